From an optimization exercise on the open Yosys and OpenROAD flow, aimed at small area; shortcuts taken in it are not production practice.
The RTL was checked by simulation tests, not by an equivalence proof against the original design.
The runs stand in the order in which they began. Some may have run side by side, so a run need not build on the results above it, and the first need not be the original design.
Some runs may be left out. An edit can pass the tests and still lose a function that they never use.

--- flow/design.v ---
module gaussian_blur #(
   parameter PIXEL_DEPTH = 8,
   parameter KERNEL_SIZE = 7,
   parameter PPC = 1
) (
   input bit clk,
   input bit rst_n,
   input logic [KERNEL_SIZE*(KERNEL_SIZE+PPC-1)*PIXEL_DEPTH-1:0] in_data,
   output logic [PIXEL_DEPTH-1:0] out_pixel
);
logic [KERNEL_SIZE-1:0][KERNEL_SIZE-1 + (PPC-1): 0][PIXEL_DEPTH-1:0] in_win;
assign in_win = in_data;
localparam [KERNEL_SIZE*KERNEL_SIZE*10-1:0] KERNEL = {
   10'd1, 10'd6, 10'd15, 10'd20, 10'd15, 10'd6, 10'd1,
   10'd6, 10'd36, 10'd90, 10'd120, 10'd90, 10'd36, 10'd6,
   10'd15, 10'd90, 10'd225, 10'd300, 10'd225, 10'd90, 10'd15,
   10'd20, 10'd120, 10'd300, 10'd400, 10'd300, 10'd120, 10'd20,
   10'd15, 10'd90, 10'd225, 10'd300, 10'd225, 10'd90, 10'd15,
   10'd6, 10'd36, 10'd90, 10'd120, 10'd90, 10'd36, 10'd6,
   10'd1, 10'd6, 10'd15, 10'd20, 10'd15, 10'd6, 10'd1
};
logic [PIXEL_DEPTH + 11: 0] temp_data;
always_comb begin
   temp_data = 0;
   for(int i = 0; i < KERNEL_SIZE; i++)
      for(int j = 0; j < KERNEL_SIZE; j++)
         temp_data += in_win[i][j] * KERNEL[(KERNEL_SIZE*KERNEL_SIZE-1 - (i*KERNEL_SIZE+j))*10 +: 10];
end
always_ff @(posedge clk) begin
   if(~rst_n) begin
      out_pixel <= '0;
   end else begin
      out_pixel <= temp_data >> 12;
   end
end
endmodule
--- flow/run.sh ---
#!/bin/bash
# synth_recipe.tcl (not shown) runs the flow's synth.tcl, then flattens the netlist and writes it again
# the make line also repeats each setting of config.mk as NAME=value (left out here)
make -C /OpenROAD-flow-scripts/flow DESIGN_CONFIG=/design/flow/config.mk WORK_HOME=/design/flow/orfs CLKGATE_MAP_FILE= SYNTH_SCRIPT=/design/flow/synth_recipe.tcl finish
--- flow/config.mk ---
export PLATFORM = sky130hd
export DESIGN_NAME = gaussian_blur
export DESIGN_NICKNAME = gaussian_blur
export VERILOG_FILES = /design/flow/design.v
export SDC_FILE = /design/flow/constraint.sdc
export NUM_CORES = 4
export LEC_CHECK = 0
export CAP_MARGIN = 20
export CORE_MARGIN = 2
export CORE_UTILIZATION = 40
export SLEW_MARGIN = 20
--- flow/constraint.sdc ---
create_clock -name core_clock -period 16.0 [get_ports {clk}]
set_input_delay 3.2000 -clock core_clock [delete_from_list [all_inputs] [get_ports {clk}]]
set_output_delay 3.2000 -clock core_clock [all_outputs]
set_load 0.01 [all_outputs]
==> run_results.csv, run 1 <==
group,metric,value,unit
run_status,status,"finished clean",
cts,post_cts.repair.setup_buffers,0,
hold_path,hp-start,"rst_n",
floorplan,io_pins,402,
detailed_routing,vias_per_cell,4.659,
setup_path,cp_max_fo,4,
cts,clock-sinks,8,
synthesis,synth.most_common_cell,"inv_1",
setup_path,worst_setup_path_start_kind,"primary input",
cts,clkSlewWorstSetupHoldPaths,0.04,ns
sta,tns,0,ns
synthesis,synth_area_leaders,"fa_1 (46%), ha_1 (26%), inv_1 (13%)",
sta,slew_violations,0,
synthesis,ys_ff_latch,8,
cells_and_area,instances_no_fill,6066,
job,maxCapViolCount,0,
setup_path,slowest_stage,"fa_1",
cells_and_area,largest_reg_flops,8,
detailed_routing,first_pass_iters,5,
setup_path,arrival,14.28,ns
cells_and_area,drive_gt1_share,0.6217,%
global_routing,gr-total-overflow,0,
cells_and_area,layout-area-overhead-vs-synth,13.90,%
cells_and_area,fin_nets,6892,
synthesis,synth_top_flop_cell,"dfxtp_1",
hold_path,holdPathEnd,"out_pixel[6]",
synthesis,synthTopCellsByCount,"inv_1 (1430), fa_1 (958), ha_1 (873)",
detailed_routing,drc,0,
floorplan,die_area,107900,sq um
synthesis,yosys_warnings,1,
placed_design,routabilityCongestion,0.8984,
synthesis,synth_cell_types,58,
setup_path,critical_path_required,16.12,ns
global_routing,antenna_found_initial,20,
sta,whs,3.634,ns
sta,finalHoldViolCount,0,
cells_and_area,fillers,10155,
synthesis,syn_area,42120,sq um
cells_and_area,top_regs,"out_pixel: 8 flops",
cts,cts.hold.buffers_added,0,
floorplan,num_rows,119,
synthesis,syn_area_per_cell,9.884,sq um
cts,cts_tree,"yes",
global_routing,grt_usage,21.80,%
cts,cts_repair_resize_count,0,
sta,final-setup-viol-count,0,
synthesis,synth_top_area_share,45.54,%
placed_design,io_buffers,401,
floorplan,initial_core_util,40.18,%
sta,min_period,14.16,ns
placed_design,dp.cells,6053,
synthesis,synth_edf_count,0,
synthesis,synth_top_area_cell,"fa_1",
setup_path,cp_slowest_stage_delay,0.56,ns
sta,finalCritPeriodShare,88.50,%
detailed_routing,drt-initial-drc-count,926,
floorplan,die_w,328.5,um
detailed_routing,vias,28259,
global_routing,first_global_vias,31484,
cts,cts_buffers,3,
hold_path,hold_depth,3,
global_routing,grt_max_degree,8,
placed_design,dp_hpwl,111200,um
synthesis,synthArstFlopShare,0,%
sta,final.setup.worst_slack,1.840,ns
cells_and_area,top_register,"out_pixel",
cts,htree_levels,1,
floorplan,core_area,104800,sq um
synthesis,synth_seq_area_share,0.3803,%
global_routing,grt_pass1_wl,177500,um
setup_path,cp_common_cell,"fa_1",
sta,max_freq,70.62,MHz
cells_and_area,seqCellArea,160.2,sq um
synthesis,syn-num-nets,6486,
sta,worst_slew_pin_slew,0.6588,ns
cts,cts-root-buf,"clkbuf_16",
detailed_routing,wl_per_cell,18.79,um
placed_design,dp_slack,1.537,ns
floorplan,die_h,328.5,um
synthesis,syn_inst,4261,
hold_path,hold_path_class,"primary input to flop",
detailed_routing,ant_nets,0,
sta,rsz0062_at_grt,"false",
cells_and_area,multi_input_area,36590,sq um
setup_path,path_class,"primary input to flop",
cts,cts_buffer_depth,2,
detailed_routing,drt_wl_total,114000,um
sta,max_slew_margin,55.52,%
setup_path,endpoint_kind,"flop",
==> worst max-delay path by stage <==
stage                       startpoint      endpoint  slack [ns]
after floorplan           in_data[204]  out_pixel[7]        2.78
final                     in_data[204]  out_pixel[7]        1.84
after detailed placement  in_data[204]  out_pixel[7]        1.54
after CTS                 in_data[204]  out_pixel[7]        1.76
after global routing      in_data[121]  out_pixel[7]        1.30
after global placement    in_data[204]  out_pixel[7]        1.66
==> metal layers <==
| metal | GRT usage [%] | wire, um | vias to the layer above |
|---|---|---|---|
| li1 | - | - | 13705 |
| met1 | 28.40 | 49440 | 14055 |
| met2 | 39.46 | 58120 | 398 |
| met3 | 2.394 | 4130 | 81 |
| met4 | 3.534 | 2146 | 20 |
| met5 | 0 | 126 | - |
==> cells by family (layout without fill, tap and decap cells) <==
| kind of cell | after synthesis | after routing | synth area share (%) |
|---|---|---|---|
| other | 0 | 10 | 0 |
| xor gates and xnor gates | 227 | 227 | 4.721 |
| and+or+nand+nor | 373 | 373 | 4.397 |
| AOI/OAI and AO/OA | 388 | 388 | 6.185 |
| adders and majority gates | 1831 | 1831 | 71.47 |
| buffers and inverters | 1430 | 1834 | 12.74 |
| muxes | 4 | 4 | 0.1010 |
| DFF | 8 | 8 | 0.3803 |
==> worst max-delay path, delay by kind of cell <==
kind	cells	cell delay [ns]
mux	1	0.36
compound gates	7	1.45
xor+xnor	1	0.19
fa+ha+maj	17	7.84
simple gates	1	0.21
buf+inv	11	0.99
==> cell usage in the layout (no fill, tap or decap), types with 4 or more instances in the layout <==
cell | synthesis | routed
inv_1 | 1430 | 1430
fa_1 | 958 | 958
ha_1 | 873 | 873
clkdlybuf4s50_1 | 0 | 401
xnor2_1 | 150 | 150
nor2_1 | 115 | 115
a21oi_1 | 112 | 112
xor2_1 | 77 | 77
a21o_1 | 72 | 72
nand2_1 | 64 | 64
o21ai_0 | 62 | 62
nor3_1 | 50 | 50
nor2b_1 | 47 | 47
o21a_1 | 39 | 39
nand2b_1 | 22 | 22
o21bai_1 | 17 | 17
and3_1 | 14 | 14
o41ai_1 | 14 | 14
and2_1 | 11 | 11
a211oi_1 | 11 | 11
diode_2 | 0 | 10
or3_1 | 10 | 10
a21boi_0 | 8 | 8
dfxtp_1 | 8 | 8
or4_1 | 7 | 7
nand3_1 | 7 | 7
o211ai_1 | 7 | 7
or2_2 | 6 | 6
nor4_1 | 6 | 6
a31o_2 | 5 | 5
nand4_1 | 4 | 4
a31oi_1 | 4 | 4
==> layout make-up <==
type,count,area share (%)
timing repair buffer,401,8.367
sequential,8,0.3339
antenna,10,0.05216
multi-input combinational,2823,76.27
tap,1391,3.628
inverter,1430,11.19
clock buffer,3,0.1565
==> stage by stage <==
stage | util (%) | cell area (sq um)
floorplan | - | 42120
global placement | 45.67 | 47870
detailed placement | 45.67 | 47870
CTS | 45.74 | 47950
global route | 45.76 | 47960
finish | 45.76 | 47970
Power of run 1 is not shown: default switching activity piles up to over one toggle a cycle in this logic, so the estimate is an artifact.
==> inputs of run 2 (changes only) <==
==> flow/design.v (replaced) <==
module gb_fa (input a, input b, input c, output s, output co);
assign s = a ^ b ^ c;
assign co = (a & b) | (a & c) | (b & c);
endmodule
module gb_ha (input a, input b, output s, output co);
assign s = a ^ b;
assign co = a & b;
endmodule
module gaussian_blur #(
   parameter PIXEL_DEPTH = 8,
   parameter KERNEL_SIZE = 7,
   parameter PPC = 1
) (
   input bit clk,
   input bit rst_n,
   input logic [KERNEL_SIZE*(KERNEL_SIZE+PPC-1)*PIXEL_DEPTH-1:0] in_data,
   output logic [PIXEL_DEPTH-1:0] out_pixel
);
wire s1;
wire c2;
wire s3;
wire c4;
wire s5;
wire c6;
wire s7;
wire c8;
wire s9;
wire c10;
wire s11;
wire c12;
wire s13;
wire c14;
wire s15;
wire c16;
wire s17;
wire c18;
wire s19;
wire c20;
wire s21;
wire c22;
wire s23;
wire c24;
wire s25;
wire c26;
wire s27;
wire c28;
wire s29;
wire c30;
wire s31;
wire c32;
wire s33;
wire c34;
wire s35;
wire c36;
wire s37;
wire c38;
wire s39;
wire c40;
wire s41;
wire c42;
wire s43;
wire c44;
wire s45;
wire c46;
wire s47;
wire c48;
wire s49;
wire c50;
wire s51;
wire c52;
wire s53;
wire c54;
wire s55;
wire c56;
wire s57;
wire c58;
wire s59;
wire c60;
wire s61;
wire c62;
wire s63;
wire c64;
wire s65;
wire c66;
wire s67;
wire c68;
wire s69;
wire c70;
wire s71;
wire c72;
wire s73;
wire c74;
wire s75;
wire c76;
wire s77;
wire c78;
wire s79;
wire c80;
wire s81;
wire c82;
wire s83;
wire c84;
wire s85;
wire c86;
wire s87;
wire c88;
wire s89;
wire c90;
wire s91;
wire c92;
wire s93;
wire c94;
wire s95;
wire c96;
wire s97;
wire c98;
wire s99;
wire c100;
wire s101;
wire c102;
wire s103;
wire c104;
wire s105;
wire c106;
wire s107;
wire c108;
wire s109;
wire c110;
wire s111;
wire c112;
wire s113;
wire c114;
wire s115;
wire c116;
wire s117;
wire c118;
wire s119;
wire c120;
wire s121;
wire c122;
wire s123;
wire c124;
wire s125;
wire c126;
wire s127;
wire c128;
wire s129;
wire c130;
wire s131;
wire c132;
wire s133;
wire c134;
wire s135;
wire c136;
wire s137;
wire c138;
wire s139;
wire c140;
wire s141;
wire c142;
wire s143;
wire c144;
wire s145;
wire c146;
wire s147;
wire c148;
wire s149;
wire c150;
wire s151;
wire c152;
wire s153;
wire c154;
wire s155;
wire c156;
wire s157;
wire c158;
wire s159;
wire c160;
wire s161;
wire c162;
wire s163;
wire c164;
wire s165;
wire c166;
wire s167;
wire c168;
wire s169;
wire c170;
wire s171;
wire c172;
wire s173;
wire c174;
wire s175;
wire c176;
wire s177;
wire c178;
wire s179;
wire c180;
wire s181;
wire c182;
wire s183;
wire c184;
wire s185;
wire c186;
wire s187;
wire c188;
wire s189;
wire c190;
wire s191;
wire c192;
wire s193;
wire c194;
wire s195;
wire c196;
wire s197;
wire c198;
wire s199;
wire c200;
wire s201;
wire c202;
wire s203;
wire c204;
wire s205;
wire c206;
wire s207;
wire c208;
wire s209;
wire c210;
wire s211;
wire c212;
wire s213;
wire c214;
wire s215;
wire c216;
wire s217;
wire c218;
wire s219;
wire c220;
wire s221;
wire c222;
wire s223;
wire c224;
wire s225;
wire c226;
wire s227;
wire c228;
wire s229;
wire c230;
wire s231;
wire c232;
wire s233;
wire c234;
wire s235;
wire c236;
wire s237;
wire c238;
wire s239;
wire c240;
wire s241;
wire c242;
wire s243;
wire c244;
wire s245;
wire c246;
wire s247;
wire c248;
wire s249;
wire c250;
wire s251;
wire c252;
wire s253;
wire c254;
wire s255;
wire c256;
wire s257;
wire c258;
wire s259;
wire c260;
wire s261;
wire c262;
wire s263;
wire c264;
wire s265;
wire c266;
wire s267;
wire c268;
wire s269;
wire c270;
wire s271;
wire c272;
wire s273;
wire c274;
wire s275;
wire c276;
wire s277;
wire c278;
wire s279;
wire c280;
wire s281;
wire c282;
wire s283;
wire c284;
wire s285;
wire c286;
wire s287;
wire c288;
wire s289;
wire c290;
wire s291;
wire c292;
wire s293;
wire c294;
wire s295;
wire c296;
wire s297;
wire c298;
wire s299;
wire c300;
wire s301;
wire c302;
wire s303;
wire c304;
wire s305;
wire c306;
wire s307;
wire c308;
wire s309;
wire c310;
wire s311;
wire c312;
wire s313;
wire c314;
wire s315;
wire c316;
wire s317;
wire c318;
wire s319;
wire c320;
wire s321;
wire c322;
wire s323;
wire c324;
wire s325;
wire c326;
wire s327;
wire c328;
wire s329;
wire c330;
wire s331;
wire c332;
wire s333;
wire c334;
wire s335;
wire c336;
wire s337;
wire c338;
wire s339;
wire c340;
wire s341;
wire c342;
wire s343;
wire c344;
wire s345;
wire c346;
wire s347;
wire c348;
wire s349;
wire c350;
wire s351;
wire c352;
wire s353;
wire c354;
wire s355;
wire c356;
wire s357;
wire c358;
wire s359;
wire c360;
wire s361;
wire c362;
wire s363;
wire c364;
wire s365;
wire c366;
wire s367;
wire c368;
wire s369;
wire c370;
wire s371;
wire c372;
wire s373;
wire c374;
wire s375;
wire c376;
wire s377;
wire c378;
wire s379;
wire c380;
wire s381;
wire c382;
wire s383;
wire c384;
wire s385;
wire c386;
wire s387;
wire c388;
wire s389;
wire c390;
wire s391;
wire c392;
wire s393;
wire c394;
wire s395;
wire c396;
wire s397;
wire c398;
wire s399;
wire c400;
wire s401;
wire c402;
wire s403;
wire c404;
wire s405;
wire c406;
wire s407;
wire c408;
wire s409;
wire c410;
wire s411;
wire c412;
wire s413;
wire c414;
wire s415;
wire c416;
wire s417;
wire c418;
wire s419;
wire c420;
wire s421;
wire c422;
wire s423;
wire c424;
wire s425;
wire c426;
wire s427;
wire c428;
wire s429;
wire c430;
wire s431;
wire c432;
wire s433;
wire c434;
wire s435;
wire c436;
wire s437;
wire c438;
wire s439;
wire c440;
wire s441;
wire c442;
wire s443;
wire c444;
wire s445;
wire c446;
wire s447;
wire c448;
wire s449;
wire c450;
wire s451;
wire c452;
wire n453;
wire n454;
wire n455;
wire n456;
wire n457;
wire n458;
wire n459;
wire n460;
wire n461;
wire n462;
wire s463;
wire c464;
wire s465;
wire c466;
wire s467;
wire c468;
wire s469;
wire c470;
wire n471;
wire s472;
wire c473;
wire s474;
wire c475;
wire s476;
wire c477;
wire s478;
wire c479;
wire s480;
wire c481;
wire s482;
wire c483;
wire s484;
wire c485;
wire s486;
wire c487;
wire s488;
wire c489;
wire s490;
wire c491;
wire s492;
wire c493;
wire s494;
wire c495;
wire s496;
wire c497;
wire s498;
wire c499;
wire s500;
wire c501;
wire s502;
wire c503;
wire s504;
wire c505;
wire s506;
wire c507;
wire s508;
wire c509;
wire s510;
wire c511;
wire s512;
wire c513;
wire s514;
wire c515;
wire s516;
wire c517;
wire s518;
wire c519;
wire s520;
wire c521;
wire s522;
wire c523;
wire s524;
wire c525;
wire s526;
wire c527;
wire s528;
wire c529;
wire s530;
wire c531;
wire s532;
wire c533;
wire s534;
wire c535;
wire s536;
wire c537;
wire s538;
wire c539;
wire s540;
wire c541;
wire s542;
wire c543;
wire s544;
wire c545;
wire s546;
wire c547;
wire s548;
wire c549;
wire s550;
wire c551;
wire s552;
wire c553;
wire s554;
wire c555;
wire s556;
wire c557;
wire s558;
wire c559;
wire s560;
wire c561;
wire s562;
wire c563;
wire s564;
wire c565;
wire s566;
wire c567;
wire s568;
wire c569;
wire s570;
wire c571;
wire s572;
wire c573;
wire s574;
wire c575;
wire s576;
wire c577;
wire s578;
wire c579;
wire s580;
wire c581;
wire s582;
wire c583;
wire s584;
wire c585;
wire s586;
wire c587;
wire s588;
wire c589;
wire s590;
wire c591;
wire s592;
wire c593;
wire s594;
wire c595;
wire s596;
wire c597;
wire s598;
wire c599;
wire s600;
wire c601;
wire s602;
wire c603;
wire s604;
wire c605;
wire s606;
wire c607;
wire s608;
wire c609;
wire s610;
wire c611;
wire s612;
wire c613;
wire s614;
wire c615;
wire s616;
wire c617;
wire s618;
wire c619;
wire s620;
wire c621;
wire s622;
wire c623;
wire s624;
wire c625;
wire s626;
wire c627;
wire s628;
wire c629;
wire s630;
wire c631;
wire s632;
wire c633;
wire s634;
wire c635;
wire s636;
wire c637;
wire s638;
wire c639;
wire s640;
wire c641;
wire s642;
wire c643;
wire s644;
wire c645;
wire s646;
wire c647;
wire s648;
wire c649;
wire n650;
wire s651;
wire c652;
wire s653;
wire c654;
wire s655;
wire c656;
wire s657;
wire c658;
wire s659;
wire c660;
wire s661;
wire n663;
wire n664;
wire n665;
wire n666;
wire n667;
wire n668;
wire n669;
wire n670;
wire n671;
wire n672;
wire s673;
wire c674;
wire s675;
wire c676;
wire n677;
wire s678;
wire c679;
wire s680;
wire c681;
wire s682;
wire c683;
wire s684;
wire c685;
wire s686;
wire c687;
wire s688;
wire c689;
wire s690;
wire c691;
wire s692;
wire c693;
wire s694;
wire c695;
wire s696;
wire c697;
wire s698;
wire c699;
wire s700;
wire c701;
wire s702;
wire c703;
wire s704;
wire c705;
wire s706;
wire c707;
wire s708;
wire c709;
wire s710;
wire c711;
wire s712;
wire c713;
wire s714;
wire c715;
wire s716;
wire c717;
wire s718;
wire c719;
wire s720;
wire c721;
wire s722;
wire c723;
wire s724;
wire c725;
wire s726;
wire c727;
wire s728;
wire c729;
wire s730;
wire c731;
wire s732;
wire c733;
wire s734;
wire c735;
wire s736;
wire c737;
wire s738;
wire c739;
wire s740;
wire c741;
wire s742;
wire c743;
wire s744;
wire c745;
wire s746;
wire c747;
wire s748;
wire c749;
wire s750;
wire c751;
wire s752;
wire c753;
wire s754;
wire c755;
wire s756;
wire c757;
wire s758;
wire c759;
wire s760;
wire c761;
wire s762;
wire c763;
wire s764;
wire c765;
wire s766;
wire c767;
wire s768;
wire c769;
wire s770;
wire c771;
wire s772;
wire c773;
wire s774;
wire c775;
wire s776;
wire c777;
wire s778;
wire c779;
wire s780;
wire c781;
wire s782;
wire c783;
wire s784;
wire c785;
wire s786;
wire c787;
wire s788;
wire c789;
wire s790;
wire c791;
wire s792;
wire c793;
wire s794;
wire c795;
wire s796;
wire c797;
wire s798;
wire c799;
wire s800;
wire c801;
wire s802;
wire c803;
wire s804;
wire c805;
wire s806;
wire c807;
wire s808;
wire c809;
wire s810;
wire c811;
wire s812;
wire c813;
wire s814;
wire c815;
wire s816;
wire c817;
wire s818;
wire c819;
wire s820;
wire c821;
wire s822;
wire c823;
wire s824;
wire c825;
wire s826;
wire c827;
wire s828;
wire c829;
wire n830;
wire s831;
wire c832;
wire s833;
wire c834;
wire s835;
wire n837;
wire n838;
wire n839;
wire n840;
wire n841;
wire n842;
wire n843;
wire n844;
wire n845;
wire n846;
wire n847;
wire n848;
wire n849;
wire n850;
wire n851;
wire s852;
wire c853;
wire s854;
wire c855;
wire s856;
wire c857;
wire s858;
wire c859;
wire s860;
wire c861;
wire c863;
wire s864;
wire c865;
wire s866;
wire c867;
wire s868;
wire c869;
wire s870;
wire c871;
wire s872;
wire c873;
wire c874;
wire s875;
wire c876;
wire s877;
wire c878;
wire s879;
wire c880;
wire s881;
wire c882;
wire s883;
wire c884;
wire s885;
wire c886;
wire c887;
wire s888;
wire c889;
wire s890;
wire c891;
wire s892;
wire c893;
wire s894;
wire c895;
wire s896;
wire c897;
wire s898;
wire c899;
wire s900;
wire c901;
wire c903;
wire s904;
wire c905;
wire s906;
wire c907;
wire s908;
wire c909;
wire s910;
wire c911;
wire s912;
wire c913;
wire s914;
wire c915;
wire s916;
wire c917;
wire s918;
wire c919;
wire c920;
wire s921;
wire c922;
wire s923;
wire c924;
wire s925;
wire c926;
wire s927;
wire c928;
wire s929;
wire c930;
wire s931;
wire c932;
wire s933;
wire c934;
wire s935;
wire c936;
wire c938;
wire s939;
wire c940;
wire s941;
wire c942;
wire s943;
wire c944;
wire s945;
wire c946;
wire s947;
wire c948;
wire s949;
wire c950;
wire s951;
wire c952;
wire s953;
wire c954;
wire c956;
wire s957;
wire c958;
wire s959;
wire c960;
wire s961;
wire c962;
wire s963;
wire c964;
wire s965;
wire c966;
wire s967;
wire c968;
wire c970;
wire s971;
wire c972;
wire s973;
wire c974;
wire s975;
wire c976;
wire s977;
wire c978;
wire s979;
wire c980;
wire c982;
wire s983;
wire c984;
wire s985;
wire c986;
wire s987;
wire c988;
wire s989;
wire c990;
wire s991;
wire c992;
wire c993;
wire s994;
wire c995;
wire s996;
wire c997;
wire s998;
wire c999;
wire s1000;
wire c1001;
wire s1002;
wire c1003;
wire c1004;
wire s1005;
wire c1006;
wire s1007;
wire c1008;
wire s1009;
wire c1010;
wire s1011;
wire c1012;
wire s1013;
wire c1014;
wire s1015;
wire c1016;
wire s1017;
wire c1018;
wire s1019;
wire c1020;
wire s1021;
wire c1022;
wire s1023;
wire c1024;
wire s1025;
wire c1026;
wire s1027;
wire c1028;
wire s1029;
wire c1030;
wire s1031;
wire c1032;
wire s1033;
wire c1034;
wire s1035;
wire c1036;
wire s1037;
wire c1038;
wire s1039;
wire c1040;
wire s1041;
wire c1042;
wire s1043;
wire c1044;
wire s1045;
wire c1046;
wire s1047;
wire c1048;
wire s1049;
wire c1050;
wire s1051;
wire c1052;
wire n1053;
wire s1054;
wire c1055;
wire s1056;
wire c1057;
wire s1058;
wire c1059;
wire s1060;
wire c1061;
wire s1062;
wire c1063;
wire n1064;
wire s1065;
wire n1067;
wire [7:0] res;
gb_fa us1 (.a(in_data[64]), .b(in_data[96]), .c(in_data[288]), .s(s1), .co(c2));
gb_ha us3 (.a(in_data[320]), .b(s1), .s(s3), .co(c4));
gb_fa us5 (.a(in_data[65]), .b(in_data[97]), .c(in_data[289]), .s(s5), .co(c6));
gb_fa us7 (.a(in_data[321]), .b(c2), .c(s5), .s(s7), .co(c8));
gb_ha us9 (.a(c4), .b(s7), .s(s9), .co(c10));
gb_fa us11 (.a(in_data[66]), .b(in_data[98]), .c(in_data[290]), .s(s11), .co(c12));
gb_fa us13 (.a(in_data[322]), .b(c6), .c(s11), .s(s13), .co(c14));
gb_fa us15 (.a(c8), .b(s13), .c(c10), .s(s15), .co(c16));
gb_fa us17 (.a(in_data[67]), .b(in_data[99]), .c(in_data[291]), .s(s17), .co(c18));
gb_fa us19 (.a(in_data[323]), .b(c12), .c(s17), .s(s19), .co(c20));
gb_fa us21 (.a(c14), .b(s19), .c(c16), .s(s21), .co(c22));
gb_fa us23 (.a(in_data[68]), .b(in_data[100]), .c(in_data[292]), .s(s23), .co(c24));
gb_fa us25 (.a(in_data[324]), .b(c18), .c(s23), .s(s25), .co(c26));
gb_fa us27 (.a(c20), .b(s25), .c(c22), .s(s27), .co(c28));
gb_fa us29 (.a(in_data[69]), .b(in_data[101]), .c(in_data[293]), .s(s29), .co(c30));
gb_fa us31 (.a(in_data[325]), .b(c24), .c(s29), .s(s31), .co(c32));
gb_fa us33 (.a(c26), .b(s31), .c(c28), .s(s33), .co(c34));
gb_fa us35 (.a(in_data[70]), .b(in_data[102]), .c(in_data[294]), .s(s35), .co(c36));
gb_fa us37 (.a(in_data[326]), .b(c30), .c(s35), .s(s37), .co(c38));
gb_fa us39 (.a(c32), .b(s37), .c(c34), .s(s39), .co(c40));
gb_fa us41 (.a(in_data[71]), .b(in_data[103]), .c(in_data[295]), .s(s41), .co(c42));
gb_fa us43 (.a(in_data[327]), .b(c36), .c(s41), .s(s43), .co(c44));
gb_fa us45 (.a(c38), .b(s43), .c(c40), .s(s45), .co(c46));
gb_fa us47 (.a(c42), .b(c44), .c(c46), .s(s47), .co(c48));
gb_fa us49 (.a(in_data[72]), .b(in_data[88]), .c(in_data[120]), .s(s49), .co(c50));
gb_fa us51 (.a(in_data[152]), .b(in_data[232]), .c(in_data[264]), .s(s51), .co(c52));
gb_fa us53 (.a(in_data[296]), .b(in_data[312]), .c(s49), .s(s53), .co(c54));
gb_ha us55 (.a(s51), .b(s53), .s(s55), .co(c56));
gb_fa us57 (.a(in_data[73]), .b(in_data[89]), .c(in_data[121]), .s(s57), .co(c58));
gb_fa us59 (.a(in_data[153]), .b(in_data[233]), .c(in_data[265]), .s(s59), .co(c60));
gb_fa us61 (.a(in_data[297]), .b(in_data[313]), .c(c50), .s(s61), .co(c62));
gb_fa us63 (.a(c52), .b(s57), .c(s59), .s(s63), .co(c64));
gb_fa us65 (.a(c54), .b(s61), .c(s63), .s(s65), .co(c66));
gb_ha us67 (.a(c56), .b(s65), .s(s67), .co(c68));
gb_fa us69 (.a(in_data[74]), .b(in_data[90]), .c(in_data[122]), .s(s69), .co(c70));
gb_fa us71 (.a(in_data[154]), .b(in_data[234]), .c(in_data[266]), .s(s71), .co(c72));
gb_fa us73 (.a(in_data[298]), .b(in_data[314]), .c(c58), .s(s73), .co(c74));
gb_fa us75 (.a(c60), .b(s69), .c(s71), .s(s75), .co(c76));
gb_fa us77 (.a(c62), .b(c64), .c(s73), .s(s77), .co(c78));
gb_fa us79 (.a(s75), .b(c66), .c(s77), .s(s79), .co(c80));
gb_ha us81 (.a(c68), .b(s79), .s(s81), .co(c82));
gb_fa us83 (.a(in_data[75]), .b(in_data[91]), .c(in_data[123]), .s(s83), .co(c84));
gb_fa us85 (.a(in_data[155]), .b(in_data[235]), .c(in_data[267]), .s(s85), .co(c86));
gb_fa us87 (.a(in_data[299]), .b(in_data[315]), .c(c70), .s(s87), .co(c88));
gb_fa us89 (.a(c72), .b(s83), .c(s85), .s(s89), .co(c90));
gb_fa us91 (.a(c74), .b(c76), .c(s87), .s(s91), .co(c92));
gb_fa us93 (.a(s89), .b(c78), .c(s91), .s(s93), .co(c94));
gb_fa us95 (.a(c80), .b(s93), .c(c82), .s(s95), .co(c96));
gb_fa us97 (.a(in_data[76]), .b(in_data[92]), .c(in_data[124]), .s(s97), .co(c98));
gb_fa us99 (.a(in_data[156]), .b(in_data[236]), .c(in_data[268]), .s(s99), .co(c100));
gb_fa us101 (.a(in_data[300]), .b(in_data[316]), .c(c84), .s(s101), .co(c102));
gb_fa us103 (.a(c86), .b(s97), .c(s99), .s(s103), .co(c104));
gb_fa us105 (.a(c88), .b(c90), .c(s101), .s(s105), .co(c106));
gb_fa us107 (.a(s103), .b(c92), .c(s105), .s(s107), .co(c108));
gb_fa us109 (.a(c94), .b(s107), .c(c96), .s(s109), .co(c110));
gb_fa us111 (.a(in_data[77]), .b(in_data[93]), .c(in_data[125]), .s(s111), .co(c112));
gb_fa us113 (.a(in_data[157]), .b(in_data[237]), .c(in_data[269]), .s(s113), .co(c114));
gb_fa us115 (.a(in_data[301]), .b(in_data[317]), .c(c98), .s(s115), .co(c116));
gb_fa us117 (.a(c100), .b(s111), .c(s113), .s(s117), .co(c118));
gb_fa us119 (.a(c102), .b(c104), .c(s115), .s(s119), .co(c120));
gb_fa us121 (.a(s117), .b(c106), .c(s119), .s(s121), .co(c122));
gb_fa us123 (.a(c108), .b(s121), .c(c110), .s(s123), .co(c124));
gb_fa us125 (.a(in_data[78]), .b(in_data[94]), .c(in_data[126]), .s(s125), .co(c126));
gb_fa us127 (.a(in_data[158]), .b(in_data[238]), .c(in_data[270]), .s(s127), .co(c128));
gb_fa us129 (.a(in_data[302]), .b(in_data[318]), .c(c112), .s(s129), .co(c130));
gb_fa us131 (.a(c114), .b(s125), .c(s127), .s(s131), .co(c132));
gb_fa us133 (.a(c116), .b(c118), .c(s129), .s(s133), .co(c134));
gb_fa us135 (.a(s131), .b(c120), .c(s133), .s(s135), .co(c136));
gb_fa us137 (.a(c122), .b(s135), .c(c124), .s(s137), .co(c138));
gb_fa us139 (.a(in_data[79]), .b(in_data[95]), .c(in_data[127]), .s(s139), .co(c140));
gb_fa us141 (.a(in_data[159]), .b(in_data[239]), .c(in_data[271]), .s(s141), .co(c142));
gb_fa us143 (.a(in_data[303]), .b(in_data[319]), .c(c126), .s(s143), .co(c144));
gb_fa us145 (.a(c128), .b(s139), .c(s141), .s(s145), .co(c146));
gb_fa us147 (.a(c130), .b(c132), .c(s143), .s(s147), .co(c148));
gb_fa us149 (.a(s145), .b(c134), .c(s147), .s(s149), .co(c150));
gb_fa us151 (.a(c136), .b(s149), .c(c138), .s(s151), .co(c152));
gb_fa us153 (.a(c140), .b(c142), .c(c144), .s(s153), .co(c154));
gb_fa us155 (.a(c146), .b(c148), .c(s153), .s(s155), .co(c156));
gb_fa us157 (.a(s155), .b(c150), .c(c152), .s(s157), .co(c158));
gb_fa us159 (.a(c154), .b(c156), .c(c158), .s(s159), .co(c160));
gb_fa us161 (.a(in_data[128]), .b(in_data[144]), .c(in_data[240]), .s(s161), .co(c162));
gb_ha us163 (.a(in_data[256]), .b(s161), .s(s163), .co(c164));
gb_fa us165 (.a(in_data[129]), .b(in_data[145]), .c(in_data[241]), .s(s165), .co(c166));
gb_fa us167 (.a(in_data[257]), .b(c162), .c(s165), .s(s167), .co(c168));
gb_ha us169 (.a(c164), .b(s167), .s(s169), .co(c170));
gb_fa us171 (.a(in_data[130]), .b(in_data[146]), .c(in_data[242]), .s(s171), .co(c172));
gb_fa us173 (.a(in_data[258]), .b(c166), .c(s171), .s(s173), .co(c174));
gb_fa us175 (.a(c168), .b(s173), .c(c170), .s(s175), .co(c176));
gb_fa us177 (.a(in_data[131]), .b(in_data[147]), .c(in_data[243]), .s(s177), .co(c178));
gb_fa us179 (.a(in_data[259]), .b(c172), .c(s177), .s(s179), .co(c180));
gb_fa us181 (.a(c174), .b(s179), .c(c176), .s(s181), .co(c182));
gb_fa us183 (.a(in_data[132]), .b(in_data[148]), .c(in_data[244]), .s(s183), .co(c184));
gb_fa us185 (.a(in_data[260]), .b(c178), .c(s183), .s(s185), .co(c186));
gb_fa us187 (.a(c180), .b(s185), .c(c182), .s(s187), .co(c188));
gb_fa us189 (.a(in_data[133]), .b(in_data[149]), .c(in_data[245]), .s(s189), .co(c190));
gb_fa us191 (.a(in_data[261]), .b(c184), .c(s189), .s(s191), .co(c192));
gb_fa us193 (.a(c186), .b(s191), .c(c188), .s(s193), .co(c194));
gb_fa us195 (.a(in_data[134]), .b(in_data[150]), .c(in_data[246]), .s(s195), .co(c196));
gb_fa us197 (.a(in_data[262]), .b(c190), .c(s195), .s(s197), .co(c198));
gb_fa us199 (.a(c192), .b(s197), .c(c194), .s(s199), .co(c200));
gb_fa us201 (.a(in_data[135]), .b(in_data[151]), .c(in_data[247]), .s(s201), .co(c202));
gb_fa us203 (.a(in_data[263]), .b(c196), .c(s201), .s(s203), .co(c204));
gb_fa us205 (.a(c198), .b(s203), .c(c200), .s(s205), .co(c206));
gb_fa us207 (.a(c202), .b(c204), .c(c206), .s(s207), .co(c208));
gb_fa us209 (.a(in_data[80]), .b(in_data[176]), .c(in_data[208]), .s(s209), .co(c210));
gb_ha us211 (.a(in_data[304]), .b(s209), .s(s211), .co(c212));
gb_fa us213 (.a(in_data[81]), .b(in_data[177]), .c(in_data[209]), .s(s213), .co(c214));
gb_fa us215 (.a(in_data[305]), .b(c210), .c(s213), .s(s215), .co(c216));
gb_ha us217 (.a(c212), .b(s215), .s(s217), .co(c218));
gb_fa us219 (.a(in_data[82]), .b(in_data[178]), .c(in_data[210]), .s(s219), .co(c220));
gb_fa us221 (.a(in_data[306]), .b(c214), .c(s219), .s(s221), .co(c222));
gb_fa us223 (.a(c216), .b(s221), .c(c218), .s(s223), .co(c224));
gb_fa us225 (.a(in_data[83]), .b(in_data[179]), .c(in_data[211]), .s(s225), .co(c226));
gb_fa us227 (.a(in_data[307]), .b(c220), .c(s225), .s(s227), .co(c228));
gb_fa us229 (.a(c222), .b(s227), .c(c224), .s(s229), .co(c230));
gb_fa us231 (.a(in_data[84]), .b(in_data[180]), .c(in_data[212]), .s(s231), .co(c232));
gb_fa us233 (.a(in_data[308]), .b(c226), .c(s231), .s(s233), .co(c234));
gb_fa us235 (.a(c228), .b(s233), .c(c230), .s(s235), .co(c236));
gb_fa us237 (.a(in_data[85]), .b(in_data[181]), .c(in_data[213]), .s(s237), .co(c238));
gb_fa us239 (.a(in_data[309]), .b(c232), .c(s237), .s(s239), .co(c240));
gb_fa us241 (.a(c234), .b(s239), .c(c236), .s(s241), .co(c242));
gb_fa us243 (.a(in_data[86]), .b(in_data[182]), .c(in_data[214]), .s(s243), .co(c244));
gb_fa us245 (.a(in_data[310]), .b(c238), .c(s243), .s(s245), .co(c246));
gb_fa us247 (.a(c240), .b(s245), .c(c242), .s(s247), .co(c248));
gb_fa us249 (.a(in_data[87]), .b(in_data[183]), .c(in_data[215]), .s(s249), .co(c250));
gb_fa us251 (.a(in_data[311]), .b(c244), .c(s249), .s(s251), .co(c252));
gb_fa us253 (.a(c246), .b(s251), .c(c248), .s(s253), .co(c254));
gb_fa us255 (.a(c250), .b(c252), .c(c254), .s(s255), .co(c256));
gb_fa us257 (.a(in_data[136]), .b(in_data[184]), .c(in_data[200]), .s(s257), .co(c258));
gb_ha us259 (.a(in_data[248]), .b(s257), .s(s259), .co(c260));
gb_fa us261 (.a(in_data[137]), .b(in_data[185]), .c(in_data[201]), .s(s261), .co(c262));
gb_fa us263 (.a(in_data[249]), .b(c258), .c(s261), .s(s263), .co(c264));
gb_ha us265 (.a(c260), .b(s263), .s(s265), .co(c266));
gb_fa us267 (.a(in_data[138]), .b(in_data[186]), .c(in_data[202]), .s(s267), .co(c268));
gb_fa us269 (.a(in_data[250]), .b(c262), .c(s267), .s(s269), .co(c270));
gb_fa us271 (.a(c264), .b(s269), .c(c266), .s(s271), .co(c272));
gb_fa us273 (.a(in_data[139]), .b(in_data[187]), .c(in_data[203]), .s(s273), .co(c274));
gb_fa us275 (.a(in_data[251]), .b(c268), .c(s273), .s(s275), .co(c276));
gb_fa us277 (.a(c270), .b(s275), .c(c272), .s(s277), .co(c278));
gb_fa us279 (.a(in_data[140]), .b(in_data[188]), .c(in_data[204]), .s(s279), .co(c280));
gb_fa us281 (.a(in_data[252]), .b(c274), .c(s279), .s(s281), .co(c282));
gb_fa us283 (.a(c276), .b(s281), .c(c278), .s(s283), .co(c284));
gb_fa us285 (.a(in_data[141]), .b(in_data[189]), .c(in_data[205]), .s(s285), .co(c286));
gb_fa us287 (.a(in_data[253]), .b(c280), .c(s285), .s(s287), .co(c288));
gb_fa us289 (.a(c282), .b(s287), .c(c284), .s(s289), .co(c290));
gb_fa us291 (.a(in_data[142]), .b(in_data[190]), .c(in_data[206]), .s(s291), .co(c292));
gb_fa us293 (.a(in_data[254]), .b(c286), .c(s291), .s(s293), .co(c294));
gb_fa us295 (.a(c288), .b(s293), .c(c290), .s(s295), .co(c296));
gb_fa us297 (.a(in_data[143]), .b(in_data[191]), .c(in_data[207]), .s(s297), .co(c298));
gb_fa us299 (.a(in_data[255]), .b(c292), .c(s297), .s(s299), .co(c300));
gb_fa us301 (.a(c294), .b(s299), .c(c296), .s(s301), .co(c302));
gb_fa us303 (.a(c298), .b(c300), .c(c302), .s(s303), .co(c304));
gb_fa us305 (.a(in_data[8]), .b(in_data[40]), .c(in_data[56]), .s(s305), .co(c306));
gb_fa us307 (.a(in_data[104]), .b(in_data[280]), .c(in_data[328]), .s(s307), .co(c308));
gb_fa us309 (.a(in_data[344]), .b(in_data[376]), .c(s305), .s(s309), .co(c310));
gb_ha us311 (.a(s307), .b(s309), .s(s311), .co(c312));
gb_fa us313 (.a(in_data[9]), .b(in_data[41]), .c(in_data[57]), .s(s313), .co(c314));
gb_fa us315 (.a(in_data[105]), .b(in_data[281]), .c(in_data[329]), .s(s315), .co(c316));
gb_fa us317 (.a(in_data[345]), .b(in_data[377]), .c(c306), .s(s317), .co(c318));
gb_fa us319 (.a(c308), .b(s313), .c(s315), .s(s319), .co(c320));
gb_fa us321 (.a(s3), .b(c310), .c(s317), .s(s321), .co(c322));
gb_fa us323 (.a(s319), .b(c312), .c(s321), .s(s323), .co(c324));
gb_fa us325 (.a(in_data[10]), .b(in_data[42]), .c(in_data[58]), .s(s325), .co(c326));
gb_fa us327 (.a(in_data[106]), .b(in_data[282]), .c(in_data[330]), .s(s327), .co(c328));
gb_fa us329 (.a(in_data[346]), .b(in_data[378]), .c(c314), .s(s329), .co(c330));
gb_fa us331 (.a(c316), .b(s325), .c(s327), .s(s331), .co(c332));
gb_fa us333 (.a(s3), .b(c318), .c(c320), .s(s333), .co(c334));
gb_fa us335 (.a(s329), .b(s331), .c(s9), .s(s335), .co(c336));
gb_fa us337 (.a(c322), .b(s333), .c(s335), .s(s337), .co(c338));
gb_ha us339 (.a(c324), .b(s337), .s(s339), .co(c340));
gb_fa us341 (.a(in_data[11]), .b(in_data[43]), .c(in_data[59]), .s(s341), .co(c342));
gb_fa us343 (.a(in_data[107]), .b(in_data[283]), .c(in_data[331]), .s(s343), .co(c344));
gb_fa us345 (.a(in_data[347]), .b(in_data[379]), .c(c326), .s(s345), .co(c346));
gb_fa us347 (.a(c328), .b(s341), .c(s343), .s(s347), .co(c348));
gb_fa us349 (.a(c330), .b(c332), .c(s345), .s(s349), .co(c350));
gb_fa us351 (.a(s347), .b(s9), .c(c334), .s(s351), .co(c352));
gb_fa us353 (.a(s349), .b(c336), .c(s15), .s(s353), .co(c354));
gb_fa us355 (.a(s351), .b(c338), .c(s353), .s(s355), .co(c356));
gb_ha us357 (.a(c340), .b(s355), .s(s357), .co(c358));
gb_fa us359 (.a(in_data[12]), .b(in_data[44]), .c(in_data[60]), .s(s359), .co(c360));
gb_fa us361 (.a(in_data[108]), .b(in_data[284]), .c(in_data[332]), .s(s361), .co(c362));
gb_fa us363 (.a(in_data[348]), .b(in_data[380]), .c(c342), .s(s363), .co(c364));
gb_fa us365 (.a(c344), .b(s359), .c(s361), .s(s365), .co(c366));
gb_fa us367 (.a(c346), .b(c348), .c(s363), .s(s367), .co(c368));
gb_fa us369 (.a(s365), .b(c350), .c(s367), .s(s369), .co(c370));
gb_fa us371 (.a(s15), .b(c352), .c(s369), .s(s371), .co(c372));
gb_fa us373 (.a(s21), .b(c354), .c(s371), .s(s373), .co(c374));
gb_fa us375 (.a(c356), .b(c358), .c(s373), .s(s375), .co(c376));
gb_fa us377 (.a(in_data[13]), .b(in_data[45]), .c(in_data[61]), .s(s377), .co(c378));
gb_fa us379 (.a(in_data[109]), .b(in_data[285]), .c(in_data[333]), .s(s379), .co(c380));
gb_fa us381 (.a(in_data[349]), .b(in_data[381]), .c(c360), .s(s381), .co(c382));
gb_fa us383 (.a(c362), .b(s377), .c(s379), .s(s383), .co(c384));
gb_fa us385 (.a(c364), .b(c366), .c(s381), .s(s385), .co(c386));
gb_fa us387 (.a(s383), .b(c368), .c(s385), .s(s387), .co(c388));
gb_fa us389 (.a(c370), .b(s387), .c(s21), .s(s389), .co(c390));
gb_fa us391 (.a(c372), .b(s27), .c(s389), .s(s391), .co(c392));
gb_fa us393 (.a(c374), .b(s391), .c(c376), .s(s393), .co(c394));
gb_fa us395 (.a(in_data[14]), .b(in_data[46]), .c(in_data[62]), .s(s395), .co(c396));
gb_fa us397 (.a(in_data[110]), .b(in_data[286]), .c(in_data[334]), .s(s397), .co(c398));
gb_fa us399 (.a(in_data[350]), .b(in_data[382]), .c(c378), .s(s399), .co(c400));
gb_fa us401 (.a(c380), .b(s395), .c(s397), .s(s401), .co(c402));
gb_fa us403 (.a(c382), .b(c384), .c(s399), .s(s403), .co(c404));
gb_fa us405 (.a(s401), .b(c386), .c(s403), .s(s405), .co(c406));
gb_fa us407 (.a(c388), .b(s405), .c(s27), .s(s407), .co(c408));
gb_fa us409 (.a(c390), .b(s33), .c(c392), .s(s409), .co(c410));
gb_fa us411 (.a(s407), .b(s409), .c(c394), .s(s411), .co(c412));
gb_fa us413 (.a(in_data[15]), .b(in_data[47]), .c(in_data[63]), .s(s413), .co(c414));
gb_fa us415 (.a(in_data[111]), .b(in_data[287]), .c(in_data[335]), .s(s415), .co(c416));
gb_fa us417 (.a(in_data[351]), .b(in_data[383]), .c(c396), .s(s417), .co(c418));
gb_fa us419 (.a(c398), .b(s413), .c(s415), .s(s419), .co(c420));
gb_fa us421 (.a(c400), .b(c402), .c(s417), .s(s421), .co(c422));
gb_fa us423 (.a(s419), .b(c404), .c(s421), .s(s423), .co(c424));
gb_fa us425 (.a(c406), .b(s423), .c(s33), .s(s425), .co(c426));
gb_fa us427 (.a(c408), .b(s39), .c(c410), .s(s427), .co(c428));
gb_fa us429 (.a(s425), .b(s427), .c(c412), .s(s429), .co(c430));
gb_fa us431 (.a(c414), .b(c416), .c(c418), .s(s431), .co(c432));
gb_fa us433 (.a(c420), .b(c422), .c(s431), .s(s433), .co(c434));
gb_fa us435 (.a(s433), .b(c424), .c(s39), .s(s435), .co(c436));
gb_fa us437 (.a(c426), .b(s45), .c(c428), .s(s437), .co(c438));
gb_fa us439 (.a(s435), .b(s437), .c(c430), .s(s439), .co(c440));
gb_fa us441 (.a(c432), .b(c434), .c(s45), .s(s441), .co(c442));
gb_fa us443 (.a(c436), .b(s47), .c(c438), .s(s443), .co(c444));
gb_fa us445 (.a(s441), .b(s443), .c(c440), .s(s445), .co(c446));
gb_fa us447 (.a(c48), .b(s47), .c(c442), .s(s447), .co(c448));
gb_fa us449 (.a(c444), .b(s447), .c(c446), .s(s449), .co(c450));
gb_fa us451 (.a(c48), .b(c448), .c(c450), .s(s451), .co(c452));
assign n453 = ~s163;
assign n454 = ~s169;
assign n455 = ~s175;
assign n456 = ~s181;
assign n457 = ~s187;
assign n458 = ~s193;
assign n459 = ~s199;
assign n460 = ~s205;
assign n461 = ~s207;
assign n462 = ~c208;
gb_fa us463 (.a(in_data[16]), .b(in_data[32]), .c(in_data[112]), .s(s463), .co(c464));
gb_fa us465 (.a(in_data[160]), .b(in_data[224]), .c(in_data[272]), .s(s465), .co(c466));
gb_fa us467 (.a(in_data[352]), .b(in_data[368]), .c(s463), .s(s467), .co(c468));
gb_fa us469 (.a(s465), .b(n453), .c(s467), .s(s469), .co(c470));
assign n471 = ~s469;
gb_fa us472 (.a(in_data[17]), .b(in_data[33]), .c(in_data[113]), .s(s472), .co(c473));
gb_fa us474 (.a(in_data[161]), .b(in_data[225]), .c(in_data[273]), .s(s474), .co(c475));
gb_fa us476 (.a(in_data[353]), .b(in_data[369]), .c(c464), .s(s476), .co(c477));
gb_fa us478 (.a(c466), .b(s472), .c(s474), .s(s478), .co(c479));
gb_fa us480 (.a(c468), .b(s476), .c(s478), .s(s480), .co(c481));
gb_fa us482 (.a(s55), .b(n454), .c(c470), .s(s482), .co(c483));
gb_fa us484 (.a(s469), .b(s480), .c(s482), .s(s484), .co(c485));
gb_fa us486 (.a(in_data[18]), .b(in_data[34]), .c(in_data[114]), .s(s486), .co(c487));
gb_fa us488 (.a(in_data[162]), .b(in_data[226]), .c(in_data[274]), .s(s488), .co(c489));
gb_fa us490 (.a(in_data[354]), .b(in_data[370]), .c(c473), .s(s490), .co(c491));
gb_fa us492 (.a(c475), .b(s486), .c(s488), .s(s492), .co(c493));
gb_fa us494 (.a(c477), .b(c479), .c(s490), .s(s494), .co(c495));
gb_fa us496 (.a(s492), .b(s55), .c(c481), .s(s496), .co(c497));
gb_fa us498 (.a(s494), .b(s67), .c(n455), .s(s498), .co(c499));
gb_fa us500 (.a(c483), .b(s496), .c(s498), .s(s500), .co(c501));
gb_ha us502 (.a(c485), .b(s500), .s(s502), .co(c503));
gb_fa us504 (.a(in_data[19]), .b(in_data[35]), .c(in_data[115]), .s(s504), .co(c505));
gb_fa us506 (.a(in_data[163]), .b(in_data[227]), .c(in_data[275]), .s(s506), .co(c507));
gb_fa us508 (.a(in_data[355]), .b(in_data[371]), .c(c487), .s(s508), .co(c509));
gb_fa us510 (.a(c489), .b(s504), .c(s506), .s(s510), .co(c511));
gb_fa us512 (.a(c491), .b(c493), .c(s508), .s(s512), .co(c513));
gb_fa us514 (.a(s510), .b(c495), .c(s512), .s(s514), .co(c515));
gb_fa us516 (.a(s67), .b(c497), .c(s514), .s(s516), .co(c517));
gb_fa us518 (.a(s81), .b(n456), .c(c499), .s(s518), .co(c519));
gb_fa us520 (.a(s516), .b(c501), .c(s518), .s(s520), .co(c521));
gb_ha us522 (.a(c503), .b(s520), .s(s522), .co(c523));
gb_fa us524 (.a(in_data[20]), .b(in_data[36]), .c(in_data[116]), .s(s524), .co(c525));
gb_fa us526 (.a(in_data[164]), .b(in_data[228]), .c(in_data[276]), .s(s526), .co(c527));
gb_fa us528 (.a(in_data[356]), .b(in_data[372]), .c(c505), .s(s528), .co(c529));
gb_fa us530 (.a(c507), .b(s524), .c(s526), .s(s530), .co(c531));
gb_fa us532 (.a(s163), .b(c509), .c(c511), .s(s532), .co(c533));
gb_fa us534 (.a(s528), .b(s530), .c(c513), .s(s534), .co(c535));
gb_fa us536 (.a(s532), .b(s534), .c(c515), .s(s536), .co(c537));
gb_fa us538 (.a(s81), .b(c517), .c(s536), .s(s538), .co(c539));
gb_fa us540 (.a(s95), .b(n457), .c(c519), .s(s540), .co(c541));
gb_fa us542 (.a(s538), .b(c521), .c(s540), .s(s542), .co(c543));
gb_ha us544 (.a(c523), .b(s542), .s(s544), .co(c545));
gb_fa us546 (.a(in_data[21]), .b(in_data[37]), .c(in_data[117]), .s(s546), .co(c547));
gb_fa us548 (.a(in_data[165]), .b(in_data[229]), .c(in_data[277]), .s(s548), .co(c549));
gb_fa us550 (.a(in_data[357]), .b(in_data[373]), .c(c525), .s(s550), .co(c551));
gb_fa us552 (.a(c527), .b(s546), .c(s548), .s(s552), .co(c553));
gb_fa us554 (.a(c529), .b(c531), .c(s550), .s(s554), .co(c555));
gb_fa us556 (.a(s552), .b(s169), .c(c533), .s(s556), .co(c557));
gb_fa us558 (.a(s554), .b(c535), .c(s556), .s(s558), .co(c559));
gb_fa us560 (.a(c537), .b(s558), .c(s95), .s(s560), .co(c561));
gb_fa us562 (.a(c539), .b(s109), .c(n458), .s(s562), .co(c563));
gb_fa us564 (.a(c541), .b(s560), .c(c543), .s(s564), .co(c565));
gb_fa us566 (.a(s562), .b(c545), .c(s564), .s(s566), .co(c567));
gb_fa us568 (.a(in_data[22]), .b(in_data[38]), .c(in_data[118]), .s(s568), .co(c569));
gb_fa us570 (.a(in_data[166]), .b(in_data[230]), .c(in_data[278]), .s(s570), .co(c571));
gb_fa us572 (.a(in_data[358]), .b(in_data[374]), .c(c547), .s(s572), .co(c573));
gb_fa us574 (.a(c549), .b(s568), .c(s570), .s(s574), .co(c575));
gb_fa us576 (.a(c551), .b(c553), .c(s572), .s(s576), .co(c577));
gb_fa us578 (.a(s574), .b(c555), .c(s576), .s(s578), .co(c579));
gb_fa us580 (.a(s175), .b(c557), .c(s578), .s(s580), .co(c581));
gb_fa us582 (.a(c559), .b(s580), .c(c561), .s(s582), .co(c583));
gb_fa us584 (.a(s109), .b(s123), .c(n459), .s(s584), .co(c585));
gb_fa us586 (.a(c563), .b(s582), .c(c565), .s(s586), .co(c587));
gb_fa us588 (.a(s584), .b(s586), .c(c567), .s(s588), .co(c589));
gb_fa us590 (.a(in_data[23]), .b(in_data[39]), .c(in_data[119]), .s(s590), .co(c591));
gb_fa us592 (.a(in_data[167]), .b(in_data[231]), .c(in_data[279]), .s(s592), .co(c593));
gb_fa us594 (.a(in_data[359]), .b(in_data[375]), .c(c569), .s(s594), .co(c595));
gb_fa us596 (.a(c571), .b(s590), .c(s592), .s(s596), .co(c597));
gb_fa us598 (.a(c573), .b(c575), .c(s594), .s(s598), .co(c599));
gb_fa us600 (.a(s596), .b(c577), .c(s598), .s(s600), .co(c601));
gb_fa us602 (.a(c579), .b(s600), .c(s181), .s(s602), .co(c603));
gb_fa us604 (.a(c581), .b(s602), .c(c583), .s(s604), .co(c605));
gb_fa us606 (.a(s123), .b(s137), .c(n460), .s(s606), .co(c607));
gb_fa us608 (.a(c585), .b(s604), .c(c587), .s(s608), .co(c609));
gb_fa us610 (.a(s606), .b(s608), .c(c589), .s(s610), .co(c611));
gb_fa us612 (.a(c591), .b(c593), .c(c595), .s(s612), .co(c613));
gb_fa us614 (.a(c597), .b(c599), .c(s612), .s(s614), .co(c615));
gb_fa us616 (.a(s614), .b(c601), .c(s187), .s(s616), .co(c617));
gb_fa us618 (.a(c603), .b(s616), .c(c605), .s(s618), .co(c619));
gb_fa us620 (.a(s137), .b(s151), .c(n461), .s(s620), .co(c621));
gb_fa us622 (.a(c607), .b(s618), .c(s620), .s(s622), .co(c623));
gb_fa us624 (.a(c609), .b(s622), .c(c611), .s(s624), .co(c625));
gb_fa us626 (.a(c613), .b(c615), .c(s193), .s(s626), .co(c627));
gb_fa us628 (.a(c617), .b(s626), .c(n462), .s(s628), .co(c629));
gb_fa us630 (.a(c619), .b(s151), .c(s157), .s(s630), .co(c631));
gb_fa us632 (.a(c621), .b(s628), .c(s630), .s(s632), .co(c633));
gb_fa us634 (.a(c623), .b(s632), .c(c625), .s(s634), .co(c635));
assign s636 = ~(s199 ^ c627);
assign c637 = s199 | c627;
gb_fa us638 (.a(s636), .b(c629), .c(s157), .s(s638), .co(c639));
gb_fa us640 (.a(s159), .b(c631), .c(s638), .s(s640), .co(c641));
gb_fa us642 (.a(c633), .b(s640), .c(c635), .s(s642), .co(c643));
gb_fa us644 (.a(s205), .b(c637), .c(c160), .s(s644), .co(c645));
gb_fa us646 (.a(s159), .b(c639), .c(s644), .s(s646), .co(c647));
gb_fa us648 (.a(c641), .b(s646), .c(c643), .s(s648), .co(c649));
assign n650 = ~s648;
assign s651 = ~(s207 ^ c160);
assign c652 = s207 | c160;
gb_fa us653 (.a(c645), .b(s651), .c(c647), .s(s653), .co(c654));
gb_fa us655 (.a(s653), .b(c649), .c(s648), .s(s655), .co(c656));
assign s657 = ~(c208 ^ c652);
assign c658 = c208 | c652;
gb_fa us659 (.a(s657), .b(c654), .c(c656), .s(s659), .co(c660));
assign s661 = ~(c658 ^ c660);
assign n663 = ~s259;
assign n664 = ~s265;
assign n665 = ~s271;
assign n666 = ~s277;
assign n667 = ~s283;
assign n668 = ~s289;
assign n669 = ~s295;
assign n670 = ~s301;
assign n671 = ~s303;
assign n672 = ~c304;
gb_fa us673 (.a(in_data[24]), .b(in_data[168]), .c(in_data[216]), .s(s673), .co(c674));
gb_fa us675 (.a(in_data[360]), .b(s673), .c(n663), .s(s675), .co(c676));
assign n677 = ~s675;
gb_fa us678 (.a(in_data[25]), .b(in_data[169]), .c(in_data[217]), .s(s678), .co(c679));
gb_fa us680 (.a(in_data[361]), .b(c674), .c(s678), .s(s680), .co(c681));
gb_fa us682 (.a(s211), .b(s680), .c(c676), .s(s682), .co(c683));
gb_fa us684 (.a(n664), .b(s675), .c(s682), .s(s684), .co(c685));
gb_fa us686 (.a(in_data[26]), .b(in_data[170]), .c(in_data[218]), .s(s686), .co(c687));
gb_fa us688 (.a(in_data[362]), .b(in_data[192]), .c(c679), .s(s688), .co(c689));
gb_fa us690 (.a(s686), .b(s211), .c(c681), .s(s690), .co(c691));
gb_fa us692 (.a(s688), .b(s217), .c(s690), .s(s692), .co(c693));
gb_fa us694 (.a(c683), .b(n665), .c(s692), .s(s694), .co(c695));
gb_ha us696 (.a(c685), .b(s694), .s(s696), .co(c697));
gb_fa us698 (.a(in_data[27]), .b(in_data[171]), .c(in_data[219]), .s(s698), .co(c699));
gb_fa us700 (.a(in_data[363]), .b(in_data[193]), .c(c687), .s(s700), .co(c701));
gb_fa us702 (.a(s698), .b(c689), .c(s700), .s(s702), .co(c703));
gb_fa us704 (.a(s217), .b(c691), .c(s702), .s(s704), .co(c705));
gb_fa us706 (.a(s223), .b(c693), .c(s704), .s(s706), .co(c707));
gb_fa us708 (.a(n666), .b(c695), .c(s706), .s(s708), .co(c709));
gb_ha us710 (.a(c697), .b(s708), .s(s710), .co(c711));
gb_fa us712 (.a(in_data[28]), .b(in_data[172]), .c(in_data[220]), .s(s712), .co(c713));
gb_fa us714 (.a(in_data[364]), .b(in_data[194]), .c(in_data[192]), .s(s714), .co(c715));
gb_fa us716 (.a(c699), .b(s712), .c(s714), .s(s716), .co(c717));
gb_fa us718 (.a(s259), .b(c701), .c(s716), .s(s718), .co(c719));
gb_fa us720 (.a(c703), .b(s718), .c(s223), .s(s720), .co(c721));
gb_fa us722 (.a(c705), .b(s229), .c(s720), .s(s722), .co(c723));
gb_fa us724 (.a(c707), .b(n667), .c(s722), .s(s724), .co(c725));
gb_fa us726 (.a(c709), .b(c711), .c(s724), .s(s726), .co(c727));
gb_fa us728 (.a(in_data[29]), .b(in_data[173]), .c(in_data[221]), .s(s728), .co(c729));
gb_fa us730 (.a(in_data[365]), .b(in_data[195]), .c(in_data[193]), .s(s730), .co(c731));
gb_fa us732 (.a(c713), .b(c715), .c(s728), .s(s732), .co(c733));
gb_fa us734 (.a(s730), .b(c717), .c(s732), .s(s734), .co(c735));
gb_fa us736 (.a(s265), .b(c719), .c(s734), .s(s736), .co(c737));
gb_fa us738 (.a(s736), .b(s229), .c(c721), .s(s738), .co(c739));
gb_fa us740 (.a(s235), .b(c723), .c(s738), .s(s740), .co(c741));
gb_fa us742 (.a(n668), .b(c725), .c(s740), .s(s742), .co(c743));
gb_ha us744 (.a(c727), .b(s742), .s(s744), .co(c745));
gb_fa us746 (.a(in_data[30]), .b(in_data[174]), .c(in_data[222]), .s(s746), .co(c747));
gb_fa us748 (.a(in_data[366]), .b(in_data[196]), .c(in_data[194]), .s(s748), .co(c749));
gb_fa us750 (.a(c729), .b(c731), .c(s746), .s(s750), .co(c751));
gb_fa us752 (.a(s748), .b(c733), .c(s750), .s(s752), .co(c753));
gb_fa us754 (.a(c735), .b(s752), .c(s271), .s(s754), .co(c755));
gb_fa us756 (.a(c737), .b(s754), .c(s235), .s(s756), .co(c757));
gb_fa us758 (.a(c739), .b(s241), .c(c741), .s(s758), .co(c759));
gb_fa us760 (.a(s756), .b(n669), .c(c743), .s(s760), .co(c761));
gb_fa us762 (.a(s758), .b(c745), .c(s760), .s(s762), .co(c763));
gb_fa us764 (.a(in_data[31]), .b(in_data[175]), .c(in_data[223]), .s(s764), .co(c765));
gb_fa us766 (.a(in_data[367]), .b(in_data[197]), .c(in_data[195]), .s(s766), .co(c767));
gb_fa us768 (.a(c747), .b(c749), .c(s764), .s(s768), .co(c769));
gb_fa us770 (.a(s766), .b(c751), .c(s768), .s(s770), .co(c771));
gb_fa us772 (.a(c753), .b(s770), .c(s277), .s(s772), .co(c773));
gb_fa us774 (.a(c755), .b(s772), .c(s241), .s(s774), .co(c775));
gb_fa us776 (.a(c757), .b(s247), .c(c759), .s(s776), .co(c777));
gb_fa us778 (.a(s774), .b(n670), .c(c761), .s(s778), .co(c779));
gb_fa us780 (.a(s776), .b(c763), .c(s778), .s(s780), .co(c781));
gb_fa us782 (.a(in_data[198]), .b(in_data[196]), .c(c765), .s(s782), .co(c783));
gb_fa us784 (.a(c767), .b(c769), .c(s782), .s(s784), .co(c785));
gb_fa us786 (.a(c771), .b(s784), .c(s283), .s(s786), .co(c787));
gb_fa us788 (.a(c773), .b(s786), .c(s247), .s(s788), .co(c789));
gb_fa us790 (.a(c775), .b(s253), .c(c777), .s(s790), .co(c791));
gb_fa us792 (.a(s788), .b(n671), .c(s790), .s(s792), .co(c793));
gb_fa us794 (.a(c779), .b(s792), .c(c781), .s(s794), .co(c795));
gb_fa us796 (.a(in_data[199]), .b(in_data[197]), .c(c783), .s(s796), .co(c797));
gb_fa us798 (.a(c785), .b(s796), .c(s289), .s(s798), .co(c799));
gb_fa us800 (.a(c787), .b(s798), .c(s253), .s(s800), .co(c801));
gb_fa us802 (.a(c789), .b(s255), .c(n672), .s(s802), .co(c803));
gb_fa us804 (.a(c791), .b(s800), .c(s802), .s(s804), .co(c805));
gb_fa us806 (.a(c793), .b(s804), .c(c795), .s(s806), .co(c807));
assign s808 = ~(in_data[198] ^ c797);
assign c809 = in_data[198] | c797;
gb_fa us810 (.a(s808), .b(s295), .c(c799), .s(s810), .co(c811));
gb_fa us812 (.a(s810), .b(c256), .c(s255), .s(s812), .co(c813));
gb_fa us814 (.a(c801), .b(c803), .c(s812), .s(s814), .co(c815));
gb_fa us816 (.a(c805), .b(s814), .c(c807), .s(s816), .co(c817));
assign s818 = ~(in_data[199] ^ c809);
assign c819 = in_data[199] | c809;
gb_fa us820 (.a(s818), .b(s301), .c(c811), .s(s820), .co(c821));
gb_fa us822 (.a(c256), .b(s820), .c(c813), .s(s822), .co(c823));
gb_fa us824 (.a(c815), .b(s822), .c(c817), .s(s824), .co(c825));
gb_fa us826 (.a(c819), .b(s303), .c(c821), .s(s826), .co(c827));
gb_fa us828 (.a(s826), .b(c823), .c(c825), .s(s828), .co(c829));
assign n830 = ~s828;
assign s831 = ~(c304 ^ c827);
assign c832 = c304 | c827;
gb_fa us833 (.a(s831), .b(c829), .c(s828), .s(s833), .co(c834));
assign s835 = ~(c832 ^ c834);
assign n837 = ~n471;
assign n838 = ~s484;
assign n839 = ~s502;
assign n840 = ~s522;
assign n841 = ~s544;
assign n842 = ~s566;
assign n843 = ~s588;
assign n844 = ~s610;
assign n845 = ~s624;
assign n846 = ~s634;
assign n847 = ~s642;
assign n848 = ~n650;
assign n849 = ~s655;
assign n850 = ~s659;
assign n851 = ~s661;
gb_fa us852 (.a(in_data[0]), .b(in_data[48]), .c(in_data[336]), .s(s852), .co(c853));
gb_fa us854 (.a(in_data[384]), .b(s852), .c(n837), .s(s854), .co(c855));
gb_fa us856 (.a(in_data[1]), .b(in_data[49]), .c(in_data[337]), .s(s856), .co(c857));
gb_fa us858 (.a(in_data[385]), .b(c853), .c(s856), .s(s858), .co(c859));
gb_fa us860 (.a(s858), .b(s311), .c(c855), .s(s860), .co(c861));
assign c863 = (s854 & n838) | (s854 & s860) | (n838 & s860);
gb_fa us864 (.a(in_data[2]), .b(in_data[50]), .c(in_data[338]), .s(s864), .co(c865));
gb_fa us866 (.a(in_data[386]), .b(c857), .c(s864), .s(s866), .co(c867));
gb_fa us868 (.a(c859), .b(s866), .c(s311), .s(s868), .co(c869));
gb_fa us870 (.a(n677), .b(s868), .c(s323), .s(s870), .co(c871));
gb_fa us872 (.a(s870), .b(c861), .c(c863), .s(s872), .co(c873));
assign c874 = n839 & s872;
gb_fa us875 (.a(in_data[3]), .b(in_data[51]), .c(in_data[339]), .s(s875), .co(c876));
gb_fa us877 (.a(in_data[387]), .b(c865), .c(s875), .s(s877), .co(c878));
gb_fa us879 (.a(c867), .b(s877), .c(c869), .s(s879), .co(c880));
gb_fa us881 (.a(s323), .b(s879), .c(s684), .s(s881), .co(c882));
gb_fa us883 (.a(c871), .b(s339), .c(s881), .s(s883), .co(c884));
gb_fa us885 (.a(s883), .b(c873), .c(n840), .s(s885), .co(c886));
assign c887 = c874 & s885;
gb_fa us888 (.a(in_data[4]), .b(in_data[52]), .c(in_data[340]), .s(s888), .co(c889));
gb_fa us890 (.a(in_data[388]), .b(c876), .c(s888), .s(s890), .co(c891));
gb_fa us892 (.a(c878), .b(s890), .c(n677), .s(s892), .co(c893));
gb_fa us894 (.a(n471), .b(s892), .c(c880), .s(s894), .co(c895));
gb_fa us896 (.a(s339), .b(s894), .c(s696), .s(s896), .co(c897));
gb_fa us898 (.a(c882), .b(s357), .c(s896), .s(s898), .co(c899));
gb_fa us900 (.a(c884), .b(s898), .c(n841), .s(s900), .co(c901));
assign c903 = (c886 & c887) | (c886 & s900) | (c887 & s900);
gb_fa us904 (.a(in_data[5]), .b(in_data[53]), .c(in_data[341]), .s(s904), .co(c905));
gb_fa us906 (.a(in_data[389]), .b(c889), .c(s904), .s(s906), .co(c907));
gb_fa us908 (.a(c891), .b(s906), .c(c893), .s(s908), .co(c909));
gb_fa us910 (.a(s684), .b(s908), .c(s484), .s(s910), .co(c911));
gb_fa us912 (.a(c895), .b(s910), .c(s357), .s(s912), .co(c913));
gb_fa us914 (.a(c897), .b(s710), .c(s375), .s(s914), .co(c915));
gb_fa us916 (.a(s912), .b(c899), .c(s914), .s(s916), .co(c917));
gb_fa us918 (.a(s916), .b(c901), .c(n842), .s(s918), .co(c919));
assign c920 = c903 & s918;
gb_fa us921 (.a(in_data[6]), .b(in_data[54]), .c(in_data[342]), .s(s921), .co(c922));
gb_fa us923 (.a(in_data[390]), .b(c905), .c(s921), .s(s923), .co(c924));
gb_fa us925 (.a(c907), .b(s923), .c(c909), .s(s925), .co(c926));
gb_fa us927 (.a(s696), .b(s925), .c(c911), .s(s927), .co(c928));
gb_fa us929 (.a(s502), .b(s927), .c(c913), .s(s929), .co(c930));
gb_fa us931 (.a(s375), .b(s726), .c(s393), .s(s931), .co(c932));
gb_fa us933 (.a(c915), .b(s929), .c(c917), .s(s933), .co(c934));
gb_fa us935 (.a(s931), .b(s933), .c(n843), .s(s935), .co(c936));
assign c938 = (c919 & c920) | (c919 & s935) | (c920 & s935);
gb_fa us939 (.a(in_data[7]), .b(in_data[55]), .c(in_data[343]), .s(s939), .co(c940));
gb_fa us941 (.a(in_data[391]), .b(c922), .c(s939), .s(s941), .co(c942));
gb_fa us943 (.a(c924), .b(s941), .c(c926), .s(s943), .co(c944));
gb_fa us945 (.a(s710), .b(s943), .c(c928), .s(s945), .co(c946));
gb_fa us947 (.a(s522), .b(s945), .c(c930), .s(s947), .co(c948));
gb_fa us949 (.a(s393), .b(s744), .c(s411), .s(s949), .co(c950));
gb_fa us951 (.a(c932), .b(s947), .c(c934), .s(s951), .co(c952));
gb_fa us953 (.a(s949), .b(s951), .c(n844), .s(s953), .co(c954));
assign c956 = (c936 & c938) | (c936 & s953) | (c938 & s953);
gb_fa us957 (.a(c940), .b(c942), .c(c944), .s(s957), .co(c958));
gb_fa us959 (.a(s726), .b(s957), .c(c946), .s(s959), .co(c960));
gb_fa us961 (.a(s544), .b(s959), .c(c948), .s(s961), .co(c962));
gb_fa us963 (.a(s411), .b(s762), .c(s429), .s(s963), .co(c964));
gb_fa us965 (.a(c950), .b(s961), .c(s963), .s(s965), .co(c966));
gb_fa us967 (.a(c952), .b(s965), .c(n845), .s(s967), .co(c968));
assign c970 = (c954 & c956) | (c954 & s967) | (c956 & s967);
gb_fa us971 (.a(c958), .b(s744), .c(c960), .s(s971), .co(c972));
gb_fa us973 (.a(s566), .b(s971), .c(s429), .s(s973), .co(c974));
gb_fa us975 (.a(c962), .b(s780), .c(s439), .s(s975), .co(c976));
gb_fa us977 (.a(c964), .b(s973), .c(c966), .s(s977), .co(c978));
gb_fa us979 (.a(s975), .b(s977), .c(n846), .s(s979), .co(c980));
assign c982 = (c968 & c970) | (c968 & s979) | (c970 & s979);
gb_fa us983 (.a(s762), .b(c972), .c(s588), .s(s983), .co(c984));
gb_fa us985 (.a(s439), .b(c974), .c(s794), .s(s985), .co(c986));
gb_fa us987 (.a(s983), .b(s445), .c(c976), .s(s987), .co(c988));
gb_fa us989 (.a(s985), .b(c978), .c(s987), .s(s989), .co(c990));
gb_fa us991 (.a(s989), .b(n847), .c(c980), .s(s991), .co(c992));
assign c993 = c982 & s991;
gb_fa us994 (.a(s780), .b(s610), .c(c984), .s(s994), .co(c995));
gb_fa us996 (.a(s445), .b(s806), .c(c986), .s(s996), .co(c997));
gb_fa us998 (.a(s994), .b(s449), .c(c988), .s(s998), .co(c999));
gb_fa us1000 (.a(s996), .b(c990), .c(s998), .s(s1000), .co(c1001));
gb_fa us1002 (.a(s1000), .b(c992), .c(n848), .s(s1002), .co(c1003));
assign c1004 = c993 & s1002;
gb_fa us1005 (.a(s794), .b(s624), .c(c995), .s(s1005), .co(c1006));
gb_fa us1007 (.a(s449), .b(s816), .c(c997), .s(s1007), .co(c1008));
gb_fa us1009 (.a(s1005), .b(s451), .c(c999), .s(s1009), .co(c1010));
gb_fa us1011 (.a(s1007), .b(c1001), .c(s1009), .s(s1011), .co(c1012));
gb_fa us1013 (.a(s1011), .b(n849), .c(c1003), .s(s1013), .co(c1014));
gb_ha us1015 (.a(c1004), .b(s1013), .s(s1015), .co(c1016));
gb_fa us1017 (.a(s806), .b(s634), .c(c1006), .s(s1017), .co(c1018));
gb_fa us1019 (.a(c452), .b(s451), .c(s824), .s(s1019), .co(c1020));
gb_fa us1021 (.a(c1008), .b(s1017), .c(c1010), .s(s1021), .co(c1022));
gb_fa us1023 (.a(s1019), .b(c1012), .c(s1021), .s(s1023), .co(c1024));
gb_fa us1025 (.a(s1023), .b(n850), .c(c1014), .s(s1025), .co(c1026));
gb_ha us1027 (.a(c1016), .b(s1025), .s(s1027), .co(c1028));
gb_fa us1029 (.a(s816), .b(c452), .c(s642), .s(s1029), .co(c1030));
gb_fa us1031 (.a(c1018), .b(c1020), .c(n830), .s(s1031), .co(c1032));
gb_fa us1033 (.a(s1029), .b(c1022), .c(s1031), .s(s1033), .co(c1034));
gb_fa us1035 (.a(c1024), .b(s1033), .c(n851), .s(s1035), .co(c1036));
gb_fa us1037 (.a(c1026), .b(c1028), .c(s1035), .s(s1037), .co(c1038));
assign s1039 = ~(s824 ^ c1030);
assign c1040 = s824 | c1030;
gb_fa us1041 (.a(n650), .b(s833), .c(c1032), .s(s1041), .co(c1042));
gb_fa us1043 (.a(s1039), .b(c1034), .c(s1041), .s(s1043), .co(c1044));
gb_fa us1045 (.a(s1043), .b(c1036), .c(c1038), .s(s1045), .co(c1046));
gb_fa us1047 (.a(n830), .b(c1040), .c(s655), .s(s1047), .co(c1048));
gb_fa us1049 (.a(s835), .b(c1042), .c(s1047), .s(s1049), .co(c1050));
gb_fa us1051 (.a(c1044), .b(s1049), .c(c1046), .s(s1051), .co(c1052));
assign n1053 = ~s1051;
assign s1054 = ~(s833 ^ s659);
assign c1055 = s833 | s659;
gb_fa us1056 (.a(c1048), .b(c1050), .c(s1054), .s(s1056), .co(c1057));
gb_fa us1058 (.a(s1056), .b(c1052), .c(s1051), .s(s1058), .co(c1059));
gb_fa us1060 (.a(s835), .b(s661), .c(c1055), .s(s1060), .co(c1061));
gb_fa us1062 (.a(c1057), .b(s1060), .c(c1059), .s(s1062), .co(c1063));
assign n1064 = ~s1062;
assign s1065 = c1061 ^ c1063 ^ s1062;
assign n1067 = ~s1065;
assign res[0] = s1015;
assign res[1] = s1027;
assign res[2] = s1037;
assign res[3] = s1045;
assign res[4] = n1053;
assign res[5] = s1058;
assign res[6] = n1064;
assign res[7] = n1067;
always_ff @(posedge clk) begin
   if (~rst_n) out_pixel <= 8'd0;
   else out_pixel <= res;
end
endmodule
--- a/flow/config.mk
+++ b/flow/config.mk
@@ -8,4 +8,7 @@
 export CAP_MARGIN = 20
 export CORE_MARGIN = 2
 export CORE_UTILIZATION = 40
+export CTS_BUF_LIST = sky130_fd_sc_hd__clkbuf_2
 export SLEW_MARGIN = 20
+export SYNTH_HIERARCHICAL = 1
+export SYNTH_MINIMUM_KEEP_SIZE = 0
==> run_results.csv, run 2 <==
group,metric,value,unit
hold_path,hold_path_class,"primary input to flop",
synthesis,synth_top_flop_cell,"dfxtp_1",
global_routing,grt_max_degree,9,
setup_path,cp_slowest_stage_delay,0.58,ns
setup_path,slowest_stage,"fa_1",
cells_and_area,top_regs,"out_pixel: 8 flops",
setup_path,cp_common_cell,"fa_1",
cts,cts_tree,"yes",
sta,slew_violations,0,
cts,cts-root-buf,"clkbuf_2",
cts,cts_repair_resize_count,0,
sta,worst_slew_pin_slew,0.3628,ns
synthesis,synthMuxAreaShare,0,%
global_routing,grt_pass1_wl,44900,um
synthesis,synth_seq_area_share,1.548,%
cts,cts_buffers,3,
global_routing,antenna_found_initial,0,
synthesis,synth_simple_gate_area_share,0.6290,%
cts,cts_buffer_depth,2,
floorplan,die_w,164.8,um
sta,finalCritPeriodShare,92.29,%
synthesis,ys_ff_latch,8,
synthesis,synth-compound-area-share,0.5322,%
sta,finalHoldViolCount,0,
cells_and_area,top_register,"out_pixel",
placed_design,io_buffers,401,
cells_and_area,antenna-diode-count,0,
synthesis,synthTopCellsByCount,"fa_1 (471), inv_1 (57), ha_1 (30)",
job,maxCapViolCount,0,
cts,htree_levels,1,
setup_path,worst_setup_path_start_kind,"primary input",
synthesis,synthArstFlopShare,0,%
global_routing,first_global_vias,8399,
setup_path,worstPathBufferInverterCount,2,
cells_and_area,layout_common_cells,"fa_1 (471), clkdlybuf4s50_1 (401), inv_1 (57)",
synthesis,yosys_warnings,7,
cells_and_area,fin_nets,1891,
setup_path,path_class,"primary input to flop",
detailed_routing,drc,0,
global_routing,gr-total-overflow,0,
synthesis,syn_inst,590,
cts,clock-sinks,8,
sta,rsz0062_at_grt,"false",
synthesis,syn_area_per_cell,17.53,sq um
sta,min_period,14.77,ns
detailed_routing,vias,6160,
detailed_routing,drt-initial-drc-count,107,
cells_and_area,largest_reg_flops,8,
setup_path,cp_max_fo,3,
sta,max_slew_margin,75.73,%
detailed_routing,first_pass_iters,4,
placed_design,routabilityCongestion,0.9109,
cells_and_area,layout-area-overhead-vs-synth,42.94,%
synthesis,syn_area,10340,sq um
synthesis,synth_xor_xnor_area_share,0.3387,%
synthesis,synth_edf_count,0,
floorplan,num_rows,58,
synthesis,synth_cell_types,17,
cts,cts.hold.buffers_added,0,
synthesis,synth_area_leaders,"fa_1 (91%), ha_1 (3.6%), inv_1 (2.1%)",
cts,clkSlewWorstSetupHoldPaths,0.08,ns
cells_and_area,utilization,58.55,%
global_routing,grt_usage,21.90,%
cells_and_area,fillers,1992,
synthesis,synth.most_common_cell,"fa_1",
floorplan,io_pins,402,
cells_and_area,final_common_cell,"fa_1",
detailed_routing,wl_per_cell,20.62,um
floorplan,die_h,164.8,um
cells_and_area,multi_input_area,9970,sq um
setup_path,arrival,14.90,ns
sta,max_freq,67.72,MHz
cells_and_area,seqCellArea,160.2,sq um
setup_path,crit_family,"adder cells",
sta,final-setup-viol-count,0,
cells_and_area,drive_gt1_share,0.3018,%
floorplan,initial_core_util,40.96,%
detailed_routing,ant_nets,0,
setup_path,critical_path_required,16.13,ns
detailed_routing,vias_per_cell,4.653,
placed_design,dp_hpwl,27850,um
synthesis,synthAdderAreaFrac,94.88,%
synthesis,synth_top_area_cell,"fa_1",
detailed_routing,drt_wl_total,27300,um
synthesis,syn-num-nets,1485,
floorplan,die_area,27160,sq um
cts,post_cts.repair.setup_buffers,0,
synthesis,synth_top_area_share,91.16,%
run_status,status,"finished clean",
setup_path,endpoint_kind,"flop",
floorplan,core_area,25250,sq um
synthesis,synth_top_family_by_area,"adder cells",
sta,tns,0,ns
## run 2: worst paths after layout
kind	endpoint	slack [ns]	from	depth (start not counted)
setup / recovery	out_pixel[7]	1.23	in_data[73]	30
hold / removal	out_pixel[6]	3.67	rst_n	2
## run 2: logic make-up (layout without fill, tap and decap cells)
group,count (synthesis),after routing
flip-flops,8,8
AND/OR/NAND/NOR,11,11
buffers and inverters,57,461
adder cells (fa/ha/maj),502,502
XOR/XNOR,4,4
AO/OA/AOI/OAI,8,8
## run 2: area by class of cell
| class | instances | area share [%] |
|---|---|---|
| multi-input combinational | 525 | 67.43 |
| inverter | 57 | 1.447 |
| tap | 330 | 2.793 |
| sequential | 8 | 1.083 |
| clock buffer | 3 | 0.1015 |
| timing repair buffer | 401 | 27.15 |
## run 2: modules after synthesis, one instance, submodules excluded
module / flops+latches / cells
gaussian_blur: 8 / 97
gb_fa: 0 / 1
gb_ha: 0 / 1
## run 2: per-stage QoR
stage	instances	hold WS, ns	worst slack [ns]	area [sq um]
after global placement	1321	3.912	1.124	14770
after global routing	1324	3.681	0.8893	14790
after floorplan	590	3.322	1.897	10340
final	1324	3.665	1.233	14790
after CTS	1324	3.651	1.161	14790
after detailed placement	1321	3.927	0.8779	14770
## run 2: layer usage
metal | track usage (%) | vias up | wire [um]
met5 | 0 | - | 0
met4 | 2.530 | 0 | 332
met3 | 1.205 | 24 | 1052
met2 | 39.08 | 161 | 15130
met1 | 31.00 | 3405 | 10780
li1 | - | 2570 | -
Power of run 2 is left out for the same reason.
==> inputs of run 3 (changes only) <==
==> flow/flow/run.sh (new file) <==
#!/bin/bash
set -euo pipefail
export BUFFER_PORTS_ARGS="-buffer_cell sky130_fd_sc_hd__buf_1"
bash standard.sh > standard_flow.log 2>&1
==> flow/standard.sh (new file) <==
#!/bin/bash
# synth_recipe.tcl (not shown) runs the flow's synth.tcl, then flattens the netlist and writes it again
# the make line also repeats each setting of config.mk as NAME=value (left out here)
make -C /OpenROAD-flow-scripts/flow DESIGN_CONFIG=/design/flow/config.mk WORK_HOME=/design/flow/orfs CLKGATE_MAP_FILE= SYNTH_SCRIPT=/design/flow/synth_recipe.tcl "${@:-finish}"
removed: flow/run.sh
==> run_results.csv, run 3 <==
group,metric,value,unit
cells_and_area,layout-area-overhead-vs-synth,18.71,%
sta,finalHoldViolCount,0,
global_routing,grt_max_degree,9,
cts,post_cts.repair.setup_buffers,0,
synthesis,synth_seq_area_share,1.548,%
synthesis,syn_area_per_cell,17.53,sq um
floorplan,num_rows,58,
global_routing,antenna_found_initial,0,
cells_and_area,layout_common_cells,"fa_1 (471), buf_1 (401), inv_1 (57)",
cts,cts_tree,"yes",
floorplan,io_pins,402,
setup_path,critical_path_required,16.13,ns
setup_path,endpoint_kind,"flop",
floorplan,die_w,164.8,um
cells_and_area,largest_reg_flops,8,
cts,cts_buffer_depth,2,
global_routing,first_global_vias,7755,
sta,min_period,14.28,ns
global_routing,gr-total-overflow,0,
cells_and_area,seqCellArea,160.2,sq um
cts,cts_repair_resize_count,0,
detailed_routing,drt-initial-drc-count,99,
detailed_routing,wl_per_cell,17.79,um
detailed_routing,ant_nets,0,
sta,worst_slew_pin_slew,0.3858,ns
placed_design,routabilityCongestion,0.8872,
synthesis,synth_top_area_cell,"fa_1",
cells_and_area,drive_gt1_share,0.3018,%
synthesis,synth_area_leaders,"fa_1 (91%), ha_1 (3.6%), inv_1 (2.1%)",
cells_and_area,final_common_cell,"fa_1",
synthesis,yosys_warnings,7,
setup_path,cp_common_cell,"fa_1",
synthesis,syn_inst,590,
cts,cts_buffers,3,
floorplan,die_area,27160,sq um
setup_path,slowest_stage,"fa_1",
synthesis,synth.most_common_cell,"fa_1",
setup_path,path_class,"primary input to flop",
detailed_routing,drc,0,
hold_path,hold_depth,2,
cts,clock-sinks,8,
cts,clkSlewWorstSetupHoldPaths,0.08,ns
synthesis,synth_top_flop_cell,"dfxtp_1",
detailed_routing,vias,5986,
synthesis,syn-num-nets,1485,
global_routing,grt_usage,18.85,%
cts,cts.hold.buffers_added,0,
sta,max_freq,70.01,MHz
detailed_routing,drt_wl_total,23580,um
cells_and_area,top_regs,"out_pixel: 8 flops",
cts,cts-root-buf,"clkbuf_2",
setup_path,cp_max_fo,3,
synthesis,synthTopCellsByCount,"fa_1 (471), inv_1 (57), ha_1 (30)",
cells_and_area,fillers,2268,
synthesis,synth_cell_types,17,
synthesis,synth_top_area_share,91.16,%
cells_and_area,multi_input_area,9970,sq um
hold_path,hold_path_class,"primary input to flop",
detailed_routing,vias_per_cell,4.518,
detailed_routing,first_pass_iters,6,
cells_and_area,top_register,"out_pixel",
sta,finalCritPeriodShare,89.27,%
job,maxCapViolCount,0,
synthesis,ys_ff_latch,8,
placed_design,io_buffers,401,
setup_path,worst_setup_path_start_kind,"primary input",
sta,final-setup-viol-count,0,
global_routing,grt_pass1_wl,38840,um
floorplan,initial_core_util,40.96,%
placed_design,dp_hpwl,24690,um
synthesis,syn_area,10340,sq um
floorplan,core_area,25250,sq um
cts,htree_levels,1,
setup_path,arrival,14.42,ns
setup_path,cp_slowest_stage_delay,0.58,ns
run_status,status,"finished clean",
sta,rsz0062_at_grt,"false",
floorplan,die_h,164.8,um
synthesis,synthArstFlopShare,0,%
sta,max_slew_margin,74.19,%
synthesis,synth_edf_count,0,
cells_and_area,fin_nets,1891,
sta,slew_violations,0,
sta,whs,3.318,ns
sta,tns,0,ns
==> run 3: cell counts after synthesis <==
Identical to the previous run, type by type.
==> run 3: layer usage <==
layer / up-vias / global-route usage, % / share of wire, %
met2: 161 / 33.97 / 56
met5: - / 0 / 0
met3: 22 / 1.557 / 4.3
met1: 3230 / 25.99 / 39
met4: 0 / 2.174 / 1.3
li1: 2573 / - / -
==> run 3: layout make-up <==
class	instances	area share (%)
sequential	8	1.304
inverter	57	1.742
multi-input combinational	525	81.19
antenna	1	0.02038
clock buffer	3	0.1223
tap	330	3.363
timing repair buffer	401	12.26
==> run 3: stage by stage <==
step                area [sq um]  setup slack (ns)  cells  utilization [%]
floorplan                  10340             1.897    590                -
global placement           12260             1.535   1321            48.55
detailed placement         12260             1.380   1321            48.55
CTS                        12280             1.640   1324            48.61
global route               12280             1.335   1324            48.61
finish                     12280             1.717   1325            48.62
==> run 3: cells by family after synthesis <==
kind of cell | Yosys count | synth area share [%]
adders and majority gates | 502 | 94.88
xor gates and xnor gates | 4 | 0.3388
DFF | 8 | 1.548
AOI/OAI and AO/OA | 8 | 0.5323
and+or+nand+nor | 11 | 0.6291
buffers and inverters | 57 | 2.069
==> run 3: worst max-delay path, delay by kind of cell <==
| family | cells | cell delay (ns) |
|---|---|---|
| and+or+nand+nor | 1 | 0.15 |
| buffers and inverters | 2 | 0.16 |
| xor gates and xnor gates | 2 | 0.30 |
| adders and majority gates | 25 | 10.59 |
==> run 3: Yosys stat by module (local to each module, per instance) <==
module	cell area, sq um	cells inside	flip-flops and latches	times used
gb_ha	12.51	1	0	22
gaussian_blur	639.4	97	8	1
gb_fa	20.02	1	0	471
==> run 3: final timing paths <==
path                startpoint      endpoint  slack [ns]
hold / removal           rst_n  out_pixel[7]        3.32
setup / recovery  in_data[153]  out_pixel[7]        1.72
Power of run 3 is left out for the same reason.
==> run 4: too many edits to list; what changed since run 3 <==
flow/design.v: 1655 -> 1675 lines; modules unchanged: 2
  gb_maj: new, 3 lines
  gb_xor: new, 3 lines
  gb_nor: new, 3 lines
  gb_and: new, 3 lines
  gb_inv: new, 3 lines
  gaussian_blur: edited, 1647 -> 1652 lines, shown in part
==> module gb_maj as of run 4 <==
module gb_maj (input a, input b, input c, output y);
assign y = (a & b) | (a & c) | (b & c);
endmodule
==> module gb_xor as of run 4 <==
module gb_xor (input a, input b, output y);
assign y = a ^ b;
endmodule
==> module gb_nor as of run 4 <==
module gb_nor (input a, input b, output y);
assign y = ~(a | b);
endmodule
==> module gb_and as of run 4 <==
module gb_and (input a, input b, output y);
assign y = a & b;
endmodule
==> module gb_inv as of run 4 <==
module gb_inv (input a, output y);
assign y = ~a;
endmodule
==> module gaussian_blur as of run 4, first 159 of 1652 lines <==
module gaussian_blur #(
   parameter PIXEL_DEPTH = 8,
   parameter KERNEL_SIZE = 7,
   parameter PPC = 1
) (
   input bit clk,
   input bit rst_n,
   input logic [KERNEL_SIZE*(KERNEL_SIZE+PPC-1)*PIXEL_DEPTH-1:0] in_data,
   output logic [PIXEL_DEPTH-1:0] out_pixel
);
wire w1;
wire w2;
wire w3;
wire w4;
wire w5;
wire w6;
wire w7;
wire w8;
wire w9;
wire w10;
wire w11;
wire w12;
wire w13;
wire w14;
wire w15;
wire w16;
wire w17;
wire w18;
wire w19;
wire w20;
wire w21;
wire w22;
wire w23;
wire w24;
wire w25;
wire w26;
wire w27;
wire w28;
wire w29;
wire w30;
wire w31;
wire w32;
wire w33;
wire w34;
wire w35;
wire w36;
wire w37;
wire w38;
wire w39;
wire w40;
wire w41;
wire w42;
wire w43;
wire w44;
wire w45;
wire w46;
wire w47;
wire w48;
wire w49;
wire w50;
wire w51;
wire w52;
wire w53;
wire w54;
wire w55;
wire w56;
wire w57;
wire w58;
wire w59;
wire w60;
wire w61;
wire w62;
wire w63;
wire w64;
wire w65;
wire w66;
wire w67;
wire w68;
wire w69;
wire w70;
wire w71;
wire w72;
wire w73;
wire w74;
wire w75;
wire w76;
wire w77;
wire w78;
wire w79;
wire w80;
wire w81;
wire w82;
wire w83;
wire w84;
wire w85;
wire w86;
wire w87;
wire w88;
wire w89;
wire w90;
wire w91;
wire w92;
wire w93;
wire w94;
wire w95;
wire w96;
wire w97;
wire w98;
wire w99;
wire w100;
wire w101;
wire w102;
wire w103;
wire w104;
wire w105;
wire w106;
wire w107;
wire w108;
wire w109;
wire w110;
wire w111;
wire w112;
wire w113;
wire w114;
wire w115;
wire w116;
wire w117;
wire w118;
wire w119;
wire w120;
wire w121;
wire w122;
wire w123;
wire w124;
wire w125;
wire w126;
wire w127;
wire w128;
wire w129;
wire w130;
wire w131;
wire w132;
wire w133;
wire w134;
wire w135;
wire w136;
wire w137;
wire w138;
wire w139;
wire w140;
wire w141;
wire w142;
wire w143;
wire w144;
wire w145;
wire w146;
wire w147;
wire w148;
wire w149;
==> flow/flow/run.sh (replaced) <==
#!/bin/bash
# The standard layout, with two changes: the port buffers use the smallest buffer cell,
# and after placement resizing every logic cell goes back to drive strength 1.
set -euo pipefail
export BUFFER_PORTS_ARGS="-buffer_cell sky130_fd_sc_hd__buf_1"
export POST_RESIZE_TCL="$(pwd)/flow/downsize.tcl"
bash standard.sh > standard_flow.log 2>&1
==> flow/flow/downsize.tcl (new file) <==
# After placement resizing: put every logic cell back to its smallest drive strength.
# Later timing repair (after CTS and global routing) sizes up whatever needs it.
set db [ord::get_db]
set n 0
foreach inst [[ord::get_db_block] getInsts] {
  set m [[$inst getMaster] getName]
  if { [regexp {^(sky130_fd_sc_hd__[a-z0-9]+)_([0-9]+)$} $m -> base drv] && $drv > 1
       && ![string match "*clk*" $base] && ![string match "*tap*" $base]
       && ![string match "*dly*" $base] } {
    if { [$db findMaster ${base}_1] ne "NULL" } {
      replace_cell [$inst getName] ${base}_1
      incr n
    }
  }
}
puts "downsize: $n cells set to drive strength 1"
==> run_results.csv, run 4 <==
group,metric,value,unit
hold_path,hold_path_class,"primary input to flop",
floorplan,io_pins,402,
cts,cts_buffers,3,
floorplan,core_area,25250,sq um
sta,slew_violations,0,
sta,whs,3.322,ns
synthesis,synthArstFlopShare,0,%
cells_and_area,layout_common_cells,"fa_1 (445), buf_1 (413), inv_1 (42)",
detailed_routing,drc,0,
cells_and_area,antenna-diode-count,0,
floorplan,num_rows,58,
setup_path,crit_family,"adder cells",
detailed_routing,ant_nets,0,
cells_and_area,top_register,"out_pixel",
sta,worst_slew_pin_slew,0.3823,ns
synthesis,syn-num-nets,1471,
sta,max_freq,62.05,MHz
sta,max_slew_margin,74.42,%
cells_and_area,instances_no_fill,1331,
synthesis,synth_cell_types,10,
global_routing,grt_usage,16.99,%
synthesis,yosys_warnings,7,
cts,cts_buffer_depth,2,
detailed_routing,first_pass_iters,4,
sta,finalCritPeriodShare,100.7,%
cells_and_area,drive_gt1_share,4.196,%
synthesis,synth_edf_count,0,
cts,cts_tree,"yes",
global_routing,first_global_vias,7371,
floorplan,die_area,27100,sq um
cells_and_area,fin_nets,1891,
placed_design,dp_hpwl,22260,um
setup_path,cp_slowest_stage_delay,0.59,ns
floorplan,die_w,164.6,um
cts,cts.hold.buffers_added,0,
setup_path,arrival,16.25,ns
global_routing,grt_max_degree,9,
detailed_routing,wl_per_cell,15.91,um
detailed_routing,drt-initial-drc-count,91,
setup_path,worst_setup_path_start_kind,"primary input",
floorplan,die_h,164.6,um
cells_and_area,final_common_cell,"fa_1",
synthesis,synth_seq_area_share,1.552,%
cts,clkSlewWorstSetupHoldPaths,0.08,ns
sta,rsz0062_at_grt,"true",
placed_design,io_buffers,401,
run_status,so.violations,"setup timing",
global_routing,antenna_found_initial,0,
synthesis,synth_top_flop_cell,"dfxtp_1",
setup_path,slowest_stage,"fa_1",
synthesis,ys_ff_latch,8,
cells_and_area,top_regs,"out_pixel: 8 flops",
cells_and_area,largest_reg_flops,8,
cts,htree_levels,1,
synthesis,syn_area,10320,sq um
run_status,status,"finished with violations",
setup_path,endpoint_kind,"flop",
sta,final-setup-viol-count,1,
cts,cts-root-buf,"clkbuf_2",
sta,final.setup.worst_slack,-0.1161,ns
floorplan,initial_core_util,40.86,%
synthesis,synth_area_leaders,"fa_1 (91%), ha_1 (2.8%), inv_1 (1.6%)",
synthesis,syn_inst,583,
detailed_routing,vias,5923,
sta,min_period,16.12,ns
global_routing,grt_pass1_wl,35660,um
synthesis,synth_top_area_cell,"fa_1",
sta,finalHoldViolCount,0,
global_routing,gr-total-overflow,0,
synthesis,synth_top_area_share,91.37,%
placed_design,dp.cells,1327,
synthesis,syn_area_per_cell,17.70,sq um
job,maxCapViolCount,0,
cells_and_area,layout-area-overhead-vs-synth,20.15,%
cts,clock-sinks,8,
synthesis,synthTopCellsByCount,"fa_1 (471), inv_1 (44), ha_1 (23)",
sta,tns,-0.1161,ns
synthesis,synth.most_common_cell,"fa_1",
setup_path,worstPathBufferInverterCount,3,
setup_path,path_class,"primary input to flop",
setup_path,critical_path_required,16.13,ns
setup_path,cp_common_cell,"fa_2",
setup_path,cp_max_fo,2,
detailed_routing,drt_wl_total,21180,um
placed_design,routabilityCongestion,0.8329,
detailed_routing,vias_per_cell,4.450,
[run 4: per-stage QoR]
stage / setup WS (ns) / utilization, % / instance area (sq um)
global placement: -0.3463 / 49.20 / 12430
finish: -0.1161 / 49.10 / 12400
CTS: -0.1602 / 49.01 / 12380
global route: -0.4654 / 49.10 / 12400
floorplan: -0.02877 / - / 10410
detailed placement: -1.163 / 48.61 / 12280
[run 4: worst paths after layout]
check,from,endpoint,cells past startpoint
worst max-delay path,in_data[112],out_pixel[7],37
worst min-delay path,rst_n,out_pixel[7],2
[run 4: logic make-up after synthesis]
kind of cell | synth area share, %
and+or+nand+nor | 1.103
xor gates and xnor gates | 0.9335
adders and majority gates | 94.81
DFF | 1.552
buffers and inverters | 1.600
[run 4: what timing repair did]
action,4_1_cts,5_1_grt
setup buffers,1,0
pin swaps,18,12
setup endpoints to repair,3,3
gates resized for setup,30,9
[run 4: Yosys stat by module, one instance, submodules excluded]
module         times used  flip-flops and latches  cell area, sq um
gaussian_blur           1                       8             216.5
gb_fa                 471                       0             20.02
gb_ha                  23                       0             12.51
gb_maj                  6                       0             11.26
gb_xor                 11                       0             8.758
gb_and                  5                       0             6.256
gb_inv                 44                       0             3.754
gb_nor                  7                       0             3.754
[run 4: area by class of cell]
class | instances | area [sq um]
sequential | 8 | 160.2
timing repair buffer | 415 | 1569
fill | 2233 | 12850
clock buffer | 3 | 15.01
tap | 330 | 412.9
inverter | 44 | 165.2
multi-input combinational | 531 | 10080
[run 4: per-layer routing]
| metal | up-vias | routed length (um) | track usage (%) |
|---|---|---|---|
| li1 | 2571 | - | - |
| met1 | 3141 | 8129 | 23.50 |
| met2 | 195 | 11800 | 31.08 |
| met3 | 16 | 1062 | 1.130 |
| met4 | 0 | 189 | 1.344 |
| met5 | - | 0 | 0 |
Power of run 4 is left out for the same reason.
==> run 5: too many edits to list; what changed since run 4 <==
flow/design.v: 1675 -> 1605 lines; modules unchanged: 7
  gaussian_blur: edited, 1652 -> 1582 lines, shown in part
==> module gaussian_blur, changes in run 5, first 137 of 1286 lines <==
@@ -671,6 +671,7 @@
 wire w661;
 wire w662;
 wire w663;
+wire w664;
 wire w665;
 wire w666;
 wire w667;
@@ -768,7 +769,6 @@
 wire w759;
 wire w760;
 wire w761;
-wire w762;
 wire w763;
 wire w764;
 wire w765;
@@ -796,7 +796,6 @@
 wire w787;
 wire w788;
 wire w789;
-wire w790;
 wire w791;
 wire w792;
 wire w793;
@@ -808,7 +807,6 @@
 wire w799;
 wire w800;
 wire w801;
-wire w802;
 wire w803;
 wire w804;
 wire w805;
@@ -822,7 +820,6 @@
 wire w813;
 wire w814;
 wire w815;
-wire w816;
 wire w817;
 wire w818;
 wire w819;
@@ -845,6 +842,7 @@
 wire w836;
 wire w837;
 wire w838;
+wire w839;
 wire w840;
 wire w841;
 wire w842;
@@ -856,9 +854,9 @@
 wire w848;
 wire w849;
 wire w850;
+wire w851;
 wire w852;
 wire w853;
-wire w854;
 wire w855;
 wire w856;
 wire w857;
@@ -899,8 +897,8 @@
 wire w892;
 wire w893;
 wire w894;
+wire w895;
 wire w896;
-wire w897;
 wire w898;
 wire w899;
 wire w900;
@@ -918,7 +916,6 @@
 wire w912;
 wire w913;
 wire w914;
-wire w915;
 wire w916;
 wire w917;
 wire w918;
@@ -934,8 +931,8 @@
 wire w928;
 wire w929;
 wire w930;
-wire w931;
 wire w932;
+wire w933;
 wire w934;
 wire w935;
 wire w936;
@@ -954,6 +951,7 @@
 wire w949;
 wire w950;
 wire w951;
+wire w952;
 wire w953;
 wire w954;
 wire w955;
@@ -968,6 +966,7 @@
 wire w964;
 wire w965;
 wire w966;
+wire w967;
 wire w968;
 wire w969;
 wire w970;
@@ -980,6 +979,7 @@
 wire w977;
 wire w978;
 wire w979;
+wire w980;
 wire w981;
 wire w982;
 wire w983;
@@ -1024,627 +1024,557 @@
 wire w1022;
 wire w1023;
 wire w1024;
+wire w1025x;
 wire w1025;
-wire w1026;
-wire w1027;
-wire w1028;
-wire w1029;
-wire w1030;
-wire w1031;
-wire w1032;
-wire w1033;
-wire w1034;
-wire w1035;
-wire w1036;
-wire w1037;
-wire w1038;
-wire w1039;
-wire w1040;
-wire w1041;
-wire w1042;
-wire w1043;
-wire w1044;
-wire w1045;
removed: flow/flow/downsize.tcl
==> flow/flow/run.sh (replaced) <==
#!/bin/bash
set -euo pipefail
export BUFFER_PORTS_ARGS="-buffer_cell sky130_fd_sc_hd__buf_1"
bash standard.sh > standard_flow.log 2>&1
==> run_results.csv, run 5 <==
group,metric,value,unit
run_status,status,"finished clean",
sta,tns,0,ns
synthesis,synth_top_area_share,91.64,%
setup_path,worst_setup_path_start_kind,"primary input",
detailed_routing,drt_wl_total,22850,um
cts,cts-root-buf,"clkbuf_2",
synthesis,syn_inst,556,
cts,cts_buffer_depth,2,
floorplan,num_rows,57,
cells_and_area,seqCellArea,160.2,sq um
sta,final-setup-viol-count,0,
sta,final.setup.worst_slack,0.4519,ns
setup_path,cp_max_fo,2,
synthesis,synthArstFlopShare,0,%
detailed_routing,drt-initial-drc-count,133,
setup_path,endpoint_kind,"flop",
placed_design,dp_slack,-0.05739,ns
cells_and_area,drive_gt1_share,2.804,%
placed_design,routabilityCongestion,0.8280,
setup_path,critical_path_required,16.13,ns
cts,cts_tree,"yes",
synthesis,synth.most_common_cell,"fa_1",
global_routing,grt_usage,19.26,%
detailed_routing,vias_per_cell,4.474,
placed_design,dp_hpwl,23700,um
sta,rsz0062_at_grt,"false",
synthesis,syn_area,9962,sq um
floorplan,io_pins,402,
cts,cts_buffers,3,
synthesis,synth_edf_count,0,
cells_and_area,layout_common_cells,"fa_1 (450), buf_1 (401), inv_1 (38)",
cells_and_area,fin_nets,1837,
detailed_routing,ant_nets,0,
cts,clock-sinks,8,
setup_path,slowest_stage,"fa_1",
job,maxCapViolCount,0,
placed_design,io_buffers,401,
synthesis,ys_ff_latch,8,
cells_and_area,fillers,2223,
cts,cts.hold.buffers_added,0,
hold_path,hold_path_class,"primary input to flop",
synthesis,synth_top_area_cell,"fa_1",
sta,max_slew_margin,83.62,%
detailed_routing,drc,0,
setup_path,arrival,15.68,ns
sta,slew_violations,0,
global_routing,antenna_found_initial,1,
cts,clkSlewWorstSetupHoldPaths,0.08,ns
cells_and_area,antenna-diode-count,0,
global_routing,grt_max_degree,9,
synthesis,syn-num-nets,1428,
detailed_routing,vias,5758,
synthesis,synth_cell_types,10,
cells_and_area,multi_input_area,9674,sq um
synthesis,synth_area_leaders,"fa_1 (92%), ha_1 (2.8%), dfxtp_1 (1.6%)",
floorplan,core_area,24390,sq um
cells_and_area,final_common_cell,"fa_1",
global_routing,grt_pass1_wl,38780,um
floorplan,die_h,161.8,um
global_routing,first_global_vias,7505,
synthesis,synth_top_flop_cell,"dfxtp_1",
sta,finalCritPeriodShare,97.18,%
cells_and_area,top_register,"out_pixel",
detailed_routing,wl_per_cell,17.75,um
detailed_routing,first_pass_iters,4,
cells_and_area,top_regs,"out_pixel: 8 flops",
floorplan,die_w,161.8,um
synthesis,yosys_warnings,7,
sta,finalHoldViolCount,0,
setup_path,path_class,"primary input to flop",
setup_path,cp_common_cell,"fa_1",
cells_and_area,largest_reg_flops,8,
sta,min_period,15.55,ns
cts,htree_levels,1,
synthesis,synthTopCellsByCount,"fa_1 (456), inv_1 (38), ha_1 (22)",
floorplan,die_area,26180,sq um
sta,worst_slew_pin_slew,0.2449,ns
sta,max_freq,64.32,MHz
synthesis,syn_area_per_cell,17.92,sq um
setup_path,cp_slowest_stage_delay,0.58,ns
global_routing,gr-total-overflow,0,
cells_and_area,layout-area-overhead-vs-synth,19.71,%
synthesis,synth_seq_area_share,1.608,%
floorplan,initial_core_util,40.84,%
## run 5: cell count changes in the layout (fill, tap and decap cells not counted), moves of 5 or more
| cell | change |
|---|---|
| and2_1 | -6 |
| and2_2 | +6 |
| buf_1 | -12 |
| fa_1 | +5 |
| fa_2 | -20 |
## run 5: worst paths after layout
| check | startpoint | endpoint | cells past startpoint |
|---|---|---|---|
| min | rst_n | out_pixel[3] | 2 |
| max | in_data[153] | out_pixel[7] | 34 |
## run 5: routing by layer
layer | share of wire, % | vias to the layer above | GRT usage [%]
met1 | 39 | 3073 | 26.95
met3 | 5.7 | 8 | 1.788
li1 | - | 2475 | -
met4 | 0.53 | 2 | 1.327
met5 | 0.057 | - | 0
met2 | 55 | 200 | 34.68
## run 5: what timing repair did
item / CTS / global route
setup buffers: 0 / 1
gates resized for setup: 0 / 6
endpoints found under the setup margin: 0 / 1
## run 5: logic make-up after synthesis
| kind of cell | count (synthesis) | synth area share [%] |
|---|---|---|
| XOR/XNOR | 8 | 0.7034 |
| adder cells (fa/ha/maj) | 485 | 95.19 |
| buffers and inverters | 38 | 1.432 |
| flip-flops | 8 | 1.608 |
| AND/OR/NAND/NOR | 17 | 1.068 |
## run 5: worst max-delay path, delay by kind of cell
kind	cells	cell delay, ns
xor gates and xnor gates	2	0.33
adders and majority gates	28	11.80
buffers and inverters	3	0.20
and+or+nand+nor	1	0.19
## run 5: modules after synthesis (local to each module, per instance)
module / copies in the design / area [sq um] / cells inside / flip-flops and latches
gb_nor: 5 / 3.754 / 1 / 0
gb_xor: 8 / 8.758 / 1 / 0
gb_ha: 22 / 12.51 / 1 / 0
gb_maj: 7 / 11.26 / 1 / 0
gaussian_blur: 1 / 222.7 / 16 / 8
gb_inv: 38 / 3.754 / 1 / 0
gb_fa: 456 / 20.02 / 1 / 0
gb_and: 4 / 6.256 / 1 / 0
## run 5: through the flow
step	cells	cell area, sq um	utilization (%)	hold slack [ns]
after floorplan	556	9962	-	3.336
after global placement	1283	11890	48.74	3.587
after detailed placement	1283	11890	48.74	3.588
after CTS	1286	11900	48.80	3.322
after global routing	1287	11930	48.89	3.339
final	1287	11930	48.89	3.341
## run 5: cell type report
cell class	count	share of cell area (%)
Tap cell	324	3.399
Timing Repair Buffer	404	12.81
Sequential cell	8	1.343
Clock buffer	3	0.1259
Multi-Input combinational cell	510	81.12
Inverter	38	1.196
Power of run 5 is left out for the same reason.
==> inputs of run 6 (changes only) <==
--- a/flow/design.v
+++ b/flow/design.v
@@ -803,7 +803,6 @@
 wire w771;
 wire w772;
 wire w773;
-wire w774;
 wire w775;
 wire w776;
 wire w777;
@@ -816,9 +815,9 @@
 wire w784;
 wire w785;
 wire w786;
-wire w787;
 wire w788;
 wire w789;
+wire w790;
 wire w791;
 wire w792;
 wire w793;
@@ -843,6 +842,7 @@
 wire w813;
 wire w814;
 wire w815;
+wire w816;
 wire w817;
 wire w818;
 wire w819;
@@ -868,7 +868,6 @@
 wire w839;
 wire w840;
 wire w841;
-wire w842;
 wire w843;
 wire w844;
 wire w845;
@@ -880,6 +879,7 @@
 wire w851;
 wire w852;
 wire w853;
+wire w854;
 wire w855;
 wire w856;
 wire w857;
@@ -912,7 +912,6 @@
 wire w884;
 wire w885;
 wire w886;
-wire w887;
 wire w888;
 wire w889;
 wire w890;
@@ -922,6 +921,7 @@
 wire w894;
 wire w895;
 wire w896;
+wire w897;
 wire w898;
 wire w899;
 wire w900;
@@ -930,7 +930,6 @@
 wire w903;
 wire w904;
 wire w905;
-wire w906;
 wire w907;
 wire w908;
 wire w909;
@@ -939,6 +938,7 @@
 wire w912;
 wire w913;
 wire w914;
+wire w915;
 wire w916;
 wire w917;
 wire w918;
@@ -946,7 +946,6 @@
 wire w920;
 wire w921;
 wire w922;
-wire w923;
 wire w924;
 wire w925;
 wire w926;
@@ -954,6 +953,7 @@
 wire w928;
 wire w929;
 wire w930;
+wire w931;
 wire w932;
 wire w933;
 wire w934;
@@ -1037,18 +1037,8 @@
 wire w1012;
 wire w1013;
 wire w1014;
+wire w1015x;
 wire w1015;
-wire w1016;
-wire w1017;
-wire w1018;
-wire w1019;
-wire w1020;
-wire w1021;
-wire w1022;
-wire w1023;
-wire w1024;
-wire w1025x;
-wire w1025;
 wire [7:0] res;
 gb_fa u_w1 (.a(in_data[8]), .b(in_data[40]), .c(in_data[56]), .s(w1), .co(w2));
 gb_fa u_w3 (.a(in_data[104]), .b(in_data[280]), .c(in_data[328]), .s(w3), .co(w4));
@@ -1274,162 +1264,162 @@
 gb_fa u_w443 (.a(in_data[263]), .b(w436), .c(w441), .s(w443), .co(w444));
 gb_fa u_w445 (.a(w438), .b(w443), .c(w440), .s(w445), .co(w446));
 gb_fa u_w447 (.a(w442), .b(w444), .c(w446), .s(w447), .co(w448));
-gb_inv u_w449 (.a(w403), .y(w449));
-gb_inv u_w450 (.a(w409), .y(w450));
-gb_inv u_w451 (.a(w415), .y(w451));
-gb_inv u_w452 (.a(w421), .y(w452));
-gb_inv u_w453 (.a(w427), .y(w453));
-gb_inv u_w454 (.a(w433), .y(w454));
-gb_inv u_w455 (.a(w439), .y(w455));
-gb_inv u_w456 (.a(w445), .y(w456));
-gb_inv u_w457 (.a(w447), .y(w457));
-gb_inv u_w458 (.a(w448), .y(w458));
-gb_fa u_w459 (.a(in_data[16]), .b(in_data[32]), .c(in_data[112]), .s(w459), .co(w460));
-gb_fa u_w461 (.a(in_data[160]), .b(in_data[224]), .c(in_data[272]), .s(w461), .co(w462));
-gb_fa u_w463 (.a(in_data[352]), .b(in_data[368]), .c(w459), .s(w463), .co(w464));
-gb_fa u_w465 (.a(w461), .b(w449), .c(w463), .s(w465), .co(w466));
-gb_fa u_w467 (.a(in_data[17]), .b(in_data[33]), .c(in_data[113]), .s(w467), .co(w468));
-gb_fa u_w469 (.a(in_data[161]), .b(in_data[225]), .c(in_data[273]), .s(w469), .co(w470));
-gb_fa u_w471 (.a(in_data[353]), .b(in_data[369]), .c(w460), .s(w471), .co(w472));
-gb_fa u_w473 (.a(w462), .b(w467), .c(w469), .s(w473), .co(w474));
-gb_fa u_w475 (.a(w464), .b(w471), .c(w473), .s(w475), .co(w476));
-gb_fa u_w477 (.a(w247), .b(w450), .c(w466), .s(w477), .co(w478));
-gb_fa u_w479 (.a(w465), .b(w475), .c(w477), .s(w479), .co(w480));
-gb_fa u_w481 (.a(in_data[18]), .b(in_data[34]), .c(in_data[114]), .s(w481), .co(w482));
-gb_fa u_w483 (.a(in_data[162]), .b(in_data[226]), .c(in_data[274]), .s(w483), .co(w484));
-gb_fa u_w485 (.a(in_data[354]), .b(in_data[370]), .c(w468), .s(w485), .co(w486));
-gb_fa u_w487 (.a(w470), .b(w481), .c(w483), .s(w487), .co(w488));
-gb_fa u_w489 (.a(w355), .b(w472), .c(w474), .s(w489), .co(w490));
-gb_fa u_w491 (.a(w485), .b(w487), .c(w247), .s(w491), .co(w492));
-gb_fa u_w493 (.a(w476), .b(w489), .c(w491), .s(w493), .co(w494));
-gb_fa u_w495 (.a(w259), .b(w451), .c(w478), .s(w495), .co(w496));
-gb_fa u_w497 (.a(w493), .b(w480), .c(w495), .s(w497), .co(w498));
-gb_fa u_w499 (.a(in_data[19]), .b(in_data[35]), .c(in_data[115]), .s(w499), .co(w500));
-gb_fa u_w501 (.a(in_data[163]), .b(in_data[227]), .c(in_data[275]), .s(w501), .co(w502));
-gb_fa u_w503 (.a(in_data[355]), .b(in_data[371]), .c(in_data[80]), .s(w503), .co(w504));
-gb_fa u_w505 (.a(in_data[176]), .b(in_data[208]), .c(in_data[304]), .s(w505), .co(w506));
-gb_fa u_w507 (.a(w482), .b(w484), .c(w499), .s(w507), .co(w508));
-gb_fa u_w509 (.a(w501), .b(w503), .c(w505), .s(w509), .co(w510));
-gb_fa u_w511 (.a(w486), .b(w488), .c(w507), .s(w511), .co(w512));
-gb_fa u_w513 (.a(w509), .b(w361), .c(w490), .s(w513), .co(w514));
-gb_fa u_w515 (.a(w511), .b(w492), .c(w259), .s(w515), .co(w516));
-gb_fa u_w517 (.a(w513), .b(w273), .c(w494), .s(w517), .co(w518));
-gb_fa u_w519 (.a(w452), .b(w515), .c(w496), .s(w519), .co(w520));
-gb_fa u_w521 (.a(w517), .b(w498), .c(w519), .s(w521), .co(w522));
-gb_fa u_w523 (.a(in_data[20]), .b(in_data[36]), .c(in_data[116]), .s(w523), .co(w524));
-gb_fa u_w525 (.a(in_data[164]), .b(in_data[228]), .c(in_data[276]), .s(w525), .co(w526));
-gb_fa u_w527 (.a(in_data[356]), .b(in_data[372]), .c(in_data[81]), .s(w527), .co(w528));
-gb_fa u_w529 (.a(in_data[177]), .b(in_data[209]), .c(in_data[305]), .s(w529), .co(w530));
-gb_fa u_w531 (.a(w500), .b(w502), .c(w504), .s(w531), .co(w532));
-gb_fa u_w533 (.a(w506), .b(w523), .c(w525), .s(w533), .co(w534));
-gb_fa u_w535 (.a(w527), .b(w529), .c(w355), .s(w535), .co(w536));
-gb_fa u_w537 (.a(w403), .b(w508), .c(w510), .s(w537), .co(w538));
-gb_fa u_w539 (.a(w531), .b(w533), .c(w535), .s(w539), .co(w540));
-gb_fa u_w541 (.a(w512), .b(w537), .c(w367), .s(w541), .co(w542));
-gb_fa u_w543 (.a(w539), .b(w514), .c(w273), .s(w543), .co(w544));
-gb_fa u_w545 (.a(w516), .b(w541), .c(w287), .s(w545), .co(w546));
-gb_fa u_w547 (.a(w518), .b(w453), .c(w543), .s(w547), .co(w548));
-gb_fa u_w549 (.a(w520), .b(w545), .c(w547), .s(w549), .co(w550));
-gb_ha u_w551 (.a(w522), .b(w549), .s(w551), .co(w552));
-gb_fa u_w553 (.a(in_data[21]), .b(in_data[37]), .c(in_data[117]), .s(w553), .co(w554));
-gb_fa u_w555 (.a(in_data[165]), .b(in_data[229]), .c(in_data[277]), .s(w555), .co(w556));
-gb_fa u_w557 (.a(in_data[357]), .b(in_data[373]), .c(in_data[82]), .s(w557), .co(w558));
-gb_fa u_w559 (.a(in_data[178]), .b(in_data[210]), .c(in_data[306]), .s(w559), .co(w560));
-gb_fa u_w561 (.a(w524), .b(w526), .c(w528), .s(w561), .co(w562));
-gb_fa u_w563 (.a(w530), .b(w553), .c(w555), .s(w563), .co(w564));
-gb_fa u_w565 (.a(w557), .b(w559), .c(w532), .s(w565), .co(w566));
-gb_fa u_w567 (.a(w534), .b(w561), .c(w563), .s(w567), .co(w568));
-gb_fa u_w569 (.a(w536), .b(w361), .c(w409), .s(w569), .co(w570));
-gb_fa u_w571 (.a(w538), .b(w565), .c(w567), .s(w571), .co(w572));
-gb_fa u_w573 (.a(w540), .b(w569), .c(w571), .s(w573), .co(w574));
-gb_fa u_w575 (.a(w373), .b(w542), .c(w573), .s(w575), .co(w576));
-gb_fa u_w577 (.a(w287), .b(w544), .c(w575), .s(w577), .co(w578));
-gb_fa u_w579 (.a(w546), .b(w301), .c(w454), .s(w579), .co(w580));
-gb_fa u_w581 (.a(w548), .b(w577), .c(w579), .s(w581), .co(w582));
-gb_fa u_w583 (.a(w550), .b(w552), .c(w581), .s(w583), .co(w584));
-gb_fa u_w585 (.a(in_data[22]), .b(in_data[38]), .c(in_data[118]), .s(w585), .co(w586));
-gb_fa u_w587 (.a(in_data[166]), .b(in_data[230]), .c(in_data[278]), .s(w587), .co(w588));
-gb_fa u_w589 (.a(in_data[358]), .b(in_data[374]), .c(in_data[83]), .s(w589), .co(w590));
-gb_fa u_w591 (.a(in_data[179]), .b(in_data[211]), .c(in_data[307]), .s(w591), .co(w592));
-gb_fa u_w593 (.a(w554), .b(w556), .c(w558), .s(w593), .co(w594));
-gb_fa u_w595 (.a(w560), .b(w585), .c(w587), .s(w595), .co(w596));
-gb_fa u_w597 (.a(w589), .b(w591), .c(w562), .s(w597), .co(w598));
-gb_fa u_w599 (.a(w564), .b(w593), .c(w595), .s(w599), .co(w600));
-gb_fa u_w601 (.a(w566), .b(w597), .c(w568), .s(w601), .co(w602));
-gb_fa u_w603 (.a(w599), .b(w570), .c(w367), .s(w603), .co(w604));
-gb_fa u_w605 (.a(w415), .b(w572), .c(w601), .s(w605), .co(w606));
-gb_fa u_w607 (.a(w603), .b(w574), .c(w605), .s(w607), .co(w608));
-gb_fa u_w609 (.a(w379), .b(w576), .c(w607), .s(w609), .co(w610));
-gb_fa u_w611 (.a(w301), .b(w578), .c(w609), .s(w611), .co(w612));
-gb_fa u_w613 (.a(w315), .b(w455), .c(w580), .s(w613), .co(w614));
-gb_fa u_w615 (.a(w611), .b(w582), .c(w613), .s(w615), .co(w616));
-gb_ha u_w617 (.a(w615), .b(w584), .s(w617), .co(w618));
-gb_fa u_w619 (.a(in_data[23]), .b(in_data[39]), .c(in_data[119]), .s(w619), .co(w620));
-gb_fa u_w621 (.a(in_data[167]), .b(in_data[231]), .c(in_data[279]), .s(w621), .co(w622));
-gb_fa u_w623 (.a(in_data[359]), .b(in_data[375]), .c(in_data[84]), .s(w623), .co(w624));
-gb_fa u_w625 (.a(in_data[180]), .b(in_data[212]), .c(in_data[308]), .s(w625), .co(w626));
-gb_fa u_w627 (.a(w586), .b(w588), .c(w590), .s(w627), .co(w628));
-gb_fa u_w629 (.a(w592), .b(w619), .c(w621), .s(w629), .co(w630));
-gb_fa u_w631 (.a(w623), .b(w625), .c(w594), .s(w631), .co(w632));
-gb_fa u_w633 (.a(w596), .b(w627), .c(w629), .s(w633), .co(w634));
-gb_fa u_w635 (.a(w598), .b(w631), .c(w600), .s(w635), .co(w636));
-gb_fa u_w637 (.a(w633), .b(w602), .c(w635), .s(w637), .co(w638));
-gb_fa u_w639 (.a(w373), .b(w421), .c(w604), .s(w639), .co(w640));
-gb_fa u_w641 (.a(w606), .b(w637), .c(w639), .s(w641), .co(w642));
-gb_fa u_w643 (.a(w608), .b(w385), .c(w641), .s(w643), .co(w644));
-gb_fa u_w645 (.a(w610), .b(w315), .c(w643), .s(w645), .co(w646));
-gb_fa u_w647 (.a(w612), .b(w329), .c(w456), .s(w647), .co(w648));
-gb_fa u_w649 (.a(w614), .b(w645), .c(w616), .s(w649), .co(w650));
-gb_fa u_w651 (.a(w647), .b(w618), .c(w649), .s(w651), .co(w652));
-gb_fa u_w653 (.a(in_data[85]), .b(in_data[181]), .c(in_data[213]), .s(w653), .co(w654));
-gb_fa u_w655 (.a(in_data[309]), .b(w620), .c(w622), .s(w655), .co(w656));
-gb_fa u_w657 (.a(w624), .b(w626), .c(w653), .s(w657), .co(w658));
-gb_fa u_w659 (.a(w628), .b(w630), .c(w655), .s(w659), .co(w660));
-gb_fa u_w661 (.a(w657), .b(w632), .c(w634), .s(w661), .co(w662));
-gb_fa u_w663 (.a(w659), .b(w636), .c(w661), .s(w663), .co(w664));
-gb_fa u_w665 (.a(w638), .b(w663), .c(w379), .s(w665), .co(w666));
-gb_fa u_w667 (.a(w427), .b(w640), .c(w642), .s(w667), .co(w668));
-gb_fa u_w669 (.a(w665), .b(w391), .c(w644), .s(w669), .co(w670));
-gb_fa u_w671 (.a(w667), .b(w329), .c(w646), .s(w671), .co(w672));
-gb_fa u_w673 (.a(w669), .b(w343), .c(w457), .s(w673), .co(w674));
-gb_fa u_w675 (.a(w648), .b(w671), .c(w673), .s(w675), .co(w676));
-gb_fa u_w677 (.a(w650), .b(w675), .c(w652), .s(w677), .co(w678));
-gb_fa u_w679 (.a(in_data[86]), .b(in_data[182]), .c(in_data[214]), .s(w679), .co(w680));
-gb_fa u_w681 (.a(in_data[310]), .b(w654), .c(w679), .s(w681), .co(w682));
-gb_fa u_w683 (.a(w656), .b(w658), .c(w681), .s(w683), .co(w684));
-gb_fa u_w685 (.a(w660), .b(w683), .c(w662), .s(w685), .co(w686));
-gb_fa u_w687 (.a(w664), .b(w685), .c(w385), .s(w687), .co(w688));
-gb_fa u_w689 (.a(w433), .b(w666), .c(w668), .s(w689), .co(w690));
-gb_fa u_w691 (.a(w687), .b(w397), .c(w670), .s(w691), .co(w692));
-gb_fa u_w693 (.a(w689), .b(w458), .c(w343), .s(w693), .co(w694));
-gb_fa u_w695 (.a(w672), .b(w691), .c(w349), .s(w695), .co(w696));
-gb_fa u_w697 (.a(w674), .b(w693), .c(w695), .s(w697), .co(w698));
-gb_fa u_w699 (.a(w676), .b(w697), .c(w678), .s(w699), .co(w700));
+gb_fa u_w449 (.a(in_data[16]), .b(in_data[32]), .c(in_data[112]), .s(w449), .co(w450));
+gb_fa u_w451 (.a(in_data[160]), .b(in_data[224]), .c(in_data[272]), .s(w451), .co(w452));
+gb_fa u_w453 (.a(in_data[352]), .b(in_data[368]), .c(w449), .s(w453), .co(w454));
+gb_inv u_w455 (.a(w403), .y(w455));
+gb_fa u_w456 (.a(w451), .b(w455), .c(w453), .s(w456), .co(w457));
+gb_fa u_w458 (.a(in_data[17]), .b(in_data[33]), .c(in_data[113]), .s(w458), .co(w459));
+gb_fa u_w460 (.a(in_data[161]), .b(in_data[225]), .c(in_data[273]), .s(w460), .co(w461));
+gb_fa u_w462 (.a(in_data[353]), .b(in_data[369]), .c(w450), .s(w462), .co(w463));
+gb_fa u_w464 (.a(w452), .b(w458), .c(w460), .s(w464), .co(w465));
+gb_fa u_w466 (.a(w454), .b(w462), .c(w464), .s(w466), .co(w467));
+gb_fa u_w468 (.a(w247), .b(w457), .c(w456), .s(w468), .co(w469));
+gb_inv u_w470 (.a(w409), .y(w470));
+gb_fa u_w471 (.a(w470), .b(w466), .c(w468), .s(w471), .co(w472));
+gb_fa u_w473 (.a(in_data[18]), .b(in_data[34]), .c(in_data[114]), .s(w473), .co(w474));
+gb_fa u_w475 (.a(in_data[162]), .b(in_data[226]), .c(in_data[274]), .s(w475), .co(w476));
+gb_fa u_w477 (.a(in_data[354]), .b(in_data[370]), .c(w459), .s(w477), .co(w478));
+gb_fa u_w479 (.a(w461), .b(w473), .c(w475), .s(w479), .co(w480));
+gb_fa u_w481 (.a(w355), .b(w463), .c(w465), .s(w481), .co(w482));
+gb_fa u_w483 (.a(w477), .b(w479), .c(w247), .s(w483), .co(w484));
+gb_fa u_w485 (.a(w467), .b(w481), .c(w483), .s(w485), .co(w486));
+gb_fa u_w487 (.a(w259), .b(w469), .c(w485), .s(w487), .co(w488));
+gb_inv u_w489 (.a(w415), .y(w489));
+gb_fa u_w490 (.a(w489), .b(w472), .c(w487), .s(w490), .co(w491));
+gb_fa u_w492 (.a(in_data[19]), .b(in_data[35]), .c(in_data[115]), .s(w492), .co(w493));
+gb_fa u_w494 (.a(in_data[163]), .b(in_data[227]), .c(in_data[275]), .s(w494), .co(w495));
+gb_fa u_w496 (.a(in_data[355]), .b(in_data[371]), .c(in_data[80]), .s(w496), .co(w497));
+gb_fa u_w498 (.a(in_data[176]), .b(in_data[208]), .c(in_data[304]), .s(w498), .co(w499));
+gb_fa u_w500 (.a(w474), .b(w476), .c(w492), .s(w500), .co(w501));
+gb_fa u_w502 (.a(w494), .b(w496), .c(w498), .s(w502), .co(w503));
+gb_fa u_w504 (.a(w478), .b(w480), .c(w500), .s(w504), .co(w505));
+gb_fa u_w506 (.a(w502), .b(w361), .c(w482), .s(w506), .co(w507));
+gb_fa u_w508 (.a(w504), .b(w484), .c(w259), .s(w508), .co(w509));
+gb_fa u_w510 (.a(w506), .b(w273), .c(w486), .s(w510), .co(w511));
+gb_fa u_w512 (.a(w508), .b(w488), .c(w510), .s(w512), .co(w513));
+gb_inv u_w514 (.a(w421), .y(w514));
+gb_fa u_w515 (.a(w514), .b(w491), .c(w512), .s(w515), .co(w516));
+gb_fa u_w517 (.a(in_data[20]), .b(in_data[36]), .c(in_data[116]), .s(w517), .co(w518));
+gb_fa u_w519 (.a(in_data[164]), .b(in_data[228]), .c(in_data[276]), .s(w519), .co(w520));
+gb_fa u_w521 (.a(in_data[356]), .b(in_data[372]), .c(in_data[81]), .s(w521), .co(w522));
+gb_fa u_w523 (.a(in_data[177]), .b(in_data[209]), .c(in_data[305]), .s(w523), .co(w524));
+gb_fa u_w525 (.a(w493), .b(w495), .c(w497), .s(w525), .co(w526));
+gb_fa u_w527 (.a(w499), .b(w517), .c(w519), .s(w527), .co(w528));
+gb_fa u_w529 (.a(w521), .b(w523), .c(w355), .s(w529), .co(w530));
+gb_fa u_w531 (.a(w403), .b(w501), .c(w503), .s(w531), .co(w532));
+gb_fa u_w533 (.a(w525), .b(w527), .c(w529), .s(w533), .co(w534));
+gb_fa u_w535 (.a(w505), .b(w531), .c(w367), .s(w535), .co(w536));
+gb_fa u_w537 (.a(w533), .b(w507), .c(w273), .s(w537), .co(w538));
+gb_fa u_w539 (.a(w509), .b(w535), .c(w287), .s(w539), .co(w540));
+gb_fa u_w541 (.a(w511), .b(w537), .c(w513), .s(w541), .co(w542));
+gb_fa u_w543 (.a(w539), .b(w516), .c(w541), .s(w543), .co(w544));
+gb_inv u_w545 (.a(w427), .y(w545));
+gb_ha u_w546 (.a(w545), .b(w543), .s(w546), .co(w547));
+gb_fa u_w548 (.a(in_data[21]), .b(in_data[37]), .c(in_data[117]), .s(w548), .co(w549));
+gb_fa u_w550 (.a(in_data[165]), .b(in_data[229]), .c(in_data[277]), .s(w550), .co(w551));
+gb_fa u_w552 (.a(in_data[357]), .b(in_data[373]), .c(in_data[82]), .s(w552), .co(w553));
+gb_fa u_w554 (.a(in_data[178]), .b(in_data[210]), .c(in_data[306]), .s(w554), .co(w555));
+gb_fa u_w556 (.a(w518), .b(w520), .c(w522), .s(w556), .co(w557));
+gb_fa u_w558 (.a(w524), .b(w548), .c(w550), .s(w558), .co(w559));
+gb_fa u_w560 (.a(w552), .b(w554), .c(w526), .s(w560), .co(w561));
+gb_fa u_w562 (.a(w528), .b(w556), .c(w558), .s(w562), .co(w563));
+gb_fa u_w564 (.a(w530), .b(w361), .c(w409), .s(w564), .co(w565));
+gb_fa u_w566 (.a(w532), .b(w560), .c(w562), .s(w566), .co(w567));
+gb_fa u_w568 (.a(w534), .b(w564), .c(w566), .s(w568), .co(w569));
+gb_fa u_w570 (.a(w373), .b(w536), .c(w568), .s(w570), .co(w571));
+gb_fa u_w572 (.a(w287), .b(w538), .c(w570), .s(w572), .co(w573));
+gb_fa u_w574 (.a(w540), .b(w301), .c(w572), .s(w574), .co(w575));
+gb_fa u_w576 (.a(w542), .b(w574), .c(w544), .s(w576), .co(w577));
+gb_inv u_w578 (.a(w433), .y(w578));
+gb_fa u_w579 (.a(w578), .b(w547), .c(w576), .s(w579), .co(w580));
+gb_fa u_w581 (.a(in_data[22]), .b(in_data[38]), .c(in_data[118]), .s(w581), .co(w582));
+gb_fa u_w583 (.a(in_data[166]), .b(in_data[230]), .c(in_data[278]), .s(w583), .co(w584));
+gb_fa u_w585 (.a(in_data[358]), .b(in_data[374]), .c(in_data[83]), .s(w585), .co(w586));
+gb_fa u_w587 (.a(in_data[179]), .b(in_data[211]), .c(in_data[307]), .s(w587), .co(w588));
+gb_fa u_w589 (.a(w549), .b(w551), .c(w553), .s(w589), .co(w590));
+gb_fa u_w591 (.a(w555), .b(w581), .c(w583), .s(w591), .co(w592));
+gb_fa u_w593 (.a(w585), .b(w587), .c(w557), .s(w593), .co(w594));
+gb_fa u_w595 (.a(w559), .b(w589), .c(w591), .s(w595), .co(w596));
+gb_fa u_w597 (.a(w561), .b(w593), .c(w563), .s(w597), .co(w598));
+gb_fa u_w599 (.a(w595), .b(w565), .c(w367), .s(w599), .co(w600));
+gb_fa u_w601 (.a(w415), .b(w567), .c(w597), .s(w601), .co(w602));
+gb_fa u_w603 (.a(w599), .b(w569), .c(w601), .s(w603), .co(w604));
+gb_fa u_w605 (.a(w379), .b(w571), .c(w603), .s(w605), .co(w606));
+gb_fa u_w607 (.a(w301), .b(w573), .c(w605), .s(w607), .co(w608));
+gb_fa u_w609 (.a(w315), .b(w575), .c(w607), .s(w609), .co(w610));
+gb_fa u_w611 (.a(w609), .b(w577), .c(w580), .s(w611), .co(w612));
+gb_inv u_w613 (.a(w439), .y(w613));
+gb_ha u_w614 (.a(w613), .b(w611), .s(w614), .co(w615));
+gb_fa u_w616 (.a(in_data[23]), .b(in_data[39]), .c(in_data[119]), .s(w616), .co(w617));
+gb_fa u_w618 (.a(in_data[167]), .b(in_data[231]), .c(in_data[279]), .s(w618), .co(w619));
+gb_fa u_w620 (.a(in_data[359]), .b(in_data[375]), .c(in_data[84]), .s(w620), .co(w621));
+gb_fa u_w622 (.a(in_data[180]), .b(in_data[212]), .c(in_data[308]), .s(w622), .co(w623));
+gb_fa u_w624 (.a(w582), .b(w584), .c(w586), .s(w624), .co(w625));
+gb_fa u_w626 (.a(w588), .b(w616), .c(w618), .s(w626), .co(w627));
+gb_fa u_w628 (.a(w620), .b(w622), .c(w590), .s(w628), .co(w629));
+gb_fa u_w630 (.a(w592), .b(w624), .c(w626), .s(w630), .co(w631));
+gb_fa u_w632 (.a(w594), .b(w628), .c(w596), .s(w632), .co(w633));
+gb_fa u_w634 (.a(w630), .b(w598), .c(w632), .s(w634), .co(w635));
+gb_fa u_w636 (.a(w373), .b(w421), .c(w600), .s(w636), .co(w637));
+gb_fa u_w638 (.a(w602), .b(w634), .c(w636), .s(w638), .co(w639));
+gb_fa u_w640 (.a(w604), .b(w385), .c(w638), .s(w640), .co(w641));
+gb_fa u_w642 (.a(w606), .b(w315), .c(w640), .s(w642), .co(w643));
+gb_fa u_w644 (.a(w608), .b(w329), .c(w642), .s(w644), .co(w645));
+gb_fa u_w646 (.a(w610), .b(w644), .c(w612), .s(w646), .co(w647));
+gb_inv u_w648 (.a(w445), .y(w648));
+gb_fa u_w649 (.a(w648), .b(w615), .c(w646), .s(w649), .co(w650));
+gb_fa u_w651 (.a(in_data[85]), .b(in_data[181]), .c(in_data[213]), .s(w651), .co(w652));
+gb_fa u_w653 (.a(in_data[309]), .b(w617), .c(w619), .s(w653), .co(w654));
+gb_fa u_w655 (.a(w621), .b(w623), .c(w651), .s(w655), .co(w656));
+gb_fa u_w657 (.a(w625), .b(w627), .c(w653), .s(w657), .co(w658));
+gb_fa u_w659 (.a(w655), .b(w629), .c(w631), .s(w659), .co(w660));
+gb_fa u_w661 (.a(w657), .b(w633), .c(w659), .s(w661), .co(w662));
+gb_fa u_w663 (.a(w635), .b(w661), .c(w379), .s(w663), .co(w664));
+gb_fa u_w665 (.a(w427), .b(w637), .c(w639), .s(w665), .co(w666));
+gb_fa u_w667 (.a(w663), .b(w391), .c(w641), .s(w667), .co(w668));
+gb_fa u_w669 (.a(w665), .b(w329), .c(w643), .s(w669), .co(w670));
+gb_fa u_w671 (.a(w667), .b(w343), .c(w669), .s(w671), .co(w672));
+gb_fa u_w673 (.a(w645), .b(w671), .c(w647), .s(w673), .co(w674));
+gb_inv u_w675 (.a(w447), .y(w675));
+gb_fa u_w676 (.a(w675), .b(w650), .c(w673), .s(w676), .co(w677));
+gb_fa u_w678 (.a(in_data[86]), .b(in_data[182]), .c(in_data[214]), .s(w678), .co(w679));
+gb_fa u_w680 (.a(in_data[310]), .b(w652), .c(w678), .s(w680), .co(w681));
+gb_fa u_w682 (.a(w654), .b(w656), .c(w680), .s(w682), .co(w683));
+gb_fa u_w684 (.a(w658), .b(w682), .c(w660), .s(w684), .co(w685));
+gb_fa u_w686 (.a(w662), .b(w684), .c(w385), .s(w686), .co(w687));
+gb_fa u_w688 (.a(w433), .b(w664), .c(w666), .s(w688), .co(w689));
+gb_fa u_w690 (.a(w686), .b(w397), .c(w668), .s(w690), .co(w691));
+gb_fa u_w692 (.a(w688), .b(w343), .c(w670), .s(w692), .co(w693));
+gb_fa u_w694 (.a(w690), .b(w349), .c(w672), .s(w694), .co(w695));
+gb_fa u_w696 (.a(w692), .b(w694), .c(w674), .s(w696), .co(w697));
+gb_inv u_w698 (.a(w448), .y(w698));
+gb_fa u_w699 (.a(w698), .b(w677), .c(w696), .s(w699), .co(w700));
 gb_xor u_w701 (.a(in_data[87]), .b(in_data[183]), .y(w701));
 gb_nor u_w702 (.a(in_data[87]), .b(in_data[183]), .y(w702));
-gb_fa u_w703 (.a(in_data[215]), .b(in_data[311]), .c(w680), .s(w703), .co(w704));
-gb_fa u_w705 (.a(w682), .b(w703), .c(w684), .s(w705), .co(w706));
-gb_fa u_w707 (.a(w705), .b(w686), .c(w391), .s(w707), .co(w708));
-gb_fa u_w709 (.a(w439), .b(w688), .c(w690), .s(w709), .co(w710));
+gb_fa u_w703 (.a(in_data[215]), .b(in_data[311]), .c(w679), .s(w703), .co(w704));
+gb_fa u_w705 (.a(w681), .b(w703), .c(w683), .s(w705), .co(w706));
+gb_fa u_w707 (.a(w705), .b(w685), .c(w391), .s(w707), .co(w708));
+gb_fa u_w709 (.a(w439), .b(w687), .c(w689), .s(w709), .co(w710));
 gb_fa u_w711 (.a(w707), .b(w399), .c(w709), .s(w711), .co(w712));
-gb_fa u_w713 (.a(w692), .b(w349), .c(w694), .s(w713), .co(w714));
-gb_fa u_w715 (.a(w711), .b(w351), .c(w696), .s(w715), .co(w716));
-gb_fa u_w717 (.a(w713), .b(w698), .c(w715), .s(w717), .co(w718));
+gb_fa u_w713 (.a(w691), .b(w349), .c(w711), .s(w713), .co(w714));
+gb_fa u_w715 (.a(w693), .b(w351), .c(w713), .s(w715), .co(w716));
+gb_fa u_w717 (.a(w695), .b(w715), .c(w697), .s(w717), .co(w718));
 gb_inv u_w719 (.a(w701), .y(w719));
-gb_fa u_w720 (.a(w719), .b(w717), .c(w700), .s(w720), .co(w721));
+gb_fa u_w720 (.a(w719), .b(w700), .c(w717), .s(w720), .co(w721));
 gb_fa u_w722 (.a(w704), .b(w706), .c(w397), .s(w722), .co(w723));
 gb_fa u_w724 (.a(w445), .b(w708), .c(w400), .s(w724), .co(w725));
 gb_fa u_w726 (.a(w710), .b(w722), .c(w724), .s(w726), .co(w727));
 gb_fa u_w728 (.a(w712), .b(w352), .c(w351), .s(w728), .co(w729));
-gb_fa u_w730 (.a(w726), .b(w714), .c(w716), .s(w730), .co(w731));
-gb_fa u_w732 (.a(w728), .b(w718), .c(w730), .s(w732), .co(w733));
+gb_fa u_w730 (.a(w726), .b(w714), .c(w728), .s(w730), .co(w731));
+gb_fa u_w732 (.a(w716), .b(w730), .c(w718), .s(w732), .co(w733));
 gb_inv u_w734 (.a(w702), .y(w734));
-gb_fa u_w735 (.a(w734), .b(w732), .c(w721), .s(w735), .co(w736));
+gb_fa u_w735 (.a(w734), .b(w721), .c(w732), .s(w735), .co(w736));
 gb_fa u_w737 (.a(w399), .b(w447), .c(w723), .s(w737), .co(w738));
 gb_fa u_w739 (.a(w725), .b(w737), .c(w352), .s(w739), .co(w740));
 gb_fa u_w741 (.a(w727), .b(w729), .c(w739), .s(w741), .co(w742));
 gb_fa u_w743 (.a(w731), .b(w741), .c(w733), .s(w743), .co(w744));
-gb_fa u_w745 (.a(w743), .b(w736), .c(w735), .s(w745), .co(w746));
+gb_fa u_w745 (.a(w736), .b(w743), .c(w735), .s(w745), .co(w746));
 gb_xor u_w747 (.a(w400), .b(w448), .y(w747));
 gb_nor u_w748 (.a(w400), .b(w448), .y(w748));
 gb_fa u_w749 (.a(w738), .b(w740), .c(w742), .s(w749), .co(w750));
@@ -1441,163 +1431,153 @@
 gb_inv u_w758 (.a(w755), .y(w758));
 gb_fa u_w759 (.a(w748), .b(w756), .c(w758), .s(w759), .co(w760));
 gb_xor u_w761 (.a(w757), .b(w760), .y(w761));
-gb_inv u_w763 (.a(w465), .y(w763));
-gb_inv u_w764 (.a(w479), .y(w764));
-gb_inv u_w765 (.a(w497), .y(w765));
-gb_inv u_w766 (.a(w521), .y(w766));
-gb_inv u_w767 (.a(w551), .y(w767));
-gb_inv u_w768 (.a(w583), .y(w768));
-gb_inv u_w769 (.a(w617), .y(w769));
-gb_inv u_w770 (.a(w651), .y(w770));
-gb_inv u_w771 (.a(w677), .y(w771));
-gb_inv u_w772 (.a(w699), .y(w772));
-gb_inv u_w773 (.a(w720), .y(w773));
-gb_inv u_w774 (.a(w735), .y(w774));
-gb_inv u_w775 (.a(w745), .y(w775));
-gb_inv u_w776 (.a(w754), .y(w776));
-gb_inv u_w777 (.a(w759), .y(w777));
-gb_inv u_w778 (.a(w761), .y(w778));
-gb_fa u_w779 (.a(in_data[0]), .b(in_data[48]), .c(in_data[336]), .s(w779), .co(w780));
-gb_inv u_w781 (.a(w763), .y(w781));
-gb_fa u_w782 (.a(in_data[384]), .b(w779), .c(w781), .s(w782), .co(w783));
-gb_fa u_w784 (.a(in_data[1]), .b(in_data[49]), .c(in_data[337]), .s(w784), .co(w785));
-gb_fa u_w786 (.a(in_data[385]), .b(w780), .c(w784), .s(w786), .co(w787));
-gb_fa u_w788 (.a(w786), .b(w7), .c(w783), .s(w788), .co(w789));
-gb_maj u_w791 (.a(w782), .b(w764), .c(w788), .y(w791));
-gb_fa u_w792 (.a(in_data[2]), .b(in_data[50]), .c(in_data[338]), .s(w792), .co(w793));
-gb_fa u_w794 (.a(in_data[386]), .b(w785), .c(w792), .s(w794), .co(w795));
-gb_fa u_w796 (.a(w115), .b(w163), .c(w787), .s(w796), .co(w797));
-gb_fa u_w798 (.a(w794), .b(w7), .c(w796), .s(w798), .co(w799));
-gb_fa u_w800 (.a(w19), .b(w798), .c(w789), .s(w800), .co(w801));
-gb_maj u_w803 (.a(w765), .b(w791), .c(w800), .y(w803));
-gb_fa u_w804 (.a(in_data[3]), .b(in_data[51]), .c(in_data[339]), .s(w804), .co(w805));
-gb_fa u_w806 (.a(in_data[387]), .b(w793), .c(w804), .s(w806), .co(w807));
-gb_fa u_w808 (.a(w795), .b(w806), .c(w121), .s(w808), .co(w809));
-gb_fa u_w810 (.a(w169), .b(w797), .c(w808), .s(w810), .co(w811));
-gb_fa u_w812 (.a(w19), .b(w799), .c(w33), .s(w812), .co(w813));
-gb_fa u_w814 (.a(w810), .b(w812), .c(w801), .s(w814), .co(w815));
-gb_maj u_w817 (.a(w766), .b(w803), .c(w814), .y(w817));
-gb_fa u_w818 (.a(in_data[4]), .b(in_data[52]), .c(in_data[340]), .s(w818), .co(w819));
-gb_fa u_w820 (.a(in_data[388]), .b(w805), .c(w818), .s(w820), .co(w821));
-gb_fa u_w822 (.a(w163), .b(w807), .c(w820), .s(w822), .co(w823));
-gb_fa u_w824 (.a(w822), .b(w809), .c(w127), .s(w824), .co(w825));
-gb_fa u_w826 (.a(w177), .b(w33), .c(w811), .s(w826), .co(w827));
-gb_fa u_w828 (.a(w824), .b(w47), .c(w813), .s(w828), .co(w829));
-gb_fa u_w830 (.a(w826), .b(w828), .c(w815), .s(w830), .co(w831));
-gb_fa u_w832 (.a(w817), .b(w830), .c(w767), .s(w832), .co(w833));
-gb_inv u_w834 (.a(w465), .y(w834));
-gb_and u_w835 (.a(w834), .b(w832), .y(w835));
-gb_fa u_w836 (.a(in_data[5]), .b(in_data[53]), .c(in_data[341]), .s(w836), .co(w837));
-gb_fa u_w838 (.a(in_data[389]), .b(w819), .c(w836), .s(w838), .co(w839));
-gb_fa u_w840 (.a(w115), .b(w821), .c(w838), .s(w840), .co(w841));
-gb_fa u_w842 (.a(w169), .b(w823), .c(w840), .s(w842), .co(w843));
-gb_fa u_w844 (.a(w842), .b(w133), .c(w185), .s(w844), .co(w845));
-gb_fa u_w846 (.a(w825), .b(w479), .c(w47), .s(w846), .co(w847));
-gb_fa u_w848 (.a(w827), .b(w844), .c(w829), .s(w848), .co(w849));
-gb_fa u_w850 (.a(w61), .b(w846), .c(w848), .s(w850), .co(w851));
-gb_fa u_w852 (.a(w831), .b(w850), .c(w833), .s(w852), .co(w853));
-gb_maj u_w855 (.a(w768), .b(w835), .c(w852), .y(w855));
-gb_fa u_w856 (.a(in_data[6]), .b(in_data[54]), .c(in_data[342]), .s(w856), .co(w857));
-gb_fa u_w858 (.a(in_data[390]), .b(w837), .c(w856), .s(w858), .co(w859));
-gb_fa u_w860 (.a(w839), .b(w858), .c(w121), .s(w860), .co(w861));
-gb_fa u_w862 (.a(w841), .b(w177), .c(w860), .s(w862), .co(w863));
-gb_fa u_w864 (.a(w843), .b(w862), .c(w195), .s(w864), .co(w865));
-gb_fa u_w866 (.a(w139), .b(w845), .c(w864), .s(w866), .co(w867));
-gb_fa u_w868 (.a(w497), .b(w847), .c(w61), .s(w868), .co(w869));
-gb_fa u_w870 (.a(w866), .b(w849), .c(w75), .s(w870), .co(w871));
-gb_fa u_w872 (.a(w868), .b(w851), .c(w870), .s(w872), .co(w873));
-gb_fa u_w874 (.a(w872), .b(w769), .c(w853), .s(w874), .co(w875));
-gb_and u_w876 (.a(w855), .b(w874), .y(w876));
-gb_fa u_w877 (.a(in_data[7]), .b(in_data[55]), .c(in_data[343]), .s(w877), .co(w878));
-gb_fa u_w879 (.a(in_data[391]), .b(w857), .c(w877), .s(w879), .co(w880));
-gb_fa u_w881 (.a(w859), .b(w879), .c(w861), .s(w881), .co(w882));
-gb_fa u_w883 (.a(w127), .b(w185), .c(w881), .s(w883), .co(w884));
-gb_fa u_w885 (.a(w863), .b(w883), .c(w865), .s(w885), .co(w886));
-gb_fa u_w887 (.a(w205), .b(w145), .c(w867), .s(w887), .co(w888));
-gb_fa u_w889 (.a(w885), .b(w521), .c(w75), .s(w889), .co(w890));
-gb_fa u_w891 (.a(w869), .b(w887), .c(w89), .s(w891), .co(w892));
-gb_fa u_w893 (.a(w871), .b(w889), .c(w891), .s(w893), .co(w894));
-gb_fa u_w895 (.a(w873), .b(w893), .c(w875), .s(w895), .co(w896));
-gb_maj u_w898 (.a(w770), .b(w876), .c(w895), .y(w898));
-gb_fa u_w899 (.a(w878), .b(w880), .c(w882), .s(w899), .co(w900));
-gb_fa u_w901 (.a(w133), .b(w195), .c(w884), .s(w901), .co(w902));
-gb_fa u_w903 (.a(w899), .b(w901), .c(w886), .s(w903), .co(w904));
-gb_fa u_w905 (.a(w215), .b(w151), .c(w888), .s(w905), .co(w906));
-gb_fa u_w907 (.a(w903), .b(w89), .c(w890), .s(w907), .co(w908));
-gb_fa u_w909 (.a(w551), .b(w905), .c(w103), .s(w909), .co(w910));
-gb_fa u_w911 (.a(w892), .b(w907), .c(w894), .s(w911), .co(w912));
-gb_fa u_w913 (.a(w909), .b(w911), .c(w896), .s(w913), .co(w914));
-gb_maj u_w916 (.a(w771), .b(w898), .c(w913), .y(w916));
-gb_fa u_w917 (.a(w900), .b(w139), .c(w205), .s(w917), .co(w918));
-gb_fa u_w919 (.a(w902), .b(w917), .c(w904), .s(w919), .co(w920));
-gb_fa u_w921 (.a(w225), .b(w157), .c(w906), .s(w921), .co(w922));
-gb_fa u_w923 (.a(w919), .b(w103), .c(w908), .s(w923), .co(w924));
-gb_fa u_w925 (.a(w583), .b(w921), .c(w109), .s(w925), .co(w926));
-gb_fa u_w927 (.a(w910), .b(w923), .c(w925), .s(w927), .co(w928));
-gb_fa u_w929 (.a(w912), .b(w927), .c(w914), .s(w929), .co(w930));
-gb_maj u_w932 (.a(w772), .b(w916), .c(w929), .y(w932));
-gb_fa u_w933 (.a(w145), .b(w215), .c(w918), .s(w933), .co(w934));
-gb_fa u_w935 (.a(w933), .b(w920), .c(w231), .s(w935), .co(w936));
-gb_fa u_w937 (.a(w159), .b(w922), .c(w935), .s(w937), .co(w938));
-gb_fa u_w939 (.a(w617), .b(w109), .c(w924), .s(w939), .co(w940));
-gb_fa u_w941 (.a(w937), .b(w111), .c(w926), .s(w941), .co(w942));
-gb_fa u_w943 (.a(w939), .b(w928), .c(w941), .s(w943), .co(w944));
-gb_fa u_w945 (.a(w943), .b(w930), .c(w773), .s(w945), .co(w946));
-gb_and u_w947 (.a(w932), .b(w945), .y(w947));
-gb_fa u_w948 (.a(w151), .b(w225), .c(w934), .s(w948), .co(w949));
-gb_fa u_w950 (.a(w948), .b(w160), .c(w235), .s(w950), .co(w951));
-gb_fa u_w952 (.a(w936), .b(w950), .c(w938), .s(w952), .co(w953));
-gb_fa u_w954 (.a(w112), .b(w111), .c(w940), .s(w954), .co(w955));
-gb_fa u_w956 (.a(w651), .b(w952), .c(w942), .s(w956), .co(w957));
-gb_fa u_w958 (.a(w954), .b(w944), .c(w956), .s(w958), .co(w959));
-gb_fa u_w960 (.a(w958), .b(w946), .c(w947), .s(w960), .co(w961));
-gb_inv u_w962 (.a(w774), .y(w962));
-gb_and u_w963 (.a(w962), .b(w960), .y(w963));
-gb_fa u_w964 (.a(w157), .b(w231), .c(w949), .s(w964), .co(w965));
-gb_fa u_w966 (.a(w964), .b(w237), .c(w951), .s(w966), .co(w967));
-gb_fa u_w968 (.a(w112), .b(w966), .c(w953), .s(w968), .co(w969));
-gb_fa u_w970 (.a(w955), .b(w677), .c(w968), .s(w970), .co(w971));
-gb_fa u_w972 (.a(w957), .b(w970), .c(w959), .s(w972), .co(w973));
+gb_fa u_w763 (.a(in_data[0]), .b(in_data[48]), .c(in_data[336]), .s(w763), .co(w764));
+gb_fa u_w765 (.a(in_data[384]), .b(w763), .c(w456), .s(w765), .co(w766));
+gb_fa u_w767 (.a(in_data[1]), .b(in_data[49]), .c(in_data[337]), .s(w767), .co(w768));
+gb_fa u_w769 (.a(in_data[385]), .b(w764), .c(w767), .s(w769), .co(w770));
+gb_fa u_w771 (.a(w769), .b(w7), .c(w766), .s(w771), .co(w772));
+gb_inv u_w773 (.a(w471), .y(w773));
+gb_maj u_w775 (.a(w765), .b(w771), .c(w773), .y(w775));
+gb_fa u_w776 (.a(in_data[2]), .b(in_data[50]), .c(in_data[338]), .s(w776), .co(w777));
+gb_fa u_w778 (.a(in_data[386]), .b(w768), .c(w776), .s(w778), .co(w779));
+gb_fa u_w780 (.a(w115), .b(w163), .c(w770), .s(w780), .co(w781));
+gb_fa u_w782 (.a(w778), .b(w7), .c(w780), .s(w782), .co(w783));
+gb_fa u_w784 (.a(w19), .b(w782), .c(w772), .s(w784), .co(w785));
+gb_inv u_w786 (.a(w490), .y(w786));
+gb_maj u_w788 (.a(w784), .b(w775), .c(w786), .y(w788));
+gb_fa u_w789 (.a(in_data[3]), .b(in_data[51]), .c(in_data[339]), .s(w789), .co(w790));
+gb_fa u_w791 (.a(in_data[387]), .b(w777), .c(w789), .s(w791), .co(w792));
+gb_fa u_w793 (.a(w779), .b(w791), .c(w121), .s(w793), .co(w794));
+gb_fa u_w795 (.a(w169), .b(w781), .c(w793), .s(w795), .co(w796));
+gb_fa u_w797 (.a(w19), .b(w783), .c(w33), .s(w797), .co(w798));
+gb_fa u_w799 (.a(w795), .b(w797), .c(w785), .s(w799), .co(w800));
+gb_inv u_w801 (.a(w515), .y(w801));
+gb_maj u_w803 (.a(w799), .b(w788), .c(w801), .y(w803));
+gb_fa u_w804 (.a(in_data[4]), .b(in_data[52]), .c(in_data[340]), .s(w804), .co(w805));
+gb_fa u_w806 (.a(in_data[388]), .b(w790), .c(w804), .s(w806), .co(w807));
+gb_fa u_w808 (.a(w163), .b(w792), .c(w806), .s(w808), .co(w809));
+gb_fa u_w810 (.a(w808), .b(w794), .c(w127), .s(w810), .co(w811));
+gb_fa u_w812 (.a(w177), .b(w33), .c(w796), .s(w812), .co(w813));
+gb_fa u_w814 (.a(w810), .b(w47), .c(w798), .s(w814), .co(w815));
+gb_fa u_w816 (.a(w812), .b(w814), .c(w800), .s(w816), .co(w817));
+gb_inv u_w818 (.a(w456), .y(w818));
+gb_fa u_w819 (.a(w818), .b(w816), .c(w803), .s(w819), .co(w820));
+gb_inv u_w821 (.a(w546), .y(w821));
+gb_and u_w822 (.a(w821), .b(w819), .y(w822));
+gb_fa u_w823 (.a(in_data[5]), .b(in_data[53]), .c(in_data[341]), .s(w823), .co(w824));
+gb_fa u_w825 (.a(in_data[389]), .b(w805), .c(w823), .s(w825), .co(w826));
+gb_fa u_w827 (.a(w115), .b(w807), .c(w825), .s(w827), .co(w828));
+gb_fa u_w829 (.a(w169), .b(w809), .c(w827), .s(w829), .co(w830));
+gb_fa u_w831 (.a(w829), .b(w133), .c(w185), .s(w831), .co(w832));
+gb_fa u_w833 (.a(w811), .b(w471), .c(w47), .s(w833), .co(w834));
+gb_fa u_w835 (.a(w813), .b(w831), .c(w815), .s(w835), .co(w836));
+gb_fa u_w837 (.a(w61), .b(w833), .c(w835), .s(w837), .co(w838));
+gb_fa u_w839 (.a(w817), .b(w837), .c(w820), .s(w839), .co(w840));
+gb_inv u_w841 (.a(w579), .y(w841));
+gb_maj u_w843 (.a(w822), .b(w839), .c(w841), .y(w843));
+gb_fa u_w844 (.a(in_data[6]), .b(in_data[54]), .c(in_data[342]), .s(w844), .co(w845));
+gb_fa u_w846 (.a(in_data[390]), .b(w824), .c(w844), .s(w846), .co(w847));
+gb_fa u_w848 (.a(w826), .b(w846), .c(w121), .s(w848), .co(w849));
+gb_fa u_w850 (.a(w828), .b(w177), .c(w848), .s(w850), .co(w851));
+gb_fa u_w852 (.a(w830), .b(w850), .c(w195), .s(w852), .co(w853));
+gb_fa u_w854 (.a(w139), .b(w832), .c(w852), .s(w854), .co(w855));
+gb_fa u_w856 (.a(w834), .b(w61), .c(w490), .s(w856), .co(w857));
+gb_fa u_w858 (.a(w854), .b(w836), .c(w75), .s(w858), .co(w859));
+gb_fa u_w860 (.a(w856), .b(w838), .c(w858), .s(w860), .co(w861));
+gb_fa u_w862 (.a(w860), .b(w840), .c(w843), .s(w862), .co(w863));
+gb_inv u_w864 (.a(w614), .y(w864));
+gb_and u_w865 (.a(w864), .b(w862), .y(w865));
+gb_fa u_w866 (.a(in_data[7]), .b(in_data[55]), .c(in_data[343]), .s(w866), .co(w867));
+gb_fa u_w868 (.a(in_data[391]), .b(w845), .c(w866), .s(w868), .co(w869));
+gb_fa u_w870 (.a(w847), .b(w868), .c(w849), .s(w870), .co(w871));
+gb_fa u_w872 (.a(w127), .b(w185), .c(w870), .s(w872), .co(w873));
+gb_fa u_w874 (.a(w851), .b(w872), .c(w853), .s(w874), .co(w875));
+gb_fa u_w876 (.a(w205), .b(w145), .c(w855), .s(w876), .co(w877));
+gb_fa u_w878 (.a(w874), .b(w75), .c(w857), .s(w878), .co(w879));
+gb_fa u_w880 (.a(w515), .b(w876), .c(w89), .s(w880), .co(w881));
+gb_fa u_w882 (.a(w859), .b(w878), .c(w880), .s(w882), .co(w883));
+gb_fa u_w884 (.a(w861), .b(w882), .c(w863), .s(w884), .co(w885));
+gb_inv u_w886 (.a(w649), .y(w886));
+gb_maj u_w888 (.a(w865), .b(w884), .c(w886), .y(w888));
+gb_fa u_w889 (.a(w867), .b(w869), .c(w871), .s(w889), .co(w890));
+gb_fa u_w891 (.a(w133), .b(w195), .c(w873), .s(w891), .co(w892));
+gb_fa u_w893 (.a(w889), .b(w891), .c(w875), .s(w893), .co(w894));
+gb_fa u_w895 (.a(w215), .b(w151), .c(w877), .s(w895), .co(w896));
+gb_fa u_w897 (.a(w893), .b(w89), .c(w879), .s(w897), .co(w898));
+gb_fa u_w899 (.a(w895), .b(w103), .c(w546), .s(w899), .co(w900));
+gb_fa u_w901 (.a(w881), .b(w897), .c(w883), .s(w901), .co(w902));
+gb_fa u_w903 (.a(w899), .b(w901), .c(w885), .s(w903), .co(w904));
+gb_inv u_w905 (.a(w676), .y(w905));
+gb_maj u_w907 (.a(w888), .b(w903), .c(w905), .y(w907));
+gb_fa u_w908 (.a(w890), .b(w139), .c(w205), .s(w908), .co(w909));
+gb_fa u_w910 (.a(w892), .b(w908), .c(w894), .s(w910), .co(w911));
+gb_fa u_w912 (.a(w225), .b(w157), .c(w896), .s(w912), .co(w913));
+gb_fa u_w914 (.a(w910), .b(w103), .c(w898), .s(w914), .co(w915));
+gb_fa u_w916 (.a(w912), .b(w109), .c(w900), .s(w916), .co(w917));
+gb_fa u_w918 (.a(w579), .b(w914), .c(w902), .s(w918), .co(w919));
+gb_fa u_w920 (.a(w916), .b(w918), .c(w904), .s(w920), .co(w921));
+gb_inv u_w922 (.a(w699), .y(w922));
+gb_maj u_w924 (.a(w907), .b(w920), .c(w922), .y(w924));
+gb_fa u_w925 (.a(w145), .b(w215), .c(w909), .s(w925), .co(w926));
+gb_fa u_w927 (.a(w925), .b(w911), .c(w231), .s(w927), .co(w928));
+gb_fa u_w929 (.a(w159), .b(w913), .c(w927), .s(w929), .co(w930));
+gb_fa u_w931 (.a(w109), .b(w915), .c(w929), .s(w931), .co(w932));
+gb_fa u_w933 (.a(w111), .b(w917), .c(w931), .s(w933), .co(w934));
+gb_fa u_w935 (.a(w614), .b(w919), .c(w933), .s(w935), .co(w936));
+gb_fa u_w937 (.a(w935), .b(w921), .c(w924), .s(w937), .co(w938));
+gb_inv u_w939 (.a(w720), .y(w939));
+gb_and u_w940 (.a(w939), .b(w937), .y(w940));
+gb_fa u_w941 (.a(w151), .b(w225), .c(w926), .s(w941), .co(w942));
+gb_fa u_w943 (.a(w941), .b(w160), .c(w235), .s(w943), .co(w944));
+gb_fa u_w945 (.a(w928), .b(w943), .c(w930), .s(w945), .co(w946));
+gb_fa u_w947 (.a(w112), .b(w111), .c(w932), .s(w947), .co(w948));
+gb_fa u_w949 (.a(w945), .b(w934), .c(w947), .s(w949), .co(w950));
+gb_fa u_w951 (.a(w649), .b(w936), .c(w949), .s(w951), .co(w952));
+gb_fa u_w953 (.a(w951), .b(w735), .c(w938), .s(w953), .co(w954));
+gb_and u_w955 (.a(w940), .b(w953), .y(w955));
+gb_fa u_w956 (.a(w157), .b(w231), .c(w942), .s(w956), .co(w957));
+gb_fa u_w958 (.a(w956), .b(w237), .c(w944), .s(w958), .co(w959));
+gb_fa u_w960 (.a(w112), .b(w958), .c(w946), .s(w960), .co(w961));
+gb_fa u_w962 (.a(w948), .b(w960), .c(w950), .s(w962), .co(w963));
+gb_fa u_w964 (.a(w676), .b(w952), .c(w962), .s(w964), .co(w965));
+gb_fa u_w966 (.a(w964), .b(w745), .c(w954), .s(w966), .co(w967));
+gb_ha u_w968 (.a(w955), .b(w966), .s(w968), .co(w969));
+gb_fa u_w970 (.a(w159), .b(w235), .c(w957), .s(w970), .co(w971));
+gb_fa u_w972 (.a(w970), .b(w239), .c(w959), .s(w972), .co(w973));
 gb_fa u_w974 (.a(w972), .b(w961), .c(w963), .s(w974), .co(w975));
-gb_inv u_w976 (.a(w775), .y(w976));
-gb_ha u_w977 (.a(w976), .b(w974), .s(w977), .co(w978));
-gb_fa u_w979 (.a(w159), .b(w235), .c(w965), .s(w979), .co(w980));
-gb_fa u_w981 (.a(w979), .b(w239), .c(w967), .s(w981), .co(w982));
-gb_fa u_w983 (.a(w981), .b(w969), .c(w699), .s(w983), .co(w984));
-gb_fa u_w985 (.a(w971), .b(w983), .c(w973), .s(w985), .co(w986));
-gb_fa u_w987 (.a(w985), .b(w975), .c(w776), .s(w987), .co(w988));
-gb_ha u_w989 (.a(w978), .b(w987), .s(w989), .co(w990));
-gb_fa u_w991 (.a(w160), .b(w237), .c(w980), .s(w991), .co(w992));
-gb_fa u_w993 (.a(w240), .b(w991), .c(w982), .s(w993), .co(w994));
-gb_fa u_w995 (.a(w993), .b(w720), .c(w984), .s(w995), .co(w996));
-gb_fa u_w997 (.a(w995), .b(w986), .c(w988), .s(w997), .co(w998));
-gb_inv u_w999 (.a(w777), .y(w999));
-gb_fa u_w1000 (.a(w999), .b(w990), .c(w997), .s(w1000), .co(w1001));
-gb_fa u_w1002 (.a(w239), .b(w992), .c(w994), .s(w1002), .co(w1003));
-gb_fa u_w1004 (.a(w1002), .b(w996), .c(w998), .s(w1004), .co(w1005));
-gb_inv u_w1006 (.a(w735), .y(w1006));
-gb_fa u_w1007 (.a(w1006), .b(w1001), .c(w1004), .s(w1007), .co(w1008));
-gb_inv u_w1009 (.a(w778), .y(w1009));
-gb_ha u_w1010 (.a(w1009), .b(w1007), .s(w1010), .co(w1011));
-gb_xor u_w1012 (.a(w240), .b(w1003), .y(w1012));
-gb_nor u_w1013 (.a(w240), .b(w1003), .y(w1013));
-gb_fa u_w1014 (.a(w1005), .b(w1008), .c(w1011), .s(w1014), .co(w1015));
-gb_inv u_w1016 (.a(w1014), .y(w1016));
-gb_fa u_w1017 (.a(w1012), .b(w745), .c(w1016), .s(w1017), .co(w1018));
-gb_xor u_w1019 (.a(w754), .b(w1015), .y(w1019));
-gb_nor u_w1020 (.a(w754), .b(w1015), .y(w1020));
-gb_fa u_w1021 (.a(w1013), .b(w1019), .c(w1018), .s(w1021), .co(w1022));
-gb_fa u_w1023 (.a(w759), .b(w1020), .c(w1022), .s(w1023), .co(w1024));
-gb_xor u_w1025x (.a(w761), .b(w1024), .y(w1025x));
-gb_xor u_w1025 (.a(w1025x), .b(w1023), .y(w1025));
-assign res[0] = w977;
-assign res[1] = w989;
-assign res[2] = w1000;
-assign res[3] = w1010;
-assign res[4] = ~w1017;
-assign res[5] = ~w1021;
-assign res[6] = w1023;
-assign res[7] = w1025;
+gb_fa u_w976 (.a(w699), .b(w965), .c(w974), .s(w976), .co(w977));
+gb_fa u_w978 (.a(w976), .b(w967), .c(w969), .s(w978), .co(w979));
+gb_inv u_w980 (.a(w754), .y(w980));
+gb_ha u_w981 (.a(w980), .b(w978), .s(w981), .co(w982));
+gb_fa u_w983 (.a(w160), .b(w237), .c(w971), .s(w983), .co(w984));
+gb_fa u_w985 (.a(w240), .b(w983), .c(w973), .s(w985), .co(w986));
+gb_fa u_w987 (.a(w985), .b(w975), .c(w720), .s(w987), .co(w988));
+gb_fa u_w989 (.a(w977), .b(w987), .c(w979), .s(w989), .co(w990));
+gb_fa u_w991 (.a(w982), .b(w759), .c(w989), .s(w991), .co(w992));
+gb_fa u_w993 (.a(w239), .b(w984), .c(w986), .s(w993), .co(w994));
+gb_fa u_w995 (.a(w993), .b(w988), .c(w990), .s(w995), .co(w996));
+gb_fa u_w997 (.a(w761), .b(w992), .c(w995), .s(w997), .co(w998));
+gb_inv u_w999 (.a(w735), .y(w999));
+gb_ha u_w1000 (.a(w999), .b(w997), .s(w1000), .co(w1001));
+gb_xor u_w1002 (.a(w240), .b(w994), .y(w1002));
+gb_nor u_w1003 (.a(w240), .b(w994), .y(w1003));
+gb_fa u_w1004 (.a(w996), .b(w998), .c(w1001), .s(w1004), .co(w1005));
+gb_inv u_w1006 (.a(w1004), .y(w1006));
+gb_fa u_w1007 (.a(w1002), .b(w745), .c(w1006), .s(w1007), .co(w1008));
+gb_xor u_w1009 (.a(w754), .b(w1005), .y(w1009));
+gb_nor u_w1010 (.a(w754), .b(w1005), .y(w1010));
+gb_fa u_w1011 (.a(w1003), .b(w1009), .c(w1008), .s(w1011), .co(w1012));
+gb_fa u_w1013 (.a(w759), .b(w1010), .c(w1012), .s(w1013), .co(w1014));
+gb_xor u_w1015x (.a(w761), .b(w1014), .y(w1015x));
+gb_xor u_w1015 (.a(w1015x), .b(w1013), .y(w1015));
+assign res[0] = w968;
+assign res[1] = w981;
+assign res[2] = w991;
+assign res[3] = w1000;
+assign res[4] = ~w1007;
+assign res[5] = ~w1011;
+assign res[6] = w1013;
+assign res[7] = w1015;
 always_ff @(posedge clk) begin
    if (~rst_n) out_pixel <= 8'd0;
    else out_pixel <= res;
==> run_results.csv, run 6 <==
group,metric,value,unit
sta,finalHoldViolCount,0,
global_routing,grt_pass1_wl,38640,um
hold_path,hold_depth,2,
synthesis,synth_top_area_cell,"fa_1",
sta,max_slew_margin,75.50,%
synthesis,yosys_warnings,7,
floorplan,num_rows,57,
detailed_routing,drc,0,
detailed_routing,drt-initial-drc-count,88,
synthesis,synth-compound-area-share,0,%
synthesis,syn-num-nets,1418,
synthesis,synth.most_common_cell,"fa_1",
hold_path,holdPathEnd,"out_pixel[1]",
floorplan,initial_core_util,40.81,%
cts,htree_levels,1,
setup_path,worstPathBufferInverterCount,3,
synthesis,syn_area_per_cell,18.18,sq um
cells_and_area,fillers,2176,
detailed_routing,top_layer_used,"met4",
cells_and_area,drive_gt1_share,6.295,%
setup_path,endpoint_kind,"flop",
placed_design,io_buffers,401,
cts,clock-sinks,8,
run_status,status,"finished clean",
cells_and_area,antenna-diode-count,0,
synthesis,syn_area,9925,sq um
synthesis,synthAdderAreaFrac,95.55,%
cts,cts-root-buf,"clkbuf_2",
setup_path,cp_num_cells,35,
floorplan,die_area,26090,sq um
cells_and_area,top_regs,"out_pixel: 8 flops",
sta,final-setup-viol-count,0,
synthesis,synth_seq_area_share,1.614,%
cells_and_area,fin_nets,1843,
sta,finalCritPeriodShare,99.41,%
cts,cts_tree,"yes",
floorplan,core_area,24320,sq um
synthesis,ys_ff_latch,8,
detailed_routing,ant_nets,0,
synthesis,synthTopCellsByCount,"fa_1 (456), inv_1 (28), ha_1 (22)",
setup_path,slowest_stage,"fa_1",
cts,cts_buffers,3,
setup_path,worst_setup_path_start_kind,"primary input",
synthesis,synth_area_leaders,"fa_1 (92%), ha_1 (2.8%), dfxtp_1 (1.6%)",
cts,clkSlewWorstSetupHoldPaths,0.08,ns
synthesis,synth_xor_xnor_area_share,0.7060,%
setup_path,cp_max_fo,2,
synthesis,synth_simple_gate_area_share,1.072,%
setup_path,crit_family,"adder cells",
floorplan,die_h,161.5,um
cells_and_area,layout-area-overhead-vs-synth,21.65,%
global_routing,grt_usage,19.32,%
detailed_routing,wl_per_cell,17.84,um
synthesis,syn_inst,546,
detailed_routing,drt_wl_total,23070,um
synthesis,synth_edf_count,0,
cells_and_area,top_register,"out_pixel",
synthesis,synthMuxAreaShare,0,%
placed_design,placed_area,12020,sq um
cells_and_area,utilization,49.64,%
floorplan,io_pins,402,
detailed_routing,wl_met2,12750,um
setup_path,cp_common_cell,"fa_1",
floorplan,die_w,161.5,um
global_routing,antenna_found_initial,0,
job,maxCapViolCount,0,
sta,slew_violations,0,
sta,rsz0062_at_grt,"true",
detailed_routing,vias_per_cell,4.532,
placed_design,dp_hpwl,23810,um
global_routing,gr-total-overflow,0,
hold_path,hp-start,"rst_n",
cells_and_area,final_common_cell,"fa_1",
cts,cts_buffer_depth,2,
synthesis,synthArstFlopShare,0,%
setup_path,path_class,"primary input to flop",
hold_path,hold_path_class,"primary input to flop",
synthesis,synth_cell_types,10,
placed_design,routabilityCongestion,0.9442,
detailed_routing,met1_length,8955,um
synthesis,synth_top_flop_cell,"dfxtp_1",
setup_path,critical_path_required,16.13,ns
sta,min_period,15.91,ns
cells_and_area,layout_common_cells,"fa_1 (434), buf_1 (401), inv_1 (28)",
global_routing,first_global_vias,7566,
setup_path,cp_slowest_stage_delay,0.58,ns
global_routing,grt_max_degree,9,
detailed_routing,met3_wirelength,1091,um
cells_and_area,largest_reg_flops,8,
sta,max_freq,62.87,MHz
cells_and_area,design_area,12070,sq um
sta,worst_slew_pin_slew,0.3663,ns
detailed_routing,vias,5860,
synthesis,synth_top_area_share,91.98,%
detailed_routing,first_pass_iters,4,
synthesis,synth_top_family_by_area,"adder cells",
setup_path,arrival,16.04,ns
## run 6: cell type report
class                           instances  area [sq um]  share of cell area [%]
Inverter                               28         105.1                  0.8706
Timing Repair Buffer                  420          1648                   13.65
Sequential cell                         8         160.2                   1.327
Multi-Input combinational cell        510          9739                   80.67
Clock buffer                            3         15.01                  0.1244
Tap cell                              324         405.4                   3.358
## run 6: per-layer routing
layer	up-vias	GRT usage [%]
met4	0	1.907
met3	18	1.721
met2	193	34.85
met1	3162	26.71
met5	-	0
li1	2487	-
## run 6: modules after synthesis, one instance, submodules excluded
module         cells inside  area (sq um)  times used  flops+latches
gb_maj                    1         11.26           7              0
gb_fa                     1         20.02         456              0
gaussian_blur            16         222.7           1              8
gb_inv                    1         3.754          28              0
gb_ha                     1         12.51          22              0
gb_nor                    1         3.754           5              0
gb_xor                    1         8.758           8              0
gb_and                    1         6.256           4              0
## run 6: worst max-delay path by stage
stage / startpoint / endpoint / slack (ns)
after global routing: in_data[73] / out_pixel[7] / -0.16
after global placement: in_data[20] / out_pixel[7] / -0.32
after CTS: in_data[277] / out_pixel[7] / 0.01
after detailed placement: in_data[73] / out_pixel[7] / -0.45
final: in_data[277] / out_pixel[7] / 0.09
after floorplan: in_data[73] / out_pixel[7] / 0.0001
## run 6: cell families (layout without fill, tap and decap cells)
logic type / after synthesis / in the layout
flops: 8 / 8
xor+xnor: 8 / 8
buf+inv: 28 / 451
fa+ha+maj: 485 / 485
simple gates: 17 / 17
## run 6: per-stage QoR
step	setup TNS, ns	hold WS, ns	instances	setup WS (ns)
CTS	0	3.348	1293	0.01261
global placement	-0.4329	3.593	1289	-0.3194
global route	-0.1639	3.352	1293	-0.1639
floorplan	0	3.336	546	0.00009948
finish	0	3.365	1293	0.09394
detailed placement	-0.6783	3.588	1289	-0.4508
## run 6: timing repair
item / in CTS / in global routing
setup buffers: 1 / 0
setup endpoints to repair: 1 / 2
gates cloned: 0 / 0
gates resized for setup: 9 / 2
hold buffers: 0 / 0
pin swaps: 8 / 10
Power of run 6 is left out for the same reason.
==> inputs of run 7 (changes only) <==
--- a/flow/design.v
+++ b/flow/design.v
@@ -1264,162 +1264,162 @@
 gb_fa u_w443 (.a(in_data[263]), .b(w436), .c(w441), .s(w443), .co(w444));
 gb_fa u_w445 (.a(w438), .b(w443), .c(w440), .s(w445), .co(w446));
 gb_fa u_w447 (.a(w442), .b(w444), .c(w446), .s(w447), .co(w448));
-gb_fa u_w449 (.a(in_data[16]), .b(in_data[32]), .c(in_data[112]), .s(w449), .co(w450));
-gb_fa u_w451 (.a(in_data[160]), .b(in_data[224]), .c(in_data[272]), .s(w451), .co(w452));
-gb_fa u_w453 (.a(in_data[352]), .b(in_data[368]), .c(w449), .s(w453), .co(w454));
-gb_inv u_w455 (.a(w403), .y(w455));
-gb_fa u_w456 (.a(w451), .b(w455), .c(w453), .s(w456), .co(w457));
-gb_fa u_w458 (.a(in_data[17]), .b(in_data[33]), .c(in_data[113]), .s(w458), .co(w459));
-gb_fa u_w460 (.a(in_data[161]), .b(in_data[225]), .c(in_data[273]), .s(w460), .co(w461));
-gb_fa u_w462 (.a(in_data[353]), .b(in_data[369]), .c(w450), .s(w462), .co(w463));
-gb_fa u_w464 (.a(w452), .b(w458), .c(w460), .s(w464), .co(w465));
-gb_fa u_w466 (.a(w454), .b(w462), .c(w464), .s(w466), .co(w467));
-gb_fa u_w468 (.a(w247), .b(w457), .c(w456), .s(w468), .co(w469));
-gb_inv u_w470 (.a(w409), .y(w470));
-gb_fa u_w471 (.a(w470), .b(w466), .c(w468), .s(w471), .co(w472));
-gb_fa u_w473 (.a(in_data[18]), .b(in_data[34]), .c(in_data[114]), .s(w473), .co(w474));
-gb_fa u_w475 (.a(in_data[162]), .b(in_data[226]), .c(in_data[274]), .s(w475), .co(w476));
-gb_fa u_w477 (.a(in_data[354]), .b(in_data[370]), .c(w459), .s(w477), .co(w478));
-gb_fa u_w479 (.a(w461), .b(w473), .c(w475), .s(w479), .co(w480));
-gb_fa u_w481 (.a(w355), .b(w463), .c(w465), .s(w481), .co(w482));
-gb_fa u_w483 (.a(w477), .b(w479), .c(w247), .s(w483), .co(w484));
-gb_fa u_w485 (.a(w467), .b(w481), .c(w483), .s(w485), .co(w486));
-gb_fa u_w487 (.a(w259), .b(w469), .c(w485), .s(w487), .co(w488));
-gb_inv u_w489 (.a(w415), .y(w489));
-gb_fa u_w490 (.a(w489), .b(w472), .c(w487), .s(w490), .co(w491));
-gb_fa u_w492 (.a(in_data[19]), .b(in_data[35]), .c(in_data[115]), .s(w492), .co(w493));
-gb_fa u_w494 (.a(in_data[163]), .b(in_data[227]), .c(in_data[275]), .s(w494), .co(w495));
-gb_fa u_w496 (.a(in_data[355]), .b(in_data[371]), .c(in_data[80]), .s(w496), .co(w497));
-gb_fa u_w498 (.a(in_data[176]), .b(in_data[208]), .c(in_data[304]), .s(w498), .co(w499));
-gb_fa u_w500 (.a(w474), .b(w476), .c(w492), .s(w500), .co(w501));
-gb_fa u_w502 (.a(w494), .b(w496), .c(w498), .s(w502), .co(w503));
-gb_fa u_w504 (.a(w478), .b(w480), .c(w500), .s(w504), .co(w505));
-gb_fa u_w506 (.a(w502), .b(w361), .c(w482), .s(w506), .co(w507));
-gb_fa u_w508 (.a(w504), .b(w484), .c(w259), .s(w508), .co(w509));
-gb_fa u_w510 (.a(w506), .b(w273), .c(w486), .s(w510), .co(w511));
-gb_fa u_w512 (.a(w508), .b(w488), .c(w510), .s(w512), .co(w513));
-gb_inv u_w514 (.a(w421), .y(w514));
-gb_fa u_w515 (.a(w514), .b(w491), .c(w512), .s(w515), .co(w516));
-gb_fa u_w517 (.a(in_data[20]), .b(in_data[36]), .c(in_data[116]), .s(w517), .co(w518));
-gb_fa u_w519 (.a(in_data[164]), .b(in_data[228]), .c(in_data[276]), .s(w519), .co(w520));
-gb_fa u_w521 (.a(in_data[356]), .b(in_data[372]), .c(in_data[81]), .s(w521), .co(w522));
-gb_fa u_w523 (.a(in_data[177]), .b(in_data[209]), .c(in_data[305]), .s(w523), .co(w524));
-gb_fa u_w525 (.a(w493), .b(w495), .c(w497), .s(w525), .co(w526));
-gb_fa u_w527 (.a(w499), .b(w517), .c(w519), .s(w527), .co(w528));
-gb_fa u_w529 (.a(w521), .b(w523), .c(w355), .s(w529), .co(w530));
-gb_fa u_w531 (.a(w403), .b(w501), .c(w503), .s(w531), .co(w532));
-gb_fa u_w533 (.a(w525), .b(w527), .c(w529), .s(w533), .co(w534));
-gb_fa u_w535 (.a(w505), .b(w531), .c(w367), .s(w535), .co(w536));
-gb_fa u_w537 (.a(w533), .b(w507), .c(w273), .s(w537), .co(w538));
-gb_fa u_w539 (.a(w509), .b(w535), .c(w287), .s(w539), .co(w540));
-gb_fa u_w541 (.a(w511), .b(w537), .c(w513), .s(w541), .co(w542));
-gb_fa u_w543 (.a(w539), .b(w516), .c(w541), .s(w543), .co(w544));
-gb_inv u_w545 (.a(w427), .y(w545));
-gb_ha u_w546 (.a(w545), .b(w543), .s(w546), .co(w547));
-gb_fa u_w548 (.a(in_data[21]), .b(in_data[37]), .c(in_data[117]), .s(w548), .co(w549));
-gb_fa u_w550 (.a(in_data[165]), .b(in_data[229]), .c(in_data[277]), .s(w550), .co(w551));
-gb_fa u_w552 (.a(in_data[357]), .b(in_data[373]), .c(in_data[82]), .s(w552), .co(w553));
-gb_fa u_w554 (.a(in_data[178]), .b(in_data[210]), .c(in_data[306]), .s(w554), .co(w555));
-gb_fa u_w556 (.a(w518), .b(w520), .c(w522), .s(w556), .co(w557));
-gb_fa u_w558 (.a(w524), .b(w548), .c(w550), .s(w558), .co(w559));
-gb_fa u_w560 (.a(w552), .b(w554), .c(w526), .s(w560), .co(w561));
-gb_fa u_w562 (.a(w528), .b(w556), .c(w558), .s(w562), .co(w563));
-gb_fa u_w564 (.a(w530), .b(w361), .c(w409), .s(w564), .co(w565));
-gb_fa u_w566 (.a(w532), .b(w560), .c(w562), .s(w566), .co(w567));
-gb_fa u_w568 (.a(w534), .b(w564), .c(w566), .s(w568), .co(w569));
-gb_fa u_w570 (.a(w373), .b(w536), .c(w568), .s(w570), .co(w571));
-gb_fa u_w572 (.a(w287), .b(w538), .c(w570), .s(w572), .co(w573));
-gb_fa u_w574 (.a(w540), .b(w301), .c(w572), .s(w574), .co(w575));
-gb_fa u_w576 (.a(w542), .b(w574), .c(w544), .s(w576), .co(w577));
-gb_inv u_w578 (.a(w433), .y(w578));
-gb_fa u_w579 (.a(w578), .b(w547), .c(w576), .s(w579), .co(w580));
-gb_fa u_w581 (.a(in_data[22]), .b(in_data[38]), .c(in_data[118]), .s(w581), .co(w582));
-gb_fa u_w583 (.a(in_data[166]), .b(in_data[230]), .c(in_data[278]), .s(w583), .co(w584));
-gb_fa u_w585 (.a(in_data[358]), .b(in_data[374]), .c(in_data[83]), .s(w585), .co(w586));
-gb_fa u_w587 (.a(in_data[179]), .b(in_data[211]), .c(in_data[307]), .s(w587), .co(w588));
-gb_fa u_w589 (.a(w549), .b(w551), .c(w553), .s(w589), .co(w590));
-gb_fa u_w591 (.a(w555), .b(w581), .c(w583), .s(w591), .co(w592));
-gb_fa u_w593 (.a(w585), .b(w587), .c(w557), .s(w593), .co(w594));
-gb_fa u_w595 (.a(w559), .b(w589), .c(w591), .s(w595), .co(w596));
-gb_fa u_w597 (.a(w561), .b(w593), .c(w563), .s(w597), .co(w598));
-gb_fa u_w599 (.a(w595), .b(w565), .c(w367), .s(w599), .co(w600));
-gb_fa u_w601 (.a(w415), .b(w567), .c(w597), .s(w601), .co(w602));
-gb_fa u_w603 (.a(w599), .b(w569), .c(w601), .s(w603), .co(w604));
-gb_fa u_w605 (.a(w379), .b(w571), .c(w603), .s(w605), .co(w606));
-gb_fa u_w607 (.a(w301), .b(w573), .c(w605), .s(w607), .co(w608));
-gb_fa u_w609 (.a(w315), .b(w575), .c(w607), .s(w609), .co(w610));
-gb_fa u_w611 (.a(w609), .b(w577), .c(w580), .s(w611), .co(w612));
-gb_inv u_w613 (.a(w439), .y(w613));
-gb_ha u_w614 (.a(w613), .b(w611), .s(w614), .co(w615));
-gb_fa u_w616 (.a(in_data[23]), .b(in_data[39]), .c(in_data[119]), .s(w616), .co(w617));
-gb_fa u_w618 (.a(in_data[167]), .b(in_data[231]), .c(in_data[279]), .s(w618), .co(w619));
-gb_fa u_w620 (.a(in_data[359]), .b(in_data[375]), .c(in_data[84]), .s(w620), .co(w621));
-gb_fa u_w622 (.a(in_data[180]), .b(in_data[212]), .c(in_data[308]), .s(w622), .co(w623));
-gb_fa u_w624 (.a(w582), .b(w584), .c(w586), .s(w624), .co(w625));
-gb_fa u_w626 (.a(w588), .b(w616), .c(w618), .s(w626), .co(w627));
-gb_fa u_w628 (.a(w620), .b(w622), .c(w590), .s(w628), .co(w629));
-gb_fa u_w630 (.a(w592), .b(w624), .c(w626), .s(w630), .co(w631));
-gb_fa u_w632 (.a(w594), .b(w628), .c(w596), .s(w632), .co(w633));
-gb_fa u_w634 (.a(w630), .b(w598), .c(w632), .s(w634), .co(w635));
-gb_fa u_w636 (.a(w373), .b(w421), .c(w600), .s(w636), .co(w637));
-gb_fa u_w638 (.a(w602), .b(w634), .c(w636), .s(w638), .co(w639));
-gb_fa u_w640 (.a(w604), .b(w385), .c(w638), .s(w640), .co(w641));
-gb_fa u_w642 (.a(w606), .b(w315), .c(w640), .s(w642), .co(w643));
-gb_fa u_w644 (.a(w608), .b(w329), .c(w642), .s(w644), .co(w645));
-gb_fa u_w646 (.a(w610), .b(w644), .c(w612), .s(w646), .co(w647));
-gb_inv u_w648 (.a(w445), .y(w648));
-gb_fa u_w649 (.a(w648), .b(w615), .c(w646), .s(w649), .co(w650));
-gb_fa u_w651 (.a(in_data[85]), .b(in_data[181]), .c(in_data[213]), .s(w651), .co(w652));
-gb_fa u_w653 (.a(in_data[309]), .b(w617), .c(w619), .s(w653), .co(w654));
-gb_fa u_w655 (.a(w621), .b(w623), .c(w651), .s(w655), .co(w656));
-gb_fa u_w657 (.a(w625), .b(w627), .c(w653), .s(w657), .co(w658));
-gb_fa u_w659 (.a(w655), .b(w629), .c(w631), .s(w659), .co(w660));
-gb_fa u_w661 (.a(w657), .b(w633), .c(w659), .s(w661), .co(w662));
-gb_fa u_w663 (.a(w635), .b(w661), .c(w379), .s(w663), .co(w664));
-gb_fa u_w665 (.a(w427), .b(w637), .c(w639), .s(w665), .co(w666));
-gb_fa u_w667 (.a(w663), .b(w391), .c(w641), .s(w667), .co(w668));
-gb_fa u_w669 (.a(w665), .b(w329), .c(w643), .s(w669), .co(w670));
-gb_fa u_w671 (.a(w667), .b(w343), .c(w669), .s(w671), .co(w672));
-gb_fa u_w673 (.a(w645), .b(w671), .c(w647), .s(w673), .co(w674));
-gb_inv u_w675 (.a(w447), .y(w675));
-gb_fa u_w676 (.a(w675), .b(w650), .c(w673), .s(w676), .co(w677));
-gb_fa u_w678 (.a(in_data[86]), .b(in_data[182]), .c(in_data[214]), .s(w678), .co(w679));
-gb_fa u_w680 (.a(in_data[310]), .b(w652), .c(w678), .s(w680), .co(w681));
-gb_fa u_w682 (.a(w654), .b(w656), .c(w680), .s(w682), .co(w683));
-gb_fa u_w684 (.a(w658), .b(w682), .c(w660), .s(w684), .co(w685));
-gb_fa u_w686 (.a(w662), .b(w684), .c(w385), .s(w686), .co(w687));
-gb_fa u_w688 (.a(w433), .b(w664), .c(w666), .s(w688), .co(w689));
-gb_fa u_w690 (.a(w686), .b(w397), .c(w668), .s(w690), .co(w691));
-gb_fa u_w692 (.a(w688), .b(w343), .c(w670), .s(w692), .co(w693));
-gb_fa u_w694 (.a(w690), .b(w349), .c(w672), .s(w694), .co(w695));
-gb_fa u_w696 (.a(w692), .b(w694), .c(w674), .s(w696), .co(w697));
-gb_inv u_w698 (.a(w448), .y(w698));
-gb_fa u_w699 (.a(w698), .b(w677), .c(w696), .s(w699), .co(w700));
+gb_inv u_w449 (.a(w403), .y(w449));
+gb_inv u_w450 (.a(w409), .y(w450));
+gb_inv u_w451 (.a(w415), .y(w451));
+gb_inv u_w452 (.a(w421), .y(w452));
+gb_inv u_w453 (.a(w427), .y(w453));
+gb_inv u_w454 (.a(w433), .y(w454));
+gb_inv u_w455 (.a(w439), .y(w455));
+gb_inv u_w456 (.a(w445), .y(w456));
+gb_inv u_w457 (.a(w447), .y(w457));
+gb_inv u_w458 (.a(w448), .y(w458));
+gb_fa u_w459 (.a(in_data[16]), .b(in_data[32]), .c(in_data[112]), .s(w459), .co(w460));
+gb_fa u_w461 (.a(in_data[160]), .b(in_data[224]), .c(in_data[272]), .s(w461), .co(w462));
+gb_fa u_w463 (.a(in_data[352]), .b(in_data[368]), .c(w459), .s(w463), .co(w464));
+gb_fa u_w465 (.a(w461), .b(w449), .c(w463), .s(w465), .co(w466));
+gb_fa u_w467 (.a(in_data[17]), .b(in_data[33]), .c(in_data[113]), .s(w467), .co(w468));
+gb_fa u_w469 (.a(in_data[161]), .b(in_data[225]), .c(in_data[273]), .s(w469), .co(w470));
+gb_fa u_w471 (.a(in_data[353]), .b(in_data[369]), .c(w460), .s(w471), .co(w472));
+gb_fa u_w473 (.a(w462), .b(w467), .c(w469), .s(w473), .co(w474));
+gb_fa u_w475 (.a(w464), .b(w471), .c(w473), .s(w475), .co(w476));
+gb_fa u_w477 (.a(w247), .b(w450), .c(w466), .s(w477), .co(w478));
+gb_fa u_w479 (.a(w465), .b(w475), .c(w477), .s(w479), .co(w480));
+gb_fa u_w481 (.a(in_data[18]), .b(in_data[34]), .c(in_data[114]), .s(w481), .co(w482));
+gb_fa u_w483 (.a(in_data[162]), .b(in_data[226]), .c(in_data[274]), .s(w483), .co(w484));
+gb_fa u_w485 (.a(in_data[354]), .b(in_data[370]), .c(w468), .s(w485), .co(w486));
+gb_fa u_w487 (.a(w470), .b(w481), .c(w483), .s(w487), .co(w488));
+gb_fa u_w489 (.a(w355), .b(w472), .c(w474), .s(w489), .co(w490));
+gb_fa u_w491 (.a(w485), .b(w487), .c(w247), .s(w491), .co(w492));
+gb_fa u_w493 (.a(w476), .b(w489), .c(w491), .s(w493), .co(w494));
+gb_fa u_w495 (.a(w259), .b(w451), .c(w478), .s(w495), .co(w496));
+gb_fa u_w497 (.a(w493), .b(w480), .c(w495), .s(w497), .co(w498));
+gb_fa u_w499 (.a(in_data[19]), .b(in_data[35]), .c(in_data[115]), .s(w499), .co(w500));
+gb_fa u_w501 (.a(in_data[163]), .b(in_data[227]), .c(in_data[275]), .s(w501), .co(w502));
+gb_fa u_w503 (.a(in_data[355]), .b(in_data[371]), .c(in_data[80]), .s(w503), .co(w504));
+gb_fa u_w505 (.a(in_data[176]), .b(in_data[208]), .c(in_data[304]), .s(w505), .co(w506));
+gb_fa u_w507 (.a(w482), .b(w484), .c(w499), .s(w507), .co(w508));
+gb_fa u_w509 (.a(w501), .b(w503), .c(w505), .s(w509), .co(w510));
+gb_fa u_w511 (.a(w486), .b(w488), .c(w507), .s(w511), .co(w512));
+gb_fa u_w513 (.a(w509), .b(w361), .c(w490), .s(w513), .co(w514));
+gb_fa u_w515 (.a(w511), .b(w492), .c(w259), .s(w515), .co(w516));
+gb_fa u_w517 (.a(w513), .b(w273), .c(w494), .s(w517), .co(w518));
+gb_fa u_w519 (.a(w452), .b(w515), .c(w496), .s(w519), .co(w520));
+gb_fa u_w521 (.a(w517), .b(w498), .c(w519), .s(w521), .co(w522));
+gb_fa u_w523 (.a(in_data[20]), .b(in_data[36]), .c(in_data[116]), .s(w523), .co(w524));
+gb_fa u_w525 (.a(in_data[164]), .b(in_data[228]), .c(in_data[276]), .s(w525), .co(w526));
+gb_fa u_w527 (.a(in_data[356]), .b(in_data[372]), .c(in_data[81]), .s(w527), .co(w528));
+gb_fa u_w529 (.a(in_data[177]), .b(in_data[209]), .c(in_data[305]), .s(w529), .co(w530));
+gb_fa u_w531 (.a(w500), .b(w502), .c(w504), .s(w531), .co(w532));
+gb_fa u_w533 (.a(w506), .b(w523), .c(w525), .s(w533), .co(w534));
+gb_fa u_w535 (.a(w527), .b(w529), .c(w355), .s(w535), .co(w536));
+gb_fa u_w537 (.a(w403), .b(w508), .c(w510), .s(w537), .co(w538));
+gb_fa u_w539 (.a(w531), .b(w533), .c(w535), .s(w539), .co(w540));
+gb_fa u_w541 (.a(w512), .b(w537), .c(w367), .s(w541), .co(w542));
+gb_fa u_w543 (.a(w539), .b(w514), .c(w273), .s(w543), .co(w544));
+gb_fa u_w545 (.a(w516), .b(w541), .c(w287), .s(w545), .co(w546));
+gb_fa u_w547 (.a(w518), .b(w453), .c(w543), .s(w547), .co(w548));
+gb_fa u_w549 (.a(w520), .b(w545), .c(w547), .s(w549), .co(w550));
+gb_ha u_w551 (.a(w522), .b(w549), .s(w551), .co(w552));
+gb_fa u_w553 (.a(in_data[21]), .b(in_data[37]), .c(in_data[117]), .s(w553), .co(w554));
+gb_fa u_w555 (.a(in_data[165]), .b(in_data[229]), .c(in_data[277]), .s(w555), .co(w556));
+gb_fa u_w557 (.a(in_data[357]), .b(in_data[373]), .c(in_data[82]), .s(w557), .co(w558));
+gb_fa u_w559 (.a(in_data[178]), .b(in_data[210]), .c(in_data[306]), .s(w559), .co(w560));
+gb_fa u_w561 (.a(w524), .b(w526), .c(w528), .s(w561), .co(w562));
+gb_fa u_w563 (.a(w530), .b(w553), .c(w555), .s(w563), .co(w564));
+gb_fa u_w565 (.a(w557), .b(w559), .c(w532), .s(w565), .co(w566));
+gb_fa u_w567 (.a(w534), .b(w561), .c(w563), .s(w567), .co(w568));
+gb_fa u_w569 (.a(w536), .b(w361), .c(w409), .s(w569), .co(w570));
+gb_fa u_w571 (.a(w538), .b(w565), .c(w567), .s(w571), .co(w572));
+gb_fa u_w573 (.a(w540), .b(w569), .c(w571), .s(w573), .co(w574));
+gb_fa u_w575 (.a(w373), .b(w542), .c(w573), .s(w575), .co(w576));
+gb_fa u_w577 (.a(w287), .b(w544), .c(w575), .s(w577), .co(w578));
+gb_fa u_w579 (.a(w546), .b(w301), .c(w454), .s(w579), .co(w580));
+gb_fa u_w581 (.a(w548), .b(w577), .c(w579), .s(w581), .co(w582));
+gb_fa u_w583 (.a(w550), .b(w552), .c(w581), .s(w583), .co(w584));
+gb_fa u_w585 (.a(in_data[22]), .b(in_data[38]), .c(in_data[118]), .s(w585), .co(w586));
+gb_fa u_w587 (.a(in_data[166]), .b(in_data[230]), .c(in_data[278]), .s(w587), .co(w588));
+gb_fa u_w589 (.a(in_data[358]), .b(in_data[374]), .c(in_data[83]), .s(w589), .co(w590));
+gb_fa u_w591 (.a(in_data[179]), .b(in_data[211]), .c(in_data[307]), .s(w591), .co(w592));
+gb_fa u_w593 (.a(w554), .b(w556), .c(w558), .s(w593), .co(w594));
+gb_fa u_w595 (.a(w560), .b(w585), .c(w587), .s(w595), .co(w596));
+gb_fa u_w597 (.a(w589), .b(w591), .c(w562), .s(w597), .co(w598));
+gb_fa u_w599 (.a(w564), .b(w593), .c(w595), .s(w599), .co(w600));
+gb_fa u_w601 (.a(w566), .b(w597), .c(w568), .s(w601), .co(w602));
+gb_fa u_w603 (.a(w599), .b(w570), .c(w367), .s(w603), .co(w604));
+gb_fa u_w605 (.a(w415), .b(w572), .c(w601), .s(w605), .co(w606));
+gb_fa u_w607 (.a(w603), .b(w574), .c(w605), .s(w607), .co(w608));
+gb_fa u_w609 (.a(w379), .b(w576), .c(w607), .s(w609), .co(w610));
+gb_fa u_w611 (.a(w301), .b(w578), .c(w609), .s(w611), .co(w612));
+gb_fa u_w613 (.a(w315), .b(w455), .c(w580), .s(w613), .co(w614));
+gb_fa u_w615 (.a(w611), .b(w582), .c(w613), .s(w615), .co(w616));
+gb_ha u_w617 (.a(w615), .b(w584), .s(w617), .co(w618));
+gb_fa u_w619 (.a(in_data[23]), .b(in_data[39]), .c(in_data[119]), .s(w619), .co(w620));
+gb_fa u_w621 (.a(in_data[167]), .b(in_data[231]), .c(in_data[279]), .s(w621), .co(w622));
+gb_fa u_w623 (.a(in_data[359]), .b(in_data[375]), .c(in_data[84]), .s(w623), .co(w624));
+gb_fa u_w625 (.a(in_data[180]), .b(in_data[212]), .c(in_data[308]), .s(w625), .co(w626));
+gb_fa u_w627 (.a(w586), .b(w588), .c(w590), .s(w627), .co(w628));
+gb_fa u_w629 (.a(w592), .b(w619), .c(w621), .s(w629), .co(w630));
+gb_fa u_w631 (.a(w623), .b(w625), .c(w594), .s(w631), .co(w632));
+gb_fa u_w633 (.a(w596), .b(w627), .c(w629), .s(w633), .co(w634));
+gb_fa u_w635 (.a(w598), .b(w631), .c(w600), .s(w635), .co(w636));
+gb_fa u_w637 (.a(w633), .b(w602), .c(w635), .s(w637), .co(w638));
+gb_fa u_w639 (.a(w373), .b(w421), .c(w604), .s(w639), .co(w640));
+gb_fa u_w641 (.a(w606), .b(w637), .c(w639), .s(w641), .co(w642));
+gb_fa u_w643 (.a(w608), .b(w385), .c(w641), .s(w643), .co(w644));
+gb_fa u_w645 (.a(w610), .b(w315), .c(w643), .s(w645), .co(w646));
+gb_fa u_w647 (.a(w612), .b(w329), .c(w456), .s(w647), .co(w648));
+gb_fa u_w649 (.a(w614), .b(w645), .c(w616), .s(w649), .co(w650));
+gb_fa u_w651 (.a(w647), .b(w618), .c(w649), .s(w651), .co(w652));
+gb_fa u_w653 (.a(in_data[85]), .b(in_data[181]), .c(in_data[213]), .s(w653), .co(w654));
+gb_fa u_w655 (.a(in_data[309]), .b(w620), .c(w622), .s(w655), .co(w656));
+gb_fa u_w657 (.a(w624), .b(w626), .c(w653), .s(w657), .co(w658));
+gb_fa u_w659 (.a(w628), .b(w630), .c(w655), .s(w659), .co(w660));
+gb_fa u_w661 (.a(w657), .b(w632), .c(w634), .s(w661), .co(w662));
+gb_fa u_w663 (.a(w659), .b(w636), .c(w661), .s(w663), .co(w664));
+gb_fa u_w665 (.a(w638), .b(w663), .c(w379), .s(w665), .co(w666));
+gb_fa u_w667 (.a(w427), .b(w640), .c(w642), .s(w667), .co(w668));
+gb_fa u_w669 (.a(w665), .b(w391), .c(w644), .s(w669), .co(w670));
+gb_fa u_w671 (.a(w667), .b(w329), .c(w646), .s(w671), .co(w672));
+gb_fa u_w673 (.a(w669), .b(w343), .c(w457), .s(w673), .co(w674));
+gb_fa u_w675 (.a(w648), .b(w671), .c(w673), .s(w675), .co(w676));
+gb_fa u_w677 (.a(w650), .b(w675), .c(w652), .s(w677), .co(w678));
+gb_fa u_w679 (.a(in_data[86]), .b(in_data[182]), .c(in_data[214]), .s(w679), .co(w680));
+gb_fa u_w681 (.a(in_data[310]), .b(w654), .c(w679), .s(w681), .co(w682));
+gb_fa u_w683 (.a(w656), .b(w658), .c(w681), .s(w683), .co(w684));
+gb_fa u_w685 (.a(w660), .b(w683), .c(w662), .s(w685), .co(w686));
+gb_fa u_w687 (.a(w664), .b(w685), .c(w385), .s(w687), .co(w688));
+gb_fa u_w689 (.a(w433), .b(w666), .c(w668), .s(w689), .co(w690));
+gb_fa u_w691 (.a(w687), .b(w397), .c(w670), .s(w691), .co(w692));
+gb_fa u_w693 (.a(w689), .b(w458), .c(w343), .s(w693), .co(w694));
+gb_fa u_w695 (.a(w672), .b(w691), .c(w349), .s(w695), .co(w696));
+gb_fa u_w697 (.a(w674), .b(w693), .c(w695), .s(w697), .co(w698));
+gb_fa u_w699 (.a(w676), .b(w697), .c(w678), .s(w699), .co(w700));
 gb_xor u_w701 (.a(in_data[87]), .b(in_data[183]), .y(w701));
 gb_nor u_w702 (.a(in_data[87]), .b(in_data[183]), .y(w702));
-gb_fa u_w703 (.a(in_data[215]), .b(in_data[311]), .c(w679), .s(w703), .co(w704));
-gb_fa u_w705 (.a(w681), .b(w703), .c(w683), .s(w705), .co(w706));
-gb_fa u_w707 (.a(w705), .b(w685), .c(w391), .s(w707), .co(w708));
-gb_fa u_w709 (.a(w439), .b(w687), .c(w689), .s(w709), .co(w710));
+gb_fa u_w703 (.a(in_data[215]), .b(in_data[311]), .c(w680), .s(w703), .co(w704));
+gb_fa u_w705 (.a(w682), .b(w703), .c(w684), .s(w705), .co(w706));
+gb_fa u_w707 (.a(w705), .b(w686), .c(w391), .s(w707), .co(w708));
+gb_fa u_w709 (.a(w439), .b(w688), .c(w690), .s(w709), .co(w710));
 gb_fa u_w711 (.a(w707), .b(w399), .c(w709), .s(w711), .co(w712));
-gb_fa u_w713 (.a(w691), .b(w349), .c(w711), .s(w713), .co(w714));
-gb_fa u_w715 (.a(w693), .b(w351), .c(w713), .s(w715), .co(w716));
-gb_fa u_w717 (.a(w695), .b(w715), .c(w697), .s(w717), .co(w718));
+gb_fa u_w713 (.a(w692), .b(w349), .c(w694), .s(w713), .co(w714));
+gb_fa u_w715 (.a(w711), .b(w351), .c(w696), .s(w715), .co(w716));
+gb_fa u_w717 (.a(w713), .b(w698), .c(w715), .s(w717), .co(w718));
 gb_inv u_w719 (.a(w701), .y(w719));
-gb_fa u_w720 (.a(w719), .b(w700), .c(w717), .s(w720), .co(w721));
+gb_fa u_w720 (.a(w719), .b(w717), .c(w700), .s(w720), .co(w721));
 gb_fa u_w722 (.a(w704), .b(w706), .c(w397), .s(w722), .co(w723));
 gb_fa u_w724 (.a(w445), .b(w708), .c(w400), .s(w724), .co(w725));
 gb_fa u_w726 (.a(w710), .b(w722), .c(w724), .s(w726), .co(w727));
 gb_fa u_w728 (.a(w712), .b(w352), .c(w351), .s(w728), .co(w729));
-gb_fa u_w730 (.a(w726), .b(w714), .c(w728), .s(w730), .co(w731));
-gb_fa u_w732 (.a(w716), .b(w730), .c(w718), .s(w732), .co(w733));
+gb_fa u_w730 (.a(w726), .b(w714), .c(w716), .s(w730), .co(w731));
+gb_fa u_w732 (.a(w728), .b(w718), .c(w730), .s(w732), .co(w733));
 gb_inv u_w734 (.a(w702), .y(w734));
-gb_fa u_w735 (.a(w734), .b(w721), .c(w732), .s(w735), .co(w736));
+gb_fa u_w735 (.a(w734), .b(w732), .c(w721), .s(w735), .co(w736));
 gb_fa u_w737 (.a(w399), .b(w447), .c(w723), .s(w737), .co(w738));
 gb_fa u_w739 (.a(w725), .b(w737), .c(w352), .s(w739), .co(w740));
 gb_fa u_w741 (.a(w727), .b(w729), .c(w739), .s(w741), .co(w742));
 gb_fa u_w743 (.a(w731), .b(w741), .c(w733), .s(w743), .co(w744));
-gb_fa u_w745 (.a(w736), .b(w743), .c(w735), .s(w745), .co(w746));
+gb_fa u_w745 (.a(w743), .b(w736), .c(w735), .s(w745), .co(w746));
 gb_xor u_w747 (.a(w400), .b(w448), .y(w747));
 gb_nor u_w748 (.a(w400), .b(w448), .y(w748));
 gb_fa u_w749 (.a(w738), .b(w740), .c(w742), .s(w749), .co(w750));
@@ -1432,18 +1432,18 @@
 gb_fa u_w759 (.a(w748), .b(w756), .c(w758), .s(w759), .co(w760));
 gb_xor u_w761 (.a(w757), .b(w760), .y(w761));
 gb_fa u_w763 (.a(in_data[0]), .b(in_data[48]), .c(in_data[336]), .s(w763), .co(w764));
-gb_fa u_w765 (.a(in_data[384]), .b(w763), .c(w456), .s(w765), .co(w766));
+gb_fa u_w765 (.a(in_data[384]), .b(w763), .c(w465), .s(w765), .co(w766));
 gb_fa u_w767 (.a(in_data[1]), .b(in_data[49]), .c(in_data[337]), .s(w767), .co(w768));
 gb_fa u_w769 (.a(in_data[385]), .b(w764), .c(w767), .s(w769), .co(w770));
 gb_fa u_w771 (.a(w769), .b(w7), .c(w766), .s(w771), .co(w772));
-gb_inv u_w773 (.a(w471), .y(w773));
+gb_inv u_w773 (.a(w479), .y(w773));
 gb_maj u_w775 (.a(w765), .b(w771), .c(w773), .y(w775));
 gb_fa u_w776 (.a(in_data[2]), .b(in_data[50]), .c(in_data[338]), .s(w776), .co(w777));
 gb_fa u_w778 (.a(in_data[386]), .b(w768), .c(w776), .s(w778), .co(w779));
 gb_fa u_w780 (.a(w115), .b(w163), .c(w770), .s(w780), .co(w781));
 gb_fa u_w782 (.a(w778), .b(w7), .c(w780), .s(w782), .co(w783));
 gb_fa u_w784 (.a(w19), .b(w782), .c(w772), .s(w784), .co(w785));
-gb_inv u_w786 (.a(w490), .y(w786));
+gb_inv u_w786 (.a(w497), .y(w786));
 gb_maj u_w788 (.a(w784), .b(w775), .c(w786), .y(w788));
 gb_fa u_w789 (.a(in_data[3]), .b(in_data[51]), .c(in_data[339]), .s(w789), .co(w790));
 gb_fa u_w791 (.a(in_data[387]), .b(w777), .c(w789), .s(w791), .co(w792));
@@ -1451,7 +1451,7 @@
 gb_fa u_w795 (.a(w169), .b(w781), .c(w793), .s(w795), .co(w796));
 gb_fa u_w797 (.a(w19), .b(w783), .c(w33), .s(w797), .co(w798));
 gb_fa u_w799 (.a(w795), .b(w797), .c(w785), .s(w799), .co(w800));
-gb_inv u_w801 (.a(w515), .y(w801));
+gb_inv u_w801 (.a(w521), .y(w801));
 gb_maj u_w803 (.a(w799), .b(w788), .c(w801), .y(w803));
 gb_fa u_w804 (.a(in_data[4]), .b(in_data[52]), .c(in_data[340]), .s(w804), .co(w805));
 gb_fa u_w806 (.a(in_data[388]), .b(w790), .c(w804), .s(w806), .co(w807));
@@ -1460,32 +1460,32 @@
 gb_fa u_w812 (.a(w177), .b(w33), .c(w796), .s(w812), .co(w813));
 gb_fa u_w814 (.a(w810), .b(w47), .c(w798), .s(w814), .co(w815));
 gb_fa u_w816 (.a(w812), .b(w814), .c(w800), .s(w816), .co(w817));
-gb_inv u_w818 (.a(w456), .y(w818));
+gb_inv u_w818 (.a(w465), .y(w818));
 gb_fa u_w819 (.a(w818), .b(w816), .c(w803), .s(w819), .co(w820));
-gb_inv u_w821 (.a(w546), .y(w821));
+gb_inv u_w821 (.a(w551), .y(w821));
 gb_and u_w822 (.a(w821), .b(w819), .y(w822));
 gb_fa u_w823 (.a(in_data[5]), .b(in_data[53]), .c(in_data[341]), .s(w823), .co(w824));
 gb_fa u_w825 (.a(in_data[389]), .b(w805), .c(w823), .s(w825), .co(w826));
 gb_fa u_w827 (.a(w115), .b(w807), .c(w825), .s(w827), .co(w828));
 gb_fa u_w829 (.a(w169), .b(w809), .c(w827), .s(w829), .co(w830));
 gb_fa u_w831 (.a(w829), .b(w133), .c(w185), .s(w831), .co(w832));
-gb_fa u_w833 (.a(w811), .b(w471), .c(w47), .s(w833), .co(w834));
+gb_fa u_w833 (.a(w811), .b(w479), .c(w47), .s(w833), .co(w834));
 gb_fa u_w835 (.a(w813), .b(w831), .c(w815), .s(w835), .co(w836));
 gb_fa u_w837 (.a(w61), .b(w833), .c(w835), .s(w837), .co(w838));
 gb_fa u_w839 (.a(w817), .b(w837), .c(w820), .s(w839), .co(w840));
-gb_inv u_w841 (.a(w579), .y(w841));
-gb_maj u_w843 (.a(w822), .b(w839), .c(w841), .y(w843));
+gb_inv u_w841 (.a(w583), .y(w841));
+gb_maj u_w843 (.a(w822), .b(w841), .c(w839), .y(w843));
 gb_fa u_w844 (.a(in_data[6]), .b(in_data[54]), .c(in_data[342]), .s(w844), .co(w845));
 gb_fa u_w846 (.a(in_data[390]), .b(w824), .c(w844), .s(w846), .co(w847));
 gb_fa u_w848 (.a(w826), .b(w846), .c(w121), .s(w848), .co(w849));
 gb_fa u_w850 (.a(w828), .b(w177), .c(w848), .s(w850), .co(w851));
 gb_fa u_w852 (.a(w830), .b(w850), .c(w195), .s(w852), .co(w853));
 gb_fa u_w854 (.a(w139), .b(w832), .c(w852), .s(w854), .co(w855));
-gb_fa u_w856 (.a(w834), .b(w61), .c(w490), .s(w856), .co(w857));
+gb_fa u_w856 (.a(w497), .b(w834), .c(w61), .s(w856), .co(w857));
 gb_fa u_w858 (.a(w854), .b(w836), .c(w75), .s(w858), .co(w859));
 gb_fa u_w860 (.a(w856), .b(w838), .c(w858), .s(w860), .co(w861));
 gb_fa u_w862 (.a(w860), .b(w840), .c(w843), .s(w862), .co(w863));
-gb_inv u_w864 (.a(w614), .y(w864));
+gb_inv u_w864 (.a(w617), .y(w864));
 gb_and u_w865 (.a(w864), .b(w862), .y(w865));
 gb_fa u_w866 (.a(in_data[7]), .b(in_data[55]), .c(in_data[343]), .s(w866), .co(w867));
 gb_fa u_w868 (.a(in_data[391]), .b(w845), .c(w866), .s(w868), .co(w869));
@@ -1493,37 +1493,37 @@
 gb_fa u_w872 (.a(w127), .b(w185), .c(w870), .s(w872), .co(w873));
 gb_fa u_w874 (.a(w851), .b(w872), .c(w853), .s(w874), .co(w875));
 gb_fa u_w876 (.a(w205), .b(w145), .c(w855), .s(w876), .co(w877));
-gb_fa u_w878 (.a(w874), .b(w75), .c(w857), .s(w878), .co(w879));
-gb_fa u_w880 (.a(w515), .b(w876), .c(w89), .s(w880), .co(w881));
+gb_fa u_w878 (.a(w874), .b(w521), .c(w75), .s(w878), .co(w879));
+gb_fa u_w880 (.a(w857), .b(w876), .c(w89), .s(w880), .co(w881));
 gb_fa u_w882 (.a(w859), .b(w878), .c(w880), .s(w882), .co(w883));
 gb_fa u_w884 (.a(w861), .b(w882), .c(w863), .s(w884), .co(w885));
-gb_inv u_w886 (.a(w649), .y(w886));
-gb_maj u_w888 (.a(w865), .b(w884), .c(w886), .y(w888));
+gb_inv u_w886 (.a(w651), .y(w886));
+gb_maj u_w888 (.a(w886), .b(w865), .c(w884), .y(w888));
 gb_fa u_w889 (.a(w867), .b(w869), .c(w871), .s(w889), .co(w890));
 gb_fa u_w891 (.a(w133), .b(w195), .c(w873), .s(w891), .co(w892));
 gb_fa u_w893 (.a(w889), .b(w891), .c(w875), .s(w893), .co(w894));
 gb_fa u_w895 (.a(w215), .b(w151), .c(w877), .s(w895), .co(w896));
 gb_fa u_w897 (.a(w893), .b(w89), .c(w879), .s(w897), .co(w898));
-gb_fa u_w899 (.a(w895), .b(w103), .c(w546), .s(w899), .co(w900));
+gb_fa u_w899 (.a(w551), .b(w895), .c(w103), .s(w899), .co(w900));
 gb_fa u_w901 (.a(w881), .b(w897), .c(w883), .s(w901), .co(w902));
 gb_fa u_w903 (.a(w899), .b(w901), .c(w885), .s(w903), .co(w904));
-gb_inv u_w905 (.a(w676), .y(w905));
-gb_maj u_w907 (.a(w888), .b(w903), .c(w905), .y(w907));
+gb_inv u_w905 (.a(w677), .y(w905));
+gb_maj u_w907 (.a(w905), .b(w888), .c(w903), .y(w907));
 gb_fa u_w908 (.a(w890), .b(w139), .c(w205), .s(w908), .co(w909));
 gb_fa u_w910 (.a(w892), .b(w908), .c(w894), .s(w910), .co(w911));
 gb_fa u_w912 (.a(w225), .b(w157), .c(w896), .s(w912), .co(w913));
 gb_fa u_w914 (.a(w910), .b(w103), .c(w898), .s(w914), .co(w915));
-gb_fa u_w916 (.a(w912), .b(w109), .c(w900), .s(w916), .co(w917));
-gb_fa u_w918 (.a(w579), .b(w914), .c(w902), .s(w918), .co(w919));
-gb_fa u_w920 (.a(w916), .b(w918), .c(w904), .s(w920), .co(w921));
+gb_fa u_w916 (.a(w583), .b(w912), .c(w109), .s(w916), .co(w917));
+gb_fa u_w918 (.a(w900), .b(w914), .c(w916), .s(w918), .co(w919));
+gb_fa u_w920 (.a(w902), .b(w918), .c(w904), .s(w920), .co(w921));
 gb_inv u_w922 (.a(w699), .y(w922));
-gb_maj u_w924 (.a(w907), .b(w920), .c(w922), .y(w924));
+gb_maj u_w924 (.a(w922), .b(w907), .c(w920), .y(w924));
 gb_fa u_w925 (.a(w145), .b(w215), .c(w909), .s(w925), .co(w926));
 gb_fa u_w927 (.a(w925), .b(w911), .c(w231), .s(w927), .co(w928));
 gb_fa u_w929 (.a(w159), .b(w913), .c(w927), .s(w929), .co(w930));
-gb_fa u_w931 (.a(w109), .b(w915), .c(w929), .s(w931), .co(w932));
-gb_fa u_w933 (.a(w111), .b(w917), .c(w931), .s(w933), .co(w934));
-gb_fa u_w935 (.a(w614), .b(w919), .c(w933), .s(w935), .co(w936));
+gb_fa u_w931 (.a(w617), .b(w109), .c(w915), .s(w931), .co(w932));
+gb_fa u_w933 (.a(w929), .b(w111), .c(w917), .s(w933), .co(w934));
+gb_fa u_w935 (.a(w931), .b(w919), .c(w933), .s(w935), .co(w936));
 gb_fa u_w937 (.a(w935), .b(w921), .c(w924), .s(w937), .co(w938));
 gb_inv u_w939 (.a(w720), .y(w939));
 gb_and u_w940 (.a(w939), .b(w937), .y(w940));
@@ -1531,32 +1531,32 @@
 gb_fa u_w943 (.a(w941), .b(w160), .c(w235), .s(w943), .co(w944));
 gb_fa u_w945 (.a(w928), .b(w943), .c(w930), .s(w945), .co(w946));
 gb_fa u_w947 (.a(w112), .b(w111), .c(w932), .s(w947), .co(w948));
-gb_fa u_w949 (.a(w945), .b(w934), .c(w947), .s(w949), .co(w950));
-gb_fa u_w951 (.a(w649), .b(w936), .c(w949), .s(w951), .co(w952));
+gb_fa u_w949 (.a(w651), .b(w945), .c(w934), .s(w949), .co(w950));
+gb_fa u_w951 (.a(w947), .b(w936), .c(w949), .s(w951), .co(w952));
 gb_fa u_w953 (.a(w951), .b(w735), .c(w938), .s(w953), .co(w954));
 gb_and u_w955 (.a(w940), .b(w953), .y(w955));
 gb_fa u_w956 (.a(w157), .b(w231), .c(w942), .s(w956), .co(w957));
 gb_fa u_w958 (.a(w956), .b(w237), .c(w944), .s(w958), .co(w959));
 gb_fa u_w960 (.a(w112), .b(w958), .c(w946), .s(w960), .co(w961));
-gb_fa u_w962 (.a(w948), .b(w960), .c(w950), .s(w962), .co(w963));
-gb_fa u_w964 (.a(w676), .b(w952), .c(w962), .s(w964), .co(w965));
+gb_fa u_w962 (.a(w948), .b(w677), .c(w960), .s(w962), .co(w963));
+gb_fa u_w964 (.a(w950), .b(w962), .c(w952), .s(w964), .co(w965));
 gb_fa u_w966 (.a(w964), .b(w745), .c(w954), .s(w966), .co(w967));
 gb_ha u_w968 (.a(w955), .b(w966), .s(w968), .co(w969));
 gb_fa u_w970 (.a(w159), .b(w235), .c(w957), .s(w970), .co(w971));
 gb_fa u_w972 (.a(w970), .b(w239), .c(w959), .s(w972), .co(w973));
-gb_fa u_w974 (.a(w972), .b(w961), .c(w963), .s(w974), .co(w975));
-gb_fa u_w976 (.a(w699), .b(w965), .c(w974), .s(w976), .co(w977));
+gb_fa u_w974 (.a(w972), .b(w961), .c(w699), .s(w974), .co(w975));
+gb_fa u_w976 (.a(w963), .b(w974), .c(w965), .s(w976), .co(w977));
 gb_fa u_w978 (.a(w976), .b(w967), .c(w969), .s(w978), .co(w979));
 gb_inv u_w980 (.a(w754), .y(w980));
 gb_ha u_w981 (.a(w980), .b(w978), .s(w981), .co(w982));
 gb_fa u_w983 (.a(w160), .b(w237), .c(w971), .s(w983), .co(w984));
 gb_fa u_w985 (.a(w240), .b(w983), .c(w973), .s(w985), .co(w986));
-gb_fa u_w987 (.a(w985), .b(w975), .c(w720), .s(w987), .co(w988));
-gb_fa u_w989 (.a(w977), .b(w987), .c(w979), .s(w989), .co(w990));
-gb_fa u_w991 (.a(w982), .b(w759), .c(w989), .s(w991), .co(w992));
+gb_fa u_w987 (.a(w985), .b(w720), .c(w975), .s(w987), .co(w988));
+gb_fa u_w989 (.a(w987), .b(w977), .c(w759), .s(w989), .co(w990));
+gb_fa u_w991 (.a(w979), .b(w989), .c(w982), .s(w991), .co(w992));
 gb_fa u_w993 (.a(w239), .b(w984), .c(w986), .s(w993), .co(w994));
-gb_fa u_w995 (.a(w993), .b(w988), .c(w990), .s(w995), .co(w996));
-gb_fa u_w997 (.a(w761), .b(w992), .c(w995), .s(w997), .co(w998));
+gb_fa u_w995 (.a(w993), .b(w988), .c(w761), .s(w995), .co(w996));
+gb_fa u_w997 (.a(w990), .b(w995), .c(w992), .s(w997), .co(w998));
 gb_inv u_w999 (.a(w735), .y(w999));
 gb_ha u_w1000 (.a(w999), .b(w997), .s(w1000), .co(w1001));
 gb_xor u_w1002 (.a(w240), .b(w994), .y(w1002));
==> run_results.csv, run 7 <==
group,metric,value,unit
cells_and_area,top_register,"out_pixel",
detailed_routing,vias,5744,
floorplan,num_rows,57,
setup_path,arrival,15.69,ns
sta,max_freq,64.26,MHz
synthesis,synthTopCellsByCount,"fa_1 (456), inv_1 (28), ha_1 (22)",
synthesis,synth_area_leaders,"fa_1 (92%), ha_1 (2.8%), dfxtp_1 (1.6%)",
setup_path,cp_max_fo,2,
synthesis,syn_area_per_cell,18.18,sq um
cells_and_area,layout_common_cells,"fa_1 (456), buf_1 (401), inv_1 (28)",
setup_path,slowest_stage,"fa_1",
sta,max_slew_margin,77.88,%
placed_design,routabilityCongestion,0.8454,
hold_path,hold_path_class,"primary input to flop",
cells_and_area,largest_reg_flops,8,
synthesis,syn_area,9925,sq um
synthesis,synth_top_area_cell,"fa_1",
setup_path,cp_common_cell,"fa_1",
cts,cts_tree,"yes",
sta,tns,0,ns
sta,worst_slew_pin_slew,0.3307,ns
run_status,status,"finished clean",
cells_and_area,fin_nets,1825,
cts,post_cts.repair.setup_buffers,0,
setup_path,worst_setup_path_start_kind,"primary input",
hold_path,holdPathEnd,"out_pixel[7]",
cells_and_area,layout-area-overhead-vs-synth,19.48,%
floorplan,die_h,161.5,um
hold_path,hold_depth,2,
cells_and_area,top_regs,"out_pixel: 8 flops",
synthesis,synthArstFlopShare,0,%
sta,final-setup-viol-count,0,
cts,cts-root-buf,"clkbuf_2",
setup_path,cp_slowest_stage_delay,0.56,ns
synthesis,synth_seq_area_share,1.614,%
synthesis,syn_inst,546,
synthesis,syn-num-nets,1418,
global_routing,grt_usage,18.62,%
floorplan,die_w,161.5,um
cells_and_area,antenna-diode-count,0,
setup_path,critical_path_required,16.13,ns
detailed_routing,drt_wl_total,22510,um
placed_design,io_buffers,401,
synthesis,synth.most_common_cell,"fa_1",
setup_path,endpoint_kind,"flop",
synthesis,synth_top_flop_cell,"dfxtp_1",
cts,cts.hold.buffers_added,0,
sta,final.setup.worst_slack,0.4392,ns
detailed_routing,first_pass_iters,4,
cts,clkSlewWorstSetupHoldPaths,0.08,ns
job,maxCapViolCount,0,
detailed_routing,ant_nets,0,
sta,rsz0062_at_grt,"false",
global_routing,grt_pass1_wl,37370,um
synthesis,yosys_warnings,7,
synthesis,synth_cell_types,10,
cts,cts_buffers,3,
cts,cts_buffer_depth,2,
synthesis,ys_ff_latch,8,
global_routing,antenna_found_initial,2,
global_routing,gr-total-overflow,0,
floorplan,die_area,26090,sq um
sta,slew_violations,0,
synthesis,synth_top_area_share,91.98,%
setup_path,path_class,"primary input to flop",
cells_and_area,drive_gt1_share,1.998,%
floorplan,initial_core_util,40.81,%
detailed_routing,wl_per_cell,17.65,um
global_routing,first_global_vias,7320,
sta,finalCritPeriodShare,97.25,%
cts,cts_repair_resize_count,0,
placed_design,dp_hpwl,23520,um
detailed_routing,drt-initial-drc-count,123,
detailed_routing,vias_per_cell,4.505,
detailed_routing,drc,0,
cts,clock-sinks,8,
cts,htree_levels,1,
sta,finalHoldViolCount,0,
cells_and_area,design_area,11860,sq um
global_routing,grt_max_degree,9,
floorplan,core_area,24320,sq um
placed_design,placed_area,11840,sq um
hold_path,hp-start,"rst_n",
sta,min_period,15.56,ns
cells_and_area,utilization,48.76,%
floorplan,io_pins,402,
synthesis,synth_edf_count,0,
placed_design,dp_slack,0.07120,ns
cells_and_area,final_common_cell,"fa_1",
[run 7: cell type report]
| cell class | instances | area (sq um) |
|---|---|---|
| Timing Repair Buffer | 402 | 1513 |
| Tap cell | 324 | 405.4 |
| Fill cell | 2207 | 12460 |
| Multi-Input combinational cell | 510 | 9659 |
| Sequential cell | 8 | 160.2 |
| Inverter | 28 | 105.1 |
| Clock buffer | 3 | 15.01 |
[run 7: logic make-up (layout without fill, tap and decap cells)]
family / count (synthesis) / count (layout) / synth area share, %
XOR/XNOR: 8 / 8 / 0.7060
buffers and inverters: 28 / 433 / 1.059
adder cells (fa/ha/maj): 485 / 485 / 95.55
flip-flops: 8 / 8 / 1.614
AND/OR/NAND/NOR: 17 / 17 / 1.072
[run 7: worst max path at each step]
stage	slack, ns	cells past startpoint	from	end
2_1_floorplan	0.60	33	in_data[73]	out_pixel[7]
3_3_place_gp	0.21	35	in_data[129]	out_pixel[7]
3_5_place_dp	0.07	35	in_data[129]	out_pixel[7]
4_1_cts	0.35	34	in_data[73]	out_pixel[7]
5_1_grt	0.04	35	in_data[129]	out_pixel[7]
6_report	0.44	34	in_data[73]	out_pixel[7]
[run 7: Yosys stat by module (local to each module, per instance)]
module / times used / cells
gb_xor: 8 / 1
gb_inv: 28 / 1
gaussian_blur: 1 / 16
gb_fa: 456 / 1
gb_ha: 22 / 1
gb_maj: 7 / 1
gb_and: 4 / 1
gb_nor: 5 / 1
[run 7: per-stage QoR]
stage | hold WS [ns] | std cells
2_1_floorplan | 3.336 | 546
6_report | 3.365 | 1275
3_3_place_gp | 3.592 | 1272
5_1_grt | 3.364 | 1275
4_1_cts | 3.354 | 1275
3_5_place_dp | 3.596 | 1272
[run 7: layer usage]
| metal | track usage, % | wire (um) | vias up |
|---|---|---|---|
| li1 | - | - | 2453 |
| met1 | 26.38 | 8907 | 3099 |
| met2 | 33.49 | 12460 | 178 |
| met3 | 1.592 | 1017 | 10 |
| met4 | 0.8117 | 92 | 4 |
| met5 | 0 | 27 | - |
[run 7: critical path, delay by kind of cell]
family | cells | cell delay [ns]
buffers and inverters | 3 | 0.22
xor gates and xnor gates | 2 | 0.33
and+or+nand+nor | 1 | 0.19
adders and majority gates | 28 | 11.74
Power of run 7 is left out for the same reason.
==> inputs of run 8 (changes only) <==
--- a/flow/config.mk
+++ b/flow/config.mk
@@ -7,7 +7,7 @@
 export LEC_CHECK = 0
 export CAP_MARGIN = 20
 export CORE_MARGIN = 2
-export CORE_UTILIZATION = 40
+export CORE_UTILIZATION = 65
 export CTS_BUF_LIST = sky130_fd_sc_hd__clkbuf_2
 export SLEW_MARGIN = 20
 export SYNTH_HIERARCHICAL = 1
==> run_results.csv, run 8 <==
group,metric,value,unit
setup_path,arrival,15.80,ns
cells_and_area,antenna-diode-count,0,
cells_and_area,top_regs,"out_pixel: 8 flops",
synthesis,synth_top_area_cell,"fa_1",
floorplan,initial_core_util,66.02,%
floorplan,core_area,15030,sq um
setup_path,crit_end,"out_pixel[7]",
floorplan,die_area,16270,sq um
cells_and_area,layout-area-overhead-vs-synth,18.22,%
cells_and_area,top_register,"out_pixel",
placed_design,dp_hpwl,22370,um
detailed_routing,vias_per_cell,5.215,
setup_path,worst_setup_path_start_kind,"primary input",
hold_path,hold_path_class,"primary input to flop",
synthesis,synth.most_common_cell,"fa_1",
synthesis,synth_top_flop_cell,"dfxtp_1",
detailed_routing,vias,5956,
cts,cts.hold.buffers_added,0,
synthesis,synthAdderAreaFrac,95.55,%
setup_path,crit_start,"in_data[73]",
setup_path,path_class,"primary input to flop",
sta,min_period,15.68,ns
global_routing,grt_pass1_wl,37040,um
setup_path,critical_path_required,16.12,ns
cts,clock-sinks,8,
synthesis,synth_area_leaders,"fa_1 (92%), ha_1 (2.8%), dfxtp_1 (1.6%)",
setup_path,endpoint_kind,"flop",
detailed_routing,wl_per_cell,18.96,um
setup_path,cp_slowest_stage_delay,0.57,ns
sta,slew_violations,0,
synthesis,synth_top_area_share,91.98,%
cells_and_area,fin_nets,1828,
sta,rsz0062_at_grt,"false",
synthesis,synth_cell_types,10,
floorplan,num_rows,45,
synthesis,syn_inst,546,
global_routing,gr-total-overflow,0,
cells_and_area,multi_input_area,9682,sq um
placed_design,dp.cells,1135,
floorplan,die_w,127.6,um
cells_and_area,instances_no_fill,1142,
sta,finalHoldViolCount,0,
synthesis,syn_area_per_cell,18.18,sq um
global_routing,first_global_vias,7738,
placed_design,routabilityCongestion,0.9024,
cells_and_area,largest_reg_flops,8,
synthesis,yosys_warnings,7,
sta,final-setup-viol-count,0,
synthesis,ys_ff_latch,8,
sta,max_freq,63.79,MHz
cells_and_area,fillers,952,
synthesis,synth-compound-area-share,0,%
synthesis,synth_top_family_by_area,"adder cells",
setup_path,cp_max_fo,3,
cts,cts_buffer_depth,2,
global_routing,grt_max_degree,9,
detailed_routing,first_pass_iters,4,
detailed_routing,drt_wl_total,21650,um
setup_path,slowest_stage,"fa_2",
synthesis,synth_xor_xnor_area_share,0.7060,%
cts,htree_levels,1,
synthesis,synth_seq_area_share,1.614,%
run_status,status,"finished clean",
sta,worst_slew_pin_slew,0.3086,ns
global_routing,grt_usage,30.10,%
setup_path,worstPathBufferInverterCount,3,
cts,cts_tree,"yes",
floorplan,die_h,127.6,um
job,maxCapViolCount,0,
global_routing,antenna_found_initial,0,
synthesis,syn-num-nets,1418,
synthesis,synthMuxAreaShare,0,%
cells_and_area,layout_common_cells,"fa_1 (447), buf_1 (401), inv_1 (28)",
sta,max_slew_margin,79.36,%
cts,clkSlewWorstSetupHoldPaths,0.07,ns
cells_and_area,seqCellArea,160.2,sq um
setup_path,cp_num_cells,34,
synthesis,synth_simple_gate_area_share,1.072,%
floorplan,io_pins,402,
setup_path,crit_family,"adder cells",
detailed_routing,ant_nets,0,
detailed_routing,drt-initial-drc-count,129,
placed_design,io_buffers,401,
cells_and_area,final_common_cell,"fa_1",
cells_and_area,drive_gt1_share,3.249,%
cts,cts-root-buf,"clkbuf_2",
detailed_routing,drc,0,
setup_path,cp_common_cell,"fa_1",
synthesis,synthArstFlopShare,0,%
synthesis,synthTopCellsByCount,"fa_1 (456), inv_1 (28), ha_1 (22)",
cts,cts_buffers,3,
synthesis,synth_edf_count,0,
synthesis,syn_area,9925,sq um
sta,finalCritPeriodShare,97.98,%
## run 8: final cells by class
type,instances,area share [%]
inverter,28,0.8958
multi-input combinational,510,82.52
sequential,8,1.365
timing repair buffer,405,13.09
tap,188,2.005
clock buffer,3,0.1280
## run 8: through the flow
stage | hold WS, ns | setup WS (ns) | setup TNS, ns | util (%) | area [sq um]
finish | 3.355 | 0.3236 | 0 | 78.04 | 11730
global route | 3.359 | 0.03273 | 0 | 78.04 | 11730
CTS | 3.352 | 0.1091 | 0 | 77.69 | 11680
detailed placement | 3.586 | -0.1329 | -0.1329 | 77.59 | 11660
global placement | 3.586 | 0.2427 | 0 | 77.59 | 11660
floorplan | 3.336 | 0.5967 | 0 | - | 9925
## run 8: kinds of logic after synthesis
family        count (synthesis)
fa+ha+maj                   485
buf+inv                      28
simple gates                 17
xor+xnor                      8
flops                         8
## run 8: repair_timing
| item | in CTS | in global routing |
|---|---|---|
| endpoints found under the setup margin | 0 | 2 |
| setup buffers | 0 | 4 |
| resized for setup | 0 | 9 |
## run 8: how the worst min path moves through the flow
stage	start	to	slack, ns	cells past startpoint
after floorplan	rst_n	out_pixel[6]	3.34	1
after global placement	rst_n	out_pixel[7]	3.59	2
after detailed placement	out_pixel[5]	out_pixel[5]	3.59	1
after CTS	rst_n	out_pixel[7]	3.35	2
after global routing	rst_n	out_pixel[7]	3.36	2
final	rst_n	out_pixel[7]	3.35	2
## run 8: Yosys stat by module (local to each module, per instance)
module	area [sq um]	copies in the design
gb_and	6.256	4
gb_nor	3.754	5
gb_ha	12.51	22
gb_fa	20.02	456
gb_xor	8.758	8
gb_inv	3.754	28
gaussian_blur	222.7	1
gb_maj	11.26	7
## run 8: layer usage
metal	routed length (um)	vias up	track usage, %	part of all wire [%]
li1	-	2459	-	-
met1	7933	3208	43.12	37
met2	12000	255	52.85	55
met3	1303	34	3.057	6.0
met4	417	0	4.977	1.9
met5	0	-	0	0
Power of run 8 is left out for the same reason.
==> inputs of run 9 (changes only) <==
==> flow/flow/run.sh (replaced) <==
#!/bin/bash
# The standard layout, with two changes: the port buffers use the smallest buffer cell,
# and after placement resizing every logic cell goes back to drive strength 1.
set -euo pipefail
export BUFFER_PORTS_ARGS="-buffer_cell sky130_fd_sc_hd__buf_1"
export POST_RESIZE_TCL="$(pwd)/flow/downsize.tcl"
bash standard.sh > standard_flow.log 2>&1
==> flow/flow/downsize.tcl (new file) <==
# After placement resizing: put every logic cell back to its smallest drive strength.
# Later timing repair (after CTS and global routing) sizes up whatever needs it.
set db [ord::get_db]
set n 0
foreach inst [[ord::get_db_block] getInsts] {
  set m [[$inst getMaster] getName]
  if { [regexp {^(sky130_fd_sc_hd__[a-z0-9]+)_([0-9]+)$} $m -> base drv] && $drv > 1
       && ![string match "*clk*" $base] && ![string match "*tap*" $base]
       && ![string match "*dly*" $base] } {
    if { [$db findMaster ${base}_1] ne "NULL" } {
      replace_cell [$inst getName] ${base}_1
      incr n
    }
  }
}
puts "downsize: $n cells set to drive strength 1"
--- a/flow/config.mk
+++ b/flow/config.mk
@@ -7,8 +7,9 @@
 export LEC_CHECK = 0
 export CAP_MARGIN = 20
 export CORE_MARGIN = 2
-export CORE_UTILIZATION = 65
+export CORE_UTILIZATION = 40
 export CTS_BUF_LIST = sky130_fd_sc_hd__clkbuf_2
+export CTS_CLUSTER_SIZE = 16
 export SLEW_MARGIN = 20
 export SYNTH_HIERARCHICAL = 1
 export SYNTH_MINIMUM_KEEP_SIZE = 0
==> run_results.csv, run 9 <==
group,metric,value,unit
run_status,status,"finished clean",
cells_and_area,top_register,"out_pixel",
cells_and_area,layout-area-overhead-vs-synth,19.25,%
synthesis,synth_area_leaders,"fa_1 (92%), ha_1 (2.8%), dfxtp_1 (1.6%)",
detailed_routing,vias,5767,
sta,max_slew_margin,75.74,%
synthesis,syn_inst,546,
floorplan,die_area,26090,sq um
synthesis,synth_top_flop_cell,"dfxtp_1",
synthesis,synth.most_common_cell,"fa_1",
cells_and_area,antenna-diode-count,0,
setup_path,slowest_stage,"fa_1",
detailed_routing,wl_per_cell,17.69,um
cells_and_area,seqCellArea,160.2,sq um
cts,cts_repair_resize_count,0,
cells_and_area,drive_gt1_share,0.3155,%
setup_path,arrival,15.66,ns
cts,htree_levels,1,
floorplan,die_w,161.5,um
synthesis,synth_top_area_cell,"fa_1",
cts,cts.hold.buffers_added,0,
detailed_routing,drc,0,
sta,tns,0,ns
setup_path,worst_setup_path_start_kind,"primary input",
sta,finalHoldViolCount,0,
synthesis,synth_seq_area_share,1.614,%
cells_and_area,fin_nets,1825,
synthesis,synth_top_area_share,91.98,%
setup_path,endpoint_kind,"flop",
global_routing,antenna_found_initial,2,
setup_path,cp_max_fo,2,
placed_design,io_buffers,401,
synthesis,syn-num-nets,1418,
detailed_routing,ant_nets,0,
synthesis,synth_edf_count,0,
floorplan,core_area,24320,sq um
global_routing,gr-total-overflow,0,
sta,final-setup-viol-count,0,
sta,worst_slew_pin_slew,0.3626,ns
floorplan,num_rows,57,
global_routing,grt_usage,18.61,%
cts,post_cts.repair.setup_buffers,0,
detailed_routing,drt-initial-drc-count,110,
sta,min_period,15.52,ns
placed_design,dp_hpwl,23520,um
setup_path,crit_family,"adder cells",
global_routing,first_global_vias,7288,
sta,finalCritPeriodShare,97.03,%
synthesis,synthTopCellsByCount,"fa_1 (456), inv_1 (28), ha_1 (22)",
cts,cts_tree,"yes",
detailed_routing,vias_per_cell,4.523,
cts,cts-root-buf,"clkbuf_2",
sta,whs,3.331,ns
setup_path,critical_path_required,16.13,ns
synthesis,syn_area,9925,sq um
sta,rsz0062_at_grt,"false",
cells_and_area,final_common_cell,"fa_1",
cts,cts_buffers,3,
sta,slew_violations,0,
floorplan,io_pins,402,
cells_and_area,layout_common_cells,"fa_1 (456), buf_1 (402), inv_1 (28)",
synthesis,yosys_warnings,7,
detailed_routing,drt_wl_total,22550,um
placed_design,routabilityCongestion,0.8454,
detailed_routing,first_pass_iters,4,
synthesis,syn_area_per_cell,18.18,sq um
setup_path,cp_slowest_stage_delay,0.56,ns
setup_path,cp_common_cell,"fa_1",
hold_path,hold_path_class,"primary input to flop",
floorplan,die_h,161.5,um
cts,cts_buffer_depth,2,
synthesis,ys_ff_latch,8,
cts,clkSlewWorstSetupHoldPaths,0.08,ns
cells_and_area,multi_input_area,9641,sq um
job,maxCapViolCount,0,
cells_and_area,fillers,2208,
cts,clock-sinks,8,
global_routing,grt_max_degree,9,
synthesis,synth_cell_types,10,
cells_and_area,top_regs,"out_pixel: 8 flops",
setup_path,path_class,"primary input to flop",
global_routing,grt_pass1_wl,37270,um
synthesis,synthArstFlopShare,0,%
sta,max_freq,64.41,MHz
cells_and_area,largest_reg_flops,8,
floorplan,initial_core_util,40.81,%
setup_path,worstPathBufferInverterCount,3,
[run 9: stage by stage]
stage	worst slack (ns)	instances	instance area [sq um]	utilization, %
after global routing	0.1102	1275	11840	48.66
after detailed placement	0.1146	1272	11820	48.60
final	0.4754	1275	11840	48.66
after floorplan	0.5967	546	9925	-
after CTS	0.4045	1275	11840	48.66
after global placement	0.2139	1272	11840	48.70
[run 9: final cells by class]
| type | instances | share of cell area, % |
|---|---|---|
| inverters | 28 | 0.8880 |
| well taps | 324 | 3.425 |
| repair buffers | 402 | 12.75 |
| clock buffers | 3 | 0.1269 |
| multi-input cells | 510 | 81.46 |
| flip-flops and latches | 8 | 1.353 |
[run 9: metal layers]
| metal | wire (um) | share of wire, % | up-vias | track usage [%] |
|---|---|---|---|---|
| li1 | - | - | 2450 | - |
| met1 | 8854 | 39 | 3115 | 26.37 |
| met2 | 12500 | 55 | 186 | 33.37 |
| met3 | 1069 | 4.7 | 12 | 1.592 |
| met4 | 97 | 0.43 | 4 | 0.9740 |
| met5 | 27 | 0.12 | - | 0 |
[run 9: worst paths after layout]
| kind | startpoint | endpoint | slack, ns | cells past startpoint |
|---|---|---|---|---|
| setup / recovery | in_data[73] | out_pixel[7] | 0.48 | 34 |
| hold / removal | rst_n | out_pixel[7] | 3.33 | 2 |
[run 9: kinds of logic (layout without fill, tap and decap cells)]
group,Yosys count,count (layout),share of synthesized area [%]
xor gates and xnor gates,8,8,0.7060
adders and majority gates,485,485,95.55
buffers and inverters,28,433,1.059
DFF,8,8,1.614
and+or+nand+nor,17,17,1.072
[run 9: modules after synthesis, one instance, submodules excluded]
| module | cell area, sq um | copies in the design |
|---|---|---|
| gaussian_blur | 222.7 | 1 |
| gb_and | 6.256 | 4 |
| gb_fa | 20.02 | 456 |
| gb_ha | 12.51 | 22 |
| gb_inv | 3.754 | 28 |
| gb_maj | 11.26 | 7 |
| gb_nor | 3.754 | 5 |
| gb_xor | 8.758 | 8 |
Power of run 9 is left out for the same reason.
==> inputs of run 10 (changes only) <==
==> flow/design.v (replaced) <==
module gb_fa (input a, input b, input c, output s, output co);
assign s = a ^ b ^ c;
assign co = (a & b) | (a & c) | (b & c);
endmodule
module gb_ha (input a, input b, output s, output co);
assign s = a ^ b;
assign co = a & b;
endmodule
module gb_maj (input a, input b, input c, output y);
assign y = (a & b) | (a & c) | (b & c);
endmodule
module gb_xor (input a, input b, output y);
assign y = a ^ b;
endmodule
module gb_nor (input a, input b, output y);
assign y = ~(a | b);
endmodule
module gb_and (input a, input b, output y);
assign y = a & b;
endmodule
module gb_inv (input a, output y);
assign y = ~a;
endmodule
module gaussian_blur #(
   parameter PIXEL_DEPTH = 8,
   parameter KERNEL_SIZE = 7,
   parameter PPC = 1
) (
   input bit clk,
   input bit rst_n,
   input logic [KERNEL_SIZE*(KERNEL_SIZE+PPC-1)*PIXEL_DEPTH-1:0] in_data,
   output logic [PIXEL_DEPTH-1:0] out_pixel
);
wire w1;
wire w2;
wire w3;
wire w4;
wire w5;
wire w6;
wire w7;
wire w8;
wire w9;
wire w10;
wire w11;
wire w12;
wire w13;
wire w14;
wire w15;
wire w16;
wire w17;
wire w18;
wire w19;
wire w20;
wire w21;
wire w22;
wire w23;
wire w24;
wire w25;
wire w26;
wire w27;
wire w28;
wire w29;
wire w30;
wire w31;
wire w32;
wire w33;
wire w34;
wire w35;
wire w36;
wire w37;
wire w38;
wire w39;
wire w40;
wire w41;
wire w42;
wire w43;
wire w44;
wire w45;
wire w46;
wire w47;
wire w48;
wire w49;
wire w50;
wire w51;
wire w52;
wire w53;
wire w54;
wire w55;
wire w56;
wire w57;
wire w58;
wire w59;
wire w60;
wire w61;
wire w62;
wire w63;
wire w64;
wire w65;
wire w66;
wire w67;
wire w68;
wire w69;
wire w70;
wire w71;
wire w72;
wire w73;
wire w74;
wire w75;
wire w76;
wire w77;
wire w78;
wire w79;
wire w80;
wire w81;
wire w82;
wire w83;
wire w84;
wire w85;
wire w86;
wire w87;
wire w88;
wire w89;
wire w90;
wire w91;
wire w92;
wire w93;
wire w94;
wire w95;
wire w96;
wire w97;
wire w98;
wire w99;
wire w100;
wire w101;
wire w102;
wire w103;
wire w104;
wire w105;
wire w106;
wire w107;
wire w108;
wire w109;
wire w110;
wire w111;
wire w112;
wire w113;
wire w114;
wire w115;
wire w116;
wire w117;
wire w118;
wire w119;
wire w120;
wire w121;
wire w122;
wire w123;
wire w124;
wire w125;
wire w126;
wire w127;
wire w128;
wire w129;
wire w130;
wire w131;
wire w132;
wire w133;
wire w134;
wire w135;
wire w136;
wire w137;
wire w138;
wire w139;
wire w140;
wire w141;
wire w142;
wire w143;
wire w144;
wire w145;
wire w146;
wire w147;
wire w148;
wire w149;
wire w150;
wire w151;
wire w152;
wire w153;
wire w154;
wire w155;
wire w156;
wire w157;
wire w158;
wire w159;
wire w160;
wire w161;
wire w162;
wire w163;
wire w164;
wire w165;
wire w166;
wire w167;
wire w168;
wire w169;
wire w170;
wire w171;
wire w172;
wire w173;
wire w174;
wire w175;
wire w176;
wire w177;
wire w178;
wire w179;
wire w180;
wire w181;
wire w182;
wire w183;
wire w184;
wire w185;
wire w186;
wire w187;
wire w188;
wire w189;
wire w190;
wire w191;
wire w192;
wire w193;
wire w194;
wire w195;
wire w196;
wire w197;
wire w198;
wire w199;
wire w200;
wire w201;
wire w202;
wire w203;
wire w204;
wire w205;
wire w206;
wire w207;
wire w208;
wire w209;
wire w210;
wire w211;
wire w212;
wire w213;
wire w214;
wire w215;
wire w216;
wire w217;
wire w218;
wire w219;
wire w220;
wire w221;
wire w222;
wire w223;
wire w224;
wire w225;
wire w226;
wire w227;
wire w228;
wire w229;
wire w230;
wire w231;
wire w232;
wire w233;
wire w234;
wire w235;
wire w236;
wire w237;
wire w238;
wire w239;
wire w240;
wire w241;
wire w242;
wire w243;
wire w244;
wire w245;
wire w246;
wire w247;
wire w248;
wire w249;
wire w250;
wire w251;
wire w252;
wire w253;
wire w254;
wire w255;
wire w256;
wire w257;
wire w258;
wire w259;
wire w260;
wire w261;
wire w262;
wire w263;
wire w264;
wire w265;
wire w266;
wire w267;
wire w268;
wire w269;
wire w270;
wire w271;
wire w272;
wire w273;
wire w274;
wire w275;
wire w276;
wire w277;
wire w278;
wire w279;
wire w280;
wire w281;
wire w282;
wire w283;
wire w284;
wire w285;
wire w286;
wire w287;
wire w288;
wire w289;
wire w290;
wire w291;
wire w292;
wire w293;
wire w294;
wire w295;
wire w296;
wire w297;
wire w298;
wire w299;
wire w300;
wire w301;
wire w302;
wire w303;
wire w304;
wire w305;
wire w306;
wire w307;
wire w308;
wire w309;
wire w310;
wire w311;
wire w312;
wire w313;
wire w314;
wire w315;
wire w316;
wire w317;
wire w318;
wire w319;
wire w320;
wire w321;
wire w322;
wire w323;
wire w324;
wire w325;
wire w326;
wire w327;
wire w328;
wire w329;
wire w330;
wire w331;
wire w332;
wire w333;
wire w334;
wire w335;
wire w336;
wire w337;
wire w338;
wire w339;
wire w340;
wire w341;
wire w342;
wire w343;
wire w344;
wire w345;
wire w346;
wire w347;
wire w348;
wire w349;
wire w350;
wire w351;
wire w352;
wire w353;
wire w354;
wire w355;
wire w356;
wire w357;
wire w358;
wire w359;
wire w360;
wire w361;
wire w362;
wire w363;
wire w364;
wire w365;
wire w366;
wire w367;
wire w368;
wire w369;
wire w370;
wire w371;
wire w372;
wire w373;
wire w374;
wire w375;
wire w376;
wire w377;
wire w378;
wire w379;
wire w380;
wire w381;
wire w382;
wire w383;
wire w384;
wire w385;
wire w386;
wire w387;
wire w388;
wire w389;
wire w390;
wire w391;
wire w392;
wire w393;
wire w394;
wire w395;
wire w396;
wire w397;
wire w398;
wire w399;
wire w400;
wire w401;
wire w402;
wire w403;
wire w404;
wire w405;
wire w406;
wire w407;
wire w408;
wire w409;
wire w410;
wire w411;
wire w412;
wire w413;
wire w414;
wire w415;
wire w416;
wire w417;
wire w418;
wire w419;
wire w420;
wire w421;
wire w422;
wire w423;
wire w424;
wire w425;
wire w426;
wire w427;
wire w428;
wire w429;
wire w430;
wire w431;
wire w432;
wire w433;
wire w434;
wire w435;
wire w436;
wire w437;
wire w438;
wire w439;
wire w440;
wire w441;
wire w442;
wire w443;
wire w444;
wire w445;
wire w446;
wire w447;
wire w448;
wire w449;
wire w450;
wire w451;
wire w452;
wire w453;
wire w454;
wire w455;
wire w456;
wire w457;
wire w458;
wire w459;
wire w460;
wire w461;
wire w462;
wire w463;
wire w464;
wire w465;
wire w466;
wire w467;
wire w468;
wire w469;
wire w470;
wire w471;
wire w472;
wire w473;
wire w474;
wire w475;
wire w476;
wire w477;
wire w478;
wire w479;
wire w480;
wire w481;
wire w482;
wire w483;
wire w484;
wire w485;
wire w486;
wire w487;
wire w488;
wire w489;
wire w490;
wire w491;
wire w492;
wire w493;
wire w494;
wire w495;
wire w496;
wire w497;
wire w498;
wire w499;
wire w500;
wire w501;
wire w502;
wire w503;
wire w504;
wire w505;
wire w506;
wire w507;
wire w508;
wire w509;
wire w510;
wire w511;
wire w512;
wire w513;
wire w514;
wire w515;
wire w516;
wire w517;
wire w518;
wire w519;
wire w520;
wire w521;
wire w522;
wire w523;
wire w524;
wire w525;
wire w526;
wire w527;
wire w528;
wire w529;
wire w530;
wire w531;
wire w532;
wire w533;
wire w534;
wire w535;
wire w536;
wire w537;
wire w538;
wire w539;
wire w540;
wire w541;
wire w542;
wire w543;
wire w544;
wire w545;
wire w546;
wire w547;
wire w548;
wire w549;
wire w550;
wire w551;
wire w552;
wire w553;
wire w554;
wire w555;
wire w556;
wire w557;
wire w558;
wire w559;
wire w560;
wire w561;
wire w562;
wire w563;
wire w564;
wire w565;
wire w566;
wire w567;
wire w568;
wire w569;
wire w570;
wire w571;
wire w572;
wire w573;
wire w574;
wire w575;
wire w576;
wire w577;
wire w578;
wire w579;
wire w580;
wire w581;
wire w582;
wire w583;
wire w584;
wire w585;
wire w586;
wire w587;
wire w588;
wire w589;
wire w590;
wire w591;
wire w592;
wire w593;
wire w594;
wire w595;
wire w596;
wire w597;
wire w598;
wire w599;
wire w600;
wire w601;
wire w602;
wire w603;
wire w604;
wire w605;
wire w606;
wire w607;
wire w608;
wire w609;
wire w610;
wire w611;
wire w612;
wire w613;
wire w614;
wire w615;
wire w616;
wire w617;
wire w618;
wire w619;
wire w620;
wire w621;
wire w622;
wire w623;
wire w624;
wire w625;
wire w626;
wire w627;
wire w628;
wire w629;
wire w630;
wire w631;
wire w632;
wire w633;
wire w634;
wire w635;
wire w636;
wire w637;
wire w638;
wire w639;
wire w640;
wire w641;
wire w642;
wire w643;
wire w644;
wire w645;
wire w646;
wire w647;
wire w648;
wire w649;
wire w650;
wire w651;
wire w652;
wire w653;
wire w654;
wire w655;
wire w656;
wire w657;
wire w658;
wire w659;
wire w660;
wire w661;
wire w662;
wire w663;
wire w664;
wire w665;
wire w666;
wire w667;
wire w668;
wire w669;
wire w670;
wire w671;
wire w672;
wire w673;
wire w674;
wire w675;
wire w676;
wire w677;
wire w678;
wire w679;
wire w680;
wire w681;
wire w682;
wire w683;
wire w684;
wire w685;
wire w686;
wire w687;
wire w688;
wire w689;
wire w690;
wire w691;
wire w692;
wire w693;
wire w694;
wire w695;
wire w696;
wire w697;
wire w698;
wire w699;
wire w700;
wire w701;
wire w702;
wire w703;
wire w704;
wire w705;
wire w706;
wire w707;
wire w708;
wire w709;
wire w710;
wire w711;
wire w712;
wire w713;
wire w714;
wire w715;
wire w716;
wire w717;
wire w718;
wire w719;
wire w720;
wire w721;
wire w722;
wire w723;
wire w724;
wire w725;
wire w726;
wire w727;
wire w728;
wire w729;
wire w730;
wire w731;
wire w732;
wire w733;
wire w734;
wire w735;
wire w736;
wire w737;
wire w738;
wire w739;
wire w740;
wire w741;
wire w742;
wire w743;
wire w744;
wire w745;
wire w746;
wire w747;
wire w748;
wire w749;
wire w750;
wire w751;
wire w752;
wire w753;
wire w754;
wire w755;
wire w756;
wire w757;
wire w758;
wire w759;
wire w760;
wire w761;
wire w762;
wire w763;
wire w764;
wire w765;
wire w766;
wire w767;
wire w768;
wire w769;
wire w770;
wire w771;
wire w772;
wire w773;
wire w774;
wire w776;
wire w777;
wire w778;
wire w779;
wire w780;
wire w781;
wire w782;
wire w783;
wire w784;
wire w785;
wire w786;
wire w788;
wire w789;
wire w790;
wire w791;
wire w792;
wire w793;
wire w794;
wire w795;
wire w796;
wire w797;
wire w798;
wire w799;
wire w800;
wire w802;
wire w803;
wire w804;
wire w805;
wire w806;
wire w807;
wire w808;
wire w809;
wire w810;
wire w811;
wire w812;
wire w813;
wire w814;
wire w815;
wire w816;
wire w817;
wire w818;
wire w819;
wire w820;
wire w821;
wire w822;
wire w823;
wire w824;
wire w825;
wire w826;
wire w827;
wire w828;
wire w829;
wire w830;
wire w831;
wire w832;
wire w833;
wire w834;
wire w835;
wire w836;
wire w837;
wire w839;
wire w840;
wire w841;
wire w842;
wire w843;
wire w844;
wire w845;
wire w846;
wire w847;
wire w848;
wire w849;
wire w850;
wire w851;
wire w852;
wire w853;
wire w854;
wire w855;
wire w856;
wire w857;
wire w858;
wire w859;
wire w860;
wire w861;
wire w862;
wire w863;
wire w864;
wire w865;
wire w866;
wire w867;
wire w868;
wire w869;
wire w870;
wire w871;
wire w872;
wire w873;
wire w874;
wire w875;
wire w876;
wire w877;
wire w878;
wire w879;
wire w880;
wire w882;
wire w883;
wire w884;
wire w885;
wire w886;
wire w887;
wire w888;
wire w889;
wire w890;
wire w891;
wire w892;
wire w893;
wire w894;
wire w895;
wire w896;
wire w897;
wire w898;
wire w900;
wire w901;
wire w902;
wire w903;
wire w904;
wire w905;
wire w906;
wire w907;
wire w908;
wire w909;
wire w910;
wire w911;
wire w912;
wire w913;
wire w914;
wire w916;
wire w917;
wire w918;
wire w919;
wire w920;
wire w921;
wire w922;
wire w923;
wire w924;
wire w925;
wire w926;
wire w927;
wire w928;
wire w929;
wire w930;
wire w931;
wire w932;
wire w933;
wire w934;
wire w935;
wire w936;
wire w937;
wire w938;
wire w939;
wire w940;
wire w941;
wire w942;
wire w943;
wire w944;
wire w945;
wire w946;
wire w947;
wire w948;
wire w949;
wire w950;
wire w951;
wire w952;
wire w953;
wire w954;
wire w955;
wire w956;
wire w957;
wire w958;
wire w959;
wire w960;
wire w961;
wire w962;
wire w963;
wire w964;
wire w965;
wire w966;
wire w967;
wire w968;
wire w969;
wire w970;
wire w971;
wire w972;
wire w973;
wire w974;
wire w975;
wire w976;
wire w977;
wire w978;
wire w979;
wire w980;
wire w981;
wire w982;
wire w983;
wire w984;
wire w985;
wire w986;
wire w987;
wire w988;
wire w989;
wire w990;
wire w991;
wire w992;
wire w993;
wire w994;
wire w995;
wire w996;
wire w997;
wire w998;
wire w999;
wire w1000;
wire w1001;
wire w1002;
wire w1003;
wire w1004;
wire w1005;
wire w1006;
wire w1007x;
wire w1007;
wire [7:0] res;
gb_fa u_w1 (.a(in_data[8]), .b(in_data[40]), .c(in_data[56]), .s(w1), .co(w2));
gb_fa u_w3 (.a(in_data[104]), .b(in_data[280]), .c(in_data[328]), .s(w3), .co(w4));
gb_fa u_w5 (.a(in_data[344]), .b(in_data[376]), .c(w1), .s(w5), .co(w6));
gb_ha u_w7 (.a(w3), .b(w5), .s(w7), .co(w8));
gb_fa u_w9 (.a(in_data[9]), .b(in_data[41]), .c(in_data[57]), .s(w9), .co(w10));
gb_fa u_w11 (.a(in_data[105]), .b(in_data[281]), .c(in_data[329]), .s(w11), .co(w12));
gb_fa u_w13 (.a(in_data[345]), .b(in_data[377]), .c(w2), .s(w13), .co(w14));
gb_fa u_w15 (.a(w4), .b(w9), .c(w11), .s(w15), .co(w16));
gb_fa u_w17 (.a(w6), .b(w13), .c(w15), .s(w17), .co(w18));
gb_ha u_w19 (.a(w8), .b(w17), .s(w19), .co(w20));
gb_fa u_w21 (.a(in_data[10]), .b(in_data[42]), .c(in_data[58]), .s(w21), .co(w22));
gb_fa u_w23 (.a(in_data[106]), .b(in_data[282]), .c(in_data[330]), .s(w23), .co(w24));
gb_fa u_w25 (.a(in_data[346]), .b(in_data[378]), .c(w10), .s(w25), .co(w26));
gb_fa u_w27 (.a(w12), .b(w21), .c(w23), .s(w27), .co(w28));
gb_fa u_w29 (.a(w14), .b(w16), .c(w25), .s(w29), .co(w30));
gb_fa u_w31 (.a(w27), .b(w18), .c(w29), .s(w31), .co(w32));
gb_ha u_w33 (.a(w20), .b(w31), .s(w33), .co(w34));
gb_fa u_w35 (.a(in_data[11]), .b(in_data[43]), .c(in_data[59]), .s(w35), .co(w36));
gb_fa u_w37 (.a(in_data[107]), .b(in_data[283]), .c(in_data[331]), .s(w37), .co(w38));
gb_fa u_w39 (.a(in_data[347]), .b(in_data[379]), .c(w22), .s(w39), .co(w40));
gb_fa u_w41 (.a(w24), .b(w35), .c(w37), .s(w41), .co(w42));
gb_fa u_w43 (.a(w26), .b(w28), .c(w39), .s(w43), .co(w44));
gb_fa u_w45 (.a(w41), .b(w30), .c(w43), .s(w45), .co(w46));
gb_fa u_w47 (.a(w32), .b(w45), .c(w34), .s(w47), .co(w48));
gb_fa u_w49 (.a(in_data[12]), .b(in_data[44]), .c(in_data[60]), .s(w49), .co(w50));
gb_fa u_w51 (.a(in_data[108]), .b(in_data[284]), .c(in_data[332]), .s(w51), .co(w52));
gb_fa u_w53 (.a(in_data[348]), .b(in_data[380]), .c(w36), .s(w53), .co(w54));
gb_fa u_w55 (.a(w38), .b(w49), .c(w51), .s(w55), .co(w56));
gb_fa u_w57 (.a(w40), .b(w42), .c(w53), .s(w57), .co(w58));
gb_fa u_w59 (.a(w55), .b(w44), .c(w57), .s(w59), .co(w60));
gb_fa u_w61 (.a(w46), .b(w59), .c(w48), .s(w61), .co(w62));
gb_fa u_w63 (.a(in_data[13]), .b(in_data[45]), .c(in_data[61]), .s(w63), .co(w64));
gb_fa u_w65 (.a(in_data[109]), .b(in_data[285]), .c(in_data[333]), .s(w65), .co(w66));
gb_fa u_w67 (.a(in_data[349]), .b(in_data[381]), .c(w50), .s(w67), .co(w68));
gb_fa u_w69 (.a(w52), .b(w63), .c(w65), .s(w69), .co(w70));
gb_fa u_w71 (.a(w54), .b(w56), .c(w67), .s(w71), .co(w72));
gb_fa u_w73 (.a(w69), .b(w58), .c(w71), .s(w73), .co(w74));
gb_fa u_w75 (.a(w60), .b(w73), .c(w62), .s(w75), .co(w76));
gb_fa u_w77 (.a(in_data[14]), .b(in_data[46]), .c(in_data[62]), .s(w77), .co(w78));
gb_fa u_w79 (.a(in_data[110]), .b(in_data[286]), .c(in_data[334]), .s(w79), .co(w80));
gb_fa u_w81 (.a(in_data[350]), .b(in_data[382]), .c(w64), .s(w81), .co(w82));
gb_fa u_w83 (.a(w66), .b(w77), .c(w79), .s(w83), .co(w84));
gb_fa u_w85 (.a(w68), .b(w70), .c(w81), .s(w85), .co(w86));
gb_fa u_w87 (.a(w83), .b(w72), .c(w85), .s(w87), .co(w88));
gb_fa u_w89 (.a(w74), .b(w87), .c(w76), .s(w89), .co(w90));
gb_fa u_w91 (.a(in_data[15]), .b(in_data[47]), .c(in_data[63]), .s(w91), .co(w92));
gb_fa u_w93 (.a(in_data[111]), .b(in_data[287]), .c(in_data[335]), .s(w93), .co(w94));
gb_fa u_w95 (.a(in_data[351]), .b(in_data[383]), .c(w78), .s(w95), .co(w96));
gb_fa u_w97 (.a(w80), .b(w91), .c(w93), .s(w97), .co(w98));
gb_fa u_w99 (.a(w82), .b(w84), .c(w95), .s(w99), .co(w100));
gb_fa u_w101 (.a(w97), .b(w86), .c(w99), .s(w101), .co(w102));
gb_fa u_w103 (.a(w88), .b(w101), .c(w90), .s(w103), .co(w104));
gb_fa u_w105 (.a(w92), .b(w94), .c(w96), .s(w105), .co(w106));
gb_fa u_w107 (.a(w98), .b(w100), .c(w105), .s(w107), .co(w108));
gb_fa u_w109 (.a(w107), .b(w102), .c(w104), .s(w109), .co(w110));
gb_fa u_w111 (.a(w106), .b(w108), .c(w110), .s(w111), .co(w112));
gb_fa u_w113 (.a(in_data[64]), .b(in_data[96]), .c(in_data[288]), .s(w113), .co(w114));
gb_ha u_w115 (.a(in_data[320]), .b(w113), .s(w115), .co(w116));
gb_fa u_w117 (.a(in_data[65]), .b(in_data[97]), .c(in_data[289]), .s(w117), .co(w118));
gb_fa u_w119 (.a(in_data[321]), .b(w114), .c(w117), .s(w119), .co(w120));
gb_ha u_w121 (.a(w116), .b(w119), .s(w121), .co(w122));
gb_fa u_w123 (.a(in_data[66]), .b(in_data[98]), .c(in_data[290]), .s(w123), .co(w124));
gb_fa u_w125 (.a(in_data[322]), .b(w118), .c(w123), .s(w125), .co(w126));
gb_fa u_w127 (.a(w120), .b(w125), .c(w122), .s(w127), .co(w128));
gb_fa u_w129 (.a(in_data[67]), .b(in_data[99]), .c(in_data[291]), .s(w129), .co(w130));
gb_fa u_w131 (.a(in_data[323]), .b(w124), .c(w129), .s(w131), .co(w132));
gb_fa u_w133 (.a(w126), .b(w131), .c(w128), .s(w133), .co(w134));
gb_fa u_w135 (.a(in_data[68]), .b(in_data[100]), .c(in_data[292]), .s(w135), .co(w136));
gb_fa u_w137 (.a(in_data[324]), .b(w130), .c(w135), .s(w137), .co(w138));
gb_fa u_w139 (.a(w132), .b(w137), .c(w134), .s(w139), .co(w140));
gb_fa u_w141 (.a(in_data[69]), .b(in_data[101]), .c(in_data[293]), .s(w141), .co(w142));
gb_fa u_w143 (.a(in_data[325]), .b(w136), .c(w141), .s(w143), .co(w144));
gb_fa u_w145 (.a(w138), .b(w143), .c(w140), .s(w145), .co(w146));
gb_fa u_w147 (.a(in_data[70]), .b(in_data[102]), .c(in_data[294]), .s(w147), .co(w148));
gb_fa u_w149 (.a(in_data[326]), .b(w142), .c(w147), .s(w149), .co(w150));
gb_fa u_w151 (.a(w144), .b(w149), .c(w146), .s(w151), .co(w152));
gb_fa u_w153 (.a(in_data[71]), .b(in_data[103]), .c(in_data[295]), .s(w153), .co(w154));
gb_fa u_w155 (.a(in_data[327]), .b(w148), .c(w153), .s(w155), .co(w156));
gb_fa u_w157 (.a(w150), .b(w155), .c(w152), .s(w157), .co(w158));
gb_fa u_w159 (.a(w154), .b(w156), .c(w158), .s(w159), .co(w160));
gb_fa u_w161 (.a(in_data[24]), .b(in_data[168]), .c(in_data[216]), .s(w161), .co(w162));
gb_ha u_w163 (.a(in_data[360]), .b(w161), .s(w163), .co(w164));
gb_fa u_w165 (.a(in_data[25]), .b(in_data[169]), .c(in_data[217]), .s(w165), .co(w166));
gb_fa u_w167 (.a(in_data[361]), .b(w162), .c(w165), .s(w167), .co(w168));
gb_ha u_w169 (.a(w164), .b(w167), .s(w169), .co(w170));
gb_fa u_w171 (.a(in_data[26]), .b(in_data[170]), .c(in_data[218]), .s(w171), .co(w172));
gb_fa u_w173 (.a(in_data[362]), .b(in_data[192]), .c(w166), .s(w173), .co(w174));
gb_fa u_w175 (.a(w171), .b(w168), .c(w173), .s(w175), .co(w176));
gb_ha u_w177 (.a(w170), .b(w175), .s(w177), .co(w178));
gb_fa u_w179 (.a(in_data[27]), .b(in_data[171]), .c(in_data[219]), .s(w179), .co(w180));
gb_fa u_w181 (.a(in_data[363]), .b(in_data[193]), .c(w172), .s(w181), .co(w182));
gb_fa u_w183 (.a(w179), .b(w174), .c(w181), .s(w183), .co(w184));
gb_fa u_w185 (.a(w176), .b(w183), .c(w178), .s(w185), .co(w186));
gb_fa u_w187 (.a(in_data[28]), .b(in_data[172]), .c(in_data[220]), .s(w187), .co(w188));
gb_fa u_w189 (.a(in_data[364]), .b(in_data[194]), .c(in_data[192]), .s(w189), .co(w190));
gb_fa u_w191 (.a(w180), .b(w187), .c(w189), .s(w191), .co(w192));
gb_fa u_w193 (.a(w182), .b(w191), .c(w184), .s(w193), .co(w194));
gb_ha u_w195 (.a(w193), .b(w186), .s(w195), .co(w196));
gb_fa u_w197 (.a(in_data[29]), .b(in_data[173]), .c(in_data[221]), .s(w197), .co(w198));
gb_fa u_w199 (.a(in_data[365]), .b(in_data[195]), .c(in_data[193]), .s(w199), .co(w200));
gb_fa u_w201 (.a(w188), .b(w190), .c(w197), .s(w201), .co(w202));
gb_fa u_w203 (.a(w199), .b(w192), .c(w201), .s(w203), .co(w204));
gb_fa u_w205 (.a(w203), .b(w194), .c(w196), .s(w205), .co(w206));
gb_fa u_w207 (.a(in_data[30]), .b(in_data[174]), .c(in_data[222]), .s(w207), .co(w208));
gb_fa u_w209 (.a(in_data[366]), .b(in_data[196]), .c(in_data[194]), .s(w209), .co(w210));
gb_fa u_w211 (.a(w198), .b(w200), .c(w207), .s(w211), .co(w212));
gb_fa u_w213 (.a(w209), .b(w202), .c(w211), .s(w213), .co(w214));
gb_fa u_w215 (.a(w204), .b(w213), .c(w206), .s(w215), .co(w216));
gb_fa u_w217 (.a(in_data[31]), .b(in_data[175]), .c(in_data[223]), .s(w217), .co(w218));
gb_fa u_w219 (.a(in_data[367]), .b(in_data[197]), .c(in_data[195]), .s(w219), .co(w220));
gb_fa u_w221 (.a(w208), .b(w210), .c(w217), .s(w221), .co(w222));
gb_fa u_w223 (.a(w219), .b(w212), .c(w221), .s(w223), .co(w224));
gb_fa u_w225 (.a(w214), .b(w223), .c(w216), .s(w225), .co(w226));
gb_fa u_w227 (.a(in_data[198]), .b(in_data[196]), .c(w218), .s(w227), .co(w228));
gb_fa u_w229 (.a(w220), .b(w222), .c(w227), .s(w229), .co(w230));
gb_fa u_w231 (.a(w224), .b(w229), .c(w226), .s(w231), .co(w232));
gb_fa u_w233 (.a(in_data[199]), .b(in_data[197]), .c(w228), .s(w233), .co(w234));
gb_fa u_w235 (.a(w230), .b(w233), .c(w232), .s(w235), .co(w236));
gb_fa u_w237 (.a(in_data[198]), .b(w234), .c(w236), .s(w237), .co(w238));
gb_ha u_w239 (.a(in_data[199]), .b(w238), .s(w239), .co(w240));
gb_fa u_w241 (.a(in_data[72]), .b(in_data[88]), .c(in_data[120]), .s(w241), .co(w242));
gb_fa u_w243 (.a(in_data[152]), .b(in_data[232]), .c(in_data[264]), .s(w243), .co(w244));
gb_fa u_w245 (.a(in_data[296]), .b(in_data[312]), .c(w241), .s(w245), .co(w246));
gb_ha u_w247 (.a(w243), .b(w245), .s(w247), .co(w248));
gb_fa u_w249 (.a(in_data[73]), .b(in_data[89]), .c(in_data[121]), .s(w249), .co(w250));
gb_fa u_w251 (.a(in_data[153]), .b(in_data[233]), .c(in_data[265]), .s(w251), .co(w252));
gb_fa u_w253 (.a(in_data[297]), .b(in_data[313]), .c(w242), .s(w253), .co(w254));
gb_fa u_w255 (.a(w244), .b(w249), .c(w251), .s(w255), .co(w256));
gb_fa u_w257 (.a(w246), .b(w253), .c(w255), .s(w257), .co(w258));
gb_ha u_w259 (.a(w248), .b(w257), .s(w259), .co(w260));
gb_fa u_w261 (.a(in_data[74]), .b(in_data[90]), .c(in_data[122]), .s(w261), .co(w262));
gb_fa u_w263 (.a(in_data[154]), .b(in_data[234]), .c(in_data[266]), .s(w263), .co(w264));
gb_fa u_w265 (.a(in_data[298]), .b(in_data[314]), .c(w250), .s(w265), .co(w266));
gb_fa u_w267 (.a(w252), .b(w261), .c(w263), .s(w267), .co(w268));
gb_fa u_w269 (.a(w254), .b(w256), .c(w265), .s(w269), .co(w270));
gb_fa u_w271 (.a(w267), .b(w258), .c(w269), .s(w271), .co(w272));
gb_ha u_w273 (.a(w260), .b(w271), .s(w273), .co(w274));
gb_fa u_w275 (.a(in_data[75]), .b(in_data[91]), .c(in_data[123]), .s(w275), .co(w276));
gb_fa u_w277 (.a(in_data[155]), .b(in_data[235]), .c(in_data[267]), .s(w277), .co(w278));
gb_fa u_w279 (.a(in_data[299]), .b(in_data[315]), .c(w262), .s(w279), .co(w280));
gb_fa u_w281 (.a(w264), .b(w275), .c(w277), .s(w281), .co(w282));
gb_fa u_w283 (.a(w266), .b(w268), .c(w279), .s(w283), .co(w284));
gb_fa u_w285 (.a(w281), .b(w270), .c(w283), .s(w285), .co(w286));
gb_fa u_w287 (.a(w272), .b(w285), .c(w274), .s(w287), .co(w288));
gb_fa u_w289 (.a(in_data[76]), .b(in_data[92]), .c(in_data[124]), .s(w289), .co(w290));
gb_fa u_w291 (.a(in_data[156]), .b(in_data[236]), .c(in_data[268]), .s(w291), .co(w292));
gb_fa u_w293 (.a(in_data[300]), .b(in_data[316]), .c(w276), .s(w293), .co(w294));
gb_fa u_w295 (.a(w278), .b(w289), .c(w291), .s(w295), .co(w296));
gb_fa u_w297 (.a(w280), .b(w282), .c(w293), .s(w297), .co(w298));
gb_fa u_w299 (.a(w295), .b(w284), .c(w297), .s(w299), .co(w300));
gb_fa u_w301 (.a(w286), .b(w299), .c(w288), .s(w301), .co(w302));
gb_fa u_w303 (.a(in_data[77]), .b(in_data[93]), .c(in_data[125]), .s(w303), .co(w304));
gb_fa u_w305 (.a(in_data[157]), .b(in_data[237]), .c(in_data[269]), .s(w305), .co(w306));
gb_fa u_w307 (.a(in_data[301]), .b(in_data[317]), .c(w290), .s(w307), .co(w308));
gb_fa u_w309 (.a(w292), .b(w303), .c(w305), .s(w309), .co(w310));
gb_fa u_w311 (.a(w294), .b(w296), .c(w307), .s(w311), .co(w312));
gb_fa u_w313 (.a(w309), .b(w298), .c(w311), .s(w313), .co(w314));
gb_fa u_w315 (.a(w300), .b(w313), .c(w302), .s(w315), .co(w316));
gb_fa u_w317 (.a(in_data[78]), .b(in_data[94]), .c(in_data[126]), .s(w317), .co(w318));
gb_fa u_w319 (.a(in_data[158]), .b(in_data[238]), .c(in_data[270]), .s(w319), .co(w320));
gb_fa u_w321 (.a(in_data[302]), .b(in_data[318]), .c(w304), .s(w321), .co(w322));
gb_fa u_w323 (.a(w306), .b(w317), .c(w319), .s(w323), .co(w324));
gb_fa u_w325 (.a(w308), .b(w310), .c(w321), .s(w325), .co(w326));
gb_fa u_w327 (.a(w323), .b(w312), .c(w325), .s(w327), .co(w328));
gb_fa u_w329 (.a(w314), .b(w327), .c(w316), .s(w329), .co(w330));
gb_fa u_w331 (.a(in_data[79]), .b(in_data[95]), .c(in_data[127]), .s(w331), .co(w332));
gb_fa u_w333 (.a(in_data[159]), .b(in_data[239]), .c(in_data[271]), .s(w333), .co(w334));
gb_fa u_w335 (.a(in_data[303]), .b(in_data[319]), .c(w318), .s(w335), .co(w336));
gb_fa u_w337 (.a(w320), .b(w331), .c(w333), .s(w337), .co(w338));
gb_fa u_w339 (.a(w322), .b(w324), .c(w335), .s(w339), .co(w340));
gb_fa u_w341 (.a(w337), .b(w326), .c(w339), .s(w341), .co(w342));
gb_fa u_w343 (.a(w328), .b(w341), .c(w330), .s(w343), .co(w344));
gb_fa u_w345 (.a(w332), .b(w334), .c(w336), .s(w345), .co(w346));
gb_fa u_w347 (.a(w338), .b(w340), .c(w345), .s(w347), .co(w348));
gb_fa u_w349 (.a(w347), .b(w342), .c(w344), .s(w349), .co(w350));
gb_fa u_w351 (.a(w346), .b(w348), .c(w350), .s(w351), .co(w352));
gb_fa u_w353 (.a(in_data[128]), .b(in_data[144]), .c(in_data[240]), .s(w353), .co(w354));
gb_ha u_w355 (.a(in_data[256]), .b(w353), .s(w355), .co(w356));
gb_fa u_w357 (.a(in_data[129]), .b(in_data[145]), .c(in_data[241]), .s(w357), .co(w358));
gb_fa u_w359 (.a(in_data[257]), .b(w354), .c(w357), .s(w359), .co(w360));
gb_ha u_w361 (.a(w356), .b(w359), .s(w361), .co(w362));
gb_fa u_w363 (.a(in_data[130]), .b(in_data[146]), .c(in_data[242]), .s(w363), .co(w364));
gb_fa u_w365 (.a(in_data[258]), .b(w358), .c(w363), .s(w365), .co(w366));
gb_fa u_w367 (.a(w360), .b(w365), .c(w362), .s(w367), .co(w368));
gb_fa u_w369 (.a(in_data[131]), .b(in_data[147]), .c(in_data[243]), .s(w369), .co(w370));
gb_fa u_w371 (.a(in_data[259]), .b(w364), .c(w369), .s(w371), .co(w372));
gb_fa u_w373 (.a(w366), .b(w371), .c(w368), .s(w373), .co(w374));
gb_fa u_w375 (.a(in_data[132]), .b(in_data[148]), .c(in_data[244]), .s(w375), .co(w376));
gb_fa u_w377 (.a(in_data[260]), .b(w370), .c(w375), .s(w377), .co(w378));
gb_fa u_w379 (.a(w372), .b(w377), .c(w374), .s(w379), .co(w380));
gb_fa u_w381 (.a(in_data[133]), .b(in_data[149]), .c(in_data[245]), .s(w381), .co(w382));
gb_fa u_w383 (.a(in_data[261]), .b(w376), .c(w381), .s(w383), .co(w384));
gb_fa u_w385 (.a(w378), .b(w383), .c(w380), .s(w385), .co(w386));
gb_fa u_w387 (.a(in_data[134]), .b(in_data[150]), .c(in_data[246]), .s(w387), .co(w388));
gb_fa u_w389 (.a(in_data[262]), .b(w382), .c(w387), .s(w389), .co(w390));
gb_fa u_w391 (.a(w384), .b(w389), .c(w386), .s(w391), .co(w392));
gb_fa u_w393 (.a(in_data[135]), .b(in_data[151]), .c(in_data[247]), .s(w393), .co(w394));
gb_fa u_w395 (.a(in_data[263]), .b(w388), .c(w393), .s(w395), .co(w396));
gb_fa u_w397 (.a(w390), .b(w395), .c(w392), .s(w397), .co(w398));
gb_fa u_w399 (.a(w394), .b(w396), .c(w398), .s(w399), .co(w400));
gb_ha u_w401 (.a(w355), .b(w361), .s(w401), .co(w402));
gb_fa u_w403 (.a(in_data[136]), .b(in_data[184]), .c(in_data[200]), .s(w403), .co(w404));
gb_fa u_w405 (.a(in_data[248]), .b(w403), .c(w361), .s(w405), .co(w406));
gb_fa u_w407 (.a(w402), .b(w367), .c(w405), .s(w407), .co(w408));
gb_fa u_w409 (.a(in_data[137]), .b(in_data[185]), .c(in_data[201]), .s(w409), .co(w410));
gb_fa u_w411 (.a(in_data[249]), .b(w404), .c(w409), .s(w411), .co(w412));
gb_fa u_w413 (.a(w411), .b(w406), .c(w367), .s(w413), .co(w414));
gb_fa u_w415 (.a(w373), .b(w408), .c(w413), .s(w415), .co(w416));
gb_fa u_w417 (.a(in_data[138]), .b(in_data[186]), .c(in_data[202]), .s(w417), .co(w418));
gb_fa u_w419 (.a(in_data[250]), .b(w410), .c(w417), .s(w419), .co(w420));
gb_fa u_w421 (.a(w412), .b(w419), .c(w373), .s(w421), .co(w422));
gb_fa u_w423 (.a(w414), .b(w379), .c(w416), .s(w423), .co(w424));
gb_ha u_w425 (.a(w421), .b(w423), .s(w425), .co(w426));
gb_fa u_w427 (.a(in_data[139]), .b(in_data[187]), .c(in_data[203]), .s(w427), .co(w428));
gb_fa u_w429 (.a(in_data[251]), .b(w418), .c(w427), .s(w429), .co(w430));
gb_fa u_w431 (.a(w420), .b(w429), .c(w379), .s(w431), .co(w432));
gb_fa u_w433 (.a(w422), .b(w385), .c(w424), .s(w433), .co(w434));
gb_fa u_w435 (.a(w431), .b(w426), .c(w433), .s(w435), .co(w436));
gb_fa u_w437 (.a(in_data[140]), .b(in_data[188]), .c(in_data[204]), .s(w437), .co(w438));
gb_fa u_w439 (.a(in_data[252]), .b(w428), .c(w437), .s(w439), .co(w440));
gb_fa u_w441 (.a(w430), .b(w439), .c(w385), .s(w441), .co(w442));
gb_fa u_w443 (.a(w432), .b(w391), .c(w434), .s(w443), .co(w444));
gb_fa u_w445 (.a(w441), .b(w436), .c(w443), .s(w445), .co(w446));
gb_fa u_w447 (.a(in_data[141]), .b(in_data[189]), .c(in_data[205]), .s(w447), .co(w448));
gb_fa u_w449 (.a(in_data[253]), .b(w438), .c(w447), .s(w449), .co(w450));
gb_fa u_w451 (.a(w440), .b(w449), .c(w391), .s(w451), .co(w452));
gb_fa u_w453 (.a(w442), .b(w397), .c(w444), .s(w453), .co(w454));
gb_fa u_w455 (.a(w451), .b(w446), .c(w453), .s(w455), .co(w456));
gb_fa u_w457 (.a(in_data[142]), .b(in_data[190]), .c(in_data[206]), .s(w457), .co(w458));
gb_fa u_w459 (.a(in_data[254]), .b(w448), .c(w457), .s(w459), .co(w460));
gb_fa u_w461 (.a(w450), .b(w459), .c(w397), .s(w461), .co(w462));
gb_fa u_w463 (.a(w452), .b(w399), .c(w454), .s(w463), .co(w464));
gb_fa u_w465 (.a(w461), .b(w463), .c(w456), .s(w465), .co(w466));
gb_fa u_w467 (.a(in_data[143]), .b(in_data[191]), .c(in_data[207]), .s(w467), .co(w468));
gb_fa u_w469 (.a(in_data[255]), .b(w458), .c(w467), .s(w469), .co(w470));
gb_fa u_w471 (.a(w460), .b(w469), .c(w400), .s(w471), .co(w472));
gb_fa u_w473 (.a(w399), .b(w462), .c(w471), .s(w473), .co(w474));
gb_fa u_w475 (.a(w464), .b(w473), .c(w466), .s(w475), .co(w476));
gb_fa u_w477 (.a(w468), .b(w470), .c(w400), .s(w477), .co(w478));
gb_fa u_w479 (.a(w472), .b(w477), .c(w474), .s(w479), .co(w480));
gb_ha u_w481 (.a(w479), .b(w476), .s(w481), .co(w482));
gb_fa u_w483 (.a(w478), .b(w480), .c(w482), .s(w483), .co(w484));
gb_fa u_w485 (.a(in_data[16]), .b(in_data[32]), .c(in_data[112]), .s(w485), .co(w486));
gb_fa u_w487 (.a(in_data[160]), .b(in_data[224]), .c(in_data[272]), .s(w487), .co(w488));
gb_fa u_w489 (.a(in_data[352]), .b(in_data[368]), .c(w485), .s(w489), .co(w490));
gb_fa u_w491 (.a(w487), .b(w355), .c(w489), .s(w491), .co(w492));
gb_fa u_w493 (.a(in_data[17]), .b(in_data[33]), .c(in_data[113]), .s(w493), .co(w494));
gb_fa u_w495 (.a(in_data[161]), .b(in_data[225]), .c(in_data[273]), .s(w495), .co(w496));
gb_fa u_w497 (.a(in_data[353]), .b(in_data[369]), .c(w486), .s(w497), .co(w498));
gb_fa u_w499 (.a(w488), .b(w493), .c(w495), .s(w499), .co(w500));
gb_fa u_w501 (.a(w490), .b(w497), .c(w499), .s(w501), .co(w502));
gb_fa u_w503 (.a(w247), .b(w492), .c(w501), .s(w503), .co(w504));
gb_ha u_w505 (.a(w401), .b(w503), .s(w505), .co(w506));
gb_fa u_w507 (.a(in_data[18]), .b(in_data[34]), .c(in_data[114]), .s(w507), .co(w508));
gb_fa u_w509 (.a(in_data[162]), .b(in_data[226]), .c(in_data[274]), .s(w509), .co(w510));
gb_fa u_w511 (.a(in_data[354]), .b(in_data[370]), .c(w494), .s(w511), .co(w512));
gb_fa u_w513 (.a(w496), .b(w507), .c(w509), .s(w513), .co(w514));
gb_fa u_w515 (.a(w355), .b(w498), .c(w500), .s(w515), .co(w516));
gb_fa u_w517 (.a(w511), .b(w513), .c(w247), .s(w517), .co(w518));
gb_fa u_w519 (.a(w502), .b(w515), .c(w517), .s(w519), .co(w520));
gb_fa u_w521 (.a(w259), .b(w504), .c(w506), .s(w521), .co(w522));
gb_fa u_w523 (.a(w407), .b(w519), .c(w521), .s(w523), .co(w524));
gb_fa u_w525 (.a(in_data[19]), .b(in_data[35]), .c(in_data[115]), .s(w525), .co(w526));
gb_fa u_w527 (.a(in_data[163]), .b(in_data[227]), .c(in_data[275]), .s(w527), .co(w528));
gb_fa u_w529 (.a(in_data[355]), .b(in_data[371]), .c(in_data[80]), .s(w529), .co(w530));
gb_fa u_w531 (.a(in_data[176]), .b(in_data[208]), .c(in_data[304]), .s(w531), .co(w532));
gb_fa u_w533 (.a(w508), .b(w510), .c(w525), .s(w533), .co(w534));
gb_fa u_w535 (.a(w527), .b(w529), .c(w531), .s(w535), .co(w536));
gb_fa u_w537 (.a(w512), .b(w514), .c(w533), .s(w537), .co(w538));
gb_fa u_w539 (.a(w535), .b(w516), .c(w537), .s(w539), .co(w540));
gb_fa u_w541 (.a(w401), .b(w518), .c(w259), .s(w541), .co(w542));
gb_fa u_w543 (.a(w539), .b(w273), .c(w520), .s(w543), .co(w544));
gb_fa u_w545 (.a(w541), .b(w522), .c(w415), .s(w545), .co(w546));
gb_fa u_w547 (.a(w543), .b(w524), .c(w545), .s(w547), .co(w548));
gb_fa u_w549 (.a(in_data[20]), .b(in_data[36]), .c(in_data[116]), .s(w549), .co(w550));
gb_fa u_w551 (.a(in_data[164]), .b(in_data[228]), .c(in_data[276]), .s(w551), .co(w552));
gb_fa u_w553 (.a(in_data[356]), .b(in_data[372]), .c(in_data[81]), .s(w553), .co(w554));
gb_fa u_w555 (.a(in_data[177]), .b(in_data[209]), .c(in_data[305]), .s(w555), .co(w556));
gb_fa u_w557 (.a(w526), .b(w528), .c(w530), .s(w557), .co(w558));
gb_fa u_w559 (.a(w532), .b(w549), .c(w551), .s(w559), .co(w560));
gb_fa u_w561 (.a(w553), .b(w555), .c(w534), .s(w561), .co(w562));
gb_fa u_w563 (.a(w536), .b(w557), .c(w559), .s(w563), .co(w564));
gb_fa u_w565 (.a(w538), .b(w561), .c(w563), .s(w565), .co(w566));
gb_fa u_w567 (.a(w540), .b(w565), .c(w273), .s(w567), .co(w568));
gb_fa u_w569 (.a(w542), .b(w407), .c(w287), .s(w569), .co(w570));
gb_fa u_w571 (.a(w544), .b(w567), .c(w546), .s(w571), .co(w572));
gb_fa u_w573 (.a(w569), .b(w425), .c(w548), .s(w573), .co(w574));
gb_ha u_w575 (.a(w571), .b(w573), .s(w575), .co(w576));
gb_fa u_w577 (.a(in_data[21]), .b(in_data[37]), .c(in_data[117]), .s(w577), .co(w578));
gb_fa u_w579 (.a(in_data[165]), .b(in_data[229]), .c(in_data[277]), .s(w579), .co(w580));
gb_fa u_w581 (.a(in_data[357]), .b(in_data[373]), .c(in_data[82]), .s(w581), .co(w582));
gb_fa u_w583 (.a(in_data[178]), .b(in_data[210]), .c(in_data[306]), .s(w583), .co(w584));
gb_fa u_w585 (.a(w550), .b(w552), .c(w554), .s(w585), .co(w586));
gb_fa u_w587 (.a(w556), .b(w577), .c(w579), .s(w587), .co(w588));
gb_fa u_w589 (.a(w581), .b(w583), .c(w558), .s(w589), .co(w590));
gb_fa u_w591 (.a(w560), .b(w585), .c(w587), .s(w591), .co(w592));
gb_fa u_w593 (.a(w562), .b(w589), .c(w564), .s(w593), .co(w594));
gb_fa u_w595 (.a(w591), .b(w566), .c(w593), .s(w595), .co(w596));
gb_fa u_w597 (.a(w595), .b(w287), .c(w568), .s(w597), .co(w598));
gb_fa u_w599 (.a(w415), .b(w570), .c(w301), .s(w599), .co(w600));
gb_fa u_w601 (.a(w597), .b(w572), .c(w599), .s(w601), .co(w602));
gb_fa u_w603 (.a(w435), .b(w574), .c(w601), .s(w603), .co(w604));
gb_ha u_w605 (.a(w576), .b(w603), .s(w605), .co(w606));
gb_fa u_w607 (.a(in_data[22]), .b(in_data[38]), .c(in_data[118]), .s(w607), .co(w608));
gb_fa u_w609 (.a(in_data[166]), .b(in_data[230]), .c(in_data[278]), .s(w609), .co(w610));
gb_fa u_w611 (.a(in_data[358]), .b(in_data[374]), .c(in_data[83]), .s(w611), .co(w612));
gb_fa u_w613 (.a(in_data[179]), .b(in_data[211]), .c(in_data[307]), .s(w613), .co(w614));
gb_fa u_w615 (.a(w578), .b(w580), .c(w582), .s(w615), .co(w616));
gb_fa u_w617 (.a(w584), .b(w607), .c(w609), .s(w617), .co(w618));
gb_fa u_w619 (.a(w611), .b(w613), .c(w586), .s(w619), .co(w620));
gb_fa u_w621 (.a(w588), .b(w615), .c(w617), .s(w621), .co(w622));
gb_fa u_w623 (.a(w590), .b(w619), .c(w592), .s(w623), .co(w624));
gb_fa u_w625 (.a(w621), .b(w594), .c(w623), .s(w625), .co(w626));
gb_fa u_w627 (.a(w596), .b(w625), .c(w598), .s(w627), .co(w628));
gb_fa u_w629 (.a(w301), .b(w425), .c(w315), .s(w629), .co(w630));
gb_fa u_w631 (.a(w600), .b(w627), .c(w602), .s(w631), .co(w632));
gb_fa u_w633 (.a(w629), .b(w445), .c(w604), .s(w633), .co(w634));
gb_fa u_w635 (.a(w631), .b(w606), .c(w633), .s(w635), .co(w636));
gb_fa u_w637 (.a(in_data[23]), .b(in_data[39]), .c(in_data[119]), .s(w637), .co(w638));
gb_fa u_w639 (.a(in_data[167]), .b(in_data[231]), .c(in_data[279]), .s(w639), .co(w640));
gb_fa u_w641 (.a(in_data[359]), .b(in_data[375]), .c(in_data[84]), .s(w641), .co(w642));
gb_fa u_w643 (.a(in_data[180]), .b(in_data[212]), .c(in_data[308]), .s(w643), .co(w644));
gb_fa u_w645 (.a(w608), .b(w610), .c(w612), .s(w645), .co(w646));
gb_fa u_w647 (.a(w614), .b(w637), .c(w639), .s(w647), .co(w648));
gb_fa u_w649 (.a(w641), .b(w643), .c(w616), .s(w649), .co(w650));
gb_fa u_w651 (.a(w618), .b(w645), .c(w647), .s(w651), .co(w652));
gb_fa u_w653 (.a(w620), .b(w649), .c(w622), .s(w653), .co(w654));
gb_fa u_w655 (.a(w651), .b(w624), .c(w653), .s(w655), .co(w656));
gb_fa u_w657 (.a(w626), .b(w655), .c(w628), .s(w657), .co(w658));
gb_fa u_w659 (.a(w315), .b(w329), .c(w630), .s(w659), .co(w660));
gb_fa u_w661 (.a(w657), .b(w435), .c(w659), .s(w661), .co(w662));
gb_fa u_w663 (.a(w632), .b(w455), .c(w661), .s(w663), .co(w664));
gb_fa u_w665 (.a(w634), .b(w663), .c(w636), .s(w665), .co(w666));
gb_fa u_w667 (.a(in_data[85]), .b(in_data[181]), .c(in_data[213]), .s(w667), .co(w668));
gb_fa u_w669 (.a(in_data[309]), .b(w638), .c(w640), .s(w669), .co(w670));
gb_fa u_w671 (.a(w642), .b(w644), .c(w667), .s(w671), .co(w672));
gb_fa u_w673 (.a(w646), .b(w648), .c(w669), .s(w673), .co(w674));
gb_fa u_w675 (.a(w671), .b(w650), .c(w652), .s(w675), .co(w676));
gb_fa u_w677 (.a(w673), .b(w654), .c(w675), .s(w677), .co(w678));
gb_fa u_w679 (.a(w656), .b(w677), .c(w658), .s(w679), .co(w680));
gb_fa u_w681 (.a(w329), .b(w343), .c(w660), .s(w681), .co(w682));
gb_fa u_w683 (.a(w679), .b(w445), .c(w662), .s(w683), .co(w684));
gb_fa u_w685 (.a(w681), .b(w465), .c(w664), .s(w685), .co(w686));
gb_fa u_w687 (.a(w683), .b(w685), .c(w666), .s(w687), .co(w688));
gb_fa u_w689 (.a(in_data[86]), .b(in_data[182]), .c(in_data[214]), .s(w689), .co(w690));
gb_fa u_w691 (.a(in_data[310]), .b(w668), .c(w689), .s(w691), .co(w692));
gb_fa u_w693 (.a(w670), .b(w672), .c(w691), .s(w693), .co(w694));
gb_fa u_w695 (.a(w674), .b(w693), .c(w676), .s(w695), .co(w696));
gb_fa u_w697 (.a(w678), .b(w695), .c(w680), .s(w697), .co(w698));
gb_fa u_w699 (.a(w343), .b(w349), .c(w682), .s(w699), .co(w700));
gb_fa u_w701 (.a(w697), .b(w455), .c(w684), .s(w701), .co(w702));
gb_fa u_w703 (.a(w699), .b(w475), .c(w686), .s(w703), .co(w704));
gb_fa u_w705 (.a(w701), .b(w703), .c(w688), .s(w705), .co(w706));
gb_fa u_w707 (.a(in_data[87]), .b(in_data[183]), .c(in_data[215]), .s(w707), .co(w708));
gb_fa u_w709 (.a(in_data[311]), .b(w690), .c(w707), .s(w709), .co(w710));
gb_fa u_w711 (.a(w692), .b(w709), .c(w694), .s(w711), .co(w712));
gb_fa u_w713 (.a(w711), .b(w696), .c(w349), .s(w713), .co(w714));
gb_fa u_w715 (.a(w698), .b(w351), .c(w700), .s(w715), .co(w716));
gb_fa u_w717 (.a(w713), .b(w465), .c(w702), .s(w717), .co(w718));
gb_fa u_w719 (.a(w715), .b(w481), .c(w704), .s(w719), .co(w720));
gb_fa u_w721 (.a(w717), .b(w719), .c(w706), .s(w721), .co(w722));
gb_fa u_w723 (.a(w708), .b(w710), .c(w712), .s(w723), .co(w724));
gb_fa u_w725 (.a(w723), .b(w352), .c(w351), .s(w725), .co(w726));
gb_fa u_w727 (.a(w714), .b(w716), .c(w725), .s(w727), .co(w728));
gb_fa u_w729 (.a(w475), .b(w718), .c(w727), .s(w729), .co(w730));
gb_fa u_w731 (.a(w483), .b(w720), .c(w729), .s(w731), .co(w732));
gb_ha u_w733 (.a(w722), .b(w731), .s(w733), .co(w734));
gb_fa u_w735 (.a(w724), .b(w352), .c(w726), .s(w735), .co(w736));
gb_fa u_w737 (.a(w481), .b(w728), .c(w735), .s(w737), .co(w738));
gb_fa u_w739 (.a(w484), .b(w730), .c(w737), .s(w739), .co(w740));
gb_fa u_w741 (.a(w732), .b(w739), .c(w734), .s(w741), .co(w742));
gb_fa u_w743 (.a(w736), .b(w483), .c(w738), .s(w743), .co(w744));
gb_fa u_w745 (.a(w740), .b(w743), .c(w742), .s(w745), .co(w746));
gb_fa u_w747 (.a(w484), .b(w744), .c(w746), .s(w747), .co(w748));
gb_inv u_w749 (.a(w491), .y(w749));
gb_inv u_w750 (.a(w505), .y(w750));
gb_inv u_w751 (.a(w523), .y(w751));
gb_inv u_w752 (.a(w547), .y(w752));
gb_inv u_w753 (.a(w575), .y(w753));
gb_inv u_w754 (.a(w605), .y(w754));
gb_inv u_w755 (.a(w635), .y(w755));
gb_inv u_w756 (.a(w665), .y(w756));
gb_inv u_w757 (.a(w687), .y(w757));
gb_inv u_w758 (.a(w705), .y(w758));
gb_inv u_w759 (.a(w721), .y(w759));
gb_inv u_w760 (.a(w733), .y(w760));
gb_inv u_w761 (.a(w741), .y(w761));
gb_inv u_w762 (.a(w745), .y(w762));
gb_inv u_w763 (.a(w747), .y(w763));
gb_inv u_w764 (.a(w748), .y(w764));
gb_fa u_w765 (.a(in_data[0]), .b(in_data[48]), .c(in_data[336]), .s(w765), .co(w766));
gb_fa u_w767 (.a(in_data[384]), .b(w765), .c(w749), .s(w767), .co(w768));
gb_fa u_w769 (.a(in_data[1]), .b(in_data[49]), .c(in_data[337]), .s(w769), .co(w770));
gb_fa u_w771 (.a(in_data[385]), .b(w766), .c(w769), .s(w771), .co(w772));
gb_fa u_w773 (.a(w771), .b(w7), .c(w768), .s(w773), .co(w774));
gb_maj u_w776 (.a(w767), .b(w750), .c(w773), .y(w776));
gb_fa u_w777 (.a(in_data[2]), .b(in_data[50]), .c(in_data[338]), .s(w777), .co(w778));
gb_fa u_w779 (.a(in_data[386]), .b(w770), .c(w777), .s(w779), .co(w780));
gb_fa u_w781 (.a(w115), .b(w163), .c(w772), .s(w781), .co(w782));
gb_fa u_w783 (.a(w779), .b(w7), .c(w781), .s(w783), .co(w784));
gb_fa u_w785 (.a(w19), .b(w783), .c(w774), .s(w785), .co(w786));
gb_maj u_w788 (.a(w776), .b(w785), .c(w751), .y(w788));
gb_fa u_w789 (.a(in_data[3]), .b(in_data[51]), .c(in_data[339]), .s(w789), .co(w790));
gb_fa u_w791 (.a(in_data[387]), .b(w778), .c(w789), .s(w791), .co(w792));
gb_fa u_w793 (.a(w780), .b(w791), .c(w121), .s(w793), .co(w794));
gb_fa u_w795 (.a(w169), .b(w782), .c(w793), .s(w795), .co(w796));
gb_fa u_w797 (.a(w19), .b(w784), .c(w33), .s(w797), .co(w798));
gb_fa u_w799 (.a(w795), .b(w797), .c(w786), .s(w799), .co(w800));
gb_maj u_w802 (.a(w799), .b(w788), .c(w752), .y(w802));
gb_fa u_w803 (.a(in_data[4]), .b(in_data[52]), .c(in_data[340]), .s(w803), .co(w804));
gb_fa u_w805 (.a(in_data[388]), .b(w790), .c(w803), .s(w805), .co(w806));
gb_fa u_w807 (.a(w163), .b(w792), .c(w805), .s(w807), .co(w808));
gb_fa u_w809 (.a(w491), .b(w807), .c(w794), .s(w809), .co(w810));
gb_fa u_w811 (.a(w127), .b(w177), .c(w809), .s(w811), .co(w812));
gb_fa u_w813 (.a(w33), .b(w796), .c(w47), .s(w813), .co(w814));
gb_fa u_w815 (.a(w798), .b(w811), .c(w813), .s(w815), .co(w816));
gb_fa u_w817 (.a(w800), .b(w815), .c(w802), .s(w817), .co(w818));
gb_and u_w819 (.a(w753), .b(w817), .y(w819));
gb_fa u_w820 (.a(in_data[5]), .b(in_data[53]), .c(in_data[341]), .s(w820), .co(w821));
gb_fa u_w822 (.a(in_data[389]), .b(w804), .c(w820), .s(w822), .co(w823));
gb_fa u_w824 (.a(w115), .b(w806), .c(w822), .s(w824), .co(w825));
gb_fa u_w826 (.a(w169), .b(w808), .c(w824), .s(w826), .co(w827));
gb_fa u_w828 (.a(w826), .b(w810), .c(w133), .s(w828), .co(w829));
gb_fa u_w830 (.a(w185), .b(w505), .c(w47), .s(w830), .co(w831));
gb_fa u_w832 (.a(w812), .b(w828), .c(w814), .s(w832), .co(w833));
gb_fa u_w834 (.a(w61), .b(w830), .c(w816), .s(w834), .co(w835));
gb_fa u_w836 (.a(w832), .b(w834), .c(w818), .s(w836), .co(w837));
gb_maj u_w839 (.a(w819), .b(w754), .c(w836), .y(w839));
gb_fa u_w840 (.a(in_data[6]), .b(in_data[54]), .c(in_data[342]), .s(w840), .co(w841));
gb_fa u_w842 (.a(in_data[390]), .b(w821), .c(w840), .s(w842), .co(w843));
gb_fa u_w844 (.a(w823), .b(w842), .c(w121), .s(w844), .co(w845));
gb_fa u_w846 (.a(w825), .b(w177), .c(w844), .s(w846), .co(w847));
gb_fa u_w848 (.a(w827), .b(w846), .c(w195), .s(w848), .co(w849));
gb_fa u_w850 (.a(w139), .b(w829), .c(w848), .s(w850), .co(w851));
gb_fa u_w852 (.a(w831), .b(w61), .c(w523), .s(w852), .co(w853));
gb_fa u_w854 (.a(w850), .b(w833), .c(w75), .s(w854), .co(w855));
gb_fa u_w856 (.a(w852), .b(w835), .c(w854), .s(w856), .co(w857));
gb_fa u_w858 (.a(w856), .b(w837), .c(w755), .s(w858), .co(w859));
gb_and u_w860 (.a(w839), .b(w858), .y(w860));
gb_fa u_w861 (.a(in_data[7]), .b(in_data[55]), .c(in_data[343]), .s(w861), .co(w862));
gb_fa u_w863 (.a(in_data[391]), .b(w841), .c(w861), .s(w863), .co(w864));
gb_fa u_w865 (.a(w843), .b(w863), .c(w845), .s(w865), .co(w866));
gb_fa u_w867 (.a(w127), .b(w185), .c(w865), .s(w867), .co(w868));
gb_fa u_w869 (.a(w847), .b(w867), .c(w849), .s(w869), .co(w870));
gb_fa u_w871 (.a(w205), .b(w145), .c(w851), .s(w871), .co(w872));
gb_fa u_w873 (.a(w869), .b(w75), .c(w853), .s(w873), .co(w874));
gb_fa u_w875 (.a(w547), .b(w871), .c(w89), .s(w875), .co(w876));
gb_fa u_w877 (.a(w855), .b(w873), .c(w875), .s(w877), .co(w878));
gb_fa u_w879 (.a(w857), .b(w877), .c(w756), .s(w879), .co(w880));
gb_maj u_w882 (.a(w859), .b(w860), .c(w879), .y(w882));
gb_fa u_w883 (.a(w862), .b(w864), .c(w866), .s(w883), .co(w884));
gb_fa u_w885 (.a(w133), .b(w195), .c(w868), .s(w885), .co(w886));
gb_fa u_w887 (.a(w883), .b(w885), .c(w870), .s(w887), .co(w888));
gb_fa u_w889 (.a(w215), .b(w151), .c(w872), .s(w889), .co(w890));
gb_fa u_w891 (.a(w887), .b(w89), .c(w874), .s(w891), .co(w892));
gb_fa u_w893 (.a(w889), .b(w103), .c(w575), .s(w893), .co(w894));
gb_fa u_w895 (.a(w876), .b(w891), .c(w878), .s(w895), .co(w896));
gb_fa u_w897 (.a(w893), .b(w895), .c(w757), .s(w897), .co(w898));
gb_maj u_w900 (.a(w880), .b(w882), .c(w897), .y(w900));
gb_fa u_w901 (.a(w884), .b(w139), .c(w205), .s(w901), .co(w902));
gb_fa u_w903 (.a(w886), .b(w901), .c(w888), .s(w903), .co(w904));
gb_fa u_w905 (.a(w225), .b(w157), .c(w890), .s(w905), .co(w906));
gb_fa u_w907 (.a(w903), .b(w103), .c(w892), .s(w907), .co(w908));
gb_fa u_w909 (.a(w905), .b(w109), .c(w605), .s(w909), .co(w910));
gb_fa u_w911 (.a(w894), .b(w907), .c(w896), .s(w911), .co(w912));
gb_fa u_w913 (.a(w909), .b(w911), .c(w758), .s(w913), .co(w914));
gb_maj u_w916 (.a(w898), .b(w900), .c(w913), .y(w916));
gb_fa u_w917 (.a(w145), .b(w215), .c(w902), .s(w917), .co(w918));
gb_fa u_w919 (.a(w917), .b(w904), .c(w231), .s(w919), .co(w920));
gb_fa u_w921 (.a(w159), .b(w906), .c(w919), .s(w921), .co(w922));
gb_fa u_w923 (.a(w109), .b(w908), .c(w921), .s(w923), .co(w924));
gb_fa u_w925 (.a(w111), .b(w910), .c(w635), .s(w925), .co(w926));
gb_fa u_w927 (.a(w923), .b(w912), .c(w925), .s(w927), .co(w928));
gb_fa u_w929 (.a(w927), .b(w759), .c(w914), .s(w929), .co(w930));
gb_and u_w931 (.a(w916), .b(w929), .y(w931));
gb_fa u_w932 (.a(w151), .b(w225), .c(w918), .s(w932), .co(w933));
gb_fa u_w934 (.a(w932), .b(w160), .c(w235), .s(w934), .co(w935));
gb_fa u_w936 (.a(w920), .b(w934), .c(w922), .s(w936), .co(w937));
gb_fa u_w938 (.a(w112), .b(w111), .c(w924), .s(w938), .co(w939));
gb_fa u_w940 (.a(w936), .b(w665), .c(w926), .s(w940), .co(w941));
gb_fa u_w942 (.a(w938), .b(w928), .c(w940), .s(w942), .co(w943));
gb_fa u_w944 (.a(w942), .b(w760), .c(w930), .s(w944), .co(w945));
gb_and u_w946 (.a(w931), .b(w944), .y(w946));
gb_fa u_w947 (.a(w157), .b(w231), .c(w933), .s(w947), .co(w948));
gb_fa u_w949 (.a(w947), .b(w237), .c(w935), .s(w949), .co(w950));
gb_fa u_w951 (.a(w112), .b(w949), .c(w937), .s(w951), .co(w952));
gb_fa u_w953 (.a(w939), .b(w951), .c(w687), .s(w953), .co(w954));
gb_fa u_w955 (.a(w941), .b(w943), .c(w953), .s(w955), .co(w956));
gb_fa u_w957 (.a(w955), .b(w761), .c(w945), .s(w957), .co(w958));
gb_ha u_w959 (.a(w946), .b(w957), .s(w959), .co(w960));
gb_fa u_w961 (.a(w159), .b(w235), .c(w948), .s(w961), .co(w962));
gb_fa u_w963 (.a(w961), .b(w239), .c(w950), .s(w963), .co(w964));
gb_fa u_w965 (.a(w963), .b(w952), .c(w705), .s(w965), .co(w966));
gb_fa u_w967 (.a(w954), .b(w956), .c(w965), .s(w967), .co(w968));
gb_fa u_w969 (.a(w967), .b(w762), .c(w958), .s(w969), .co(w970));
gb_ha u_w971 (.a(w960), .b(w969), .s(w971), .co(w972));
gb_fa u_w973 (.a(w160), .b(w237), .c(w962), .s(w973), .co(w974));
gb_fa u_w975 (.a(w240), .b(w973), .c(w964), .s(w975), .co(w976));
gb_fa u_w977 (.a(w975), .b(w721), .c(w966), .s(w977), .co(w978));
gb_fa u_w979 (.a(w968), .b(w977), .c(w763), .s(w979), .co(w980));
gb_fa u_w981 (.a(w970), .b(w972), .c(w979), .s(w981), .co(w982));
gb_fa u_w983 (.a(w239), .b(w974), .c(w976), .s(w983), .co(w984));
gb_fa u_w985 (.a(w983), .b(w733), .c(w978), .s(w985), .co(w986));
gb_fa u_w987 (.a(w985), .b(w764), .c(w980), .s(w987), .co(w988));
gb_ha u_w989 (.a(w982), .b(w987), .s(w989), .co(w990));
gb_xor u_w991 (.a(w240), .b(w984), .y(w991));
gb_nor u_w992 (.a(w240), .b(w984), .y(w992));
gb_fa u_w993 (.a(w741), .b(w986), .c(w988), .s(w993), .co(w994));
gb_inv u_w995 (.a(w991), .y(w995));
gb_fa u_w996 (.a(w995), .b(w990), .c(w993), .s(w996), .co(w997));
gb_xor u_w998 (.a(w745), .b(w994), .y(w998));
gb_nor u_w999 (.a(w745), .b(w994), .y(w999));
gb_inv u_w1000 (.a(w997), .y(w1000));
gb_fa u_w1001 (.a(w992), .b(w998), .c(w1000), .s(w1001), .co(w1002));
gb_inv u_w1003 (.a(w747), .y(w1003));
gb_fa u_w1004 (.a(w1003), .b(w999), .c(w1002), .s(w1004), .co(w1005));
gb_inv u_w1006 (.a(w748), .y(w1006));
gb_xor u_w1007x (.a(w1006), .b(w1005), .y(w1007x));
gb_xor u_w1007 (.a(w1007x), .b(w1004), .y(w1007));
assign res[0] = w959;
assign res[1] = w971;
assign res[2] = w981;
assign res[3] = w989;
assign res[4] = w996;
assign res[5] = ~w1001;
assign res[6] = w1004;
assign res[7] = w1007;
always_ff @(posedge clk) begin
   if (~rst_n) out_pixel <= 8'd0;
   else out_pixel <= res;
end
endmodule
==> run_results.csv, run 10 <==
group,metric,value,unit
floorplan,core_area,24320,sq um
sta,final-setup-viol-count,0,
cells_and_area,largest_reg_flops,8,
detailed_routing,first_pass_iters,4,
sta,finalCritPeriodShare,89.88,%
global_routing,gr-total-overflow,0,
detailed_routing,drc,0,
placed_design,placed_area,11800,sq um
cts,cts.hold.buffers_added,0,
setup_path,worstPathBufferInverterCount,3,
floorplan,die_w,161.4,um
cells_and_area,top_regs,"out_pixel: 8 flops",
cells_and_area,layout-area-overhead-vs-synth,19.25,%
synthesis,synthArstFlopShare,0,%
setup_path,slowest_stage,"fa_1",
placed_design,routabilityCongestion,0.8581,
setup_path,worst_setup_path_start_kind,"primary input",
placed_design,io_buffers,401,
cells_and_area,antenna-diode-count,0,
detailed_routing,ant_nets,0,
synthesis,synth_top_area_share,92.37,%
detailed_routing,drt_wl_total,22280,um
detailed_routing,wl_per_cell,17.64,um
hold_path,holdPathEnd,"out_pixel[3]",
sta,worst_slew_pin_slew,0.2658,ns
synthesis,synth_seq_area_share,1.617,%
synthesis,ys_ff_latch,8,
cells_and_area,fin_nets,1817,
global_routing,grt_pass1_wl,37560,um
sta,min_period,14.38,ns
job,maxCapViolCount,0,
synthesis,syn_area,9904,sq um
setup_path,crit_family,"adder cells",
hold_path,hold_path_class,"primary input to flop",
setup_path,path_class,"primary input to flop",
detailed_routing,vias_per_cell,4.494,
detailed_routing,drt-initial-drc-count,108,
cells_and_area,layout_common_cells,"fa_1 (457), buf_1 (401), ha_1 (25)",
synthesis,synth_top_area_cell,"fa_1",
cells_and_area,fillers,2197,
setup_path,cp_slowest_stage_delay,0.57,ns
hold_path,hold_depth,2,
cts,cts-root-buf,"clkbuf_2",
detailed_routing,vias,5676,
sta,slew_violations,0,
synthesis,syn_inst,535,
setup_path,critical_path_required,16.13,ns
synthesis,synth_area_leaders,"fa_1 (92%), ha_1 (3.2%), dfxtp_1 (1.6%)",
cts,htree_levels,1,
global_routing,first_global_vias,7433,
cells_and_area,final_common_cell,"fa_1",
setup_path,cp_common_cell,"fa_1",
cts,cts_buffer_depth,2,
synthesis,yosys_warnings,7,
synthesis,syn_area_per_cell,18.51,sq um
global_routing,antenna_found_initial,1,
cells_and_area,multi_input_area,9651,sq um
sta,max_freq,69.54,MHz
hold_path,hp-start,"rst_n",
cells_and_area,top_register,"out_pixel",
synthesis,synth_edf_count,0,
synthesis,synth_cell_types,10,
placed_design,dp_hpwl,23310,um
floorplan,io_pins,402,
global_routing,grt_usage,18.76,%
cells_and_area,design_area,11810,sq um
synthesis,synth.most_common_cell,"fa_1",
floorplan,die_h,161.4,um
cts,cts_tree,"yes",
sta,finalHoldViolCount,0,
setup_path,cp_max_fo,2,
cts,post_cts.repair.setup_buffers,0,
cts,cts_repair_resize_count,0,
sta,rsz0062_at_grt,"false",
synthesis,syn-num-nets,1411,
synthesis,synthTopCellsByCount,"fa_1 (457), ha_1 (25), inv_1 (20)",
setup_path,endpoint_kind,"flop",
global_routing,grt_max_degree,9,
synthesis,synth_top_flop_cell,"dfxtp_1",
sta,tns,0,ns
run_status,status,"finished clean",
floorplan,initial_core_util,40.73,%
cts,clock-sinks,8,
cts,cts_buffers,3,
sta,max_slew_margin,82.28,%
floorplan,die_area,26040,sq um
floorplan,num_rows,57,
cells_and_area,drive_gt1_share,0.3195,%
cells_and_area,seqCellArea,160.2,sq um
setup_path,arrival,14.51,ns
cts,clkSlewWorstSetupHoldPaths,0.08,ns
[run 10: cells by family after synthesis]
| group | share of synthesized area, % |
|---|---|
| adder cells (fa/ha/maj) | 96.32 |
| XOR/XNOR | 0.3537 |
| AND/OR/NAND/NOR | 0.9474 |
| buffers and inverters | 0.7579 |
| flip-flops | 1.617 |
[run 10: cell type report]
| cell class | count | area share [%] |
|---|---|---|
| Multi-Input combinational cell | 507 | 81.71 |
| Inverter | 20 | 0.6356 |
| Sequential cell | 8 | 1.356 |
| Clock buffer | 3 | 0.1271 |
| Tap cell | 324 | 3.432 |
| Timing Repair Buffer | 401 | 12.74 |
[run 10: how the worst max path moves through the flow]
stage / from / slack (ns) / end / depth (start not counted)
3_3_place_gp: in_data[129] / 1.40 / out_pixel[7] / 32
5_1_grt: in_data[129] / 1.14 / out_pixel[7] / 32
2_1_floorplan: in_data[129] / 1.80 / out_pixel[7] / 31
4_1_cts: in_data[129] / 1.53 / out_pixel[7] / 32
3_5_place_dp: in_data[129] / 1.26 / out_pixel[7] / 32
6_report: in_data[129] / 1.62 / out_pixel[7] / 32
[run 10: per-layer routing]
metal | track usage, % | vias up | part of all wire (%)
met5 | 0 | - | 0.058
met4 | 1.299 | 2 | 0.39
met3 | 1.721 | 6 | 4.8
met2 | 33.59 | 175 | 55
met1 | 26.44 | 3063 | 40
li1 | - | 2430 | -
[run 10: through the flow]
step / util (%) / setup WS [ns] / instances / hold slack, ns
after floorplan: - / 1.803 / 535 / 3.336
after CTS: 48.57 / 1.532 / 1263 / 3.286
after detailed placement: 48.51 / 1.258 / 1260 / 3.545
final: 48.57 / 1.620 / 1263 / 3.300
after global routing: 48.57 / 1.138 / 1263 / 3.297
after global placement: 48.58 / 1.397 / 1260 / 3.586
[run 10: Yosys stat by module (local to each module, per instance)]
module / cells / flip-flops and latches
gb_inv: 1 / 0
gb_xor: 1 / 0
gb_fa: 1 / 0
gb_and: 1 / 0
gb_nor: 1 / 0
gb_maj: 1 / 0
gaussian_blur: 16 / 8
gb_ha: 1 / 0
Power of run 10 is left out for the same reason.
==> inputs of run 11 (changes only) <==
--- a/flow/design.v
+++ b/flow/design.v
@@ -15,8 +15,8 @@
 module gb_nor (input a, input b, output y);
 assign y = ~(a | b);
 endmodule
-module gb_and (input a, input b, output y);
-assign y = a & b;
+module gb_andn (input a, input b, output y);
+assign y = a & ~b;
 endmodule
 module gb_inv (input a, output y);
 assign y = ~a;
@@ -791,7 +791,6 @@
 wire w758;
 wire w759;
 wire w760;
-wire w761;
 wire w762;
 wire w763;
 wire w764;
@@ -804,7 +803,7 @@
 wire w771;
 wire w772;
 wire w773;
-wire w774;
+wire w775;
 wire w776;
 wire w777;
 wire w778;
@@ -816,8 +815,8 @@
 wire w784;
 wire w785;
 wire w786;
+wire w787;
 wire w788;
-wire w789;
 wire w790;
 wire w791;
 wire w792;
@@ -829,6 +828,7 @@
 wire w798;
 wire w799;
 wire w800;
+wire w801;
 wire w802;
 wire w803;
 wire w804;
@@ -854,7 +854,6 @@
 wire w824;
 wire w825;
 wire w826;
-wire w827;
 wire w828;
 wire w829;
 wire w830;
@@ -865,6 +864,7 @@
 wire w835;
 wire w836;
 wire w837;
+wire w838;
 wire w839;
 wire w840;
 wire w841;
@@ -897,7 +897,6 @@
 wire w868;
 wire w869;
 wire w870;
-wire w871;
 wire w872;
 wire w873;
 wire w874;
@@ -907,6 +906,7 @@
 wire w878;
 wire w879;
 wire w880;
+wire w881;
 wire w882;
 wire w883;
 wire w884;
@@ -915,7 +915,6 @@
 wire w887;
 wire w888;
 wire w889;
-wire w890;
 wire w891;
 wire w892;
 wire w893;
@@ -924,6 +923,7 @@
 wire w896;
 wire w897;
 wire w898;
+wire w899;
 wire w900;
 wire w901;
 wire w902;
@@ -931,7 +931,6 @@
 wire w904;
 wire w905;
 wire w906;
-wire w907;
 wire w908;
 wire w909;
 wire w910;
@@ -939,6 +938,7 @@
 wire w912;
 wire w913;
 wire w914;
+wire w915;
 wire w916;
 wire w917;
 wire w918;
@@ -1024,14 +1024,8 @@
 wire w998;
 wire w999;
 wire w1000;
+wire w1001x;
 wire w1001;
-wire w1002;
-wire w1003;
-wire w1004;
-wire w1005;
-wire w1006;
-wire w1007x;
-wire w1007;
 wire [7:0] res;
 gb_fa u_w1 (.a(in_data[8]), .b(in_data[40]), .c(in_data[56]), .s(w1), .co(w2));
 gb_fa u_w3 (.a(in_data[104]), .b(in_data[280]), .c(in_data[328]), .s(w3), .co(w4));
@@ -1407,159 +1401,155 @@
 gb_fa u_w743 (.a(w736), .b(w483), .c(w738), .s(w743), .co(w744));
 gb_fa u_w745 (.a(w740), .b(w743), .c(w742), .s(w745), .co(w746));
 gb_fa u_w747 (.a(w484), .b(w744), .c(w746), .s(w747), .co(w748));
-gb_inv u_w749 (.a(w491), .y(w749));
-gb_inv u_w750 (.a(w505), .y(w750));
-gb_inv u_w751 (.a(w523), .y(w751));
-gb_inv u_w752 (.a(w547), .y(w752));
-gb_inv u_w753 (.a(w575), .y(w753));
-gb_inv u_w754 (.a(w605), .y(w754));
-gb_inv u_w755 (.a(w635), .y(w755));
-gb_inv u_w756 (.a(w665), .y(w756));
-gb_inv u_w757 (.a(w687), .y(w757));
-gb_inv u_w758 (.a(w705), .y(w758));
-gb_inv u_w759 (.a(w721), .y(w759));
-gb_inv u_w760 (.a(w733), .y(w760));
-gb_inv u_w761 (.a(w741), .y(w761));
-gb_inv u_w762 (.a(w745), .y(w762));
-gb_inv u_w763 (.a(w747), .y(w763));
-gb_inv u_w764 (.a(w748), .y(w764));
-gb_fa u_w765 (.a(in_data[0]), .b(in_data[48]), .c(in_data[336]), .s(w765), .co(w766));
-gb_fa u_w767 (.a(in_data[384]), .b(w765), .c(w749), .s(w767), .co(w768));
-gb_fa u_w769 (.a(in_data[1]), .b(in_data[49]), .c(in_data[337]), .s(w769), .co(w770));
-gb_fa u_w771 (.a(in_data[385]), .b(w766), .c(w769), .s(w771), .co(w772));
-gb_fa u_w773 (.a(w771), .b(w7), .c(w768), .s(w773), .co(w774));
-gb_maj u_w776 (.a(w767), .b(w750), .c(w773), .y(w776));
-gb_fa u_w777 (.a(in_data[2]), .b(in_data[50]), .c(in_data[338]), .s(w777), .co(w778));
-gb_fa u_w779 (.a(in_data[386]), .b(w770), .c(w777), .s(w779), .co(w780));
-gb_fa u_w781 (.a(w115), .b(w163), .c(w772), .s(w781), .co(w782));
-gb_fa u_w783 (.a(w779), .b(w7), .c(w781), .s(w783), .co(w784));
-gb_fa u_w785 (.a(w19), .b(w783), .c(w774), .s(w785), .co(w786));
-gb_maj u_w788 (.a(w776), .b(w785), .c(w751), .y(w788));
-gb_fa u_w789 (.a(in_data[3]), .b(in_data[51]), .c(in_data[339]), .s(w789), .co(w790));
-gb_fa u_w791 (.a(in_data[387]), .b(w778), .c(w789), .s(w791), .co(w792));
-gb_fa u_w793 (.a(w780), .b(w791), .c(w121), .s(w793), .co(w794));
-gb_fa u_w795 (.a(w169), .b(w782), .c(w793), .s(w795), .co(w796));
-gb_fa u_w797 (.a(w19), .b(w784), .c(w33), .s(w797), .co(w798));
-gb_fa u_w799 (.a(w795), .b(w797), .c(w786), .s(w799), .co(w800));
-gb_maj u_w802 (.a(w799), .b(w788), .c(w752), .y(w802));
-gb_fa u_w803 (.a(in_data[4]), .b(in_data[52]), .c(in_data[340]), .s(w803), .co(w804));
-gb_fa u_w805 (.a(in_data[388]), .b(w790), .c(w803), .s(w805), .co(w806));
-gb_fa u_w807 (.a(w163), .b(w792), .c(w805), .s(w807), .co(w808));
-gb_fa u_w809 (.a(w491), .b(w807), .c(w794), .s(w809), .co(w810));
-gb_fa u_w811 (.a(w127), .b(w177), .c(w809), .s(w811), .co(w812));
-gb_fa u_w813 (.a(w33), .b(w796), .c(w47), .s(w813), .co(w814));
-gb_fa u_w815 (.a(w798), .b(w811), .c(w813), .s(w815), .co(w816));
-gb_fa u_w817 (.a(w800), .b(w815), .c(w802), .s(w817), .co(w818));
-gb_and u_w819 (.a(w753), .b(w817), .y(w819));
-gb_fa u_w820 (.a(in_data[5]), .b(in_data[53]), .c(in_data[341]), .s(w820), .co(w821));
-gb_fa u_w822 (.a(in_data[389]), .b(w804), .c(w820), .s(w822), .co(w823));
-gb_fa u_w824 (.a(w115), .b(w806), .c(w822), .s(w824), .co(w825));
-gb_fa u_w826 (.a(w169), .b(w808), .c(w824), .s(w826), .co(w827));
-gb_fa u_w828 (.a(w826), .b(w810), .c(w133), .s(w828), .co(w829));
-gb_fa u_w830 (.a(w185), .b(w505), .c(w47), .s(w830), .co(w831));
-gb_fa u_w832 (.a(w812), .b(w828), .c(w814), .s(w832), .co(w833));
-gb_fa u_w834 (.a(w61), .b(w830), .c(w816), .s(w834), .co(w835));
-gb_fa u_w836 (.a(w832), .b(w834), .c(w818), .s(w836), .co(w837));
-gb_maj u_w839 (.a(w819), .b(w754), .c(w836), .y(w839));
-gb_fa u_w840 (.a(in_data[6]), .b(in_data[54]), .c(in_data[342]), .s(w840), .co(w841));
-gb_fa u_w842 (.a(in_data[390]), .b(w821), .c(w840), .s(w842), .co(w843));
-gb_fa u_w844 (.a(w823), .b(w842), .c(w121), .s(w844), .co(w845));
-gb_fa u_w846 (.a(w825), .b(w177), .c(w844), .s(w846), .co(w847));
-gb_fa u_w848 (.a(w827), .b(w846), .c(w195), .s(w848), .co(w849));
-gb_fa u_w850 (.a(w139), .b(w829), .c(w848), .s(w850), .co(w851));
-gb_fa u_w852 (.a(w831), .b(w61), .c(w523), .s(w852), .co(w853));
-gb_fa u_w854 (.a(w850), .b(w833), .c(w75), .s(w854), .co(w855));
-gb_fa u_w856 (.a(w852), .b(w835), .c(w854), .s(w856), .co(w857));
-gb_fa u_w858 (.a(w856), .b(w837), .c(w755), .s(w858), .co(w859));
-gb_and u_w860 (.a(w839), .b(w858), .y(w860));
-gb_fa u_w861 (.a(in_data[7]), .b(in_data[55]), .c(in_data[343]), .s(w861), .co(w862));
-gb_fa u_w863 (.a(in_data[391]), .b(w841), .c(w861), .s(w863), .co(w864));
-gb_fa u_w865 (.a(w843), .b(w863), .c(w845), .s(w865), .co(w866));
-gb_fa u_w867 (.a(w127), .b(w185), .c(w865), .s(w867), .co(w868));
-gb_fa u_w869 (.a(w847), .b(w867), .c(w849), .s(w869), .co(w870));
-gb_fa u_w871 (.a(w205), .b(w145), .c(w851), .s(w871), .co(w872));
-gb_fa u_w873 (.a(w869), .b(w75), .c(w853), .s(w873), .co(w874));
-gb_fa u_w875 (.a(w547), .b(w871), .c(w89), .s(w875), .co(w876));
-gb_fa u_w877 (.a(w855), .b(w873), .c(w875), .s(w877), .co(w878));
-gb_fa u_w879 (.a(w857), .b(w877), .c(w756), .s(w879), .co(w880));
-gb_maj u_w882 (.a(w859), .b(w860), .c(w879), .y(w882));
-gb_fa u_w883 (.a(w862), .b(w864), .c(w866), .s(w883), .co(w884));
-gb_fa u_w885 (.a(w133), .b(w195), .c(w868), .s(w885), .co(w886));
-gb_fa u_w887 (.a(w883), .b(w885), .c(w870), .s(w887), .co(w888));
-gb_fa u_w889 (.a(w215), .b(w151), .c(w872), .s(w889), .co(w890));
-gb_fa u_w891 (.a(w887), .b(w89), .c(w874), .s(w891), .co(w892));
-gb_fa u_w893 (.a(w889), .b(w103), .c(w575), .s(w893), .co(w894));
-gb_fa u_w895 (.a(w876), .b(w891), .c(w878), .s(w895), .co(w896));
-gb_fa u_w897 (.a(w893), .b(w895), .c(w757), .s(w897), .co(w898));
-gb_maj u_w900 (.a(w880), .b(w882), .c(w897), .y(w900));
-gb_fa u_w901 (.a(w884), .b(w139), .c(w205), .s(w901), .co(w902));
-gb_fa u_w903 (.a(w886), .b(w901), .c(w888), .s(w903), .co(w904));
-gb_fa u_w905 (.a(w225), .b(w157), .c(w890), .s(w905), .co(w906));
-gb_fa u_w907 (.a(w903), .b(w103), .c(w892), .s(w907), .co(w908));
-gb_fa u_w909 (.a(w905), .b(w109), .c(w605), .s(w909), .co(w910));
-gb_fa u_w911 (.a(w894), .b(w907), .c(w896), .s(w911), .co(w912));
-gb_fa u_w913 (.a(w909), .b(w911), .c(w758), .s(w913), .co(w914));
-gb_maj u_w916 (.a(w898), .b(w900), .c(w913), .y(w916));
-gb_fa u_w917 (.a(w145), .b(w215), .c(w902), .s(w917), .co(w918));
-gb_fa u_w919 (.a(w917), .b(w904), .c(w231), .s(w919), .co(w920));
-gb_fa u_w921 (.a(w159), .b(w906), .c(w919), .s(w921), .co(w922));
-gb_fa u_w923 (.a(w109), .b(w908), .c(w921), .s(w923), .co(w924));
-gb_fa u_w925 (.a(w111), .b(w910), .c(w635), .s(w925), .co(w926));
-gb_fa u_w927 (.a(w923), .b(w912), .c(w925), .s(w927), .co(w928));
-gb_fa u_w929 (.a(w927), .b(w759), .c(w914), .s(w929), .co(w930));
-gb_and u_w931 (.a(w916), .b(w929), .y(w931));
-gb_fa u_w932 (.a(w151), .b(w225), .c(w918), .s(w932), .co(w933));
-gb_fa u_w934 (.a(w932), .b(w160), .c(w235), .s(w934), .co(w935));
-gb_fa u_w936 (.a(w920), .b(w934), .c(w922), .s(w936), .co(w937));
-gb_fa u_w938 (.a(w112), .b(w111), .c(w924), .s(w938), .co(w939));
-gb_fa u_w940 (.a(w936), .b(w665), .c(w926), .s(w940), .co(w941));
-gb_fa u_w942 (.a(w938), .b(w928), .c(w940), .s(w942), .co(w943));
-gb_fa u_w944 (.a(w942), .b(w760), .c(w930), .s(w944), .co(w945));
-gb_and u_w946 (.a(w931), .b(w944), .y(w946));
-gb_fa u_w947 (.a(w157), .b(w231), .c(w933), .s(w947), .co(w948));
-gb_fa u_w949 (.a(w947), .b(w237), .c(w935), .s(w949), .co(w950));
-gb_fa u_w951 (.a(w112), .b(w949), .c(w937), .s(w951), .co(w952));
-gb_fa u_w953 (.a(w939), .b(w951), .c(w687), .s(w953), .co(w954));
-gb_fa u_w955 (.a(w941), .b(w943), .c(w953), .s(w955), .co(w956));
-gb_fa u_w957 (.a(w955), .b(w761), .c(w945), .s(w957), .co(w958));
-gb_ha u_w959 (.a(w946), .b(w957), .s(w959), .co(w960));
-gb_fa u_w961 (.a(w159), .b(w235), .c(w948), .s(w961), .co(w962));
-gb_fa u_w963 (.a(w961), .b(w239), .c(w950), .s(w963), .co(w964));
-gb_fa u_w965 (.a(w963), .b(w952), .c(w705), .s(w965), .co(w966));
-gb_fa u_w967 (.a(w954), .b(w956), .c(w965), .s(w967), .co(w968));
-gb_fa u_w969 (.a(w967), .b(w762), .c(w958), .s(w969), .co(w970));
-gb_ha u_w971 (.a(w960), .b(w969), .s(w971), .co(w972));
-gb_fa u_w973 (.a(w160), .b(w237), .c(w962), .s(w973), .co(w974));
-gb_fa u_w975 (.a(w240), .b(w973), .c(w964), .s(w975), .co(w976));
-gb_fa u_w977 (.a(w975), .b(w721), .c(w966), .s(w977), .co(w978));
-gb_fa u_w979 (.a(w968), .b(w977), .c(w763), .s(w979), .co(w980));
-gb_fa u_w981 (.a(w970), .b(w972), .c(w979), .s(w981), .co(w982));
-gb_fa u_w983 (.a(w239), .b(w974), .c(w976), .s(w983), .co(w984));
-gb_fa u_w985 (.a(w983), .b(w733), .c(w978), .s(w985), .co(w986));
-gb_fa u_w987 (.a(w985), .b(w764), .c(w980), .s(w987), .co(w988));
-gb_ha u_w989 (.a(w982), .b(w987), .s(w989), .co(w990));
-gb_xor u_w991 (.a(w240), .b(w984), .y(w991));
-gb_nor u_w992 (.a(w240), .b(w984), .y(w992));
-gb_fa u_w993 (.a(w741), .b(w986), .c(w988), .s(w993), .co(w994));
-gb_inv u_w995 (.a(w991), .y(w995));
-gb_fa u_w996 (.a(w995), .b(w990), .c(w993), .s(w996), .co(w997));
-gb_xor u_w998 (.a(w745), .b(w994), .y(w998));
-gb_nor u_w999 (.a(w745), .b(w994), .y(w999));
-gb_inv u_w1000 (.a(w997), .y(w1000));
-gb_fa u_w1001 (.a(w992), .b(w998), .c(w1000), .s(w1001), .co(w1002));
-gb_inv u_w1003 (.a(w747), .y(w1003));
-gb_fa u_w1004 (.a(w1003), .b(w999), .c(w1002), .s(w1004), .co(w1005));
-gb_inv u_w1006 (.a(w748), .y(w1006));
-gb_xor u_w1007x (.a(w1006), .b(w1005), .y(w1007x));
-gb_xor u_w1007 (.a(w1007x), .b(w1004), .y(w1007));
-assign res[0] = w959;
-assign res[1] = w971;
-assign res[2] = w981;
-assign res[3] = w989;
-assign res[4] = w996;
-assign res[5] = ~w1001;
-assign res[6] = w1004;
-assign res[7] = w1007;
+gb_fa u_w749 (.a(in_data[0]), .b(in_data[48]), .c(in_data[336]), .s(w749), .co(w750));
+gb_inv u_w751 (.a(w491), .y(w751));
+gb_fa u_w752 (.a(in_data[384]), .b(w749), .c(w751), .s(w752), .co(w753));
+gb_fa u_w754 (.a(in_data[1]), .b(in_data[49]), .c(in_data[337]), .s(w754), .co(w755));
+gb_fa u_w756 (.a(in_data[385]), .b(w750), .c(w754), .s(w756), .co(w757));
+gb_fa u_w758 (.a(w756), .b(w7), .c(w753), .s(w758), .co(w759));
+gb_inv u_w760 (.a(w505), .y(w760));
+gb_maj u_w762 (.a(w752), .b(w760), .c(w758), .y(w762));
+gb_fa u_w763 (.a(in_data[2]), .b(in_data[50]), .c(in_data[338]), .s(w763), .co(w764));
+gb_fa u_w765 (.a(in_data[386]), .b(w755), .c(w763), .s(w765), .co(w766));
+gb_fa u_w767 (.a(w115), .b(w163), .c(w757), .s(w767), .co(w768));
+gb_fa u_w769 (.a(w765), .b(w7), .c(w767), .s(w769), .co(w770));
+gb_fa u_w771 (.a(w19), .b(w769), .c(w759), .s(w771), .co(w772));
+gb_inv u_w773 (.a(w523), .y(w773));
+gb_maj u_w775 (.a(w762), .b(w771), .c(w773), .y(w775));
+gb_fa u_w776 (.a(in_data[3]), .b(in_data[51]), .c(in_data[339]), .s(w776), .co(w777));
+gb_fa u_w778 (.a(in_data[387]), .b(w764), .c(w776), .s(w778), .co(w779));
+gb_fa u_w780 (.a(w766), .b(w778), .c(w121), .s(w780), .co(w781));
+gb_fa u_w782 (.a(w169), .b(w768), .c(w780), .s(w782), .co(w783));
+gb_fa u_w784 (.a(w19), .b(w770), .c(w33), .s(w784), .co(w785));
+gb_fa u_w786 (.a(w782), .b(w784), .c(w772), .s(w786), .co(w787));
+gb_inv u_w788 (.a(w547), .y(w788));
+gb_maj u_w790 (.a(w786), .b(w775), .c(w788), .y(w790));
+gb_fa u_w791 (.a(in_data[4]), .b(in_data[52]), .c(in_data[340]), .s(w791), .co(w792));
+gb_fa u_w793 (.a(in_data[388]), .b(w777), .c(w791), .s(w793), .co(w794));
+gb_fa u_w795 (.a(w163), .b(w779), .c(w793), .s(w795), .co(w796));
+gb_fa u_w797 (.a(w491), .b(w795), .c(w781), .s(w797), .co(w798));
+gb_fa u_w799 (.a(w127), .b(w177), .c(w797), .s(w799), .co(w800));
+gb_fa u_w801 (.a(w33), .b(w783), .c(w47), .s(w801), .co(w802));
+gb_fa u_w803 (.a(w785), .b(w799), .c(w801), .s(w803), .co(w804));
+gb_fa u_w805 (.a(w787), .b(w803), .c(w790), .s(w805), .co(w806));
+gb_andn u_w807 (.a(w805), .b(w575), .y(w807));
+gb_fa u_w808 (.a(in_data[5]), .b(in_data[53]), .c(in_data[341]), .s(w808), .co(w809));
+gb_fa u_w810 (.a(in_data[389]), .b(w792), .c(w808), .s(w810), .co(w811));
+gb_fa u_w812 (.a(w115), .b(w794), .c(w810), .s(w812), .co(w813));
+gb_fa u_w814 (.a(w169), .b(w796), .c(w812), .s(w814), .co(w815));
+gb_fa u_w816 (.a(w814), .b(w798), .c(w133), .s(w816), .co(w817));
+gb_fa u_w818 (.a(w185), .b(w505), .c(w47), .s(w818), .co(w819));
+gb_fa u_w820 (.a(w800), .b(w816), .c(w802), .s(w820), .co(w821));
+gb_fa u_w822 (.a(w61), .b(w818), .c(w804), .s(w822), .co(w823));
+gb_fa u_w824 (.a(w820), .b(w822), .c(w806), .s(w824), .co(w825));
+gb_inv u_w826 (.a(w605), .y(w826));
+gb_maj u_w828 (.a(w807), .b(w826), .c(w824), .y(w828));
+gb_fa u_w829 (.a(in_data[6]), .b(in_data[54]), .c(in_data[342]), .s(w829), .co(w830));
+gb_fa u_w831 (.a(in_data[390]), .b(w809), .c(w829), .s(w831), .co(w832));
+gb_fa u_w833 (.a(w811), .b(w831), .c(w121), .s(w833), .co(w834));
+gb_fa u_w835 (.a(w813), .b(w177), .c(w833), .s(w835), .co(w836));
+gb_fa u_w837 (.a(w815), .b(w835), .c(w195), .s(w837), .co(w838));
+gb_fa u_w839 (.a(w139), .b(w817), .c(w837), .s(w839), .co(w840));
+gb_fa u_w841 (.a(w819), .b(w61), .c(w523), .s(w841), .co(w842));
+gb_fa u_w843 (.a(w839), .b(w821), .c(w75), .s(w843), .co(w844));
+gb_fa u_w845 (.a(w841), .b(w823), .c(w843), .s(w845), .co(w846));
+gb_fa u_w847 (.a(w845), .b(w825), .c(w828), .s(w847), .co(w848));
+gb_andn u_w849 (.a(w847), .b(w635), .y(w849));
+gb_fa u_w850 (.a(in_data[7]), .b(in_data[55]), .c(in_data[343]), .s(w850), .co(w851));
+gb_fa u_w852 (.a(in_data[391]), .b(w830), .c(w850), .s(w852), .co(w853));
+gb_fa u_w854 (.a(w832), .b(w852), .c(w834), .s(w854), .co(w855));
+gb_fa u_w856 (.a(w127), .b(w185), .c(w854), .s(w856), .co(w857));
+gb_fa u_w858 (.a(w836), .b(w856), .c(w838), .s(w858), .co(w859));
+gb_fa u_w860 (.a(w205), .b(w145), .c(w840), .s(w860), .co(w861));
+gb_fa u_w862 (.a(w858), .b(w75), .c(w842), .s(w862), .co(w863));
+gb_fa u_w864 (.a(w547), .b(w860), .c(w89), .s(w864), .co(w865));
+gb_fa u_w866 (.a(w844), .b(w862), .c(w864), .s(w866), .co(w867));
+gb_fa u_w868 (.a(w846), .b(w866), .c(w848), .s(w868), .co(w869));
+gb_inv u_w870 (.a(w665), .y(w870));
+gb_maj u_w872 (.a(w870), .b(w849), .c(w868), .y(w872));
+gb_fa u_w873 (.a(w851), .b(w853), .c(w855), .s(w873), .co(w874));
+gb_fa u_w875 (.a(w133), .b(w195), .c(w857), .s(w875), .co(w876));
+gb_fa u_w877 (.a(w873), .b(w875), .c(w859), .s(w877), .co(w878));
+gb_fa u_w879 (.a(w215), .b(w151), .c(w861), .s(w879), .co(w880));
+gb_fa u_w881 (.a(w877), .b(w89), .c(w863), .s(w881), .co(w882));
+gb_fa u_w883 (.a(w879), .b(w103), .c(w575), .s(w883), .co(w884));
+gb_fa u_w885 (.a(w865), .b(w881), .c(w867), .s(w885), .co(w886));
+gb_fa u_w887 (.a(w883), .b(w885), .c(w869), .s(w887), .co(w888));
+gb_inv u_w889 (.a(w687), .y(w889));
+gb_maj u_w891 (.a(w889), .b(w872), .c(w887), .y(w891));
+gb_fa u_w892 (.a(w874), .b(w139), .c(w205), .s(w892), .co(w893));
+gb_fa u_w894 (.a(w876), .b(w892), .c(w878), .s(w894), .co(w895));
+gb_fa u_w896 (.a(w225), .b(w157), .c(w880), .s(w896), .co(w897));
+gb_fa u_w898 (.a(w894), .b(w103), .c(w882), .s(w898), .co(w899));
+gb_fa u_w900 (.a(w896), .b(w109), .c(w605), .s(w900), .co(w901));
+gb_fa u_w902 (.a(w884), .b(w898), .c(w886), .s(w902), .co(w903));
+gb_fa u_w904 (.a(w900), .b(w902), .c(w888), .s(w904), .co(w905));
+gb_inv u_w906 (.a(w705), .y(w906));
+gb_maj u_w908 (.a(w906), .b(w891), .c(w904), .y(w908));
+gb_fa u_w909 (.a(w145), .b(w215), .c(w893), .s(w909), .co(w910));
+gb_fa u_w911 (.a(w909), .b(w895), .c(w231), .s(w911), .co(w912));
+gb_fa u_w913 (.a(w159), .b(w897), .c(w911), .s(w913), .co(w914));
+gb_fa u_w915 (.a(w109), .b(w899), .c(w913), .s(w915), .co(w916));
+gb_fa u_w917 (.a(w111), .b(w901), .c(w635), .s(w917), .co(w918));
+gb_fa u_w919 (.a(w915), .b(w903), .c(w917), .s(w919), .co(w920));
+gb_fa u_w921 (.a(w919), .b(w905), .c(w908), .s(w921), .co(w922));
+gb_andn u_w923 (.a(w921), .b(w721), .y(w923));
+gb_fa u_w924 (.a(w151), .b(w225), .c(w910), .s(w924), .co(w925));
+gb_fa u_w926 (.a(w924), .b(w160), .c(w235), .s(w926), .co(w927));
+gb_fa u_w928 (.a(w912), .b(w926), .c(w914), .s(w928), .co(w929));
+gb_fa u_w930 (.a(w112), .b(w111), .c(w916), .s(w930), .co(w931));
+gb_fa u_w932 (.a(w928), .b(w665), .c(w918), .s(w932), .co(w933));
+gb_fa u_w934 (.a(w930), .b(w920), .c(w932), .s(w934), .co(w935));
+gb_fa u_w936 (.a(w934), .b(w922), .c(w923), .s(w936), .co(w937));
+gb_andn u_w938 (.a(w936), .b(w733), .y(w938));
+gb_fa u_w939 (.a(w157), .b(w231), .c(w925), .s(w939), .co(w940));
+gb_fa u_w941 (.a(w939), .b(w237), .c(w927), .s(w941), .co(w942));
+gb_fa u_w943 (.a(w112), .b(w941), .c(w929), .s(w943), .co(w944));
+gb_fa u_w945 (.a(w931), .b(w943), .c(w687), .s(w945), .co(w946));
+gb_fa u_w947 (.a(w933), .b(w935), .c(w945), .s(w947), .co(w948));
+gb_fa u_w949 (.a(w947), .b(w937), .c(w938), .s(w949), .co(w950));
+gb_xor u_w951 (.a(w949), .b(w741), .y(w951));
+gb_andn u_w952 (.a(w949), .b(w741), .y(w952));
+gb_fa u_w953 (.a(w159), .b(w235), .c(w940), .s(w953), .co(w954));
+gb_fa u_w955 (.a(w953), .b(w239), .c(w942), .s(w955), .co(w956));
+gb_fa u_w957 (.a(w955), .b(w944), .c(w705), .s(w957), .co(w958));
+gb_fa u_w959 (.a(w946), .b(w948), .c(w957), .s(w959), .co(w960));
+gb_fa u_w961 (.a(w959), .b(w950), .c(w952), .s(w961), .co(w962));
+gb_xor u_w963 (.a(w961), .b(w745), .y(w963));
+gb_andn u_w964 (.a(w961), .b(w745), .y(w964));
+gb_fa u_w965 (.a(w160), .b(w237), .c(w954), .s(w965), .co(w966));
+gb_fa u_w967 (.a(w240), .b(w965), .c(w956), .s(w967), .co(w968));
+gb_fa u_w969 (.a(w967), .b(w721), .c(w958), .s(w969), .co(w970));
+gb_inv u_w971 (.a(w747), .y(w971));
+gb_fa u_w972 (.a(w960), .b(w969), .c(w971), .s(w972), .co(w973));
+gb_fa u_w974 (.a(w972), .b(w962), .c(w964), .s(w974), .co(w975));
+gb_fa u_w976 (.a(w239), .b(w966), .c(w968), .s(w976), .co(w977));
+gb_fa u_w978 (.a(w976), .b(w733), .c(w970), .s(w978), .co(w979));
+gb_inv u_w980 (.a(w748), .y(w980));
+gb_fa u_w981 (.a(w978), .b(w980), .c(w973), .s(w981), .co(w982));
+gb_ha u_w983 (.a(w981), .b(w975), .s(w983), .co(w984));
+gb_xor u_w985 (.a(w240), .b(w977), .y(w985));
+gb_nor u_w986 (.a(w240), .b(w977), .y(w986));
+gb_inv u_w987 (.a(w985), .y(w987));
+gb_fa u_w988 (.a(w987), .b(w741), .c(w979), .s(w988), .co(w989));
+gb_fa u_w990 (.a(w988), .b(w982), .c(w984), .s(w990), .co(w991));
+gb_xor u_w992 (.a(w745), .b(w989), .y(w992));
+gb_nor u_w993 (.a(w745), .b(w989), .y(w993));
+gb_inv u_w994 (.a(w991), .y(w994));
+gb_fa u_w995 (.a(w986), .b(w992), .c(w994), .s(w995), .co(w996));
+gb_inv u_w997 (.a(w747), .y(w997));
+gb_fa u_w998 (.a(w993), .b(w997), .c(w996), .s(w998), .co(w999));
+gb_inv u_w1000 (.a(w748), .y(w1000));
+gb_xor u_w1001x (.a(w1000), .b(w999), .y(w1001x));
+gb_xor u_w1001 (.a(w1001x), .b(w998), .y(w1001));
+assign res[0] = ~w951;
+assign res[1] = ~w963;
+assign res[2] = w974;
+assign res[3] = w983;
+assign res[4] = w990;
+assign res[5] = ~w995;
+assign res[6] = w998;
+assign res[7] = w1001;
 always_ff @(posedge clk) begin
    if (~rst_n) out_pixel <= 8'd0;
    else out_pixel <= res;
==> run_results.csv, run 11 <==
group,metric,value,unit
run_status,status,"finished clean",
setup_path,cp_common_cell,"fa_1",
detailed_routing,drc,0,
synthesis,synth_cell_types,11,
floorplan,die_area,26100,sq um
detailed_routing,met3_wirelength,1359,um
detailed_routing,vias,5663,
hold_path,hold_depth,2,
global_routing,gr-total-overflow,0,
synthesis,synthArstFlopShare,0,%
floorplan,num_rows,57,
cells_and_area,drive_gt1_share,0.3209,%
cts,clock-sinks,8,
sta,max_freq,66.03,MHz
setup_path,cp_max_fo,2,
cts,cts_tree,"yes",
floorplan,die_w,161.6,um
synthesis,syn_area,9930,sq um
cells_and_area,fin_nets,1811,
cells_and_area,top_regs,"out_pixel: 8 flops",
cells_and_area,final_common_cell,"fa_1",
cts,cts.hold.buffers_added,0,
hold_path,hold_path_class,"primary input to flop",
global_routing,grt_max_degree,9,
cells_and_area,seqCellArea,160.2,sq um
job,maxCapViolCount,0,
synthesis,synth_seq_area_share,1.613,%
floorplan,initial_core_util,40.83,%
cells_and_area,layout_common_cells,"fa_1 (457), buf_1 (401), ha_1 (23)",
setup_path,cp_num_cells,35,
cts,cts_repair_resize_count,0,
floorplan,core_area,24320,sq um
detailed_routing,wl_met2,12200,um
synthesis,ys_ff_latch,8,
synthesis,syn-num-nets,1405,
synthesis,yosys_warnings,7,
global_routing,antenna_found_initial,1,
placed_design,routabilityCongestion,0.8595,
cts,cts-root-buf,"clkbuf_2",
detailed_routing,ant_nets,0,
setup_path,cp_slowest_stage_delay,0.60,ns
floorplan,io_pins,402,
sta,finalCritPeriodShare,94.66,%
sta,final-setup-viol-count,0,
placed_design,io_buffers,401,
synthesis,synth_top_area_cell,"fa_1",
detailed_routing,met1_length,8613,um
setup_path,crit_family,"adder cells",
cells_and_area,layout-area-overhead-vs-synth,18.83,%
cts,post_cts.repair.setup_buffers,0,
floorplan,die_h,161.6,um
setup_path,critical_path_required,16.13,ns
sta,tns,0,ns
cts,clkSlewWorstSetupHoldPaths,0.07,ns
detailed_routing,vias_per_cell,4.494,
sta,slew_violations,0,
sta,max_slew_margin,85.12,%
sta,finalHoldViolCount,0,
synthesis,syn_area_per_cell,18.70,sq um
cts,htree_levels,1,
cts,cts_buffer_depth,2,
setup_path,arrival,15.28,ns
synthesis,synth.most_common_cell,"fa_1",
setup_path,worst_setup_path_start_kind,"primary input",
cells_and_area,fillers,2192,
setup_path,worstPathBufferInverterCount,3,
sta,worst_slew_pin_slew,0.2225,ns
cells_and_area,top_register,"out_pixel",
placed_design,dp_hpwl,23490,um
cts,cts_buffers,3,
setup_path,slowest_stage,"fa_1",
setup_path,path_class,"primary input to flop",
cells_and_area,multi_input_area,9658,sq um
global_routing,grt_pass1_wl,38490,um
synthesis,synth_top_flop_cell,"dfxtp_1",
detailed_routing,top_layer_used,"met4",
synthesis,syn_inst,531,
detailed_routing,drt-initial-drc-count,104,
detailed_routing,first_pass_iters,4,
sta,rsz0062_at_grt,"false",
sta,min_period,15.15,ns
global_routing,first_global_vias,7530,
global_routing,grt_usage,19.04,%
synthesis,synth_edf_count,0,
synthesis,synthTopCellsByCount,"fa_1 (457), ha_1 (23), inv_1 (14)",
synthesis,synth_top_area_share,92.14,%
cells_and_area,largest_reg_flops,8,
detailed_routing,wl_per_cell,17.74,um
synthesis,synth_area_leaders,"fa_1 (92%), ha_1 (2.9%), dfxtp_1 (1.6%)",
setup_path,endpoint_kind,"flop",
detailed_routing,drt_wl_total,22350,um
[run 11: changes by cell type after synthesis, sizes merged]
cell   change
and2       -6
inv        -6
nor2b      +6
and2b      +2
ha         -2
xor2       +2
[run 11: per-module statistics from Yosys (local to each module, per instance)]
module | cells | flops+latches | times used | cell area [sq um]
gaussian_blur | 16 | 8 | 1 | 219.0
gb_fa | 1 | 0 | 457 | 20.02
gb_andn | 1 | 0 | 6 | 13.76
gb_ha | 1 | 0 | 23 | 12.51
gb_maj | 1 | 0 | 7 | 11.26
gb_xor | 1 | 0 | 6 | 8.758
gb_inv | 1 | 0 | 14 | 3.754
gb_nor | 1 | 0 | 2 | 3.754
[run 11: cell families (layout without fill, tap and decap cells)]
group,count (synthesis),after routing,synth area share (%)
XOR/XNOR,6,6,0.5292
adder cells (fa/ha/maj),487,487,95.83
flip-flops,8,8,1.613
AND/OR/NAND/NOR,16,16,1.500
other,0,1,0
buffers and inverters,14,418,0.5292
[run 11: layout make-up]
cell class / instances / share of cell area [%]
well taps: 324 / 3.436
flip-flops and latches: 8 / 1.357
diodes: 1 / 0.02121
clock buffers: 3 / 0.1273
repair buffers: 401 / 12.76
multi-input cells: 509 / 81.86
inverters: 14 / 0.4454
[run 11: final timing paths]
kind                         start      endpoint  slack [ns]
worst min-delay path         rst_n  out_pixel[6]        3.31
worst max-delay path  in_data[129]  out_pixel[7]        0.85
[run 11: stage by stage]
step | util, % | cells | worst slack, ns | hold WS (ns) | cell area [sq um]
3_3_place_gp | 48.69 | 1256 | 0.9589 | 3.557 | 11840
5_1_grt | 48.51 | 1259 | 0.3550 | 3.330 | 11800
2_1_floorplan | - | 531 | 1.454 | 3.322 | 9930
4_1_cts | 48.51 | 1259 | 0.7645 | 3.293 | 11800
6_report | 48.52 | 1260 | 0.8545 | 3.313 | 11800
3_5_place_dp | 48.44 | 1256 | 0.5421 | 3.544 | 11780
[run 11: per-layer routing]
layer  global-route usage [%]  vias up
li1                         -     2418
met1                    26.79     3026
met2                    33.70      203
met3                    2.131       16
met4                    1.623        0
met5                        0        -
Power of run 11 is left out for the same reason.

-- afterwards: timing with drivers on the ports --
In the flow no input, the clock included, has a driving cell. The finished layouts below were timed again as built, in two steps.
Step 1 (the two cells are an assumption about what drives the block):
set clk [get_ports {clk}]
set_driving_cell -lib_cell sky130_fd_sc_hd__clkbuf_16 $clk
set_driving_cell -lib_cell sky130_fd_sc_hd__buf_2 [delete_from_list [all_inputs] $clk]
Step 2, shift: input delay + t, output delay - t, t = (earliest + latest rising clock arrival at the registers) / 2. This alone moves slack from input paths to output paths.
a / b / c = no drivers / after step 1 / after step 2; a / b = the first two.
run	t, ns	setup WS [ns]	clock arrival spread, ns
run 1	0.264	1.840 / 1.853 / 1.589	0.000 / 0.000
run 2	0.254	1.233 / 1.219 / 0.965	0.006 / 0.007
run 3	0.243	1.717 / 1.707 / 1.464	0.009 / 0.009
run 4	0.239	-0.116 / -0.129 / -0.368	0.013 / 0.012
run 5	0.246	0.452 / 0.447 / 0.201	0.000 / 0.000
run 6	0.248	0.094 / 0.084 / -0.164	0.006 / 0.006
run 7	0.245	0.439 / 0.435 / 0.190	0.006 / 0.007
run 8	0.240	0.324 / 0.319 / 0.079	0.001 / 0.001
run 9	0.248	0.475 / 0.463 / 0.215	0.005 / 0.005
run 10	0.241	1.620 / 1.613 / 1.371	0.005 / 0.005
run 11	0.246	0.855 / 0.847 / 0.600	0.008 / 0.007
With both steps, setup timing fails in run 6, where it was met with ideal ports. The setup slack of run 2, which loses most, moves by -0.014 ns with the drivers and by -0.268 ns with both steps.
